This design comes from an exercise in tuning for small area on the open sky130 flow, not from production work.
At most, simulation tests tie the RTL to the original design; equivalence was not proved.
The runs stand in the order in which they began. Some may have run side by side, so a run need not build on the results above it, and the first need not be the original design.
Some runs may be left out. An edit can pass the tests and still lose a function that they never use.
For runs 2, 3, 10, 13, 17 to 19, 22, 23, 31, 37, 45 and 46, only the layout was checked, not whether the RTL still works.
The flow treats the clock pin as an ideal source, which a real chip does not have.
Power and IR drop assume default switching activity.

### flow/constraint.sdc
create_clock -name core_clock -period 5.0 [get_ports {clk}]
set_input_delay 1.0000 -clock core_clock [delete_from_list [all_inputs] [get_ports {clk}]]
set_output_delay 1.0000 -clock core_clock [all_outputs]
set_load 0.01 [all_outputs]
### flow/config.mk
export PLATFORM = sky130hd
export DESIGN_NAME = QAM
export DESIGN_NICKNAME = QAM
export VERILOG_FILES = /design/flow/design.v
export SDC_FILE = /design/flow/constraint.sdc
export NUM_CORES = 4
export LEC_CHECK = 0
export CAP_MARGIN = 20
export CORE_MARGIN = 2
export CORE_UTILIZATION = 40
export SLEW_MARGIN = 20
### flow/run.sh
#!/bin/bash
# synth_recipe.tcl (not shown) runs the flow's synth.tcl, then flattens the netlist and writes it again
# the make line also repeats each setting of config.mk as NAME=value (left out here)
make -C /OpenROAD-flow-scripts/flow DESIGN_CONFIG=/design/flow/config.mk WORK_HOME=/design/flow/orfs CLKGATE_MAP_FILE= SYNTH_SCRIPT=/design/flow/synth_recipe.tcl finish
### flow/design.v
`timescale 1ns/10ps
module QAM(clk, rst, en, Din, IFout);
input clk, rst, en;
input Din;
output reg signed [17:0] IFout;
reg ce2;           
reg sm_ctrl;       
reg swap;          
reg [1:0] spc;     
reg sm_i, sm_q;    
reg sync_i0, sync_q0, sync_i1, sync_q1;
reg [3:0] usi;     
reg [3:0] cnt;     
reg [8:0] sym_i, sym_q;  
reg [1:0] mix_cnt;
wire en0 = en & ce2;
wire en1 = sm_ctrl & ce2;
wire en2 = usi[3];
wire load = en2 & (usi[1:0] == 2'd2);
wire [1:0] d = usi[1:0] + 2'd1;    
wire neg = ~mix_cnt[1];
wire [8:0] s = mix_cnt[0] ? sym_i : sym_q;
reg [17:0] kt;
always @(*) begin
  case ({neg, cnt, d})
    7'd0: kt = 18'd221980;
    7'd1: kt = 18'd223466;
    7'd2: kt = 18'd223408;
    7'd3: kt = 18'd223466;
    7'd4: kt = 18'd221812;
    7'd5: kt = 18'd223392;
    7'd6: kt = 18'd223593;
    7'd7: kt = 18'd223733;
    7'd8: kt = 18'd221848;
    7'd9: kt = 18'd223116;
    7'd10: kt = 18'd223360;
    7'd11: kt = 18'd224011;
    7'd12: kt = 18'd222561;
    7'd13: kt = 18'd223354;
    7'd14: kt = 18'd222098;
    7'd15: kt = 18'd221419;
    7'd16: kt = 18'd220831;
    7'd17: kt = 18'd225952;
    7'd18: kt = 18'd231597;
    7'd19: kt = 18'd237377;
    7'd20: kt = 18'd239415;
    7'd21: kt = 18'd241910;
    7'd22: kt = 18'd241096;
    7'd23: kt = 18'd239975;
    7'd24: kt = 18'd237685;
    7'd25: kt = 18'd239318;
    7'd26: kt = 18'd239834;
    7'd27: kt = 18'd240213;
    7'd28: kt = 18'd238398;
    7'd29: kt = 18'd239596;
    7'd30: kt = 18'd239601;
    7'd31: kt = 18'd239937;
    7'd32: kt = 18'd238434;
    7'd33: kt = 18'd239863;
    7'd34: kt = 18'd239786;
    7'd35: kt = 18'd239863;
    7'd36: kt = 18'd238266;
    7'd37: kt = 18'd239863;
    7'd38: kt = 18'd239786;
    7'd39: kt = 18'd239863;
    7'd64: kt = 18'd254552;
    7'd65: kt = 18'd256260;
    7'd66: kt = 18'd256164;
    7'd67: kt = 18'd256260;
    7'd68: kt = 18'd254720;
    7'd69: kt = 18'd256334;
    7'd70: kt = 18'd255979;
    7'd71: kt = 18'd255993;
    7'd72: kt = 18'd254684;
    7'd73: kt = 18'd256610;
    7'd74: kt = 18'd256212;
    7'd75: kt = 18'd255715;
    7'd76: kt = 18'd253971;
    7'd77: kt = 18'd256372;
    7'd78: kt = 18'd257474;
    7'd79: kt = 18'd258307;
    7'd80: kt = 18'd255701;
    7'd81: kt = 18'd253774;
    7'd82: kt = 18'd247975;
    7'd83: kt = 18'd242349;
    7'd84: kt = 18'd237117;
    7'd85: kt = 18'd237816;
    7'd86: kt = 18'd238476;
    7'd87: kt = 18'd239751;
    7'd88: kt = 18'd238847;
    7'd89: kt = 18'd240408;
    7'd90: kt = 18'd239738;
    7'd91: kt = 18'd239513;
    7'd92: kt = 18'd238134;
    7'd93: kt = 18'd240130;
    7'd94: kt = 18'd239971;
    7'd95: kt = 18'd239789;
    7'd96: kt = 18'd238098;
    7'd97: kt = 18'd239863;
    7'd98: kt = 18'd239786;
    7'd99: kt = 18'd239863;
    7'd100: kt = 18'd238266;
    7'd101: kt = 18'd239863;
    7'd102: kt = 18'd239786;
    7'd103: kt = 18'd239863;
    default: kt = 18'd0;
  endcase
end
reg [8:0] p;
always @(*) begin
  case (d)
    2'd0: p = 9'b100101001;
    2'd1: p = 9'b000100011;
    2'd2: p = 9'b001100110;
    2'd3: p = 9'b011000100;
  endcase
end
wire [8:0] wv = ~(s ^ p ^ {9{neg}});
reg [15:0] a0;
always @(*) begin
  case (d)
    2'd0: a0 = 16'd168;
    2'd1: a0 = 16'd74;
    2'd2: a0 = 16'd185;
    2'd3: a0 = 16'd267;
  endcase
end
reg [15:0] a1;
always @(*) begin
  case (d)
    2'd0: a1 = 16'd36;
    2'd1: a1 = 16'd276;
    2'd2: a1 = 16'd233;
    2'd3: a1 = 16'd278;
  endcase
end
reg [15:0] a2;
always @(*) begin
  case (d)
    2'd0: a2 = 16'd713;
    2'd1: a2 = 16'd238;
    2'd2: a2 = 16'd1262;
    2'd3: a2 = 16'd2592;
  endcase
end
reg [15:0] a3;
always @(*) begin
  case (d)
    2'd0: a3 = 16'd1730;
    2'd1: a3 = 16'd2598;
    2'd2: a3 = 16'd9499;
    2'd3: a3 = 16'd15958;
  endcase
end
reg [15:0] a4;
always @(*) begin
  case (d)
    2'd0: a4 = 16'd18584;
    2'd1: a4 = 16'd15958;
    2'd2: a4 = 16'd9499;
    2'd3: a4 = 16'd2598;
  endcase
end
reg [15:0] a5;
always @(*) begin
  case (d)
    2'd0: a5 = 16'd1730;
    2'd1: a5 = 16'd2592;
    2'd2: a5 = 16'd1262;
    2'd3: a5 = 16'd238;
  endcase
end
reg [15:0] a6;
always @(*) begin
  case (d)
    2'd0: a6 = 16'd713;
    2'd1: a6 = 16'd278;
    2'd2: a6 = 16'd233;
    2'd3: a6 = 16'd276;
  endcase
end
reg [15:0] a7;
always @(*) begin
  case (d)
    2'd0: a7 = 16'd36;
    2'd1: a7 = 16'd267;
    2'd2: a7 = 16'd185;
    2'd3: a7 = 16'd74;
  endcase
end
reg [15:0] a8;
always @(*) begin
  case (d)
    2'd0: a8 = 16'd168;
    2'd1: a8 = 16'd0;
    2'd2: a8 = 16'd0;
    2'd3: a8 = 16'd0;
  endcase
end
wire [17:0] u = (wv[0] ? {2'd0, a0} : 18'd0) + (wv[1] ? {2'd0, a1} : 18'd0) + (wv[2] ? {2'd0, a2} : 18'd0) + (wv[3] ? {2'd0, a3} : 18'd0) + (wv[4] ? {2'd0, a4} : 18'd0) + (wv[5] ? {2'd0, a5} : 18'd0) + (wv[6] ? {2'd0, a6} : 18'd0) + (wv[7] ? {2'd0, a7} : 18'd0) + (wv[8] ? {2'd0, a8} : 18'd0);
wire [17:0] nxt = kt + {u[16:0], 1'b0};
always @(posedge clk or posedge rst) begin
	if (rst) begin
		ce2 <= 1'b0; sm_ctrl <= 1'b0; swap <= 1'b0; spc <= 2'd0;
		sm_i <= 1'b0; sm_q <= 1'b0;
		sync_i0 <= 1'b0; sync_q0 <= 1'b0; sync_i1 <= 1'b0; sync_q1 <= 1'b0;
		usi <= 4'd0; cnt <= 4'd0; sym_i <= 9'd0; sym_q <= 9'd0;
		mix_cnt <= 2'd0; IFout <= 18'd0;
	end
	else begin
		ce2 <= ~ce2;
		if (ce2) sm_ctrl <= ~sm_ctrl;
		if (en0) begin
			swap <= ~swap;
			if (!swap) spc[0] <= Din;
			else spc <= {spc[0], Din};
		end
		if (en1) begin
			sm_i <= spc[1];
			sm_q <= spc[0];
		end
		sync_i0 <= sm_i; sync_q0 <= sm_q;
		sync_i1 <= sync_i0; sync_q1 <= sync_q0;
		if (!usi[3]) begin
			if (en) usi <= usi + 4'd1;
		end
		else usi[1:0] <= usi[1:0] + 2'd1;
		if (load) begin
			sym_i <= {sym_i[7:0], sync_i1};
			sym_q <= {sym_q[7:0], sync_q1};
			if (cnt != 4'd9) cnt <= cnt + 4'd1;
		end
		if (en) mix_cnt <= mix_cnt + 2'd1;
		IFout <= nxt;
	end
end
endmodule
==> results of run 1 <==
==> registers in the layout (all words and copies together) (netlist names) <==
name	cells
IFout	18
sym_i	9
sym_q	9
cnt	4
usi	4
mix_cnt	2
spc	2
ce2	1
sm_ctrl	1
sm_i	1
sm_q	1
swap	1
sync_i0	1
sync_i1	1
sync_q0	1
sync_q1	1
==> path summary, 6_finish.rpt <==
kind | from | end | slack (ps) | cells past startpoint
max in group asynchronous | rst | mix_cnt[0] | 3280 | 3
max | usi[1] | IFout[16] | -1370 | 25
min reg2reg | sync_i0 | sync_i1 | 350 | 0
min in group asynchronous | rst | cnt[3] | 1200 | 3
min | sync_i0 | sync_i1 | 350 | 0
max reg2reg | usi[1] | IFout[16] | -1370 | 25
==> through the flow <==
stage                     worst slack [ps]  hold slack [ps]  instances  util [%]  setup TNS [ps]
after floorplan                      -1382            331.2        852         -          -11570
after global placement               -1506            333.6       1208     50.46          -13960
after detailed placement             -1545            350.2       1208     50.46          -14240
after CTS                            -1320            361.9       1242     54.59          -11800
after global routing                 -1627            367.5       1248     55.88          -15260
final                                -1370            353.3       1248     55.88          -12280
==> layer usage <==
metal | part of all wire [%] | up-vias | track usage, % | wire, µm
met4 | 1.8 | 0 | 5.954 | 364
li1 | - | 3234 | - | -
met2 | 49 | 163 | 34.47 | 10040
met5 | 0 | - | 0 | 0
met1 | 46 | 3138 | 31.27 | 9388
met3 | 3.9 | 22 | 2.017 | 809
==> repair_timing <==
action                     4_1_cts  5_1_grt
pin swaps                       72       61
gates resized for setup         62       41
setup endpoints to repair       14       14
hold buffers                     0        0
setup buffers                   19        7
==> kinds of logic (layout without fill, tap and decap cells) <==
family                     count (synthesis)  after routing  synth area share (%)
xor gates and xnor gates                  51             51                 6.116
and+or+nand+nor                          214            214                 13.56
adders and majority gates                135            135                 28.31
buffers and inverters                    150            317                 8.138
AOI/OAI and AO/OA                        201            201                 17.64
DFF                                       57             57                 19.21
muxes                                     44             44                 7.026
==> final cells by class <==
| cell class | instances | share of cell area, % |
|---|---|---|
| multi-input cells | 645 | 60.03 |
| repair buffers | 198 | 15.97 |
| flip-flops and latches | 57 | 14.15 |
| inverters | 103 | 3.962 |
| well taps | 229 | 2.835 |
| clock buffers | 12 | 2.538 |
| clock inverters | 4 | 0.5076 |
==> layout by cell type (no fill, tap or decap), types with 16 or more instances in the layout <==
| cell type | synthesis | layout |
|---|---|---|
| a21oi_1 | 50 | 40 |
| and2_1 | 23 | 16 |
| buf_4 | 5 | 164 |
| clkdlybuf4s50_1 | 0 | 21 |
| dfrtp_1 | 57 | 54 |
| fa_1 | 55 | 49 |
| ha_1 | 80 | 62 |
| inv_1 | 98 | 81 |
| inv_2 | 4 | 18 |
| mux2_2 | 25 | 25 |
| nand2_1 | 76 | 69 |
| nor2_1 | 53 | 46 |
| o21ai_0 | 51 | 43 |
| xnor2_1 | 34 | 21 |
==> run_results.csv, run 1 <==
group,metric,value,unit
outcome,status,"complete, but fails checks",
outcome,failed_checks,"setup timing",
timing,max_freq,0.1570,GHz
die,start_util,41.06,%
global_route,grt_first_pass_wirelength,33.91,mm
drt,via_count,6557,
timing,min_period_over_period,127.4,%
placement,gp_congestion,0.9086,
yosys,synth-seq-area-share,19.21,%
setup_path,max_stage_delay,580,ps
clock_network,numCtsBuffers,9,
yosys,synthTopCellsByArea,"dfrtp_1 (19%), fa_1 (15%), ha_1 (13%)",
yosys,postSynthAreaPerCell,8.716,µm²
setup_path,crit_path_end_kind,"register",
global_route,grtUsageTotal,21.53,%
layout,seqCellArea,1430,µm²
layout,fillCellCount,1547,
clock_network,clkLatencyLatePin,340,ps
yosys,synth_nets,991,
clock_network,clkTransAtPathRegs,50,ps
setup_path,required,5260,ps
layout,multi_input_area,6067,µm²
timing,setup_viol,13,
timing,slew_headroom,50.06,%
die,coreArea,18090,µm²
yosys,synth_cells,852,
yosys,synth_commonest_cells,"inv_1 (98), ha_1 (80), nand2_1 (76), dfrtp_1 (57), fa_1 (55)",
placement,dp_hpwl,15.43,mm
clock_network,cts_buffer_depth,2,
layout,area.growth.synth_to_final,36.09,%
setup_path,criticalPathCategory,"reg2reg",
drt,drt_iter0_markers,571,
timing,rsz0062_at_grt,"true",
setup_path,critPathSlowestCell,"fa_1",
clock_network,cts_root_buf,"clkbuf_16",
die,die_area,19670,µm²
clock_network,htree_levels,3,
timing,skew,13.58,ps
setup_path,crit_fanout,4,
placement,dpl-instance-area,9126,µm²
yosys,synth_edf_count,0,
yosys,synth-seq-cells,57,
global_route,grt_pass1_vias,6411,
setup_path,startpoint_type,"register",
setup_path,worstPathArrival,6630,ps
yosys,syn_area,7426,µm²
layout,nets,1153,
yosys,synth.distinct_cells,63,
layout,finalInstanceArea,10110,µm²
yosys,ys.flop_type,"dfrtp_1",
clock_network,cts_tree,"yes",
yosys,synthArstFlopShare,100.0,%
yosys,yosysMostFrequentCell,"inv_1",
die,die_y,140.3,µm
yosys,synth.largest_area_cell,"dfrtp_1",
drt,drc,0,
hold_path,hp-class,"reg2reg",
timing,setup_ws,-1370,ps
drt,drt-pass1-iter-count,5,
timing,min_period,6370,ps
drt,avgRoutedWirePerCell,16.51,µm
setup_path,worst-path-buf-inv,5,
layout,drive_gt1_share,34.35,%
placement,numPortBuffers,21,
timing,tightest_slew,749.1,ps
die,row_count,49,
timing,drv_slew,0,
global_route,grt_antenna_before_repair,0,
clock_network,clock-sinks,57,
setup_path,crit_family,"adder cells",
global_route,grt_max_degree,58,
global_route,grt_overflow,0,
drt,vias_per_cell,5.254,
setup_path,crit_path_frequent_cell,"fa_1",
yosys,synth_top_area_share,19.21,%
yosys,ys_warn_count,1,
drt,ant_nets,0,
run,maxCapViolations,0,
die,num_io_pins,22,
layout,num_antenna_cells,0,
drt,postRouteWirelength,20.60,mm
die,dieWidth,140.3,µm
timing,finalHoldViolCount,0,
Power of run 1 is left out: the tool's default activity adds up to more than one toggle a clock period on the data nets, which glitch-free logic cannot reach.
--- run 2: outline of the changes from run 1 ---
flow/design.v: 237 -> 456 lines; modules unchanged: 0
  QAM: edited, 236 -> 455 lines, not shown
--- a/flow/config.mk
+++ b/flow/config.mk
@@ -5,6 +5,7 @@
 export SDC_FILE = /design/flow/constraint.sdc
 export NUM_CORES = 4
 export LEC_CHECK = 0
+export ABC_AREA = 1
 export CAP_MARGIN = 20
 export CORE_MARGIN = 2
 export CORE_UTILIZATION = 40
==> run_results.csv, run 2 <==
group,metric,value,unit
outcome,status,"finished clean",
setup_path,worst_r2r_path_depth,23,
global_route,grt_antenna_before_repair,0,
die,die_area,17270,µm²
yosys,syn_area,6492,µm²
drt,drt-pass1-iter-count,5,
setup_path,crit_path_cell_trace,"inv_2 > ha_4 > buf_12 > nor2_4 > clkinv_4 > o21ai_2 > inv_2 > fa_1 > inv_1 > fa_1 > fa_2 > fa_1 > inv_1 > fa_1 > inv_2 > ha_4 > nand2_4 > inv_4 > nand2_2 > nor3_2 > a21oi_1 > nand2_1 > nand2_1",
setup_path,worst-path-buf-inv,8,
layout,reg.largest.list,"acc (16), sym_i (9), sym_q (9)",
drt,postRouteWirelength,17.41,mm
yosys,synth-seq-area-share,21.20,%
layout,area.growth.synth_to_final,23.90,%
yosys,synth_top_area_share,24.36,%
layout,finalNonFillerCells,1145,
timing,slew_headroom,36.66,%
die,die_y,131.4,µm
hold_path,hold_depth,0,
yosys,synthTopCellsByArea,"fa_1 (24%), dfrtp_1 (21%), nand2_1 (13%)",
setup_path,max_stage_delay,550,ps
global_route,grt_pass1_vias,5377,
yosys,postSynthAreaPerCell,7.558,µm²
die,num_io_pins,22,
layout,num_antenna_cells,0,
layout,layout_common_cells,"nand2_1 (191), inv_1 (155), fa_1 (64)",
yosys,ys.flop_type,"dfrtp_1",
timing,finalHoldViolCount,0,
timing,max_freq,0.2042,GHz
yosys,synth.distinct_cells,39,
die,dieWidth,131.4,µm
yosys,yosysMostFrequentCell,"nand2_1",
yosys,synth-seq-cells,55,
setup_path,crit_family,"adder cells",
timing,skew,18.27,ps
die,row_count,46,
layout,final_common_cell,"nand2_1",
timing,rsz0062_at_grt,"true",
setup_path,startpoint_type,"register",
clock_network,clock-sinks,55,
run,maxCapViolations,0,
yosys,synth_commonest_cells,"nand2_1 (218), inv_1 (177), fa_1 (79), dfrtp_1 (55)",
setup_path,crit_fanout,7,
drt,avgRoutedWirePerCell,15.20,µm
global_route,grtUsageTotal,20.48,%
layout,nets,1045,
layout,final_core_util,50.64,%
placement,numPortBuffers,21,
global_route,grt_overflow,0,
clock_network,cts_tree,"yes",
timing,tightest_slew,947.8,ps
clock_network,cts_buffer_depth,2,
clock_network,htree_levels,2,
yosys,synth_cells,859,
yosys,synthArstFlopShare,100.0,%
die,coreArea,15890,µm²
drt,vias_per_cell,4.838,
layout,largest_register,"acc",
layout,drive_gt1_share,24.33,%
setup_path,crit_path_end_kind,"register",
timing,min_period,4896,ps
placement,gp_congestion,0.9271,
timing,fin_tns_setup,0,ps
timing,drv_slew,0,
clock_network,cts_root_buf,"clkbuf_16",
yosys,synth_edf_count,0,
setup_path,required,5210,ps
yosys,ys_warn_count,1,
placement,dp_hpwl,13.94,mm
clock_network,clkTransAtPathRegs,90,ps
global_route,grt_max_degree,39,
timing,setup_viol,0,
timing,min_period_over_period,97.93,%
setup_path,worstPathArrival,5110,ps
setup_path,path_depth,23,
clock_network,clkLatencyLatePin,330,ps
placement,dp.cells,1113,
setup_path,critPathSlowestCell,"fa_1",
yosys,synth.largest_area_cell,"fa_1",
hold_path,hp-class,"reg2reg",
global_route,grt_first_pass_wirelength,27.65,mm
setup_path,criticalPathCategory,"reg2reg",
drt,drc,0,
drt,via_count,5540,
layout,largest_register_ff_count,16,
yosys,synth_nets,976,
drt,ant_nets,0,
clock_network,numCtsBuffers,5,
die,start_util,40.87,%
drt,drt_iter0_markers,358,
setup_path,crit_path_frequent_cell,"fa_1",
[run 2: timing repair]
item                       in CTS  in global routing
pin swaps                       1                 73
buffers inserted                0                 23
setup endpoints to repair       6                 11
cloned                          0                  1
gates resized for setup         6                121
hold buffers                    0                  0
[run 2: worst paths after layout]
check / startpoint / slack (ps) / end
setup / recovery: usi[1] / 100 / acc[15]
hold / removal: sync_q0 / 360 / sync_q1
setup reg to reg: usi[1] / 100 / acc[15]
hold reg to reg: sync_q0 / 360 / sync_q1
max in group asynchronous: rst / 3130 / mix_cnt[0]
min in group asynchronous: rst / 990 / acc[2]
[run 2: kinds of logic (layout without fill, tap and decap cells)]
group           count (synthesis)  count (layout)  synth area share [%]
flops                          55              55                 21.20
buf+inv                       214             284                 12.93
xor+xnor                       19              19                 2.563
fa+ha+maj                     113             113                 30.91
compound gates                 96              96                 7.978
simple gates                  361             361                 24.24
mux                             1               1                0.1734
[run 2: worst reg2reg max path, cell delays in order (launching register included)]
cell      delay, ps
dfrtp_1         390
inv_2            80
ha_4            250
buf_12          150
nor2_4          140
clkinv_4         90
o21ai_2         160
inv_2            60
fa_1            550
inv_1            60
fa_1            510
fa_2            410
fa_1            480
inv_1            50
fa_1            480
inv_2            50
ha_4            320
nand2_4          60
inv_4            80
nand2_2          50
nor3_2          180
a21oi_1          90
nand2_1          60
nand2_1          40
[run 2: layout make-up]
cell class / count / area, µm²
fillers: 1579 / 7841
multi-input cells: 590 / 4760
flip-flops and latches: 55 / 1378
repair buffers: 86 / 743.2
inverters: 190 / 734.5
well taps: 216 / 270.3
clock buffers: 5 / 125.1
clock inverters: 3 / 33.78
[run 2: routing by layer]
metal | track usage (%) | vias to the layer above | routed length (µm)
met4 | 6.159 | 0 | 493
li1 | - | 2744 | -
met3 | 3.665 | 30 | 879
met5 | 0 | - | 0
met1 | 27.83 | 2624 | 7824
met2 | 33.45 | 142 | 8210
[run 2: stage by stage]
stage | setup WS, ps | instance area (µm²) | hold slack, ps
after floorplan | 1.811 | 6666 | 331.2
after global placement | 21.81 | 7295 | 332.9
after detailed placement | -64.08 | 7295 | 334.7
after CTS | 3.487 | 7481 | 357.0
after global routing | -75.83 | 8044 | 366.7
final | 103.5 | 8044 | 356.1
Power of run 2 is left out for the same reason.
==> run 3: changes to the inputs <==
--- a/flow/design.v
+++ b/flow/design.v
@@ -413,10 +413,38 @@
 wire hs181 = fc154 ^ fs155;
 wire hc182 = fc154 & fs155;
 wire fs183 = fc156 ^ g4[15] ^ 1'b1;
-wire [15:0] cpa_a = {hc182, hc180, fc178, fc176, fc174, fc172, fc170, fc168, fc166, fc164, fc162, fc160, fc158, fs157, fc128, fs127};
-wire [15:0] cpa_b = {fs183, hs181, hs179, fs177, fs175, fs173, fs171, fs169, fs167, fs165, fs163, fs161, fs159, 1'b0, fs129, kt[0]};
-wire [15:0] cpa_s = cpa_a + cpa_b;
-wire [15:0] nxt = {cpa_s[15], cpa_s[14], cpa_s[13], cpa_s[12], cpa_s[11], cpa_s[10], cpa_s[9], cpa_s[8], cpa_s[7], cpa_s[6], cpa_s[5], cpa_s[4], cpa_s[3], cpa_s[2], cpa_s[1], cpa_s[0]};
+wire rs185 = fs127 ^ kt[0];
+wire rc186 = fs127 & kt[0];
+wire rs187 = fc128 ^ fs129 ^ rc186;
+wire rc188 = (fc128 & fs129) | (fc128 & rc186) | (fs129 & rc186);
+wire rs189 = fs157 ^ rc188;
+wire rc190 = fs157 & rc188;
+wire rs191 = fc158 ^ fs159 ^ rc190;
+wire rc192 = (fc158 & fs159) | (fc158 & rc190) | (fs159 & rc190);
+wire rs193 = fc160 ^ fs161 ^ rc192;
+wire rc194 = (fc160 & fs161) | (fc160 & rc192) | (fs161 & rc192);
+wire rs195 = fc162 ^ fs163 ^ rc194;
+wire rc196 = (fc162 & fs163) | (fc162 & rc194) | (fs163 & rc194);
+wire rs197 = fc164 ^ fs165 ^ rc196;
+wire rc198 = (fc164 & fs165) | (fc164 & rc196) | (fs165 & rc196);
+wire rs199 = fc166 ^ fs167 ^ rc198;
+wire rc200 = (fc166 & fs167) | (fc166 & rc198) | (fs167 & rc198);
+wire rs201 = fc168 ^ fs169 ^ rc200;
+wire rc202 = (fc168 & fs169) | (fc168 & rc200) | (fs169 & rc200);
+wire rs203 = fc170 ^ fs171 ^ rc202;
+wire rc204 = (fc170 & fs171) | (fc170 & rc202) | (fs171 & rc202);
+wire rs205 = fc172 ^ fs173 ^ rc204;
+wire rc206 = (fc172 & fs173) | (fc172 & rc204) | (fs173 & rc204);
+wire rs207 = fc174 ^ fs175 ^ rc206;
+wire rc208 = (fc174 & fs175) | (fc174 & rc206) | (fs175 & rc206);
+wire rs209 = fc176 ^ fs177 ^ rc208;
+wire rc210 = (fc176 & fs177) | (fc176 & rc208) | (fs177 & rc208);
+wire rs211 = fc178 ^ hs179 ^ rc210;
+wire rc212 = (fc178 & hs179) | (fc178 & rc210) | (hs179 & rc210);
+wire rs213 = hc180 ^ hs181 ^ rc212;
+wire rc214 = (hc180 & hs181) | (hc180 & rc212) | (hs181 & rc212);
+wire rs215 = hc182 ^ fs183 ^ rc214;
+wire [15:0] nxt = {rs215, rs213, rs211, rs209, rs207, rs205, rs203, rs201, rs199, rs197, rs195, rs193, rs191, rs189, rs187, rs185};
 always @(posedge clk or posedge rst) begin
 	if (rst) begin
 		ce2 <= 1'b0; sm_ctrl <= 1'b0; swap <= 1'b0; spc <= 2'd0;
==> run_results.csv, run 3 <==
group,metric,value,unit
global_route,grtUsageTotal,22.97,%
clock_network,clkTransAtPathRegs,90,ps
layout,nets,1029,
clock_network,clock-sinks,55,
setup_path,crit_family,"adder cells",
yosys,synth_nets,863,
setup_path,regToRegSetupSlack,-2910,ps
setup_path,crit_path_frequent_cell,"fa_2",
setup_path,startpoint_type,"register",
yosys,synth.distinct_cells,34,
clock_network,cts_tree,"yes",
drt,drt-pass1-iter-count,6,
yosys,ys.flop_type,"dfrtp_1",
timing,slew_headroom,51.07,%
placement,gp_congestion,0.9758,
drt,avgRoutedWirePerCell,15.67,µm
timing,drv_slew,0,
die,num_io_pins,22,
die,start_util,41.09,%
outcome,failed_checks,"setup timing",
global_route,grt_pass1_vias,5539,
setup_path,crit_fanout,5,
drt,drt_iter0_markers,485,
timing,finalHoldViolCount,0,
global_route,grt_first_pass_wirelength,28.35,mm
die,die_area,15980,µm²
drt,drc,0,
timing,min_period,7911,ps
yosys,yosysMostFrequentCell,"nand2_1",
yosys,postSynthAreaPerCell,8.057,µm²
layout,final_common_cell,"nand2_1",
drt,vias_per_cell,4.858,
yosys,ys_warn_count,1,
layout,reg.largest.list,"acc (16), sym_i (9), sym_q (9)",
clock_network,cts_root_buf,"clkbuf_16",
drt,via_count,5320,
die,coreArea,14590,µm²
setup_path,required,5220,ps
layout,largest_register,"acc",
yosys,synth.largest_area_cell,"fa_1",
global_route,grt_max_degree,56,
run,maxCapViolations,0,
placement,dp_hpwl,13.85,mm
global_route,grt_antenna_before_repair,0,
setup_path,timing.rr.end,"acc[15]",
setup_path,criticalPathCategory,"reg2reg",
setup_path,worstPathArrival,8140,ps
hold_path,hold_depth,0,
yosys,syn_area,5994,µm²
setup_path,critPathSlowestCell,"fa_2",
timing,setup_ws,-2911,ps
hold_path,min_from,"sync_q0",
timing,min_period_over_period,158.2,%
clock_network,cts_buffer_depth,2,
yosys,synth_commonest_cells,"nand2_1 (191), inv_1 (162), fa_1 (91), dfrtp_1 (55), nand3_1 (45)",
timing,rsz0062_at_grt,"true",
clock_network,numCtsBuffers,5,
yosys,synthArstFlopShare,100.0,%
die,die_y,126.4,µm
setup_path,worst_r2r_path_depth,39,
timing,max_freq,0.1264,GHz
yosys,synth_top_area_share,30.39,%
yosys,synth-seq-cells,55,
layout,final_core_util,54.64,%
clock_network,postCtsHoldBufs,0,
setup_path,crit_path_end_kind,"register",
setup_path,worstReg2RegStart,"cnt[0]",
yosys,synth-seq-area-share,22.96,%
setup_path,worst-path-buf-inv,12,
yosys,synth_edf_count,0,
layout,largest_register_ff_count,16,
layout,area.growth.synth_to_final,32.98,%
clock_network,clkLatencyLatePin,320,ps
layout,layout_common_cells,"nand2_1 (176), buf_4 (158), inv_1 (140)",
die,dieWidth,126.4,µm
setup_path,max_stage_delay,580,ps
hold_path,hp-class,"reg2reg",
drt,postRouteWirelength,17.16,mm
yosys,synth_cells,744,
timing,setup_viol,10,
layout,num_antenna_cells,0,
yosys,synthTopCellsByArea,"fa_1 (30%), dfrtp_1 (23%), nand2_1 (12%)",
die,row_count,44,
timing,skew,11.15,ps
outcome,status,"complete, but fails checks",
timing,tightest_slew,733.9,ps
timing,fin_tns_setup,-14320,ps
clock_network,htree_levels,2,
drt,ant_nets,0,
hold_path,worstHoldEndpoint,"sync_q1",
placement,numPortBuffers,21,
global_route,grt_overflow,0,
layout,drive_gt1_share,28.98,%
-- run 3: cell types whose count changed after synthesis, moves of 6 or more --
cell and change:
xor2_1 -7, nand2_1 -27, nor2_1 -7, inv_1 -15, a21oi_1 -17, nand3_1 -6
ha_1 -10, fa_1 +12, inv_2 -7
-- run 3: worst max path at each step --
stage               startpoint      end  slack, ps  depth (start not counted)
floorplan               usi[0]  acc[15]      -3020                         40
global placement        cnt[0]  acc[15]      -3060                         38
detailed placement      cnt[1]  acc[15]      -3200                         38
CTS                     cnt[0]  acc[15]      -2940                         37
global route            cnt[0]  acc[15]      -3210                         39
finish                  cnt[0]  acc[15]      -2910                         39
-- run 3: layout make-up --
class                           instances  area [µm²]
Clock buffer                            5       125.1
Timing Repair Buffer                  184        1461
Tap cell                              184       230.2
Sequential cell                        55        1378
Multi-Input combinational cell        496        4108
Inverter                              168       638.1
Clock inverter                          3       31.28
Fill cell                            1334        6618
-- run 3: logic make-up (layout without fill, tap and decap cells) --
family                   Yosys count  count (layout)  share of synthesized area [%]
AND/OR/NAND/NOR                  300             300                          20.87
XOR/XNOR                          11              11                          1.607
adder cells (fa/ha/maj)          115             115                          35.40
multiplexers                       3               3                         0.5427
AO/OA/AOI/OAI                     67              67                          5.865
flip-flops                        55              55                          22.96
buffers and inverters            193             360                          12.75
-- run 3: metal layers --
metal	vias up	track usage, %	part of all wire, %
met5	-	0	0
met4	0	8.339	3.5
met3	37	4.555	7.2
met2	171	36.17	46
met1	2565	31.70	43
li1	2547	-	-
-- run 3: what timing repair did --
action	CTS	global route
pin swaps	5	5
setup buffers	5	8
gates resized for setup	40	37
endpoints found under the setup margin	11	11
-- run 3: through the flow --
| stage | std cells | worst slack [ps] | area [µm²] | hold slack [ps] |
|---|---|---|---|---|
| floorplan | 744 | -3022 | 6066 | 331.2 |
| global placement | 1074 | -3058 | 7480 | 335.3 |
| detailed placement | 1074 | -3201 | 7480 | 337.1 |
| CTS | 1087 | -2939 | 7771 | 361.0 |
| global route | 1095 | -3210 | 7971 | 369.0 |
| finish | 1095 | -2911 | 7971 | 357.1 |
Power of run 3 is left out for the same reason.
--- run 4: outline of the changes from run 3 ---
flow/design.v: 484 -> 423 lines; modules unchanged: 0
  QAM: edited, 483 -> 422 lines, not shown
==> run_results.csv, run 4 <==
group,metric,value,unit
run,maxCapViolations,0,
timing,drv_slew,0,
global_route,grt_first_pass_wirelength,25.07,mm
yosys,synth_commonest_cells,"nand2_1 (202), inv_1 (155), fa_1 (76), nor2_1 (63), dfrtp_1 (51)",
layout,reg.largest.list,"acc (16), sym_i (9), sym_q (9)",
yosys,synth_cells,782,
global_route,grt_pass1_vias,5006,
timing,min_period_over_period,95.49,%
global_route,grtUsageTotal,20.13,%
drt,drt-pass1-iter-count,5,
setup_path,crit_path_end_kind,"register",
layout,largest_register_ff_count,16,
outcome,status,"finished clean",
clock_network,clkTransAtPathRegs,80,ps
yosys,ys.flop_type,"dfrtp_1",
timing,tightest_slew,940.4,ps
setup_path,cp-startpoint,"cnt[1]",
timing,finalHoldViolCount,0,
drt,drc,0,
layout,final_common_cell,"nand2_1",
yosys,synth_nets,891,
yosys,synthArstFlopShare,100.0,%
setup_path,critPathSlowestCell,"fa_1",
setup_path,crit_path_frequent_cell,"nand2_1",
drt,vias_per_cell,4.993,
yosys,synth_top_area_share,25.64,%
yosys,synth_edf_count,0,
drt,drt_iter0_markers,425,
setup_path,startpoint_type,"register",
clock_network,clock-sinks,51,
setup_path,timing.rr.end,"acc[10]",
yosys,postSynthAreaPerCell,7.589,µm²
layout,drive_gt1_share,11.46,%
layout,nets,928,
die,num_io_pins,22,
layout,largest_register,"acc",
global_route,grt_overflow,0,
yosys,ys_warn_count,1,
timing,max_freq,0.2094,GHz
placement,dpl-instance-area,6437,µm²
global_route,grt_antenna_before_repair,0,
yosys,synth.distinct_cells,34,
setup_path,required,5210,ps
layout,area.growth.synth_to_final,14.67,%
die,row_count,44,
layout,finalInstanceArea,6805,µm²
timing,skew,9.186,ps
setup_path,crit_end,"acc[10]",
yosys,syn_area,5934,µm²
layout,num_antenna_cells,0,
clock_network,cts_buffer_depth,2,
drt,avgRoutedWirePerCell,14.96,µm
clock_network,cts_root_buf,"clkbuf_16",
placement,numPortBuffers,21,
setup_path,worst_r2r_path_depth,24,
clock_network,htree_levels,2,
clock_network,clkLatencyLatePin,310,ps
die,die_y,125.8,µm
drt,ant_nets,0,
drt,postRouteWirelength,15.02,mm
drt,via_count,5013,
yosys,synth.largest_area_cell,"fa_1",
yosys,synthTopCellsByArea,"fa_1 (26%), dfrtp_1 (22%), nand2_1 (13%)",
timing,min_period,4775,ps
yosys,synth-seq-cells,51,
setup_path,crit_path_cell_trace,"inv_2 > ha_1 > nor2_2 > nand2_1 > nand2_2 > nand3_2 > inv_1 > nor2_1 > or2_1 > fa_2 > fa_1 > fa_1 > inv_1 > fa_1 > inv_1 > ha_1 > a21oi_1 > nand2_1 > nand3_1 > nand2_1 > nand2_1 > nand2_1 > nand2_1 > nand2_1",
clock_network,numCtsBuffers,5,
die,start_util,40.83,%
setup_path,regToRegSetupSlack,230,ps
setup_path,crit_fanout,5,
yosys,yosysMostFrequentCell,"nand2_1",
clock_network,postCtsHoldBufs,0,
setup_path,max_stage_delay,550,ps
timing,rsz0062_at_grt,"true",
layout,layout_common_cells,"nand2_1 (196), inv_1 (152), fa_1 (74)",
placement,dp_hpwl,12.19,mm
die,die_area,15830,µm²
setup_path,criticalPathCategory,"reg2reg",
setup_path,worstPathArrival,4980,ps
timing,setup_viol,0,
die,coreArea,14530,µm²
timing,slew_headroom,37.16,%
global_route,grt_max_degree,52,
layout,final_core_util,46.82,%
hold_path,hp-class,"reg2reg",
yosys,synth-seq-area-share,21.51,%
setup_path,worstReg2RegStart,"cnt[1]",
clock_network,cts_tree,"yes",
placement,gp_congestion,0.9566,
die,dieWidth,125.8,µm
[run 4: kinds of logic after synthesis]
family	Yosys count	share of synthesized area [%]
flip-flops	51	21.51
AO/OA/AOI/OAI	92	8.581
AND/OR/NAND/NOR	328	22.92
buffers and inverters	186	12.29
adder cells (fa/ha/maj)	105	31.75
XOR/XNOR	20	2.952
[run 4: metrics by stage]
stage | instances | hold slack (ps) | setup WS, ps | TNS [ps]
2_1_floorplan | 782 | 441.5 | 465.1 | 0
3_3_place_gp | 988 | 457.2 | -37.15 | -37.15
3_5_place_dp | 988 | 456.7 | -80.17 | -88.96
4_1_cts | 997 | 470.3 | 35.38 | 0
5_1_grt | 1004 | 490.7 | -25.90 | -50.63
6_report | 1004 | 467.9 | 225.4 | 0
[run 4: worst max-delay path: cells and delay by family, from the launching register on]
kind,cells,cell delay [ps]
adder cells (fa/ha/maj),6,2390
AND/OR/NAND/NOR,13,1420
flip-flops,1,420
buffers and inverters,4,300
AO/OA/AOI/OAI,1,150
[run 4: repair_timing]
action                                 CTS  global route
setup endpoints to repair                2            11
buffers inserted                         1             7
gates resized for setup                  4            30
endpoints found under the hold margin    0             0
pin swaps                                0             6
[run 4: layer usage]
metal	vias to the layer above	GRT usage (%)	part of all wire (%)
met4	0	5.818	2.1
li1	2434	-	-
met1	2354	28.49	46
met5	-	0	0
met3	24	4.503	8.4
met2	201	31.22	44
[run 4: final cells by class]
cell class / instances / area (µm²)
fillers: 1471 / 7729
inverters: 163 / 611.8
well taps: 184 / 230.2
repair buffers: 53 / 447.9
clock buffers: 5 / 125.1
flip-flops and latches: 51 / 1279
multi-input cells: 545 / 4084
clock inverters: 3 / 27.53
[run 4: worst min path at each step]
stage | endpoint | slack [ps] | from | cells after the start
2_1_floorplan | sm_ctrl | 440 | sm_ctrl | 1
3_3_place_gp | sm_ctrl | 460 | sm_ctrl | 1
3_5_place_dp | sm_ctrl | 460 | sm_ctrl | 1
4_1_cts | sm_ctrl | 470 | sm_ctrl | 1
5_1_grt | usi[2] | 490 | usi[2] | 1
6_report | sm_ctrl | 470 | sm_ctrl | 1
Power of run 4 is left out for the same reason.
==> run 5: changes to the inputs <==
--- a/flow/config.mk
+++ b/flow/config.mk
@@ -5,7 +5,6 @@
 export SDC_FILE = /design/flow/constraint.sdc
 export NUM_CORES = 4
 export LEC_CHECK = 0
-export ABC_AREA = 1
 export CAP_MARGIN = 20
 export CORE_MARGIN = 2
 export CORE_UTILIZATION = 40
==> run_results.csv, run 5 <==
group,metric,value,unit
setup_path,startpoint_type,"register",
die,num_io_pins,22,
clock_network,clkLatencyLatePin,310,ps
yosys,synth_top_area_share,26.31,%
setup_path,crit_end,"acc[9]",
layout,layout_common_cells,"buf_4 (108), inv_1 (92), fa_1 (61)",
yosys,yosysMostFrequentCell,"inv_1",
yosys,ys_warn_count,1,
placement,dp_hpwl,13.07,mm
setup_path,crit_fanout,7,
timing,drv_slew,0,
setup_path,regToRegSetupSlack,170,ps
drt,drt_iter0_markers,366,
yosys,ys.flop_type,"dfrtp_1",
timing,min_period_over_period,96.56,%
yosys,synth_nets,741,
die,die_y,124.2,µm
global_route,grt_pass1_vias,5010,
yosys,synthTopCellsByArea,"fa_1 (26%), dfrtp_1 (22%), inv_1 (6.6%)",
placement,numPortBuffers,21,
setup_path,crit_path_cell_trace,"buf_6 > mux2i_4 > xnor2_2 > buf_4 > buf_4 > nand2_1 > a21oi_1 > fa_1 > fa_2 > fa_1 > inv_2 > fa_1 > inv_2 > ha_4 > nor2b_4 > o2111ai_2 > buf_4 > a21boi_2 > or4_1 > nand3_1",
die,dieWidth,124.2,µm
layout,final_common_cell,"buf_4",
drt,drt-pass1-iter-count,5,
die,die_area,15440,µm²
timing,max_freq,0.2071,GHz
die,start_util,41.34,%
global_route,grt_max_degree,52,
setup_path,crit_path_end_kind,"register",
clock_network,cts_tree,"yes",
layout,largest_register,"acc",
layout,finalNonFillerCells,931,
die,row_count,43,
global_route,grt_overflow,0,
setup_path,cp-startpoint,"mix_cnt[0]",
global_route,grtUsageTotal,21.48,%
placement,gp_congestion,0.9965,
drt,ant_nets,0,
yosys,synth_cells,632,
setup_path,criticalPathCategory,"reg2reg",
layout,reg.largest.list,"acc (16), sym_i (9), sym_q (9)",
yosys,synthArstFlopShare,100.0,%
yosys,synth-seq-cells,51,
placement,pre_cts_ws,-232.7,ps
yosys,synth-seq-area-share,22.07,%
clock_network,htree_levels,2,
drt,drc,0,
drt,avgRoutedWirePerCell,17.72,µm
global_route,grt_first_pass_wirelength,26.09,mm
setup_path,required,5250,ps
clock_network,cts_buffer_depth,2,
timing,setup_viol,0,
yosys,synth.largest_area_cell,"fa_1",
layout,area.growth.synth_to_final,33.86,%
layout,nets,859,
clock_network,clock-sinks,51,
drt,via_count,4771,
run,maxCapViolations,0,
clock_network,clkTransAtPathRegs,80,ps
clock_network,postCtsHoldBufs,0,
placement,dp.cells,914,
hold_path,hp-class,"reg2reg",
layout,largest_register_ff_count,16,
setup_path,critPathSlowestCell,"fa_1",
setup_path,worst_r2r_path_depth,20,
yosys,synth_commonest_cells,"inv_1 (102), fa_1 (76), nand2_1 (57), nor2_1 (56), dfrtp_1 (51)",
timing,slew_headroom,39.66,%
timing,skew,12.74,ps
timing,rsz0062_at_grt,"true",
clock_network,cts_root_buf,"clkbuf_16",
yosys,synth_edf_count,0,
setup_path,max_stage_delay,550,ps
outcome,status,"finished clean",
yosys,postSynthAreaPerCell,9.150,µm²
layout,drive_gt1_share,36.09,%
timing,tightest_slew,905.1,ps
drt,vias_per_cell,5.125,
yosys,synth.distinct_cells,49,
layout,num_antenna_cells,0,
drt,postRouteWirelength,16.50,mm
global_route,grt_antenna_before_repair,0,
timing,setup_ws,172.1,ps
setup_path,worstPathArrival,5080,ps
setup_path,worstReg2RegStart,"mix_cnt[0]",
yosys,syn_area,5783,µm²
timing,min_period,4828,ps
setup_path,timing.rr.end,"acc[9]",
clock_network,numCtsBuffers,5,
die,coreArea,13990,µm²
timing,finalHoldViolCount,0,
layout,fillCellCount,1282,
## run 5: cell count changes after synthesis, sizes merged, moves of 6 or more
cell	previous run	this run
nand2	204	57
inv	163	105
mux2	0	24
nand3	40	16
xnor2	3	25
o21ai	43	29
mux2i	0	12
nor2	69	57
nor3	1	10
nand4	8	0
o22ai	3	11
o21a	0	6
## run 5: how the worst min path moves through the flow
stage | start | end | slack (ps) | cells after the start
finish | sm_ctrl | sm_ctrl | 470 | 1
global route | usi[2] | usi[2] | 500 | 1
CTS | sm_ctrl | sm_ctrl | 470 | 1
detailed placement | sm_ctrl | sm_ctrl | 460 | 1
global placement | usi[2] | usi[2] | 460 | 1
floorplan | sm_ctrl | sm_ctrl | 440 | 1
## run 5: metrics by stage
| stage | setup TNS [ps] | hold WS (ps) | area (µm²) | utilization, % |
|---|---|---|---|---|
| after floorplan | 0 | 441.5 | 5783 | - |
| after global placement | -811.0 | 458.0 | 6932 | 49.55 |
| after detailed placement | -1235 | 457.8 | 6932 | 49.55 |
| after CTS | 0 | 474.8 | 7181 | 51.33 |
| after global routing | -155.7 | 497.1 | 7741 | 55.34 |
| final | 0 | 474.3 | 7741 | 55.34 |
## run 5: per-layer routing
metal	track usage, %	part of all wire (%)	vias to the layer above
met2	36.74	50	120
met3	3.571	4.1	21
met5	0	0	-
met4	5.288	2.0	0
li1	-	-	2264
met1	28.50	43	2366
## run 5: layout make-up
class / instances / area, µm² / share of cell area [%]
clock inverters: 2 / 38.79 / 0.5011
inverters: 105 / 395.4 / 5.107
well taps: 180 / 225.2 / 2.909
multi-input cells: 449 / 4533 / 58.56
repair buffers: 138 / 1140 / 14.72
flip-flops and latches: 51 / 1280 / 16.53
clock buffers: 6 / 128.9 / 1.665
## run 5: cells by family (layout without fill, tap and decap cells)
group | count (synthesis) | after routing | synth area share, %
flip-flops | 51 | 51 | 22.07
XOR/XNOR | 37 | 37 | 6.383
buffers and inverters | 132 | 251 | 8.936
AND/OR/NAND/NOR | 156 | 156 | 11.47
AO/OA/AOI/OAI | 115 | 115 | 11.81
adder cells (fa/ha/maj) | 105 | 105 | 32.58
multiplexers | 36 | 36 | 6.750
## run 5: timing repair
item	4_1_cts	5_1_grt
gates resized for setup	21	118
endpoints found under the setup margin	9	10
pin swaps	3	32
endpoints found under the hold margin	0	0
buffers inserted	1	8
## run 5: critical path: cells and delay by family (launching register included)
family | cells | cell delay (ps)
xor+xnor | 1 | 130
buf+inv | 6 | 700
mux | 1 | 180
flops | 1 | 500
fa+ha+maj | 5 | 2150
simple gates | 4 | 700
compound gates | 3 | 410
Power of run 5 is left out for the same reason.
==> run 6: changes to the inputs <==
--- a/flow/design.v
+++ b/flow/design.v
@@ -31,174 +31,220 @@
 assign v[6] = cnt > 4'd6;
 assign v[7] = cnt > 4'd7;
 assign v[8] = cnt > 4'd8;
-reg [15:0] t0;    
+wire [15:0] t0;    
+reg [15:0] kz0;
 always @(*) begin
-  case ({sw, x[0], v[0]})
-    4'd0: t0 = 16'd74;
-    4'd1: t0 = 16'd0;
-    4'd2: t0 = 16'd74;
-    4'd3: t0 = 16'd148;
-    4'd4: t0 = 16'd0;
-    4'd5: t0 = 16'd0;
-    4'd6: t0 = 16'd0;
-    4'd7: t0 = 16'd0;
-    4'd8: t0 = 16'd0;
-    4'd9: t0 = 16'd0;
-    4'd10: t0 = 16'd0;
-    4'd11: t0 = 16'd0;
-    4'd12: t0 = 16'd168;
-    4'd13: t0 = 16'd0;
-    4'd14: t0 = 16'd168;
-    4'd15: t0 = 16'd336;
-  endcase
-end
-reg [15:0] t1;    
-always @(*) begin
-  case ({sw, x[1], v[1]})
-    4'd0: t1 = 16'd276;
-    4'd1: t1 = 16'd0;
-    4'd2: t1 = 16'd276;
-    4'd3: t1 = 16'd552;
-    4'd4: t1 = 16'd185;
-    4'd5: t1 = 16'd370;
-    4'd6: t1 = 16'd185;
-    4'd7: t1 = 16'd0;
-    4'd8: t1 = 16'd267;
-    4'd9: t1 = 16'd534;
-    4'd10: t1 = 16'd267;
-    4'd11: t1 = 16'd0;
-    4'd12: t1 = 16'd36;
-    4'd13: t1 = 16'd72;
-    4'd14: t1 = 16'd36;
-    4'd15: t1 = 16'd0;
-  endcase
-end
-reg [15:0] t2;    
-always @(*) begin
-  case ({sw, x[2], v[2]})
-    4'd0: t2 = 16'd238;
-    4'd1: t2 = 16'd476;
-    4'd2: t2 = 16'd238;
-    4'd3: t2 = 16'd0;
-    4'd4: t2 = 16'd233;
-    4'd5: t2 = 16'd0;
-    4'd6: t2 = 16'd233;
-    4'd7: t2 = 16'd466;
-    4'd8: t2 = 16'd278;
-    4'd9: t2 = 16'd556;
-    4'd10: t2 = 16'd278;
-    4'd11: t2 = 16'd0;
-    4'd12: t2 = 16'd713;
-    4'd13: t2 = 16'd1426;
-    4'd14: t2 = 16'd713;
-    4'd15: t2 = 16'd0;
-  endcase
-end
-reg [15:0] t3;    
-always @(*) begin
-  case ({sw, x[3], v[3]})
-    4'd0: t3 = 16'd2598;
-    4'd1: t3 = 16'd5196;
-    4'd2: t3 = 16'd2598;
-    4'd3: t3 = 16'd0;
-    4'd4: t3 = 16'd1262;
-    4'd5: t3 = 16'd0;
-    4'd6: t3 = 16'd1262;
-    4'd7: t3 = 16'd2524;
-    4'd8: t3 = 16'd2592;
-    4'd9: t3 = 16'd0;
-    4'd10: t3 = 16'd2592;
-    4'd11: t3 = 16'd5184;
-    4'd12: t3 = 16'd1730;
-    4'd13: t3 = 16'd0;
-    4'd14: t3 = 16'd1730;
-    4'd15: t3 = 16'd3460;
-  endcase
-end
-reg [15:0] t4;    
-always @(*) begin
-  case ({sw, x[4], v[4]})
-    4'd0: t4 = 16'd15958;
-    4'd1: t4 = 16'd31916;
-    4'd2: t4 = 16'd15958;
-    4'd3: t4 = 16'd0;
-    4'd4: t4 = 16'd9499;
-    4'd5: t4 = 16'd18998;
-    4'd6: t4 = 16'd9499;
-    4'd7: t4 = 16'd0;
-    4'd8: t4 = 16'd15958;
-    4'd9: t4 = 16'd31916;
-    4'd10: t4 = 16'd15958;
-    4'd11: t4 = 16'd0;
-    4'd12: t4 = 16'd18584;
-    4'd13: t4 = 16'd37168;
-    4'd14: t4 = 16'd18584;
-    4'd15: t4 = 16'd0;
-  endcase
-end
-reg [15:0] t5;    
-always @(*) begin
-  case ({sw, x[5], v[5]})
-    4'd0: t5 = 16'd2592;
-    4'd1: t5 = 16'd0;
-    4'd2: t5 = 16'd2592;
-    4'd3: t5 = 16'd5184;
-    4'd4: t5 = 16'd9499;
-    4'd5: t5 = 16'd18998;
-    4'd6: t5 = 16'd9499;
-    4'd7: t5 = 16'd0;
-    4'd8: t5 = 16'd2598;
-    4'd9: t5 = 16'd5196;
-    4'd10: t5 = 16'd2598;
-    4'd11: t5 = 16'd0;
-    4'd12: t5 = 16'd1730;
-    4'd13: t5 = 16'd0;
-    4'd14: t5 = 16'd1730;
-    4'd15: t5 = 16'd3460;
-  endcase
-end
-reg [15:0] t6;    
-always @(*) begin
-  case ({sw, x[6], v[6]})
-    4'd0: t6 = 16'd278;
-    4'd1: t6 = 16'd556;
-    4'd2: t6 = 16'd278;
-    4'd3: t6 = 16'd0;
-    4'd4: t6 = 16'd1262;
-    4'd5: t6 = 16'd0;
-    4'd6: t6 = 16'd1262;
-    4'd7: t6 = 16'd2524;
-    4'd8: t6 = 16'd238;
-    4'd9: t6 = 16'd476;
-    4'd10: t6 = 16'd238;
-    4'd11: t6 = 16'd0;
-    4'd12: t6 = 16'd713;
-    4'd13: t6 = 16'd1426;
-    4'd14: t6 = 16'd713;
-    4'd15: t6 = 16'd0;
-  endcase
-end
-reg [15:0] t7;    
-always @(*) begin
-  case ({sw, x[7], v[7]})
-    4'd0: t7 = 16'd267;
-    4'd1: t7 = 16'd534;
-    4'd2: t7 = 16'd267;
-    4'd3: t7 = 16'd0;
-    4'd4: t7 = 16'd233;
-    4'd5: t7 = 16'd0;
-    4'd6: t7 = 16'd233;
-    4'd7: t7 = 16'd466;
-    4'd8: t7 = 16'd276;
-    4'd9: t7 = 16'd0;
-    4'd10: t7 = 16'd276;
-    4'd11: t7 = 16'd552;
-    4'd12: t7 = 16'd36;
-    4'd13: t7 = 16'd72;
-    4'd14: t7 = 16'd36;
-    4'd15: t7 = 16'd0;
+  case (sw)
+    2'd0: kz0 = 16'd74;
+    2'd1: kz0 = 16'd0;
+    2'd2: kz0 = 16'd0;
+    2'd3: kz0 = 16'd168;
   endcase
 end
+reg [15:0] kxp0;
+always @(*) begin
+  case (sw)
+    2'd0: kxp0 = 16'd148;
+    2'd1: kxp0 = 16'd0;
+    2'd2: kxp0 = 16'd0;
+    2'd3: kxp0 = 16'd336;
+  endcase
+end
+assign t0 = ({16{~v[0]}} & kz0) | ({16{v[0] & x[0]}} & kxp0);
+wire [15:0] t1;    
+reg [15:0] kz1;
+always @(*) begin
+  case (sw)
+    2'd0: kz1 = 16'd276;
+    2'd1: kz1 = 16'd185;
+    2'd2: kz1 = 16'd267;
+    2'd3: kz1 = 16'd36;
+  endcase
+end
+reg [15:0] kxp1;
+always @(*) begin
+  case (sw)
+    2'd0: kxp1 = 16'd552;
+    2'd1: kxp1 = 16'd0;
+    2'd2: kxp1 = 16'd0;
+    2'd3: kxp1 = 16'd0;
+  endcase
+end
+reg [15:0] kxn1;
+always @(*) begin
+  case (sw)
+    2'd0: kxn1 = 16'd0;
+    2'd1: kxn1 = 16'd370;
+    2'd2: kxn1 = 16'd534;
+    2'd3: kxn1 = 16'd72;
+  endcase
+end
+assign t1 = ({16{~v[1]}} & kz1) | ({16{v[1] & x[1]}} & kxp1) | ({16{v[1] & ~x[1]}} & kxn1);
+wire [15:0] t2;    
+reg [15:0] kz2;
+always @(*) begin
+  case (sw)
+    2'd0: kz2 = 16'd238;
+    2'd1: kz2 = 16'd233;
+    2'd2: kz2 = 16'd278;
+    2'd3: kz2 = 16'd713;
+  endcase
+end
+reg [15:0] kxp2;
+always @(*) begin
+  case (sw)
+    2'd0: kxp2 = 16'd0;
+    2'd1: kxp2 = 16'd466;
+    2'd2: kxp2 = 16'd0;
+    2'd3: kxp2 = 16'd0;
+  endcase
+end
+reg [15:0] kxn2;
+always @(*) begin
+  case (sw)
+    2'd0: kxn2 = 16'd476;
+    2'd1: kxn2 = 16'd0;
+    2'd2: kxn2 = 16'd556;
+    2'd3: kxn2 = 16'd1426;
+  endcase
+end
+assign t2 = ({16{~v[2]}} & kz2) | ({16{v[2] & x[2]}} & kxp2) | ({16{v[2] & ~x[2]}} & kxn2);
+wire [15:0] t3;    
+reg [15:0] kz3;
+always @(*) begin
+  case (sw)
+    2'd0: kz3 = 16'd2598;
+    2'd1: kz3 = 16'd1262;
+    2'd2: kz3 = 16'd2592;
+    2'd3: kz3 = 16'd1730;
+  endcase
+end
+reg [15:0] kxp3;
+always @(*) begin
+  case (sw)
+    2'd0: kxp3 = 16'd0;
+    2'd1: kxp3 = 16'd2524;
+    2'd2: kxp3 = 16'd5184;
+    2'd3: kxp3 = 16'd3460;
+  endcase
+end
+reg [15:0] kxn3;
+always @(*) begin
+  case (sw)
+    2'd0: kxn3 = 16'd5196;
+    2'd1: kxn3 = 16'd0;
+    2'd2: kxn3 = 16'd0;
+    2'd3: kxn3 = 16'd0;
+  endcase
+end
+assign t3 = ({16{~v[3]}} & kz3) | ({16{v[3] & x[3]}} & kxp3) | ({16{v[3] & ~x[3]}} & kxn3);
+wire [15:0] t4;    
+reg [15:0] kz4;
+always @(*) begin
+  case (sw)
+    2'd0: kz4 = 16'd15958;
+    2'd1: kz4 = 16'd9499;
+    2'd2: kz4 = 16'd15958;
+    2'd3: kz4 = 16'd18584;
+  endcase
+end
+reg [15:0] kxn4;
+always @(*) begin
+  case (sw)
+    2'd0: kxn4 = 16'd31916;
+    2'd1: kxn4 = 16'd18998;
+    2'd2: kxn4 = 16'd31916;
+    2'd3: kxn4 = 16'd37168;
+  endcase
+end
+assign t4 = ({16{~v[4]}} & kz4) | ({16{v[4] & ~x[4]}} & kxn4);
+wire [15:0] t5;    
+reg [15:0] kz5;
+always @(*) begin
+  case (sw)
+    2'd0: kz5 = 16'd2592;
+    2'd1: kz5 = 16'd9499;
+    2'd2: kz5 = 16'd2598;
+    2'd3: kz5 = 16'd1730;
+  endcase
+end
+reg [15:0] kxp5;
+always @(*) begin
+  case (sw)
+    2'd0: kxp5 = 16'd5184;
+    2'd1: kxp5 = 16'd0;
+    2'd2: kxp5 = 16'd0;
+    2'd3: kxp5 = 16'd3460;
+  endcase
+end
+reg [15:0] kxn5;
+always @(*) begin
+  case (sw)
+    2'd0: kxn5 = 16'd0;
+    2'd1: kxn5 = 16'd18998;
+    2'd2: kxn5 = 16'd5196;
+    2'd3: kxn5 = 16'd0;
+  endcase
+end
+assign t5 = ({16{~v[5]}} & kz5) | ({16{v[5] & x[5]}} & kxp5) | ({16{v[5] & ~x[5]}} & kxn5);
+wire [15:0] t6;    
+reg [15:0] kz6;
+always @(*) begin
+  case (sw)
+    2'd0: kz6 = 16'd278;
+    2'd1: kz6 = 16'd1262;
+    2'd2: kz6 = 16'd238;
+    2'd3: kz6 = 16'd713;
+  endcase
+end
+reg [15:0] kxp6;
+always @(*) begin
+  case (sw)
+    2'd0: kxp6 = 16'd0;
+    2'd1: kxp6 = 16'd2524;
+    2'd2: kxp6 = 16'd0;
+    2'd3: kxp6 = 16'd0;
+  endcase
+end
+reg [15:0] kxn6;
+always @(*) begin
+  case (sw)
+    2'd0: kxn6 = 16'd556;
+    2'd1: kxn6 = 16'd0;
+    2'd2: kxn6 = 16'd476;
+    2'd3: kxn6 = 16'd1426;
+  endcase
+end
+assign t6 = ({16{~v[6]}} & kz6) | ({16{v[6] & x[6]}} & kxp6) | ({16{v[6] & ~x[6]}} & kxn6);
+wire [15:0] t7;    
+reg [15:0] kz7;
+always @(*) begin
+  case (sw)
+    2'd0: kz7 = 16'd267;
+    2'd1: kz7 = 16'd233;
+    2'd2: kz7 = 16'd276;
+    2'd3: kz7 = 16'd36;
+  endcase
+end
+reg [15:0] kxp7;
+always @(*) begin
+  case (sw)
+    2'd0: kxp7 = 16'd0;
+    2'd1: kxp7 = 16'd466;
+    2'd2: kxp7 = 16'd552;
+    2'd3: kxp7 = 16'd0;
+  endcase
+end
+reg [15:0] kxn7;
+always @(*) begin
+  case (sw)
+    2'd0: kxn7 = 16'd534;
+    2'd1: kxn7 = 16'd0;
+    2'd2: kxn7 = 16'd0;
+    2'd3: kxn7 = 16'd72;
+  endcase
+end
+assign t7 = ({16{~v[7]}} & kz7) | ({16{v[7] & x[7]}} & kxp7) | ({16{v[7] & ~x[7]}} & kxn7);
 reg [15:0] t8;    
 always @(*) begin
   case ({sw, x[8], v[8]})
--- a/flow/config.mk
+++ b/flow/config.mk
@@ -5,6 +5,7 @@
 export SDC_FILE = /design/flow/constraint.sdc
 export NUM_CORES = 4
 export LEC_CHECK = 0
+export ABC_AREA = 1
 export CAP_MARGIN = 20
 export CORE_MARGIN = 2
 export CORE_UTILIZATION = 40
==> run_results.csv, run 6 <==
group,metric,value,unit
outcome,status,"finished clean",
drt,drc,0,
die,dieWidth,124.3,µm
yosys,synth_edf_count,0,
drt,vias_per_cell,4.872,
layout,largest_register,"acc",
layout,num_antenna_cells,0,
setup_path,worstPathArrival,4990,ps
yosys,yosysMostFrequentCell,"inv_1",
timing,skew,13.13,ps
global_route,grt_pass1_vias,5192,
timing,finalHoldViolCount,0,
layout,drive_gt1_share,24.06,%
die,num_io_pins,22,
yosys,syn_area,5787,µm²
timing,tightest_slew,889.1,ps
drt,avgRoutedWirePerCell,17.77,µm
timing,slew_headroom,40.66,%
drt,ant_nets,0,
yosys,postSynthAreaPerCell,8.015,µm²
setup_path,crit_fanout,4,
die,die_y,124.3,µm
hold_path,hp-class,"reg2reg",
layout,largest_register_ff_count,16,
yosys,synth-seq-area-share,22.05,%
yosys,synth-seq-cells,51,
clock_network,cts_root_buf,"clkbuf_16",
placement,gp_congestion,1.033,
setup_path,startpoint_type,"register",
clock_network,cts_buffer_depth,2,
global_route,grt_max_degree,52,
global_route,grt_antenna_before_repair,0,
placement,dp.cells,1015,
placement,numPortBuffers,21,
setup_path,required,5200,ps
layout,finalNonFillerCells,1028,
yosys,synth_top_area_share,25.25,%
placement,pre_cts_ws,-63.19,ps
yosys,synthArstFlopShare,100.0,%
yosys,synth.largest_area_cell,"fa_1",
global_route,grtUsageTotal,24.43,%
timing,setup_ws,215.7,ps
timing,whs,473.6,ps
yosys,synthTopCellsByArea,"fa_1 (25%), dfrtp_1 (22%), inv_1 (11%)",
drt,drt_iter0_markers,318,
timing,setup_viol,0,
drt,via_count,5008,
clock_network,cts_tree,"yes",
global_route,grt_overflow,0,
die,start_util,41.37,%
layout,nets,959,
layout,fillCellCount,1363,
die,row_count,43,
layout,layout_common_cells,"inv_1 (164), nand2_1 (130), buf_4 (107)",
layout,reg.largest.list,"acc (16), sym_i (9), sym_q (9)",
timing,min_period_over_period,95.69,%
placement,dp_hpwl,15.83,mm
layout,seqCellArea,1279,µm²
yosys,synth.distinct_cells,38,
layout,multi_input_area,4050,µm²
clock_network,htree_levels,2,
run,maxCapViolations,0,
timing,drv_slew,0,
timing,max_freq,0.2090,GHz
layout,final_common_cell,"inv_1",
drt,postRouteWirelength,18.27,mm
drt,drt-pass1-iter-count,5,
yosys,synth_nets,834,
timing,fin_tns_setup,0,ps
yosys,ys_warn_count,1,
clock_network,clkTransAtPathRegs,90,ps
clock_network,clkLatencyLatePin,320,ps
die,die_area,15450,µm²
yosys,synth_commonest_cells,"inv_1 (168), nand2_1 (138), fa_1 (73), nor2_1 (56), dfrtp_1 (51)",
die,coreArea,13990,µm²
timing,rsz0062_at_grt,"true",
setup_path,criticalPathCategory,"reg2reg",
yosys,ys.flop_type,"dfrtp_1",
yosys,synth_cells,722,
clock_network,numCtsBuffers,5,
global_route,grt_first_pass_wirelength,28.65,mm
setup_path,crit_path_end_kind,"register",
layout,area.growth.synth_to_final,28.22,%
clock_network,postCtsHoldBufs,0,
clock_network,clock-sinks,51,
timing,min_period,4784,ps
## run 6: cell count changes after synthesis, moves of 7 or more
cell	change
a21oi_1	-7
o21ai_0	+25
o22ai_1	-8
mux2_2	-23
nor3_1	-9
o21ai_1	-8
inv_1	+66
xor2_1	+10
nand2_1	+81
xnor2_1	-13
clkbuf_1	-8
mux2i_1	-12
nand3_1	+13
## run 6: layout make-up
cell class | instances | area share [%]
clock buffers | 5 | 1.686
clock inverters | 3 | 0.3204
inverters | 175 | 8.938
multi-input cells | 484 | 54.59
flip-flops and latches | 51 | 17.23
well taps | 180 | 3.035
repair buffers | 130 | 14.20
## run 6: what timing repair did
| item | CTS | global route |
|---|---|---|
| setup buffers | 2 | 2 |
| gates resized for setup | 12 | 63 |
| pin swaps | 1 | 18 |
| gates cloned | 0 | 1 |
| endpoints found under the setup margin | 6 | 11 |
## run 6: kinds of logic (layout without fill, tap and decap cells)
kind of cell    Yosys count  after routing  synth area share, %
fa+ha+maj               108            108                32.82
buf+inv                 188            313                12.82
xor+xnor                 28             28                4.238
mux                       1              1               0.1946
compound gates          105            105                10.38
flops                    51             51                22.05
simple gates            241            242                17.49
## run 6: worst paths after layout
kind,startpoint,to,slack (ps),cells past startpoint
setup reg to reg,cnt[1],acc[15],220,23
hold / removal,sm_ctrl,sm_ctrl,470,1
setup / recovery,cnt[1],acc[15],220,23
max in group asynchronous,rst,cnt[2],3260,2
hold reg to reg,sm_ctrl,sm_ctrl,470,1
min in group asynchronous,rst,acc[3],1170,2
## run 6: per-layer routing
metal	GRT usage [%]	wire length (µm)	vias up
met5	0	0	-
met4	7.733	597	0
met3	3.866	743	28
met2	40.47	8387	118
met1	32.93	8540	2416
li1	-	-	2446
## run 6: through the flow
| stage | cell area [µm²] | utilization (%) |
|---|---|---|
| after CTS | 7171 | 51.26 |
| final | 7420 | 53.04 |
| after global routing | 7420 | 53.04 |
| after global placement | 6953 | 49.70 |
| after floorplan | 5787 | - |
| after detailed placement | 6953 | 49.70 |
## run 6: critical path, cell delays in order (launching register included)
cell and delay, ps:
dfrtp_1 380, buf_4 150, ha_1 190, o21ai_2 300
buf_4 190, nand3_1 130, nand2_1 130, a21oi_1 80
fa_1 520, fa_1 460, fa_1 520, inv_1 50
fa_1 560, ha_4 230, nand2_1 60, nand2_1 50
inv_1 60, nor2_1 50, o21ai_0 160, nand3_1 140
nor2_2 120, inv_1 50, nand2_1 50, nand2_1 40
Power of run 6 is left out for the same reason.
==> run 7: changes to the inputs <==
--- a/flow/config.mk
+++ b/flow/config.mk
@@ -9,4 +9,5 @@
 export CAP_MARGIN = 20
 export CORE_MARGIN = 2
 export CORE_UTILIZATION = 40
+export GPL_TIMING_DRIVEN = 0
 export SLEW_MARGIN = 20
==> run_results.csv, run 7 <==
group,metric,value,unit
outcome,status,"finished clean",
yosys,synthTopCellsByArea,"fa_1 (25%), dfrtp_1 (22%), inv_1 (11%)",
die,row_count,43,
die,coreArea,13990,µm²
clock_network,htree_levels,2,
yosys,yosys-mux-area-fraction,0.1946,%
die,die_y,124.3,µm
layout,finalNonFillerCells,956,
layout,largest_register_ff_count,16,
yosys,synth_commonest_cells,"inv_1 (168), nand2_1 (138), fa_1 (73), nor2_1 (56), dfrtp_1 (51)",
setup_path,crit_fanout,8,
yosys,synth_top_area_share,25.25,%
layout,final_common_cell,"inv_1",
layout,reg.largest.list,"acc (16), sym_i (9), sym_q (9)",
clock_network,clock-sinks,51,
die,dieWidth,124.3,µm
hold_path,hp-class,"reg2reg",
yosys,synthAdderAreaFrac,32.82,%
layout,final_core_util,49.76,%
placement,dpl-instance-area,6242,µm²
global_route,grt_overflow,0,
yosys,yosysMostFrequentCell,"inv_1",
timing,setup_ws,195.6,ps
setup_path,worst_r2r_path_depth,26,
yosys,synthArstFlopShare,100.0,%
clock_network,postCtsHoldBufs,0,
drt,avgRoutedWirePerCell,16.60,µm
drt,drt-pass1-iter-count,5,
timing,max_freq,0.2081,GHz
yosys,synth_xor_area_share,4.238,%
timing,drv_slew,0,
timing,finalHoldViolCount,0,
layout,nets,887,
clock_network,clkLatencyLatePin,310,ps
yosys,ys.flop_type,"dfrtp_1",
placement,pre_cts_ws,-560.1,ps
clock_network,cts_root_buf,"clkbuf_16",
timing,skew,9.968,ps
setup_path,startpoint_type,"register",
clock_network,cts_tree,"yes",
hold_path,hold_depth,1,
layout,num_antenna_cells,0,
global_route,grtUsageTotal,21.20,%
setup_path,crit_path_end_kind,"register",
timing,min_period_over_period,96.09,%
global_route,grt_pass1_vias,4785,
yosys,synth_top_family_by_area,"adder cells",
run,maxCapViolations,0,
yosys,synth-seq-area-share,22.05,%
layout,drive_gt1_share,18.04,%
yosys,synth-simple-area-share,17.49,%
clock_network,numCtsBuffers,5,
drt,via_count,4789,
clock_network,clkTransAtPathRegs,70,ps
global_route,grt_first_pass_wirelength,25.48,mm
drt,vias_per_cell,5.009,
placement,dp_hpwl,13.08,mm
yosys,ys_warn_count,1,
timing,tightest_slew,437.8,ps
setup_path,regToRegSetupSlack,200,ps
yosys,postSynthAreaPerCell,8.015,µm²
global_route,grt_max_degree,36,
drt,drc,0,
yosys,synth_compound_area_share,10.38,%
layout,finalInstanceArea,6960,µm²
clock_network,cts_buffer_depth,2,
timing,slew_headroom,70.51,%
layout,largest_register,"acc",
yosys,synth_cells,722,
die,die_area,15450,µm²
drt,postRouteWirelength,15.87,mm
global_route,grt_antenna_before_repair,0,
yosys,synth.distinct_cells,38,
setup_path,required,5190,ps
drt,ant_nets,0,
yosys,synth_nets,834,
setup_path,criticalPathCategory,"reg2reg",
yosys,synth-seq-cells,51,
placement,numPortBuffers,21,
yosys,synth.largest_area_cell,"fa_1",
setup_path,worstPathArrival,4990,ps
placement,dp.cells,924,
layout,area.growth.synth_to_final,20.28,%
timing,min_period,4804,ps
timing,setup_viol,0,
die,num_io_pins,22,
placement,gp_congestion,1.018,
layout,layout_common_cells,"inv_1 (160), nand2_1 (130), fa_1 (68)",
yosys,synth_edf_count,0,
yosys,syn_area,5787,µm²
drt,drt_iter0_markers,306,
die,start_util,41.37,%
## run 7: cell types whose count changed in the layout (fill, tap and decap cells not counted), sizes merged
cell,previous run,this run
clkinvlp,1,2
nand2,141,140
buf,109,33
clkbuf,5,10
bufinv,0,1
clkinv,2,0
## run 7: final timing paths
| kind | end | from |
|---|---|---|
| worst max-delay path | acc[15] | mix_cnt[0] |
| worst min-delay path | sm_ctrl | sm_ctrl |
| worst max register to register | acc[15] | mix_cnt[0] |
| worst min register to register | sm_ctrl | sm_ctrl |
| max in group asynchronous | usi[0] | rst |
| min in group asynchronous | acc[3] | rst |
## run 7: worst max-delay path, stage by stage (launching register included)
cell and delay, ps:
dfrtp_1 380, buf_6 140, inv_2 100, o21ai_1 90
or2_1 210, nand2_1 160, nor2_4 60, inv_2 90
nor2_1 60, or2_1 250, fa_1 610, inv_1 80
fa_1 370, inv_1 90, fa_1 410, inv_1 80
fa_1 410, inv_1 100, ha_4 230, a21oi_4 140
o21ai_1 90, a21oi_2 180, nor2_2 80, nor2_2 120
inv_1 50, nand2_1 60, nand2_1 70
## run 7: per-layer routing
metal	GRT usage, %	share of wire, %	up-vias
li1	-	-	2294
met1	30.49	47	2316
met2	32.43	44	148
met3	2.835	5.4	31
met4	8.460	3.6	0
met5	0	0	-
## run 7: per-stage QoR
stage                     setup TNS (ps)  hold WS (ps)
after global routing              -55.52         490.3
after global placement             -3996         455.4
after CTS                         -2.630         472.9
final                                  0         475.9
after detailed placement           -3856         459.5
after floorplan                        0         438.7
## run 7: what timing repair did
item,in CTS,in global routing
resized for setup,35,70
pin swaps,3,20
setup endpoints to repair,11,10
setup buffers,7,17
gates cloned,0,0
## run 7: kinds of logic after synthesis
| group | after synthesis |
|---|---|
| multiplexers | 1 |
| XOR/XNOR | 28 |
| adder cells (fa/ha/maj) | 108 |
| flip-flops | 51 |
| buffers and inverters | 188 |
| AO/OA/AOI/OAI | 105 |
| AND/OR/NAND/NOR | 241 |
## run 7: cell type report
| cell class | instances | area, µm² |
|---|---|---|
| Buffer | 13 | 105.1 |
| Clock buffer | 5 | 125.1 |
| Clock inverter | 3 | 46.29 |
| Fill cell | 1384 | 7028 |
| Inverter | 175 | 665.6 |
| Multi-Input combinational cell | 483 | 4103 |
| Sequential cell | 51 | 1280 |
| Tap cell | 180 | 225.2 |
| Timing Repair Buffer | 46 | 410.4 |
Power of run 7 is left out for the same reason.
==> run 8: changes to the inputs <==
==> flow/flow/run.sh (new file) <==
#!/bin/bash
# Layout flow: the standard ORFS flow (standard.sh), with Yosys's generic synthesis run
# without its intermediate ABC pass (SYNTH_ARGS=-noabc), so that the adder tree written in
# the RTL reaches full-adder extraction as written. Registers, their names and cell types
# are those of the standard synthesis. Each ORFS step writes its own log under
# orfs/logs/; make's own output goes to make.log in this folder.
set -euo pipefail
bash standard.sh SYNTH_ARGS=-noabc finish > make.log 2>&1
==> flow/standard.sh (new file) <==
#!/bin/bash
# synth_recipe.tcl (not shown) runs the flow's synth.tcl, then flattens the netlist and writes it again
# the make line also repeats each setting of config.mk as NAME=value (left out here)
make -C /OpenROAD-flow-scripts/flow DESIGN_CONFIG=/design/flow/config.mk WORK_HOME=/design/flow/orfs CLKGATE_MAP_FILE= SYNTH_SCRIPT=/design/flow/synth_recipe.tcl "${@:-finish}"
--- a/flow/config.mk
+++ b/flow/config.mk
@@ -9,5 +9,4 @@
 export CAP_MARGIN = 20
 export CORE_MARGIN = 2
 export CORE_UTILIZATION = 40
-export GPL_TIMING_DRIVEN = 0
 export SLEW_MARGIN = 20
removed: flow/run.sh
==> run_results.csv, run 8 <==
group,metric,value,unit
drt,via_count,4508,
global_route,grt_max_degree,52,
die,dieWidth,121.8,µm
die,die_area,14830,µm²
yosys,synthTopCellsByArea,"fa_1 (27%), dfrtp_1 (23%), nand2_1 (13%)",
timing,slew_headroom,36.44,%
outcome,status,"finished clean",
clock_network,clkLatencyLatePin,300,ps
die,coreArea,13720,µm²
yosys,ys.flop_type,"dfrtp_1",
yosys,synth_top_area_share,27.42,%
clock_network,cts_buffer_depth,2,
die,start_util,40.44,%
hold_path,hold_depth,1,
global_route,grtUsageTotal,22.31,%
setup_path,criticalPathCategory,"reg2reg",
global_route,grt_antenna_before_repair,0,
placement,numPortBuffers,21,
yosys,syn_area,5548,µm²
yosys,synthAdderAreaFrac,34.87,%
timing,min_period_over_period,94.51,%
yosys,synth-seq-cells,51,
layout,fillCellCount,1347,
run,maxCapViolations,0,
timing,tightest_slew,951.1,ps
setup_path,critPathSlowestCell,"fa_1",
setup_path,crit_fanout,14,
layout,final_core_util,46.68,%
yosys,synth-simple-area-share,22.76,%
die,die_y,121.8,µm
yosys,synth_edf_count,0,
global_route,grt_first_pass_wirelength,24.57,mm
drt,drt_iter0_markers,412,
layout,drive_gt1_share,10.61,%
drt,postRouteWirelength,15.36,mm
setup_path,worstReg2RegStart,"usi[0]",
yosys,synth_commonest_cells,"nand2_1 (187), fa_1 (76), inv_1 (76), nor2_1 (55), dfrtp_1 (51)",
yosys,synth_cells,663,
timing,fin_tns_setup,0,ps
layout,largest_register_ff_count,16,
setup_path,crit_family,"adder cells",
yosys,synth_xor_area_share,3.947,%
drt,drt-pass1-iter-count,5,
clock_network,htree_levels,2,
setup_path,required,5200,ps
timing,finalHoldViolCount,0,
timing,setup_viol,0,
die,num_io_pins,22,
yosys,synth_compound_area_share,8.029,%
global_route,grt_pass1_vias,4518,
clock_network,post_cts_buffers,0,
yosys,synth-seq-area-share,23.00,%
placement,dp_hpwl,13.14,mm
yosys,postSynthAreaPerCell,8.368,µm²
drt,avgRoutedWirePerCell,17.14,µm
layout,area.growth.synth_to_final,15.45,%
setup_path,crit_path_end_kind,"register",
setup_path,max_stage_delay,530,ps
global_route,grt_overflow,0,
clock_network,numCtsBuffers,5,
clock_network,clock-sinks,51,
timing,max_freq,0.2116,GHz
yosys,synth.distinct_cells,35,
clock_network,postCtsHoldBufs,0,
yosys,yosysMostFrequentCell,"nand2_1",
layout,layout_common_cells,"nand2_1 (187), fa_1 (76), inv_1 (73)",
setup_path,timing.rr.end,"acc[14]",
layout,largest_register,"acc",
timing,rsz0062_at_grt,"false",
setup_path,worst_r2r_path_depth,18,
drt,ant_nets,0,
timing,skew,4.819,ps
die,row_count,43,
setup_path,worstPathArrival,4920,ps
drt,drc,0,
setup_path,crit_path_frequent_cell,"nand2_1",
yosys,synth.largest_area_cell,"fa_1",
layout,nets,828,
setup_path,worst-path-buf-inv,3,
setup_path,startpoint_type,"register",
clock_network,cts_root_buf,"clkbuf_16",
layout,reg.largest.list,"acc (16), sym_i (9), sym_q (9)",
clock_network,cts_tree,"yes",
layout,num_antenna_cells,0,
yosys,yosys-mux-area-fraction,0.4060,%
yosys,synth_top_family_by_area,"adder cells",
placement,gp_congestion,1.013,
hold_path,hp-class,"reg2reg",
yosys,ys_warn_count,1,
timing,drv_slew,0,
hold_path,worstHoldEndpoint,"sm_ctrl",
yosys,synthArstFlopShare,100.0,%
layout,final_common_cell,"nand2_1",
setup_path,regToRegSetupSlack,270,ps
drt,vias_per_cell,5.031,
setup_path,crit_path_cell_trace,"clkinv_1 > ha_1 > buf_4 > a21oi_1 > nand2_1 > o211ai_1 > buf_4 > fa_1 > fa_1 > fa_1 > fa_1 > ha_1 > a21oi_1 > nand2_1 > a21oi_1 > nand2_1 > nand2_1 > nand2_1",
timing,min_period,4725,ps
hold_path,min_from,"sm_ctrl",
yosys,synth_nets,776,
clock_network,clkTransAtPathRegs,70,ps
[run 8: cell count changes after synthesis, sizes merged, moves of 3 or more]
cell / change
nand2: +47
xnor2: -5
a21oi: -11
nand3: +11
a22oi: -4
clkbuf: +3
nor3: +3
fa: +3
inv: -95
o211ai: -6
[run 8: worst max-delay path by stage]
stage	startpoint	end	depth (start not counted)	slack, ps
after floorplan	usi[1]	acc[14]	21	380
after global placement	cnt[1]	acc[11]	20	90
after detailed placement	cnt[1]	acc[11]	20	20
after CTS	cnt[1]	acc[11]	20	140
after global routing	usi[0]	acc[14]	20	30
final	usi[0]	acc[14]	18	270
[run 8: per-layer routing]
layer  global-route usage (%)  up-vias  wire, µm
met3                    4.026       29       987
li1                         -     2178         -
met4                    8.836        0       561
met2                    34.11      150      6722
met1                    31.48     2151      7087
met5                        0        -         0
[run 8: repair_timing]
action	in CTS	in global routing
gates cloned	0	0
setup endpoints to repair	1	8
resized for setup	1	7
[run 8: cell type report]
cell class,instances,area [µm²],share of cell area [%]
Tap cell,180,225.2,3.516
Clock inverter,3,67.56,1.055
Timing Repair Buffer,60,503.0,7.853
Sequential cell,51,1277,19.95
Multi-Input combinational cell,516,3901,60.91
Inverter,81,305.3,4.767
Clock buffer,5,125.1,1.954
[run 8: kinds of logic after synthesis]
group | count (synthesis)
buf+inv | 96
compound gates | 77
simple gates | 303
xor+xnor | 25
flops | 51
fa+ha+maj | 109
mux | 2
[run 8: metrics by stage]
| step | setup WS (ps) | std cells | area (µm²) | hold WS, ps |
|---|---|---|---|---|
| floorplan | 376.5 | 663 | 5548 | 441.5 |
| finish | 274.5 | 896 | 6405 | 468.0 |
| global placement | 87.60 | 888 | 6192 | 456.9 |
| CTS | 141.8 | 896 | 6387 | 471.1 |
| detailed placement | 16.35 | 888 | 6192 | 457.4 |
| global route | 30.34 | 896 | 6405 | 505.9 |
Power of run 8 is left out for the same reason.
==> run 9: changes to the inputs <==
--- a/flow/config.mk
+++ b/flow/config.mk
@@ -9,4 +9,5 @@
 export CAP_MARGIN = 20
 export CORE_MARGIN = 2
 export CORE_UTILIZATION = 40
+export GPL_TIMING_DRIVEN = 0
 export SLEW_MARGIN = 20
==> run_results.csv, run 9 <==
group,metric,value,unit
die,row_count,43,
layout,final_core_util,45.82,%
timing,tightest_slew,535.6,ps
global_route,grt_first_pass_wirelength,25.43,mm
timing,skew,8.302,ps
yosys,synth-seq-area-share,23.00,%
yosys,syn_area,5548,µm²
clock_network,clkTransAtPathRegs,80,ps
hold_path,hp-class,"reg2reg",
drt,vias_per_cell,5.108,
global_route,grt_use_met3,6.320,%
drt,postRouteWirelength,16.08,mm
yosys,synthTopCellsByArea,"fa_1 (27%), dfrtp_1 (23%), nand2_1 (13%)",
drt,avgRoutedWirePerCell,18.42,µm
clock_network,cts_buffer_depth,2,
drt,drc,0,
drt,drt-pass1-iter-count,5,
timing,finalHoldViolCount,0,
yosys,synth_top_area_share,27.42,%
global_route,grtUsageTotal,23.22,%
global_route,grt_max_degree,31,
clock_network,numCtsBuffers,5,
setup_path,max_stage_delay,550,ps
global_route,grt-busiest-layer,"met2",
placement,numPortBuffers,21,
timing,setup_viol,0,
layout,final_common_cell,"nand2_1",
layout,fillCellCount,1374,
die,num_io_pins,22,
setup_path,startpoint_type,"register",
timing,min_period_over_period,95.18,%
placement,dp_hpwl,13.58,mm
run,maxCapViolations,0,
yosys,synth_nets,776,
global_route,grt_use_met2,34.71,%
timing,slew_headroom,64.24,%
timing,min_period,4759,ps
yosys,yosysMostFrequentCell,"nand2_1",
layout,largest_register_ff_count,16,
layout,layout_common_cells,"nand2_1 (186), fa_1 (75), inv_1 (71)",
global_route,grtUsageMet1,33.15,%
global_route,grt_pass1_vias,4521,
setup_path,crit_path_end_kind,"register",
die,start_util,40.44,%
setup_path,critPathSlowestCell,"fa_2",
clock_network,htree_levels,2,
timing,fin_tns_setup,0,ps
die,coreArea,13720,µm²
layout,num_antenna_cells,0,
setup_path,crit_fanout,10,
timing,rsz0062_at_grt,"false",
layout,drive_gt1_share,9.957,%
yosys,synthArstFlopShare,100.0,%
layout,area.growth.synth_to_final,13.31,%
drt,ant_nets,0,
yosys,synth_cells,663,
global_route,grt_overflow,0,
clock_network,clkLatencyLatePin,310,ps
clock_network,cts_tree,"yes",
yosys,synth_edf_count,0,
timing,whs,478.1,ps
layout,nets,805,
global_route,grt_antenna_before_repair,0,
yosys,synth-seq-cells,51,
die,die_y,121.8,µm
timing,drv_slew,0,
yosys,ys_warn_count,1,
drt,drt_iter0_markers,353,
clock_network,clock-sinks,51,
drt,via_count,4459,
yosys,synth.distinct_cells,35,
clock_network,cts_root_buf,"clkbuf_16",
yosys,postSynthAreaPerCell,8.368,µm²
timing,max_freq,0.2101,GHz
yosys,synth.largest_area_cell,"fa_1",
die,dieWidth,121.8,µm
setup_path,criticalPathCategory,"reg2reg",
setup_path,worstPathArrival,4950,ps
setup_path,required,5190,ps
layout,reg.largest.list,"acc (16), sym_i (9), sym_q (9)",
die,die_area,14830,µm²
setup_path,crit_path_frequent_cell,"nand2_1",
yosys,ys.flop_type,"dfrtp_1",
yosys,synth_commonest_cells,"nand2_1 (187), fa_1 (76), inv_1 (76), nor2_1 (55), dfrtp_1 (51)",
placement,gp_congestion,0.9940,
setup_path,crit_path_cell_trace,"buf_2 > inv_4 > ha_4 > buf_4 > clkinvlp_4 > nand2_1 > nand3_1 > fa_2 > fa_1 > fa_1 > fa_1 > ha_1 > nor2_1 > inv_1 > nand3_1 > nand2_1 > nand2_1 > nand3_1 > nand2_1 > nand2_1",
outcome,status,"finished clean",
layout,largest_register,"acc",
[run 9: layout make-up]
class / count / area, µm² / share of cell area [%]
timing repair buffer: 24 / 245.2 / 3.901
inverter: 81 / 312.8 / 4.976
tap: 180 / 225.2 / 3.583
multi-input combinational: 516 / 3986 / 63.42
clock buffer: 5 / 125.1 / 1.990
sequential: 51 / 1277 / 20.32
buffer: 13 / 86.33 / 1.373
clock inverter: 3 / 27.53 / 0.4379
[run 9: worst paths after layout]
| kind | from | slack (ps) | cells after the start | end |
|---|---|---|---|---|
| max reg2reg | usi[1] | 240 | 20 | acc[15] |
| max in group asynchronous | rst | 3390 | 3 | cnt[0] |
| max | usi[1] | 240 | 20 | acc[15] |
| min | usi[2] | 480 | 1 | usi[2] |
| min in group asynchronous | rst | 1050 | 2 | sym_q[3] |
| min reg2reg | usi[2] | 480 | 1 | usi[2] |
[run 9: metal layers]
layer  vias to the layer above  wire length, µm  share of wire (%)
met2                       166             6965                 43
met3                        30             1269                7.9
li1                       2140                -                  -
met5                         -                0                  0
met1                      2123             7421                 46
met4                         0              425                2.6
[run 9: logic make-up after synthesis]
logic type | count (synthesis) | synth area share (%)
AO/OA/AOI/OAI | 77 | 8.029
AND/OR/NAND/NOR | 303 | 22.76
flip-flops | 51 | 23.00
adder cells (fa/ha/maj) | 109 | 34.87
multiplexers | 2 | 0.4059
XOR/XNOR | 25 | 3.947
buffers and inverters | 96 | 6.991
[run 9: through the flow]
step,setup slack [ps],cell area (µm²),cells
after floorplan,376.5,5548,663
after global placement,-548.7,5983,864
after detailed placement,-560.2,6003,865
after CTS,40.55,6187,873
after global routing,0.1488,6286,873
final,240.9,6286,873
[run 9: timing repair]
| item | 4_1_cts | 5_1_grt |
|---|---|---|
| setup endpoints to repair | 12 | 10 |
| setup buffers | 1 | 1 |
| pin swaps | 1 | 1 |
| hold buffers | 0 | 0 |
| gates resized for setup | 13 | 33 |
[run 9: critical path, delay by kind of cell, from the launching register on]
kind                     cells  cell delay [ps]
adder cells (fa/ha/maj)      6             2440
AND/OR/NAND/NOR              9              960
buffers and inverters        5              810
flip-flops                   1              430
Power of run 9 is left out for the same reason.
==> run 10: changes to the inputs <==
--- a/flow/design.v
+++ b/flow/design.v
@@ -429,10 +429,102 @@
 wire fs161 = fc132 ^ t4[14] ^ t5[14];
 wire fc162 = (fc132 & t4[14]) | (fc132 & t5[14]) | (t4[14] & t5[14]);
 wire hs163 = t4[15] ^ 1'b1;
-wire [15:0] cpa_a = {fc162, fc160, fc158, fc156, fc154, fc152, fc150, fc148, fc146, fc144, fc142, fc140, hc138, fc136, fc134, fs133};
-wire [15:0] cpa_b = {hs163, fs161, fs159, fs157, fs155, fs153, fs151, fs149, fs147, fs145, fs143, fs141, fs139, hs137, fs135, 1'b0};
-wire [15:0] cpa_s = cpa_a + cpa_b;
-wire [15:0] nxt = {cpa_s[15], cpa_s[14], cpa_s[13], cpa_s[12], cpa_s[11], cpa_s[10], cpa_s[9], cpa_s[8], cpa_s[7], cpa_s[6], cpa_s[5], cpa_s[4], cpa_s[3], cpa_s[2], cpa_s[1], cpa_s[0]};
+wire pp164 = fc134 ^ fs135;
+wire pg165 = fc134 & fs135;
+wire pp166 = fc136 ^ hs137;
+wire pg167 = fc136 & hs137;
+wire pp168 = hc138 ^ fs139;
+wire pg169 = hc138 & fs139;
+wire pp170 = fc140 ^ fs141;
+wire pg171 = fc140 & fs141;
+wire pp172 = fc142 ^ fs143;
+wire pg173 = fc142 & fs143;
+wire pp174 = fc144 ^ fs145;
+wire pg175 = fc144 & fs145;
+wire pp176 = fc146 ^ fs147;
+wire pg177 = fc146 & fs147;
+wire pp178 = fc148 ^ fs149;
+wire pg179 = fc148 & fs149;
+wire pp180 = fc150 ^ fs151;
+wire pg181 = fc150 & fs151;
+wire pp182 = fc152 ^ fs153;
+wire pg183 = fc152 & fs153;
+wire pp184 = fc154 ^ fs155;
+wire pg185 = fc154 & fs155;
+wire pp186 = fc156 ^ fs157;
+wire pg187 = fc156 & fs157;
+wire pp188 = fc158 ^ fs159;
+wire pg189 = fc158 & fs159;
+wire pp190 = fc160 ^ fs161;
+wire pg191 = fc160 & fs161;
+wire pp192 = fc162 ^ hs163;
+wire pg193 = fc162 & hs163;
+wire cp194 = (pp164 & fs133);
+wire cg195 = (pg169 | (pp168 & pg167));
+wire cp196 = (pp168 & pp166);
+wire cg197 = (pg173 | (pp172 & pg171));
+wire cp198 = (pp172 & pp170);
+wire cg199 = (pg177 | (pp176 & pg175));
+wire cp200 = (pp176 & pp174);
+wire cg201 = (pg181 | (pp180 & pg179));
+wire cp202 = (pp180 & pp178);
+wire cg203 = (pg185 | (pp184 & pg183));
+wire cp204 = (pp184 & pp182);
+wire cg205 = (pg189 | (pp188 & pg187));
+wire cp206 = (pp188 & pp186);
+wire cg207 = (pg193 | (pp192 & pg191));
+wire cp208 = (pp192 & pp190);
+wire cg209 = (cg195 | (cp196 & pg165));
+wire cp210 = (cp196 & cp194);
+wire cg211 = (cg199 | (cp200 & cg197));
+wire cp212 = (cp200 & cp198);
+wire cg213 = (cg203 | (cp204 & cg201));
+wire cp214 = (cp204 & cp202);
+wire cg215 = (cg207 | (cp208 & cg205));
+wire cp216 = (cp208 & cp206);
+wire cg217 = (cg211 | (cp212 & cg209));
+wire cp218 = (cp212 & cp210);
+wire cg219 = (cg215 | (cp216 & cg213));
+wire cp220 = (cp216 & cp214);
+wire cg221 = (cg219 | (cp220 & cg217));
+wire cp222 = (cp220 & cp218);
+wire cg223 = (cg213 | (cp214 & cg217));
+wire cp224 = (cp214 & cp218);
+wire cg225 = (cg197 | (cp198 & cg209));
+wire cp226 = (cp198 & cp210);
+wire cg227 = (cg201 | (cp202 & cg217));
+wire cp228 = (cp202 & cp218);
+wire cg229 = (cg205 | (cp206 & cg223));
+wire cp230 = (cp206 & cp224);
+wire cg231 = (pg167 | (pp166 & pg165));
+wire cp232 = (pp166 & cp194);
+wire cg233 = (pg171 | (pp170 & cg209));
+wire cp234 = (pp170 & cp210);
+wire cg235 = (pg175 | (pp174 & cg225));
+wire cp236 = (pp174 & cp226);
+wire cg237 = (pg179 | (pp178 & cg217));
+wire cp238 = (pp178 & cp218);
+wire cg239 = (pg183 | (pp182 & cg227));
+wire cp240 = (pp182 & cp228);
+wire cg241 = (pg187 | (pp186 & cg223));
+wire cp242 = (pp186 & cp224);
+wire cg243 = (pg191 | (pp190 & cg229));
+wire cp244 = (pp190 & cp230);
+wire sum245 = pp166 ^ pg165;
+wire sum246 = pp168 ^ cg231;
+wire sum247 = pp170 ^ cg209;
+wire sum248 = pp172 ^ cg233;
+wire sum249 = pp174 ^ cg225;
+wire sum250 = pp176 ^ cg235;
+wire sum251 = pp178 ^ cg217;
+wire sum252 = pp180 ^ cg237;
+wire sum253 = pp182 ^ cg227;
+wire sum254 = pp184 ^ cg239;
+wire sum255 = pp186 ^ cg223;
+wire sum256 = pp188 ^ cg241;
+wire sum257 = pp190 ^ cg229;
+wire sum258 = pp192 ^ cg243;
+wire [15:0] nxt = {sum258, sum257, sum256, sum255, sum254, sum253, sum252, sum251, sum250, sum249, sum248, sum247, sum246, sum245, pp164, fs133};
 always @(posedge clk or posedge rst) begin
 	if (rst) begin
 		ce2 <= 1'b0; sm_ctrl <= 1'b0; swap <= 1'b0; spc <= 2'd0;
==> run_results.csv, run 10 <==
group,metric,value,unit
timing,fin_tns_setup,-237.8,ps
drt,ant_nets,0,
die,start_util,40.68,%
timing,min_period_over_period,104.5,%
global_route,grt_use_met2,39.14,%
yosys,yosys-mux-area-fraction,0,%
timing,skew,11.81,ps
timing,tightest_slew,667.4,ps
drt,postRouteWirelength,16.44,mm
setup_path,criticalPathCategory,"reg2reg",
clock_network,numCtsBuffers,5,
layout,finalNonFillerCells,850,
yosys,synth.distinct_cells,33,
placement,numPortBuffers,20,
die,die_y,119.8,µm
yosys,synth_top_area_share,30.59,%
setup_path,crit_fanout,7,
timing,setup_ws,-226.8,ps
global_route,grt_first_pass_wirelength,26.65,mm
global_route,grtUsageMet1,33.90,%
global_route,grt_antenna_before_repair,0,
clock_network,cts_buffer_depth,2,
setup_path,cp-startpoint,"usi[1]",
outcome,failed_checks,"setup timing",
yosys,synth_compound_area_share,8.300,%
setup_path,crit_path_end_kind,"register",
layout,area.growth.synth_to_final,31.01,%
yosys,synth_top_family_by_area,"adder cells",
yosys,postSynthAreaPerCell,9.019,µm²
die,num_io_pins,22,
setup_path,worst_r2r_path_depth,26,
drt,drt-pass1-iter-count,5,
drt,drt_iter0_markers,275,
clock_network,clock-sinks,51,
hold_path,hp-class,"reg2reg",
placement,dp_hpwl,12.64,mm
setup_path,startpoint_type,"register",
setup_path,required,5210,ps
yosys,synth.largest_area_cell,"fa_1",
timing,slew_headroom,55.51,%
clock_network,htree_levels,2,
layout,reg.largest.list,"acc (16), sym_i (9), sym_q (9)",
yosys,synth_cells,595,
global_route,grt_pass1_vias,4724,
yosys,synth_edf_count,0,
placement,gp_congestion,0.9952,
global_route,grt-busiest-layer,"met2",
layout,final_common_cell,"nand2_1",
setup_path,worstPathArrival,5430,ps
setup_path,worstReg2RegStart,"usi[1]",
die,row_count,42,
yosys,synth_nets,713,
drt,drc,0,
clock_network,clkLatencyLatePin,320,ps
clock_network,clkTransAtPathRegs,90,ps
die,dieWidth,119.8,µm
yosys,yosysMostFrequentCell,"nand2_1",
yosys,synthTopCellsByArea,"fa_1 (31%), dfrtp_1 (24%), nand2_1 (9.4%)",
global_route,grt_use_met3,5.038,%
layout,multi_input_area,4304,µm²
global_route,grt_max_degree,52,
drt,avgRoutedWirePerCell,19.34,µm
timing,finalHoldViolCount,0,
yosys,synth-simple-area-share,19.31,%
drt,via_count,4391,
die,die_area,14360,µm²
timing,min_period,5227,ps
layout,largest_register_ff_count,16,
layout,layout_common_cells,"nand2_1 (112), inv_1 (53), fa_1 (52)",
run,maxCapViolations,0,
layout,fillCellCount,1197,
setup_path,crit_end,"acc[15]",
layout,drive_gt1_share,34.27,%
drt,vias_per_cell,5.166,
yosys,syn_area,5366,µm²
layout,seqCellArea,1282,µm²
layout,num_antenna_cells,0,
timing,setup_viol,3,
timing,max_freq,0.1913,GHz
yosys,ys.flop_type,"dfrtp_1",
timing,drv_slew,0,
yosys,synth_xor_area_share,3.427,%
yosys,synth-seq-area-share,23.78,%
yosys,synth_commonest_cells,"nand2_1 (134), fa_1 (82), inv_1 (71), dfrtp_1 (51), nand3_1 (48)",
timing,rsz0062_at_grt,"true",
yosys,synthAdderAreaFrac,38.05,%
layout,largest_register,"acc",
yosys,synthArstFlopShare,100.0,%
setup_path,timing.rr.end,"acc[15]",
setup_path,regToRegSetupSlack,-230,ps
clock_network,cts_tree,"yes",
yosys,ys_warn_count,1,
global_route,grt_overflow,0,
layout,nets,791,
yosys,synth-seq-cells,51,
placement,dp.cells,791,
die,coreArea,13190,µm²
global_route,grtUsageTotal,24.91,%
outcome,status,"complete, but fails checks",
clock_network,cts_root_buf,"clkbuf_16",
[run 10: worst min-delay path by stage]
stage               cells after the start  slack, ps  endpoint     from
floorplan                               1        440   sm_ctrl  sm_ctrl
global placement                        1        460   sm_ctrl  sm_ctrl
detailed placement                      1        460   sm_ctrl  sm_ctrl
CTS                                     1        480   sm_ctrl  sm_ctrl
global route                            1        490      swap     swap
finish                                  1        480   sm_ctrl  sm_ctrl
[run 10: stage by stage]
step                cell area, µm²  util (%)  hold WS, ps  setup WS [ps]
global route                  7030     53.30        490.7         -443.6
floorplan                     5386         -        441.5          9.347
finish                        7030     53.30        475.4         -226.8
global placement              5807     44.02        459.3          -1246
detailed placement            5809     44.04        461.7          -1215
CTS                           6770     51.33        476.5         -255.2
[run 10: critical path: stages, from the launching register on]
cell	delay (ps)
dfrtp_2	400
clkinvlp_4	140
ha_4	190
buf_8	130
nor2_4	160
clkinvlp_4	160
buf_6	160
nand2_4	70
nand2_4	50
fa_2	450
fa_2	410
fa_1	510
fa_1	580
ha_1	240
nand2_2	80
inv_2	40
a21oi_2	140
nand2_2	110
nand2_2	90
nand2_4	50
nand2_2	50
nand2_2	50
fa_2	350
xnor2_2	190
nand4_1	130
nand2_2	130
inv_1	40
[run 10: final cells by class]
type	instances	share of cell area, %
flip-flops and latches	51	18.24
repair buffers	72	9.130
multi-input cells	452	61.22
clock buffers	5	1.780
inverters	76	4.414
plain buffers	15	1.726
clock inverters	3	0.3559
well taps	176	3.132
[run 10: metal layers]
layer / vias up / part of all wire, %
met3: 36 / 6.7
met2: 154 / 46
met4: 0 / 3.4
li1: 2039 / -
met1: 2162 / 44
met5: - / 0
[run 10: cells by family (layout without fill, tap and decap cells)]
| group | Yosys count | count (layout) |
|---|---|---|
| xor+xnor | 21 | 21 |
| simple gates | 240 | 240 |
| compound gates | 77 | 77 |
| fa+ha+maj | 114 | 114 |
| flops | 51 | 51 |
| buf+inv | 92 | 171 |
[run 10: repair_timing]
item | in CTS | in global routing
hold endpoints to repair | 0 | 0
setup endpoints to repair | 12 | 8
pin swaps | 52 | 37
cloned | 1 | 2
buffers inserted | 38 | 11
hold buffers | 0 | 0
resized for setup | 143 | 34
Power of run 10 is left out for the same reason.
==> run 11: changes to the inputs <==
==> flow/design.v: back to that of run 6 <==
--- a/flow/config.mk
+++ b/flow/config.mk
@@ -8,6 +8,8 @@
 export ABC_AREA = 1
 export CAP_MARGIN = 20
 export CORE_MARGIN = 2
-export CORE_UTILIZATION = 40
+export CORE_UTILIZATION = 60
+export CTS_BUF_LIST = sky130_fd_sc_hd__clkbuf_8
 export GPL_TIMING_DRIVEN = 0
+export PLACE_DENSITY = 0.8
 export SLEW_MARGIN = 20
==> run_results.csv, run 11 <==
group,metric,value,unit
clock_network,cts_tree,"yes",
run,maxCapViolations,0,
hold_path,hp-class,"reg2reg",
yosys,synth_cells,663,
timing,skew,9.246,ps
outcome,status,"finished clean",
yosys,synth_compound_area_share,8.029,%
global_route,grt_antenna_before_repair,0,
yosys,synth-seq-cells,51,
die,row_count,35,
placement,gp_congestion,1.044,
yosys,synthArstFlopShare,100.0,%
drt,drc,0,
global_route,grt_max_degree,33,
clock_network,postCtsHoldBufs,0,
global_route,grt_first_pass_wirelength,24.31,mm
placement,pre_cts_ws,-581.0,ps
setup_path,crit_fanout,10,
timing,slew_headroom,57.11,%
layout,largest_register_ff_count,16,
yosys,syn_area,5548,µm²
timing,setup_viol,0,
layout,reg.largest.list,"acc (16), sym_i (9), sym_q (9)",
die,die_area,10030,µm²
setup_path,worstPathArrival,5040,ps
global_route,grt_overflow,0,
timing,setup_ws,188.4,ps
global_route,grt_pass1_vias,4541,
layout,finalInstanceArea,6160,µm²
yosys,yosysMostFrequentCell,"nand2_1",
clock_network,numCtsBuffers,5,
setup_path,startpoint_type,"register",
yosys,postSynthAreaPerCell,8.368,µm²
die,dieWidth,100.2,µm
timing,min_period,4812,ps
global_route,grtUsageTotal,32.29,%
clock_network,htree_levels,2,
yosys,synth.distinct_cells,35,
layout,drive_gt1_share,9.483,%
drt,avgRoutedWirePerCell,18.75,µm
yosys,synth_nets,776,
timing,fin_tns_setup,0,ps
timing,min_period_over_period,96.23,%
layout,num_antenna_cells,0,
yosys,synthAdderAreaFrac,34.87,%
placement,dpl-instance-area,5917,µm²
yosys,synth_edf_count,0,
layout,area.growth.synth_to_final,11.03,%
setup_path,required,5230,ps
drt,ant_nets,0,
yosys,synth.largest_area_cell,"fa_1",
timing,max_freq,0.2078,GHz
clock_network,cts_buffer_depth,2,
drt,drt-pass1-iter-count,5,
clock_network,clkTransAtPathRegs,110,ps
placement,numPortBuffers,21,
yosys,synth_top_area_share,27.42,%
drt,vias_per_cell,5.674,
yosys,synth-simple-area-share,22.76,%
die,num_io_pins,22,
layout,layout_common_cells,"nand2_1 (185), fa_1 (76), inv_1 (72)",
drt,postRouteWirelength,15.14,mm
timing,drv_slew,0,
timing,finalHoldViolCount,0,
drt,drt_iter0_markers,362,
die,coreArea,9109,µm²
yosys,yosys-mux-area-fraction,0.4060,%
clock_network,cts_root_buf,"clkbuf_8",
yosys,synthTopCellsByArea,"fa_1 (27%), dfrtp_1 (23%), nand2_1 (13%)",
clock_network,clkLatencyLatePin,320,ps
yosys,synth_commonest_cells,"nand2_1 (187), fa_1 (76), inv_1 (76), nor2_1 (55), dfrtp_1 (51)",
layout,nets,808,
setup_path,crit_path_end_kind,"register",
clock_network,clock-sinks,51,
timing,tightest_slew,643.3,ps
yosys,ys_warn_count,1,
yosys,ys.flop_type,"dfrtp_1",
die,die_y,100.2,µm
setup_path,criticalPathCategory,"reg2reg",
die,start_util,60.91,%
drt,via_count,4579,
layout,final_common_cell,"nand2_1",
yosys,synth_top_family_by_area,"adder cells",
placement,dp_hpwl,12.54,mm
yosys,synth-seq-area-share,23.00,%
yosys,synth_xor_area_share,3.947,%
layout,largest_register,"acc",
-- run 11: cell count changes after synthesis, sizes merged, moves of 4 or more --
| cell | before | now |
|---|---|---|
| nand2 | 138 | 187 |
| nor2 | 42 | 63 |
| nand3 | 53 | 42 |
| fa | 82 | 76 |
| a21oi | 17 | 22 |
| xor2 | 18 | 23 |
| inv | 76 | 80 |
-- run 11: worst max-delay path, cell delays in order, from the launching register on --
cell and delay (ps):
dfrtp_1 380, clkbuf_4 210, clkinvlp_4 160, ha_2 240
clkbuf_4 220, inv_1 160, nand3_2 140, o21ai_0 160
fa_1 540, fa_1 440, fa_1 540, fa_1 410
ha_1 330, nor2_1 160, inv_1 70, nand3_1 110
nand2_2 120, nand2_1 80, nand3_1 100, nand2_1 90
nand2_1 50
-- run 11: timing repair --
action                                  in CTS  in global routing
gates resized for setup                     10                 29
pin swaps                                    1                  2
buffers inserted                             1                  4
gates cloned                                 0                  0
endpoints found under the setup margin      12                 10
-- run 11: logic make-up after synthesis --
family | Yosys count
compound gates | 77
xor+xnor | 25
fa+ha+maj | 109
buf+inv | 96
flops | 51
mux | 2
simple gates | 303
-- run 11: through the flow --
stage	hold WS, ps	std cells	util [%]
2_1_floorplan	441.5	663	-
3_3_place_gp	454.0	795	64.74
3_5_place_dp	457.1	796	64.96
4_1_cts	475.8	804	66.36
5_1_grt	499.4	807	67.62
6_report	471.5	807	67.62
-- run 11: per-layer routing --
metal	track usage [%]	routed length (µm)	vias to the layer above
met1	48.07	6628	2232
met5	0	0	-
li1	-	-	2139
met4	7.376	244	0
met3	4.457	1266	19
met2	50.85	6995	189
-- run 11: path summary, 6_finish.rpt --
kind | startpoint | endpoint | slack [ps] | cells past startpoint
hold reg to reg | sm_ctrl | sm_ctrl | 470 | 1
max in group asynchronous | rst | cnt[0] | 3460 | 3
min in group asynchronous | rst | acc[4] | 1000 | 2
setup reg to reg | usi[1] | acc[15] | 190 | 20
hold / removal | sm_ctrl | sm_ctrl | 470 | 1
setup / recovery | usi[1] | acc[15] | 190 | 20
-- run 11: final cells by class --
| type | instances | area, µm² |
|---|---|---|
| flip-flops and latches | 51 | 1277 |
| well taps | 111 | 138.9 |
| inverters | 81 | 310.3 |
| fillers | 765 | 2949 |
| repair buffers | 27 | 267.8 |
| multi-input cells | 516 | 3975 |
| clock buffers | 5 | 68.82 |
| clock inverters | 3 | 27.53 |
| plain buffers | 13 | 93.84 |
Power of run 11 is left out for the same reason.
==> run 12: changes to the inputs <==
--- a/flow/config.mk
+++ b/flow/config.mk
@@ -11,5 +11,4 @@
 export CORE_UTILIZATION = 60
 export CTS_BUF_LIST = sky130_fd_sc_hd__clkbuf_8
 export GPL_TIMING_DRIVEN = 0
-export PLACE_DENSITY = 0.8
 export SLEW_MARGIN = 20
==> run_results.csv, run 12 <==
group,metric,value,unit
outcome,status,"finished clean",
drt,avgRoutedWirePerCell,18.55,µm
placement,dpl-instance-area,5917,µm²
timing,setup_viol,0,
placement,dp_hpwl,12.60,mm
timing,slew_headroom,58.03,%
setup_path,crit_fanout,10,
timing,finalHoldViolCount,0,
yosys,synth-seq-area-share,23.00,%
yosys,synth-seq-cells,51,
layout,area.growth.synth_to_final,11.32,%
timing,skew,10.69,ps
yosys,ys_warn_count,1,
die,die_area,10030,µm²
layout,fillCellCount,763,
timing,setup_ws,197.3,ps
timing,fin_tns_setup,0,ps
placement,numPortBuffers,21,
global_route,grt_pass1_vias,4589,
layout,finalInstanceArea,6176,µm²
global_route,grtUsageTotal,31.66,%
drt,drc,0,
yosys,syn_area,5548,µm²
clock_network,clkLatencyLatePin,320,ps
layout,reg.largest.list,"acc (16), sym_i (9), sym_q (9)",
yosys,synth_cells,663,
drt,postRouteWirelength,15.06,mm
drt,ant_nets,0,
die,die_y,100.2,µm
layout,nets,813,
yosys,yosysMostFrequentCell,"nand2_1",
global_route,grt_max_degree,38,
die,coreArea,9109,µm²
die,row_count,35,
setup_path,required,5190,ps
clock_network,cts_buffer_depth,2,
drt,drt-pass1-iter-count,6,
layout,num_antenna_cells,0,
timing,tightest_slew,629.5,ps
yosys,synth_nets,776,
die,dieWidth,100.2,µm
clock_network,cts_root_buf,"clkbuf_8",
hold_path,hp-class,"reg2reg",
timing,drv_slew,0,
placement,dp.cells,796,
timing,min_period,4803,ps
layout,largest_register,"acc",
layout,final_common_cell,"nand2_1",
yosys,synth.distinct_cells,35,
setup_path,crit_path_end_kind,"register",
layout,layout_common_cells,"nand2_1 (187), fa_1 (76), inv_1 (72)",
setup_path,worstPathArrival,5000,ps
run,maxCapViolations,0,
yosys,synth_top_area_share,27.42,%
global_route,grt_overflow,0,
clock_network,clkTransAtPathRegs,100,ps
clock_network,htree_levels,2,
layout,largest_register_ff_count,16,
setup_path,criticalPathCategory,"reg2reg",
setup_path,startpoint_type,"register",
layout,finalNonFillerCells,812,
drt,vias_per_cell,5.741,
layout,drive_gt1_share,9.843,%
drt,via_count,4662,
timing,min_period_over_period,96.05,%
yosys,synth.largest_area_cell,"fa_1",
yosys,synthTopCellsByArea,"fa_1 (27%), dfrtp_1 (23%), nand2_1 (13%)",
global_route,grt_antenna_before_repair,0,
yosys,ys.flop_type,"dfrtp_1",
clock_network,clock-sinks,51,
placement,pre_cts_ws,-443.7,ps
clock_network,cts_tree,"yes",
die,num_io_pins,22,
yosys,synth_edf_count,0,
timing,max_freq,0.2082,GHz
clock_network,numCtsBuffers,5,
yosys,synth_commonest_cells,"nand2_1 (187), fa_1 (76), inv_1 (76), nor2_1 (55), dfrtp_1 (51)",
die,start_util,60.91,%
global_route,grt_first_pass_wirelength,23.89,mm
yosys,synthArstFlopShare,100.0,%
drt,drt_iter0_markers,415,
yosys,postSynthAreaPerCell,8.368,µm²
placement,gp_congestion,1.093,
-- run 12: changes by cell type in the layout (fill, tap and decap cells not counted), sizes merged --
cell,change
buf,+6
clkbuf,-1
clkinv,+1
clkinvlp,-1
-- run 12: metal layers --
metal  wire length [µm]  global-route usage (%)
met3               1053                   4.178
met1               6499                   44.75
met5                  0                       0
met4                546                   11.17
met2               6959                   50.65
-- run 12: layout make-up --
| type | count | area [µm²] | share of cell area (%) |
|---|---|---|---|
| clock buffer | 5 | 68.82 | 1.114 |
| timing repair buffer | 32 | 305.3 | 4.943 |
| sequential | 51 | 1279 | 20.71 |
| inverter | 81 | 307.8 | 4.984 |
| multi-input combinational | 516 | 3968 | 64.24 |
| buffer | 13 | 85.08 | 1.378 |
| clock inverter | 3 | 23.77 | 0.3849 |
| tap | 111 | 138.9 | 2.249 |
-- run 12: path summary, 6_finish.rpt --
check	depth (start not counted)	end	slack [ps]	start
worst max-delay path	20	acc[15]	200	usi[1]
worst min-delay path	1	ce2	480	ce2
worst max register to register	20	acc[15]	200	usi[1]
worst min register to register	1	ce2	480	ce2
max in group asynchronous	3	cnt[0]	3520	rst
min in group asynchronous	2	acc[2]	960	rst
-- run 12: logic make-up after synthesis --
kind of cell	after synthesis	synth area share (%)
flip-flops	51	23.00
AND/OR/NAND/NOR	303	22.76
buffers and inverters	96	6.991
XOR/XNOR	25	3.947
adder cells (fa/ha/maj)	109	34.87
AO/OA/AOI/OAI	77	8.029
multiplexers	2	0.4059
-- run 12: critical path, stage by stage (launching register included) --
cell and delay, ps:
dfrtp_1 420, clkbuf_2 180, inv_2 150, ha_2 250
clkbuf_4 250, inv_1 110, nand3_2 130, o21ai_0 120
fa_1 530, fa_1 450, fa_1 540, fa_1 410
ha_1 360, nor2_2 170, inv_1 70, nand3_1 80
nand2_1 140, nand2_1 90, nand3_1 60, nand2_1 70
nand2_1 80
-- run 12: repair_timing --
action / 4_1_cts / 5_1_grt
cloned: 0 / 0
hold buffers: 0 / 0
buffers inserted: 1 / 9
endpoints found under the setup margin: 11 / 11
resized for setup: 12 / 20
pin swaps: 1 / 4
-- run 12: stage by stage --
| step | hold slack [ps] | utilization [%] |
|---|---|---|
| after CTS | 485.9 | 66.39 |
| after global placement | 454.2 | 64.74 |
| final | 484.4 | 67.80 |
| after detailed placement | 472.4 | 64.96 |
| after global routing | 503.1 | 67.80 |
| after floorplan | 441.5 | - |
Power of run 12 is left out for the same reason.
## Run 13: large edit since run 12, in outline
flow/design.v: 469 -> 277 lines; modules unchanged: 0
  QAM: edited, 468 -> 276 lines, not shown
==> run_results.csv, run 13 <==
group,metric,value,unit
outcome,status,"finished clean",
yosys,synth-seq-area-share,23.86,%
yosys,synthTopCellsByArea,"fa_1 (26%), dfrtp_1 (23%), nand2_1 (12%)",
timing,slew_headroom,52.62,%
clock_network,cts_buffer_depth,2,
drt,drt-pass1-iter-count,5,
drt,via_count,4816,
pwr,vdd_ir_drop_max,0.2221,mV
hold_path,hp-class,"reg2reg",
timing,skew,11.29,ps
clock_network,clkTransAtPathRegs,120,ps
timing,max_freq,0.2084,GHz
layout,area.growth.synth_to_final,9.859,%
die,die_y,102.1,µm
timing,min_period,4798,ps
yosys,synth_nets,777,
pwr,internal_power,0.0007378,W
timing,tightest_slew,710.7,ps
clock_network,numCtsBuffers,5,
layout,finalNonFillerCells,833,
layout,layout_common_cells,"nand2_1 (177), fa_1 (76), inv_1 (73)",
pwr,combPwrFrac,24.9,%
die,num_io_pins,22,
yosys,synthArstFlopShare,100.0,%
layout,final_common_cell,"nand2_1",
placement,pre_cts_ws,-50.64,ps
drt,drt_iter0_markers,494,
clock_network,postCtsHoldBufs,0,
die,dieWidth,102.1,µm
run,maxCapViolations,0,
layout,final_core_util,68.33,%
die,die_area,10420,µm²
yosys,synth_cells,670,
timing,rsz0062_at_grt,"false",
global_route,grt_overflow,0,
setup_path,startpoint_type,"register",
yosys,syn_area,5774,µm²
die,row_count,35,
timing,setup_ws,202.5,ps
pwr,pwr-share-clk,30.1,%
die,start_util,62.20,%
pwr,p_seq_share,45.0,%
yosys,synth.largest_area_cell,"fa_1",
drt,avgRoutedWirePerCell,18.50,µm
timing,drv_slew,0,
layout,nets,810,
layout,largest_register,"acc",
pwr,power.total,0.001135,W
placement,dp.cells,820,
setup_path,crit_fanout,6,
global_route,grt_antenna_before_repair,0,
yosys,synth_top_area_share,26.35,%
clock_network,clkLatencyLatePin,330,ps
pwr,switching_power,0.0003975,W
yosys,ys.flop_type,"dfrtp_1",
pwr,switching_share,35.01,%
yosys,yosysMostFrequentCell,"nand2_1",
global_route,grtUsageTotal,31.78,%
clock_network,cts_root_buf,"clkbuf_8",
yosys,synth-seq-cells,55,
timing,min_period_over_period,95.95,%
drt,drc,0,
drt,postRouteWirelength,15.41,mm
setup_path,worstPathArrival,5040,ps
clock_network,htree_levels,2,
clock_network,cts_tree,"yes",
layout,fillCellCount,777,
timing,fin_tns_setup,0,ps
timing,setup_viol,0,
pwr,power_leakage,3.625,nW
clock_network,clock-sinks,55,
layout,reg.largest.list,"acc (16), sym_i (9), sym_q (9)",
global_route,grt_first_pass_wirelength,24.52,mm
pwr,p_per_area,179.0,nW/µm²
setup_path,criticalPathCategory,"reg2reg",
placement,dpl-instance-area,6148,µm²
layout,num_antenna_cells,0,
layout,largest_register_ff_count,16,
global_route,grt_pass1_vias,4756,
timing,finalHoldViolCount,0,
drt,ant_nets,0,
die,coreArea,9284,µm²
placement,gp_congestion,1.069,
timing,whs,475.7,ps
placement,dp_hpwl,12.45,mm
setup_path,required,5240,ps
yosys,postSynthAreaPerCell,8.618,µm²
layout,finalInstanceArea,6344,µm²
global_route,grt_max_degree,56,
drt,vias_per_cell,5.782,
yosys,synth_edf_count,0,
yosys,synth.distinct_cells,45,
layout,drive_gt1_share,11.36,%
setup_path,crit_path_end_kind,"register",
yosys,synth_commonest_cells,"nand2_1 (177), fa_1 (76), inv_1 (75), dfrtp_1 (54)",
setup_path,regToRegSetupSlack,200,ps
yosys,ys_warn_count,1,
placement,numPortBuffers,21,
-- run 13: changes by cell type in the layout (fill, tap and decap cells not counted), sizes merged, moves of 2 or more --
cell	delta
o21ai	+12
a21oi	-6
ha	-6
inv	+5
buf	-3
dfrtp	+3
nand2	-3
nor3	-3
nor2	-2
o211ai	+2
o22ai	+2
-- run 13: final cells by class --
type / instances / area, µm² / area share, %
Sequential cell: 55 / 1380 / 21.76
Clock buffer: 5 / 68.82 / 1.085
Multi-Input combinational cell: 513 / 3986 / 62.84
Inverter: 86 / 335.3 / 5.286
Clock inverter: 3 / 50.05 / 0.7890
Timing Repair Buffer: 26 / 247.7 / 3.905
Buffer: 16 / 113.9 / 1.795
Tap cell: 129 / 161.4 / 2.544
-- run 13: kinds of logic after synthesis --
| family | after synthesis | share of synthesized area (%) |
|---|---|---|
| compound gates | 89 | 9.599 |
| xor+xnor | 26 | 4.204 |
| fa+ha+maj | 103 | 32.20 |
| buf+inv | 102 | 7.692 |
| flops | 55 | 23.86 |
| mux | 1 | 0.1950 |
| simple gates | 294 | 22.25 |
-- run 13: worst max-delay path, cell delays in order, from the launching register on --
cell and delay (ps):
dfrtp_2 470, inv_1 150, ha_1 220, nor2_4 70, o21ai_4 290, nor2_2 120
nand2_1 170, nand3_1 140, fa_1 490, fa_1 450, fa_1 560, fa_1 410
ha_1 400, nand2_1 120, nor2_1 190, nand2_1 70, a21oi_1 160, nor2_1 90
nand2_1 70, nand2_1 50
-- run 13: power by group through the flow --
stage | sequential, W | clock [W] | combinational (W)
after detailed placement | 0.000520 | 0 | 0.000279
after global placement | 0.000515 | 0 | 0.000270
after global routing | 0.000516 | 0.000359 | 0.000314
after floorplan | 0.000512 | 0 | 0.000221
after CTS | 0.000511 | 0.000344 | 0.000281
final | 0.000511 | 0.000342 | 0.000283
-- run 13: repair_timing --
item	in CTS	in global routing
buffers inserted	0	5
setup endpoints to repair	2	6
pin swaps	0	4
gates resized for setup	2	12
-- run 13: layer usage --
metal | up-vias | track usage, % | wire length, µm
li1 | 2176 | - | -
met1 | 2351 | 45.26 | 6553
met2 | 253 | 49.70 | 6935
met3 | 36 | 6.430 | 1504
met4 | 0 | 9.641 | 420
met5 | - | 0 | 0
-- run 13: path summary, 6_finish.rpt --
check / startpoint / end / depth (start not counted)
min reg2reg: sm_ctrl / sm_ctrl / 1
max reg2reg: cnt[0] / acc[15] / 19
max in group asynchronous: rst / cnt[0] / 2
min: sm_ctrl / sm_ctrl / 1
max: cnt[0] / acc[15] / 19
min in group asynchronous: rst / acc[0] / 2
==> run 14: changes to the inputs <==
==> flow/design.v: back to that of run 6 <==
==> flow/flow/run.sh (replaced) <==
#!/bin/bash
# Layout flow: the standard ORFS flow (standard.sh) with two synthesis changes that keep
# the standard synthesis's registers, names and cell types:
#  - Yosys's generic synthesis runs without its intermediate ABC pass (SYNTH_ARGS=-noabc),
#    so the adder tree written in the RTL reaches full-adder extraction as written;
#  - the final ABC technology mapping uses an area-oriented script (flow/abc_area.script),
#    through a copy of ORFS's scripts folder that differs only in that file.
# Each ORFS step writes its own log under orfs/logs/; make's output goes to make.log here.
set -euo pipefail
rm -rf scripts_local
cp -r "$FLOW_HOME/scripts" scripts_local
cp flow/abc_area.script scripts_local/abc_area.script
bash standard.sh SYNTH_ARGS=-noabc SCRIPTS_DIR="$PWD/scripts_local" finish > make.log 2>&1
==> flow/flow/abc_area.script (new file) <==
strash
dc2
dch -f
map -a
strash
dch -f
map -a
topo
dnsize -c
--- a/flow/config.mk
+++ b/flow/config.mk
@@ -8,7 +8,7 @@
 export ABC_AREA = 1
 export CAP_MARGIN = 20
 export CORE_MARGIN = 2
-export CORE_UTILIZATION = 60
+export CORE_UTILIZATION = 40
 export CTS_BUF_LIST = sky130_fd_sc_hd__clkbuf_8
 export GPL_TIMING_DRIVEN = 0
 export SLEW_MARGIN = 20
==> run_results.csv, run 14 <==
group,metric,value,unit
clock_network,clock-sinks,51,
yosys,synth_edf_count,0,
layout,final_common_cell,"buf_4",
yosys,syn_area,5035,µm²
layout,area.growth.synth_to_final,41.87,%
drt,postRouteWirelength,15.36,mm
clock_network,htree_levels,2,
timing,min_period_over_period,108.5,%
layout,final_core_util,58.73,%
clock_network,numCtsBuffers,5,
yosys,ys_warn_count,1,
drt,ant_nets,0,
clock_network,postCtsHoldBufs,0,
yosys,synth_nets,655,
setup_path,regToRegSetupSlack,-420,ps
yosys,synth.largest_area_cell,"fa_1",
drt,avgRoutedWirePerCell,18.31,µm
placement,gp_congestion,1.001,
hold_path,min_from,"sm_ctrl",
drt,drt_iter0_markers,286,
layout,layout_common_cells,"buf_4 (88), nand2_1 (69), fa_1 (63)",
hold_path,hp-class,"reg2reg",
timing,max_freq,0.1844,GHz
die,coreArea,12160,µm²
global_route,grt_pass1_vias,4386,
die,dieWidth,116.2,µm
die,start_util,41.40,%
setup_path,criticalPathCategory,"reg2reg",
timing,drv_slew,0,
yosys,ys.flop_type,"dfrtp_1",
setup_path,worstReg2RegStart,"usi[0]",
die,die_area,13500,µm²
global_route,grtUsageTotal,24.71,%
setup_path,required,5250,ps
outcome,status,"complete, but fails checks",
yosys,synth-seq-cells,51,
yosys,synth.distinct_cells,21,
yosys,synthArstFlopShare,100.0,%
timing,tightest_slew,965.2,ps
drt,drt-pass1-iter-count,5,
layout,largest_register,"acc",
setup_path,crit_fanout,7,
clock_network,cts_tree,"yes",
layout,fillCellCount,1088,
run,maxCapViolations,0,
setup_path,crit_path_end_kind,"register",
setup_path,worstPathArrival,5670,ps
yosys,synth_cells,542,
setup_path,startpoint_type,"register",
yosys,synth_commonest_cells,"nand2_1 (83), clkinv_1 (76), fa_1 (76), o21ai_0 (63), nor2_1 (58)",
timing,slew_headroom,35.50,%
layout,num_antenna_cells,0,
die,row_count,40,
yosys,postSynthAreaPerCell,9.289,µm²
yosys,yosysMostFrequentCell,"nand2_1",
timing,skew,13.33,ps
placement,numPortBuffers,21,
global_route,grt_overflow,0,
drt,drc,0,
timing,rsz0062_at_grt,"true",
die,num_io_pins,22,
timing,min_period,5424,ps
yosys,synthTopCellsByArea,"fa_1 (30%), dfrtp_1 (25%), ha_1 (8.2%)",
global_route,grt_first_pass_wirelength,24.33,mm
yosys,synth-seq-area-share,25.35,%
yosys,synth_top_area_share,30.22,%
die,die_y,116.2,µm
placement,dp_hpwl,11.12,mm
layout,nets,783,
drt,vias_per_cell,5.187,
timing,finalHoldViolCount,0,
clock_network,cts_root_buf,"clkbuf_8",
clock_network,clkLatencyLatePin,350,ps
timing,setup_viol,7,
layout,reg.largest.list,"acc (16), sym_i (9), sym_q (9)",
clock_network,cts_buffer_depth,2,
drt,via_count,4352,
outcome,failed_checks,"setup timing",
global_route,grt_antenna_before_repair,0,
layout,largest_register_ff_count,16,
clock_network,clkTransAtPathRegs,120,ps
global_route,grt_max_degree,39,
timing,fin_tns_setup,-1957,ps
timing,setup_ws,-423.6,ps
setup_path,cp-startpoint,"usi[0]",
layout,drive_gt1_share,40.83,%
run 14: changes by cell type in the layout (fill, tap and decap cells not counted), sizes merged, moves of 10 or more:
cell	change
buf	+87
inv	-72
clkinv	+61
nand2	-101
a21oi	+10
nand3	-33
run 14: cell families after synthesis:
family,after synthesis,synth area share (%)
muxes,1,0.2236
adders and majority gates,109,38.42
and+or+nand+nor,157,12.13
AOI/OAI and AO/OA,115,12.52
DFF,51,25.35
xor gates and xnor gates,31,5.393
buffers and inverters,78,5.964
run 14: layout make-up:
type / instances / area, µm² / area share (%)
plain buffers: 2 / 15.01 / 0.2102
clock buffers: 5 / 68.82 / 0.9634
clock inverters: 3 / 27.53 / 0.3854
inverters: 76 / 361.6 / 5.062
multi-input cells: 413 / 4143 / 58.00
flip-flops and latches: 51 / 1286 / 18.01
well taps: 168 / 210.2 / 2.943
repair buffers: 121 / 1031 / 14.43
run 14: timing repair:
item / 4_1_cts / 5_1_grt
buffers inserted: 95 / 18
gates resized for setup: 120 / 64
pin swaps: 76 / 71
endpoints found under the setup margin: 9 / 9
gates cloned: 1 / 0
run 14: final timing paths:
check	to	depth (start not counted)
setup / recovery	acc[7]	23
hold / removal	sm_ctrl	1
setup reg to reg	acc[7]	23
hold reg to reg	sm_ctrl	1
max in group asynchronous	cnt[0]	3
min in group asynchronous	acc[3]	2
run 14: critical path, stage by stage (launching register included):
cell	delay, ps
dfrtp_2	530
clkinv_4	130
ha_4	230
nor2_2	320
o211ai_1	190
fa_2	470
fa_1	560
fa_1	450
fa_1	560
ha_4	230
a21oi_4	160
o21bai_4	80
a21oi_2	140
o21bai_2	80
buf_4	130
buf_4	120
buf_4	120
buf_4	110
buf_4	110
buf_4	120
buf_4	120
buf_4	120
buf_4	120
xor2_1	130
run 14: metal layers:
metal / up-vias / wire length [µm] / global-route usage (%)
met3: 39 / 856 / 4.203
met4: 0 / 476 / 8.016
li1: 2009 / - / -
met5: - / 0 / 0
met2: 168 / 7196 / 39.42
met1: 2136 / 6832 / 34.61
run 14: stage by stage:
| stage | area [µm²] | worst slack [ps] | hold WS (ps) | cells |
|---|---|---|---|---|
| global placement | 5655 | -1082 | 458.3 | 731 |
| global route | 7143 | -648.7 | 490.5 | 839 |
| finish | 7143 | -423.6 | 474.7 | 839 |
| CTS | 6792 | -431.0 | 478.0 | 822 |
| detailed placement | 5677 | -1080 | 456.3 | 732 |
| floorplan | 5235 | -105.4 | 441.5 | 542 |
Power of run 14 is left out: the tool's default activity adds up to more than one toggle a clock period on the data nets, which glitch-free logic cannot reach.
==> run 15: changes to the inputs <==
==> flow/flow/run.sh (replaced) <==
#!/bin/bash
# Layout flow: the standard ORFS flow (standard.sh) with these changes:
#  - Yosys's generic synthesis runs without its intermediate ABC pass (SYNTH_ARGS=-noabc),
#    so the adder tree written in the RTL reaches full-adder extraction as written;
#    registers, their names and cell types are those of the standard synthesis;
#  - every input and output port still gets its own buffer, but the smallest one
#    (sky130_fd_sc_hd__buf_1); the resizer may still resize it.
# Each ORFS step writes its own log under orfs/logs/; make's output goes to make.log here.
set -euo pipefail
bash standard.sh SYNTH_ARGS=-noabc "BUFFER_PORTS_ARGS=-buffer_cell sky130_fd_sc_hd__buf_1" finish > make.log 2>&1
--- a/flow/config.mk
+++ b/flow/config.mk
@@ -9,6 +9,5 @@
 export CAP_MARGIN = 20
 export CORE_MARGIN = 2
 export CORE_UTILIZATION = 40
-export CTS_BUF_LIST = sky130_fd_sc_hd__clkbuf_8
 export GPL_TIMING_DRIVEN = 0
 export SLEW_MARGIN = 20
removed: flow/flow/abc_area.script
==> run_results.csv, run 15 <==
group,metric,value,unit
outcome,status,"finished clean",
layout,seqCellArea,1280,µm²
die,num_io_pins,22,
placement,dp_hpwl,13.40,mm
clock_network,postCtsHoldBufs,0,
timing,min_period_over_period,94.97,%
clock_network,clkLatencyLatePin,320,ps
layout,drive_gt1_share,13.87,%
drt,avgRoutedWirePerCell,17.85,µm
hold_path,hp-class,"reg2reg",
yosys,syn_area,5548,µm²
layout,area.growth.synth_to_final,16.13,%
yosys,synth-seq-cells,51,
hold_path,worstHoldEndpoint,"usi[2]",
drt,drt_iter0_markers,388,
layout,final_common_cell,"nand2_1",
run,maxCapViolations,0,
placement,dpl-instance-area,5872,µm²
setup_path,crit_family,"adder cells",
layout,largest_register,"acc",
yosys,synth.largest_area_cell,"fa_1",
setup_path,required,5210,ps
timing,skew,9.088,ps
timing,setup_viol,0,
layout,multi_input_area,4079,µm²
placement,numPortBuffers,21,
timing,max_freq,0.2106,GHz
setup_path,crit_fanout,10,
yosys,synth_nets,776,
clock_network,clkTransAtPathRegs,80,ps
drt,drt-pass1-iter-count,5,
die,coreArea,13720,µm²
die,die_y,121.8,µm
layout,layout_common_cells,"nand2_1 (185), fa_1 (76), inv_1 (67)",
yosys,ys_warn_count,1,
layout,num_antenna_cells,0,
die,die_area,14830,µm²
setup_path,crit_path_end_kind,"register",
layout,fillCellCount,1391,
timing,rsz0062_at_grt,"false",
clock_network,cts_buffer_depth,2,
yosys,synth_commonest_cells,"nand2_1 (187), fa_1 (76), inv_1 (76), nor2_1 (55), dfrtp_1 (51)",
timing,slew_headroom,52.85,%
setup_path,crit_path_cell_trace,"clkinv_2 > ha_1 > nor2_4 > clkinvlp_4 > nand2_1 > nand3_1 > fa_1 > fa_1 > fa_1 > fa_1 > ha_1 > nor2_1 > inv_1 > nand3_1 > nand2_2 > nand2_1 > nand3_1 > nand2_1 > nand2_1",
die,start_util,40.44,%
layout,final_core_util,46.96,%
drt,vias_per_cell,5.206,
yosys,synth.distinct_cells,35,
placement,gp_congestion,0.9641,
die,dieWidth,121.8,µm
timing,drv_slew,0,
yosys,ys.flop_type,"dfrtp_1",
setup_path,worstReg2RegStart,"usi[0]",
yosys,synth-seq-area-share,23.00,%
global_route,grt_first_pass_wirelength,25.30,mm
global_route,grt_max_degree,36,
setup_path,worst_r2r_path_depth,19,
clock_network,numCtsBuffers,5,
setup_path,worstPathArrival,4960,ps
timing,whs,474.5,ps
clock_network,htree_levels,2,
global_route,grt_antenna_before_repair,0,
clock_network,cts_root_buf,"clkbuf_16",
setup_path,max_stage_delay,570,ps
layout,reg.largest.list,"acc (16), sym_i (9), sym_q (9)",
yosys,synth_cells,663,
yosys,synth_top_area_share,27.42,%
hold_path,hold_depth,1,
setup_path,worst-path-buf-inv,3,
drt,drc,0,
setup_path,startpoint_type,"register",
clock_network,clock-sinks,51,
timing,min_period,4749,ps
setup_path,criticalPathCategory,"reg2reg",
placement,dp.cells,865,
global_route,grtUsageTotal,23.09,%
layout,nets,826,
drt,via_count,4654,
setup_path,timing.rr.end,"acc[15]",
hold_path,min_from,"usi[2]",
global_route,grt_overflow,0,
layout,finalNonFillerCells,894,
setup_path,critPathSlowestCell,"fa_1",
global_route,grt_pass1_vias,4600,
yosys,yosysMostFrequentCell,"nand2_1",
layout,finalInstanceArea,6442,µm²
yosys,synth_edf_count,0,
layout,largest_register_ff_count,16,
yosys,synthTopCellsByArea,"fa_1 (27%), dfrtp_1 (23%), nand2_1 (13%)",
setup_path,regToRegSetupSlack,250,ps
timing,finalHoldViolCount,0,
clock_network,cts_tree,"yes",
yosys,postSynthAreaPerCell,8.368,µm²
yosys,synthArstFlopShare,100.0,%
drt,postRouteWirelength,15.96,mm
drt,ant_nets,0,
timing,tightest_slew,707.3,ps
die,row_count,43,
-- run 15: changes by cell type in the layout (fill, tap and decap cells not counted), sizes merged, moves of 7 or more --
cell	change
clkinv	-61
o21ai	-14
clkdlybuf4s50	-21
o21bai	-7
nand2	+104
buf	-50
nand3	+32
inv	+63
-- run 15: metal layers --
metal / wire, µm / track usage, %
met1: 7219 / 31.70
met2: 7614 / 37.74
met3: 732 / 3.558
met4: 388 / 7.112
met5: 0 / 0
-- run 15: per-stage QoR --
stage / setup slack [ps] / TNS [ps]
finish: 251.4 / 0
global route: 14.80 / 0
CTS: 11.40 / 0
detailed placement: -549.9 / -4886
global placement: -558.0 / -4876
floorplan: 376.5 / 0
-- run 15: cell families (layout without fill, tap and decap cells) --
group,after synthesis,in the layout,share of synthesized area [%]
xor+xnor,25,25,3.947
simple gates,303,303,22.76
mux,2,2,0.4059
fa+ha+maj,109,109,34.87
buf+inv,96,147,6.991
compound gates,77,77,8.029
flops,51,51,23.00
-- run 15: area by class of cell --
type / instances / share of cell area [%]
buffer: 13 / 1.418
inverter: 81 / 5.030
sequential: 51 / 19.87
tap: 180 / 3.496
clock buffer: 5 / 1.942
timing repair buffer: 45 / 4.409
multi-input combinational: 516 / 63.31
clock inverter: 3 / 0.5244
-- run 15: worst max path at each step --
stage               startpoint       to  slack [ps]  cells past startpoint
floorplan               usi[1]  acc[14]         380                     21
global placement        usi[1]  acc[15]        -560                     20
detailed placement      usi[1]  acc[11]        -550                     19
CTS                     cnt[0]  acc[14]          10                     18
global route            usi[1]  acc[15]          10                     21
finish                  usi[0]  acc[15]         250                     19
-- run 15: what timing repair did --
item,in CTS,in global routing
setup endpoints to repair,11,10
pin swaps,1,7
setup buffers,1,22
resized for setup,11,45
Power of run 15 is left out for the same reason.
==> run 16: changes to the inputs <==
--- a/flow/config.mk
+++ b/flow/config.mk
@@ -9,5 +9,6 @@
 export CAP_MARGIN = 20
 export CORE_MARGIN = 2
 export CORE_UTILIZATION = 40
+export CTS_BUF_LIST = sky130_fd_sc_hd__clkbuf_8
 export GPL_TIMING_DRIVEN = 0
 export SLEW_MARGIN = 20
==> run_results.csv, run 16 <==
group,metric,value,unit
timing,max_freq,0.2094,GHz
layout,seqCellArea,1280,µm²
yosys,synth_edf_count,0,
layout,finalInstanceArea,6269,µm²
placement,dp_hpwl,13.40,mm
layout,fillCellCount,1399,
clock_network,clkTransAtPathRegs,120,ps
layout,drive_gt1_share,12.31,%
yosys,synth.distinct_cells,35,
timing,slew_headroom,53.88,%
die,start_util,40.44,%
yosys,syn_area,5548,µm²
layout,area.growth.synth_to_final,12.99,%
clock_network,clock-sinks,51,
die,row_count,43,
clock_network,clkLatencyLatePin,350,ps
placement,gp_congestion,0.9641,
setup_path,crit_fanout,10,
placement,pre_cts_ws,-549.9,ps
global_route,grtUsageTotal,23.00,%
layout,num_antenna_cells,0,
timing,rsz0062_at_grt,"true",
drt,via_count,4622,
timing,min_period_over_period,95.53,%
die,dieWidth,121.8,µm
layout,multi_input_area,4026,µm²
yosys,postSynthAreaPerCell,8.368,µm²
clock_network,cts_tree,"yes",
die,num_io_pins,22,
setup_path,startpoint_type,"register",
setup_path,worst_r2r_path_depth,19,
global_route,grt_antenna_before_repair,0,
yosys,synth.largest_area_cell,"fa_1",
drt,drc,0,
run,maxCapViolations,0,
clock_network,postCtsHoldBufs,0,
timing,setup_viol,0,
timing,finalHoldViolCount,0,
yosys,synth_top_area_share,27.42,%
yosys,synth_cells,663,
yosys,synth_commonest_cells,"nand2_1 (187), fa_1 (76), inv_1 (76), nor2_1 (55), dfrtp_1 (51)",
placement,numPortBuffers,21,
setup_path,crit_path_end_kind,"register",
hold_path,hp-class,"reg2reg",
clock_network,cts_root_buf,"clkbuf_8",
yosys,ys.flop_type,"dfrtp_1",
drt,postRouteWirelength,16.00,mm
drt,avgRoutedWirePerCell,18.04,µm
die,die_area,14830,µm²
placement,dpl-instance-area,5872,µm²
setup_path,worstPathArrival,5070,ps
timing,setup_ws,223.6,ps
layout,layout_common_cells,"nand2_1 (185), fa_1 (76), inv_1 (69)",
setup_path,criticalPathCategory,"reg2reg",
timing,skew,14.50,ps
yosys,synth-seq-cells,51,
yosys,ys_warn_count,1,
timing,tightest_slew,691.8,ps
layout,final_common_cell,"nand2_1",
hold_path,hold_depth,1,
layout,nets,819,
global_route,grt_max_degree,36,
outcome,status,"finished clean",
setup_path,required,5290,ps
drt,ant_nets,0,
clock_network,cts_buffer_depth,2,
layout,largest_register_ff_count,16,
die,coreArea,13720,µm²
clock_network,htree_levels,2,
yosys,synthArstFlopShare,100.0,%
drt,drt-pass1-iter-count,4,
yosys,synth-seq-area-share,23.00,%
timing,min_period,4776,ps
drt,vias_per_cell,5.211,
yosys,synthTopCellsByArea,"fa_1 (27%), dfrtp_1 (23%), nand2_1 (13%)",
global_route,grt_pass1_vias,4594,
yosys,synth_nets,776,
drt,drt_iter0_markers,281,
yosys,yosysMostFrequentCell,"nand2_1",
global_route,grt_first_pass_wirelength,25.27,mm
global_route,grt_overflow,0,
timing,drv_slew,0,
clock_network,numCtsBuffers,5,
layout,largest_register,"acc",
layout,reg.largest.list,"acc (16), sym_i (9), sym_q (9)",
die,die_y,121.8,µm
## run 16: cell counts after synthesis
No cell type changed its count.
## run 16: stage by stage
step | setup TNS (ps) | util [%] | hold slack (ps) | instances
CTS | 0 | 43.76 | 483.7 | 873
global route | -38.11 | 45.69 | 495.9 | 887
floorplan | 0 | - | 441.5 | 663
detailed placement | -4886 | 42.80 | 463.3 | 865
global placement | -4876 | 42.65 | 457.4 | 864
finish | 0 | 45.69 | 480.0 | 887
## run 16: critical path: stages, from the launching register on
cell	delay, ps
dfrtp_2	450
clkinv_2	180
ha_1	350
nor2_4	230
clkinvlp_4	230
buf_4	190
nand2_1	70
nand3_1	100
fa_1	520
fa_1	430
fa_1	510
fa_1	410
ha_1	370
nand2_1	130
nor2_1	120
and2_1	160
nand2_1	60
nand3_1	90
nand2_1	60
nand2_1	60
## run 16: cells by family (layout without fill, tap and decap cells)
family                   Yosys count  count (layout)  share of synthesized area, %
AO/OA/AOI/OAI                     77              77                         8.029
XOR/XNOR                          25              25                         3.947
adder cells (fa/ha/maj)          109             109                         34.87
buffers and inverters             96             140                         6.991
flip-flops                        51              51                         23.00
multiplexers                       2               2                        0.4059
AND/OR/NAND/NOR                  303             303                         22.76
## run 16: layer usage
metal / wire length [µm] / global-route usage [%] / part of all wire (%) / up-vias
li1: - / - / - / 2159
met4: 498 / 8.046 / 3.1 / 0
met2: 7517 / 37.05 / 47 / 134
met1: 7363 / 31.82 / 46 / 2304
met3: 625 / 3.277 / 3.9 / 25
met5: 0 / 0 / 0 / -
## run 16: cell type report
class                      instances  area share [%]
inverter                          81           5.170
sequential                        51           20.42
timing repair buffer              38           3.493
tap                              180           3.593
multi-input combinational        516           64.23
buffer                            13           1.457
clock buffer                       5           1.098
clock inverter                     3          0.5389
## run 16: worst paths after layout
kind	from	end	slack [ps]
min in group asynchronous	rst	acc[1]	610
max in group asynchronous	rst	usi[0]	3840
max reg2reg	usi[0]	acc[15]	220
min	usi[2]	usi[2]	480
max	usi[0]	acc[15]	220
min reg2reg	usi[2]	usi[2]	480
## run 16: timing repair
action	CTS	global route
cloned	0	0
buffers inserted	1	15
pin swaps	1	6
gates resized for setup	11	36
setup endpoints to repair	11	10
Power of run 16 is left out for the same reason.
==> run 17: changes to the inputs <==
--- a/flow/design.v
+++ b/flow/design.v
@@ -31,220 +31,94 @@
 assign v[6] = cnt > 4'd6;
 assign v[7] = cnt > 4'd7;
 assign v[8] = cnt > 4'd8;
-wire [15:0] t0;    
-reg [15:0] kz0;
+reg sg0; reg [15:0] ka0, kb0;    
 always @(*) begin
   case (sw)
-    2'd0: kz0 = 16'd74;
-    2'd1: kz0 = 16'd0;
-    2'd2: kz0 = 16'd0;
-    2'd3: kz0 = 16'd168;
+    2'd0: begin sg0 = 1'b1; ka0 = 16'd74; kb0 = 16'd148; end
+    2'd1: begin sg0 = 1'b0; ka0 = 16'd0; kb0 = 16'd0; end
+    2'd2: begin sg0 = 1'b0; ka0 = 16'd0; kb0 = 16'd0; end
+    2'd3: begin sg0 = 1'b1; ka0 = 16'd168; kb0 = 16'd336; end
   endcase
 end
-reg [15:0] kxp0;
+wire wp0 = v[0] & ~(x[0] ^ sg0);
+wire [15:0] t0 = ({16{wp0}} & kb0) | ({16{~v[0]}} & ka0);
+reg sg1; reg [15:0] ka1, kb1;    
 always @(*) begin
   case (sw)
-    2'd0: kxp0 = 16'd148;
-    2'd1: kxp0 = 16'd0;
-    2'd2: kxp0 = 16'd0;
-    2'd3: kxp0 = 16'd336;
+    2'd0: begin sg1 = 1'b1; ka1 = 16'd276; kb1 = 16'd552; end
+    2'd1: begin sg1 = 1'b0; ka1 = 16'd185; kb1 = 16'd370; end
+    2'd2: begin sg1 = 1'b0; ka1 = 16'd267; kb1 = 16'd534; end
+    2'd3: begin sg1 = 1'b0; ka1 = 16'd36; kb1 = 16'd72; end
   endcase
 end
-assign t0 = ({16{~v[0]}} & kz0) | ({16{v[0] & x[0]}} & kxp0);
-wire [15:0] t1;    
-reg [15:0] kz1;
+wire wp1 = v[1] & ~(x[1] ^ sg1);
+wire [15:0] t1 = ({16{wp1}} & kb1) | ({16{~v[1]}} & ka1);
+reg sg2; reg [15:0] ka2, kb2;    
 always @(*) begin
   case (sw)
-    2'd0: kz1 = 16'd276;
-    2'd1: kz1 = 16'd185;
-    2'd2: kz1 = 16'd267;
-    2'd3: kz1 = 16'd36;
+    2'd0: begin sg2 = 1'b0; ka2 = 16'd238; kb2 = 16'd476; end
+    2'd1: begin sg2 = 1'b1; ka2 = 16'd233; kb2 = 16'd466; end
+    2'd2: begin sg2 = 1'b0; ka2 = 16'd278; kb2 = 16'd556; end
+    2'd3: begin sg2 = 1'b0; ka2 = 16'd713; kb2 = 16'd1426; end
   endcase
 end
-reg [15:0] kxp1;
+wire wp2 = v[2] & ~(x[2] ^ sg2);
+wire [15:0] t2 = ({16{wp2}} & kb2) | ({16{~v[2]}} & ka2);
+reg sg3; reg [15:0] ka3, kb3;    
 always @(*) begin
   case (sw)
-    2'd0: kxp1 = 16'd552;
-    2'd1: kxp1 = 16'd0;
-    2'd2: kxp1 = 16'd0;
-    2'd3: kxp1 = 16'd0;
+    2'd0: begin sg3 = 1'b0; ka3 = 16'd2598; kb3 = 16'd5196; end
+    2'd1: begin sg3 = 1'b1; ka3 = 16'd1262; kb3 = 16'd2524; end
+    2'd2: begin sg3 = 1'b1; ka3 = 16'd2592; kb3 = 16'd5184; end
+    2'd3: begin sg3 = 1'b1; ka3 = 16'd1730; kb3 = 16'd3460; end
   endcase
 end
-reg [15:0] kxn1;
+wire wp3 = v[3] & ~(x[3] ^ sg3);
+wire [15:0] t3 = ({16{wp3}} & kb3) | ({16{~v[3]}} & ka3);
+reg sg4; reg [15:0] ka4, kb4;    
 always @(*) begin
   case (sw)
-    2'd0: kxn1 = 16'd0;
-    2'd1: kxn1 = 16'd370;
-    2'd2: kxn1 = 16'd534;
-    2'd3: kxn1 = 16'd72;
+    2'd0: begin sg4 = 1'b0; ka4 = 16'd15958; kb4 = 16'd31916; end
+    2'd1: begin sg4 = 1'b0; ka4 = 16'd9499; kb4 = 16'd18998; end
+    2'd2: begin sg4 = 1'b0; ka4 = 16'd15958; kb4 = 16'd31916; end
+    2'd3: begin sg4 = 1'b0; ka4 = 16'd18584; kb4 = 16'd37168; end
   endcase
 end
-assign t1 = ({16{~v[1]}} & kz1) | ({16{v[1] & x[1]}} & kxp1) | ({16{v[1] & ~x[1]}} & kxn1);
-wire [15:0] t2;    
-reg [15:0] kz2;
+wire wp4 = v[4] & ~(x[4] ^ sg4);
+wire [15:0] t4 = ({16{wp4}} & kb4) | ({16{~v[4]}} & ka4);
+reg sg5; reg [15:0] ka5, kb5;    
 always @(*) begin
   case (sw)
-    2'd0: kz2 = 16'd238;
-    2'd1: kz2 = 16'd233;
-    2'd2: kz2 = 16'd278;
-    2'd3: kz2 = 16'd713;
+    2'd0: begin sg5 = 1'b1; ka5 = 16'd2592; kb5 = 16'd5184; end
+    2'd1: begin sg5 = 1'b0; ka5 = 16'd9499; kb5 = 16'd18998; end
+    2'd2: begin sg5 = 1'b0; ka5 = 16'd2598; kb5 = 16'd5196; end
+    2'd3: begin sg5 = 1'b1; ka5 = 16'd1730; kb5 = 16'd3460; end
   endcase
 end
-reg [15:0] kxp2;
+wire wp5 = v[5] & ~(x[5] ^ sg5);
+wire [15:0] t5 = ({16{wp5}} & kb5) | ({16{~v[5]}} & ka5);
+reg sg6; reg [15:0] ka6, kb6;    
 always @(*) begin
   case (sw)
-    2'd0: kxp2 = 16'd0;
-    2'd1: kxp2 = 16'd466;
-    2'd2: kxp2 = 16'd0;
-    2'd3: kxp2 = 16'd0;
+    2'd0: begin sg6 = 1'b0; ka6 = 16'd278; kb6 = 16'd556; end
+    2'd1: begin sg6 = 1'b1; ka6 = 16'd1262; kb6 = 16'd2524; end
+    2'd2: begin sg6 = 1'b0; ka6 = 16'd238; kb6 = 16'd476; end
+    2'd3: begin sg6 = 1'b0; ka6 = 16'd713; kb6 = 16'd1426; end
   endcase
 end
-reg [15:0] kxn2;
+wire wp6 = v[6] & ~(x[6] ^ sg6);
+wire [15:0] t6 = ({16{wp6}} & kb6) | ({16{~v[6]}} & ka6);
+reg sg7; reg [15:0] ka7, kb7;    
 always @(*) begin
   case (sw)
-    2'd0: kxn2 = 16'd476;
-    2'd1: kxn2 = 16'd0;
-    2'd2: kxn2 = 16'd556;
-    2'd3: kxn2 = 16'd1426;
+    2'd0: begin sg7 = 1'b0; ka7 = 16'd267; kb7 = 16'd534; end
+    2'd1: begin sg7 = 1'b1; ka7 = 16'd233; kb7 = 16'd466; end
+    2'd2: begin sg7 = 1'b1; ka7 = 16'd276; kb7 = 16'd552; end
+    2'd3: begin sg7 = 1'b0; ka7 = 16'd36; kb7 = 16'd72; end
   endcase
 end
-assign t2 = ({16{~v[2]}} & kz2) | ({16{v[2] & x[2]}} & kxp2) | ({16{v[2] & ~x[2]}} & kxn2);
-wire [15:0] t3;    
-reg [15:0] kz3;
-always @(*) begin
-  case (sw)
-    2'd0: kz3 = 16'd2598;
-    2'd1: kz3 = 16'd1262;
-    2'd2: kz3 = 16'd2592;
-    2'd3: kz3 = 16'd1730;
-  endcase
-end
-reg [15:0] kxp3;
-always @(*) begin
-  case (sw)
-    2'd0: kxp3 = 16'd0;
-    2'd1: kxp3 = 16'd2524;
-    2'd2: kxp3 = 16'd5184;
-    2'd3: kxp3 = 16'd3460;
-  endcase
-end
-reg [15:0] kxn3;
-always @(*) begin
-  case (sw)
-    2'd0: kxn3 = 16'd5196;
-    2'd1: kxn3 = 16'd0;
-    2'd2: kxn3 = 16'd0;
-    2'd3: kxn3 = 16'd0;
-  endcase
-end
-assign t3 = ({16{~v[3]}} & kz3) | ({16{v[3] & x[3]}} & kxp3) | ({16{v[3] & ~x[3]}} & kxn3);
-wire [15:0] t4;    
-reg [15:0] kz4;
-always @(*) begin
-  case (sw)
-    2'd0: kz4 = 16'd15958;
-    2'd1: kz4 = 16'd9499;
-    2'd2: kz4 = 16'd15958;
-    2'd3: kz4 = 16'd18584;
-  endcase
-end
-reg [15:0] kxn4;
-always @(*) begin
-  case (sw)
-    2'd0: kxn4 = 16'd31916;
-    2'd1: kxn4 = 16'd18998;
-    2'd2: kxn4 = 16'd31916;
-    2'd3: kxn4 = 16'd37168;
-  endcase
-end
-assign t4 = ({16{~v[4]}} & kz4) | ({16{v[4] & ~x[4]}} & kxn4);
-wire [15:0] t5;    
-reg [15:0] kz5;
-always @(*) begin
-  case (sw)
-    2'd0: kz5 = 16'd2592;
-    2'd1: kz5 = 16'd9499;
-    2'd2: kz5 = 16'd2598;
-    2'd3: kz5 = 16'd1730;
-  endcase
-end
-reg [15:0] kxp5;
-always @(*) begin
-  case (sw)
-    2'd0: kxp5 = 16'd5184;
-    2'd1: kxp5 = 16'd0;
-    2'd2: kxp5 = 16'd0;
-    2'd3: kxp5 = 16'd3460;
-  endcase
-end
-reg [15:0] kxn5;
-always @(*) begin
-  case (sw)
-    2'd0: kxn5 = 16'd0;
-    2'd1: kxn5 = 16'd18998;
-    2'd2: kxn5 = 16'd5196;
-    2'd3: kxn5 = 16'd0;
-  endcase
-end
-assign t5 = ({16{~v[5]}} & kz5) | ({16{v[5] & x[5]}} & kxp5) | ({16{v[5] & ~x[5]}} & kxn5);
-wire [15:0] t6;    
-reg [15:0] kz6;
-always @(*) begin
-  case (sw)
-    2'd0: kz6 = 16'd278;
-    2'd1: kz6 = 16'd1262;
-    2'd2: kz6 = 16'd238;
-    2'd3: kz6 = 16'd713;
-  endcase
-end
-reg [15:0] kxp6;
-always @(*) begin
-  case (sw)
-    2'd0: kxp6 = 16'd0;
-    2'd1: kxp6 = 16'd2524;
-    2'd2: kxp6 = 16'd0;
-    2'd3: kxp6 = 16'd0;
-  endcase
-end
-reg [15:0] kxn6;
-always @(*) begin
-  case (sw)
-    2'd0: kxn6 = 16'd556;
-    2'd1: kxn6 = 16'd0;
-    2'd2: kxn6 = 16'd476;
-    2'd3: kxn6 = 16'd1426;
-  endcase
-end
-assign t6 = ({16{~v[6]}} & kz6) | ({16{v[6] & x[6]}} & kxp6) | ({16{v[6] & ~x[6]}} & kxn6);
-wire [15:0] t7;    
-reg [15:0] kz7;
-always @(*) begin
-  case (sw)
-    2'd0: kz7 = 16'd267;
-    2'd1: kz7 = 16'd233;
-    2'd2: kz7 = 16'd276;
-    2'd3: kz7 = 16'd36;
-  endcase
-end
-reg [15:0] kxp7;
-always @(*) begin
-  case (sw)
-    2'd0: kxp7 = 16'd0;
-    2'd1: kxp7 = 16'd466;
-    2'd2: kxp7 = 16'd552;
-    2'd3: kxp7 = 16'd0;
-  endcase
-end
-reg [15:0] kxn7;
-always @(*) begin
-  case (sw)
-    2'd0: kxn7 = 16'd534;
-    2'd1: kxn7 = 16'd0;
-    2'd2: kxn7 = 16'd0;
-    2'd3: kxn7 = 16'd72;
-  endcase
-end
-assign t7 = ({16{~v[7]}} & kz7) | ({16{v[7] & x[7]}} & kxp7) | ({16{v[7] & ~x[7]}} & kxn7);
+wire wp7 = v[7] & ~(x[7] ^ sg7);
+wire [15:0] t7 = ({16{wp7}} & kb7) | ({16{~v[7]}} & ka7);
 reg [15:0] t8;    
 always @(*) begin
   case ({sw, x[8], v[8]})
==> flow/flow/run.sh (replaced) <==
#!/bin/bash
# Layout flow: the standard ORFS flow (standard.sh) with two synthesis changes that keep
# the standard synthesis's registers, names and cell types:
#  - Yosys's generic synthesis runs without its intermediate ABC pass (SYNTH_ARGS=-noabc),
#    so the adder tree written in the RTL reaches full-adder extraction as written;
#  - the final ABC technology mapping uses an area-oriented script (flow/abc_area.script),
#    through a copy of ORFS's scripts folder that differs only in that file.
# Each ORFS step writes its own log under orfs/logs/; make's output goes to make.log here.
set -euo pipefail
rm -rf scripts_local
cp -r "$FLOW_HOME/scripts" scripts_local
cp flow/abc_area.script scripts_local/abc_area.script
bash standard.sh SYNTH_ARGS=-noabc SCRIPTS_DIR="$PWD/scripts_local" finish > make.log 2>&1
==> flow/flow/abc_area.script (new file) <==
strash
dch -f
map -D 800
topo
stime -c
buffer -c
upsize -c -D 800
dnsize -c -D 800
--- a/flow/config.mk
+++ b/flow/config.mk
@@ -9,6 +9,5 @@
 export CAP_MARGIN = 20
 export CORE_MARGIN = 2
 export CORE_UTILIZATION = 40
-export CTS_BUF_LIST = sky130_fd_sc_hd__clkbuf_8
 export GPL_TIMING_DRIVEN = 0
 export SLEW_MARGIN = 20
==> run_results.csv, run 17 <==
group,metric,value,unit
outcome,status,"finished clean",
die,num_io_pins,22,
placement,gp_congestion,1.009,
clock_network,clock-sinks,51,
yosys,syn_area,5187,µm²
clock_network,cts_root_buf,"clkbuf_16",
setup_path,critPathSlowestCell,"fa_1",
yosys,synth_cells,566,
clock_network,clkTransAtPathRegs,80,ps
yosys,synth_commonest_cells,"nand2_1 (80), fa_1 (76), o21ai_0 (62), nor2_1 (57)",
yosys,yosysMostFrequentCell,"nand2_1",
yosys,synth.distinct_cells,37,
layout,layout_common_cells,"nand2_1 (75), fa_1 (69), o21ai_0 (50)",
layout,num_antenna_cells,0,
clock_network,cts_buffer_depth,2,
setup_path,worstPathArrival,5020,ps
die,row_count,41,
setup_path,worst_r2r_path_depth,20,
setup_path,criticalPathCategory,"reg2reg",
timing,setup_viol,0,
hold_path,worstHoldEndpoint,"swap",
hold_path,hold_depth,1,
layout,final_core_util,49.88,%
die,start_util,41.11,%
drt,avgRoutedWirePerCell,18.54,µm
drt,via_count,4207,
timing,min_period,4822,ps
clock_network,cts_tree,"yes",
layout,largest_register_ff_count,16,
setup_path,crit_fanout,6,
die,dieWidth,117.9,µm
setup_path,crit_family,"adder cells",
layout,largest_register,"acc",
yosys,ys_warn_count,1,
global_route,grt_first_pass_wirelength,23.78,mm
setup_path,timing.rr.end,"acc[15]",
yosys,synth_edf_count,0,
timing,rsz0062_at_grt,"true",
setup_path,crit_path_frequent_cell,"fa_1",
yosys,synth_top_area_share,29.33,%
clock_network,htree_levels,2,
die,coreArea,12620,µm²
timing,max_freq,0.2074,GHz
die,die_area,13900,µm²
global_route,grt_overflow,0,
yosys,synthTopCellsByArea,"fa_1 (29%), dfrtp_1 (25%), ha_1 (8.0%)",
global_route,grt_pass1_vias,4401,
setup_path,crit_path_cell_trace,"clkinv_4 > ha_1 > buf_6 > xor2_4 > xnor2_2 > nand2_2 > buf_6 > o21ai_2 > fa_1 > fa_1 > fa_1 > fa_1 > ha_4 > nand3_1 > nand2_2 > nand2_4 > a211oi_4 > nor2_1 > nand3_1 > nand2_1",
drt,drt-pass1-iter-count,5,
run,maxCapViolations,0,
global_route,grt_antenna_before_repair,0,
drt,drc,0,
clock_network,clkLatencyLatePin,320,ps
setup_path,required,5200,ps
timing,finalHoldViolCount,0,
yosys,synthArstFlopShare,100.0,%
drt,drt_iter0_markers,262,
setup_path,worstReg2RegStart,"usi[0]",
hold_path,min_from,"swap",
timing,tightest_slew,516.6,ps
layout,nets,721,
global_route,grt_max_degree,36,
yosys,postSynthAreaPerCell,9.165,µm²
layout,area.growth.synth_to_final,21.35,%
yosys,synth-seq-cells,51,
setup_path,crit_path_end_kind,"register",
hold_path,hp-class,"reg2reg",
setup_path,max_stage_delay,540,ps
placement,dp_hpwl,11.14,mm
timing,drv_slew,0,
yosys,synth_nets,679,
setup_path,regToRegSetupSlack,180,ps
clock_network,numCtsBuffers,5,
die,die_y,117.9,µm
drt,postRouteWirelength,14.48,mm
global_route,grtUsageTotal,22.19,%
layout,reg.largest.list,"acc (16), sym_i (9), sym_q (9)",
timing,slew_headroom,65.19,%
layout,drive_gt1_share,20.20,%
setup_path,worst-path-buf-inv,3,
timing,min_period_over_period,96.43,%
yosys,synth.largest_area_cell,"fa_1",
layout,final_common_cell,"nand2_1",
drt,ant_nets,0,
timing,skew,13.94,ps
setup_path,startpoint_type,"register",
placement,numPortBuffers,20,
drt,vias_per_cell,5.387,
yosys,synth-seq-area-share,24.60,%
yosys,ys.flop_type,"dfrtp_1",
clock_network,postCtsHoldBufs,0,
## run 17: timing repair
item | 4_1_cts | 5_1_grt
setup buffers | 6 | 12
endpoints found under the setup margin | 12 | 10
gates resized for setup | 37 | 76
pin swaps | 2 | 21
## run 17: area by class of cell
type	count	area [µm²]
Tap cell	172	215.2
Sequential cell	51	1281
Clock inverter	3	23.77
Inverter	55	215.2
Multi-Input combinational cell	438	3974
Timing Repair Buffer	39	359.1
Clock buffer	5	125.1
Buffer	18	101.3
Fill cell	1256	6325
## run 17: routing by layer
metal | track usage (%) | up-vias | wire length, µm
met5 | 0 | - | 0
met2 | 33.36 | 164 | 6542
met3 | 5.184 | 25 | 1084
li1 | - | 1934 | -
met4 | 6.250 | 0 | 339
met1 | 32.07 | 2084 | 6517
## run 17: worst max path at each step
stage / start / to / slack, ps / cells after the start
after floorplan: usi[0] / acc[15] / 20 / 22
after global placement: usi[1] / acc[15] / -790 / 17
after detailed placement: usi[1] / acc[15] / -790 / 17
after CTS: usi[0] / acc[15] / -9 / 20
after global routing: usi[0] / acc[15] / -20 / 20
final: usi[0] / acc[15] / 180 / 20
## run 17: logic make-up after synthesis
logic type | count (synthesis) | synth area share [%]
AO/OA/AOI/OAI | 120 | 12.59
AND/OR/NAND/NOR | 183 | 15.12
buffers and inverters | 77 | 5.861
flip-flops | 51 | 24.60
XOR/XNOR | 26 | 4.535
adder cells (fa/ha/maj) | 109 | 37.29
## run 17: metrics by stage
stage | hold slack [ps] | setup TNS, ps | worst slack [ps] | instances | cell area [µm²]
5_1_grt | 505.8 | -33.64 | -21.05 | 781 | 6295
3_5_place_dp | 463.7 | -6118 | -787.9 | 759 | 5624
2_1_floorplan | 441.5 | 0 | 17.34 | 566 | 5189
6_report | 476.4 | 0 | 178.3 | 781 | 6295
4_1_cts | 478.0 | -8.782 | -8.782 | 770 | 5937
3_3_place_gp | 459.0 | -5775 | -786.6 | 758 | 5604
Power of run 17 is left out for the same reason.
==> run 18: changes to the inputs <==
==> flow/flow/abc_area.script (replaced) <==
strash
dch -f
map -D 1100
topo
stime -c
buffer -c
upsize -c -D 1100
dnsize -c -D 1100
==> run_results.csv, run 18 <==
group,metric,value,unit
clock_network,clkLatencyLatePin,310,ps
clock_network,cts_root_buf,"clkbuf_16",
drt,ant_nets,0,
drt,drt-pass1-iter-count,5,
setup_path,timing.rr.end,"acc[15]",
setup_path,required,5200,ps
layout,largest_register,"acc",
yosys,ys_warn_count,1,
die,die_area,13830,µm²
layout,layout_common_cells,"nand2_1 (82), fa_1 (55), dfrtp_1 (48)",
timing,drv_slew,0,
placement,numPortBuffers,20,
timing,setup_viol,0,
setup_path,crit_fanout,10,
clock_network,cts_tree,"yes",
setup_path,worstReg2RegStart,"usi[1]",
die,start_util,40.90,%
hold_path,hp-class,"reg2reg",
global_route,grt_antenna_before_repair,0,
drt,vias_per_cell,5.280,
clock_network,cts_buffer_depth,2,
clock_network,clock-sinks,51,
drt,avgRoutedWirePerCell,17.75,µm
timing,min_period,4881,ps
drt,via_count,4208,
layout,largest_register_ff_count,16,
clock_network,htree_levels,2,
yosys,synthTopCellsByArea,"fa_1 (29%), dfrtp_1 (25%), ha_1 (8.0%)",
clock_network,numCtsBuffers,5,
die,num_io_pins,22,
yosys,synth_cells,559,
timing,fin_tns_setup,0,ps
outcome,status,"finished clean",
die,coreArea,12620,µm²
timing,slew_headroom,62.79,%
yosys,synth.largest_area_cell,"fa_1",
setup_path,criticalPathCategory,"reg2reg",
yosys,synth-seq-area-share,24.73,%
yosys,synthArstFlopShare,100.0,%
die,dieWidth,117.6,µm
global_route,grt_first_pass_wirelength,22.69,mm
layout,num_antenna_cells,0,
layout,final_core_util,52.78,%
layout,final_common_cell,"nand2_1",
setup_path,worst_r2r_path_depth,19,
global_route,grt_max_degree,33,
yosys,synth_top_area_share,29.48,%
run,maxCapViolations,0,
setup_path,regToRegSetupSlack,120,ps
setup_path,crit_path_end_kind,"register",
yosys,synth.distinct_cells,36,
setup_path,critPathSlowestCell,"fa_1",
clock_network,clkTransAtPathRegs,80,ps
yosys,postSynthAreaPerCell,9.233,µm²
timing,max_freq,0.2049,GHz
setup_path,startpoint_type,"register",
global_route,grtUsageTotal,21.21,%
setup_path,crit_path_cell_trace,"buf_4 > buf_4 > ha_2 > nor2_4 > buf_4 > nor2_2 > fa_2 > fa_1 > fa_1 > fa_1 > ha_1 > buf_6 > inv_4 > o21bai_4 > a31oi_4 > nor2_1 > nor3_1 > o221ai_2 > xor2_1",
setup_path,worstPathArrival,5080,ps
layout,reg.largest.list,"acc (16), sym_i (9), sym_q (9)",
timing,skew,6.296,ps
placement,dp_hpwl,10.79,mm
timing,tightest_slew,552.3,ps
setup_path,cp-startpoint,"usi[1]",
setup_path,max_stage_delay,590,ps
yosys,synth_edf_count,0,
drt,postRouteWirelength,14.14,mm
global_route,grt_overflow,0,
yosys,yosysMostFrequentCell,"nand2_1",
placement,gp_congestion,0.9659,
drt,drc,0,
yosys,synth_commonest_cells,"nand2_1 (89), fa_1 (76), o21ai_0 (61), inv_1 (52)",
global_route,grt_pass1_vias,4236,
timing,finalHoldViolCount,0,
layout,area.growth.synth_to_final,29.04,%
yosys,synth-seq-cells,51,
die,die_y,117.6,µm
timing,min_period_over_period,97.63,%
drt,drt_iter0_markers,409,
yosys,ys.flop_type,"dfrtp_1",
die,row_count,41,
hold_path,min_from,"sm_ctrl",
layout,drive_gt1_share,29.28,%
yosys,syn_area,5161,µm²
layout,nets,737,
setup_path,crit_end,"acc[15]",
yosys,synth_nets,672,
[run 18: routing by layer]
| metal | GRT usage, % | share of wire, % |
|---|---|---|
| met5 | 0 | 0 |
| met3 | 4.748 | 6.8 |
| met1 | 29.58 | 45 |
| met2 | 34.06 | 47 |
| met4 | 4.669 | 1.2 |
[run 18: worst min path at each step]
stage / endpoint / slack [ps] / cells past startpoint
6_report: sm_ctrl / 470 / 1
5_1_grt: sm_ctrl / 510 / 1
4_1_cts: sm_ctrl / 470 / 1
3_5_place_dp: sm_ctrl / 460 / 1
3_3_place_gp: sym_i[8] / 460 / 2
2_1_floorplan: sm_ctrl / 440 / 1
[run 18: final cells by class]
cell class              count  area [µm²]
fillers                  1194        5959
repair buffers             62       528.0
inverters                  58       254.0
well taps                 172       215.2
multi-input cells         430        4109
clock buffers               5       125.1
flip-flops and latches     51        1280
plain buffers              16       121.4
clock inverters             3       27.53
[run 18: repair_timing]
action | in CTS | in global routing
endpoints found under the setup margin | 12 | 8
gates cloned | 0 | 0
resized for setup | 62 | 110
hold buffers | 0 | 0
pin swaps | 10 | 29
buffers inserted | 21 | 20
[run 18: cell families (layout without fill, tap and decap cells)]
group	Yosys count	in the layout	share of synthesized area, %
compound gates	116	116	12.32
xor+xnor	30	30	5.091
fa+ha+maj	109	109	37.48
buf+inv	78	144	6.230
flops	51	51	24.73
mux	1	1	0.2182
simple gates	174	174	13.94
[run 18: worst max-delay path: cells and delay by family (launching register included)]
family          cells  cell delay [ps]
compound gates      3              400
fa+ha+maj           6             2470
xor+xnor            1              170
buf+inv             5              690
simple gates        4              580
flops               1              440
[run 18: stage by stage]
step / worst slack [ps] / cells / cell area (µm²) / hold slack, ps
after global routing: -50.35 / 797 / 6660 / 508.6
after CTS: 8.971 / 779 / 6121 / 471.4
after detailed placement: -957.2 / 752 / 5598 / 456.7
final: 118.7 / 797 / 6660 / 467.0
after floorplan: 98.76 / 559 / 5162 / 441.5
after global placement: -943.7 / 751 / 5578 / 459.6
Power of run 18 is left out for the same reason.
==> run 19: changes to the inputs <==
==> flow/flow/run.sh (replaced) <==
#!/bin/bash
# Layout flow: the standard ORFS flow (standard.sh), with Yosys's generic synthesis run
# without its intermediate ABC pass (SYNTH_ARGS=-noabc), so that the adder tree written in
# the RTL reaches full-adder extraction as written. Registers, their names and cell types
# are those of the standard synthesis. Each ORFS step writes its own log under
# orfs/logs/; make's own output goes to make.log in this folder.
set -euo pipefail
bash standard.sh SYNTH_ARGS=-noabc finish > make.log 2>&1
removed: flow/flow/abc_area.script
==> run_results.csv, run 19 <==
group,metric,value,unit
yosys,synth_nets,724,
yosys,synth_top_area_share,27.76,%
layout,largest_register_ff_count,16,
setup_path,criticalPathCategory,"reg2reg",
yosys,synth_commonest_cells,"nand2_1 (114), fa_1 (76), inv_1 (69), dfrtp_1 (51), nor2_1 (50)",
clock_network,postCtsHoldBufs,0,
clock_network,cts_buffer_depth,2,
yosys,syn_area,5482,µm²
yosys,synth.distinct_cells,39,
placement,gp_congestion,0.9625,
layout,multi_input_area,4070,µm²
drt,drc,0,
clock_network,cts_tree,"yes",
die,die_y,121.1,µm
outcome,status,"finished clean",
clock_network,clkTransAtPathRegs,70,ps
global_route,grt_max_degree,36,
placement,dp.cells,809,
clock_network,clock-sinks,51,
run,maxCapViolations,0,
hold_path,hp-class,"reg2reg",
timing,whs,470.3,ps
global_route,grtUsageTotal,21.50,%
layout,final_common_cell,"nand2_1",
die,row_count,42,
yosys,yosysMostFrequentCell,"nand2_1",
layout,seqCellArea,1279,µm²
global_route,grt_overflow,0,
global_route,grt_first_pass_wirelength,23.76,mm
timing,min_period_over_period,95.92,%
drt,drt_iter0_markers,312,
timing,slew_headroom,57.29,%
yosys,synth_cells,611,
layout,reg.largest.list,"acc (16), sym_i (9), sym_q (9)",
timing,min_period,4796,ps
setup_path,startpoint_type,"register",
yosys,postSynthAreaPerCell,8.971,µm²
setup_path,required,5180,ps
timing,finalHoldViolCount,0,
drt,avgRoutedWirePerCell,18.13,µm
clock_network,clkLatencyLatePin,300,ps
yosys,ys.flop_type,"dfrtp_1",
clock_network,htree_levels,2,
drt,postRouteWirelength,15.01,mm
yosys,synth-seq-area-share,23.28,%
timing,fin_tns_setup,0,ps
layout,area.growth.synth_to_final,17.87,%
timing,tightest_slew,640.7,ps
placement,dp_hpwl,11.76,mm
die,die_area,14660,µm²
drt,ant_nets,0,
placement,numPortBuffers,21,
timing,max_freq,0.2085,GHz
drt,via_count,4446,
yosys,synthArstFlopShare,100.0,%
layout,fillCellCount,1275,
die,num_io_pins,22,
setup_path,worstPathArrival,4970,ps
yosys,synth.largest_area_cell,"fa_1",
global_route,grt_pass1_vias,4402,
drt,vias_per_cell,5.370,
setup_path,crit_path_end_kind,"register",
layout,layout_common_cells,"nand2_1 (108), fa_1 (73), inv_1 (64)",
timing,setup_viol,0,
global_route,grt_antenna_before_repair,0,
timing,skew,3.677,ps
clock_network,numCtsBuffers,5,
layout,num_antenna_cells,0,
yosys,synth-seq-cells,51,
placement,pre_cts_ws,-415.4,ps
yosys,synth_edf_count,0,
layout,nets,764,
die,coreArea,13300,µm²
timing,setup_ws,204.0,ps
layout,finalNonFillerCells,828,
timing,drv_slew,0,
die,start_util,41.23,%
yosys,synthTopCellsByArea,"fa_1 (28%), dfrtp_1 (23%), nand2_1 (7.8%)",
yosys,ys_warn_count,1,
die,dieWidth,121.1,µm
layout,drive_gt1_share,17.18,%
clock_network,cts_root_buf,"clkbuf_16",
drt,drt-pass1-iter-count,5,
setup_path,crit_fanout,10,
layout,largest_register,"acc",
-- run 19: cell count changes after synthesis, sizes merged, moves of 5 or more --
cell and delta:
inv +17, nor3 -6, nand2 +26, a21oi +7, nand3 +19, o22ai +11, buf +5, o21ai -13
-- run 19: critical path, cell delays in order, from the launching register on --
cell and delay (ps):
dfrtp_2 400, clkinvlp_4 150, ha_4 300, xnor2_4 270, xor2_4 250, nand2_2 100
buf_6 160, o21ai_2 150, fa_2 520, fa_1 440, fa_1 530, fa_1 460
ha_4 310, inv_1 40, nand2_1 60, nand3_1 150, a21oi_1 170, nor2_1 50
nand3_1 60, nand2_1 90
-- run 19: path summary, 6_finish.rpt --
path                       slack (ps)  startpoint      end  depth (start not counted)
setup / recovery                  200      usi[0]  acc[15]                         19
hold / removal                    470     sm_ctrl  sm_ctrl                          1
setup reg to reg                  200      usi[0]  acc[15]                         19
hold reg to reg                   470     sm_ctrl  sm_ctrl                          1
max in group asynchronous        3470         rst   usi[0]                          3
min in group asynchronous        1000         rst   acc[0]                          2
-- run 19: cells by family after synthesis --
kind of cell               share of synthesized area [%]
AOI/OAI and AO/OA                                  12.53
xor gates and xnor gates                           4.428
adders and majority gates                          35.29
buffers and inverters                              7.510
DFF                                                23.28
muxes                                             0.4108
and+or+nand+nor                                    16.55
-- run 19: layout make-up --
class | count | share of cell area (%)
Clock inverter | 2 | 0.2517
Clock buffer | 6 | 1.995
Timing Repair Buffer | 33 | 4.841
Multi-Input combinational cell | 466 | 62.99
Inverter | 73 | 4.376
Buffer | 21 | 2.343
Tap cell | 176 | 3.408
Sequential cell | 51 | 19.79
-- run 19: metrics by stage --
step	utilization, %	instance area (µm²)
4_1_cts	46.33	6160
3_3_place_gp	44.47	5912
6_report	48.60	6461
5_1_grt	48.60	6461
2_1_floorplan	-	5482
3_5_place_dp	44.62	5932
-- run 19: repair_timing --
action / in CTS / in global routing
buffers inserted: 4 / 7
pin swaps: 2 / 6
setup endpoints to repair: 12 / 11
resized for setup: 15 / 55
-- run 19: routing by layer --
metal	up-vias	routed length [µm]	GRT usage [%]	share of wire (%)
li1	2054	-	-	-
met1	2235	6974	30.94	46
met2	136	6676	31.88	44
met3	21	1031	5.357	6.9
met4	0	325	6.613	2.2
met5	-	0	0	0
Power of run 19 is left out for the same reason.
==> run 20: changes to the inputs <==
==> flow/design.v: back to that of run 6 <==
--- a/flow/config.mk
+++ b/flow/config.mk
@@ -9,5 +9,7 @@
 export CAP_MARGIN = 20
 export CORE_MARGIN = 2
 export CORE_UTILIZATION = 40
+export CTS_CLUSTER_DIAMETER = 300
+export CTS_CLUSTER_SIZE = 50
 export GPL_TIMING_DRIVEN = 0
 export SLEW_MARGIN = 20
==> run_results.csv, run 20 <==
group,metric,value,unit
global_route,grtUsageTotal,23.22,%
hold_path,hp-class,"reg2reg",
layout,area.growth.synth_to_final,13.31,%
placement,gp_congestion,0.9940,
yosys,synth_nets,776,
placement,numPortBuffers,21,
layout,largest_register_ff_count,16,
clock_network,cts_root_buf,"clkbuf_16",
drt,postRouteWirelength,16.08,mm
yosys,ys_warn_count,1,
clock_network,numCtsBuffers,5,
clock_network,htree_levels,2,
yosys,synth-seq-area-share,23.00,%
die,dieWidth,121.8,µm
yosys,synthTopCellsByArea,"fa_1 (27%), dfrtp_1 (23%), nand2_1 (13%)",
die,die_y,121.8,µm
global_route,grt_first_pass_wirelength,25.43,mm
yosys,synth_top_area_share,27.42,%
yosys,synth_edf_count,0,
clock_network,cts_buffer_depth,2,
layout,fillCellCount,1374,
drt,drc,0,
setup_path,worstPathArrival,4950,ps
layout,largest_register,"acc",
timing,drv_slew,0,
yosys,synth-seq-cells,51,
yosys,ys.flop_type,"dfrtp_1",
yosys,postSynthAreaPerCell,8.368,µm²
setup_path,cp-startpoint,"usi[1]",
setup_path,crit_fanout,10,
yosys,synth_commonest_cells,"nand2_1 (187), fa_1 (76), inv_1 (76), nor2_1 (55), dfrtp_1 (51)",
die,coreArea,13720,µm²
timing,min_period_over_period,95.18,%
placement,pre_cts_ws,-560.2,ps
clock_network,clkTransAtPathRegs,80,ps
global_route,grt_overflow,0,
drt,via_count,4459,
layout,reg.largest.list,"acc (16), sym_i (9), sym_q (9)",
outcome,status,"finished clean",
drt,vias_per_cell,5.108,
hold_path,worstHoldEndpoint,"usi[2]",
drt,avgRoutedWirePerCell,18.42,µm
yosys,synth.largest_area_cell,"fa_1",
clock_network,clkLatencyLatePin,310,ps
layout,final_common_cell,"nand2_1",
global_route,grt_max_degree,31,
hold_path,hold_depth,1,
clock_network,postCtsHoldBufs,0,
drt,drt-pass1-iter-count,5,
layout,nets,805,
timing,setup_viol,0,
global_route,grt_pass1_vias,4521,
timing,finalHoldViolCount,0,
run,maxCapViolations,0,
die,start_util,40.44,%
yosys,yosysMostFrequentCell,"nand2_1",
die,num_io_pins,22,
drt,ant_nets,0,
die,die_area,14830,µm²
clock_network,cts_tree,"yes",
setup_path,regToRegSetupSlack,240,ps
timing,rsz0062_at_grt,"false",
timing,tightest_slew,535.6,ps
die,row_count,43,
layout,num_antenna_cells,0,
timing,min_period,4759,ps
setup_path,crit_path_end_kind,"register",
clock_network,clock-sinks,51,
timing,max_freq,0.2101,GHz
yosys,synth_cells,663,
yosys,synth.distinct_cells,35,
setup_path,timing.rr.end,"acc[15]",
yosys,synthArstFlopShare,100.0,%
setup_path,worstReg2RegStart,"usi[1]",
placement,dp_hpwl,13.58,mm
hold_path,min_from,"usi[2]",
setup_path,criticalPathCategory,"reg2reg",
global_route,grt_antenna_before_repair,0,
setup_path,required,5190,ps
yosys,syn_area,5548,µm²
layout,drive_gt1_share,9.957,%
timing,skew,8.302,ps
setup_path,worst_r2r_path_depth,20,
layout,layout_common_cells,"nand2_1 (186), fa_1 (75), inv_1 (71)",
setup_path,startpoint_type,"register",
timing,setup_ws,240.9,ps
timing,slew_headroom,64.24,%
drt,drt_iter0_markers,353,
==> run 20: changes by cell type in the layout (fill, tap and decap cells not counted), moves of 5 or more <==
cell,previous run,this run
nand2_2,9,1
clkbuf_4,5,0
o22ai_1,19,2
xor2_1,15,23
o22ai_2,10,0
inv_1,64,71
buf_4,14,7
nand2_1,108,186
o21ai_1,8,2
ha_4,9,1
nand3_1,29,39
ha_1,21,30
a21oi_1,25,19
==> run 20: timing repair <==
action                     4_1_cts  5_1_grt
pin swaps                        1        1
setup endpoints to repair       12       10
gates resized for setup         13       33
hold endpoints to repair         0        0
setup buffers                    1        1
==> run 20: how the worst max path moves through the flow <==
| stage | to | slack [ps] |
|---|---|---|
| after floorplan | acc[14] | 380 |
| after global placement | acc[15] | -550 |
| after detailed placement | acc[14] | -560 |
| after CTS | acc[14] | 40 |
| after global routing | acc[15] | 0.1 |
| final | acc[15] | 240 |
==> run 20: routing by layer <==
metal	part of all wire (%)	track usage (%)	routed length, µm
met5	0	0	0
met4	2.6	6.537	425
met3	7.9	6.320	1269
met2	43	34.71	6965
met1	46	33.15	7421
==> run 20: area by class of cell <==
type / count / area, µm² / area share [%]
sequential: 51 / 1277 / 20.32
tap: 180 / 225.2 / 3.583
buffer: 13 / 86.33 / 1.373
multi-input combinational: 516 / 3986 / 63.42
inverter: 81 / 312.8 / 4.976
clock buffer: 5 / 125.1 / 1.990
timing repair buffer: 24 / 245.2 / 3.901
clock inverter: 3 / 27.53 / 0.4379
==> run 20: logic make-up after synthesis <==
logic type               after synthesis  synth area share (%)
AND/OR/NAND/NOR                      303                 22.76
multiplexers                           2                0.4059
adder cells (fa/ha/maj)              109                 34.87
AO/OA/AOI/OAI                         77                 8.029
flip-flops                            51                 23.00
XOR/XNOR                              25                 3.947
buffers and inverters                 96                 6.991
==> run 20: critical path: stages (launching register included) <==
cell and delay [ps]:
dfrtp_1 430, buf_2 210, inv_4 120, ha_4 210, buf_4 220, clkinvlp_4 190
nand2_1 140, nand3_1 120, fa_2 550, fa_1 410, fa_1 530, fa_1 410
ha_1 330, nor2_1 160, inv_1 70, nand3_1 90, nand2_1 130, nand2_1 100
nand3_1 70, nand2_1 70, nand2_1 80
==> run 20: through the flow <==
step,TNS (ps),hold slack [ps],util (%),instances,instance area (µm²)
after floorplan,0,441.5,-,663,5548
after global placement,-4551,456.2,43.61,864,5983
after detailed placement,-4678,464.6,43.76,865,6003
after CTS,0,479.9,45.10,873,6187
after global routing,0,497.4,45.82,873,6286
final,0,478.1,45.82,873,6286
Power of run 20 is left out for the same reason.
==> run 21: changes to the inputs <==
--- a/flow/config.mk
+++ b/flow/config.mk
@@ -9,7 +9,7 @@
 export CAP_MARGIN = 20
 export CORE_MARGIN = 2
 export CORE_UTILIZATION = 40
-export CTS_CLUSTER_DIAMETER = 300
-export CTS_CLUSTER_SIZE = 50
+export CTS_CLUSTER_DIAMETER = 100
+export CTS_CLUSTER_SIZE = 30
 export GPL_TIMING_DRIVEN = 0
 export SLEW_MARGIN = 20
==> run_results.csv, run 21 <==
group,metric,value,unit
global_route,grt_max_degree,31,
timing,tightest_slew,535.6,ps
timing,drv_slew,0,
drt,avgRoutedWirePerCell,18.42,µm
placement,dp_hpwl,13.58,mm
layout,largest_register_ff_count,16,
drt,via_count,4459,
layout,largest_register,"acc",
timing,rsz0062_at_grt,"false",
global_route,grt_pass1_vias,4521,
layout,reg.largest.list,"acc (16), sym_i (9), sym_q (9)",
die,die_y,121.8,µm
yosys,synth_nets,776,
drt,routed-wl-met3,1.269,mm
setup_path,regToRegSetupSlack,240,ps
clock_network,cts_buffer_depth,2,
drt,top_layer,"met4",
layout,multi_input_area,3986,µm²
clock_network,clock-sinks,51,
yosys,syn_area,5548,µm²
timing,slew_headroom,64.24,%
setup_path,worstPathArrival,4950,ps
yosys,synth-seq-area-share,23.00,%
yosys,synthArstFlopShare,100.0,%
drt,postRouteWirelength,16.08,mm
timing,fin_tns_setup,0,ps
placement,gp_congestion,0.9940,
setup_path,criticalPathCategory,"reg2reg",
yosys,synth_edf_count,0,
global_route,grt_first_pass_wirelength,25.43,mm
drt,met1_length,7.421,mm
placement,numPortBuffers,21,
die,coreArea,13720,µm²
clock_network,postCtsHoldBufs,0,
drt,drt-pass1-iter-count,5,
yosys,synth.distinct_cells,35,
outcome,status,"finished clean",
die,die_area,14830,µm²
yosys,ys.flop_type,"dfrtp_1",
drt,wl_met2,6.965,mm
setup_path,startpoint_type,"register",
clock_network,cts_root_buf,"clkbuf_16",
layout,fillCellCount,1374,
yosys,synth-seq-cells,51,
layout,num_antenna_cells,0,
clock_network,cts_tree,"yes",
clock_network,clkLatencyLatePin,310,ps
yosys,yosysMostFrequentCell,"nand2_1",
setup_path,cp-startpoint,"usi[1]",
setup_path,crit_fanout,10,
layout,seqCellArea,1277,µm²
timing,skew,8.302,ps
timing,setup_ws,240.9,ps
yosys,synth_top_area_share,27.42,%
die,start_util,40.44,%
timing,min_period_over_period,95.18,%
timing,whs,478.1,ps
placement,dpl-instance-area,6003,µm²
global_route,grtUsageTotal,23.22,%
drt,drt_iter0_markers,353,
global_route,grt_antenna_before_repair,0,
drt,ant_nets,0,
setup_path,crit_end,"acc[15]",
timing,setup_viol,0,
clock_network,clkTransAtPathRegs,80,ps
die,num_io_pins,22,
hold_path,hp-class,"reg2reg",
layout,drive_gt1_share,9.957,%
layout,nets,805,
timing,min_period,4759,ps
timing,finalHoldViolCount,0,
drt,vias_per_cell,5.108,
layout,finalInstanceArea,6286,µm²
drt,drc,0,
yosys,synth.largest_area_cell,"fa_1",
die,dieWidth,121.8,µm
setup_path,required,5190,ps
clock_network,htree_levels,2,
global_route,grt_overflow,0,
run,maxCapViolations,0,
yosys,synth_cells,663,
yosys,synth_commonest_cells,"nand2_1 (187), fa_1 (76), inv_1 (76), nor2_1 (55), dfrtp_1 (51)",
setup_path,worst_r2r_path_depth,20,
setup_path,crit_path_end_kind,"register",
yosys,ys_warn_count,1,
yosys,postSynthAreaPerCell,8.368,µm²
layout,area.growth.synth_to_final,13.31,%
timing,max_freq,0.2101,GHz
die,row_count,43,
clock_network,numCtsBuffers,5,
setup_path,timing.rr.end,"acc[15]",
layout,layout_common_cells,"nand2_1 (186), fa_1 (75), inv_1 (71)",
yosys,synthTopCellsByArea,"fa_1 (27%), dfrtp_1 (23%), nand2_1 (13%)",
setup_path,worstReg2RegStart,"usi[1]",
layout,final_common_cell,"nand2_1",
placement,pre_cts_ws,-560.2,ps
run 21: cell counts after synthesis:
Identical to the previous run, type by type.
run 21: layout make-up:
class,count,area share (%)
Tap cell,180,3.583
Sequential cell,51,20.32
Clock buffer,5,1.990
Multi-Input combinational cell,516,63.42
Inverter,81,4.976
Clock inverter,3,0.4379
Buffer,13,1.373
Timing Repair Buffer,24,3.901
run 21: how the worst min path moves through the flow:
| stage | cells past startpoint | from | slack [ps] | to |
|---|---|---|---|---|
| finish | 1 | usi[2] | 480 | usi[2] |
| floorplan | 1 | sm_ctrl | 440 | sm_ctrl |
| global route | 1 | usi[2] | 500 | usi[2] |
| detailed placement | 1 | sm_ctrl | 460 | sm_ctrl |
| global placement | 1 | sm_ctrl | 460 | sm_ctrl |
| CTS | 1 | sm_ctrl | 480 | sm_ctrl |
run 21: worst max-delay path: stages (launching register included):
cell	delay [ps]
dfrtp_1	430
buf_2	210
inv_4	120
ha_4	210
buf_4	220
clkinvlp_4	190
nand2_1	140
nand3_1	120
fa_2	550
fa_1	410
fa_1	530
fa_1	410
ha_1	330
nor2_1	160
inv_1	70
nand3_1	90
nand2_1	130
nand2_1	100
nand3_1	70
nand2_1	70
nand2_1	80
run 21: through the flow:
stage / std cells / util [%]
after floorplan: 663 / -
after global placement: 864 / 43.61
after detailed placement: 865 / 43.76
after CTS: 873 / 45.10
after global routing: 873 / 45.82
final: 873 / 45.82
run 21: metal layers:
metal	up-vias	track usage, %
met2	166	34.71
li1	2140	-
met3	30	6.320
met1	2123	33.15
met4	0	6.537
met5	-	0
run 21: timing repair:
action,in CTS,in global routing
buffers inserted,1,1
endpoints found under the setup margin,12,10
pin swaps,1,1
resized for setup,13,33
run 21: logic make-up after synthesis:
family          Yosys count  synth area share, %
simple gates            303                22.76
fa+ha+maj               109                34.87
buf+inv                  96                6.991
compound gates           77                8.029
flops                    51                23.00
xor+xnor                 25                3.947
mux                       2               0.4059
Power of run 21 is left out for the same reason.
## Run 22: large edit since run 21, in outline
flow/design.v: 469 -> 456 lines; modules unchanged: 0
  QAM: edited, 468 -> 455 lines, not shown
--- a/flow/config.mk
+++ b/flow/config.mk
@@ -9,7 +9,5 @@
 export CAP_MARGIN = 20
 export CORE_MARGIN = 2
 export CORE_UTILIZATION = 40
-export CTS_CLUSTER_DIAMETER = 100
-export CTS_CLUSTER_SIZE = 30
 export GPL_TIMING_DRIVEN = 0
 export SLEW_MARGIN = 20
==> run_results.csv, run 22 <==
group,metric,value,unit
drt,vias_per_cell,5.147,
yosys,synthAdderAreaFrac,34.05,%
yosys,synth.largest_area_cell,"fa_1",
placement,dp_hpwl,12.16,mm
layout,final_core_util,48.21,%
yosys,synth-seq-cells,60,
layout,fillCellCount,1421,
yosys,syn_area,6077,µm²
die,row_count,45,
placement,pre_cts_ws,-502.9,ps
placement,gp_congestion,0.9503,
yosys,synth_commonest_cells,"nand2_1 (224), inv_1 (97), fa_1 (79), nor2_1 (61), dfrtp_1 (60)",
yosys,synth_top_family_by_area,"adder cells",
setup_path,criticalPathCategory,"reg2reg",
clock_network,clkTransAtPathRegs,60,ps
yosys,synth-simple-area-share,23.22,%
timing,drv_slew,0,
setup_path,crit_fanout,7,
die,coreArea,15030,µm²
timing,min_period_over_period,97.05,%
run,maxCapViolations,0,
layout,layout_common_cells,"nand2_1 (220), inv_1 (90), fa_1 (68)",
setup_path,crit_path_end_kind,"register",
clock_network,clkLatencyLatePin,340,ps
yosys,synth_cells,748,
timing,finalHoldViolCount,0,
yosys,synthArstFlopShare,100.0,%
drt,drc,0,
drt,avgRoutedWirePerCell,15.63,µm
setup_path,worstPathArrival,5080,ps
drt,ant_nets,0,
layout,drive_gt1_share,15.33,%
yosys,synth_edf_count,0,
yosys,synth_top_area_share,26.02,%
global_route,grt-busiest-layer,"met2",
drt,drt_iter0_markers,228,
yosys,synth_nets,870,
layout,multi_input_area,4385,µm²
yosys,synthTopCellsByArea,"fa_1 (26%), dfrtp_1 (25%), nand2_1 (14%)",
timing,slew_headroom,68.36,%
timing,setup_viol,0,
clock_network,clock-sinks,60,
yosys,postSynthAreaPerCell,8.124,µm²
clock_network,cts_root_buf,"clkbuf_16",
layout,num_antenna_cells,0,
drt,via_count,5065,
layout,nets,913,
timing,min_period,4853,ps
layout,largest_register_ff_count,16,
setup_path,required,5230,ps
placement,numPortBuffers,20,
global_route,grtUsageTotal,20.28,%
global_route,grt_overflow,0,
clock_network,numCtsBuffers,9,
drt,drt-pass1-iter-count,5,
yosys,ys_warn_count,1,
die,num_io_pins,22,
yosys,synth-seq-area-share,24.71,%
die,dieWidth,127.3,µm
global_route,grt_max_degree,46,
setup_path,regToRegSetupSlack,150,ps
die,die_y,127.3,µm
die,start_util,40.42,%
yosys,yosysMostFrequentCell,"nand2_1",
layout,largest_register,"acc",
timing,max_freq,0.2061,GHz
timing,rsz0062_at_grt,"true",
setup_path,startpoint_type,"register",
timing,skew,12.84,ps
yosys,ys.flop_type,"dfrtp_1",
yosys,yosys-mux-area-fraction,0.1853,%
clock_network,htree_levels,3,
timing,setup_ws,147.4,ps
yosys,synth_xor_area_share,1.585,%
global_route,grt_antenna_before_repair,0,
drt,postRouteWirelength,15.38,mm
die,die_area,16200,µm²
hold_path,hp-class,"reg2reg",
global_route,grt_use_met2,34.70,%
layout,seqCellArea,1506,µm²
clock_network,cts_tree,"yes",
global_route,grt_first_pass_wirelength,25.63,mm
global_route,grtUsageMet1,23.49,%
global_route,grt_use_met3,4.941,%
yosys,synth_compound_area_share,8.256,%
timing,tightest_slew,469.7,ps
global_route,grt_pass1_vias,5307,
clock_network,cts_buffer_depth,2,
layout,final_common_cell,"nand2_1",
layout,area.growth.synth_to_final,19.27,%
outcome,status,"finished clean",
yosys,synth.distinct_cells,30,
## run 22: cell count changes after synthesis, sizes merged, moves of 3 or more
cell,delta
o22ai,+24
ha,+6
o21ai,-9
fa,+3
xor2,-14
nand2,+39
inv,+19
dfrtp,+9
clkinv,+3
clkbuf,-7
nand3,+5
buf,+7
## run 22: per-stage QoR
step	area (µm²)	setup TNS, ps	instances	hold WS, ps
2_1_floorplan	6077	0	748	438.7
3_3_place_gp	6513	-4870	956	454.7
3_5_place_dp	6543	-4823	957	455.9
6_report	7248	0	984	470.9
5_1_grt	7248	-81.12	984	498.8
4_1_cts	6999	0	975	471.6
## run 22: critical path, stage by stage, from the launching register on
cell	delay, ps
dfrtp_2	460
inv_4	110
ha_2	310
nor2_2	100
o21ai_0	130
o21ai_0	230
fa_1	550
fa_2	460
fa_1	450
fa_1	530
fa_1	450
ha_4	310
nand2_2	80
nor2_2	150
and2_1	140
nand2_1	100
nand4_1	110
nand2_1	60
## run 22: layer usage
metal | vias to the layer above | routed length [µm]
li1 | 2454 | -
met1 | 2365 | 6128
met2 | 187 | 7686
met3 | 59 | 860
met4 | 0 | 701
met5 | - | 0
## run 22: path summary, 6_finish.rpt
check                        start       to  cells past startpoint
min reg2reg                sm_ctrl  sm_ctrl                      1
max                         usi[0]  acc[13]                     17
max in group asynchronous      rst   cnt[0]                      3
min in group asynchronous      rst   acc[1]                      2
max reg2reg                 usi[0]  acc[13]                     17
min                        sm_ctrl  sm_ctrl                      1
## run 22: cell families (layout without fill, tap and decap cells)
family | after synthesis | count (layout)
fa+ha+maj | 118 | 118
buf+inv | 118 | 166
flops | 60 | 60
mux | 1 | 1
simple gates | 348 | 348
xor+xnor | 11 | 11
compound gates | 92 | 92
## run 22: timing repair
| action | CTS | global route |
|---|---|---|
| pin swaps | 0 | 4 |
| hold buffers | 0 | 0 |
| resized for setup | 45 | 49 |
| setup buffers | 2 | 9 |
| hold endpoints to repair | 0 | 0 |
| cloned | 0 | 0 |
| endpoints found under the setup margin | 12 | 12 |
## run 22: cell type report
cell class              instances  share of cell area (%)
plain buffers                  15                   1.726
clock buffers                   9                   3.107
clock inverters                 7                  0.8113
inverters                     103                   5.541
multi-input cells             570                   60.50
flip-flops and latches         60                   20.78
well taps                     188                   3.245
repair buffers                 32                   4.281
Power of run 22 is left out for the same reason.
==> run 23: changes to the inputs <==
--- a/flow/design.v
+++ b/flow/design.v
@@ -420,10 +420,104 @@
 wire fs171 = fc144 ^ t4[14] ^ t5[14];
 wire fc172 = (fc144 & t4[14]) | (fc144 & t5[14]) | (t4[14] & t5[14]);
 wire hs173 = t4[15] ^ 1'b1;
-wire [15:0] cpa_a = {fc172, fc170, hc168, fc166, fc164, fc162, fc160, fc158, fc156, fc154, fc152, hc150, fc148, fc146, fs145, fs117};
-wire [15:0] cpa_b = {hs173, fs171, fs169, hs167, fs165, fs163, fs161, fs159, fs157, fs155, fs153, fs151, hs149, fs147, 1'b0, kc[0]};
-wire [15:0] cpa_s = cpa_a + cpa_b;
-wire [15:0] nxt = {cpa_s[15], cpa_s[14], cpa_s[13], cpa_s[12], cpa_s[11], cpa_s[10], cpa_s[9], cpa_s[8], cpa_s[7], cpa_s[6], cpa_s[5], cpa_s[4], cpa_s[3], cpa_s[2], cpa_s[1], cpa_s[0]};
+wire pp174 = fs117 ^ kc[0];
+wire pg175 = fs117 & kc[0];
+wire pp176 = fc146 ^ fs147;
+wire pg177 = fc146 & fs147;
+wire pp178 = fc148 ^ hs149;
+wire pg179 = fc148 & hs149;
+wire pp180 = hc150 ^ fs151;
+wire pg181 = hc150 & fs151;
+wire pp182 = fc152 ^ fs153;
+wire pg183 = fc152 & fs153;
+wire pp184 = fc154 ^ fs155;
+wire pg185 = fc154 & fs155;
+wire pp186 = fc156 ^ fs157;
+wire pg187 = fc156 & fs157;
+wire pp188 = fc158 ^ fs159;
+wire pg189 = fc158 & fs159;
+wire pp190 = fc160 ^ fs161;
+wire pg191 = fc160 & fs161;
+wire pp192 = fc162 ^ fs163;
+wire pg193 = fc162 & fs163;
+wire pp194 = fc164 ^ fs165;
+wire pg195 = fc164 & fs165;
+wire pp196 = fc166 ^ hs167;
+wire pg197 = fc166 & hs167;
+wire pp198 = hc168 ^ fs169;
+wire pg199 = hc168 & fs169;
+wire pp200 = fc170 ^ fs171;
+wire pg201 = fc170 & fs171;
+wire pp202 = fc172 ^ hs173;
+wire pg203 = fc172 & hs173;
+wire cg204 = (fs145 & pg175);
+wire cp205 = (fs145 & pp174);
+wire cg206 = (pg179 | (pp178 & pg177));
+wire cp207 = (pp178 & pp176);
+wire cg208 = (pg183 | (pp182 & pg181));
+wire cp209 = (pp182 & pp180);
+wire cg210 = (pg187 | (pp186 & pg185));
+wire cp211 = (pp186 & pp184);
+wire cg212 = (pg191 | (pp190 & pg189));
+wire cp213 = (pp190 & pp188);
+wire cg214 = (pg195 | (pp194 & pg193));
+wire cp215 = (pp194 & pp192);
+wire cg216 = (pg199 | (pp198 & pg197));
+wire cp217 = (pp198 & pp196);
+wire cg218 = (pg203 | (pp202 & pg201));
+wire cp219 = (pp202 & pp200);
+wire cg220 = (cg206 | (cp207 & cg204));
+wire cp221 = (cp207 & cp205);
+wire cg222 = (cg210 | (cp211 & cg208));
+wire cp223 = (cp211 & cp209);
+wire cg224 = (cg214 | (cp215 & cg212));
+wire cp225 = (cp215 & cp213);
+wire cg226 = (cg218 | (cp219 & cg216));
+wire cp227 = (cp219 & cp217);
+wire cg228 = (cg222 | (cp223 & cg220));
+wire cp229 = (cp223 & cp221);
+wire cg230 = (cg226 | (cp227 & cg224));
+wire cp231 = (cp227 & cp225);
+wire cg232 = (cg230 | (cp231 & cg228));
+wire cp233 = (cp231 & cp229);
+wire cg234 = (cg224 | (cp225 & cg228));
+wire cp235 = (cp225 & cp229);
+wire cg236 = (cg208 | (cp209 & cg220));
+wire cp237 = (cp209 & cp221);
+wire cg238 = (cg212 | (cp213 & cg228));
+wire cp239 = (cp213 & cp229);
+wire cg240 = (cg216 | (cp217 & cg234));
+wire cp241 = (cp217 & cp235);
+wire cg242 = (pg177 | (pp176 & cg204));
+wire cp243 = (pp176 & cp205);
+wire cg244 = (pg181 | (pp180 & cg220));
+wire cp245 = (pp180 & cp221);
+wire cg246 = (pg185 | (pp184 & cg236));
+wire cp247 = (pp184 & cp237);
+wire cg248 = (pg189 | (pp188 & cg228));
+wire cp249 = (pp188 & cp229);
+wire cg250 = (pg193 | (pp192 & cg238));
+wire cp251 = (pp192 & cp239);
+wire cg252 = (pg197 | (pp196 & cg234));
+wire cp253 = (pp196 & cp235);
+wire cg254 = (pg201 | (pp200 & cg240));
+wire cp255 = (pp200 & cp241);
+wire sum256 = fs145 ^ pg175;
+wire sum257 = pp176 ^ cg204;
+wire sum258 = pp178 ^ cg242;
+wire sum259 = pp180 ^ cg220;
+wire sum260 = pp182 ^ cg244;
+wire sum261 = pp184 ^ cg236;
+wire sum262 = pp186 ^ cg246;
+wire sum263 = pp188 ^ cg228;
+wire sum264 = pp190 ^ cg248;
+wire sum265 = pp192 ^ cg238;
+wire sum266 = pp194 ^ cg250;
+wire sum267 = pp196 ^ cg234;
+wire sum268 = pp198 ^ cg252;
+wire sum269 = pp200 ^ cg240;
+wire sum270 = pp202 ^ cg254;
+wire [15:0] nxt = {sum270, sum269, sum268, sum267, sum266, sum265, sum264, sum263, sum262, sum261, sum260, sum259, sum258, sum257, sum256, pp174};
 always @(posedge clk or posedge rst) begin
 	if (rst) begin
 		ce2 <= 1'b0; sm_ctrl <= 1'b0; swap <= 1'b0; spc <= 2'd0;
==> flow/flow/run.sh (replaced) <==
#!/bin/bash
# Layout flow: the standard ORFS flow (standard.sh) with two synthesis changes that keep
# the standard synthesis's registers, names and cell types:
#  - Yosys's generic synthesis runs without its intermediate ABC pass (SYNTH_ARGS=-noabc),
#    so the adder tree written in the RTL reaches full-adder extraction as written;
#  - the final ABC technology mapping uses an area-oriented script (flow/abc_area.script),
#    through a copy of ORFS's scripts folder that differs only in that file.
# Each ORFS step writes its own log under orfs/logs/; make's output goes to make.log here.
set -euo pipefail
rm -rf scripts_local
cp -r "$FLOW_HOME/scripts" scripts_local
cp flow/abc_area.script scripts_local/abc_area.script
bash standard.sh SYNTH_ARGS=-noabc SCRIPTS_DIR="$PWD/scripts_local" finish > make.log 2>&1
==> flow/flow/abc_area.script (new file) <==
strash
dch -f
map -D 800
topo
stime -c
buffer -c
upsize -c -D 800
dnsize -c -D 800
==> run_results.csv, run 23 <==
group,metric,value,unit
yosys,synth_commonest_cells,"fa_1 (86), nand2_1 (70), inv_1 (63), dfrtp_1 (60), nor2_1 (49)",
layout,num_antenna_cells,0,
global_route,grt_antenna_before_repair,0,
yosys,synth_top_area_share,30.75,%
clock_network,cts_buffer_depth,2,
clock_network,clkTransAtPathRegs,50,ps
setup_path,crit_path_cell_trace,"inv_4 > buf_6 > ha_4 > nor2_4 > buf_8 > a21oi_4 > fa_1 > fa_2 > fa_1 > fa_1 > fa_2 > ha_4 > nand3_2 > nand2_2 > a21boi_2 > o21ai_2 > nand4_1 > nand3_2 > nand3_2 > nand2_2 > fa_2 > xnor2_2 > xnor2_1",
yosys,synth.largest_area_cell,"fa_1",
drt,via_count,4383,
setup_path,crit_fanout,5,
clock_network,cts_root_buf,"clkbuf_16",
drt,drc,0,
timing,skew,8.716,ps
die,die_area,14960,µm²
hold_path,hold_depth,1,
layout,drive_gt1_share,28.96,%
die,die_y,122.3,µm
hold_path,min_from,"sm_ctrl",
global_route,grt_pass1_vias,4714,
global_route,grt_first_pass_wirelength,25.29,mm
timing,min_period,5435,ps
setup_path,cp-startpoint,"usi[0]",
hold_path,worstHoldEndpoint,"sm_ctrl",
yosys,synthTopCellsByArea,"fa_1 (31%), dfrtp_1 (27%), ha_1 (8.5%)",
yosys,synth_nets,688,
global_route,grt_overflow,0,
timing,tightest_slew,696.8,ps
yosys,ys.flop_type,"dfrtp_1",
drt,avgRoutedWirePerCell,18.54,µm
layout,area.growth.synth_to_final,32.67,%
setup_path,worst-path-buf-inv,3,
timing,slew_headroom,53.06,%
layout,final_common_cell,"fa_1",
die,dieWidth,122.3,µm
setup_path,timing.rr.end,"acc[15]",
drt,ant_nets,0,
timing,max_freq,0.1840,GHz
setup_path,worstReg2RegStart,"usi[0]",
setup_path,startpoint_type,"register",
yosys,synth-seq-area-share,26.82,%
timing,setup_ws,-434.7,ps
layout,fillCellCount,1248,
placement,numPortBuffers,21,
yosys,syn_area,5599,µm²
die,row_count,43,
drt,vias_per_cell,5.199,
timing,min_period_over_period,108.7,%
placement,dp_hpwl,11.67,mm
placement,dpl-instance-area,6197,µm²
layout,finalInstanceArea,7428,µm²
layout,largest_register_ff_count,16,
setup_path,required,5220,ps
layout,nets,786,
timing,rsz0062_at_grt,"true",
setup_path,max_stage_delay,600,ps
yosys,ys_warn_count,1,
yosys,yosysMostFrequentCell,"fa_1",
timing,finalHoldViolCount,0,
yosys,synth_cells,560,
setup_path,regToRegSetupSlack,-430,ps
clock_network,htree_levels,3,
hold_path,hp-class,"reg2reg",
setup_path,worstPathArrival,5650,ps
die,coreArea,13770,µm²
layout,largest_register,"acc",
run,maxCapViolations,0,
drt,drt-pass1-iter-count,5,
setup_path,crit_path_end_kind,"register",
global_route,grtUsageTotal,22.65,%
timing,drv_slew,0,
drt,drt_iter0_markers,151,
placement,gp_congestion,0.9286,
setup_path,criticalPathCategory,"reg2reg",
clock_network,clkLatencyLatePin,340,ps
setup_path,critPathSlowestCell,"fa_2",
yosys,synth_edf_count,0,
drt,postRouteWirelength,15.63,mm
outcome,status,"complete, but fails checks",
global_route,grt_max_degree,47,
setup_path,crit_family,"adder cells",
die,num_io_pins,22,
clock_network,numCtsBuffers,9,
yosys,synth-seq-cells,60,
yosys,synth.distinct_cells,44,
timing,setup_viol,8,
outcome,failed_checks,"setup timing",
yosys,synthArstFlopShare,100.0,%
layout,layout_common_cells,"fa_1 (67), nand2_1 (66), buf_4 (59)",
die,start_util,40.65,%
setup_path,worst_r2r_path_depth,23,
clock_network,clock-sinks,60,
yosys,postSynthAreaPerCell,9.998,µm²
clock_network,cts_tree,"yes",
## run 23: changes by cell type after synthesis, moves of 7 or more
cell and delta:
nand2_1 -154, nand3_1 -36, inv_1 -34, nor2_1 -12
clkbuf_1 +8, o22ai_1 +8, xor2_1 +8, fa_1 +7
## run 23: layout make-up
type / count / area (µm²) / area share (%)
well taps: 180 / 225.2 / 3.032
clock inverters: 4 / 72.57 / 0.9769
inverters: 69 / 275.3 / 3.706
multi-input cells: 414 / 4188 / 56.38
clock buffers: 12 / 256.5 / 3.453
plain buffers: 16 / 140.1 / 1.886
repair buffers: 88 / 767.0 / 10.33
flip-flops and latches: 60 / 1504 / 20.25
## run 23: metrics by stage
step / hold slack (ps) / TNS (ps) / setup WS, ps / utilization [%] / cells
2_1_floorplan: 438.4 / -818.8 / -335.2 / - / 560
3_3_place_gp: 453.1 / -8907 / -1315 / 44.78 / 761
3_5_place_dp: 463.3 / -8824 / -1320 / 44.99 / 762
4_1_cts: 475.7 / -2211 / -577.7 / 51.36 / 816
5_1_grt: 512.2 / -3560 / -655.5 / 53.93 / 843
6_report: 474.4 / -2051 / -434.7 / 53.93 / 843
## run 23: how the worst max path moves through the flow
stage                    to  depth (start not counted)  slack [ps]
floorplan           acc[15]                         23        -340
global placement    acc[15]                         23       -1320
detailed placement  acc[15]                         23       -1320
CTS                 acc[15]                         23        -580
global route        acc[15]                         24        -660
finish              acc[15]                         23        -430
## run 23: kinds of logic after synthesis
logic type,after synthesis,share of synthesized area (%)
xor gates and xnor gates,23,3.866
AOI/OAI and AO/OA,121,13.18
and+or+nand+nor,146,10.88
adders and majority gates,124,39.24
buffers and inverters,86,6.011
DFF,60,26.82
## run 23: worst reg2reg max path: stages (launching register included)
cell and delay [ps]:
dfrtp_2 440, inv_4 80, buf_6 120, ha_4 180
nor2_4 190, buf_8 140, a21oi_4 30, fa_1 470
fa_2 550, fa_1 440, fa_1 510, fa_2 600
ha_4 210, nand3_2 60, nand2_2 80, a21boi_2 170
o21ai_2 90, nand4_1 90, nand3_2 110, nand3_2 90
nand2_2 50, fa_2 350, xnor2_2 140, xnor2_1 120
## run 23: what timing repair did
action / CTS / global route
gates resized for setup: 65 / 39
hold buffers: 0 / 0
endpoints found under the setup margin: 12 / 10
setup buffers: 38 / 28
pin swaps: 31 / 33
cloned: 0 / 0
## run 23: routing by layer
metal  share of wire (%)  global-route usage (%)
met4                 2.5                   9.555
met2                  51                   38.02
met5                   0                       0
met3                 5.4                   4.089
met1                  41                   28.80
Power of run 23 is left out for the same reason.
==> run 24: changes to the inputs <==
==> flow/design.v: back to that of run 6 <==
==> flow/flow/run.sh (replaced) <==
#!/bin/bash
# Layout flow: the standard ORFS flow (standard.sh), with Yosys's generic synthesis run
# without its intermediate ABC pass (SYNTH_ARGS=-noabc), so that the adder tree written in
# the RTL reaches full-adder extraction as written. Registers, their names and cell types
# are those of the standard synthesis. Each ORFS step writes its own log under
# orfs/logs/; make's own output goes to make.log in this folder.
set -euo pipefail
bash standard.sh SYNTH_ARGS=-noabc finish > make.log 2>&1
--- a/flow/config.mk
+++ b/flow/config.mk
@@ -10,4 +10,5 @@
 export CORE_MARGIN = 2
 export CORE_UTILIZATION = 40
 export GPL_TIMING_DRIVEN = 0
+export PLACE_DENSITY = 0.85
 export SLEW_MARGIN = 20
removed: flow/flow/abc_area.script
==> run_results.csv, run 24 <==
group,metric,value,unit
die,die_y,121.8,µm
placement,dpl-instance-area,6003,µm²
setup_path,worstPathArrival,4970,ps
hold_path,hp-class,"reg2reg",
clock_network,cts_buffer_depth,2,
yosys,synthArstFlopShare,100.0,%
drt,avgRoutedWirePerCell,16.63,µm
layout,largest_register,"acc",
setup_path,required,5210,ps
timing,min_period,4766,ps
hold_path,hold_depth,1,
clock_network,clock-sinks,51,
setup_path,max_stage_delay,540,ps
global_route,grt_max_degree,36,
timing,min_period_over_period,95.32,%
global_route,grtUsageMet1,28.49,%
timing,drv_slew,0,
yosys,ys.flop_type,"dfrtp_1",
layout,nets,807,
die,dieWidth,121.8,µm
setup_path,crit_path_cell_trace,"clkbuf_4 > inv_2 > ha_4 > nor2_2 > nor2_1 > nand2_1 > nand3_1 > fa_1 > fa_1 > fa_1 > fa_1 > ha_1 > nand3_1 > nand3_1 > nand2_1 > nand3_1 > nand2_1 > nand2_1 > nand2_1 > nand2_1",
setup_path,crit_path_end_kind,"register",
drt,via_count,4625,
placement,dp.cells,865,
timing,finalHoldViolCount,0,
drt,postRouteWirelength,14.55,mm
layout,num_antenna_cells,0,
timing,slew_headroom,58.03,%
layout,layout_common_cells,"nand2_1 (186), fa_1 (76), inv_1 (71)",
yosys,synth.largest_area_cell,"fa_1",
yosys,yosysMostFrequentCell,"nand2_1",
yosys,syn_area,5548,µm²
setup_path,path_depth,20,
clock_network,postCtsHoldBufs,0,
global_route,grt_pass1_vias,4658,
layout,drive_gt1_share,9.784,%
yosys,synth_edf_count,0,
global_route,grt_antenna_before_repair,0,
timing,max_freq,0.2098,GHz
setup_path,regToRegSetupSlack,230,ps
die,die_area,14830,µm²
layout,area.growth.synth_to_final,13.53,%
setup_path,crit_family,"adder cells",
setup_path,worst_r2r_path_depth,20,
layout,finalNonFillerCells,875,
drt,vias_per_cell,5.286,
yosys,synth_cells,663,
yosys,synth_commonest_cells,"nand2_1 (187), fa_1 (76), inv_1 (76), nor2_1 (55), dfrtp_1 (51)",
layout,fillCellCount,1320,
layout,multi_input_area,3983,µm²
global_route,grt-busiest-layer,"met2",
drt,ant_nets,0,
global_route,grt_use_met3,2.762,%
setup_path,critPathSlowestCell,"fa_1",
clock_network,cts_tree,"yes",
placement,dp_hpwl,11.85,mm
placement,gp_congestion,1.004,
yosys,postSynthAreaPerCell,8.368,µm²
die,num_io_pins,22,
yosys,synth.distinct_cells,35,
placement,numPortBuffers,21,
clock_network,cts_root_buf,"clkbuf_16",
yosys,synth_nets,776,
clock_network,clkLatencyLatePin,310,ps
setup_path,criticalPathCategory,"reg2reg",
die,coreArea,13720,µm²
clock_network,clkTransAtPathRegs,90,ps
layout,final_core_util,45.91,%
drt,drc,0,
yosys,synth-seq-cells,51,
yosys,synthTopCellsByArea,"fa_1 (27%), dfrtp_1 (23%), nand2_1 (13%)",
run,maxCapViolations,0,
setup_path,startpoint_type,"register",
layout,seqCellArea,1279,µm²
layout,finalInstanceArea,6299,µm²
setup_path,worst-path-buf-inv,2,
yosys,synth_top_area_share,27.42,%
die,row_count,43,
global_route,grt_overflow,0,
layout,largest_register_ff_count,16,
setup_path,crit_fanout,8,
global_route,grt_first_pass_wirelength,23.92,mm
drt,drt_iter0_markers,345,
timing,skew,14.39,ps
layout,reg.largest.list,"acc (16), sym_i (9), sym_q (9)",
yosys,ys_warn_count,1,
setup_path,crit_path_frequent_cell,"nand2_1",
global_route,grtUsageTotal,21.16,%
layout,final_common_cell,"nand2_1",
clock_network,numCtsBuffers,5,
clock_network,htree_levels,2,
drt,drt-pass1-iter-count,5,
timing,setup_viol,0,
yosys,synth-seq-area-share,23.00,%
outcome,status,"finished clean",
timing,tightest_slew,629.6,ps
die,start_util,40.44,%
global_route,grt_use_met2,34.39,%
run 24: cell types whose count changed after synthesis, sizes merged, moves of 4 or more:
cell   previous run  this run
o21ai            43        49
inv              66        80
xor2             19        23
nor2             52        63
o22ai            34         2
nand3            10        42
ha               38        33
dfrtp            60        51
fa               86        76
nand2            74       187
run 24: worst paths after layout:
path / from / end
min: usi[2] / usi[2]
max in group asynchronous: rst / cnt[0]
max: usi[1] / acc[14]
min reg2reg: usi[2] / usi[2]
min in group asynchronous: rst / acc[2]
max reg2reg: usi[1] / acc[14]
run 24: metrics by stage:
stage / worst slack, ps / setup TNS [ps] / hold slack [ps]
CTS: 8.845 / 0 / 472.5
detailed placement: -534.9 / -3744 / 457.7
global placement: -491.4 / -3507 / 455.9
finish: 234.0 / 0 / 471.4
floorplan: 376.5 / 0 / 441.5
global route: -1.589 / -1.589 / 483.2
run 24: kinds of logic after synthesis:
logic type	count (synthesis)	share of synthesized area (%)
mux	2	0.4059
flops	51	23.00
buf+inv	96	6.991
simple gates	303	22.76
compound gates	77	8.029
fa+ha+maj	109	34.87
xor+xnor	25	3.947
run 24: area by class of cell:
class                   count  area share [%]
multi-input cells         516           63.23
flip-flops and latches     51           20.30
inverters                  81           4.847
repair buffers             26           4.132
well taps                 180           3.576
clock buffers               5           1.986
plain buffers              13           1.490
clock inverters             3          0.4370
run 24: what timing repair did:
action	CTS	global route
setup buffers	1	3
pin swaps	1	2
endpoints found under the hold margin	0	0
endpoints found under the setup margin	12	10
gates resized for setup	10	28
run 24: layer usage:
layer / vias to the layer above / share of wire, %
li1: 2142 / -
met1: 2250 / 42
met2: 194 / 47
met3: 39 / 7.4
met4: 0 / 4.1
met5: - / 0
run 24: worst reg2reg max path: cells and delay by family, from the launching register on:
| kind | cells | cell delay, ps |
|---|---|---|
| and+or+nand+nor | 12 | 1410 |
| DFF | 1 | 410 |
| buffers and inverters | 2 | 330 |
| adders and majority gates | 6 | 2530 |
Power of run 24 is left out for the same reason.
==> run 25: changes to the inputs <==
--- a/flow/config.mk
+++ b/flow/config.mk
@@ -5,10 +5,9 @@
 export SDC_FILE = /design/flow/constraint.sdc
 export NUM_CORES = 4
 export LEC_CHECK = 0
-export ABC_AREA = 1
+export ABC_AREA = 0
 export CAP_MARGIN = 20
 export CORE_MARGIN = 2
 export CORE_UTILIZATION = 40
 export GPL_TIMING_DRIVEN = 0
-export PLACE_DENSITY = 0.85
 export SLEW_MARGIN = 20
==> run_results.csv, run 25 <==
group,metric,value,unit
outcome,status,"finished clean",
timing,setup_viol,0,
clock_network,clkTransAtPathRegs,90,ps
clock_network,cts_root_buf,"clkbuf_16",
run,maxCapViolations,0,
setup_path,criticalPathCategory,"reg2reg",
global_route,grt_pass1_vias,4608,
die,num_io_pins,22,
die,die_area,14840,µm²
setup_path,max_stage_delay,520,ps
timing,drv_slew,0,
die,die_y,121.8,µm
yosys,synth_commonest_cells,"fa_1 (76), dfrtp_1 (51), nor2_1 (49), o21ai_0 (44), nand2_1 (43)",
yosys,synthArstFlopShare,100.0,%
die,coreArea,13720,µm²
setup_path,crit_path_cell_trace,"buf_12 > mux2i_4 > xor2_2 > buf_4 > o31a_1 > o21ai_2 > fa_2 > fa_2 > fa_1 > fa_1 > ha_4 > and3_4 > nand3b_1 > a31oi_4 > mux2i_1 > o311ai_1",
yosys,synth_cells,551,
yosys,synthTopCellsByArea,"fa_1 (27%), dfrtp_1 (23%), ha_1 (7.4%)",
clock_network,clkLatencyLatePin,330,ps
layout,largest_register_ff_count,16,
timing,finalHoldViolCount,0,
layout,layout_common_cells,"fa_1 (51), dfrtp_1 (47), buf_4 (39)",
placement,gp_congestion,1.001,
yosys,synth.largest_area_cell,"fa_1",
setup_path,crit_end,"acc[14]",
drt,top_layer,"met4",
setup_path,startpoint_type,"register",
yosys,synth-seq-cells,51,
timing,skew,19.34,ps
global_route,grt_max_degree,36,
layout,final_common_cell,"fa_1",
layout,reg.largest.list,"acc (16), sym_i (9), sym_q (9)",
placement,dp_hpwl,12.13,mm
setup_path,regToRegSetupSlack,90,ps
yosys,synth_nets,664,
timing,whs,471.5,ps
drt,via_count,4514,
yosys,yosysMostFrequentCell,"fa_1",
drt,wl_met2,7.659,mm
layout,nets,728,
yosys,synth_top_area_share,27.39,%
timing,min_period_over_period,98.21,%
drt,postRouteWirelength,16.24,mm
yosys,syn_area,5554,µm²
timing,fin_tns_setup,0,ps
setup_path,worstPathArrival,5120,ps
timing,tightest_slew,562.2,ps
layout,area.growth.synth_to_final,33.27,%
clock_network,cts_tree,"yes",
setup_path,crit_family,"adder cells",
setup_path,worst_r2r_path_depth,16,
yosys,ys_warn_count,1,
clock_network,cts_buffer_depth,2,
layout,finalInstanceArea,7402,µm²
setup_path,worstReg2RegStart,"mix_cnt[0]",
global_route,grt_overflow,0,
yosys,synth-seq-area-share,22.98,%
die,dieWidth,121.8,µm
layout,drive_gt1_share,40.10,%
drt,ant_nets,0,
timing,rsz0062_at_grt,"true",
drt,avgRoutedWirePerCell,20.40,µm
timing,slew_headroom,62.36,%
setup_path,required,5210,ps
setup_path,critPathSlowestCell,"fa_1",
layout,fillCellCount,1187,
placement,dpl-instance-area,6011,µm²
drt,drt_iter0_markers,322,
clock_network,numCtsBuffers,5,
global_route,grt_first_pass_wirelength,25.28,mm
setup_path,crit_fanout,5,
global_route,grtUsageTotal,22.79,%
setup_path,timing.rr.end,"acc[14]",
clock_network,htree_levels,2,
yosys,synth_edf_count,0,
die,start_util,40.48,%
layout,largest_register,"acc",
yosys,postSynthAreaPerCell,10.08,µm²
layout,num_antenna_cells,0,
timing,min_period,4910,ps
hold_path,hp-class,"reg2reg",
placement,numPortBuffers,20,
yosys,ys.flop_type,"dfrtp_1",
timing,max_freq,0.2036,GHz
setup_path,cp-startpoint,"mix_cnt[0]",
setup_path,path_depth,16,
drt,vias_per_cell,5.671,
drt,drc,0,
drt,drt-pass1-iter-count,4,
drt,met1_length,6.398,mm
yosys,synth.distinct_cells,54,
setup_path,worst-path-buf-inv,2,
global_route,grt_antenna_before_repair,0,
clock_network,clock-sinks,51,
setup_path,crit_path_end_kind,"register",
drt,routed-wl-met3,1.179,mm
die,row_count,43,
[run 25: cell count changes after synthesis, sizes merged, moves of 10 or more]
cell | previous run | this run
mux2 | 2 | 24
xnor2 | 2 | 19
inv | 80 | 28
nor2 | 63 | 49
nand3 | 42 | 10
xor2 | 23 | 13
mux2i | 0 | 15
nand2 | 187 | 45
[run 25: stage by stage]
step,util (%),cells,worst slack (ps)
floorplan,-,551,65.59
global placement,43.67,751,-724.2
detailed placement,43.81,752,-791.7
CTS,50.04,775,0.01776
global route,53.95,796,-66.69
finish,53.95,796,89.59
[run 25: kinds of logic after synthesis]
group,after synthesis,share of synthesized area [%]
buffers and inverters,55,4.235
AO/OA/AOI/OAI,121,12.93
AND/OR/NAND/NOR,143,11.74
flip-flops,51,22.98
multiplexers,39,7.637
XOR/XNOR,32,5.452
adder cells (fa/ha/maj),110,35.03
[run 25: per-layer routing]
| metal | track usage (%) | up-vias |
|---|---|---|
| li1 | - | 1997 |
| met1 | 29.20 | 2257 |
| met2 | 36.70 | 197 |
| met3 | 4.401 | 63 |
| met4 | 11.93 | 0 |
| met5 | 0 | - |
[run 25: cell type report]
cell class / count / area [µm²] / area share [%]
plain buffers: 25 / 203.9 / 2.755
clock buffers: 5 / 125.1 / 1.690
clock inverters: 3 / 27.53 / 0.3719
inverters: 28 / 107.6 / 1.454
multi-input cells: 445 / 4890 / 66.06
flip-flops and latches: 51 / 1281 / 17.31
well taps: 180 / 225.2 / 3.043
repair buffers: 59 / 541.8 / 7.319
[run 25: what timing repair did]
item / CTS / global route
setup buffers: 16 / 21
pin swaps: 27 / 57
setup endpoints to repair: 11 / 8
cloned: 1 / 0
hold buffers: 0 / 0
resized for setup: 143 / 94
[run 25: worst min path at each step]
stage            start  endpoint  slack (ps)  cells past startpoint
2_1_floorplan  sm_ctrl   sm_ctrl         440                      1
3_3_place_gp    usi[2]    usi[2]         460                      1
3_5_place_dp    usi[2]    usi[2]         460                      1
4_1_cts         usi[2]    usi[2]         480                      1
5_1_grt        sm_ctrl   sm_ctrl         520                      1
6_report        usi[2]    usi[2]         470                      1
[run 25: worst reg2reg max path, stage by stage (launching register included)]
cell and delay (ps):
dfrtp_2 460, buf_12 170, mux2i_4 200, xor2_2 190, buf_4 160, o31a_1 290, o21ai_2 180, fa_2 500
fa_2 370, fa_1 460, fa_1 520, ha_4 320, and3_4 190, nand3b_1 210, a31oi_4 260, mux2i_1 210
o311ai_1 110
Power of run 25 is left out for the same reason.
==> run 26: changes to the inputs <==
--- a/flow/config.mk
+++ b/flow/config.mk
@@ -5,9 +5,10 @@
 export SDC_FILE = /design/flow/constraint.sdc
 export NUM_CORES = 4
 export LEC_CHECK = 0
-export ABC_AREA = 0
+export ABC_AREA = 1
 export CAP_MARGIN = 20
 export CORE_MARGIN = 2
 export CORE_UTILIZATION = 40
+export CTS_BUF_LIST = sky130_fd_sc_hd__clkbuf_8
 export GPL_TIMING_DRIVEN = 0
 export SLEW_MARGIN = 20
==> run_results.csv, run 26 <==
group,metric,value,unit
layout,finalNonFillerCells,873,
layout,fillCellCount,1379,
global_route,grt-busiest-layer,"met2",
global_route,grtUsageMet1,33.49,%
drt,avgRoutedWirePerCell,18.40,µm
timing,drv_slew,0,
clock_network,clkLatencyLatePin,330,ps
die,row_count,43,
yosys,ys.flop_type,"dfrtp_1",
layout,largest_register_ff_count,16,
global_route,grt_use_met2,34.50,%
yosys,synth_commonest_cells,"nand2_1 (187), fa_1 (76), inv_1 (76), nor2_1 (55), dfrtp_1 (51)",
run,maxCapViolations,0,
hold_path,hp-class,"reg2reg",
layout,multi_input_area,3986,µm²
global_route,grt_pass1_vias,4525,
hold_path,min_from,"sm_ctrl",
drt,drt_iter0_markers,363,
die,dieWidth,121.8,µm
drt,drt-pass1-iter-count,6,
yosys,synth_top_family_by_area,"adder cells",
timing,slew_headroom,64.44,%
yosys,postSynthAreaPerCell,8.368,µm²
drt,via_count,4472,
setup_path,worstReg2RegStart,"usi[1]",
yosys,synth-simple-area-share,22.76,%
layout,drive_gt1_share,9.957,%
timing,min_period,4778,ps
yosys,synth.distinct_cells,35,
global_route,grt_antenna_before_repair,0,
die,die_area,14830,µm²
timing,finalHoldViolCount,0,
timing,max_freq,0.2093,GHz
timing,skew,8.228,ps
yosys,synth_compound_area_share,8.029,%
hold_path,hold_depth,1,
setup_path,required,5220,ps
placement,numPortBuffers,21,
clock_network,clkTransAtPathRegs,110,ps
global_route,grt_use_met3,5.946,%
die,start_util,40.44,%
layout,reg.largest.list,"acc (16), sym_i (9), sym_q (9)",
placement,dp.cells,865,
die,num_io_pins,22,
timing,tightest_slew,532.7,ps
placement,dp_hpwl,13.58,mm
yosys,synth_top_area_share,27.42,%
drt,postRouteWirelength,16.06,mm
clock_network,cts_buffer_depth,2,
yosys,synthTopCellsByArea,"fa_1 (27%), dfrtp_1 (23%), nand2_1 (13%)",
clock_network,cts_root_buf,"clkbuf_8",
outcome,status,"finished clean",
setup_path,criticalPathCategory,"reg2reg",
yosys,synth_cells,663,
hold_path,worstHoldEndpoint,"sm_ctrl",
yosys,synth-seq-cells,51,
setup_path,timing.rr.end,"acc[15]",
yosys,yosys-mux-area-fraction,0.4060,%
drt,vias_per_cell,5.123,
drt,ant_nets,0,
yosys,synthArstFlopShare,100.0,%
timing,min_period_over_period,95.56,%
global_route,grt_first_pass_wirelength,25.43,mm
yosys,synthAdderAreaFrac,34.87,%
layout,nets,805,
yosys,syn_area,5548,µm²
layout,seqCellArea,1277,µm²
setup_path,crit_fanout,10,
setup_path,worst_r2r_path_depth,20,
global_route,grtUsageTotal,23.29,%
layout,largest_register,"acc",
placement,dpl-instance-area,6003,µm²
setup_path,crit_path_end_kind,"register",
timing,setup_viol,0,
yosys,synth-seq-area-share,23.00,%
setup_path,regToRegSetupSlack,220,ps
die,coreArea,13720,µm²
clock_network,postCtsHoldBufs,0,
global_route,grt_max_degree,31,
global_route,grt_overflow,0,
layout,final_common_cell,"nand2_1",
clock_network,cts_tree,"yes",
layout,finalInstanceArea,6230,µm²
clock_network,htree_levels,2,
clock_network,numCtsBuffers,5,
yosys,synth.largest_area_cell,"fa_1",
layout,area.growth.synth_to_final,12.29,%
layout,num_antenna_cells,0,
timing,fin_tns_setup,0,ps
layout,layout_common_cells,"nand2_1 (186), fa_1 (75), inv_1 (71)",
placement,gp_congestion,0.9940,
setup_path,startpoint_type,"register",
setup_path,worstPathArrival,5000,ps
yosys,synth_edf_count,0,
clock_network,clock-sinks,51,
drt,drc,0,
yosys,synth_xor_area_share,3.947,%
yosys,synth_nets,776,
yosys,ys_warn_count,1,
die,die_y,121.8,µm
yosys,yosysMostFrequentCell,"nand2_1",
==> run 26: per-stage QoR <==
step                      util, %  worst slack [ps]  hold slack, ps
final                       45.41             222.2           481.2
after global routing        45.41            -9.110           503.1
after CTS                   44.69             36.07           485.1
after detailed placement    43.76            -560.2           464.6
after global placement      43.61            -548.7           456.2
after floorplan                 -             376.5           441.5
==> run 26: logic make-up (layout without fill, tap and decap cells) <==
kind of cell	count (synthesis)	after routing
DFF	51	51
muxes	2	2
AOI/OAI and AO/OA	77	77
buffers and inverters	96	126
and+or+nand+nor	303	303
xor gates and xnor gates	25	25
adders and majority gates	109	109
==> run 26: area by class of cell <==
cell class	count	share of cell area, %
multi-input cells	516	63.99
flip-flops and latches	51	20.51
inverters	81	5.021
repair buffers	24	3.937
well taps	180	3.615
plain buffers	13	1.386
clock buffers	5	1.105
clock inverters	3	0.4419
==> run 26: repair_timing <==
item / CTS / global route
setup endpoints to repair: 12 / 10
gates resized for setup: 13 / 33
setup buffers: 1 / 1
pin swaps: 1 / 1
==> run 26: how the worst max path moves through the flow <==
stage | from | endpoint | cells past startpoint
6_report | usi[1] | acc[15] | 20
5_1_grt | cnt[1] | acc[15] | 21
4_1_cts | cnt[1] | acc[14] | 18
3_5_place_dp | usi[1] | acc[14] | 18
3_3_place_gp | usi[1] | acc[15] | 21
2_1_floorplan | usi[1] | acc[14] | 21
==> run 26: metal layers <==
metal | wire (µm) | vias up
met1 | 7509 | 2166
met4 | 401 | 0
li1 | - | 2137
met5 | 0 | -
met2 | 6965 | 140
met3 | 1182 | 29
==> run 26: worst max-delay path: stages (launching register included) <==
cell	delay [ps]
dfrtp_1	440
buf_2	210
inv_4	120
ha_4	210
buf_4	230
clkinvlp_4	190
nand2_1	150
nand3_1	120
fa_2	550
fa_1	410
fa_1	530
fa_1	410
ha_1	330
nor2_1	160
inv_1	70
nand3_1	80
nand2_1	130
nand2_1	100
nand3_1	70
nand2_1	70
nand2_1	80
Power of run 26 is left out for the same reason.
==> run 27: changes to the inputs <==
==> flow/flow/run.sh (replaced) <==
#!/bin/bash
# Layout flow: the standard ORFS flow (standard.sh) with these changes:
#  - Yosys's generic synthesis runs without its intermediate ABC pass (SYNTH_ARGS=-noabc),
#    so the adder tree written in the RTL reaches full-adder extraction as written;
#    registers, their names and cell types are those of the standard synthesis;
#  - after clock-tree synthesis, flow/post_cts.tcl delays the clock of the output register
#    (useful skew for the register-to-register paths into it), then runs the CTS step's
#    timing repair, which ORFS is told to skip (SKIP_CTS_REPAIR_TIMING=1).
# Each ORFS step writes its own log under orfs/logs/; make's output goes to make.log here.
set -euo pipefail
bash standard.sh SYNTH_ARGS=-noabc SKIP_CTS_REPAIR_TIMING=1 POST_CTS_TCL="$PWD/flow/post_cts.tcl" \
  "SKEW_CELLS=sky130_fd_sc_hd__clkdlybuf4s50_1 sky130_fd_sc_hd__clkbuf_8" finish > make.log 2>&1
==> flow/flow/post_cts.tcl (new file) <==
# Runs at the end of ORFS's CTS step (POST_CTS_TCL), which is told to skip its own timing
# repair (SKIP_CTS_REPAIR_TIMING=1); this script does that repair after the change below.
#
# Useful skew for the register-to-register paths into the output register acc (IFout):
# acc's clock pins are moved from the clock tree's leaf nets to one net that a delay cell
# and a clock buffer drive from the leaf net of acc[0]. Every path into acc comes from
# another register of the design; acc's outputs go only to the output ports, whose
# timing this makes harder, not easier. Inputs reach no acc data pin combinationally.
set block [ord::get_db_block]
set db [ord::get_db]
set accs {}
foreach inst [$block getInsts] {
  if {[string match {acc\[*} [$inst getName]] && [$inst findITerm CLK] != "NULL"} {
    lappend accs $inst
  }
}
puts "skew: [llength $accs] acc registers"
set first [lindex $accs 0]
set leaf [[$first findITerm CLK] getNet]
set sx 0; set sy 0
foreach inst $accs {
  lassign [$inst getLocation] x y
  set sx [expr {$sx + $x}]; set sy [expr {$sy + $y}]
}
set cx [expr {int($sx / [llength $accs])}]
set cy [expr {int($sy / [llength $accs])}]
set prev $leaf
set i 0
foreach cell $::env(SKEW_CELLS) {
  set master [$db findMaster $cell]
  set buf [odb::dbInst_create $block $master "skew_buf_$i"]
  set net [odb::dbNet_create $block "skew_net_$i"]
  $net setSigType CLOCK
  [$buf findITerm A] connect $prev
  [$buf findITerm X] connect $net
  $buf setLocation $cx $cy
  $buf setPlacementStatus PLACED
  set prev $net
  incr i
}
foreach inst $accs {
  set it [$inst findITerm CLK]
  $it disconnect
  $it connect $prev
}
set_propagated_clock [all_clocks]
estimate_parasitics -placement
set result [catch { detailed_placement } msg]
if { $result != 0 } { error "Detailed placement failed after skew: $msg" }
estimate_parasitics -placement
report_checks -path_delay max -group_path_count 1 -format end
repair_timing_helper
set result [catch { detailed_placement } msg]
if { $result != 0 } { error "Detailed placement failed after repair: $msg" }
check_placement -verbose
report_design_area
--- a/flow/config.mk
+++ b/flow/config.mk
@@ -9,6 +9,5 @@
 export CAP_MARGIN = 20
 export CORE_MARGIN = 2
 export CORE_UTILIZATION = 40
-export CTS_BUF_LIST = sky130_fd_sc_hd__clkbuf_8
 export GPL_TIMING_DRIVEN = 0
 export SLEW_MARGIN = 20
==> run_results.csv, run 27 <==
group,metric,value,unit
yosys,ys.flop_type,"dfrtp_1",
yosys,synth_commonest_cells,"nand2_1 (187), fa_1 (76), inv_1 (76), nor2_1 (55), dfrtp_1 (51)",
yosys,synth_cells,663,
yosys,synth_top_area_share,27.42,%
clock_network,clock-sinks,51,
yosys,synth-seq-cells,51,
die,num_io_pins,22,
placement,dp_hpwl,13.58,mm
yosys,synth.distinct_cells,35,
outcome,firstError,"Error: cts.tcl, 90 Empty command name \"\"",
outcome,lastStage,"clock tree synthesis (4_1_cts)",
yosys,synth_edf_count,0,
yosys,synth_nets,776,
die,die_y,121.8,µm
yosys,synth-seq-area-share,23.00,%
placement,gp_congestion,0.9940,
yosys,synth.largest_area_cell,"fa_1",
outcome,status,"did not finish",
yosys,ys_warn_count,1,
yosys,synthArstFlopShare,100.0,%
die,dieWidth,121.8,µm
yosys,syn_area,5548,µm²
die,row_count,43,
yosys,synthTopCellsByArea,"fa_1 (27%), dfrtp_1 (23%), nand2_1 (13%)",
placement,numPortBuffers,21,
yosys,yosysMostFrequentCell,"nand2_1",
yosys,postSynthAreaPerCell,8.368,µm²
die,start_util,40.44,%
-- run 27: how the worst max path moves through the flow --
stage	cells past startpoint	endpoint
floorplan	21	acc[14]
detailed placement	18	acc[14]
global placement	21	acc[15]
-- run 27: kinds of logic after synthesis --
family / after synthesis / share of synthesized area, %
and+or+nand+nor: 303 / 22.76
adders and majority gates: 109 / 34.87
buffers and inverters: 96 / 6.991
AOI/OAI and AO/OA: 77 / 8.029
DFF: 51 / 23.00
xor gates and xnor gates: 25 / 3.947
muxes: 2 / 0.4059
-- run 27: through the flow --
step | worst slack [ps] | area (µm²) | hold slack (ps) | cells
2_1_floorplan | 376.5 | 5548 | 441.5 | 663
3_3_place_gp | -548.7 | 5983 | 456.2 | 864
3_5_place_dp | -560.2 | 6003 | 464.6 | 865
==> run 28: changes to the inputs <==
--- a/flow/flow/post_cts.tcl
+++ b/flow/flow/post_cts.tcl
@@ -10,7 +10,7 @@
 set db [ord::get_db]
 set accs {}
 foreach inst [$block getInsts] {
-  if {[string match {acc\[*} [$inst getName]] && [$inst findITerm CLK] != "NULL"} {
+  if {[string range [$inst getName] 0 3] eq "acc\\" && [$inst findITerm CLK] ne "NULL"} {
     lappend accs $inst
   }
 }
==> run_results.csv, run 28 <==
group,metric,value,unit
outcome,status,"finished clean",
die,die_area,14830,µm²
setup_path,required,5890,ps
placement,numPortBuffers,21,
layout,nets,807,
drt,drt-pass1-iter-count,5,
yosys,syn_area,5548,µm²
timing,whs,337.2,ps
drt,met1_length,7.398,mm
timing,tightest_slew,678.7,ps
layout,fillCellCount,1373,
clock_network,clock-sinks,51,
yosys,synthTopCellsByArea,"fa_1 (27%), dfrtp_1 (23%), nand2_1 (13%)",
yosys,synth-simple-area-share,22.76,%
yosys,synth_xor_area_share,3.947,%
layout,finalNonFillerCells,875,
yosys,synth.distinct_cells,35,
drt,wl_met2,6.975,mm
global_route,grt_pass1_vias,4546,
yosys,postSynthAreaPerCell,8.368,µm²
layout,area.growth.synth_to_final,11.46,%
clock_network,clkLatencyLatePin,1000,ps
global_route,grt_max_degree,31,
die,coreArea,13720,µm²
yosys,synth_cells,663,
yosys,ys_warn_count,1,
layout,largest_register,"acc",
hold_path,hp-class,"reg2reg",
drt,avgRoutedWirePerCell,18.34,µm
global_route,grt_first_pass_wirelength,25.47,mm
yosys,yosys-mux-area-fraction,0.4060,%
global_route,grtUsageTotal,23.34,%
timing,skew,715.1,ps
die,die_y,121.8,µm
yosys,synth_nets,776,
run,maxCapViolations,0,
yosys,synth_edf_count,0,
timing,max_freq,0.2143,GHz
yosys,synthArstFlopShare,100.0,%
clock_network,clkTransAtPathRegs,110,ps
timing,min_period,4666,ps
die,dieWidth,121.8,µm
placement,dp.cells,865,
yosys,synth_compound_area_share,8.029,%
yosys,ys.flop_type,"dfrtp_1",
layout,final_common_cell,"nand2_1",
placement,dp_hpwl,13.58,mm
setup_path,worstPathArrival,5560,ps
global_route,grt_antenna_before_repair,0,
die,num_io_pins,22,
layout,reg.largest.list,"acc (16), sym_i (9), sym_q (9)",
yosys,synth_top_area_share,27.42,%
setup_path,crit_path_end_kind,"register",
die,row_count,43,
global_route,grt_overflow,0,
yosys,synth.largest_area_cell,"fa_1",
drt,routed-wl-met3,1.265,mm
yosys,synthAdderAreaFrac,34.87,%
drt,top_layer,"met4",
placement,pre_cts_ws,-560.2,ps
layout,layout_common_cells,"nand2_1 (187), fa_1 (76), inv_1 (75)",
drt,via_count,4502,
setup_path,startpoint_type,"register",
layout,num_antenna_cells,0,
setup_path,criticalPathCategory,"reg2reg",
drt,postRouteWirelength,16.05,mm
drt,ant_nets,0,
yosys,synth_top_family_by_area,"adder cells",
yosys,synth_commonest_cells,"nand2_1 (187), fa_1 (76), inv_1 (76), nor2_1 (55), dfrtp_1 (51)",
yosys,synth-seq-cells,51,
yosys,synth-seq-area-share,23.00,%
drt,drc,0,
timing,slew_headroom,54.75,%
drt,drt_iter0_markers,410,
setup_path,crit_fanout,10,
layout,largest_register_ff_count,16,
drt,vias_per_cell,5.145,
timing,setup_viol,0,
timing,finalHoldViolCount,0,
yosys,yosysMostFrequentCell,"nand2_1",
placement,gp_congestion,0.9940,
die,start_util,40.44,%
timing,setup_ws,334.5,ps
timing,min_period_over_period,93.31,%
timing,drv_slew,0,
layout,drive_gt1_share,5.899,%
clock_network,cts_tree,"yes",
timing,rsz0062_at_grt,"false",
run 28: kinds of logic (layout without fill, tap and decap cells):
| family | count (synthesis) | after routing |
|---|---|---|
| XOR/XNOR | 25 | 25 |
| AO/OA/AOI/OAI | 77 | 77 |
| adder cells (fa/ha/maj) | 109 | 109 |
| multiplexers | 2 | 2 |
| flip-flops | 51 | 51 |
| AND/OR/NAND/NOR | 303 | 303 |
| buffers and inverters | 96 | 128 |
run 28: stage by stage:
stage,TNS [ps],utilization (%),area [µm²]
after floorplan,0,-,5548
after global placement,-4551,43.61,5983
after detailed placement,-4678,43.76,6003
after global routing,0,45.07,6183
final,0,45.07,6183
run 28: layout make-up, clock buffers not listed:
| cell class | instances | area (µm²) | share of cell area, % |
|---|---|---|---|
| multi-input combinational | 516 | 3886 | 62.85 |
| sequential | 51 | 1276 | 20.64 |
| inverter | 81 | 304.0 | 4.917 |
| timing repair buffer | 22 | 230.2 | 3.723 |
| tap | 180 | 225.2 | 3.642 |
| buffer | 17 | 108.9 | 1.760 |
| clock inverter | 3 | 27.53 | 0.4452 |
run 28: critical path: stages, from the launching register on:
cell	delay (ps)
dfrtp_1	440
clkbuf_1	230
inv_1	240
ha_1	290
buf_1	470
nand3_1	350
o211ai_1	310
fa_1	550
fa_1	430
fa_1	530
fa_1	410
ha_1	340
nand2_1	80
inv_1	50
nand3_1	80
nand2_1	130
nand2_1	100
nand3_1	70
nand2_1	70
nand2_1	80
run 28: worst paths after layout:
kind / start / end / slack [ps] / depth (start not counted)
min in group asynchronous: rst / acc[1] / 350 / 2
max in group asynchronous: rst / sym_i[7] / 3390 / 3
hold reg to reg: sym_i[4] / acc[15] / 340 / 7
setup reg to reg: usi[1] / acc[15] / 330 / 19
setup / recovery: usi[1] / acc[15] / 330 / 19
hold / removal: sym_i[4] / acc[15] / 340 / 7
run 28: metal layers:
metal / global-route usage (%) / vias up
li1: - / 2140
met1: 33.57 / 2165
met2: 34.92 / 169
met3: 5.524 / 28
met4: 7.184 / 0
met5: 0 / -
Power of run 28 is left out for the same reason.
==> run 29: changes to the inputs <==
==> flow/flow/run.sh (replaced) <==
#!/bin/bash
# Layout flow: the standard ORFS flow (standard.sh) with these changes:
#  - Yosys's generic synthesis runs without its intermediate ABC pass (SYNTH_ARGS=-noabc),
#    so the adder tree written in the RTL reaches full-adder extraction as written;
#    registers, their names and cell types are those of the standard synthesis;
#  - the final ABC technology mapping uses an area-oriented script (flow/abc_area.script),
#    through a copy of ORFS's scripts folder that differs only in that file;
#  - after clock-tree synthesis, flow/post_cts.tcl delays the clock of the output register
#    (useful skew for the register-to-register paths into it), then runs the CTS step's
#    timing repair, which ORFS is told to skip (SKIP_CTS_REPAIR_TIMING=1).
# Each ORFS step writes its own log under orfs/logs/; make's output goes to make.log here.
set -euo pipefail
rm -rf scripts_local
cp -r "$FLOW_HOME/scripts" scripts_local
cp flow/abc_area.script scripts_local/abc_area.script
bash standard.sh SYNTH_ARGS=-noabc SCRIPTS_DIR="$PWD/scripts_local" SKIP_CTS_REPAIR_TIMING=1 \
  POST_CTS_TCL="$PWD/flow/post_cts.tcl" \
  "SKEW_CELLS=sky130_fd_sc_hd__clkdlybuf4s50_1 sky130_fd_sc_hd__clkbuf_8" finish > make.log 2>&1
==> flow/flow/abc_area.script (new file) <==
strash
dch -f
amap
topo
dnsize -c
==> run_results.csv, run 29 <==
group,metric,value,unit
setup_path,cp-startpoint,"cnt[3]",
placement,dp_hpwl,11.22,mm
global_route,grt_overflow,0,
timing,drv_slew,0,
drt,drt-pass1-iter-count,7,
layout,area.growth.synth_to_final,17.22,%
drt,vias_per_cell,5.612,
yosys,synthTopCellsByArea,"fa_1 (30%), dfrtp_1 (25%), ha_1 (8.2%)",
layout,layout_common_cells,"fa_1 (76), nor2_1 (67), o21ai_0 (51)",
yosys,ys_warn_count,1,
yosys,synth_cells,516,
hold_path,hp-class,"in2async",
layout,reg.largest.list,"acc (16), sym_i (9), sym_q (9)",
die,dieWidth,115.9,µm
yosys,ys.flop_type,"dfrtp_1",
yosys,synthArstFlopShare,100.0,%
setup_path,worstReg2RegStart,"cnt[3]",
drt,postRouteWirelength,14.02,mm
setup_path,worst-path-buf-inv,3,
placement,gp_congestion,0.9370,
die,die_y,115.9,µm
yosys,synth_commonest_cells,"fa_1 (76), nor2_1 (71), o21ai_0 (60), dfrtp_1 (51), clkinv_1 (48)",
setup_path,critPathSlowestCell,"dfrtp_2",
drt,ant_nets,0,
yosys,synth_nets,629,
timing,setup_ws,257.3,ps
yosys,postSynthAreaPerCell,9.714,µm²
placement,dpl-instance-area,5458,µm²
clock_network,clock-sinks,51,
outcome,status,"finished clean",
global_route,grt_max_degree,36,
timing,max_freq,0.2108,GHz
yosys,synth_edf_count,0,
layout,largest_register,"acc",
setup_path,criticalPathCategory,"reg2reg",
global_route,grt_antenna_before_repair,0,
yosys,synth-seq-cells,51,
die,num_io_pins,22,
yosys,synth.distinct_cells,31,
layout,largest_register_ff_count,16,
timing,min_period_over_period,94.85,%
yosys,yosysMostFrequentCell,"fa_1",
global_route,grt_first_pass_wirelength,22.52,mm
layout,nets,665,
placement,pre_cts_ws,-1506,ps
die,die_area,13440,µm²
setup_path,required,5930,ps
clock_network,cts_tree,"yes",
layout,num_antenna_cells,0,
yosys,synth_top_area_share,30.35,%
timing,whs,257.7,ps
setup_path,crit_path_end_kind,"register",
drt,avgRoutedWirePerCell,19.45,µm
drt,drt_iter0_markers,276,
layout,final_core_util,48.51,%
die,coreArea,12110,µm²
yosys,syn_area,5012,µm²
drt,drc,0,
timing,slew_headroom,52.11,%
layout,final_common_cell,"fa_1",
yosys,synth.largest_area_cell,"fa_1",
setup_path,startpoint_type,"register",
global_route,grt_pass1_vias,4050,
placement,numPortBuffers,21,
drt,via_count,4046,
timing,skew,697.8,ps
layout,drive_gt1_share,11.39,%
setup_path,max_stage_delay,540,ps
global_route,grtUsageTotal,22.53,%
setup_path,crit_path_cell_trace,"nor2_4 > clkinv_2 > o21ai_0 > bufinv_8 > nand2_2 > nor2_4 > clkinv_1 > o21ai_0 > or2_0 > fa_1 > fa_1 > fa_1 > fa_1 > ha_1 > a21oi_1 > o31ai_2 > o32ai_2 > nor2_1 > a21oi_1",
timing,min_period,4743,ps
setup_path,worstPathArrival,5670,ps
die,start_util,41.38,%
die,row_count,40,
timing,setup_viol,0,
layout,finalInstanceArea,5876,µm²
timing,finalHoldViolCount,0,
run,maxCapViolations,0,
setup_path,crit_family,"adder cells",
yosys,synth-seq-area-share,25.46,%
setup_path,crit_path_frequent_cell,"fa_1",
timing,tightest_slew,716.6,ps
clock_network,clkLatencyLatePin,990,ps
setup_path,crit_fanout,16,
clock_network,clkTransAtPathRegs,120,ps
[run 29: cell types whose count changed after synthesis, moves of 5 or more]
cell,before,now
a21oi_1,20,31
nor3_1,4,11
clkinv_1,1,48
nor2_2,5,0
o21ai_0,43,60
inv_1,76,0
nand3_1,41,2
nor2_1,55,71
clkbuf_1,8,0
nand2_1,187,40
o22ai_1,2,31
o22a_1,0,20
xor2_1,23,0
or2_0,0,6
[run 29: layout make-up, clock buffers not listed]
| type | instances | area (µm²) |
|---|---|---|
| buffer | 4 | 38.79 |
| clock inverter | 3 | 23.77 |
| fill | 1190 | 6236 |
| inverter | 48 | 219.0 |
| multi-input combinational | 415 | 3709 |
| sequential | 51 | 1282 |
| tap | 168 | 210.2 |
| timing repair buffer | 27 | 267.8 |
[run 29: logic make-up after synthesis]
| kind of cell | synth area share, % |
|---|---|
| simple gates | 10.86 |
| compound gates | 21.19 |
| buf+inv | 3.894 |
| flops | 25.46 |
| fa+ha+maj | 38.59 |
[run 29: path summary, 6_finish.rpt]
| kind | to | slack, ps | cells after the start |
|---|---|---|---|
| worst min register to register | acc[15] | 410 | 5 |
| worst min-delay path | acc[0] | 260 | 2 |
| worst max register to register | acc[14] | 260 | 19 |
| worst max-delay path | acc[14] | 260 | 19 |
| min in group core_clock | acc[15] | 410 | 5 |
| max in group asynchronous | cnt[3] | 3530 | 3 |
[run 29: through the flow]
step,std cells,setup TNS (ps)
after detailed placement,706,-14150
final,721,0
after global placement,705,-14970
after global routing,721,-23.50
after floorplan,516,-35.19
[run 29: layer usage]
metal  track usage [%]  share of wire [%]
met4             5.794                1.4
met3             3.504                5.7
met2             33.92                 45
met1             34.13                 48
met5                 0                  0
Power of run 29 is left out for the same reason.
==> run 30: changes to the inputs <==
--- a/flow/flow/run.sh
+++ b/flow/flow/run.sh
@@ -15,4 +15,4 @@
 cp flow/abc_area.script scripts_local/abc_area.script
 bash standard.sh SYNTH_ARGS=-noabc SCRIPTS_DIR="$PWD/scripts_local" SKIP_CTS_REPAIR_TIMING=1 \
   POST_CTS_TCL="$PWD/flow/post_cts.tcl" \
-  "SKEW_CELLS=sky130_fd_sc_hd__clkdlybuf4s50_1 sky130_fd_sc_hd__clkbuf_8" finish > make.log 2>&1
+  "SKEW_CELLS=sky130_fd_sc_hd__clkdlybuf4s50_1 sky130_fd_sc_hd__clkdlybuf4s50_1 sky130_fd_sc_hd__clkbuf_8" finish > make.log 2>&1
==> run_results.csv, run 30 <==
group,metric,value,unit
timing,min_period_over_period,93.64,%
yosys,yosysMostFrequentCell,"fa_1",
die,start_util,41.38,%
hold_path,hold_depth,2,
timing,skew,1184,ps
clock_network,clkLatencyLatePin,1480,ps
layout,area.growth.synth_to_final,14.38,%
timing,finalHoldViolCount,0,
drt,postRouteWirelength,14.01,mm
setup_path,crit_fanout,10,
layout,largest_register_ff_count,16,
yosys,ys_warn_count,1,
placement,numPortBuffers,21,
clock_network,clock-sinks,51,
die,row_count,40,
global_route,grt_antenna_before_repair,0,
drt,drt_iter0_markers,255,
die,coreArea,12110,µm²
die,dieWidth,115.9,µm
drt,ant_nets,0,
die,die_area,13440,µm²
setup_path,required,6370,ps
global_route,grt_first_pass_wirelength,22.53,mm
setup_path,regToRegSetupSlack,320,ps
layout,largest_register,"acc",
clock_network,clkTransAtPathRegs,120,ps
yosys,syn_area,5012,µm²
timing,slew_headroom,51.31,%
clock_network,cts_tree,"yes",
yosys,synthArstFlopShare,100.0,%
placement,gp_congestion,0.9370,
layout,reg.largest.list,"acc (16), sym_i (9), sym_q (9)",
setup_path,worst_r2r_path_depth,18,
layout,drive_gt1_share,5.787,%
global_route,grt_overflow,0,
timing,setup_viol,0,
yosys,synth-seq-area-share,25.46,%
drt,drc,0,
run,maxCapViolations,0,
drt,drt-pass1-iter-count,5,
hold_path,min_from,"cnt[3]",
setup_path,worstReg2RegStart,"usi[1]",
die,num_io_pins,22,
layout,finalInstanceArea,5733,µm²
timing,min_period,4682,ps
timing,drv_slew,0,
layout,final_common_cell,"fa_1",
yosys,synth.distinct_cells,31,
yosys,synth_edf_count,0,
drt,vias_per_cell,5.652,
hold_path,hp-class,"reg2reg",
yosys,postSynthAreaPerCell,9.714,µm²
drt,avgRoutedWirePerCell,19.43,µm
layout,fillCellCount,1209,
setup_path,crit_path_end_kind,"register",
setup_path,worstPathArrival,6050,ps
layout,num_antenna_cells,0,
hold_path,worstHoldEndpoint,"acc[0]",
setup_path,startpoint_type,"register",
setup_path,criticalPathCategory,"reg2reg",
global_route,grt_pass1_vias,4088,
yosys,ys.flop_type,"dfrtp_1",
die,die_y,115.9,µm
global_route,grt_max_degree,36,
yosys,synth_commonest_cells,"fa_1 (76), nor2_1 (71), o21ai_0 (60), dfrtp_1 (51), clkinv_1 (48)",
placement,dp_hpwl,11.22,mm
yosys,synth.largest_area_cell,"fa_1",
timing,whs,73.16,ps
yosys,synth-seq-cells,51,
layout,nets,665,
setup_path,timing.rr.end,"acc[14]",
drt,via_count,4075,
yosys,synthTopCellsByArea,"fa_1 (30%), dfrtp_1 (25%), ha_1 (8.2%)",
timing,tightest_slew,728.6,ps
global_route,grtUsageTotal,22.56,%
outcome,status,"finished clean",
yosys,synth_top_area_share,30.35,%
timing,max_freq,0.2136,GHz
placement,dpl-instance-area,5458,µm²
yosys,synth_cells,516,
yosys,synth_nets,629,
layout,layout_common_cells,"fa_1 (76), nor2_1 (69), o21ai_0 (57)",
-- run 30: cell counts after synthesis --
No cell type changed its count.
-- run 30: logic make-up (layout without fill, tap and decap cells) --
family / Yosys count / count (layout) / synth area share [%]
AOI/OAI and AO/OA: 172 / 172 / 21.19
and+or+nand+nor: 134 / 134 / 10.86
adders and majority gates: 109 / 109 / 38.59
DFF: 51 / 51 / 25.46
buffers and inverters: 50 / 87 / 3.894
-- run 30: final cells by class, clock buffers not listed --
| class | count | area [µm²] | area share (%) |
|---|---|---|---|
| multi-input cells | 415 | 3588 | 62.59 |
| clock inverters | 3 | 23.77 | 0.4147 |
| repair buffers | 26 | 265.3 | 4.627 |
| inverters | 48 | 192.7 | 3.361 |
| well taps | 168 | 210.2 | 3.667 |
| plain buffers | 5 | 48.80 | 0.8512 |
| flip-flops and latches | 51 | 1279 | 22.30 |
-- run 30: metal layers --
metal	routed length (µm)	track usage, %	vias to the layer above
li1	-	-	1887
met1	6555	33.98	2034
met2	6222	33.61	140
met3	1000	3.609	14
met4	232	6.825	0
met5	0	0	-
-- run 30: metrics by stage --
stage                     std cells  worst slack [ps]  utilization, %  TNS (ps)
after global routing            721            -11.72           47.33    -11.72
after detailed placement        706             -1506           45.06    -14150
after floorplan                 516            -35.19               -    -35.19
after global placement          705             -1577           44.89    -14970
final                           721             318.0           47.33         0
-- run 30: worst max path at each step --
stage	startpoint	end	slack (ps)	depth (start not counted)
floorplan	cnt[0]	acc[14]	-40	19
global placement	cnt[3]	acc[15]	-1580	17
detailed placement	cnt[3]	acc[15]	-1510	17
global route	cnt[1]	acc[14]	-10	22
finish	usi[1]	acc[14]	320	18
-- run 30: critical path, stage by stage (launching register included) --
cell,delay [ps]
dfrtp_1,540
clkinv_1,300
ha_2,350
clkinvlp_4,140
buf_4,140
o21ai_0,240
o21ai_0,620
fa_1,550
fa_1,410
fa_1,540
fa_1,420
ha_1,340
clkinv_1,110
nor3_1,270
nor2_1,120
nor3_1,340
o32ai_2,160
nor2_1,120
a21oi_1,50
Power of run 30 is left out for the same reason.
==> run 31: changes to the inputs <==
==> flow/design.v: back to that of run 17 <==
==> run_results.csv, run 31 <==
group,metric,value,unit
outcome,status,"finished clean",
yosys,synth_commonest_cells,"fa_1 (76), nor2_1 (65), o21ai_0 (52), dfrtp_1 (51), clkinv_1 (45)",
setup_path,startpoint_type,"register",
drt,via_count,4060,
yosys,yosys-mux-area-fraction,0,%
timing,min_period_over_period,95.30,%
yosys,synth.distinct_cells,29,
yosys,synthAdderAreaFrac,39.06,%
layout,final_common_cell,"fa_1",
setup_path,crit_fanout,7,
layout,area.growth.synth_to_final,16.27,%
yosys,postSynthAreaPerCell,9.944,µm²
setup_path,worstPathArrival,6150,ps
clock_network,clkLatencyLatePin,1500,ps
yosys,synth_top_area_share,30.72,%
hold_path,worstHoldEndpoint,"acc[15]",
drt,avgRoutedWirePerCell,18.63,µm
yosys,synth-simple-area-share,10.69,%
die,num_io_pins,22,
timing,slew_headroom,37.40,%
yosys,synthArstFlopShare,100.0,%
setup_path,timing.rr.end,"acc[14]",
setup_path,worst_r2r_path_depth,18,
die,dieWidth,115.3,µm
run,maxCapViolations,0,
global_route,grt_first_pass_wirelength,21.76,mm
yosys,synth-seq-area-share,25.77,%
timing,tightest_slew,929.1,ps
yosys,synth_cells,498,
yosys,synth.largest_area_cell,"fa_1",
layout,multi_input_area,3621,µm²
placement,gp_congestion,0.9772,
global_route,grt_pass1_vias,4130,
yosys,synth_nets,611,
die,coreArea,12060,µm²
drt,drt-pass1-iter-count,5,
yosys,syn_area,4952,µm²
layout,largest_register_ff_count,16,
layout,fillCellCount,1142,
yosys,synth_xor_area_share,0,%
drt,vias_per_cell,5.783,
setup_path,criticalPathCategory,"reg2reg",
die,start_util,41.06,%
hold_path,hold_depth,9,
yosys,synth-seq-cells,51,
global_route,grtUsageTotal,21.67,%
layout,layout_common_cells,"fa_1 (76), nor2_1 (63), o21ai_0 (48), dfrtp_1 (48), o22ai_1 (40)",
die,die_y,115.3,µm
global_route,grt_overflow,0,
yosys,synthTopCellsByArea,"fa_1 (31%), dfrtp_1 (26%), ha_1 (8.3%)",
setup_path,crit_path_end_kind,"register",
yosys,synth_edf_count,0,
global_route,grt_max_degree,31,
global_route,grt_antenna_before_repair,0,
layout,num_antenna_cells,0,
timing,setup_viol,0,
timing,finalHoldViolCount,0,
setup_path,worstReg2RegStart,"cnt[0]",
drt,postRouteWirelength,13.08,mm
clock_network,clock-sinks,51,
hold_path,min_from,"sym_q[4]",
yosys,synth_top_family_by_area,"adder cells",
timing,drv_slew,0,
placement,dpl-instance-area,5512,µm²
clock_network,cts_tree,"yes",
placement,numPortBuffers,21,
layout,largest_register,"acc",
timing,min_period,4765,ps
yosys,ys_warn_count,1,
layout,reg.largest.list,"acc (16), sym_i (9), sym_q (9)",
timing,skew,1216,ps
layout,seqCellArea,1280,µm²
setup_path,regToRegSetupSlack,230,ps
drt,drc,0,
clock_network,clkTransAtPathRegs,110,ps
yosys,synth_compound_area_share,20.77,%
placement,dp_hpwl,10.06,mm
yosys,yosysMostFrequentCell,"fa_1",
hold_path,hp-class,"reg2reg",
layout,finalInstanceArea,5758,µm²
timing,max_freq,0.2099,GHz
die,row_count,40,
yosys,ys.flop_type,"dfrtp_1",
drt,drt_iter0_markers,335,
layout,drive_gt1_share,7.491,%
setup_path,required,6390,ps
layout,nets,646,
die,die_area,13290,µm²
drt,ant_nets,0,
## run 31: cell types whose count changed after synthesis, sizes merged, moves of 2 or more
| cell | previous run | this run |
|---|---|---|
| or2 | 6 | 8 |
| nor2b | 1 | 3 |
| or3 | 1 | 3 |
| nand2 | 40 | 36 |
| a21oi | 31 | 21 |
| o21bai | 3 | 0 |
| o22ai | 31 | 43 |
| nor2 | 71 | 65 |
| clkinv | 48 | 45 |
| nor3 | 11 | 7 |
| o21ai | 60 | 52 |
## run 31: critical path: stages, from the launching register on
cell	delay (ps)
dfrtp_1	480
clkinv_1	190
ha_1	250
o211ai_1	680
o221ai_4	340
or2_0	310
o21ai_0	220
fa_1	540
fa_1	450
fa_1	530
fa_1	410
ha_1	340
clkinv_1	110
nor3_1	280
nor2_1	130
nor3_1	290
o32ai_1	150
nand2_1	80
o21ai_0	70
## run 31: logic make-up (layout without fill, tap and decap cells)
group,count (synthesis),in the layout
fa+ha+maj,109,109
simple gates,127,127
buf+inv,47,83
flops,51,51
compound gates,164,164
## run 31: how the worst max path moves through the flow
stage	end	cells past startpoint	start
global route	acc[14]	18	cnt[0]
finish	acc[14]	18	cnt[0]
floorplan	acc[14]	22	usi[0]
global placement	acc[12]	15	usi[0]
detailed placement	acc[15]	18	cnt[3]
## run 31: cell type report, clock buffers not listed
cell class              count  area share [%]
inverters                  45           3.259
plain buffers               5          0.8475
flip-flops and latches     51           22.23
multi-input cells         400           62.89
well taps                 168           3.651
clock inverters             3          0.4781
repair buffers             25           4.476
## run 31: layer usage
layer / GRT usage, % / share of wire, % / vias up
met1: 30.63 / 45 / 2020
met2: 33.02 / 45 / 160
met3: 4.270 / 6.6 / 37
met5: 0 / 0 / -
met4: 8.514 / 3.3 / 0
li1: - / - / 1843
## run 31: per-stage QoR
stage                     instances  utilization [%]  hold slack [ps]  setup TNS, ps  worst slack [ps]
after floorplan                 498                -            439.8         -4.987            -4.987
after global placement          687            45.46            454.5         -10380             -1172
after detailed placement        689            45.70            464.6          -9341             -1088
after global routing            702            47.74            156.3         -4.252            -4.252
final                           702            47.74            72.81              0             234.8
Power of run 31 is left out for the same reason.
==> run 32: changes to the inputs <==
==> flow/design.v: back to that of run 6 <==
--- a/flow/flow/run.sh
+++ b/flow/flow/run.sh
@@ -7,12 +7,14 @@
 #    through a copy of ORFS's scripts folder that differs only in that file;
 #  - after clock-tree synthesis, flow/post_cts.tcl delays the clock of the output register
 #    (useful skew for the register-to-register paths into it), then runs the CTS step's
-#    timing repair, which ORFS is told to skip (SKIP_CTS_REPAIR_TIMING=1).
+#    timing repair, which ORFS is told to skip (SKIP_CTS_REPAIR_TIMING=1);
+#  - every input and output port still gets its own buffer, but the smallest one
+#    (sky130_fd_sc_hd__buf_1); the resizer may still resize it.
 # Each ORFS step writes its own log under orfs/logs/; make's output goes to make.log here.
 set -euo pipefail
 rm -rf scripts_local
 cp -r "$FLOW_HOME/scripts" scripts_local
 cp flow/abc_area.script scripts_local/abc_area.script
 bash standard.sh SYNTH_ARGS=-noabc SCRIPTS_DIR="$PWD/scripts_local" SKIP_CTS_REPAIR_TIMING=1 \
-  POST_CTS_TCL="$PWD/flow/post_cts.tcl" \
+  POST_CTS_TCL="$PWD/flow/post_cts.tcl" "BUFFER_PORTS_ARGS=-buffer_cell sky130_fd_sc_hd__buf_1" \
   "SKEW_CELLS=sky130_fd_sc_hd__clkdlybuf4s50_1 sky130_fd_sc_hd__clkdlybuf4s50_1 sky130_fd_sc_hd__clkbuf_8" finish > make.log 2>&1
==> run_results.csv, run 32 <==
group,metric,value,unit
setup_path,crit_family,"adder cells",
setup_path,path_depth,18,
layout,fillCellCount,1187,
yosys,synth-seq-area-share,25.46,%
layout,reg.largest.list,"acc (16), sym_i (9), sym_q (9)",
yosys,synth_commonest_cells,"fa_1 (76), nor2_1 (71), o21ai_0 (60), dfrtp_1 (51), clkinv_1 (48)",
yosys,synth.largest_area_cell,"fa_1",
setup_path,crit_path_frequent_cell,"fa_1",
timing,max_freq,0.2071,GHz
placement,pre_cts_ws,-1478,ps
timing,drv_slew,0,
layout,largest_register_ff_count,16,
die,num_io_pins,22,
clock_network,clkLatencyLatePin,1450,ps
layout,drive_gt1_share,5.425,%
drt,drt_iter0_markers,389,
drt,ant_nets,0,
outcome,status,"finished clean",
yosys,synthTopCellsByArea,"fa_1 (30%), dfrtp_1 (25%), ha_1 (8.2%)",
placement,gp_congestion,0.9839,
yosys,synth_compound_area_share,21.19,%
setup_path,crit_fanout,11,
die,start_util,41.38,%
setup_path,startpoint_type,"register",
timing,slew_headroom,52.93,%
drt,via_count,4094,
layout,layout_common_cells,"fa_1 (76), nor2_1 (69), o21ai_0 (57)",
setup_path,criticalPathCategory,"reg2reg",
yosys,syn_area,5012,µm²
global_route,grt_pass1_vias,3990,
yosys,synth_nets,629,
yosys,yosysMostFrequentCell,"fa_1",
setup_path,critPathSlowestCell,"nor3_1",
layout,area.growth.synth_to_final,11.58,%
drt,vias_per_cell,5.678,
timing,finalHoldViolCount,0,
layout,num_antenna_cells,0,
setup_path,required,6350,ps
drt,drc,0,
setup_path,crit_path_cell_trace,"clkinv_1 > ha_2 > clkinv_1 > nor3_1 > a21oi_1 > o21ai_0 > fa_1 > fa_1 > fa_1 > fa_1 > ha_1 > clkinv_1 > nor3_1 > nor2_1 > nor3_1 > o32ai_2 > nor2_1 > a21oi_1",
hold_path,hp-class,"in2async",
setup_path,worst_r2r_path_depth,18,
clock_network,clock-sinks,51,
global_route,grt_antenna_before_repair,0,
layout,multi_input_area,3576,µm²
drt,postRouteWirelength,13.38,mm
timing,setup_ws,172.0,ps
timing,min_period_over_period,96.56,%
setup_path,cp-startpoint,"usi[1]",
yosys,synth_top_family_by_area,"adder cells",
layout,largest_register,"acc",
yosys,synth.distinct_cells,31,
yosys,synth_top_area_share,30.35,%
timing,skew,1152,ps
setup_path,regToRegSetupSlack,170,ps
timing,setup_viol,0,
clock_network,clkTransAtPathRegs,110,ps
yosys,synth_edf_count,0,
global_route,grtUsageTotal,21.74,%
die,die_area,13440,µm²
die,dieWidth,115.9,µm
yosys,ys.flop_type,"dfrtp_1",
yosys,ys_warn_count,1,
setup_path,max_stage_delay,620,ps
setup_path,crit_path_end_kind,"register",
timing,tightest_slew,704.4,ps
die,die_y,115.9,µm
yosys,synth-seq-cells,51,
global_route,grt_max_degree,36,
yosys,synthArstFlopShare,100.0,%
yosys,postSynthAreaPerCell,9.714,µm²
timing,min_period,4828,ps
setup_path,timing.rr.end,"acc[14]",
layout,final_common_cell,"fa_1",
yosys,yosys-mux-area-fraction,0,%
drt,drt-pass1-iter-count,7,
clock_network,cts_tree,"yes",
setup_path,worstReg2RegStart,"usi[1]",
yosys,synth_xor_area_share,0,%
placement,numPortBuffers,21,
setup_path,crit_end,"acc[14]",
global_route,grt_first_pass_wirelength,21.81,mm
layout,seqCellArea,1279,µm²
global_route,grt_overflow,0,
drt,avgRoutedWirePerCell,18.56,µm
run,maxCapViolations,0,
setup_path,worstPathArrival,6170,ps
placement,dp_hpwl,10.61,mm
yosys,synthAdderAreaFrac,38.59,%
layout,nets,665,
die,coreArea,12110,µm²
yosys,synth-simple-area-share,10.86,%
layout,final_core_util,46.18,%
die,row_count,40,
yosys,synth_cells,516,
setup_path,worst-path-buf-inv,3,
[run 32: logic make-up (layout without fill, tap and decap cells)]
logic type | after synthesis | after routing
flops | 51 | 51
buf+inv | 50 | 87
simple gates | 134 | 134
fa+ha+maj | 109 | 109
compound gates | 172 | 172
[run 32: cell type report, clock buffers not listed]
cell class,count,area share [%]
sequential,51,22.86
timing repair buffer,26,2.394
buffer,5,0.8725
multi-input combinational,415,63.94
tap,168,3.758
clock inverter,3,0.4922
inverter,48,3.445
[run 32: worst min path at each step]
stage	endpoint	cells after the start	slack, ps
after floorplan	usi[2]	1	440
after global placement	usi[2]	1	450
after detailed placement	usi[2]	1	460
after global routing	acc[0]	3	5
final	acc[0]	3	4
[run 32: layer usage]
metal / vias to the layer above / global-route usage [%] / wire (µm)
met3: 37 / 4.550 / 1098
met2: 180 / 31.23 / 5696
met5: - / 0 / 0
met4: 0 / 8.810 / 458
met1: 1998 / 32.06 / 6129
li1: 1879 / - / -
[run 32: worst min-delay path, stage by stage]
cell	delay [ps]
dlygate4sd3_1	530
buf_1	100
clkinv_2	240
[run 32: stage by stage]
step | cells | hold slack [ps] | setup TNS, ps | area [µm²]
floorplan | 516 | 440.2 | -35.19 | 5016
global placement | 705 | 451.1 | -14030 | 5305
detailed placement | 706 | 463.5 | -13890 | 5326
global route | 721 | 5.461 | -8.674 | 5593
finish | 721 | 3.746 | 0 | 5593
Power of run 32 is left out for the same reason.
==> run 33: changes to the inputs <==
--- a/flow/flow/run.sh
+++ b/flow/flow/run.sh
@@ -7,14 +7,12 @@
 #    through a copy of ORFS's scripts folder that differs only in that file;
 #  - after clock-tree synthesis, flow/post_cts.tcl delays the clock of the output register
 #    (useful skew for the register-to-register paths into it), then runs the CTS step's
-#    timing repair, which ORFS is told to skip (SKIP_CTS_REPAIR_TIMING=1);
-#  - every input and output port still gets its own buffer, but the smallest one
-#    (sky130_fd_sc_hd__buf_1); the resizer may still resize it.
+#    timing repair, which ORFS is told to skip (SKIP_CTS_REPAIR_TIMING=1).
 # Each ORFS step writes its own log under orfs/logs/; make's output goes to make.log here.
 set -euo pipefail
 rm -rf scripts_local
 cp -r "$FLOW_HOME/scripts" scripts_local
 cp flow/abc_area.script scripts_local/abc_area.script
 bash standard.sh SYNTH_ARGS=-noabc SCRIPTS_DIR="$PWD/scripts_local" SKIP_CTS_REPAIR_TIMING=1 \
-  POST_CTS_TCL="$PWD/flow/post_cts.tcl" "BUFFER_PORTS_ARGS=-buffer_cell sky130_fd_sc_hd__buf_1" \
+  POST_CTS_TCL="$PWD/flow/post_cts.tcl" \
   "SKEW_CELLS=sky130_fd_sc_hd__clkdlybuf4s50_1 sky130_fd_sc_hd__clkdlybuf4s50_1 sky130_fd_sc_hd__clkbuf_8" finish > make.log 2>&1
--- a/flow/config.mk
+++ b/flow/config.mk
@@ -9,5 +9,6 @@
 export CAP_MARGIN = 20
 export CORE_MARGIN = 2
 export CORE_UTILIZATION = 40
+export CTS_BUF_LIST = sky130_fd_sc_hd__clkbuf_8
 export GPL_TIMING_DRIVEN = 0
 export SLEW_MARGIN = 20
==> run_results.csv, run 33 <==
group,metric,value,unit
clock_network,clock-sinks,51,
yosys,synth-simple-area-share,10.86,%
layout,final_common_cell,"fa_1",
yosys,yosysMostFrequentCell,"fa_1",
placement,dpl-instance-area,5458,µm²
timing,skew,1177,ps
drt,drt_iter0_markers,267,
layout,largest_register,"acc",
layout,area.growth.synth_to_final,12.98,%
yosys,postSynthAreaPerCell,9.714,µm²
global_route,grt_max_degree,36,
drt,via_count,4040,
yosys,synth_cells,516,
yosys,synthTopCellsByArea,"fa_1 (30%), dfrtp_1 (25%), ha_1 (8.2%)",
die,start_util,41.38,%
setup_path,crit_path_end_kind,"register",
yosys,synth_nets,629,
placement,pre_cts_ws,-1506,ps
timing,tightest_slew,726.7,ps
yosys,synth.distinct_cells,31,
yosys,syn_area,5012,µm²
yosys,synthAdderAreaFrac,38.59,%
yosys,yosys-mux-area-fraction,0,%
setup_path,startpoint_type,"register",
layout,layout_common_cells,"fa_1 (76), nor2_1 (69), o21ai_0 (55)",
die,num_io_pins,22,
layout,nets,663,
drt,avgRoutedWirePerCell,19.43,µm
layout,largest_register_ff_count,16,
die,die_area,13440,µm²
die,dieWidth,115.9,µm
yosys,ys_warn_count,1,
layout,multi_input_area,3588,µm²
clock_network,clkTransAtPathRegs,120,ps
yosys,synth_top_family_by_area,"adder cells",
clock_network,clkLatencyLatePin,1500,ps
timing,finalHoldViolCount,0,
timing,drv_slew,0,
die,die_y,115.9,µm
timing,setup_ws,375.0,ps
yosys,synth.largest_area_cell,"fa_1",
timing,fin_tns_setup,0,ps
setup_path,required,6440,ps
timing,slew_headroom,51.44,%
layout,num_antenna_cells,0,
outcome,status,"finished clean",
die,coreArea,12110,µm²
layout,finalInstanceArea,5663,µm²
drt,drc,0,
drt,drt-pass1-iter-count,5,
layout,reg.largest.list,"acc (16), sym_i (9), sym_q (9)",
yosys,synth_edf_count,0,
placement,dp_hpwl,11.22,mm
drt,ant_nets,0,
global_route,grt_first_pass_wirelength,22.46,mm
run,maxCapViolations,0,
layout,seqCellArea,1279,µm²
timing,setup_viol,0,
setup_path,worstPathArrival,6060,ps
layout,drive_gt1_share,5.626,%
yosys,synth_compound_area_share,21.19,%
clock_network,cts_tree,"yes",
yosys,synth_top_area_share,30.35,%
setup_path,crit_fanout,11,
yosys,synth-seq-area-share,25.46,%
yosys,synthArstFlopShare,100.0,%
drt,postRouteWirelength,13.97,mm
yosys,synth_commonest_cells,"fa_1 (76), nor2_1 (71), o21ai_0 (60), dfrtp_1 (51), clkinv_1 (48)",
global_route,grt_pass1_vias,4046,
hold_path,hp-class,"reg2reg",
timing,min_period_over_period,92.50,%
die,row_count,40,
global_route,grt_overflow,0,
yosys,synth-seq-cells,51,
timing,min_period,4625,ps
setup_path,criticalPathCategory,"reg2reg",
layout,fillCellCount,1220,
placement,numPortBuffers,21,
global_route,grtUsageTotal,22.48,%
global_route,grt_antenna_before_repair,0,
placement,gp_congestion,0.9370,
drt,vias_per_cell,5.619,
yosys,synth_xor_area_share,0,%
yosys,ys.flop_type,"dfrtp_1",
timing,max_freq,0.2162,GHz
## run 33: changes by cell type in the layout (fill, tap and decap cells not counted), moves of 2 or more
cell and delta:
o21ai_1 +2, buf_1 -21, o21ai_0 -2, clkbuf_16 -5, clkinv_1 -2, buf_4 -2
clkbuf_8 +5, clkinv_2 +2, clkdlybuf4s50_1 +21
## run 33: worst max-delay path, stage by stage (launching register included)
cell and delay (ps):
dfrtp_2 500, clkinvlp_4 250, o22ai_1 210, nor2_1 60, a21oi_1 320, nand2_1 230
nor2_2 230, clkinv_1 150, o21ai_0 240, fa_1 540, fa_1 410, fa_1 450
fa_1 460, ha_1 350, a21o_1 170, a31oi_1 250, nor3_1 110, nor2_1 210
nor3_1 120, o32ai_2 290, nor2_1 70, a21oi_1 110
## run 33: final timing paths
path | startpoint | end | slack, ps | cells after the start
hold / removal | usi[0] | acc[0] | 70 | 4
hold reg to reg | usi[0] | acc[0] | 70 | 4
max in group asynchronous | rst | cnt[3] | 3000 | 4
setup / recovery | mix_cnt[0] | acc[14] | 380 | 21
setup reg to reg | mix_cnt[0] | acc[14] | 380 | 21
min in group asynchronous | rst | acc[0] | 320 | 3
## run 33: logic make-up (layout without fill, tap and decap cells)
logic type	after synthesis	count (layout)
fa+ha+maj	109	109
flops	51	51
simple gates	134	134
buf+inv	50	85
compound gates	172	172
## run 33: per-stage QoR
step	instances	hold WS, ps	util, %
floorplan	516	440.2	-
global placement	705	450.9	44.89
detailed placement	706	461.9	45.06
global route	719	142.3	46.76
finish	719	72.36	46.76
## run 33: metal layers
layer / global-route usage, % / part of all wire (%)
met1: 34.11 / 47
met2: 34.04 / 44
met3: 3.609 / 7.0
met4: 5.079 / 1.2
met5: 0 / 0
## run 33: area by class of cell, clock buffers not listed
class	count	share of cell area [%]
plain buffers	5	0.8617
well taps	168	3.712
repair buffers	24	4.419
inverters	48	3.425
multi-input cells	415	63.37
clock inverters	3	0.4198
flip-flops and latches	51	22.58
Power of run 33 is left out for the same reason.
==> run 34: changes to the inputs <==
--- a/flow/flow/run.sh
+++ b/flow/flow/run.sh
@@ -7,12 +7,14 @@
 #    through a copy of ORFS's scripts folder that differs only in that file;
 #  - after clock-tree synthesis, flow/post_cts.tcl delays the clock of the output register
 #    (useful skew for the register-to-register paths into it), then runs the CTS step's
-#    timing repair, which ORFS is told to skip (SKIP_CTS_REPAIR_TIMING=1).
+#    timing repair, which ORFS is told to skip (SKIP_CTS_REPAIR_TIMING=1);
+#  - every input and output port still gets its own buffer, but the smallest one
+#    (sky130_fd_sc_hd__buf_1); the resizer may still resize it.
 # Each ORFS step writes its own log under orfs/logs/; make's output goes to make.log here.
 set -euo pipefail
 rm -rf scripts_local
 cp -r "$FLOW_HOME/scripts" scripts_local
 cp flow/abc_area.script scripts_local/abc_area.script
 bash standard.sh SYNTH_ARGS=-noabc SCRIPTS_DIR="$PWD/scripts_local" SKIP_CTS_REPAIR_TIMING=1 \
-  POST_CTS_TCL="$PWD/flow/post_cts.tcl" \
+  POST_CTS_TCL="$PWD/flow/post_cts.tcl" "BUFFER_PORTS_ARGS=-buffer_cell sky130_fd_sc_hd__buf_1" \
   "SKEW_CELLS=sky130_fd_sc_hd__clkdlybuf4s50_1 sky130_fd_sc_hd__clkdlybuf4s50_1 sky130_fd_sc_hd__clkbuf_8" finish > make.log 2>&1
==> run_results.csv, run 34 <==
group,metric,value,unit
yosys,ys.flop_type,"dfrtp_1",
layout,finalNonFillerCells,722,
die,dieWidth,115.9,µm
global_route,grt_first_pass_wirelength,21.68,mm
layout,reg.largest.list,"acc (16), sym_i (9), sym_q (9)",
die,die_y,115.9,µm
drt,via_count,4087,
layout,num_antenna_cells,0,
yosys,synth-seq-cells,51,
yosys,synth_commonest_cells,"fa_1 (76), nor2_1 (71), o21ai_0 (60), dfrtp_1 (51), clkinv_1 (48)",
setup_path,worstPathArrival,6080,ps
setup_path,crit_fanout,11,
die,die_area,13440,µm²
yosys,synth_top_area_share,30.35,%
clock_network,cts_tree,"yes",
layout,layout_common_cells,"fa_1 (76), nor2_1 (69), o21ai_0 (57)",
placement,dpl-instance-area,5326,µm²
yosys,synth_edf_count,0,
timing,rsz0062_at_grt,"false",
global_route,grt_antenna_before_repair,0,
layout,seqCellArea,1279,µm²
die,start_util,41.38,%
timing,setup_viol,0,
yosys,ys_warn_count,1,
timing,min_period,4698,ps
timing,min_period_over_period,93.95,%
setup_path,crit_path_cell_trace,"clkinv_1 > o21ai_2 > o221ai_2 > or3_1 > o21ai_0 > fa_1 > fa_1 > fa_1 > fa_1 > ha_1 > a21o_1 > a31oi_1 > o21ai_0 > nand2_1 > o221ai_1 > o21ai_0",
yosys,synth_cells,516,
die,coreArea,12110,µm²
yosys,synth_nets,629,
yosys,synth-seq-area-share,25.46,%
clock_network,clkTransAtPathRegs,110,ps
yosys,synthArstFlopShare,100.0,%
drt,ant_nets,0,
clock_network,clkLatencyLatePin,1500,ps
drt,drc,0,
layout,area.growth.synth_to_final,10.76,%
timing,setup_ws,302.3,ps
layout,largest_register,"acc",
setup_path,startpoint_type,"register",
drt,drt-pass1-iter-count,5,
global_route,grtUsageTotal,21.54,%
die,num_io_pins,22,
setup_path,required,6390,ps
yosys,postSynthAreaPerCell,9.714,µm²
yosys,syn_area,5012,µm²
layout,largest_register_ff_count,16,
layout,finalInstanceArea,5552,µm²
timing,drv_slew,0,
placement,dp.cells,706,
timing,tightest_slew,711.8,ps
outcome,status,"finished clean",
drt,postRouteWirelength,13.32,mm
timing,slew_headroom,52.43,%
layout,final_common_cell,"fa_1",
setup_path,criticalPathCategory,"reg2reg",
layout,multi_input_area,3581,µm²
layout,drive_gt1_share,5.596,%
layout,nets,666,
yosys,synth.distinct_cells,31,
global_route,grt_overflow,0,
yosys,synth.largest_area_cell,"fa_1",
clock_network,clock-sinks,51,
drt,drt_iter0_markers,319,
timing,max_freq,0.2129,GHz
timing,skew,1181,ps
drt,avgRoutedWirePerCell,18.44,µm
global_route,grt_pass1_vias,3966,
placement,gp_congestion,0.9839,
drt,vias_per_cell,5.661,
placement,pre_cts_ws,-1478,ps
timing,fin_tns_setup,0,ps
timing,finalHoldViolCount,0,
yosys,synthTopCellsByArea,"fa_1 (30%), dfrtp_1 (25%), ha_1 (8.2%)",
placement,numPortBuffers,21,
hold_path,hp-class,"reg2reg",
layout,fillCellCount,1183,
global_route,grt_max_degree,36,
yosys,yosysMostFrequentCell,"fa_1",
run,maxCapViolations,0,
setup_path,max_stage_delay,600,ps
setup_path,crit_path_frequent_cell,"fa_1",
die,row_count,40,
setup_path,crit_path_end_kind,"register",
setup_path,critPathSlowestCell,"o21ai_2",
placement,dp_hpwl,10.61,mm
-- run 34: cell counts after synthesis --
No cell type changed its count.
-- run 34: metal layers --
| layer | vias to the layer above | GRT usage [%] | share of wire [%] | wire (µm) |
|---|---|---|---|---|
| met1 | 2003 | 31.84 | 47 | 6220 |
| li1 | 1885 | - | - | - |
| met4 | 0 | 8.333 | 3.6 | 481 |
| met5 | - | 0 | 0 | 0 |
| met2 | 163 | 31.27 | 43 | 5701 |
| met3 | 36 | 4.236 | 6.8 | 912 |
-- run 34: stage by stage --
| stage | util [%] | hold slack [ps] |
|---|---|---|
| 5_1_grt | 45.84 | 70.81 |
| 3_5_place_dp | 43.98 | 463.5 |
| 6_report | 45.84 | 57.32 |
| 2_1_floorplan | - | 440.2 |
| 3_3_place_gp | 43.80 | 451.1 |
-- run 34: kinds of logic (layout without fill, tap and decap cells) --
group | Yosys count | count (layout) | synth area share, %
AND/OR/NAND/NOR | 134 | 134 | 10.86
adder cells (fa/ha/maj) | 109 | 109 | 38.59
AO/OA/AOI/OAI | 172 | 172 | 21.19
flip-flops | 51 | 51 | 25.46
buffers and inverters | 50 | 88 | 3.894
-- run 34: critical path, delay by kind of cell, from the launching register on --
kind / cells / cell delay (ps)
DFF: 1 / 440
and+or+nand+nor: 2 / 580
buffers and inverters: 1 / 170
AOI/OAI and AO/OA: 8 / 2310
adders and majority gates: 5 / 2240
-- run 34: final cells by class, clock buffers not listed --
type / count / area share [%]
Buffer: 5 / 0.8790
Clock inverter: 3 / 0.4958
Inverter: 48 / 3.471
Multi-Input combinational cell: 415 / 64.50
Sequential cell: 51 / 23.03
Tap cell: 168 / 3.786
Timing Repair Buffer: 27 / 2.592
-- run 34: worst paths after layout --
| path | cells after the start | slack, ps | start | to |
|---|---|---|---|---|
| min in group asynchronous | 4 | 530 | rst | acc[0] |
| min | 2 | 60 | cnt[3] | acc[0] |
| max in group asynchronous | 5 | 2790 | rst | mix_cnt[0] |
| max reg2reg | 16 | 300 | cnt[2] | acc[15] |
| max | 16 | 300 | cnt[2] | acc[15] |
| min reg2reg | 2 | 60 | cnt[3] | acc[0] |
Power of run 34 is left out for the same reason.
--- run 35: outline of the changes from run 34 ---
flow/design.v: 469 -> 448 lines; modules unchanged: 0
  QAM: edited, 468 -> 447 lines, shown in part
==> module QAM as of run 35, first 26 of 447 lines <==
module QAM(clk, rst, en, Din, IFout);
input clk, rst, en;
input Din;
output reg signed [17:0] IFout;
reg ce2;           
reg sm_ctrl;       
reg swap;          
reg [1:0] spc;     
reg sm_i, sm_q;    
reg [3:0] usi;     
reg [3:0] cnt;     
reg [8:0] sym_i, sym_q;  
reg [1:0] mix_cnt;
reg [15:0] acc;    
wire en0 = en & ce2;
wire en1 = sm_ctrl & ce2;
wire en2 = usi[3];
wire [1:0] sw = usi[1:0];
wire load = en2 & (sw == 2'd0);
wire neg = ~mix_cnt[1];                         
wire [8:0] s = mix_cnt[0] ? sym_i : sym_q;      
wire [8:0] x = s ^ {9{neg}};
wire [8:0] v;      
assign v[0] = cnt > 4'd0;
assign v[1] = cnt > 4'd1;
assign v[2] = cnt > 4'd2;
changed, not shown: flow/flow/run.sh
--- a/flow/config.mk
+++ b/flow/config.mk
@@ -9,6 +9,5 @@
 export CAP_MARGIN = 20
 export CORE_MARGIN = 2
 export CORE_UTILIZATION = 40
-export CTS_BUF_LIST = sky130_fd_sc_hd__clkbuf_8
 export GPL_TIMING_DRIVEN = 0
 export SLEW_MARGIN = 20
==> run_results.csv, run 35 <==
group,metric,value,unit
hold_path,min_from,"sym_i[4]",
layout,finalInstanceArea,5369,µm²
global_route,grtUsageTotal,21.64,%
run,maxCapViolations,0,
setup_path,worstReg2RegStart,"mix_cnt[0]",
yosys,synth_cells,551,
hold_path,hp-class,"reg2reg",
drt,ant_nets,0,
layout,reg.largest.list,"acc (16), sym_i (9), sym_q (9)",
yosys,synth.distinct_cells,35,
yosys,syn_area,4612,µm²
timing,setup_viol,0,
placement,numPortBuffers,21,
timing,min_period_over_period,93.10,%
placement,dp_hpwl,9.902,mm
setup_path,crit_path_cell_trace,"clkinv_2 > o22ai_2 > nand2_1 > o21ai_4 > clkinv_2 > o21ai_0 > nand2_1 > o311ai_0 > o311ai_2 > fa_1 > fa_1 > fa_1 > ha_1 > clkinv_1 > o21ai_1 > clkinv_1 > o31ai_2 > clkinv_1 > nor3_2 > o32ai_1 > o41ai_2 > nor2_1 > a21oi_1",
global_route,grt_max_degree,39,
timing,rsz0062_at_grt,"false",
layout,final_core_util,47.42,%
setup_path,startpoint_type,"register",
yosys,ys_warn_count,1,
global_route,grt_overflow,0,
setup_path,crit_fanout,12,
hold_path,hold_depth,9,
timing,skew,1182,ps
yosys,yosysMostFrequentCell,"nor2_1",
clock_network,cts_tree,"yes",
setup_path,regToRegSetupSlack,350,ps
setup_path,crit_path_end_kind,"register",
layout,num_antenna_cells,0,
clock_network,clkLatencyLatePin,1470,ps
die,start_util,40.74,%
layout,final_common_cell,"nor2_1",
yosys,synth_nets,621,
placement,gp_congestion,0.9624,
setup_path,critPathSlowestCell,"fa_1",
setup_path,required,6400,ps
drt,avgRoutedWirePerCell,17.87,µm
layout,largest_register_ff_count,16,
setup_path,worst-path-buf-inv,5,
drt,via_count,4301,
yosys,postSynthAreaPerCell,8.370,µm²
layout,largest_register,"acc",
die,die_y,111.4,µm
yosys,synthArstFlopShare,100.0,%
drt,drt-pass1-iter-count,5,
timing,drv_slew,0,
timing,max_freq,0.2148,GHz
drt,vias_per_cell,5.908,
die,num_io_pins,22,
timing,min_period,4655,ps
setup_path,max_stage_delay,650,ps
outcome,status,"finished clean",
layout,drive_gt1_share,8.718,%
setup_path,crit_family,"compound AO/OA/AOI/OAI gates",
drt,postRouteWirelength,13.01,mm
yosys,synthTopCellsByArea,"dfrtp_1 (28%), fa_1 (16%), nor2_1 (8.7%)",
layout,layout_common_cells,"nor2_1 (101), o21ai_0 (49), dfrtp_1 (45)",
global_route,grt_first_pass_wirelength,21.88,mm
yosys,synth.largest_area_cell,"dfrtp_1",
setup_path,worstPathArrival,6060,ps
drt,drc,0,
die,row_count,39,
timing,finalHoldViolCount,0,
setup_path,timing.rr.end,"acc[14]",
yosys,synth-seq-cells,51,
yosys,synth_edf_count,0,
setup_path,criticalPathCategory,"reg2reg",
global_route,grt_antenna_before_repair,0,
setup_path,worst_r2r_path_depth,23,
timing,tightest_slew,793.3,ps
global_route,grt_pass1_vias,4327,
layout,area.growth.synth_to_final,16.41,%
placement,dpl-instance-area,5124,µm²
timing,slew_headroom,46.76,%
die,coreArea,11320,µm²
die,dieWidth,111.4,µm
yosys,ys.flop_type,"dfrtp_1",
yosys,synth_top_area_share,27.67,%
clock_network,clock-sinks,51,
yosys,synth-seq-area-share,27.67,%
hold_path,worstHoldEndpoint,"acc[15]",
clock_network,clkTransAtPathRegs,100,ps
layout,nets,654,
drt,drt_iter0_markers,534,
placement,dp.cells,716,
die,die_area,12400,µm²
layout,finalNonFillerCells,728,
yosys,synth_commonest_cells,"nor2_1 (107), clkinv_1 (58), o21ai_0 (55), dfrtp_1 (51), nand2_1 (42)",
run 35: kinds of logic after synthesis:
kind of cell | Yosys count | share of synthesized area (%)
AOI/OAI and AO/OA | 197 | 28.11
xor gates and xnor gates | 1 | 0.1899
adders and majority gates | 66 | 23.77
buffers and inverters | 60 | 5.046
DFF | 51 | 27.67
and+or+nand+nor | 176 | 15.22
run 35: routing by layer:
layer | share of wire [%] | GRT usage (%) | wire (µm)
met4 | 2.3 | 7.901 | 305
met3 | 5.6 | 2.831 | 727
met5 | 0 | 0 | 0
met2 | 47 | 34.88 | 6173
met1 | 45 | 30.12 | 5799
run 35: worst max path at each step:
stage | start | to | slack (ps) | cells after the start
6_report | mix_cnt[0] | acc[14] | 350 | 23
5_1_grt | mix_cnt[0] | acc[14] | 40 | 23
3_5_place_dp | usi[0] | acc[14] | -1250 | 20
3_3_place_gp | usi[0] | acc[14] | -1220 | 20
2_1_floorplan | cnt[2] | acc[14] | 20 | 26
run 35: per-stage QoR:
stage / hold slack, ps / TNS [ps] / worst slack, ps
after global routing: 127.0 / 0 / 37.62
after floorplan: 441.9 / 0 / 16.20
after global placement: 456.8 / -8718 / -1216
after detailed placement: 476.0 / -8706 / -1248
final: 37.19 / 0 / 345.1
run 35: worst reg2reg max path, delay by kind of cell (launching register included):
family / cells / cell delay [ps]
AO/OA/AOI/OAI: 10 / 2010
adder cells (fa/ha/maj): 4 / 1900
buffers and inverters: 5 / 870
flip-flops: 1 / 510
AND/OR/NAND/NOR: 4 / 470
run 35: cell type report, clock buffers not listed:
cell class / count / area (µm²)
buffer: 5 / 48.80
timing repair buffer: 23 / 240.2
fill: 1102 / 5952
tap: 143 / 178.9
sequential: 51 / 1286
inverter: 58 / 247.7
multi-input combinational: 440 / 3221
clock inverter: 2 / 17.52
Power of run 35 is left out for the same reason.
==> run 36: changes to the inputs <==
--- a/flow/flow/run.sh
+++ b/flow/flow/run.sh
@@ -7,12 +7,14 @@
 #    through a copy of ORFS's scripts folder that differs only in that file;
 #  - after clock-tree synthesis, flow/post_cts.tcl delays the clock of the output register
 #    (useful skew for the register-to-register paths into it), then runs the CTS step's
-#    timing repair, which ORFS is told to skip (SKIP_CTS_REPAIR_TIMING=1).
+#    timing repair, which ORFS is told to skip (SKIP_CTS_REPAIR_TIMING=1);
+#  - every input and output port still gets its own buffer, but the smallest one
+#    (sky130_fd_sc_hd__buf_1); the resizer may still resize it.
 # Each ORFS step writes its own log under orfs/logs/; make's output goes to make.log here.
 set -euo pipefail
 rm -rf scripts_local
 cp -r "$FLOW_HOME/scripts" scripts_local
 cp flow/abc_area.script scripts_local/abc_area.script
 bash standard.sh SYNTH_ARGS=-noabc SCRIPTS_DIR="$PWD/scripts_local" SKIP_CTS_REPAIR_TIMING=1 \
-  POST_CTS_TCL="$PWD/flow/post_cts.tcl" \
+  POST_CTS_TCL="$PWD/flow/post_cts.tcl" "BUFFER_PORTS_ARGS=-buffer_cell sky130_fd_sc_hd__buf_1" \
   "SKEW_CELLS=sky130_fd_sc_hd__clkdlybuf4s50_1 sky130_fd_sc_hd__clkdlybuf4s50_1 sky130_fd_sc_hd__clkbuf_8" finish > make.log 2>&1
--- a/flow/config.mk
+++ b/flow/config.mk
@@ -9,5 +9,6 @@
 export CAP_MARGIN = 20
 export CORE_MARGIN = 2
 export CORE_UTILIZATION = 40
+export CTS_BUF_LIST = sky130_fd_sc_hd__clkbuf_8
 export GPL_TIMING_DRIVEN = 0
 export SLEW_MARGIN = 20
==> run_results.csv, run 36 <==
group,metric,value,unit
drt,drt_iter0_markers,337,
setup_path,crit_fanout,11,
placement,numPortBuffers,21,
yosys,synth_commonest_cells,"nor2_1 (107), clkinv_1 (58), o21ai_0 (55), dfrtp_1 (51), nand2_1 (42)",
clock_network,clkTransAtPathRegs,100,ps
layout,final_common_cell,"nor2_1",
placement,pre_cts_ws,-1176,ps
setup_path,criticalPathCategory,"reg2reg",
placement,gp_congestion,0.9112,
timing,drv_slew,0,
yosys,synth.largest_area_cell,"dfrtp_1",
clock_network,clkLatencyLatePin,1480,ps
timing,setup_ws,312.2,ps
yosys,synth_nets,621,
global_route,grt_overflow,0,
layout,fillCellCount,1134,
yosys,synth_cells,551,
setup_path,cp-startpoint,"mix_cnt[0]",
drt,drc,0,
layout,area.growth.synth_to_final,12.53,%
yosys,yosysMostFrequentCell,"nor2_1",
yosys,ys.flop_type,"dfrtp_1",
layout,largest_register_ff_count,16,
timing,fin_tns_setup,0,ps
layout,reg.largest.list,"acc (16), sym_i (9), sym_q (9)",
yosys,synth.distinct_cells,35,
layout,drive_gt1_share,8.020,%
layout,num_antenna_cells,0,
drt,avgRoutedWirePerCell,17.35,µm
drt,drt-pass1-iter-count,5,
yosys,ys_warn_count,1,
die,row_count,39,
timing,whs,74.15,ps
setup_path,worstReg2RegStart,"mix_cnt[0]",
die,num_io_pins,22,
yosys,postSynthAreaPerCell,8.370,µm²
yosys,synth-seq-area-share,27.67,%
timing,tightest_slew,777.1,ps
timing,rsz0062_at_grt,"false",
yosys,synthArstFlopShare,100.0,%
die,coreArea,11320,µm²
drt,via_count,4213,
die,start_util,40.74,%
global_route,grtUsageTotal,21.39,%
drt,vias_per_cell,5.779,
setup_path,crit_path_end_kind,"register",
clock_network,clock-sinks,51,
setup_path,startpoint_type,"register",
yosys,synth_top_area_share,27.67,%
drt,postRouteWirelength,12.65,mm
timing,min_period,4688,ps
timing,finalHoldViolCount,0,
layout,largest_register,"acc",
setup_path,worstPathArrival,6100,ps
layout,nets,655,
outcome,status,"finished clean",
timing,slew_headroom,47.88,%
die,die_y,111.4,µm
drt,ant_nets,0,
yosys,synth-seq-cells,51,
hold_path,min_from,"sym_i[4]",
yosys,syn_area,4612,µm²
clock_network,cts_tree,"yes",
yosys,synth_edf_count,0,
timing,max_freq,0.2133,GHz
die,dieWidth,111.4,µm
timing,skew,1177,ps
global_route,grt_first_pass_wirelength,21.25,mm
global_route,grt_pass1_vias,4129,
timing,setup_viol,0,
timing,min_period_over_period,93.76,%
die,die_area,12400,µm²
global_route,grt_max_degree,39,
yosys,synthTopCellsByArea,"dfrtp_1 (28%), fa_1 (16%), nor2_1 (8.7%)",
run,maxCapViolations,0,
placement,dp_hpwl,9.966,mm
layout,layout_common_cells,"nor2_1 (101), o21ai_0 (49), dfrtp_1 (46)",
global_route,grt_antenna_before_repair,0,
hold_path,hp-class,"reg2reg",
setup_path,required,6410,ps
## run 36: cell types whose count changed in the layout (fill, tap and decap cells not counted), sizes merged
cell           change
bufinv             +1
clkinvlp           -1
clkbuf             -1
clkinv             +1
buf               +21
dlygate4sd3        +1
clkdlybuf4s50     -21
## run 36: area by class of cell, clock buffers not listed
type | count | area, µm² | area share, %
clock inverters | 3 | 43.79 | 0.8438
well taps | 143 | 178.9 | 3.447
flip-flops and latches | 51 | 1285 | 24.76
multi-input cells | 440 | 3202 | 61.69
plain buffers | 5 | 48.80 | 0.9402
inverters | 58 | 244.0 | 4.701
repair buffers | 24 | 118.9 | 2.290
## run 36: final timing paths
| kind | endpoint | slack (ps) | cells after the start |
|---|---|---|---|
| max in group asynchronous | usi[0] | 2810 | 5 |
| hold reg to reg | acc[15] | 70 | 9 |
| setup reg to reg | acc[15] | 310 | 22 |
| min in group asynchronous | acc[3] | 530 | 4 |
| hold / removal | acc[15] | 70 | 9 |
| setup / recovery | acc[15] | 310 | 22 |
## run 36: logic make-up after synthesis
group / Yosys count / synth area share (%)
flops: 51 / 27.67
simple gates: 176 / 15.22
compound gates: 197 / 28.11
xor+xnor: 1 / 0.1899
fa+ha+maj: 66 / 23.77
buf+inv: 60 / 5.046
## run 36: metrics by stage
step / utilization [%] / area (µm²) / instances
6_report: 45.84 / 5190 / 729
5_1_grt: 45.84 / 5190 / 729
3_5_place_dp: 44.10 / 4992 / 716
3_3_place_gp: 43.91 / 4971 / 715
2_1_floorplan: - / 4713 / 551
## run 36: metal layers
metal  vias up  track usage (%)  wire length [µm]
met5         -                0                 0
met4         0            6.255               350
met3        31            3.430               666
met2       158            33.54              5781
met1      1942            30.85              5851
li1       2082                -                 -
## run 36: worst max-delay path, cell delays in order, from the launching register on
cell and delay (ps):
dfrtp_2 500, clkinv_2 210, o22ai_1 200, nor2_1 60, a21oi_1 390, nor2b_1 300, nor2_1 120, nor2_1 270
nor2_1 110, o22ai_1 240, fa_1 510, fa_1 530, fa_1 470, fa_1 430, clkinv_1 70, o21ai_0 80
a21oi_1 180, nor2_1 80, o32ai_2 340, nor3_1 140, o32ai_1 330, nor2_1 80, a21oi_1 110
Power of run 36 is left out for the same reason.
## Run 37: large edit since run 36, in outline
flow/design.v: 448 -> 448 lines; modules unchanged: 0
  QAM: edited, 447 -> 447 lines, shown in part
==> module QAM as of run 37, first 35 of 447 lines <==
module QAM(clk, rst, en, Din, IFout);
input clk, rst, en;
input Din;
output reg signed [17:0] IFout;
reg ce2;           
reg sm_ctrl;       
reg swap;          
reg [1:0] spc;     
reg sm_i, sm_q;    
reg [3:0] usi;     
reg [3:0] cnt;     
reg [8:0] sym_i, sym_q;  
reg [1:0] mix_cnt;
reg [15:0] acc;    
wire en0 = en & ce2;
wire en1 = sm_ctrl & ce2;
wire en2 = usi[3];
wire [1:0] sw = usi[1:0];
wire load = en2 & (sw == 2'd0);
wire neg = ~mix_cnt[1];                         
wire [8:0] s = mix_cnt[0] ? sym_i : sym_q;      
wire [8:0] x = s ^ {9{neg}};
wire [8:0] v;      
assign v[0] = cnt > 4'd0;
assign v[1] = cnt > 4'd1;
assign v[2] = cnt > 4'd2;
assign v[3] = cnt > 4'd3;
assign v[4] = cnt > 4'd4;
assign v[5] = cnt > 4'd5;
assign v[6] = cnt > 4'd6;
assign v[7] = cnt > 4'd7;
assign v[8] = cnt > 4'd8;
reg [15:0] g0_7;    
always @(*) begin
  case ({sw, x[0], x[7], v[0], v[7]})
==> run_results.csv, run 37 <==
group,metric,value,unit
outcome,status,"finished clean",
timing,slew_headroom,49.91,%
die,die_y,110.7,µm
setup_path,crit_end,"acc[14]",
layout,largest_register,"acc",
placement,dp_hpwl,9.566,mm
layout,num_antenna_cells,0,
yosys,synth.distinct_cells,35,
timing,max_freq,0.2192,GHz
layout,area.growth.synth_to_final,14.72,%
drt,drt-pass1-iter-count,5,
setup_path,criticalPathCategory,"reg2reg",
run,maxCapViolations,0,
yosys,synth-seq-cells,51,
setup_path,worst_r2r_path_depth,25,
drt,via_count,4205,
global_route,grtUsageTotal,21.10,%
setup_path,worstReg2RegStart,"mix_cnt[0]",
yosys,ys.flop_type,"dfrtp_1",
yosys,postSynthAreaPerCell,8.298,µm²
placement,numPortBuffers,21,
yosys,synthTopCellsByArea,"dfrtp_1 (28%), fa_1 (15%), nor2_1 (8.7%)",
clock_network,clkLatencyLatePin,1450,ps
yosys,synth_top_area_share,28.01,%
setup_path,startpoint_type,"register",
yosys,ys_warn_count,1,
clock_network,clkTransAtPathRegs,100,ps
drt,postRouteWirelength,12.50,mm
drt,drc,0,
die,coreArea,10980,µm²
clock_network,clock-sinks,51,
global_route,grt_pass1_vias,4066,
yosys,yosysMostFrequentCell,"nor2_1",
yosys,synth-seq-area-share,28.01,%
setup_path,crit_path_end_kind,"register",
drt,ant_nets,0,
timing,finalHoldViolCount,0,
setup_path,worstPathArrival,5900,ps
setup_path,crit_fanout,6,
timing,tightest_slew,746.4,ps
setup_path,regToRegSetupSlack,440,ps
global_route,grt_antenna_before_repair,0,
die,num_io_pins,22,
clock_network,cts_tree,"yes",
yosys,synth_edf_count,0,
timing,fin_tns_setup,0,ps
layout,layout_common_cells,"nor2_1 (97), o21ai_0 (52), clkinv_1 (51)",
setup_path,required,6340,ps
die,die_area,12260,µm²
layout,reg.largest.list,"acc (16), sym_i (9), sym_q (9)",
die,row_count,38,
placement,gp_congestion,0.9142,
die,start_util,41.48,%
yosys,synth_nets,619,
drt,avgRoutedWirePerCell,17.15,µm
global_route,grt_overflow,0,
timing,min_period,4563,ps
global_route,grt_max_degree,32,
layout,largest_register_ff_count,16,
global_route,grt_first_pass_wirelength,20.96,mm
hold_path,hp-class,"reg2reg",
timing,drv_slew,0,
layout,nets,658,
timing,setup_viol,0,
setup_path,cp-startpoint,"mix_cnt[0]",
layout,final_common_cell,"nor2_1",
yosys,synth.largest_area_cell,"dfrtp_1",
yosys,synthArstFlopShare,100.0,%
yosys,syn_area,4556,µm²
drt,drt_iter0_markers,348,
timing,skew,1152,ps
die,dieWidth,110.7,µm
setup_path,timing.rr.end,"acc[14]",
layout,drive_gt1_share,11.54,%
timing,rsz0062_at_grt,"false",
drt,vias_per_cell,5.768,
timing,min_period_over_period,91.25,%
yosys,synth_commonest_cells,"nor2_1 (105), clkinv_1 (69), o21ai_0 (63), dfrtp_1 (51), nand2_1 (39)",
layout,fillCellCount,1084,
yosys,synth_cells,549,
==> run 37: cell types whose count changed in the layout (fill, tap and decap cells not counted), moves of 4 or more <==
cell      before  now
a21oi_1       39   34
buf_4          2    6
clkinv_1      45   51
clkinv_4       3    7
nand2_1       42   37
nor2_1       101   97
nor3_1        15   10
o21ai_1        3    7
o32ai_1       10    3
==> run 37: worst min-delay path by stage <==
| stage | start | depth (start not counted) | endpoint | slack, ps |
|---|---|---|---|---|
| final | cnt[3] | 3 | acc[0] | 110 |
| after global routing | cnt[3] | 3 | acc[0] | 120 |
| after detailed placement | usi[2] | 1 | usi[2] | 470 |
| after global placement | usi[2] | 1 | usi[2] | 450 |
| after floorplan | usi[2] | 1 | usi[2] | 440 |
==> run 37: metal layers <==
layer	vias up	global-route usage [%]	routed length [µm]
met3	25	3.280	687
li1	2055	-	-
met1	1979	30.31	5763
met2	146	32.47	5695
met4	0	7.417	353
met5	-	0	0
==> run 37: kinds of logic (layout without fill, tap and decap cells) <==
group / count (synthesis) / after routing / synth area share (%)
compound gates: 201 / 201 / 28.34
fa+ha+maj: 66 / 66 / 23.89
simple gates: 160 / 160 / 13.73
flops: 51 / 51 / 28.01
buf+inv: 71 / 111 / 6.015
==> run 37: area by class of cell, clock buffers not listed <==
class | count | area (µm²) | share of cell area, %
plain buffers | 5 | 48.80 | 0.9337
clock inverters | 3 | 21.27 | 0.4070
inverters | 69 | 299.0 | 5.722
multi-input cells | 427 | 3169 | 60.64
flip-flops and latches | 51 | 1289 | 24.66
well taps | 140 | 175.2 | 3.352
repair buffers | 29 | 155.1 | 2.969
==> run 37: critical path, cell delays in order, from the launching register on <==
cell and delay [ps]:
dfrtp_2 480, clkbuf_2 180, o22ai_2 190, nor2_1 70, a21oi_2 200, nand2_1 160
nor2_1 170, clkinv_1 140, o21ai_1 190, clkinv_1 80, o22ai_1 220, fa_1 510
fa_1 530, fa_2 470, ha_1 290, a211oi_1 70, a21oi_2 140, clkinv_1 100
o31ai_2 230, clkinv_1 140, o31ai_2 270, inv_2 90, o31ai_4 210, inv_2 90
o41ai_2 240, o21ai_0 120
==> run 37: stage by stage <==
step | instance area, µm² | utilization [%] | hold slack [ps] | setup WS, ps | std cells
after global placement | 4938 | 44.96 | 453.9 | -1212 | 710
after global routing | 5226 | 47.58 | 122.3 | 72.03 | 729
after detailed placement | 4960 | 45.16 | 465.4 | -1297 | 711
final | 5226 | 47.58 | 110.1 | 437.3 | 729
after floorplan | 4684 | - | 439.8 | -214.1 | 549
Power of run 37 is left out for the same reason.
--- run 38: outline of the changes from run 37 ---
flow/design.v: 448 -> 440 lines; modules unchanged: 0
  QAM: edited, 447 -> 439 lines, shown in part
==> module QAM as of run 38, first 12 of 439 lines <==
module QAM(clk, rst, en, Din, IFout);
input clk, rst, en;
input Din;
output reg signed [17:0] IFout;
reg ce2;           
reg sm_ctrl;       
reg swap;          
reg [1:0] spc;     
reg sm_i, sm_q;    
reg [3:0] usi;     
reg [3:0] cnt;     
reg [8:0] sym_i, sym_q;  
--- a/flow/flow/run.sh
+++ b/flow/flow/run.sh
@@ -17,4 +17,4 @@
 cp flow/abc_area.script scripts_local/abc_area.script
 bash standard.sh SYNTH_ARGS=-noabc SCRIPTS_DIR="$PWD/scripts_local" SKIP_CTS_REPAIR_TIMING=1 \
   POST_CTS_TCL="$PWD/flow/post_cts.tcl" "BUFFER_PORTS_ARGS=-buffer_cell sky130_fd_sc_hd__buf_1" \
-  "SKEW_CELLS=sky130_fd_sc_hd__clkdlybuf4s50_1 sky130_fd_sc_hd__clkdlybuf4s50_1 sky130_fd_sc_hd__clkbuf_8" finish > make.log 2>&1
+  "SKEW_CELLS=sky130_fd_sc_hd__clkdlybuf4s25_1 sky130_fd_sc_hd__clkdlybuf4s50_1 sky130_fd_sc_hd__clkbuf_8" finish > make.log 2>&1
==> run_results.csv, run 38 <==
group,metric,value,unit
die,die_y,109.6,µm
yosys,synth_commonest_cells,"nor2_1 (98), clkinv_1 (56), nand2_1 (52), dfrtp_1 (51), o21ai_0 (46)",
setup_path,criticalPathCategory,"reg2reg",
layout,multi_input_area,3074,µm²
placement,dp_hpwl,9.121,mm
yosys,ys_warn_count,1,
timing,skew,939.9,ps
setup_path,startpoint_type,"register",
layout,final_common_cell,"nor2_1",
yosys,synth.distinct_cells,38,
yosys,synth_nets,603,
yosys,synth_cells,540,
layout,num_antenna_cells,0,
global_route,grtUsageTotal,21.04,%
placement,gp_congestion,0.9441,
clock_network,cts_tree,"yes",
timing,tightest_slew,1117,ps
timing,slew_headroom,25.20,%
layout,nets,640,
timing,min_period,4683,ps
yosys,synthArstFlopShare,100.0,%
setup_path,worstPathArrival,5850,ps
yosys,postSynthAreaPerCell,8.258,µm²
clock_network,clock-sinks,51,
layout,drive_gt1_share,9.170,%
global_route,grt_overflow,0,
setup_path,worst_r2r_path_depth,20,
placement,dp.cells,702,
layout,largest_register_ff_count,16,
drt,drt-pass1-iter-count,5,
yosys,ys.flop_type,"dfrtp_1",
drt,via_count,4238,
drt,avgRoutedWirePerCell,16.93,µm
yosys,synth-seq-area-share,28.62,%
global_route,grt_max_degree,43,
setup_path,crit_path_end_kind,"register",
timing,setup_viol,0,
layout,seqCellArea,1285,µm²
timing,max_freq,0.2135,GHz
hold_path,hp-class,"reg2reg",
setup_path,required,6170,ps
yosys,synth_edf_count,0,
hold_path,min_from,"usi[0]",
clock_network,clkLatencyLatePin,1240,ps
die,row_count,38,
yosys,synth-seq-cells,51,
global_route,grt_antenna_before_repair,0,
layout,reg.largest.list,"acc (16), sym_i (9), sym_q (9)",
hold_path,hold_depth,2,
yosys,synthTopCellsByArea,"dfrtp_1 (29%), fa_1 (15%), nor2_1 (8.2%)",
layout,finalNonFillerCells,718,
outcome,status,"finished clean",
drt,drc,0,
setup_path,crit_fanout,32,
timing,drv_slew,0,
layout,finalInstanceArea,5055,µm²
timing,fin_tns_setup,0,ps
timing,min_period_over_period,93.66,%
yosys,synth_top_area_share,28.62,%
setup_path,worstReg2RegStart,"usi[0]",
timing,finalHoldViolCount,0,
layout,layout_common_cells,"nor2_1 (90), nand2_1 (52), dfrtp_1 (48)",
die,num_io_pins,22,
placement,numPortBuffers,21,
layout,final_core_util,46.63,%
drt,drt_iter0_markers,521,
yosys,synth.largest_area_cell,"dfrtp_1",
global_route,grt_pass1_vias,3925,
die,coreArea,10840,µm²
yosys,yosysMostFrequentCell,"nor2_1",
die,dieWidth,109.6,µm
layout,area.growth.synth_to_final,13.36,%
yosys,syn_area,4459,µm²
drt,ant_nets,0,
global_route,grt_first_pass_wirelength,19.40,mm
placement,dpl-instance-area,4765,µm²
layout,fillCellCount,1051,
drt,vias_per_cell,5.903,
die,die_area,12010,µm²
hold_path,worstHoldEndpoint,"acc[0]",
layout,largest_register,"acc",
clock_network,clkTransAtPathRegs,100,ps
die,start_util,41.14,%
setup_path,timing.rr.end,"acc[14]",
setup_path,regToRegSetupSlack,320,ps
drt,postRouteWirelength,12.16,mm
run,maxCapViolations,0,
-- run 38: changes by cell type after synthesis, moves of 5 or more --
| cell | delta |
|---|---|
| o21ai_0 | -17 |
| clkinv_1 | -13 |
| nand2_1 | +13 |
| nor3_1 | +8 |
| nor2_1 | -7 |
| nand3_1 | +6 |
| ha_1 | -5 |
-- run 38: how the worst max path moves through the flow --
stage               startpoint  endpoint  slack [ps]
finish                  usi[0]   acc[14]         320
global route            cnt[1]   acc[15]         -10
detailed placement      usi[0]   acc[14]       -1360
global placement        usi[0]   acc[14]       -1400
floorplan               cnt[0]   acc[15]         0.5
-- run 38: critical path, stage by stage (launching register included) --
cell,delay (ps)
dfrtp_4,660
clkinv_4,320
nor2_4,420
clkinv_2,370
nor2_1,240
a21oi_1,90
o21ai_0,150
fa_1,500
fa_1,430
fa_1,530
ha_1,300
a21oi_1,60
clkinv_1,50
a21oi_1,70
nor2_1,150
o32ai_2,130
o31ai_2,320
clkinv_1,110
o41ai_1,390
nor2_1,80
a21oi_1,140
-- run 38: kinds of logic (layout without fill, tap and decap cells) --
| family | after synthesis | count (layout) | synth area share (%) |
|---|---|---|---|
| fa+ha+maj | 59 | 59 | 22.11 |
| simple gates | 188 | 188 | 17.23 |
| compound gates | 184 | 184 | 26.99 |
| buf+inv | 58 | 96 | 5.050 |
| flops | 51 | 51 | 28.62 |
-- run 38: through the flow --
step,worst slack (ps),hold slack [ps]
floorplan,0.4809,440.2
global placement,-1396,461.0
detailed placement,-1358,476.6
global route,-11.00,164.7
finish,317.0,143.1
-- run 38: final cells by class, clock buffers not listed --
| type | instances | share of cell area [%] |
|---|---|---|
| plain buffers | 5 | 0.9653 |
| clock inverters | 2 | 0.3218 |
| inverters | 56 | 4.629 |
| multi-input cells | 431 | 60.82 |
| flip-flops and latches | 51 | 25.42 |
| well taps | 140 | 3.465 |
| repair buffers | 27 | 2.748 |
-- run 38: per-layer routing --
| metal | up-vias | GRT usage, % | part of all wire [%] |
|---|---|---|---|
| met5 | - | 0 | 0 |
| met1 | 1997 | 29.06 | 45 |
| met4 | 0 | 9.132 | 3.3 |
| li1 | 2032 | - | - |
| met3 | 31 | 4.327 | 7.0 |
| met2 | 178 | 31.88 | 45 |
Power of run 38 is left out for the same reason.
==> run 39: changes to the inputs <==
--- a/flow/flow/run.sh
+++ b/flow/flow/run.sh
@@ -3,7 +3,8 @@
 #  - Yosys's generic synthesis runs without its intermediate ABC pass (SYNTH_ARGS=-noabc),
 #    so the adder tree written in the RTL reaches full-adder extraction as written;
 #    registers, their names and cell types are those of the standard synthesis;
-#  - the final ABC technology mapping uses an area-oriented script (flow/abc_area.script),
+#  - the final ABC technology mapping uses an area-oriented script (flow/abc_area.script:
+#    a time-bounded &deepsyn restructuring, then area mapping),
 #    through a copy of ORFS's scripts folder that differs only in that file;
 #  - after clock-tree synthesis, flow/post_cts.tcl delays the clock of the output register
 #    (useful skew for the register-to-register paths into it), then runs the CTS step's
@@ -17,4 +18,4 @@
 cp flow/abc_area.script scripts_local/abc_area.script
 bash standard.sh SYNTH_ARGS=-noabc SCRIPTS_DIR="$PWD/scripts_local" SKIP_CTS_REPAIR_TIMING=1 \
   POST_CTS_TCL="$PWD/flow/post_cts.tcl" "BUFFER_PORTS_ARGS=-buffer_cell sky130_fd_sc_hd__buf_1" \
-  "SKEW_CELLS=sky130_fd_sc_hd__clkdlybuf4s25_1 sky130_fd_sc_hd__clkdlybuf4s50_1 sky130_fd_sc_hd__clkbuf_8" finish > make.log 2>&1
+  "SKEW_CELLS=sky130_fd_sc_hd__clkdlybuf4s50_1 sky130_fd_sc_hd__clkdlybuf4s50_1 sky130_fd_sc_hd__clkbuf_8" finish > make.log 2>&1
==> flow/flow/abc_area.script (replaced) <==
strash
&get -n
&deepsyn -T 20
&put
dch -f
amap
topo
dnsize -c
--- a/flow/config.mk
+++ b/flow/config.mk
@@ -11,4 +11,5 @@
 export CORE_UTILIZATION = 40
 export CTS_BUF_LIST = sky130_fd_sc_hd__clkbuf_8
 export GPL_TIMING_DRIVEN = 0
+export HOLD_SLACK_MARGIN = 0.1
 export SLEW_MARGIN = 20
==> run_results.csv, run 39 <==
group,metric,value,unit
yosys,postSynthAreaPerCell,8.398,µm²
setup_path,crit_path_end_kind,"register",
setup_path,crit_fanout,10,
yosys,synth_top_area_share,30.39,%
placement,dpl-instance-area,4618,µm²
timing,skew,1183,ps
timing,fin_tns_setup,-882.4,ps
die,coreArea,10280,µm²
layout,layout_common_cells,"nor2_1 (76), buf_4 (71), clkinv_1 (52)",
drt,drt-pass1-iter-count,5,
yosys,ys.flop_type,"dfrtp_1",
placement,gp_congestion,0.8816,
yosys,synth_commonest_cells,"nor2_1 (94), clkinv_1 (67), dfrtp_1 (51), a21oi_1 (41)",
yosys,synth_compound_area_share,23.33,%
yosys,synthAdderAreaFrac,23.48,%
timing,finalHoldViolCount,0,
drt,avgRoutedWirePerCell,16.49,µm
yosys,synth_cells,500,
die,die_area,11330,µm²
layout,reg.largest.list,"acc (16), sym_i (9), sym_q (9)",
yosys,synth-seq-cells,51,
outcome,status,"complete, but fails checks",
placement,dp_hpwl,8.234,mm
timing,min_period_over_period,106.7,%
setup_path,criticalPathCategory,"reg2reg",
layout,largest_register_ff_count,16,
yosys,yosysMostFrequentCell,"nor2_1",
placement,numPortBuffers,21,
yosys,ys_warn_count,1,
placement,pre_cts_ws,-2761,ps
clock_network,clkLatencyLatePin,1480,ps
hold_path,hp-class,"reg2reg",
global_route,grt_antenna_before_repair,0,
yosys,synth_nets,563,
die,dieWidth,106.5,µm
die,start_util,40.86,%
timing,setup_ws,-334.6,ps
global_route,grt_max_degree,36,
drt,via_count,4089,
global_route,grt_first_pass_wirelength,20.13,mm
yosys,syn_area,4199,µm²
clock_network,clock-sinks,51,
yosys,synth_edf_count,0,
timing,min_period,5335,ps
setup_path,max_stage_delay,540,ps
layout,final_common_cell,"nor2_1",
yosys,synth.distinct_cells,36,
global_route,grtUsageTotal,22.85,%
layout,nets,671,
yosys,synthArstFlopShare,100.0,%
yosys,synthTopCellsByArea,"dfrtp_1 (30%), fa_1 (16%), nor2_1 (8.4%)",
timing,tightest_slew,849.9,ps
layout,num_antenna_cells,0,
timing,max_freq,0.1875,GHz
clock_network,clkTransAtPathRegs,110,ps
drt,postRouteWirelength,12.29,mm
yosys,synth_xor_area_share,0.2086,%
global_route,grt_pass1_vias,3990,
die,row_count,37,
setup_path,worstPathArrival,6750,ps
drt,ant_nets,0,
timing,drv_slew,0,
yosys,synth_top_family_by_area,"adder cells",
layout,finalInstanceArea,5578,µm²
layout,largest_register,"acc",
setup_path,required,6410,ps
timing,slew_headroom,43.07,%
layout,drive_gt1_share,26.27,%
layout,area.growth.synth_to_final,32.84,%
yosys,yosys-mux-area-fraction,0,%
die,die_y,106.5,µm
yosys,synth-simple-area-share,16.24,%
setup_path,critPathSlowestCell,"fa_1",
clock_network,cts_tree,"yes",
yosys,synth.largest_area_cell,"dfrtp_1",
timing,setup_viol,5,
yosys,synth-seq-area-share,30.39,%
run,maxCapViolations,0,
outcome,failed_checks,"setup timing",
global_route,grt_overflow,0,
timing,rsz0062_at_grt,"true",
drt,drt_iter0_markers,258,
setup_path,startpoint_type,"register",
die,num_io_pins,22,
timing,whs,226.2,ps
drt,vias_per_cell,5.489,
drt,drc,0,
run 39: kinds of logic after synthesis:
family,Yosys count
AOI/OAI and AO/OA,157
xor gates and xnor gates,1
adders and majority gates,59
buffers and inverters,69
DFF,51
and+or+nand+nor,163
run 39: layout make-up, clock buffers not listed:
cell class,count,area [µm²]
Sequential cell,51,1285
Buffer,5,48.80
Timing Repair Buffer,98,690.7
Tap cell,136,170.2
Fill cell,962,4700
Inverter,67,287.8
Clock inverter,3,31.28
Multi-Input combinational cell,380,2995
run 39: worst max-delay path, delay by kind of cell, from the launching register on:
family                     cells  cell delay, ps
DFF                            1             440
AOI/OAI and AO/OA             15            2760
and+or+nand+nor               16            1600
buffers and inverters          2             240
adders and majority gates      3            1230
xor gates and xnor gates       1             160
run 39: worst paths after layout:
kind                             from         end  slack, ps  cells past startpoint
hold / removal                 cnt[3]      acc[1]        230                      7
min in group asynchronous         rst     acc[15]        280                      4
hold reg to reg                cnt[3]      acc[1]        230                      7
setup reg to reg           mix_cnt[0]     acc[15]       -330                     37
max in group asynchronous         rst  mix_cnt[0]       3340                      4
setup / recovery           mix_cnt[0]     acc[15]       -330                     37
run 39: through the flow:
stage	cells	utilization (%)
floorplan	500	-
global placement	657	44.73
detailed placement	658	44.94
global route	745	54.27
finish	745	54.27
run 39: metal layers:
metal	GRT usage (%)	vias up	routed length, µm
met4	7.607	0	338
met2	37.36	131	6010
met1	30.71	1965	5221
met5	0	-	0
met3	4.108	26	717
li1	-	1967	-
Power of run 39 is left out for the same reason.
==> run 40: changes to the inputs <==
--- a/flow/flow/run.sh
+++ b/flow/flow/run.sh
@@ -3,8 +3,7 @@
 #  - Yosys's generic synthesis runs without its intermediate ABC pass (SYNTH_ARGS=-noabc),
 #    so the adder tree written in the RTL reaches full-adder extraction as written;
 #    registers, their names and cell types are those of the standard synthesis;
-#  - the final ABC technology mapping uses an area-oriented script (flow/abc_area.script:
-#    a time-bounded &deepsyn restructuring, then area mapping),
+#  - the final ABC technology mapping uses an area-oriented script (flow/abc_area.script),
 #    through a copy of ORFS's scripts folder that differs only in that file;
 #  - after clock-tree synthesis, flow/post_cts.tcl delays the clock of the output register
 #    (useful skew for the register-to-register paths into it), then runs the CTS step's
==> flow/flow/abc_area.script (replaced) <==
strash
dch -f
amap
topo
dnsize -c
==> run_results.csv, run 40 <==
group,metric,value,unit
timing,rsz0062_at_grt,"false",
clock_network,cts_tree,"yes",
layout,drive_gt1_share,6.401,%
yosys,synth_nets,603,
layout,reg.largest.list,"acc (16), sym_i (9), sym_q (9)",
yosys,yosysMostFrequentCell,"nor2_1",
yosys,synth.largest_area_cell,"dfrtp_1",
setup_path,crit_path_end_kind,"register",
clock_network,clkLatencyLatePin,1460,ps
die,dieWidth,109.6,µm
drt,via_count,4207,
layout,nets,640,
clock_network,clkTransAtPathRegs,100,ps
setup_path,worstPathArrival,6050,ps
setup_path,worst_r2r_path_depth,20,
placement,gp_congestion,0.9441,
outcome,status,"finished clean",
placement,dpl-instance-area,4765,µm²
global_route,grtUsageTotal,21.08,%
timing,min_period,4658,ps
hold_path,hold_depth,4,
yosys,synth_cells,540,
global_route,grt_pass1_vias,3938,
yosys,synthTopCellsByArea,"dfrtp_1 (29%), fa_1 (15%), nor2_1 (8.2%)",
drt,drc,0,
timing,skew,1159,ps
layout,area.growth.synth_to_final,12.26,%
yosys,synth_edf_count,0,
layout,largest_register,"acc",
timing,min_period_over_period,93.17,%
timing,setup_viol,0,
drt,avgRoutedWirePerCell,16.76,µm
yosys,ys.flop_type,"dfrtp_1",
setup_path,crit_path_frequent_cell,"a21oi_1",
global_route,grt_antenna_before_repair,0,
timing,max_freq,0.2147,GHz
clock_network,clock-sinks,51,
die,coreArea,10840,µm²
die,num_io_pins,22,
placement,numPortBuffers,21,
die,row_count,38,
layout,final_core_util,46.18,%
placement,dp_hpwl,9.121,mm
yosys,synth-seq-cells,51,
drt,postRouteWirelength,12.03,mm
layout,num_antenna_cells,0,
yosys,ys_warn_count,1,
hold_path,hp-class,"reg2reg",
timing,whs,145.7,ps
layout,final_common_cell,"nor2_1",
global_route,grt_overflow,0,
setup_path,critPathSlowestCell,"dfrtp_2",
yosys,synth-seq-area-share,28.62,%
yosys,synth.distinct_cells,38,
layout,fillCellCount,1054,
drt,drt-pass1-iter-count,6,
yosys,postSynthAreaPerCell,8.258,µm²
layout,finalInstanceArea,5006,µm²
layout,largest_register_ff_count,16,
yosys,synth_commonest_cells,"nor2_1 (98), clkinv_1 (56), nand2_1 (52), dfrtp_1 (51), o21ai_0 (46)",
drt,drt_iter0_markers,482,
timing,tightest_slew,1161,ps
layout,layout_common_cells,"nor2_1 (93), nand2_1 (52), dfrtp_1 (48)",
setup_path,max_stage_delay,750,ps
setup_path,startpoint_type,"register",
timing,drv_slew,0,
setup_path,criticalPathCategory,"reg2reg",
global_route,grt_max_degree,43,
timing,finalHoldViolCount,0,
die,start_util,41.14,%
drt,vias_per_cell,5.859,
global_route,grt_first_pass_wirelength,19.42,mm
setup_path,crit_path_cell_trace,"clkinv_4 > nor2_4 > clkinv_2 > nor2_1 > a21oi_1 > o21ai_0 > fa_1 > fa_1 > fa_1 > ha_1 > a21oi_1 > clkinv_1 > a21oi_1 > nor2_1 > o32ai_2 > o31ai_2 > clkinv_1 > o41ai_1 > nor2_1 > a21oi_1",
yosys,syn_area,4459,µm²
die,die_y,109.6,µm
drt,ant_nets,0,
yosys,synthArstFlopShare,100.0,%
die,die_area,12010,µm²
setup_path,crit_fanout,32,
setup_path,required,6390,ps
timing,fin_tns_setup,0,ps
run,maxCapViolations,0,
yosys,synth_top_area_share,28.62,%
timing,slew_headroom,22.24,%
## run 40: final timing paths
check | end | slack, ps | startpoint
max | acc[14] | 340 | usi[0]
min | acc[1] | 150 | cnt[3]
max reg2reg | acc[14] | 340 | usi[0]
min reg2reg | acc[1] | 150 | cnt[3]
max in group asynchronous | usi[0] | 2850 | rst
min in group asynchronous | acc[11] | 520 | rst
## run 40: cell type report, clock buffers not listed
type,count,area [µm²],share of cell area (%)
timing repair buffer,27,148.9,2.974
buffer,5,48.80,0.9748
inverter,56,227.7,4.549
sequential,51,1280,25.57
clock inverter,2,16.27,0.3249
tap,140,175.2,3.499
multi-input combinational,431,3027,60.46
## run 40: per-stage QoR
step	setup WS, ps	instances
floorplan	0.4809	540
global placement	-1396	701
detailed placement	-1358	702
global route	8.402	718
finish	341.5	718
## run 40: logic make-up (layout without fill, tap and decap cells)
| family | count (synthesis) | after routing | share of synthesized area, % |
|---|---|---|---|
| AND/OR/NAND/NOR | 188 | 188 | 17.23 |
| AO/OA/AOI/OAI | 184 | 184 | 26.99 |
| adder cells (fa/ha/maj) | 59 | 59 | 22.11 |
| buffers and inverters | 58 | 96 | 5.050 |
| flip-flops | 51 | 51 | 28.62 |
## run 40: routing by layer
layer | track usage [%] | share of wire, % | vias up
li1 | - | - | 2032
met1 | 29.06 | 46 | 1944
met2 | 32.01 | 45 | 200
met3 | 4.327 | 6.9 | 31
met4 | 9.132 | 2.8 | 0
met5 | 0 | 0 | -
## run 40: worst max-delay path, delay by kind of cell, from the launching register on
family / cells / cell delay, ps
and+or+nand+nor: 4 / 930
DFF: 1 / 750
AOI/OAI and AO/OA: 8 / 1340
adders and majority gates: 4 / 1750
buffers and inverters: 4 / 930
Power of run 40 is left out for the same reason.
==> run 41: changes to the inputs <==
--- a/flow/flow/run.sh
+++ b/flow/flow/run.sh
@@ -3,7 +3,8 @@
 #  - Yosys's generic synthesis runs without its intermediate ABC pass (SYNTH_ARGS=-noabc),
 #    so the adder tree written in the RTL reaches full-adder extraction as written;
 #    registers, their names and cell types are those of the standard synthesis;
-#  - the final ABC technology mapping uses an area-oriented script (flow/abc_area.script),
+#  - the final ABC technology mapping uses an area-oriented script (flow/abc_area.script:
+#    a time-bounded &deepsyn restructuring, then area mapping),
 #    through a copy of ORFS's scripts folder that differs only in that file;
 #  - after clock-tree synthesis, flow/post_cts.tcl delays the clock of the output register
 #    (useful skew for the register-to-register paths into it), then runs the CTS step's
@@ -17,4 +18,4 @@
 cp flow/abc_area.script scripts_local/abc_area.script
 bash standard.sh SYNTH_ARGS=-noabc SCRIPTS_DIR="$PWD/scripts_local" SKIP_CTS_REPAIR_TIMING=1 \
   POST_CTS_TCL="$PWD/flow/post_cts.tcl" "BUFFER_PORTS_ARGS=-buffer_cell sky130_fd_sc_hd__buf_1" \
-  "SKEW_CELLS=sky130_fd_sc_hd__clkdlybuf4s50_1 sky130_fd_sc_hd__clkdlybuf4s50_1 sky130_fd_sc_hd__clkbuf_8" finish > make.log 2>&1
+  "SKEW_CELLS=sky130_fd_sc_hd__clkdlybuf4s50_1 sky130_fd_sc_hd__clkdlybuf4s50_1 sky130_fd_sc_hd__clkdlybuf4s50_1 sky130_fd_sc_hd__clkbuf_8" finish > make.log 2>&1
==> flow/flow/abc_area.script (replaced) <==
strash
&get -n
&deepsyn -T 20
&put
dch -f
amap
topo
dnsize -c
==> run_results.csv, run 41 <==
group,metric,value,unit
yosys,synth_nets,563,
die,die_y,106.5,µm
drt,drc,0,
drt,via_count,4156,
layout,final_common_cell,"nor2_1",
setup_path,required,6880,ps
yosys,synth_top_area_share,30.39,%
run,maxCapViolations,0,
yosys,syn_area,4199,µm²
setup_path,worstPathArrival,6720,ps
global_route,grtUsageTotal,22.16,%
layout,largest_register_ff_count,16,
die,start_util,40.86,%
timing,drv_slew,0,
hold_path,min_from,"cnt[2]",
setup_path,worstReg2RegStart,"cnt[1]",
yosys,yosysMostFrequentCell,"nor2_1",
drt,avgRoutedWirePerCell,16.60,µm
die,num_io_pins,22,
yosys,postSynthAreaPerCell,8.398,µm²
yosys,synthTopCellsByArea,"dfrtp_1 (30%), fa_1 (16%), nor2_1 (8.4%)",
global_route,grt_pass1_vias,4010,
timing,min_period,4840,ps
layout,area.growth.synth_to_final,36.44,%
global_route,grt_antenna_before_repair,0,
yosys,synth.distinct_cells,36,
yosys,synth.largest_area_cell,"dfrtp_1",
setup_path,crit_family,"compound AO/OA/AOI/OAI gates",
clock_network,clock-sinks,51,
drt,postRouteWirelength,12.50,mm
clock_network,clkLatencyLatePin,1950,ps
layout,largest_register,"acc",
setup_path,critPathSlowestCell,"fa_1",
timing,setup_viol,0,
setup_path,timing.rr.end,"acc[15]",
placement,dp_hpwl,8.234,mm
clock_network,cts_tree,"yes",
clock_network,clkTransAtPathRegs,110,ps
yosys,synthArstFlopShare,100.0,%
timing,max_freq,0.2066,GHz
layout,layout_common_cells,"nor2_1 (75), clkinv_1 (53), dfrtp_1 (46)",
timing,finalHoldViolCount,0,
layout,reg.largest.list,"acc (16), sym_i (9), sym_q (9)",
setup_path,worst-path-buf-inv,4,
yosys,ys_warn_count,1,
yosys,ys.flop_type,"dfrtp_1",
drt,ant_nets,0,
yosys,synth_edf_count,0,
timing,tightest_slew,774.5,ps
setup_path,regToRegSetupSlack,160,ps
yosys,synth_cells,500,
global_route,grt_max_degree,36,
timing,slew_headroom,47.03,%
timing,skew,1653,ps
timing,min_period_over_period,96.79,%
layout,fillCellCount,930,
setup_path,startpoint_type,"register",
hold_path,hp-class,"reg2reg",
layout,num_antenna_cells,0,
placement,gp_congestion,0.8816,
hold_path,hold_depth,9,
yosys,synth_commonest_cells,"nor2_1 (94), clkinv_1 (67), dfrtp_1 (51), a21oi_1 (41)",
timing,fin_tns_setup,0,ps
timing,rsz0062_at_grt,"true",
global_route,grt_overflow,0,
yosys,synth-seq-area-share,30.39,%
die,coreArea,10280,µm²
drt,vias_per_cell,5.519,
setup_path,crit_fanout,4,
hold_path,worstHoldEndpoint,"acc[5]",
die,dieWidth,106.5,µm
layout,nets,679,
global_route,grt_first_pass_wirelength,19.63,mm
outcome,status,"finished clean",
die,die_area,11330,µm²
setup_path,criticalPathCategory,"reg2reg",
placement,numPortBuffers,21,
die,row_count,37,
setup_path,crit_path_end_kind,"register",
setup_path,max_stage_delay,570,ps
setup_path,worst_r2r_path_depth,43,
yosys,synth-seq-cells,51,
drt,drt-pass1-iter-count,5,
drt,drt_iter0_markers,268,
layout,drive_gt1_share,20.26,%
==> run 41: worst max-delay path by stage <==
stage | from | end | slack [ps] | cells past startpoint
finish | cnt[1] | acc[15] | 160 | 43
global route | cnt[1] | acc[14] | -190 | 42
detailed placement | usi[0] | acc[14] | -2760 | 32
global placement | usi[0] | acc[14] | -2790 | 32
floorplan | cnt[0] | acc[14] | -1290 | 38
==> run 41: area by class of cell, clock buffers not listed <==
class / instances / area [µm²] / area share, %
Buffer: 6 / 58.81 / 1.026
Inverter: 67 / 285.3 / 4.979
Multi-Input combinational cell: 380 / 2994 / 52.26
Tap cell: 136 / 170.2 / 2.970
Timing Repair Buffer: 105 / 835.8 / 14.59
Sequential cell: 51 / 1285 / 22.43
Clock inverter: 3 / 31.28 / 0.5460
==> run 41: kinds of logic (layout without fill, tap and decap cells) <==
kind of cell / after synthesis / count (layout) / synth area share, %
simple gates: 163 / 163 / 16.24
compound gates: 157 / 157 / 23.33
buf+inv: 69 / 186 / 6.347
fa+ha+maj: 59 / 59 / 23.48
flops: 51 / 51 / 30.39
xor+xnor: 1 / 1 / 0.2086
==> run 41: routing by layer <==
layer	track usage (%)	vias up	part of all wire (%)
met5	0	-	0
met3	4.169	24	5.4
li1	-	1980	-
met2	36.22	133	49
met1	29.69	2019	43
met4	7.328	0	2.1
==> run 41: through the flow <==
| stage | setup slack (ps) | std cells | utilization, % | cell area [µm²] | hold WS [ps] |
|---|---|---|---|---|---|
| after floorplan | -1291 | 500 | - | 4348 | 460.0 |
| after global placement | -2787 | 657 | 44.73 | 4597 | 475.8 |
| after detailed placement | -2761 | 658 | 44.94 | 4618 | 487.4 |
| after global routing | -188.0 | 753 | 55.75 | 5729 | 196.1 |
| final | 160.5 | 753 | 55.75 | 5729 | 91.12 |
==> run 41: tightest hold or removal path: cells and delay by family, from the launching register on <==
kind,cells,cell delay (ps)
adder cells (fa/ha/maj),2,370
AO/OA/AOI/OAI,2,230
buffers and inverters,1,100
flip-flops,1,470
AND/OR/NAND/NOR,4,510
Power of run 41 is left out for the same reason.
==> run 42: changes to the inputs <==
--- a/flow/flow/run.sh
+++ b/flow/flow/run.sh
@@ -3,8 +3,7 @@
 #  - Yosys's generic synthesis runs without its intermediate ABC pass (SYNTH_ARGS=-noabc),
 #    so the adder tree written in the RTL reaches full-adder extraction as written;
 #    registers, their names and cell types are those of the standard synthesis;
-#  - the final ABC technology mapping uses an area-oriented script (flow/abc_area.script:
-#    a time-bounded &deepsyn restructuring, then area mapping),
+#  - the final ABC technology mapping uses an area-oriented script (flow/abc_area.script),
 #    through a copy of ORFS's scripts folder that differs only in that file;
 #  - after clock-tree synthesis, flow/post_cts.tcl delays the clock of the output register
 #    (useful skew for the register-to-register paths into it), then runs the CTS step's
@@ -18,4 +17,4 @@
 cp flow/abc_area.script scripts_local/abc_area.script
 bash standard.sh SYNTH_ARGS=-noabc SCRIPTS_DIR="$PWD/scripts_local" SKIP_CTS_REPAIR_TIMING=1 \
   POST_CTS_TCL="$PWD/flow/post_cts.tcl" "BUFFER_PORTS_ARGS=-buffer_cell sky130_fd_sc_hd__buf_1" \
-  "SKEW_CELLS=sky130_fd_sc_hd__clkdlybuf4s50_1 sky130_fd_sc_hd__clkdlybuf4s50_1 sky130_fd_sc_hd__clkdlybuf4s50_1 sky130_fd_sc_hd__clkbuf_8" finish > make.log 2>&1
+  "SKEW_CELLS=sky130_fd_sc_hd__clkdlybuf4s50_1 sky130_fd_sc_hd__clkdlybuf4s50_1 sky130_fd_sc_hd__clkbuf_8" finish > make.log 2>&1
==> flow/flow/abc_area.script (replaced) <==
strash
&get -n
&dc2
&dc2
&put
dch -f
amap
topo
dnsize -c
==> run_results.csv, run 42 <==
group,metric,value,unit
setup_path,worstPathArrival,6020,ps
global_route,grtUsageTotal,21.96,%
yosys,synth_commonest_cells,"nor2_1 (115), dfrtp_1 (51), clkinv_1 (50), nand2_1 (46), a21oi_1 (44)",
layout,fillCellCount,1093,
drt,avgRoutedWirePerCell,17.53,µm
setup_path,crit_family,"adder cells",
global_route,grt_max_degree,41,
layout,largest_register,"acc",
hold_path,hp-class,"reg2reg",
yosys,synth_nets,591,
timing,slew_headroom,41.43,%
placement,dp_hpwl,9.332,mm
layout,final_common_cell,"nor2_1",
drt,drt-pass1-iter-count,5,
clock_network,clkTransAtPathRegs,130,ps
layout,num_antenna_cells,0,
setup_path,max_stage_delay,590,ps
drt,vias_per_cell,5.865,
yosys,ys.flop_type,"dfrtp_1",
layout,area.growth.synth_to_final,14.10,%
setup_path,crit_fanout,19,
timing,whs,142.1,ps
layout,drive_gt1_share,9.474,%
setup_path,regToRegSetupSlack,390,ps
setup_path,crit_path_end_kind,"register",
die,dieWidth,108.6,µm
timing,rsz0062_at_grt,"false",
yosys,synthTopCellsByArea,"dfrtp_1 (29%), fa_1 (15%), nor2_1 (9.9%)",
yosys,synth_top_area_share,29.18,%
global_route,grt_antenna_before_repair,0,
hold_path,min_from,"cnt[1]",
die,num_io_pins,22,
timing,tightest_slew,872.7,ps
die,start_util,40.71,%
yosys,yosysMostFrequentCell,"nor2_1",
placement,gp_congestion,1.006,
setup_path,critPathSlowestCell,"dfrtp_2",
layout,nets,632,
outcome,status,"finished clean",
timing,setup_viol,0,
drt,postRouteWirelength,12.45,mm
setup_path,worstReg2RegStart,"usi[1]",
yosys,synth-seq-cells,51,
global_route,grt_overflow,0,
yosys,postSynthAreaPerCell,8.284,µm²
timing,skew,1201,ps
layout,multi_input_area,2990,µm²
drt,drt_iter0_markers,274,
timing,drv_slew,0,
die,row_count,38,
layout,seqCellArea,1282,µm²
drt,via_count,4164,
yosys,synthArstFlopShare,100.0,%
setup_path,timing.rr.end,"acc[15]",
setup_path,startpoint_type,"register",
layout,reg.largest.list,"acc (16), sym_i (9), sym_q (9)",
die,coreArea,10750,µm²
hold_path,worstHoldEndpoint,"acc[0]",
timing,min_period,4609,ps
setup_path,worst_r2r_path_depth,24,
hold_path,hold_depth,5,
die,die_area,11790,µm²
timing,max_freq,0.2170,GHz
drt,drc,0,
setup_path,crit_path_cell_trace,"clkinv_2 > nor2_4 > clkinv_2 > nor3_1 > a21oi_1 > o31ai_1 > fa_1 > fa_1 > ha_1 > ha_1 > fa_2 > a21oi_1 > o21bai_1 > nand2_1 > nand2b_1 > a21o_1 > and2_0 > nor2_1 > o21bai_1 > nand2_1 > a21oi_2 > a311oi_1 > nor2_1 > a21oi_1",
die,die_y,108.6,µm
setup_path,required,6420,ps
timing,min_period_over_period,92.18,%
setup_path,crit_path_frequent_cell,"a21oi_1",
run,maxCapViolations,0,
global_route,grt_pass1_vias,3939,
clock_network,clock-sinks,51,
clock_network,clkLatencyLatePin,1480,ps
placement,numPortBuffers,21,
drt,ant_nets,0,
yosys,synth.distinct_cells,38,
setup_path,criticalPathCategory,"reg2reg",
timing,fin_tns_setup,0,ps
clock_network,cts_tree,"yes",
yosys,ys_warn_count,1,
yosys,synth_cells,528,
yosys,syn_area,4374,µm²
yosys,synth-seq-area-share,29.18,%
timing,finalHoldViolCount,0,
yosys,synth_edf_count,0,
yosys,synth.largest_area_cell,"dfrtp_1",
global_route,grt_first_pass_wirelength,19.91,mm
setup_path,worst-path-buf-inv,2,
layout,layout_common_cells,"nor2_1 (106), dfrtp_1 (46), nand2_1 (45)",
layout,largest_register_ff_count,16,
[run 42: cell types whose count changed after synthesis, sizes merged, moves of 7 or more]
cell,change
nor2,+21
clkinv,-17
o22a,+17
nand2,+13
o221ai,+9
o22ai,-9
a211oi,-8
o21a,-7
o21ai,+7
[run 42: routing by layer]
metal  vias to the layer above  routed length, µm  track usage, %
met2                       197               5610           33.93
met1                      1963               5466           30.31
met4                         0                399           8.700
met5                         -                  0               0
li1                       1970                  -               -
met3                        34                972           4.340
[run 42: worst max-delay path by stage]
stage,start,end,depth (start not counted)
final,usi[1],acc[15],24
after global routing,usi[1],acc[15],22
after detailed placement,usi[1],acc[15],24
after global placement,usi[1],acc[15],24
after floorplan,mix_cnt[0],acc[15],25
[run 42: final cells by class, clock buffers not listed]
type / instances / share of cell area [%]
Multi-Input combinational cell: 425 / 59.91
Sequential cell: 51 / 25.70
Inverter: 50 / 4.262
Timing Repair Buffer: 31 / 3.585
Tap cell: 140 / 3.510
Buffer: 5 / 0.9777
Clock inverter: 3 / 0.6769
[run 42: metrics by stage]
step / utilization (%) / cell area (µm²) / instances / setup slack, ps
detailed placement: 44.14 / 4743 / 690 / -1436
finish: 46.45 / 4991 / 710 / 390.8
global route: 46.45 / 4991 / 710 / 12.11
global placement: 43.95 / 4722 / 689 / -1452
floorplan: - / 4468 / 528 / 15.25
[run 42: worst reg2reg max path, stage by stage (launching register included)]
cell and delay, ps:
dfrtp_2 590, clkinv_2 360, nor2_4 250, clkinv_2 290
nor3_1 410, a21oi_1 80, o31ai_1 150, fa_1 510
fa_1 440, ha_1 280, ha_1 230, fa_2 380
a21oi_1 160, o21bai_1 100, nand2_1 90, nand2b_1 60
a21o_1 180, and2_0 160, nor2_1 150, o21bai_1 100
nand2_1 110, a21oi_2 90, a311oi_1 300, nor2_1 90
a21oi_1 140
[run 42: kinds of logic (layout without fill, tap and decap cells)]
| family | after synthesis | count (layout) | share of synthesized area [%] |
|---|---|---|---|
| simple gates | 193 | 193 | 17.73 |
| compound gates | 173 | 173 | 25.92 |
| fa+ha+maj | 59 | 59 | 22.54 |
| buf+inv | 52 | 94 | 4.634 |
| flops | 51 | 51 | 29.18 |
Power of run 42 is left out for the same reason.
==> run 43: changes to the inputs <==
==> flow/flow/abc_area.script (replaced) <==
strash
dch -f
amap
topo
dnsize -c
--- a/flow/config.mk
+++ b/flow/config.mk
@@ -9,7 +9,7 @@
 export CAP_MARGIN = 20
 export CORE_MARGIN = 2
 export CORE_UTILIZATION = 40
-export CTS_BUF_LIST = sky130_fd_sc_hd__clkbuf_8
+export CTS_BUF_LIST = sky130_fd_sc_hd__clkbuf_4 sky130_fd_sc_hd__clkbuf_8
 export GPL_TIMING_DRIVEN = 0
 export HOLD_SLACK_MARGIN = 0.1
 export SLEW_MARGIN = 20
==> run_results.csv, run 43 <==
group,metric,value,unit
clock_network,clkTransAtPathRegs,100,ps
yosys,syn_area,4459,µm²
clock_network,clock-sinks,51,
layout,layout_common_cells,"nor2_1 (93), nand2_1 (52), dfrtp_1 (48)",
layout,reg.largest.list,"acc (16), sym_i (9), sym_q (9)",
layout,nets,640,
yosys,ys.flop_type,"dfrtp_1",
die,die_y,109.6,µm
yosys,synthArstFlopShare,100.0,%
drt,wl_met2,5.372,mm
run,maxCapViolations,0,
drt,drt-pass1-iter-count,6,
setup_path,worstPathArrival,6050,ps
timing,drv_slew,0,
layout,largest_register,"acc",
drt,drc,0,
yosys,synth_nets,603,
die,coreArea,10840,µm²
timing,setup_ws,341.5,ps
drt,top_layer,"met4",
yosys,yosysMostFrequentCell,"nor2_1",
yosys,synth_top_area_share,28.62,%
drt,vias_per_cell,5.859,
layout,drive_gt1_share,6.401,%
yosys,synth-seq-area-share,28.62,%
yosys,synth_commonest_cells,"nor2_1 (98), clkinv_1 (56), nand2_1 (52), dfrtp_1 (51), o21ai_0 (46)",
global_route,grtUsageTotal,21.08,%
timing,tightest_slew,1161,ps
yosys,synth_cells,540,
global_route,grt_max_degree,43,
clock_network,cts_tree,"yes",
setup_path,crit_fanout,32,
die,start_util,41.14,%
placement,dpl-instance-area,4765,µm²
drt,avgRoutedWirePerCell,16.76,µm
die,dieWidth,109.6,µm
layout,finalInstanceArea,5006,µm²
timing,skew,1159,ps
global_route,grt_overflow,0,
drt,postRouteWirelength,12.03,mm
timing,min_period,4658,ps
layout,num_antenna_cells,0,
drt,routed-wl-met3,829,µm
clock_network,clkLatencyLatePin,1460,ps
drt,via_count,4207,
yosys,postSynthAreaPerCell,8.258,µm²
die,row_count,38,
layout,fillCellCount,1054,
timing,min_period_over_period,93.17,%
placement,gp_congestion,0.9441,
setup_path,required,6390,ps
yosys,ys_warn_count,1,
layout,area.growth.synth_to_final,12.26,%
timing,rsz0062_at_grt,"false",
drt,drt_iter0_markers,482,
setup_path,crit_path_end_kind,"register",
layout,final_common_cell,"nor2_1",
drt,met1_length,5.500,mm
yosys,synth_edf_count,0,
layout,largest_register_ff_count,16,
global_route,grt_first_pass_wirelength,19.42,mm
timing,max_freq,0.2147,GHz
timing,setup_viol,0,
placement,numPortBuffers,21,
global_route,grt_antenna_before_repair,0,
yosys,synthTopCellsByArea,"dfrtp_1 (29%), fa_1 (15%), nor2_1 (8.2%)",
layout,final_core_util,46.18,%
setup_path,startpoint_type,"register",
timing,slew_headroom,22.24,%
global_route,grt_pass1_vias,3938,
timing,finalHoldViolCount,0,
yosys,synth.largest_area_cell,"dfrtp_1",
die,die_area,12010,µm²
drt,ant_nets,0,
outcome,status,"finished clean",
hold_path,hp-class,"reg2reg",
yosys,synth.distinct_cells,38,
placement,pre_cts_ws,-1358,ps
setup_path,criticalPathCategory,"reg2reg",
placement,dp_hpwl,9.121,mm
die,num_io_pins,22,
yosys,synth-seq-cells,51,
-- run 43: changes by cell type after synthesis, sizes merged, moves of 4 or more --
cell / before / now
clkinv: 50 / 56
nand2: 46 / 52
o211ai: 2 / 7
o21a: 8 / 4
o21ai: 36 / 46
a21oi: 44 / 40
or3: 0 / 4
nor2: 115 / 98
-- run 43: per-stage QoR --
step	hold slack, ps	instances	TNS [ps]
floorplan	440.2	540	0
global placement	461.0	701	-12610
detailed placement	476.6	702	-12110
global route	251.8	718	0
finish	145.7	718	0
-- run 43: path summary, 6_finish.rpt --
check	startpoint	cells past startpoint	end	slack [ps]
worst min-delay path	cnt[3]	4	acc[1]	150
min in group asynchronous	rst	4	acc[11]	520
worst max-delay path	usi[0]	20	acc[14]	340
worst max register to register	usi[0]	20	acc[14]	340
max in group asynchronous	rst	5	usi[0]	2850
worst min register to register	cnt[3]	4	acc[1]	150
-- run 43: worst max-delay path, cell delays in order, from the launching register on --
cell and delay (ps):
dfrtp_2 750, clkinv_4 390, nor2_4 470, clkinv_2 380
nor2_1 230, a21oi_1 90, o21ai_0 140, fa_1 490
fa_1 430, fa_1 530, ha_1 300, a21oi_1 60
clkinv_1 50, a21oi_1 70, nor2_1 150, o32ai_2 130
o31ai_2 320, clkinv_1 110, o41ai_1 390, nor2_1 80
a21oi_1 140
-- run 43: cell families after synthesis --
kind of cell    share of synthesized area [%]
fa+ha+maj                               22.11
buf+inv                                 5.050
compound gates                          26.99
flops                                   28.62
simple gates                            17.23
-- run 43: cell type report, clock buffers not listed --
type	instances	area, µm²	share of cell area (%)
Timing Repair Buffer	27	148.9	2.974
Multi-Input combinational cell	431	3027	60.46
Buffer	5	48.80	0.9748
Tap cell	140	175.2	3.499
Inverter	56	227.7	4.549
Clock inverter	2	16.27	0.3249
Sequential cell	51	1280	25.57
-- run 43: layer usage --
| metal | up-vias | GRT usage, % |
|---|---|---|
| li1 | 2032 | - |
| met1 | 1944 | 29.06 |
| met2 | 200 | 32.01 |
| met3 | 31 | 4.327 |
| met4 | 0 | 9.132 |
| met5 | - | 0 |
Power of run 43 is left out for the same reason.
==> run 44: changes to the inputs <==
--- a/flow/config.mk
+++ b/flow/config.mk
@@ -8,8 +8,8 @@
 export ABC_AREA = 1
 export CAP_MARGIN = 20
 export CORE_MARGIN = 2
-export CORE_UTILIZATION = 40
-export CTS_BUF_LIST = sky130_fd_sc_hd__clkbuf_4 sky130_fd_sc_hd__clkbuf_8
+export CORE_UTILIZATION = 55
+export CTS_BUF_LIST = sky130_fd_sc_hd__clkbuf_8
 export GPL_TIMING_DRIVEN = 0
 export HOLD_SLACK_MARGIN = 0.1
 export SLEW_MARGIN = 20
==> run_results.csv, run 44 <==
group,metric,value,unit
timing,setup_ws,401.8,ps
clock_network,cts_tree,"yes",
setup_path,max_stage_delay,750,ps
setup_path,worstReg2RegStart,"usi[1]",
drt,drt-pass1-iter-count,5,
layout,largest_register,"acc",
setup_path,crit_end,"acc[15]",
global_route,grt_antenna_before_repair,0,
yosys,syn_area,4459,µm²
setup_path,crit_family,"adder cells",
setup_path,crit_fanout,27,
drt,vias_per_cell,6.291,
die,start_util,57.12,%
layout,largest_register_ff_count,16,
setup_path,startpoint_type,"register",
placement,gp_congestion,0.9679,
yosys,synth_top_area_share,28.62,%
run,maxCapViolations,0,
global_route,grt_overflow,0,
timing,tightest_slew,1093,ps
global_route,grt_pass1_vias,4097,
setup_path,cp-startpoint,"usi[1]",
timing,skew,1209,ps
hold_path,hp-class,"reg2reg",
yosys,synth_nets,603,
global_route,grt_first_pass_wirelength,20.24,mm
setup_path,timing.rr.end,"acc[15]",
yosys,synth-seq-area-share,28.62,%
timing,fin_tns_setup,0,ps
die,die_area,8844,µm²
timing,max_freq,0.2175,GHz
die,row_count,32,
drt,via_count,4284,
setup_path,worstPathArrival,5950,ps
yosys,yosysMostFrequentCell,"nor2_1",
yosys,ys_warn_count,1,
yosys,synth.distinct_cells,38,
die,die_y,94.05,µm
timing,rsz0062_at_grt,"false",
die,num_io_pins,22,
yosys,synth_cells,540,
yosys,synth_edf_count,0,
yosys,synthArstFlopShare,100.0,%
global_route,grtUsageTotal,29.46,%
yosys,synth.largest_area_cell,"dfrtp_1",
drt,ant_nets,0,
timing,min_period,4598,ps
timing,min_period_over_period,91.96,%
outcome,status,"finished clean",
placement,pre_cts_ws,-1253,ps
setup_path,worst-path-buf-inv,4,
drt,postRouteWirelength,12.15,mm
yosys,postSynthAreaPerCell,8.258,µm²
setup_path,crit_path_frequent_cell,"fa_1",
layout,reg.largest.list,"acc (16), sym_i (9), sym_q (9)",
setup_path,regToRegSetupSlack,400,ps
placement,numPortBuffers,21,
yosys,synth-seq-cells,51,
setup_path,criticalPathCategory,"reg2reg",
timing,finalHoldViolCount,0,
global_route,grt_max_degree,39,
layout,num_antenna_cells,0,
setup_path,crit_path_end_kind,"register",
yosys,synth_commonest_cells,"nor2_1 (98), clkinv_1 (56), nand2_1 (52), dfrtp_1 (51), o21ai_0 (46)",
clock_network,clkLatencyLatePin,1490,ps
setup_path,required,6360,ps
placement,dp_hpwl,9.095,mm
clock_network,clock-sinks,51,
setup_path,crit_path_cell_trace,"clkinv_2 > nor2_4 > clkinvlp_4 > o32a_1 > o21ai_0 > fa_1 > fa_1 > fa_1 > ha_1 > clkinv_1 > o31ai_1 > clkinv_1 > nor3_2 > nand3_1 > o221ai_1 > o21ai_0",
yosys,ys.flop_type,"dfrtp_1",
layout,area.growth.synth_to_final,11.25,%
die,dieWidth,94.05,µm
timing,slew_headroom,26.77,%
setup_path,worst_r2r_path_depth,16,
drt,drt_iter0_markers,392,
layout,layout_common_cells,"nor2_1 (91), nand2_1 (52), dfrtp_1 (48)",
timing,setup_viol,0,
setup_path,path_depth,16,
setup_path,critPathSlowestCell,"dfrtp_2",
layout,final_common_cell,"nor2_1",
yosys,synthTopCellsByArea,"dfrtp_1 (29%), fa_1 (15%), nor2_1 (8.2%)",
layout,nets,641,
layout,fillCellCount,694,
timing,drv_slew,0,
drt,drc,0,
drt,avgRoutedWirePerCell,17.84,µm
layout,drive_gt1_share,6.390,%
clock_network,clkTransAtPathRegs,100,ps
die,coreArea,7807,µm²
## run 44: cell counts after synthesis
No cell type changed its count.
## run 44: cell families (layout without fill, tap and decap cells)
group                      after synthesis  count (layout)  share of synthesized area (%)
buffers and inverters                   58              97                          5.050
AOI/OAI and AO/OA                      184             184                          26.99
adders and majority gates               59              59                          22.11
DFF                                     51              51                          28.62
and+or+nand+nor                        188             188                          17.23
## run 44: layer usage
| metal | track usage [%] | wire length, µm | up-vias |
|---|---|---|---|
| met5 | 0 | 0 | - |
| met4 | 8.454 | 262 | 0 |
| met3 | 4.414 | 905 | 24 |
| met2 | 44.64 | 5560 | 228 |
| met1 | 44.07 | 5419 | 1987 |
| li1 | - | - | 2045 |
## run 44: area by class of cell, clock buffers not listed
class	instances	area [µm²]	area share, %
Multi-Input combinational cell	431	3022	60.91
Sequential cell	51	1282	25.85
Inverter	56	231.5	4.666
Timing Repair Buffer	28	158.9	3.203
Tap cell	102	127.6	2.573
Buffer	5	48.80	0.9836
Clock inverter	3	21.27	0.4288
## run 44: how the worst min path moves through the flow
| stage | start | to | slack, ps | cells after the start |
|---|---|---|---|---|
| final | cnt[3] | acc[1] | 160 | 4 |
| after global routing | cnt[3] | acc[1] | 230 | 4 |
| after detailed placement | usi[2] | usi[2] | 460 | 1 |
| after global placement | usi[2] | usi[2] | 450 | 1 |
| after floorplan | usi[2] | usi[2] | 440 | 1 |
## run 44: stage by stage
step                cells  util, %  instance area [µm²]  hold slack, ps
detailed placement    664    60.42                 4717           459.0
global placement      663    60.14                 4696           451.5
floorplan             540        -                 4489           440.2
global route          681    63.54                 4961           231.9
finish                681    63.54                 4961           161.8
## run 44: tightest hold or removal path, stage by stage, from the launching register on
cell and delay, ps:
dfrtp_1 510, nor2_1 200, fa_1 270, fa_1 190
ha_1 140
Power of run 44 is left out for the same reason.
==> run 45: changes to the inputs <==
--- a/flow/design.v
+++ b/flow/design.v
@@ -400,10 +400,114 @@
 wire hc70 = g3_5[13] & t4[13];
 wire hs71 = g3_5[14] ^ t4[14];
 wire hc72 = g3_5[14] & t4[14];
-wire [15:0] cpa_a = {hc72, hc70, fc68, hc66, fc64, fc62, fc60, fc58, fc56, fc54, fc52, fc50, fc48, hc46, fc44, fs43};
-wire [15:0] cpa_b = {t4[15], hs71, hs69, fs67, hs65, fs63, fs61, fs59, fs57, fs55, fs53, fs51, fs49, fs47, hs45, 1'b0};
-wire [15:0] cpa_s = cpa_a + cpa_b;
-wire [15:0] nxt = {cpa_s[15], cpa_s[14], cpa_s[13], cpa_s[12], cpa_s[11], cpa_s[10], cpa_s[9], cpa_s[8], cpa_s[7], cpa_s[6], cpa_s[5], cpa_s[4], cpa_s[3], cpa_s[2], cpa_s[1], cpa_s[0]};
+wire pp73 = fc44 ^ hs45;
+wire pg74 = fc44 & hs45;
+wire pp75 = hc46 ^ fs47;
+wire pg76 = hc46 & fs47;
+wire pp77 = fc48 ^ fs49;
+wire pg78 = fc48 & fs49;
+wire pp79 = fc50 ^ fs51;
+wire pg80 = fc50 & fs51;
+wire pp81 = fc52 ^ fs53;
+wire pg82 = fc52 & fs53;
+wire pp83 = fc54 ^ fs55;
+wire pg84 = fc54 & fs55;
+wire pp85 = fc56 ^ fs57;
+wire pg86 = fc56 & fs57;
+wire pp87 = fc58 ^ fs59;
+wire pg88 = fc58 & fs59;
+wire pp89 = fc60 ^ fs61;
+wire pg90 = fc60 & fs61;
+wire pp91 = fc62 ^ fs63;
+wire pg92 = fc62 & fs63;
+wire pp93 = fc64 ^ hs65;
+wire pg94 = fc64 & hs65;
+wire pp95 = hc66 ^ fs67;
+wire pg96 = hc66 & fs67;
+wire pp97 = fc68 ^ hs69;
+wire pg98 = fc68 & hs69;
+wire pp99 = hc70 ^ hs71;
+wire pg100 = hc70 & hs71;
+wire pp101 = hc72 ^ t4[15];
+wire pg102 = hc72 & t4[15];
+wire cp103 = (pp73 & fs43);
+wire cg104 = (pg78 | (pp77 & pg76));
+wire cp105 = (pp77 & pp75);
+wire cg106 = (pg82 | (pp81 & pg80));
+wire cp107 = (pp81 & pp79);
+wire cg108 = (pg86 | (pp85 & pg84));
+wire cp109 = (pp85 & pp83);
+wire cg110 = (pg90 | (pp89 & pg88));
+wire cp111 = (pp89 & pp87);
+wire cg112 = (pg94 | (pp93 & pg92));
+wire cp113 = (pp93 & pp91);
+wire cg114 = (pg98 | (pp97 & pg96));
+wire cp115 = (pp97 & pp95);
+wire cg116 = (pg102 | (pp101 & pg100));
+wire cp117 = (pp101 & pp99);
+wire cg118 = (pg76 | (pp75 & pg74));
+wire cp119 = (pp75 & cp103);
+wire cg120 = (cg104 | (cp105 & pg74));
+wire cp121 = (cp105 & cp103);
+wire cg122 = (pg84 | (pp83 & cg106));
+wire cp123 = (pp83 & cp107);
+wire cg124 = (cg108 | (cp109 & cg106));
+wire cp125 = (cp109 & cp107);
+wire cg126 = (pg92 | (pp91 & cg110));
+wire cp127 = (pp91 & cp111);
+wire cg128 = (cg112 | (cp113 & cg110));
+wire cp129 = (cp113 & cp111);
+wire cg130 = (pg100 | (pp99 & cg114));
+wire cp131 = (pp99 & cp115);
+wire cg132 = (cg116 | (cp117 & cg114));
+wire cp133 = (cp117 & cp115);
+wire cg134 = (pg80 | (pp79 & cg120));
+wire cp135 = (pp79 & cp121);
+wire cg136 = (cg106 | (cp107 & cg120));
+wire cp137 = (cp107 & cp121);
+wire cg138 = (cg122 | (cp123 & cg120));
+wire cp139 = (cp123 & cp121);
+wire cg140 = (cg124 | (cp125 & cg120));
+wire cp141 = (cp125 & cp121);
+wire cg142 = (pg96 | (pp95 & cg128));
+wire cp143 = (pp95 & cp129);
+wire cg144 = (cg114 | (cp115 & cg128));
+wire cp145 = (cp115 & cp129);
+wire cg146 = (cg130 | (cp131 & cg128));
+wire cp147 = (cp131 & cp129);
+wire cg148 = (cg132 | (cp133 & cg128));
+wire cp149 = (cp133 & cp129);
+wire cg150 = (pg88 | (pp87 & cg140));
+wire cp151 = (pp87 & cp141);
+wire cg152 = (cg110 | (cp111 & cg140));
+wire cp153 = (cp111 & cp141);
+wire cg154 = (cg126 | (cp127 & cg140));
+wire cp155 = (cp127 & cp141);
+wire cg156 = (cg128 | (cp129 & cg140));
+wire cp157 = (cp129 & cp141);
+wire cg158 = (cg142 | (cp143 & cg140));
+wire cp159 = (cp143 & cp141);
+wire cg160 = (cg144 | (cp145 & cg140));
+wire cp161 = (cp145 & cp141);
+wire cg162 = (cg146 | (cp147 & cg140));
+wire cp163 = (cp147 & cp141);
+wire cg164 = (cg148 | (cp149 & cg140));
+wire cp165 = (cp149 & cp141);
+wire sum166 = pp75 ^ pg74;
+wire sum167 = pp77 ^ cg118;
+wire sum168 = pp79 ^ cg120;
+wire sum169 = pp81 ^ cg134;
+wire sum170 = pp83 ^ cg136;
+wire sum171 = pp85 ^ cg138;
+wire sum172 = pp87 ^ cg140;
+wire sum173 = pp89 ^ cg150;
+wire sum174 = pp91 ^ cg152;
+wire sum175 = pp93 ^ cg154;
+wire sum176 = pp95 ^ cg156;
+wire sum177 = pp97 ^ cg158;
+wire sum178 = pp99 ^ cg160;
+wire sum179 = pp101 ^ cg162;
+wire [15:0] nxt = {sum179, sum178, sum177, sum176, sum175, sum174, sum173, sum172, sum171, sum170, sum169, sum168, sum167, sum166, pp73, fs43};
 always @(posedge clk or posedge rst) begin
 	if (rst) begin
 		ce2 <= 1'b0; sm_ctrl <= 1'b0; swap <= 1'b0; spc <= 2'd0;
--- a/flow/config.mk
+++ b/flow/config.mk
@@ -8,7 +8,7 @@
 export ABC_AREA = 1
 export CAP_MARGIN = 20
 export CORE_MARGIN = 2
-export CORE_UTILIZATION = 55
+export CORE_UTILIZATION = 40
 export CTS_BUF_LIST = sky130_fd_sc_hd__clkbuf_8
 export GPL_TIMING_DRIVEN = 0
 export HOLD_SLACK_MARGIN = 0.1
==> run_results.csv, run 45 <==
group,metric,value,unit
timing,tightest_slew,832.2,ps
layout,drive_gt1_share,8.214,%
layout,layout_common_cells,"nor2_1 (99), nand2_1 (50), dfrtp_1 (48)",
layout,largest_register_ff_count,16,
yosys,synthAdderAreaFrac,23.48,%
timing,setup_viol,0,
die,die_area,11780,µm²
die,die_y,108.5,µm
yosys,synth_commonest_cells,"nor2_1 (106), clkinv_1 (53), nand2_1 (52), dfrtp_1 (51), a21oi_1 (45)",
die,start_util,40.66,%
drt,drt_iter0_markers,282,
yosys,synth_compound_area_share,26.00,%
timing,slew_headroom,44.26,%
global_route,grt_first_pass_wirelength,19.97,mm
drt,via_count,4013,
setup_path,criticalPathCategory,"reg2reg",
yosys,synth_top_area_share,29.21,%
clock_network,cts_tree,"yes",
setup_path,worstPathArrival,5900,ps
layout,final_core_util,46.22,%
setup_path,worst_r2r_path_depth,21,
timing,drv_slew,0,
placement,numPortBuffers,21,
yosys,synth_cells,523,
yosys,synth_nets,588,
yosys,synth-simple-area-share,16.41,%
yosys,yosysMostFrequentCell,"nor2_1",
layout,num_antenna_cells,0,
setup_path,worst-path-buf-inv,3,
setup_path,crit_path_cell_trace,"clkinv_4 > nor2_4 > clkinv_2 > nor2_1 > a21oi_1 > o21ai_0 > fa_1 > fa_1 > fa_1 > ha_1 > a21oi_1 > nand2_1 > a31oi_2 > o31ai_2 > clkinv_1 > nor4_2 > a2111oi_4 > nor3_1 > nor3_1 > nor2_1 > a21oi_1",
setup_path,max_stage_delay,670,ps
setup_path,worstReg2RegStart,"usi[0]",
outcome,status,"finished clean",
placement,gp_congestion,0.9162,
setup_path,regToRegSetupSlack,480,ps
setup_path,crit_path_end_kind,"register",
die,num_io_pins,22,
setup_path,crit_end,"acc[15]",
timing,fin_tns_setup,0,ps
timing,min_period_over_period,90.34,%
run,maxCapViolations,0,
hold_path,hp-class,"reg2reg",
timing,skew,1158,ps
timing,setup_ws,483.0,ps
drt,drc,0,
drt,postRouteWirelength,11.94,mm
drt,vias_per_cell,5.733,
yosys,synth-seq-area-share,29.21,%
placement,pre_cts_ws,-1276,ps
clock_network,clock-sinks,51,
layout,largest_register,"acc",
yosys,synth.largest_area_cell,"dfrtp_1",
timing,rsz0062_at_grt,"false",
yosys,synth_edf_count,0,
placement,dp_hpwl,9.003,mm
global_route,grtUsageTotal,22.15,%
drt,drt-pass1-iter-count,5,
yosys,synthTopCellsByArea,"dfrtp_1 (29%), fa_1 (16%), nor2_1 (9.1%)",
die,row_count,38,
drt,ant_nets,0,
setup_path,critPathSlowestCell,"dfrtp_2",
timing,max_freq,0.2214,GHz
yosys,synthArstFlopShare,100.0,%
yosys,ys_warn_count,1,
setup_path,required,6390,ps
clock_network,clkLatencyLatePin,1450,ps
setup_path,timing.rr.end,"acc[15]",
setup_path,crit_family,"adder cells",
yosys,syn_area,4369,µm²
global_route,grt_overflow,0,
global_route,grt_pass1_vias,3898,
yosys,synth_xor_area_share,0,%
yosys,postSynthAreaPerCell,8.354,µm²
setup_path,cp-startpoint,"usi[0]",
die,coreArea,10750,µm²
yosys,ys.flop_type,"dfrtp_1",
layout,reg.largest.list,"acc (16), sym_i (9), sym_q (9)",
timing,min_period,4517,ps
setup_path,path_depth,21,
layout,finalInstanceArea,4966,µm²
layout,final_common_cell,"nor2_1",
die,dieWidth,108.5,µm
setup_path,startpoint_type,"register",
drt,avgRoutedWirePerCell,17.06,µm
layout,area.growth.synth_to_final,13.66,%
yosys,synth-seq-cells,51,
timing,finalHoldViolCount,0,
layout,nets,624,
placement,dpl-instance-area,4746,µm²
yosys,yosys-mux-area-fraction,0,%
setup_path,crit_fanout,26,
clock_network,clkTransAtPathRegs,110,ps
global_route,grt_max_degree,34,
yosys,synth.distinct_cells,35,
global_route,grt_antenna_before_repair,0,
yosys,synth_top_family_by_area,"compound AO/OA/AOI/OAI gates",
run 45: cell count changes after synthesis, sizes merged, moves of 5 or more:
cell    previous run  this run
a22oi              1         7
o211ai             7         2
o21ai             46        38
nor2              98       106
nor3              18        11
a21oi             40        45
run 45: worst reg2reg max path: stages (launching register included):
cell and delay [ps]:
dfrtp_2 670, clkinv_4 330, nor2_4 390, clkinv_2 390
nor2_1 250, a21oi_1 90, o21ai_0 140, fa_1 480
fa_1 520, fa_1 460, ha_1 200, a21oi_1 140
nand2_1 110, a31oi_2 250, o31ai_2 110, clkinv_1 80
nor4_2 50, a2111oi_4 390, nor3_1 80, nor3_1 250
nor2_1 80, a21oi_1 120
run 45: worst min-delay path by stage:
stage | from | to | slack [ps] | cells past startpoint
6_report | cnt[1] | acc[0] | 140 | 5
3_5_place_dp | usi[2] | usi[2] | 490 | 1
2_1_floorplan | usi[2] | usi[2] | 460 | 1
5_1_grt | cnt[1] | acc[0] | 180 | 5
3_3_place_gp | usi[2] | usi[2] | 480 | 1
run 45: area by class of cell, clock buffers not listed:
class	count	area, µm²
well taps	140	175.2
fillers	1095	5779
inverters	53	221.5
repair buffers	26	138.9
plain buffers	5	48.80
multi-input cells	417	3008
clock inverters	3	25.02
flip-flops and latches	51	1280
run 45: cell families after synthesis:
logic type,after synthesis
flops,51
fa+ha+maj,61
buf+inv,55
compound gates,175
simple gates,181
run 45: metal layers:
metal / global-route usage (%) / vias to the layer above / routed length, µm
met5: 0 / - / 0
met4: 7.326 / 0 / 230
met3: 3.376 / 19 / 680
met2: 34.60 / 135 / 5463
met1: 31.49 / 1910 / 5565
li1: - / 1949 / -
run 45: stage by stage:
step	hold WS, ps	instances
after global placement	475.4	684
final	144.3	700
after global routing	180.6	700
after floorplan	459.6	523
after detailed placement	487.2	685
Power of run 45 is left out for the same reason.
==> run 46: changes to the inputs <==
--- a/flow/flow/run.sh
+++ b/flow/flow/run.sh
@@ -17,4 +17,4 @@
 cp flow/abc_area.script scripts_local/abc_area.script
 bash standard.sh SYNTH_ARGS=-noabc SCRIPTS_DIR="$PWD/scripts_local" SKIP_CTS_REPAIR_TIMING=1 \
   POST_CTS_TCL="$PWD/flow/post_cts.tcl" "BUFFER_PORTS_ARGS=-buffer_cell sky130_fd_sc_hd__buf_1" \
-  "SKEW_CELLS=sky130_fd_sc_hd__clkdlybuf4s50_1 sky130_fd_sc_hd__clkdlybuf4s50_1 sky130_fd_sc_hd__clkbuf_8" finish > make.log 2>&1
+  "SKEW_CELLS=sky130_fd_sc_hd__clkdlybuf4s25_1 sky130_fd_sc_hd__clkdlybuf4s50_1 sky130_fd_sc_hd__clkbuf_8" finish > make.log 2>&1
==> run_results.csv, run 46 <==
group,metric,value,unit
outcome,status,"finished clean",
placement,gp_congestion,0.9162,
yosys,synth-seq-area-share,29.21,%
setup_path,required,6160,ps
yosys,synthAdderAreaFrac,23.48,%
layout,nets,624,
clock_network,clkLatencyLatePin,1220,ps
yosys,synth_xor_area_share,0,%
yosys,ys.flop_type,"dfrtp_1",
layout,num_antenna_cells,0,
yosys,synth-seq-cells,51,
clock_network,clock-sinks,51,
yosys,syn_area,4369,µm²
global_route,grt_antenna_before_repair,0,
yosys,postSynthAreaPerCell,8.354,µm²
yosys,yosysMostFrequentCell,"nor2_1",
drt,avgRoutedWirePerCell,17.34,µm
yosys,synth.distinct_cells,35,
yosys,synth-simple-area-share,16.41,%
timing,fin_tns_setup,0,ps
placement,dp_hpwl,9.003,mm
run,maxCapViolations,0,
setup_path,startpoint_type,"register",
layout,largest_register_ff_count,16,
yosys,synth_nets,588,
die,dieWidth,108.5,µm
global_route,grt_pass1_vias,3905,
yosys,synth_top_area_share,29.21,%
yosys,synth_commonest_cells,"nor2_1 (106), clkinv_1 (53), nand2_1 (52), dfrtp_1 (51), a21oi_1 (45)",
setup_path,criticalPathCategory,"reg2reg",
setup_path,path_depth,21,
placement,numPortBuffers,21,
layout,layout_common_cells,"nor2_1 (96), nand2_1 (50), dfrtp_1 (46)",
die,num_io_pins,22,
drt,via_count,4051,
setup_path,crit_path_cell_trace,"clkinv_4 > nor2_4 > clkinv_2 > nor2_1 > a21oi_1 > o21ai_0 > fa_1 > fa_1 > fa_1 > ha_1 > a21oi_1 > nand2_1 > a31oi_4 > o31ai_4 > clkinv_1 > nor4_4 > a2111oi_4 > nor3_1 > nor3_2 > nor2_1 > a21oi_1",
setup_path,worst_r2r_path_depth,21,
timing,drv_slew,0,
layout,largest_register,"acc",
setup_path,critPathSlowestCell,"dfrtp_2",
hold_path,hold_depth,3,
layout,drive_gt1_share,10.36,%
timing,max_freq,0.2139,GHz
drt,ant_nets,0,
timing,min_period_over_period,93.50,%
global_route,grt_overflow,0,
die,coreArea,10750,µm²
setup_path,crit_fanout,26,
drt,postRouteWirelength,12.14,mm
setup_path,worstPathArrival,5830,ps
timing,finalHoldViolCount,0,
drt,vias_per_cell,5.787,
setup_path,max_stage_delay,680,ps
die,row_count,38,
timing,rsz0062_at_grt,"false",
layout,fillCellCount,1088,
yosys,synth_cells,523,
drt,drc,0,
yosys,synth_compound_area_share,26.00,%
yosys,synth.largest_area_cell,"dfrtp_1",
clock_network,cts_tree,"yes",
die,start_util,40.66,%
setup_path,crit_path_end_kind,"register",
layout,reg.largest.list,"acc (16), sym_i (9), sym_q (9)",
clock_network,clkTransAtPathRegs,110,ps
layout,area.growth.synth_to_final,14.81,%
yosys,ys_warn_count,1,
yosys,synthTopCellsByArea,"dfrtp_1 (29%), fa_1 (16%), nor2_1 (9.1%)",
die,die_y,108.5,µm
global_route,grtUsageTotal,22.09,%
setup_path,crit_family,"adder cells",
timing,slew_headroom,40.31,%
die,die_area,11780,µm²
hold_path,hp-class,"reg2reg",
timing,setup_viol,0,
global_route,grt_max_degree,34,
timing,min_period,4675,ps
setup_path,worst-path-buf-inv,3,
global_route,grt_first_pass_wirelength,19.90,mm
timing,tightest_slew,891.2,ps
yosys,yosys-mux-area-fraction,0,%
yosys,synth_edf_count,0,
yosys,synth_top_family_by_area,"compound AO/OA/AOI/OAI gates",
drt,drt_iter0_markers,296,
drt,drt-pass1-iter-count,5,
layout,final_common_cell,"nor2_1",
timing,skew,928.6,ps
yosys,synthArstFlopShare,100.0,%
-- run 46: logic make-up after synthesis --
family          after synthesis
flops                        51
compound gates              175
simple gates                181
buf+inv                      55
fa+ha+maj                    61
-- run 46: worst paths after layout --
kind / startpoint / to / slack (ps)
setup / recovery: usi[0] / acc[15] / 320
hold / removal: cnt[3] / acc[0] / 200
setup reg to reg: usi[0] / acc[15] / 320
hold reg to reg: cnt[3] / acc[0] / 200
max in group asynchronous: rst / cnt[3] / 3320
min in group asynchronous: rst / acc[15] / 260
-- run 46: worst min-delay path: cells and delay by family (launching register included) --
kind	cells	cell delay, ps
AND/OR/NAND/NOR	1	200
flip-flops	1	530
adder cells (fa/ha/maj)	2	370
-- run 46: stage by stage --
stage               hold WS [ps]  cells  area, µm²  setup slack [ps]  utilization, %
detailed placement         487.2    685       4746             -1276           44.17
floorplan                  459.6    523       4471            -34.41               -
global route               184.3    700       5016             1.172           46.68
global placement           475.4    684       4725             -1334           43.97
finish                     197.9    700       5016             324.9           46.68
-- run 46: per-layer routing --
layer | share of wire [%] | GRT usage (%) | up-vias
li1 | - | - | 1949
met1 | 46 | 31.45 | 1926
met2 | 46 | 34.20 | 153
met3 | 6.1 | 3.436 | 23
met4 | 2.2 | 7.692 | 0
met5 | 0 | 0 | -
-- run 46: final cells by class, clock buffers not listed --
| class | instances | area [µm²] | share of cell area [%] |
|---|---|---|---|
| Buffer | 5 | 48.80 | 0.9728 |
| Timing Repair Buffer | 26 | 131.4 | 2.619 |
| Clock inverter | 3 | 25.02 | 0.4989 |
| Sequential cell | 51 | 1282 | 25.57 |
| Inverter | 53 | 222.7 | 4.440 |
| Multi-Input combinational cell | 417 | 3062 | 61.04 |
| Tap cell | 140 | 175.2 | 3.492 |
Power of run 46 is left out for the same reason.
==> run 47: changes to the inputs <==
--- a/flow/design.v
+++ b/flow/design.v
@@ -445,69 +445,57 @@
 wire cp115 = (pp97 & pp95);
 wire cg116 = (pg102 | (pp101 & pg100));
 wire cp117 = (pp101 & pp99);
-wire cg118 = (pg76 | (pp75 & pg74));
-wire cp119 = (pp75 & cp103);
-wire cg120 = (cg104 | (cp105 & pg74));
-wire cp121 = (cp105 & cp103);
-wire cg122 = (pg84 | (pp83 & cg106));
-wire cp123 = (pp83 & cp107);
-wire cg124 = (cg108 | (cp109 & cg106));
-wire cp125 = (cp109 & cp107);
-wire cg126 = (pg92 | (pp91 & cg110));
-wire cp127 = (pp91 & cp111);
-wire cg128 = (cg112 | (cp113 & cg110));
-wire cp129 = (cp113 & cp111);
-wire cg130 = (pg100 | (pp99 & cg114));
-wire cp131 = (pp99 & cp115);
-wire cg132 = (cg116 | (cp117 & cg114));
-wire cp133 = (cp117 & cp115);
-wire cg134 = (pg80 | (pp79 & cg120));
-wire cp135 = (pp79 & cp121);
-wire cg136 = (cg106 | (cp107 & cg120));
-wire cp137 = (cp107 & cp121);
-wire cg138 = (cg122 | (cp123 & cg120));
-wire cp139 = (cp123 & cp121);
-wire cg140 = (cg124 | (cp125 & cg120));
-wire cp141 = (cp125 & cp121);
-wire cg142 = (pg96 | (pp95 & cg128));
-wire cp143 = (pp95 & cp129);
-wire cg144 = (cg114 | (cp115 & cg128));
-wire cp145 = (cp115 & cp129);
-wire cg146 = (cg130 | (cp131 & cg128));
-wire cp147 = (cp131 & cp129);
-wire cg148 = (cg132 | (cp133 & cg128));
-wire cp149 = (cp133 & cp129);
-wire cg150 = (pg88 | (pp87 & cg140));
-wire cp151 = (pp87 & cp141);
-wire cg152 = (cg110 | (cp111 & cg140));
-wire cp153 = (cp111 & cp141);
-wire cg154 = (cg126 | (cp127 & cg140));
-wire cp155 = (cp127 & cp141);
-wire cg156 = (cg128 | (cp129 & cg140));
-wire cp157 = (cp129 & cp141);
-wire cg158 = (cg142 | (cp143 & cg140));
-wire cp159 = (cp143 & cp141);
-wire cg160 = (cg144 | (cp145 & cg140));
-wire cp161 = (cp145 & cp141);
-wire cg162 = (cg146 | (cp147 & cg140));
-wire cp163 = (cp147 & cp141);
-wire cg164 = (cg148 | (cp149 & cg140));
-wire cp165 = (cp149 & cp141);
-wire sum166 = pp75 ^ pg74;
-wire sum167 = pp77 ^ cg118;
-wire sum168 = pp79 ^ cg120;
-wire sum169 = pp81 ^ cg134;
-wire sum170 = pp83 ^ cg136;
-wire sum171 = pp85 ^ cg138;
-wire sum172 = pp87 ^ cg140;
-wire sum173 = pp89 ^ cg150;
-wire sum174 = pp91 ^ cg152;
-wire sum175 = pp93 ^ cg154;
-wire sum176 = pp95 ^ cg156;
-wire sum177 = pp97 ^ cg158;
-wire sum178 = pp99 ^ cg160;
-wire sum179 = pp101 ^ cg162;
-wire [15:0] nxt = {sum179, sum178, sum177, sum176, sum175, sum174, sum173, sum172, sum171, sum170, sum169, sum168, sum167, sum166, pp73, fs43};
+wire cg118 = (cg104 | (cp105 & pg74));
+wire cp119 = (cp105 & cp103);
+wire cg120 = (cg108 | (cp109 & cg106));
+wire cp121 = (cp109 & cp107);
+wire cg122 = (cg112 | (cp113 & cg110));
+wire cp123 = (cp113 & cp111);
+wire cg124 = (cg116 | (cp117 & cg114));
+wire cp125 = (cp117 & cp115);
+wire cg126 = (cg120 | (cp121 & cg118));
+wire cp127 = (cp121 & cp119);
+wire cg128 = (cg124 | (cp125 & cg122));
+wire cp129 = (cp125 & cp123);
+wire cg130 = (cg128 | (cp129 & cg126));
+wire cp131 = (cp129 & cp127);
+wire cg132 = (cg122 | (cp123 & cg126));
+wire cp133 = (cp123 & cp127);
+wire cg134 = (cg106 | (cp107 & cg118));
+wire cp135 = (cp107 & cp119);
+wire cg136 = (cg110 | (cp111 & cg126));
+wire cp137 = (cp111 & cp127);
+wire cg138 = (cg114 | (cp115 & cg132));
+wire cp139 = (cp115 & cp133);
+wire cg140 = (pg76 | (pp75 & pg74));
+wire cp141 = (pp75 & cp103);
+wire cg142 = (pg80 | (pp79 & cg118));
+wire cp143 = (pp79 & cp119);
+wire cg144 = (pg84 | (pp83 & cg134));
+wire cp145 = (pp83 & cp135);
+wire cg146 = (pg88 | (pp87 & cg126));
+wire cp147 = (pp87 & cp127);
+wire cg148 = (pg92 | (pp91 & cg136));
+wire cp149 = (pp91 & cp137);
+wire cg150 = (pg96 | (pp95 & cg132));
+wire cp151 = (pp95 & cp133);
+wire cg152 = (pg100 | (pp99 & cg138));
+wire cp153 = (pp99 & cp139);
+wire sum154 = pp75 ^ pg74;
+wire sum155 = pp77 ^ cg140;
+wire sum156 = pp79 ^ cg118;
+wire sum157 = pp81 ^ cg142;
+wire sum158 = pp83 ^ cg134;
+wire sum159 = pp85 ^ cg144;
+wire sum160 = pp87 ^ cg126;
+wire sum161 = pp89 ^ cg146;
+wire sum162 = pp91 ^ cg136;
+wire sum163 = pp93 ^ cg148;
+wire sum164 = pp95 ^ cg132;
+wire sum165 = pp97 ^ cg150;
+wire sum166 = pp99 ^ cg138;
+wire sum167 = pp101 ^ cg152;
+wire [15:0] nxt = {sum167, sum166, sum165, sum164, sum163, sum162, sum161, sum160, sum159, sum158, sum157, sum156, sum155, sum154, pp73, fs43};
 always @(posedge clk or posedge rst) begin
 	if (rst) begin
 		ce2 <= 1'b0; sm_ctrl <= 1'b0; swap <= 1'b0; spc <= 2'd0;
--- a/flow/flow/run.sh
+++ b/flow/flow/run.sh
@@ -17,4 +17,4 @@
 cp flow/abc_area.script scripts_local/abc_area.script
 bash standard.sh SYNTH_ARGS=-noabc SCRIPTS_DIR="$PWD/scripts_local" SKIP_CTS_REPAIR_TIMING=1 \
   POST_CTS_TCL="$PWD/flow/post_cts.tcl" "BUFFER_PORTS_ARGS=-buffer_cell sky130_fd_sc_hd__buf_1" \
-  "SKEW_CELLS=sky130_fd_sc_hd__clkdlybuf4s25_1 sky130_fd_sc_hd__clkdlybuf4s50_1 sky130_fd_sc_hd__clkbuf_8" finish > make.log 2>&1
+  "SKEW_CELLS=sky130_fd_sc_hd__clkdlybuf4s50_1 sky130_fd_sc_hd__clkdlybuf4s50_1 sky130_fd_sc_hd__clkbuf_8" finish > make.log 2>&1
==> run_results.csv, run 47 <==
group,metric,value,unit
placement,dp.cells,677,
run,maxCapViolations,0,
timing,slew_headroom,37.50,%
timing,whs,171.5,ps
drt,avgRoutedWirePerCell,17.10,µm
layout,layout_common_cells,"nor2_1 (104), nand2_1 (49), dfrtp_1 (48)",
yosys,syn_area,4362,µm²
timing,tightest_slew,933.1,ps
die,row_count,38,
yosys,synthTopCellsByArea,"dfrtp_1 (29%), fa_1 (18%), nor2_1 (9.5%)",
setup_path,worst_r2r_path_depth,23,
drt,postRouteWirelength,11.82,mm
yosys,synth-seq-area-share,29.26,%
global_route,grt_first_pass_wirelength,19.67,mm
die,die_area,11760,µm²
yosys,postSynthAreaPerCell,8.469,µm²
layout,area.growth.synth_to_final,12.99,%
outcome,status,"finished clean",
layout,final_common_cell,"nor2_1",
drt,vias_per_cell,5.703,
hold_path,hold_depth,6,
yosys,synth_nets,583,
die,start_util,40.59,%
global_route,grtUsageTotal,21.24,%
global_route,grt_antenna_before_repair,0,
global_route,grt_max_degree,34,
clock_network,clkTransAtPathRegs,90,ps
timing,min_period,4790,ps
setup_path,worstReg2RegStart,"mix_cnt[0]",
global_route,grt_overflow,0,
timing,skew,1128,ps
yosys,synth.distinct_cells,30,
die,num_io_pins,22,
yosys,ys.flop_type,"dfrtp_1",
layout,nets,618,
setup_path,crit_fanout,11,
layout,largest_register_ff_count,16,
global_route,grt_pass1_vias,3905,
yosys,ys_warn_count,1,
drt,via_count,3941,
placement,dp_hpwl,8.916,mm
layout,finalInstanceArea,4928,µm²
setup_path,required,6340,ps
yosys,yosysMostFrequentCell,"nor2_1",
timing,max_freq,0.2088,GHz
layout,reg.largest.list,"acc (16), sym_i (9), sym_q (9)",
clock_network,clock-sinks,51,
placement,gp_congestion,0.9545,
die,die_y,108.4,µm
yosys,synth_commonest_cells,"nor2_1 (110), dfrtp_1 (51), nand2_1 (49), clkinv_1 (45)",
yosys,synth_cells,515,
yosys,synth-seq-cells,51,
timing,setup_viol,0,
drt,drt-pass1-iter-count,5,
yosys,synthArstFlopShare,100.0,%
timing,finalHoldViolCount,0,
timing,setup_ws,210.1,ps
hold_path,worstHoldEndpoint,"acc[14]",
setup_path,regToRegSetupSlack,210,ps
setup_path,startpoint_type,"register",
placement,dpl-instance-area,4715,µm²
die,dieWidth,108.4,µm
timing,drv_slew,0,
layout,num_antenna_cells,0,
layout,largest_register,"acc",
drt,ant_nets,0,
setup_path,cp-startpoint,"mix_cnt[0]",
yosys,synth_edf_count,0,
drt,drt_iter0_markers,386,
yosys,synth.largest_area_cell,"dfrtp_1",
layout,finalNonFillerCells,691,
setup_path,worstPathArrival,6130,ps
hold_path,hp-class,"reg2reg",
timing,min_period_over_period,95.80,%
die,coreArea,10750,µm²
hold_path,min_from,"sym_i[4]",
placement,numPortBuffers,21,
setup_path,criticalPathCategory,"reg2reg",
clock_network,cts_tree,"yes",
layout,drive_gt1_share,7.804,%
setup_path,crit_path_end_kind,"register",
clock_network,clkLatencyLatePin,1420,ps
setup_path,timing.rr.end,"acc[15]",
yosys,synth_top_area_share,29.26,%
placement,pre_cts_ws,-1187,ps
drt,drc,0,
[run 47: worst max path at each step]
stage | endpoint | slack (ps)
after global placement | acc[15] | -1230
after detailed placement | acc[15] | -1190
after floorplan | acc[15] | -40
final | acc[15] | 210
after global routing | acc[15] | -1
[run 47: kinds of logic after synthesis]
family                   share of synthesized area [%]
buffers and inverters                            4.217
AO/OA/AOI/OAI                                    24.35
AND/OR/NAND/NOR                                  17.10
adder cells (fa/ha/maj)                          25.07
flip-flops                                       29.26
[run 47: through the flow]
stage / utilization [%] / TNS, ps
2_1_floorplan: - / -39.65
3_3_place_gp: 43.68 / -9183
3_5_place_dp: 43.88 / -8812
5_1_grt: 45.87 / -1.267
6_report: 45.87 / 0
[run 47: area by class of cell, clock buffers not listed]
cell class | count | area [µm²]
Buffer | 5 | 48.80
Fill cell | 1064 | 5817
Multi-Input combinational cell | 417 | 2987
Tap cell | 140 | 175.2
Timing Repair Buffer | 25 | 128.9
Sequential cell | 51 | 1282
Inverter | 45 | 193.9
Clock inverter | 3 | 43.79
[run 47: layer usage]
| layer | vias to the layer above | GRT usage, % | part of all wire (%) |
|---|---|---|---|
| met1 | 1856 | 29.94 | 45 |
| met3 | 27 | 3.255 | 7.3 |
| met5 | - | 0 | 0 |
| met2 | 154 | 33.44 | 45 |
| li1 | 1904 | - | - |
| met4 | 0 | 6.960 | 2.9 |
[run 47: critical path, stage by stage (launching register included)]
cell and delay, ps:
dfrtp_2 530, clkinv_4 160, o22ai_1 330, a21oi_2 180
nor2_1 230, clkinv_1 170, nand2_1 110, nor2_1 60
or3_1 400, o211ai_1 240, fa_1 460, fa_1 490
fa_1 400, ha_1 350, a21oi_1 140, nand2_1 110
a31oi_1 200, o21ai_1 150, a31oi_1 260, o21ai_1 130
nand3_1 100, nand2_1 60, fa_1 370, o21ai_0 200
Power of run 47 is left out for the same reason.
==> run 48: changes to the inputs <==
==> flow/flow/abc_area.script (replaced) <==
strash
&get -n
&dc2
&dc2
&put
dch -f
amap
topo
dnsize -c
==> run_results.csv, run 48 <==
group,metric,value,unit
setup_path,crit_fanout,9,
placement,gp_congestion,0.9673,
run,maxCapViolations,0,
global_route,grt_pass1_vias,3878,
global_route,grtUsageTotal,21.70,%
timing,setup_viol,0,
setup_path,crit_path_end_kind,"register",
drt,drt_iter0_markers,306,
die,coreArea,10700,µm²
layout,largest_register_ff_count,16,
yosys,synth-seq-area-share,29.36,%
drt,ant_nets,0,
layout,final_common_cell,"nor2_1",
yosys,syn_area,4347,µm²
layout,largest_register,"acc",
placement,dp_hpwl,9.386,mm
timing,min_period_over_period,91.99,%
die,die_y,108.2,µm
drt,drt-pass1-iter-count,5,
layout,finalInstanceArea,5021,µm²
clock_network,clkLatencyLatePin,1430,ps
placement,dp.cells,673,
drt,drc,0,
yosys,synth_edf_count,0,
die,start_util,40.63,%
yosys,yosysMostFrequentCell,"nor2_1",
die,num_io_pins,22,
yosys,synth_top_area_share,29.36,%
setup_path,crit_path_frequent_cell,"nand2_1",
yosys,synth.largest_area_cell,"dfrtp_1",
timing,skew,1148,ps
yosys,ys_warn_count,1,
timing,tightest_slew,944.8,ps
yosys,synthArstFlopShare,100.0,%
timing,fin_tns_setup,0,ps
die,row_count,38,
setup_path,max_stage_delay,500,ps
yosys,postSynthAreaPerCell,8.506,µm²
layout,reg.largest.list,"acc (16), sym_i (9), sym_q (9)",
setup_path,crit_family,"adder cells",
setup_path,required,6350,ps
timing,rsz0062_at_grt,"false",
yosys,synth_nets,579,
layout,drive_gt1_share,11.03,%
setup_path,worst-path-buf-inv,2,
yosys,synth_cells,511,
timing,finalHoldViolCount,0,
placement,pre_cts_ws,-1113,ps
layout,num_antenna_cells,0,
clock_network,clkTransAtPathRegs,110,ps
die,dieWidth,108.2,µm
placement,dpl-instance-area,4763,µm²
setup_path,startpoint_type,"register",
timing,max_freq,0.2174,GHz
clock_network,clock-sinks,51,
setup_path,criticalPathCategory,"reg2reg",
layout,fillCellCount,1074,
hold_path,hp-class,"reg2reg",
clock_network,cts_tree,"yes",
yosys,ys.flop_type,"dfrtp_1",
layout,seqCellArea,1285,µm²
outcome,status,"finished clean",
timing,setup_ws,400.4,ps
layout,finalNonFillerCells,693,
yosys,synth.distinct_cells,32,
layout,nets,620,
timing,drv_slew,0,
layout,area.growth.synth_to_final,15.52,%
setup_path,critPathSlowestCell,"fa_1",
drt,via_count,4065,
yosys,synthTopCellsByArea,"dfrtp_1 (29%), fa_1 (18%), nor2_1 (9.2%)",
layout,layout_common_cells,"nor2_1 (95), dfrtp_1 (46), a21oi_1 (40)",
timing,slew_headroom,36.72,%
global_route,grt_first_pass_wirelength,19.78,mm
drt,postRouteWirelength,12.19,mm
global_route,grt_antenna_before_repair,0,
yosys,synth_commonest_cells,"nor2_1 (107), clkinv_1 (52), dfrtp_1 (51), o21ai_0 (46), a21oi_1 (41)",
drt,vias_per_cell,5.866,
setup_path,worstPathArrival,5950,ps
layout,multi_input_area,2997,µm²
timing,min_period,4600,ps
drt,avgRoutedWirePerCell,17.59,µm
global_route,grt_max_degree,39,
die,die_area,11720,µm²
yosys,synth-seq-cells,51,
placement,numPortBuffers,21,
global_route,grt_overflow,0,
run 48: cell count changes after synthesis, moves of 3 or more:
cell and delta:
a31oi_1 +4, nor3_1 -3, nor2_1 -3, a221oi_1 +3, a21oi_1 -3, clkinv_1 +7, o32ai_1 -3, o221ai_1 -3
nand2_1 -10, o2111ai_1 -3, nand3_1 +4
run 48: routing by layer:
layer | wire [µm] | vias up | global-route usage (%)
li1 | - | 1904 | -
met1 | 5333 | 1977 | 29.09
met2 | 5618 | 149 | 34.82
met3 | 782 | 35 | 5.003
met4 | 455 | 0 | 7.051
met5 | 0 | - | 0
run 48: area by class of cell, clock buffers not listed:
class	instances	area share (%)
multi-input cells	406	59.68
plain buffers	5	0.9718
well taps	140	3.489
clock inverters	3	0.5731
inverters	52	4.510
flip-flops and latches	51	25.59
repair buffers	31	3.813
run 48: path summary, 6_finish.rpt:
| path | start | end | slack [ps] | cells past startpoint |
|---|---|---|---|---|
| hold / removal | mix_cnt[1] | acc[15] | 130 | 8 |
| setup / recovery | mix_cnt[0] | acc[15] | 400 | 31 |
| setup reg to reg | mix_cnt[0] | acc[15] | 400 | 31 |
| min in group asynchronous | rst | acc[10] | 570 | 4 |
| max in group asynchronous | rst | sym_q[6] | 2820 | 5 |
| hold reg to reg | mix_cnt[1] | acc[15] | 130 | 8 |
run 48: tightest hold or removal path, cell delays in order, from the launching register on:
cell,delay [ps]
dfrtp_1,390
clkinv_2,190
nand2_1,70
o21ai_0,170
nor2_1,130
clkinv_1,80
nor2_1,50
nand2_1,50
o21ai_0,60
run 48: kinds of logic after synthesis:
group | share of synthesized area [%]
simple gates | 16.15
buf+inv | 4.836
compound gates | 24.50
fa+ha+maj | 25.16
flops | 29.36
run 48: stage by stage:
step | hold WS (ps) | util (%)
2_1_floorplan | 460.0 | -
3_3_place_gp | 477.7 | 44.33
3_5_place_dp | 497.5 | 44.53
5_1_grt | 187.7 | 46.94
6_report | 125.0 | 46.94
Power of run 48 is left out for the same reason.
--- run 49: outline of the changes from run 48 ---
flow/design.v: 532 -> 534 lines; modules unchanged: 0
  QAM: edited, 531 -> 533 lines, shown in part
==> module QAM as of run 49, first 33 of 533 lines <==
module QAM(clk, rst, en, Din, IFout);
input clk, rst, en;
input Din;
output reg signed [17:0] IFout;
reg ce2;           
reg sm_ctrl;       
reg swap;          
reg [1:0] spc;     
reg sm_i, sm_q;    
reg [3:0] usi;     
reg [3:0] cnt;     
reg [8:0] sym_i, sym_q;  
reg [1:0] mix_cnt;
reg [15:0] acc;    
wire en0 = en & ce2;
wire en1 = sm_ctrl & ce2;
wire en2 = usi[3];
wire [1:0] sw = usi[1:0];
wire load = en2 & (sw == 2'd0);
wire neg = ~mix_cnt[1];                         
wire [8:0] s = mix_cnt[0] ? sym_i : sym_q;      
wire [8:0] x = s ^ {9{neg}};
wire [8:0] v;      
assign v[0] = cnt > 4'd0;
assign v[1] = cnt > 4'd1;
assign v[2] = cnt > 4'd2;
assign v[3] = cnt > 4'd3;
assign v[4] = cnt > 4'd4;
assign v[5] = cnt > 4'd5;
assign v[6] = cnt > 4'd6;
assign v[7] = cnt > 4'd7;
assign v[8] = cnt > 4'd8;
reg [15:0] g0_8;    
==> flow/flow/abc_area.script (replaced) <==
strash
dch -f
amap
topo
dnsize -c
==> run_results.csv, run 49 <==
group,metric,value,unit
die,start_util,40.54,%
clock_network,cts_tree,"yes",
layout,largest_register,"acc",
global_route,grtUsageTotal,21.48,%
yosys,yosysMostFrequentCell,"nor2_1",
yosys,ys.flop_type,"dfrtp_1",
drt,met1_length,5.200,mm
clock_network,clkLatencyLatePin,1450,ps
drt,routed-wl-met3,903,µm
global_route,grt_first_pass_wirelength,19.42,mm
layout,drive_gt1_share,9.125,%
setup_path,required,6380,ps
drt,drc,0,
drt,drt_iter0_markers,269,
layout,finalNonFillerCells,677,
yosys,synth_commonest_cells,"nor2_1 (104), dfrtp_1 (51), clkinv_1 (47), nand2_1 (45), fa_1 (40)",
drt,ant_nets,0,
yosys,synth_top_area_share,29.43,%
setup_path,crit_path_end_kind,"register",
placement,numPortBuffers,21,
die,row_count,38,
layout,finalInstanceArea,4906,µm²
timing,slew_headroom,41.29,%
yosys,synthArstFlopShare,100.0,%
layout,final_common_cell,"nor2_1",
layout,fillCellCount,1078,
layout,seqCellArea,1284,µm²
timing,tightest_slew,876.5,ps
yosys,ys_warn_count,1,
drt,postRouteWirelength,11.61,mm
yosys,syn_area,4337,µm²
timing,min_period,4661,ps
drt,drt-pass1-iter-count,5,
yosys,synth.largest_area_cell,"dfrtp_1",
drt,wl_met2,5.156,mm
layout,layout_common_cells,"nor2_1 (97), dfrtp_1 (47), nand2_1 (45)",
yosys,postSynthAreaPerCell,8.656,µm²
timing,setup_viol,0,
timing,skew,1150,ps
drt,via_count,3922,
placement,dp.cells,663,
timing,min_period_over_period,93.21,%
die,die_area,11690,µm²
global_route,grt_max_degree,37,
layout,area.growth.synth_to_final,13.13,%
die,coreArea,10700,µm²
yosys,synthTopCellsByArea,"dfrtp_1 (29%), fa_1 (18%), nor2_1 (9.0%)",
drt,vias_per_cell,5.793,
die,die_y,108.1,µm
drt,avgRoutedWirePerCell,17.15,µm
hold_path,hp-class,"reg2reg",
yosys,synth.distinct_cells,34,
layout,num_antenna_cells,0,
global_route,grt_pass1_vias,3847,
timing,finalHoldViolCount,0,
yosys,synth_nets,570,
placement,dpl-instance-area,4725,µm²
setup_path,crit_fanout,11,
timing,max_freq,0.2146,GHz
global_route,grt_antenna_before_repair,0,
yosys,synth_cells,501,
yosys,synth_edf_count,0,
timing,rsz0062_at_grt,"false",
layout,largest_register_ff_count,16,
outcome,status,"finished clean",
setup_path,worstPathArrival,6040,ps
run,maxCapViolations,0,
global_route,grt_overflow,0,
layout,reg.largest.list,"acc (16), sym_i (9), sym_q (9)",
clock_network,clock-sinks,51,
die,dieWidth,108.1,µm
setup_path,criticalPathCategory,"reg2reg",
timing,drv_slew,0,
placement,dp_hpwl,8.825,mm
drt,top_layer,"met4",
placement,gp_congestion,0.9037,
yosys,synth-seq-area-share,29.43,%
clock_network,clkTransAtPathRegs,120,ps
die,num_io_pins,22,
layout,nets,605,
setup_path,startpoint_type,"register",
yosys,synth-seq-cells,51,
layout,multi_input_area,2965,µm²
-- run 49: critical path, cell delays in order (launching register included) --
cell and delay (ps):
dfrtp_2 500, buf_4 160, o22ai_1 340, nand2_1 160, o21ai_4 170, clkinv_2 220
o21ai_0 200, o21ai_0 210, o22ai_1 270, fa_1 470, fa_1 520, fa_1 470
ha_1 300, nand3_1 70, nand2_1 80, a31oi_1 260, o21ai_1 180, a31oi_2 240
o21ai_1 150, nand3_1 100, nand2_1 60, fa_1 370, o21ai_0 180
-- run 49: final timing paths --
check	slack [ps]	cells after the start	to	startpoint
max	340	22	acc[15]	mix_cnt[0]
min	110	5	acc[15]	usi[1]
max reg2reg	340	22	acc[15]	mix_cnt[0]
min reg2reg	110	5	acc[15]	usi[1]
max in group asynchronous	3300	4	usi[0]	rst
min in group asynchronous	370	4	acc[15]	rst
-- run 49: kinds of logic (layout without fill, tap and decap cells) --
logic type	count (synthesis)	count (layout)	synth area share [%]
fa+ha+maj	65	65	25.68
compound gates	154	154	23.46
buf+inv	49	85	4.414
simple gates	182	182	17.02
flops	51	51	29.43
-- run 49: per-stage QoR --
stage	worst slack (ps)	setup TNS, ps	hold WS (ps)	util [%]
after floorplan	-13.67	-13.67	440.2	-
after global placement	-1107	-7655	454.6	43.96
after detailed placement	-1049	-7125	462.7	44.16
after global routing	23.59	0	138.7	45.86
final	339.4	0	112.4	45.86
-- run 49: metal layers --
layer  global-route usage [%]  vias to the layer above
met5                        0                        -
met1                    30.69                     1887
met2                    32.48                      142
li1                         -                     1861
met4                    7.326                        0
met3                    4.521                       32
-- run 49: area by class of cell, clock buffers not listed --
cell class | instances | area share [%]
Tap cell | 140 | 3.571
Timing Repair Buffer | 25 | 2.525
Inverter | 47 | 4.259
Buffer | 5 | 0.9946
Multi-Input combinational cell | 401 | 60.44
Sequential cell | 51 | 26.17
Clock inverter | 3 | 0.6376
Power of run 49 is left out for the same reason.
==> run 50: changes to the inputs <==
--- a/flow/config.mk
+++ b/flow/config.mk
@@ -11,5 +11,5 @@
 export CORE_UTILIZATION = 40
 export CTS_BUF_LIST = sky130_fd_sc_hd__clkbuf_8
 export GPL_TIMING_DRIVEN = 0
-export HOLD_SLACK_MARGIN = 0.1
+export HOLD_SLACK_MARGIN = 0.05
 export SLEW_MARGIN = 20
==> run_results.csv, run 50 <==
group,metric,value,unit
setup_path,crit_path_frequent_cell,"fa_1",
clock_network,clock-sinks,51,
layout,finalNonFillerCells,677,
die,num_io_pins,22,
yosys,ys_warn_count,1,
drt,vias_per_cell,5.793,
yosys,synth_nets,570,
layout,num_antenna_cells,0,
run,maxCapViolations,0,
drt,wl_met2,5.156,mm
layout,reg.largest.list,"acc (16), sym_i (9), sym_q (9)",
setup_path,crit_path_end_kind,"register",
yosys,postSynthAreaPerCell,8.656,µm²
clock_network,clkTransAtPathRegs,120,ps
layout,final_common_cell,"nor2_1",
setup_path,criticalPathCategory,"reg2reg",
drt,postRouteWirelength,11.61,mm
setup_path,required,6380,ps
setup_path,worstPathArrival,6040,ps
setup_path,timing.rr.end,"acc[15]",
yosys,yosysMostFrequentCell,"nor2_1",
global_route,grt_overflow,0,
yosys,ys.flop_type,"dfrtp_1",
yosys,synthArstFlopShare,100.0,%
yosys,synth.distinct_cells,34,
yosys,synth.largest_area_cell,"dfrtp_1",
die,die_area,11690,µm²
hold_path,worstHoldEndpoint,"acc[15]",
placement,dpl-instance-area,4725,µm²
yosys,synth_edf_count,0,
global_route,grt_first_pass_wirelength,19.42,mm
timing,min_period,4661,ps
yosys,synth_top_area_share,29.43,%
die,dieWidth,108.1,µm
drt,ant_nets,0,
timing,drv_slew,0,
layout,drive_gt1_share,9.125,%
yosys,synth_cells,501,
global_route,grt_pass1_vias,3847,
placement,dp.cells,663,
setup_path,worstReg2RegStart,"mix_cnt[0]",
timing,max_freq,0.2146,GHz
setup_path,crit_fanout,11,
timing,finalHoldViolCount,0,
drt,top_layer,"met4",
drt,routed-wl-met3,903,µm
timing,setup_viol,0,
layout,layout_common_cells,"nor2_1 (97), dfrtp_1 (47), nand2_1 (45)",
hold_path,hold_depth,5,
die,coreArea,10700,µm²
setup_path,crit_path_cell_trace,"buf_4 > o22ai_1 > nand2_1 > o21ai_4 > clkinv_2 > o21ai_0 > o21ai_0 > o22ai_1 > fa_1 > fa_1 > fa_1 > ha_1 > nand3_1 > nand2_1 > a31oi_1 > o21ai_1 > a31oi_2 > o21ai_1 > nand3_1 > nand2_1 > fa_1 > o21ai_0",
hold_path,hp-class,"reg2reg",
yosys,synth-seq-cells,51,
timing,min_period_over_period,93.21,%
timing,slew_headroom,41.29,%
die,start_util,40.54,%
layout,fillCellCount,1078,
layout,multi_input_area,2965,µm²
timing,rsz0062_at_grt,"false",
drt,drt_iter0_markers,269,
outcome,status,"finished clean",
yosys,synth_commonest_cells,"nor2_1 (104), dfrtp_1 (51), clkinv_1 (47), nand2_1 (45), fa_1 (40)",
global_route,grtUsageTotal,21.48,%
yosys,synth-seq-area-share,29.43,%
hold_path,min_from,"usi[1]",
drt,drc,0,
timing,tightest_slew,876.5,ps
yosys,syn_area,4337,µm²
layout,largest_register,"acc",
drt,via_count,3922,
setup_path,critPathSlowestCell,"fa_1",
timing,whs,112.4,ps
drt,drt-pass1-iter-count,5,
clock_network,cts_tree,"yes",
drt,met1_length,5.200,mm
die,die_y,108.1,µm
drt,avgRoutedWirePerCell,17.15,µm
layout,largest_register_ff_count,16,
clock_network,clkLatencyLatePin,1450,ps
setup_path,regToRegSetupSlack,340,ps
placement,numPortBuffers,21,
layout,area.growth.synth_to_final,13.13,%
global_route,grt_max_degree,37,
layout,nets,605,
setup_path,max_stage_delay,520,ps
die,row_count,38,
placement,dp_hpwl,8.825,mm
layout,finalInstanceArea,4906,µm²
global_route,grt_antenna_before_repair,0,
layout,seqCellArea,1284,µm²
setup_path,worst_r2r_path_depth,22,
placement,gp_congestion,0.9037,
setup_path,startpoint_type,"register",
timing,skew,1150,ps
yosys,synthTopCellsByArea,"dfrtp_1 (29%), fa_1 (18%), nor2_1 (9.0%)",
==> run 50: worst max-delay path by stage <==
stage | depth (start not counted) | end | slack, ps | from
2_1_floorplan | 24 | acc[15] | -10 | cnt[0]
3_3_place_gp | 21 | acc[15] | -1110 | usi[0]
3_5_place_dp | 21 | acc[15] | -1050 | usi[0]
5_1_grt | 23 | acc[15] | 20 | mix_cnt[0]
6_report | 22 | acc[15] | 340 | mix_cnt[0]
==> run 50: area by class of cell, clock buffers not listed <==
cell class	count	share of cell area [%]
inverters	47	4.259
multi-input cells	401	60.44
clock inverters	3	0.6376
plain buffers	5	0.9946
well taps	140	3.571
repair buffers	25	2.525
flip-flops and latches	51	26.17
==> run 50: cells by family after synthesis <==
| family | count (synthesis) | share of synthesized area [%] |
|---|---|---|
| AOI/OAI and AO/OA | 154 | 23.46 |
| buffers and inverters | 49 | 4.414 |
| and+or+nand+nor | 182 | 17.02 |
| adders and majority gates | 65 | 25.68 |
| DFF | 51 | 29.43 |
==> run 50: metal layers <==
layer / GRT usage [%] / vias up
li1: - / 1861
met1: 30.69 / 1887
met2: 32.48 / 142
met3: 4.521 / 32
met4: 7.326 / 0
met5: 0 / -
==> run 50: critical path, delay by kind of cell (launching register included) <==
family | cells | cell delay (ps)
and+or+nand+nor | 5 | 470
adders and majority gates | 5 | 2130
buffers and inverters | 2 | 380
DFF | 1 | 500
AOI/OAI and AO/OA | 10 | 2200
==> run 50: through the flow <==
step	setup TNS (ps)	utilization, %	setup WS [ps]
detailed placement	-7125	44.16	-1049
finish	0	45.86	339.4
floorplan	-13.67	-	-13.67
global placement	-7655	43.96	-1107
global route	0	45.86	23.59
Power of run 50 is left out for the same reason.
==> run 51: changes to the inputs <==
--- a/flow/flow/run.sh
+++ b/flow/flow/run.sh
@@ -17,4 +17,4 @@
 cp flow/abc_area.script scripts_local/abc_area.script
 bash standard.sh SYNTH_ARGS=-noabc SCRIPTS_DIR="$PWD/scripts_local" SKIP_CTS_REPAIR_TIMING=1 \
   POST_CTS_TCL="$PWD/flow/post_cts.tcl" "BUFFER_PORTS_ARGS=-buffer_cell sky130_fd_sc_hd__buf_1" \
-  "SKEW_CELLS=sky130_fd_sc_hd__clkdlybuf4s50_1 sky130_fd_sc_hd__clkdlybuf4s50_1 sky130_fd_sc_hd__clkbuf_8" finish > make.log 2>&1
+  "SKEW_CELLS=sky130_fd_sc_hd__clkdlybuf4s25_1 sky130_fd_sc_hd__clkdlybuf4s50_1 sky130_fd_sc_hd__clkbuf_8" finish > make.log 2>&1
--- a/flow/config.mk
+++ b/flow/config.mk
@@ -11,5 +11,5 @@
 export CORE_UTILIZATION = 40
 export CTS_BUF_LIST = sky130_fd_sc_hd__clkbuf_8
 export GPL_TIMING_DRIVEN = 0
-export HOLD_SLACK_MARGIN = 0.05
+export HOLD_SLACK_MARGIN = 0.1
 export SLEW_MARGIN = 20
==> run_results.csv, run 51 <==
group,metric,value,unit
outcome,status,"finished clean",
setup_path,timing.rr.end,"acc[15]",
layout,area.growth.synth_to_final,15.67,%
setup_path,worstPathArrival,5830,ps
layout,reg.largest.list,"acc (16), sym_i (9), sym_q (9)",
hold_path,worstHoldEndpoint,"acc[15]",
drt,postRouteWirelength,11.73,mm
setup_path,worstReg2RegStart,"mix_cnt[0]",
hold_path,hp-class,"reg2reg",
drt,via_count,3911,
setup_path,startpoint_type,"register",
layout,layout_common_cells,"nor2_1 (95), nand2_1 (45), dfrtp_1 (45)",
yosys,synth_nets,570,
layout,nets,608,
layout,largest_register_ff_count,16,
drt,drt_iter0_markers,227,
setup_path,regToRegSetupSlack,320,ps
yosys,synthTopCellsByArea,"dfrtp_1 (29%), fa_1 (18%), nor2_1 (9.0%)",
drt,avgRoutedWirePerCell,17.24,µm
yosys,ys.flop_type,"dfrtp_1",
setup_path,worst-path-buf-inv,2,
placement,dp.cells,663,
drt,drc,0,
placement,dp_hpwl,8.825,mm
yosys,syn_area,4337,µm²
placement,numPortBuffers,21,
layout,drive_gt1_share,12.59,%
setup_path,crit_path_end_kind,"register",
clock_network,cts_tree,"yes",
yosys,synth_top_area_share,29.43,%
setup_path,worst_r2r_path_depth,22,
drt,vias_per_cell,5.751,
layout,num_antenna_cells,0,
global_route,grt_pass1_vias,3836,
die,die_area,11690,µm²
yosys,synth_cells,501,
setup_path,crit_family,"adder cells",
global_route,grt_antenna_before_repair,0,
die,num_io_pins,22,
setup_path,crit_fanout,11,
placement,gp_congestion,0.9037,
die,dieWidth,108.1,µm
global_route,grtUsageTotal,21.54,%
setup_path,max_stage_delay,520,ps
yosys,ys_warn_count,1,
die,die_y,108.1,µm
clock_network,clkTransAtPathRegs,110,ps
timing,setup_viol,0,
yosys,synth_edf_count,0,
die,row_count,38,
timing,tightest_slew,871.4,ps
run,maxCapViolations,0,
timing,drv_slew,0,
global_route,grt_first_pass_wirelength,19.44,mm
drt,ant_nets,0,
timing,whs,265.7,ps
setup_path,crit_path_frequent_cell,"fa_1",
setup_path,required,6150,ps
timing,max_freq,0.2137,GHz
timing,finalHoldViolCount,0,
yosys,synth.largest_area_cell,"dfrtp_1",
clock_network,clock-sinks,51,
yosys,synth_commonest_cells,"nor2_1 (104), dfrtp_1 (51), clkinv_1 (47), nand2_1 (45), fa_1 (40)",
yosys,postSynthAreaPerCell,8.656,µm²
clock_network,clkLatencyLatePin,1220,ps
layout,finalNonFillerCells,680,
hold_path,hold_depth,5,
layout,final_common_cell,"nor2_1",
die,coreArea,10700,µm²
layout,largest_register,"acc",
die,start_util,40.54,%
timing,min_period,4678,ps
hold_path,min_from,"usi[1]",
timing,slew_headroom,41.63,%
yosys,synth-seq-area-share,29.43,%
setup_path,crit_path_cell_trace,"buf_4 > o22ai_2 > nand2_1 > o21ai_4 > clkinv_2 > o21ai_0 > o21ai_0 > o22ai_1 > fa_1 > fa_1 > fa_1 > ha_1 > nand3_1 > nand2_1 > a31oi_2 > o21ai_1 > a31oi_2 > o21ai_1 > nand3_1 > nand2_1 > fa_1 > o21ai_0",
yosys,synth-seq-cells,51,
global_route,grt_max_degree,37,
layout,fillCellCount,1073,
timing,min_period_over_period,93.57,%
yosys,synthArstFlopShare,100.0,%
yosys,yosysMostFrequentCell,"nor2_1",
timing,skew,924.0,ps
yosys,synth.distinct_cells,34,
setup_path,criticalPathCategory,"reg2reg",
setup_path,critPathSlowestCell,"fa_1",
global_route,grt_overflow,0,
drt,drt-pass1-iter-count,5,
==> run 51: cell types whose count changed in the layout (fill, tap and decap cells not counted), sizes merged <==
cell	previous run	this run
buf	26	29
clkdlybuf4s25	0	1
clkdlybuf4s50	2	1
clkinv	44	41
clkinvlp	0	1
inv	6	8
==> run 51: how the worst max path moves through the flow <==
| stage | startpoint | end | slack, ps | cells past startpoint |
|---|---|---|---|---|
| final | mix_cnt[0] | acc[15] | 320 | 22 |
| after global routing | mix_cnt[0] | acc[15] | -20 | 24 |
| after detailed placement | usi[0] | acc[15] | -1050 | 21 |
| after global placement | usi[0] | acc[15] | -1110 | 21 |
| after floorplan | cnt[0] | acc[15] | -10 | 24 |
==> run 51: kinds of logic after synthesis <==
group           synth area share, %
compound gates                23.46
fa+ha+maj                     25.68
buf+inv                       4.414
flops                         29.43
simple gates                  17.02
==> run 51: routing by layer <==
| layer | share of wire [%] | GRT usage (%) |
|---|---|---|
| met1 | 45 | 30.42 |
| met2 | 45 | 33.02 |
| met3 | 7.8 | 4.581 |
| met4 | 2.7 | 7.234 |
| met5 | 0 | 0 |
==> run 51: metrics by stage <==
stage	instance area [µm²]	utilization, %	setup TNS, ps	worst slack (ps)
5_1_grt	5016	46.89	-20.26	-20.26
6_report	5016	46.89	0	321.5
3_5_place_dp	4725	44.16	-7125	-1049
3_3_place_gp	4703	43.96	-7655	-1107
2_1_floorplan	4449	-	-13.67	-13.67
==> run 51: area by class of cell, clock buffers not listed <==
type	count	area (µm²)	area share (%)
Multi-Input combinational cell	401	3039	60.59
Sequential cell	51	1289	25.69
Inverter	47	217.7	4.340
Tap cell	140	175.2	3.492
Timing Repair Buffer	28	146.4	2.918
Buffer	5	48.80	0.9728
Clock inverter	3	31.28	0.6236
==> run 51: worst min-delay path, delay by kind of cell, from the launching register on <==
kind | cells | cell delay, ps
flops | 1 | 620
simple gates | 3 | 340
compound gates | 2 | 190
Power of run 51 is left out for the same reason.

==> afterwards: timing with drivers on the ports <==
How much do the figures lean on ideal ports? The routed layouts below were timed once more, with nothing changed but the port constraints. Step 1 assumes that a clkbuf_16 drives the clock port and a buf_2 every other input. Step 2, shift: input delay + t, output delay - t, t = (earliest + latest rising clock arrival at the registers) / 2. This alone moves slack from input paths to output paths. Three values: ideal, step 1, step 2; two values: the first two.
run	t (ns)	slack for setup (ns)	worst hold slack (ns)	worst setup path after step 2	clock arrival spread, ns	slew at the worst register clock pin (ns)	pins driven straight from the clock port
run 1	0.369	-1.370 / -1.370 / -1.370	0.353 / 0.353 / 0.353	register to register	0.013 / 0.014	0.06 / 0.06	1
run 2	0.362	0.104 / 0.104 / 0.104	0.356 / 0.356 / 0.356	register to register	0.018 / 0.018	0.09 / 0.09	1
run 3	0.354	-2.911 / -2.911 / -2.911	0.357 / 0.357 / 0.357	register to register	0.011 / 0.011	0.09 / 0.09	1
run 4	0.349	0.225 / 0.225 / 0.225	0.468 / 0.468 / 0.468	register to register	0.010 / 0.010	0.08 / 0.08	1
run 5	0.343	0.172 / 0.172 / 0.172	0.474 / 0.474 / 0.474	register to register	0.013 / 0.013	0.08 / 0.08	1
run 6	0.350	0.216 / 0.216 / 0.216	0.474 / 0.474 / 0.474	register to register	0.013 / 0.013	0.09 / 0.09	1
run 7	0.347	0.196 / 0.196 / 0.196	0.476 / 0.476 / 0.476	register to register	0.011 / 0.011	0.08 / 0.08	1
run 8	0.341	0.275 / 0.275 / 0.275	0.468 / 0.468 / 0.468	register to register	0.005 / 0.006	0.07 / 0.07	1
run 9	0.343	0.241 / 0.241 / 0.241	0.478 / 0.478 / 0.478	register to register	0.008 / 0.009	0.08 / 0.08	1
run 10	0.355	-0.227 / -0.227 / -0.227	0.475 / 0.475 / 0.475	register to register	0.012 / 0.012	0.09 / 0.09	1
run 11	0.349	0.188 / 0.188 / 0.188	0.471 / 0.471 / 0.471	register to register	0.010 / 0.010	0.11 / 0.11	1
run 12	0.350	0.197 / 0.197 / 0.197	0.484 / 0.484 / 0.484	register to register	0.012 / 0.012	0.11 / 0.11	1
run 13	0.360	0.202 / 0.202 / 0.202	0.476 / 0.476 / 0.476	register to register	0.012 / 0.012	0.12 / 0.12	1
run 14	0.372	-0.424 / -0.424 / -0.424	0.475 / 0.475 / 0.475	register to register	0.013 / 0.014	0.12 / 0.12	1
run 15	0.354	0.251 / 0.251 / 0.251	0.474 / 0.474 / 0.474	register to register	0.009 / 0.009	0.08 / 0.08	1
run 16	0.379	0.224 / 0.224 / 0.224	0.480 / 0.480 / 0.480	register to register	0.015 / 0.014	0.12 / 0.12	1
run 17	0.348	0.178 / 0.178 / 0.178	0.476 / 0.476 / 0.476	register to register	0.014 / 0.014	0.08 / 0.08	1
run 18	0.347	0.119 / 0.119 / 0.119	0.467 / 0.467 / 0.467	register to register	0.007 / 0.007	0.08 / 0.08	1
run 19	0.339	0.204 / 0.204 / 0.204	0.470 / 0.470 / 0.470	register to register	0.004 / 0.004	0.07 / 0.07	1
run 20	0.343	0.241 / 0.241 / 0.241	0.478 / 0.478 / 0.478	register to register	0.008 / 0.009	0.08 / 0.08	1
run 21	0.343	0.241 / 0.241 / 0.241	0.478 / 0.478 / 0.478	register to register	0.008 / 0.009	0.08 / 0.08	1
run 22	0.377	0.147 / 0.147 / 0.147	0.471 / 0.471 / 0.471	register to register	0.013 / 0.013	0.06 / 0.06	1
run 23	0.373	-0.435 / -0.435 / -0.435	0.474 / 0.474 / 0.474	register to register	0.009 / 0.009	0.06 / 0.06	1
run 24	0.345	0.234 / 0.234 / 0.234	0.471 / 0.471 / 0.471	register to register	0.015 / 0.014	0.09 / 0.09	1
run 25	0.357	0.090 / 0.090 / 0.090	0.472 / 0.472 / 0.472	register to register	0.020 / 0.020	0.09 / 0.09	1
run 26	0.361	0.222 / 0.222 / 0.222	0.481 / 0.481 / 0.481	register to register	0.009 / 0.009	0.11 / 0.11	1
run 28	0.688	0.334 / 0.334 / 0.334	0.337 / 0.334 / 0.337	register to register	0.715 / 0.715	0.11 / 0.11	1
run 29	0.682	0.257 / 0.257 / 0.257	0.258 / 0.243 / 0.409	register to register	0.698 / 0.697	0.12 / 0.12	1
run 30	0.926	0.318 / 0.318 / 0.318	0.073 / 0.073 / 0.073	register to register	1.185 / 1.185	0.12 / 0.12	1
run 31	0.929	0.235 / 0.235 / 0.235	0.073 / 0.073 / 0.073	register to register	1.216 / 1.216	0.11 / 0.11	1
run 32	0.916	0.172 / 0.172 / 0.172	0.004 / -0.015 / 0.067	register to register	1.152 / 1.151	0.11 / 0.11	1
run 33	0.944	0.375 / 0.375 / 0.375	0.072 / 0.072 / 0.072	register to register	1.177 / 1.177	0.12 / 0.12	1
run 34	0.942	0.302 / 0.302 / 0.302	0.057 / 0.057 / 0.057	register to register	1.180 / 1.181	0.11 / 0.11	1
run 35	0.916	0.345 / 0.345 / 0.345	0.037 / 0.037 / 0.037	register to register	1.182 / 1.183	0.10 / 0.10	1
run 36	0.925	0.312 / 0.312 / 0.312	0.074 / 0.074 / 0.074	register to register	1.177 / 1.177	0.10 / 0.10	1
run 37	0.909	0.437 / 0.437 / 0.437	0.110 / 0.110 / 0.110	register to register	1.152 / 1.152	0.10 / 0.10	1
run 38	0.800	0.317 / 0.317 / 0.317	0.143 / 0.143 / 0.143	register to register	0.940 / 0.940	0.10 / 0.10	1
run 39	0.922	-0.335 / -0.335 / -0.335	0.226 / 0.226 / 0.226	register to register	1.183 / 1.184	0.11 / 0.11	1
run 40	0.910	0.342 / 0.342 / 0.342	0.146 / 0.146 / 0.146	register to register	1.159 / 1.158	0.10 / 0.10	1
run 41	1.161	0.160 / 0.160 / 0.160	0.091 / 0.091 / 0.091	register to register	1.653 / 1.653	0.11 / 0.11	1
run 42	0.914	0.391 / 0.391 / 0.391	0.142 / 0.142 / 0.142	register to register	1.201 / 1.201	0.13 / 0.13	1
run 43	0.910	0.342 / 0.342 / 0.342	0.146 / 0.146 / 0.146	register to register	1.159 / 1.158	0.10 / 0.10	1
run 44	0.915	0.402 / 0.402 / 0.402	0.162 / 0.162 / 0.162	register to register	1.208 / 1.209	0.10 / 0.10	1
run 45	0.910	0.483 / 0.483 / 0.483	0.144 / 0.144 / 0.144	register to register	1.158 / 1.158	0.11 / 0.11	1
run 46	0.797	0.325 / 0.325 / 0.325	0.198 / 0.198 / 0.198	register to register	0.928 / 0.928	0.11 / 0.11	1
run 47	0.895	0.210 / 0.210 / 0.210	0.172 / 0.172 / 0.172	register to register	1.128 / 1.128	0.10 / 0.10	1
run 48	0.884	0.400 / 0.400 / 0.400	0.125 / 0.125 / 0.125	register to register	1.148 / 1.148	0.11 / 0.11	1
run 49	0.911	0.339 / 0.339 / 0.339	0.112 / 0.112 / 0.112	register to register	1.150 / 1.150	0.12 / 0.12	1
run 50	0.911	0.339 / 0.339 / 0.339	0.112 / 0.112 / 0.112	register to register	1.150 / 1.150	0.12 / 0.12	1
run 51	0.796	0.322 / 0.322 / 0.322	0.266 / 0.266 / 0.266	register to register	0.924 / 0.924	0.12 / 0.12	1
Clock arrivals are far apart in 24 of these runs, so t is only a midpoint there and step 2 fits no single register.
